Context: an optimization exercise on an open-source flow, tuned for small area and a short achievable clock period. The choices shown serve that exercise and are no tape-out recipe.
At most, simulation tests tie the RTL to the original design; equivalence was not proved.
Runs are listed by start time; runs that overlapped did not see each other's results, and the first one shown may already differ from the original design.
Some runs may be left out. An edit can pass the tests and still lose a function that they never use.
For runs 3 to 9, 19, 20 and 25, only the layout was checked, not whether the RTL still works.

$ cat design/flow/design.v
`timescale 1ns / 1ps
module IDP_encoder_42(   
    input wire[29 - 1 : 0] datain,     
    input wire clock,
    output reg[41:0] codeout     
    );
    reg [3:0] code_reg;
    wire [41 - 4 : 0] code_wire;     
    reg [27 - 1 : 0] r_msb;    
    always @(datain) begin       
        if(datain < 102334155) begin   
            code_reg[3:0] = 4'b0000;
            r_msb = datain; 
        end
        else if( (datain >= 102334155) && (datain < 165580141) ) begin
            code_reg[3:0] = 4'b0001;
            r_msb = datain - 63245986; 
        end
        else if( (datain >= 165580141) && (datain < 267914296) ) begin
            code_reg[3:0] = 4'b1000;
            r_msb = datain - 165580141; 
        end
        else if( (datain >= 267914296) && (datain < (165580141 * 2)) ) begin
            code_reg[3:0] = 4'b1001;
            r_msb = datain - 63245986 - 165580141; 
        end
        else if( (datain >= (165580141 * 2)) && (datain < 433494437) ) begin
            code_reg[3:0] = 4'b0011;
            r_msb = datain - 63245986 - 267914296; 
        end
        else if( (datain >= 433494437) && (datain < (267914296 * 2)) ) begin
            code_reg[3:0] = 4'b1100;
            r_msb = datain - 267914296 - 165580141; 
        end
        else if( (datain >= (267914296 * 2)) && (datain < (267914296 * 2 + 63245986)) ) begin
            code_reg[3:0] = 4'b0110;
            r_msb = datain - (267914296 * 2); 
        end
        else if( (datain >= (267914296 * 2 + 63245986)) && (datain < 701408733) ) begin
            code_reg[3:0] = 4'b0111;
            r_msb = datain - (267914296 * 2) - 63245986; 
        end
        else if( (datain >= 701408733) && (datain < (701408733 + 63245986)) ) begin
            code_reg[3:0] = 4'b1110;
            r_msb = datain - (267914296 * 2) - 165580141; 
        end
        else begin
            code_reg[3:0] = 4'b1111;
            r_msb = datain - (267914296 * 2) - 165580141 - 63245986; 
        end
    end
    wire [26 - 1 : 0] r37;
    wire [26 - 1 : 0] r36;
    wire [25 - 1 : 0] r35;
    wire [24 - 1 : 0] r34;
    wire [24 - 1 : 0] r33;
    wire [23 - 1 : 0] r32;
    wire [22 - 1 : 0] r31;
    wire [22 - 1 : 0] r30;
    wire [21 - 1 : 0] r29;
    wire [20 - 1 : 0] r28;
    wire [19 - 1 : 0] r27;
    wire [19 - 1 : 0] r26;
    wire [18 - 1 : 0] r25;
    wire [17 - 1 : 0] r24;
    wire [17 - 1 : 0] r23;
    wire [16 - 1 : 0] r22;
    wire [15 - 1 : 0] r21;
    wire [15 - 1 : 0] r20;
    wire [14 - 1 : 0] r19;
    wire [13 - 1 : 0] r18;
    wire [13 - 1 : 0] r17;
    wire [12 - 1 : 0] r16;
    wire [11 - 1 : 0] r15;
    wire [10 - 1 : 0] r14;
    wire [10 - 1 : 0] r13;
    wire [9 - 1 : 0] r12;
    wire [8 - 1 : 0] r11;
    wire [8 - 1 : 0] r10;
    wire [7 - 1 : 0] r09;
    wire [6 - 1 : 0] r08;
    wire [6 - 1 : 0] r07;
    wire [5 - 1 : 0] r06;
    wire [4 - 1 : 0] r05;
    wire [3 - 1 : 0] r04;
    wire [3 - 1 : 0] r03;
    wire [2 - 1 : 0] r02;
    wire [1 - 1 : 0] r01;
    assign r37 = (code_wire[37] == 0) ? (r_msb) : (r_msb - 39088169);
    assign r36 = (code_wire[36] == 0) ? (r37) : (r37 - 24157817);
    assign r35 = (code_wire[35] == 0) ? (r36) : (r36 - 14930352);
    assign r34 = (code_wire[34] == 0) ? (r35) : (r35 - 9227465);
    assign r33 = (code_wire[33] == 0) ? (r34) : (r34 - 5702887);
    assign r32 = (code_wire[32] == 0) ? (r33) : (r33 - 3524578);
    assign r31 = (code_wire[31] == 0) ? (r32) : (r32 - 2178309);
    assign r30 = (code_wire[30] == 0) ? (r31) : (r31 - 1346269);
    assign r29 = (code_wire[29] == 0) ? (r30) : (r30 - 832040);
    assign r28 = (code_wire[28] == 0) ? (r29) : (r29 - 514229);
    assign r27 = (code_wire[27] == 0) ? (r28) : (r28 - 317811);
    assign r26 = (code_wire[26] == 0) ? (r27) : (r27 - 196418);
    assign r25 = (code_wire[25] == 0) ? (r26) : (r26 - 121393);
    assign r24 = (code_wire[24] == 0) ? (r25) : (r25 - 75025);
    assign r23 = (code_wire[23] == 0) ? (r24) : (r24 - 46368);
    assign r22 = (code_wire[22] == 0) ? (r23) : (r23 - 28657);
    assign r21 = (code_wire[21] == 0) ? (r22) : (r22 - 17711);
    assign r20 = (code_wire[20] == 0) ? (r21) : (r21 - 10946);
    assign r19 = (code_wire[19] == 0) ? (r20) : (r20 - 6765);
    assign r18 = (code_wire[18] == 0) ? (r19) : (r19 - 4181);
    assign r17 = (code_wire[17] == 0) ? (r18) : (r18 - 2584);
    assign r16 = (code_wire[16] == 0) ? (r17) : (r17 - 1597);
    assign r15 = (code_wire[15] == 0) ? (r16) : (r16 - 987);
    assign r14 = (code_wire[14] == 0) ? (r15) : (r15 - 610);
    assign r13 = (code_wire[13] == 0) ? (r14) : (r14 - 377);
    assign r12 = (code_wire[12] == 0) ? (r13) : (r13 - 233);
    assign r11 = (code_wire[11] == 0) ? (r12) : (r12 - 144);
    assign r10 = (code_wire[10] == 0) ? (r11) : (r11 - 89);
    assign r09 = (code_wire[09] == 0) ? (r10) : (r10 - 55);
    assign r08 = (code_wire[08] == 0) ? (r09) : (r09 - 34);
    assign r07 = (code_wire[07] == 0) ? (r08) : (r08 - 21);
    assign r06 = (code_wire[06] == 0) ? (r07) : (r07 - 13);
    assign r05 = (code_wire[05] == 0) ? (r06) : (r06 - 8);
    assign r04 = (code_wire[04] == 0) ? (r05) : (r05 - 5);
    assign r03 = (code_wire[03] == 0) ? (r04) : (r04 - 3);
    assign r02 = (code_wire[02] == 0) ? (r03) : (r03 - 2);
    assign r01 = (code_wire[01] == 0) ? (r02) : (r02 - 1);
    assign code_wire[37] = (r_msb < 39088169) ? (0) : ( (r_msb >= 63245986) ? (1) : (code_reg[0]) );
    assign code_wire[36] = (r37 < 24157817) ? (0) : ( (r37 >= 39088169) ? (1) : (code_wire[37]) );
    assign code_wire[35] = (r36 < 14930352) ? (0) : ( (r36 >= 24157817) ? (1) : (code_wire[36]) );
    assign code_wire[34] = (r35 < 9227465) ? (0) : ( (r35 >= 14930352) ? (1) : (code_wire[35]) );
    assign code_wire[33] = (r34 < 5702887) ? (0) : ( (r34 >= 9227465) ? (1) : (code_wire[34]) );
    assign code_wire[32] = (r33 < 3524578) ? (0) : ( (r33 >= 5702887) ? (1) : (code_wire[33]) );
    assign code_wire[31] = (r32 < 2178309) ? (0) : ( (r32 >= 3524578) ? (1) : (code_wire[32]) );
    assign code_wire[30] = (r31 < 1346269) ? (0) : ( (r31 >= 2178309) ? (1) : (code_wire[31]) );
    assign code_wire[29] = (r30 < 832040) ? (0) : ( (r30 >= 1346269) ? (1) : (code_wire[30]) );
    assign code_wire[28] = (r29 < 514229) ? (0) : ( (r29 >= 832040) ? (1) : (code_wire[29]) );
    assign code_wire[27] = (r28 < 317811) ? (0) : ( (r28 >= 514229) ? (1) : (code_wire[28]) );
    assign code_wire[26] = (r27 < 196418) ? (0) : ( (r27 >= 317811) ? (1) : (code_wire[27]) );
    assign code_wire[25] = (r26 < 121393) ? (0) : ( (r26 >= 196418) ? (1) : (code_wire[26]) );
    assign code_wire[24] = (r25 < 75025) ? (0) : ( (r25 >= 121393) ? (1) : (code_wire[25]) );
    assign code_wire[23] = (r24 < 46368) ? (0) : ( (r24 >= 75025) ? (1) : (code_wire[24]) );
    assign code_wire[22] = (r23 < 28657) ? (0) : ( (r23 >= 46368) ? (1) : (code_wire[23]) );
    assign code_wire[21] = (r22 < 17711) ? (0) : ( (r22 >= 28657) ? (1) : (code_wire[22]) );
    assign code_wire[20] = (r21 < 10946) ? (0) : ( (r21 >= 17711) ? (1) : (code_wire[21]) );
    assign code_wire[19] = (r20 < 6765) ? (0) : ( (r20 >= 10946) ? (1) : (code_wire[20]) );
    assign code_wire[18] = (r19 < 4181) ? (0) : ( (r19 >= 6765) ? (1) : (code_wire[19]) );
    assign code_wire[17] = (r18 < 2584) ? (0) : ( (r18 >= 4181) ? (1) : (code_wire[18]) );
    assign code_wire[16] = (r17 < 1597) ? (0) : ( (r17 >= 2584) ? (1) : (code_wire[17]) );
    assign code_wire[15] = (r16 < 987) ? (0) : ( (r16 >= 1597) ? (1) : (code_wire[16]) );
    assign code_wire[14] = (r15 < 610) ? (0) : ( (r15 >= 987) ? (1) : (code_wire[15]) );
    assign code_wire[13] = (r14 < 377) ? (0) : ( (r14 >= 610) ? (1) : (code_wire[14]) );
    assign code_wire[12] = (r13 < 233) ? (0) : ( (r13 >= 377) ? (1) : (code_wire[13]) );
    assign code_wire[11] = (r12 < 144) ? (0) : ( (r12 >= 233) ? (1) : (code_wire[12]) );
    assign code_wire[10] = (r11 < 89) ? (0) : ( (r11 >= 144) ? (1) : (code_wire[11]) );
    assign code_wire[9] = (r10 < 55) ? (0) : ( (r10 >= 89) ? (1) : (code_wire[10]) );
    assign code_wire[8] = (r09 < 34) ? (0) : ( (r09 >= 55) ? (1) : (code_wire[9]) );
    assign code_wire[7] = (r08 < 21) ? (0) : ( (r08 >= 34) ? (1) : (code_wire[8]) );
    assign code_wire[6] = (r07 < 13) ? (0) : ( (r07 >= 21) ? (1) : (code_wire[7]) );
    assign code_wire[5] = (r06 < 8) ? (0) : ( (r06 >= 13) ? (1) : (code_wire[6]) );
    assign code_wire[4] = (r05 < 5) ? (0) : ( (r05 >= 8) ? (1) : (code_wire[5]) );
    assign code_wire[3] = (r04 < 3) ? (0) : ( (r04 >= 5) ? (1) : (code_wire[4]) );
    assign code_wire[2] = (r03 < 2) ? (0) : ( (r03 >= 3) ? (1) : (code_wire[3]) );
    assign code_wire[1] = (r02 < 1) ? (0) : ( (r02 >= 2) ? (1) : (code_wire[2]) );
    assign code_wire[0] = r01;
    always @(posedge clock) begin
        codeout[41 - 4 : 0] <= code_wire;
        codeout[41 : 41 - 3] <= code_reg;
    end
endmodule
$ cat design/flow/run.sh
#!/bin/bash
# synth_recipe.tcl (not shown) runs the flow's synth.tcl, then flattens the netlist and writes it again
# the make line also repeats each setting of config.mk as NAME=value (left out here)
make -C /OpenROAD-flow-scripts/flow DESIGN_CONFIG=/design/flow/config.mk WORK_HOME=/design/flow/orfs CLKGATE_MAP_FILE= SYNTH_SCRIPT=/design/flow/synth_recipe.tcl finish
$ cat design/flow/config.mk
export PLATFORM = sky130hd
export DESIGN_NAME = IDP_encoder_42
export DESIGN_NICKNAME = IDP_encoder_42
export VERILOG_FILES = /design/flow/design.v
export SDC_FILE = /design/flow/constraint.sdc
export NUM_CORES = 4
export LEC_CHECK = 0
export CAP_MARGIN = 20
export CORE_MARGIN = 2
export CORE_UTILIZATION = 40
export CTS_CLUSTER_DIAMETER = 60
export CTS_CLUSTER_SIZE = 10
export SLEW_MARGIN = 20
$ cat design/flow/constraint.sdc
create_clock -name core_clock -period 70.0 [get_ports {clock}]
set_input_delay 14.0000 -clock core_clock [delete_from_list [all_inputs] [get_ports {clock}]]
set_output_delay 14.0000 -clock core_clock [all_outputs]
set_load 0.01 [all_outputs]
==> notes.md, run 1 <==
The most numerous cell type found on the critical path is sky130_fd_sc_hd__ha_1. The count of antenna-violating nets left after detailed routing came out at 0. The tools report the total DRC errors in the routed layout as 0. The setup path with the least slack is of type input pin to flip-flop. Counting I/O delays and the setup requirement, the final critical path takes 67.50 ns. The deepest level of the CTS H-tree is 2. Routability-driven placement finished with a final weighted congestion of 1.06. The share of the synthesized area in the top cell type works out to 0.0921. The commonest cells after synthesis are sky130_fd_sc_hd__nor2_1, sky130_fd_sc_hd__nand2_1, sky130_fd_sc_hd__xnor2_1.

The area added between synthesis and finish came out at 18.2%. The die covers 0.111 sq mm. The nature of the critical path endpoint is a flip-flop. For the number of detailed-route iterations in the first pass, the log shows 9. Once layout is done, the placed cells without fillers occupy 0.0514 sq mm.

During placement, the flow inserted port buffers numbering 71. The detailed router placed 52,700 vias in this run. Prior to clock tree synthesis, the placed netlist has a worst setup slack of -1.34 ns.

The register with the most flip-flops in the layout has 42 of them. The floorplan step set the die height to 334 um. The data required time at the worst endpoint came out at 70.29 ns. The library cell with the largest summed area after synthesis was sky130_fd_sc_hd__xnor2_1.

For the final-report hold violation count, the log shows 0. The tool flagged a number of max-cap violations equal to 0. The primary flip-flop cell chosen by synthesis mapping was sky130_fd_sc_hd__dfxtp_1. Number of max-slew violations in the final report: 0. The highest-delay cell along the critical path is sky130_fd_sc_hd__or4b_2.

The tools report the total track usage as 0.304. The logs give 0.0193 for the post-synthesis sequential area ratio and 183,000 um for the final wirelength. The tools report the largest net degree at the start of global routing as 38. The synthesized netlist occupies a cell area of 0.0435 sq mm. The first-pass GRT wire length is 278,000 um, and the floorplan die width is 334 um. Register with the highest flop count: codeout. In this run the standard cell core region covers 0.107 sq mm. The synthesized area divided by synthesized cell count is 7.17 sq um.

Count of cell types in the netlist: 213. 72 I/O pins were placed. The placed wire-length estimate was 145,000 um; the worst setup margin was 2.50 ns. The largest registers in the layout are codeout (42). The clock drives 42 sinks. After detailed placement, the total cell area comes to 0.0485 sq mm. The starting density of the core was 0.405; the final worst hold slack was 14.77 ns. No sink is reached through more buffers than the 2 on the longest clock path. Setup violations remaining at the end of the flow were counted as 0. STA classifies the critical path startpoint as an input pin.

Layout cell share with drive strength beyond 1: 0.251. Of all nets on the critical path, the largest fanout is 15. For this run, the top clock speed supported by timing is 0.0148 GHz. The count of routing violations after the opening detailed-route iteration is 6,258, and the net count of the mapped netlist is 6,184. Ranked by total cell area, the synthesized netlist is headed by sky130_fd_sc_hd__xnor2_1, sky130_fd_sc_hd__nor2_1, sky130_fd_sc_hd__nand2_1. For the worst max-slew margin expressed relative to the limit, the log shows 0.245. The gate count after technology mapping is 6,063. The share of synthesized registers carrying an async set or reset was 0.

Data on the critical path arrives at its endpoint at 67.79 ns. In the post-synthesis netlist, the cell with the most instances is sky130_fd_sc_hd__nor2_1. For this run, the slowest stage of the critical path takes 0.70 ns. The via count of the first global-routing pass is 47,800. The detail-routed net length per standard cell came out at 23.0 um. Class of the tightest hold or removal check: input pin to flip-flop. Final net count: 6,669. The flow ran to the end and the layout has no timing, DRC or antenna violations.

Summed over all layers, the global routing overflow is 0. TritonCTS built the clock tree. Total CTS buffers: 5.

The family of cells with the greatest summed delay on the critical path was compound AO/OA/AOI/OAI gates. The initial antenna violation count was 4. The slew at the pin with the worst max-slew slack was 1.12 ns; the number of cell rows was 120.

Counting flops with a built-in enable in the synthesized netlist gives 0. The ratio of final minimum period to clock period came out at 0.964. The tools report the cell at the root of the clock tree as sky130_fd_sc_hd__clkbuf_16. The filler cells instantiated in the layout total 10,900. The run gives 1 as the warning count from the yosys run.

The via density per instance came out at 6.62. The flop and latch count out of synthesis is 42, and the buffering stage count on the worst path with inverters included is 35. Clock-pin transition on the worst setup and hold timing paths: 0.12 ns.
-- cells by family after synthesis --
| kind of cell | Yosys count | share of synthesized area |
|---|---|---|
| mux | 160 | 0.0407 |
| xor+xnor | 638 | 0.138 |
| buf+inv | 528 | 0.0743 |
| compound gates | 2188 | 0.401 |
| flops | 42 | 0.0193 |
| simple gates | 2416 | 0.301 |
| fa+ha+maj | 91 | 0.0262 |
-- routing by layer --
layer  part of all wire  GRT usage  vias to the layer above
met2               0.44      0.482                     2578
met4              0.027     0.0792                        0
li1                   -          -                    24400
met5                  0          0                        -
met1               0.44      0.426                    25300
met3              0.087     0.0468                      375
-- timing repair --
item	4_1_cts	5_1_grt
cloned	0	1
buffers inserted	1	108
endpoints found under the hold margin	0	0
resized for setup	17	323
setup endpoints to repair	4	8
hold buffers	0	0
pin swaps	0	74
-- stage by stage --
step,instances,utilization,setup TNS [ns]
after floorplan,6063,-,0
after global placement,7833,0.452,-0.935
after detailed placement,7833,0.452,-4.67
after CTS,7842,0.454,0
after global routing,7952,0.479,-0.953
final,7956,0.479,0
-- cell type report --
type | instances | area [sq um] | area share
clock inverters | 3 | 26.3 | 0.000511
flip-flops and latches | 42 | 841 | 0.0164
repair buffers | 788 | 6360 | 0.124
diodes | 4 | 10.0 | 0.000195
inverters | 217 | 877 | 0.0171
well taps | 1403 | 1760 | 0.0342
multi-input cells | 5494 | 41400 | 0.806
clock buffers | 5 | 125 | 0.00243
-- worst paths after layout --
kind	end	from	cells after the start	slack, ns
setup / recovery	codeout[0]	datain[6]	249	2.50
hold / removal	codeout[40]	datain[27]	5	14.77
-- placed cells by master, fill, tap and decap left out, drive strengths merged, types with 42 or more instances in the layout --
cell type and n:
buf 716, nor2 578, nand2 492, xnor2 476, a21oi 361, o21ai 359, nor3 241, nand3 218
inv 213, xor2 157, a211oi 132, a31oi 129, o211ai 118, and2 113, mux2i 109, a21o 99
nor4 96, nand4 94, or2 93, and3 91, ha 91, o31ai 84, or3 77, o21a 70
nand2b 56, mux2 51, o22ai 50, a2111oi 50, clkdlybuf4s50 48, or4 46, a221oi 44, dfxtp 42
o2111ai 42
-- worst min-delay path: cells and delay by family --
family	cells	cell delay [ns]
and+or+nand+nor	3	0.72
buffers and inverters	2	0.38
Power of run 1 is not shown: default switching activity piles up to over one toggle a cycle in this logic, so the estimate is an artifact.
==> run 2: too many edits to list; what changed since run 1 <==
design/flow/design.v: 168 -> 1666 lines; modules unchanged: 0
  IDP_encoder_42: edited, 167 -> 1666 lines, shown in part
  code outside the modules changed too, not shown
==> module IDP_encoder_42 as of run 2, first 35 of 1666 lines <==
module IDP_encoder_42(
  input wire [28:0] datain,
  input wire clock,
  output reg [41:0] codeout
);
  wire t_a63245986_b1 = ~datain[1];
  wire t_a63245986_b2 = (~datain[2] & t_a63245986_b1);
  wire t_a63245986_b3 = (~datain[3] & t_a63245986_b2);
  wire t_a63245986_b4 = (~datain[4] & t_a63245986_b3);
  wire t_a63245986_b5 = (~datain[5] | t_a63245986_b4);
  wire t_a63245986_b6 = (~datain[6] & t_a63245986_b5);
  wire t_a63245986_b7 = (~datain[7] | t_a63245986_b6);
  wire t_a63245986_b8 = (~datain[8] & t_a63245986_b7);
  wire t_a63245986_b9 = (~datain[9] | t_a63245986_b8);
  wire t_a63245986_b10 = (~datain[10] | t_a63245986_b9);
  wire t_a63245986_b11 = (~datain[11] | t_a63245986_b10);
  wire t_a63245986_b12 = (~datain[12] & t_a63245986_b11);
  wire t_a63245986_b13 = (~datain[13] & t_a63245986_b12);
  wire t_a63245986_b14 = (~datain[14] & t_a63245986_b13);
  wire t_a63245986_b15 = (~datain[15] & t_a63245986_b14);
  wire t_a63245986_b16 = (~datain[16] | t_a63245986_b15);
  wire t_a63245986_b17 = (~datain[17] & t_a63245986_b16);
  wire t_a63245986_b18 = (~datain[18] | t_a63245986_b17);
  wire t_a63245986_b19 = (~datain[19] & t_a63245986_b18);
  wire t_a63245986_b20 = (~datain[20] & t_a63245986_b19);
  wire t_a63245986_b21 = (~datain[21] & t_a63245986_b20);
  wire t_a63245986_b22 = (~datain[22] | t_a63245986_b21);
  wire t_a63245986_b23 = (~datain[23] | t_a63245986_b22);
  wire t_a63245986_b24 = (~datain[24] | t_a63245986_b23);
  wire t_a63245986_b25 = (~datain[25] | t_a63245986_b24);
  wire t_a63245986_b26 = (~datain[26] & t_a63245986_b25);
  wire t_a63245986_b27 = (~datain[27] & t_a63245986_b26);
  wire t_a63245986_b28 = (~datain[28] & t_a63245986_b27);
  wire t_a165580141_b29 = ~datain[0];
  wire t_a165580141_b30 = (~datain[1] & t_a165580141_b29);
--- a/design/flow/config.mk
+++ b/design/flow/config.mk
@@ -7,2 +7,3 @@
 export LEC_CHECK = 0
+export ABC_AREA = 1
 export CAP_MARGIN = 20
==> run 2 against run 1 <==
  * Area after synthesis fell by 64%
  * Die area is 64% lower
  * Wire length is 69% lower
  * Final area down 67%
  * Non-clock buffer count decreased by 716
  * Final cell count decreased by 56%
  * Worst hold slack got worse by 0.054 ns
  * Global-route usage shrank 3.3 points
  * Via count shrank 63%
  * Core utilization fell by 4.1 points
  * Sequential share of layout area is 3.3 points higher
  * Synthesized cell count down 52%
==> notes.md, run 2 <==
The flow ran to the end and the layout has no timing, DRC or antenna violations. The floorplan die width works out to 201 um (-40%). The worst slack at placement came out at 33.05 ns (+34.38 ns). In this design, the critical path's most frequently occurring cell is sky130_fd_sc_hd__nand2_1. The met1 layer wirelength in the final routing was 24,900 um (-69%); the count of cell types in the netlist was 72 (-66%).

The area of the core is 0.0386 sq mm (-64%), and the slew at the pin with the worst max-slew slack is 0.791 ns (-0.331 ns). The tools report the number of detailed-route iterations in the first pass as 6 (-3). The largest registers in the layout are codeout (42). The total DRC errors in the routed layout was 0 (unchanged).

The library cells used most frequently in the layout, excluding fill and tap cells, are sky130_fd_sc_hd__nand2_1, sky130_fd_sc_hd__nand3_1, sky130_fd_sc_hd__inv_1. The tools report the largest net degree at the start of global routing as 16 (-58%). The number of max-slew violations in the final report is 0 (unchanged), and the starting density of the core is 0.403 (-0.00156). The via density per instance is 5.56 (-16%), and the ratio of final minimum period to clock period is 0.529 (-0.436). The number of antenna diodes was 0 (-4); the final worst hold slack was 14.71 ns (-0.0540 ns). Source of the critical timing path: datain[3].

The library cell with the largest summed area after synthesis is sky130_fd_sc_hd__nand2_1. Relative to the synthesized area, the layout overhead comes to 8.55%. For the via count of the first global-routing pass, the log shows 17,800 (-63%). The family of cells with the greatest summed delay on the critical path was simple AND/OR/NAND/NOR gates. In this run the top signal layer used is met4. The initial antenna violation count was 0 (-4). The worst setup path is of the input pin to flip-flop kind. The total track usage was 0.271 (-0.0330). The class of the tightest hold or removal check is input pin to flip-flop. For the last weighted congestion value of the routability-driven placer, the log shows 1.00 (-5.9%).

Minimum period implied by the final worst setup slack: 37.00 ns (-30.50 ns). The most repeated cell in the gate-level netlist after synthesis was sky130_fd_sc_hd__nand2_1. The run gives 47,200 um (-67%) as the placed wire-length estimate. The most used flip-flop cell after synthesis is sky130_fd_sc_hd__dfxtp_1. The logs give 91,200 um (-67%) for the first-pass GRT wire length and 0.0405 sq mm (-64%) for the area enclosed by the die boundary. The run gives 42 (unchanged) as the clock sink total. The area of the mapped netlist came out at 0.0156 sq mm (-64%).

Following the worst setup path forward leads to its endpoint at codeout[1]. For the net count of the mapped netlist, the log shows 2,953 (-52%). The run gives 5 (unchanged) as the total CTS buffers. The logs give 3,012 (-55%) for the final net count and 33.00 ns (+30.50 ns) for the worst setup margin. The synthesized area divided by synthesized cell count is 5.34 sq um (-25%), and the gate count after technology mapping is 2,911 (-52%).

The number of synthesized flops with an enable pin was 0 (unchanged); the detail-routed net length per standard cell was 16.2 um (-29%). The tools report the sum of negative setup slack as 0 ns (unchanged). The share of synthesized registers carrying an async set or reset came out at 0 (unchanged). The warning count from the yosys run is 1 (unchanged). Flip-flop count of the largest register after layout: 42 (unchanged). The post-route core utilization came out at 0.438 (-0.0408). The tools report the nature of the critical path endpoint as a flip-flop. The count of routing violations after the opening detailed-route iteration is 1,905 (-70%). The maximum net fanout on the critical path works out to 15 (unchanged). The number of buffers inserted by hold repair at cts was 0 (unchanged).

The number of max-cap violations is 0 (unchanged), and the layout cell share with drive strength beyond 1 is 0.157 (-0.0946). The logs give 19,400 (-63%) for the routed via count and 2 (unchanged) for the number of buffers on the longest clock path. Worst max-slew margin expressed relative to the limit: 0.471 (+0.226). The buffering stage count on the worst path with inverters included was 23 (-34%); the deepest level of the CTS H-tree was 2 (unchanged).

The cell sitting at the root of the clock tree is a sky130_fd_sc_hd__clkbuf_16. The share of the synthesized area in the top cell type was 0.243 (+0.151); the number of cell rows was 72 (-40%). By count the netlist is led by sky130_fd_sc_hd__nand2_1, sky130_fd_sc_hd__nand3_1, sky130_fd_sc_hd__inv_1. The post-synthesis sequential area ratio is 0.0541 (+0.0347). The most frequent standard cell in the layout excluding fill and tap cells was sky130_fd_sc_hd__nand2_1. The startpoint identified for the worst hold timing path is datain[28]. The maximum frequency from static timing analysis was 0.0270 GHz (+82%); the final-report hold violation count was 0 (unchanged). The final setup violation count came out at 0 (unchanged). The count of buffers from port buffering is 71 (unchanged), and the number of buffers inserted by post-CTS setup repair is 0 (-1).

The met3 layer wire length in the routed design was 3370 um (-79%); the flop and latch count out of synthesis was 42 (unchanged). The final wirelength is 56,600 um (-69%). Setup repair after global routing left no endpoint under its margin. The clock-pin transition on the worst setup and hold timing paths works out to 0.08 ns (-0.04 ns). The count of instances resized after the clock tree is built is 0 (-17). The number of primary I/O pins is 72 (unchanged). The tools report the data arrival time at the worst-slack endpoint as 37.22 ns (-30.57 ns). The slowest stage of the critical path belongs to the cell sky130_fd_sc_hd__clkdlybuf4s50_1. The routed wire length on met2 was 26,700 um (-67%).

The type of origin of the critical path is an input pin. The remaining global-route overflow was 0 (unchanged). Register with the highest flop count: codeout. The longest individual stage delay on the worst path works out to 0.72 ns (+0.02 ns).

The y dimension of the die came out at 201 um (-40%). The count of antenna-violating nets left after detailed routing came out at 0 (unchanged). TritonCTS built the clock tree.

Ranked by total cell area, the synthesized netlist is headed by sky130_fd_sc_hd__nand2_1, sky130_fd_sc_hd__nand3_1, sky130_fd_sc_hd__nand4_1. The tools report the data required time at the worst endpoint as 70.22 ns (-0.07 ns). The number of stages on the worst setup path is 193 (-22%).
==> run 2: cell types whose count changed after synthesis, sizes merged, moves of 108 or more <==
cell	change
a31oi	-125
mux2i	-108
nand2	+700
xnor2	-474
o211ai	-110
inv	+149
nand3	+219
o21ai	-279
buf	-197
a21oi	-289
a211oi	-130
and2	-110
nor3	-203
nor2	-284
==> run 2: worst min path at each step <==
stage                  endpoint  depth (start not counted)
finish              codeout[39]                          5
floorplan            codeout[0]                          0
detailed placement  codeout[11]                          1
global route        codeout[39]                          5
CTS                 codeout[39]                          5
global placement    codeout[20]                          1
==> run 2: worst min-delay path: cells and delay by family <==
family | cells | cell delay, ns
buf+inv | 2 | 0.68
compound gates | 1 | 0.09
simple gates | 2 | 0.20
==> run 2: stage by stage <==
stage | std cells | cell area (sq um)
3_5_place_dp | 3481 | 16700
2_1_floorplan | 2911 | 15600
5_1_grt | 3489 | 16900
6_report | 3489 | 16900
3_3_place_gp | 3481 | 16700
4_1_cts | 3489 | 16900
==> run 2: logic make-up (layout without fill, tap and decap cells) <==
logic type | count (synthesis) | count (layout) | synth area share
AO/OA/AOI/OAI | 203 | 203 | 0.0844
XOR/XNOR | 68 | 68 | 0.0617
adder cells (fa/ha/maj) | 12 | 12 | 0.00965
buffers and inverters | 399 | 459 | 0.105
flip-flops | 42 | 42 | 0.0541
multiplexers | 1 | 1 | 0.000644
AND/OR/NAND/NOR | 2186 | 2186 | 0.684
==> run 2: layout make-up <==
| type | count | area (sq um) |
|---|---|---|
| Fill cell | 4365 | 21700 |
| Multi-Input combinational cell | 2470 | 13100 |
| Inverter | 379 | 1450 |
| Sequential cell | 42 | 841 |
| Timing Repair Buffer | 72 | 718 |
| Tap cell | 518 | 648 |
| Clock buffer | 5 | 125 |
| Clock inverter | 3 | 23.8 |
==> run 2: metal layers <==
| metal | global-route usage | vias to the layer above |
|---|---|---|
| li1 | - | 9696 |
| met1 | 0.353 | 8852 |
| met2 | 0.466 | 753 |
| met3 | 0.0311 | 98 |
| met4 | 0.0861 | 0 |
| met5 | 0 | - |
Power of run 2 is left out for the same reason.
--- run 3: outline of the changes from run 2 ---
design/flow/design.v: 1666 -> 1819 lines; modules unchanged: 0
  IDP_encoder_42: edited, 1666 -> 1819 lines, shown in part
==> module IDP_encoder_42 as of run 3, first 35 of 1819 lines <==
module IDP_encoder_42(
  input wire [28:0] datain,
  input wire clock,
  output reg [41:0] codeout
);
  wire t_a63245986_b1 = ~datain[1];
  wire t_a63245986_b2 = (~datain[2] & t_a63245986_b1);
  wire t_a63245986_b3 = (~datain[3] & t_a63245986_b2);
  wire t_a63245986_b4 = (~datain[4] & t_a63245986_b3);
  wire t_a63245986_b5 = (~datain[5] | t_a63245986_b4);
  wire t_a63245986_b6 = (~datain[6] & t_a63245986_b5);
  wire t_a63245986_b7 = (~datain[7] | t_a63245986_b6);
  wire t_a63245986_b8 = (~datain[8] & t_a63245986_b7);
  wire t_a63245986_b9 = (~datain[9] | t_a63245986_b8);
  wire t_a63245986_b10 = (~datain[10] | t_a63245986_b9);
  wire t_a63245986_b11 = (~datain[11] | t_a63245986_b10);
  wire t_a63245986_b12 = (~datain[12] & t_a63245986_b11);
  wire t_a63245986_b13 = (~datain[13] & t_a63245986_b12);
  wire t_a63245986_b14 = (~datain[14] & t_a63245986_b13);
  wire t_a63245986_b15 = (~datain[15] & t_a63245986_b14);
  wire t_a63245986_b16 = (~datain[16] | t_a63245986_b15);
  wire t_a63245986_b17 = (~datain[17] & t_a63245986_b16);
  wire t_a63245986_b18 = (~datain[18] | t_a63245986_b17);
  wire t_a63245986_b19 = (~datain[19] & t_a63245986_b18);
  wire t_a63245986_b20 = (~datain[20] & t_a63245986_b19);
  wire t_a63245986_b21 = (~datain[21] & t_a63245986_b20);
  wire t_a63245986_b22 = (~datain[22] | t_a63245986_b21);
  wire t_a63245986_b23 = (~datain[23] | t_a63245986_b22);
  wire t_a63245986_b24 = (~datain[24] | t_a63245986_b23);
  wire t_a63245986_b25 = (~datain[25] | t_a63245986_b24);
  wire t_a63245986_b26 = (~datain[26] & t_a63245986_b25);
  wire t_a63245986_b27 = (~datain[27] & t_a63245986_b26);
  wire t_a63245986_b28 = (~datain[28] & t_a63245986_b27);
  wire t_a165580141_b29 = ~datain[0];
  wire t_a165580141_b30 = (~datain[1] & t_a165580141_b29);
removed: design/flow/run.sh
==> design/flow/flow/run.sh (new file) <==
#!/bin/bash
# Own flow: the standard ORFS flow, with ORFS's area ABC script replaced by flow/abc_area.script.
set -euo pipefail
W=$(pwd)
rm -rf "$W/scripts_mod"
cp -r "$FLOW_HOME/scripts" "$W/scripts_mod"
cp "$W/flow/abc_area.script" "$W/scripts_mod/abc_area.script"
bash "$W/standard.sh" SCRIPTS_DIR="$W/scripts_mod" finish > "$W/orfs_make.log" 2>&1 || { tail -50 "$W/orfs_make.log"; exit 1; }
tail -5 "$W/orfs_make.log"
==> design/flow/flow/abc_area.script (new file) <==
strash
dc2
dch -f
amap -m
topo
stime -c
==> design/flow/standard.sh (new file) <==
#!/bin/bash
# synth_recipe.tcl (not shown) runs the flow's synth.tcl, then flattens the netlist and writes it again
# the make line also repeats each setting of config.mk as NAME=value (left out here)
make -C /OpenROAD-flow-scripts/flow DESIGN_CONFIG=/design/flow/config.mk WORK_HOME=/design/flow/orfs CLKGATE_MAP_FILE= SYNTH_SCRIPT=/design/flow/synth_recipe.tcl "${@:-finish}"
==> run 3 against run 2 <==
  * Critical path depth fell by 32
  * Core utilization grew 2.6 points
  * Non-clock buffer count up 21
  * Final area is 28% lower
  * First-iteration DRC count grew 2.0%
  * Wire length fell by 24%
  * Setup slack worse by 14 ns
==> notes.md, run 3 <==
The run finished with no timing, DRC or antenna violations. The count of buffers from port buffering works out to 71 (unchanged). The met1 demand-to-capacity share in global routing was 0.379 (+0.0256); the y dimension of the die was 167 um (-17%). Setup repair after global routing left no endpoint under its margin.

The via density per instance is 6.24 (+12%). The run gives 42,900 um (-24%) as the final wirelength. For the number of cell rows, the log shows 59 (-18%). The largest family of logic cells by synthesized area was simple AND/OR/NAND/NOR gates.

The minimum period implied by the final worst setup slack is 50.51 ns (+13.51 ns). The final setup violation count was 0 (unchanged); the detail-routed net length per standard cell was 17.0 um (+4.7%). The tools report the cell at the root of the clock tree as sky130_fd_sc_hd__clkbuf_16.

The class of the tightest hold or removal check was input pin to flip-flop. For the count of routing violations after the opening detailed-route iteration, the log shows 1,944 (+2.0%). Leaving out fill and tap cells, the most frequent cell in the layout is sky130_fd_sc_hd__nor2_1. The area of the mapped netlist came out at 0.0106 sq mm (-32%).

The layout cell share with drive strength beyond 1 is 0.0137 (-0.143), and the number of buffers inserted by post-CTS setup repair is 0 (unchanged). The logs give 70.23 ns (about the same) for the data required time at the worst endpoint and 72 (unchanged) for the number of primary I/O pins. Type of origin of the critical path: an input pin. The area of the core is 0.0261 sq mm (-32%). TritonCTS built the clock tree.

The logs give 0.0279 sq mm (-31%) for the area enclosed by the die boundary and 15,800 (-19%) for the routed via count. The final-report hold violation count came out at 0 (unchanged). For this run, the leading register cell type out of synthesis is sky130_fd_sc_hd__dfxtp_1. The final worst hold slack is 14.48 ns (-0.227 ns), and the number of synthesized flops with an enable pin is 0 (unchanged). The run gives 0 ns (unchanged) as the sum of negative setup slack. The number of max-cap violations is 0 (unchanged), and the xor and xnor area share after synthesis is 0.000823 (-0.0609). The share of the synthesized area in the top cell type came out at 0.244 (+0.00121). The total track usage was 0.291 (+0.0199). Counting instances in the post-synthesis netlist gives the leading cell types as sky130_fd_sc_hd__nor2_1, sky130_fd_sc_hd__clkinv_1, sky130_fd_sc_hd__nand2_1. The global routing's busiest layer is met2. The synthesized area divided by synthesized cell count works out to 5.10 sq um (-4.6%). In the post-synthesis netlist, the cell with the most instances is sky130_fd_sc_hd__nor2_1.

Share of synthesized registers carrying an async set or reset: 0 (unchanged). Compared with the post-synthesis result, the final layout area differs by 13.5%. The logs give 0 (unchanged) for the initial antenna violation count and 2 (unchanged) for the number of buffers on the longest clock path. The run gives 0.487 (+0.0214) as the met2 demand-to-capacity share in global routing. The met3 track utilization from global routing was 0.0291 (-0.00203). The mux cell area share after synthesis works out to 0 (-0.000644).

The run gives 2 (unchanged) as the deepest level of the CTS H-tree. The highest-delay cell along the critical path is sky130_fd_sc_hd__o21ai_0. The placed wire-length estimate was 34,600 um (-27%); the longest individual stage delay on the worst path was 0.78 ns (+0.06 ns). For the count of instances resized after the clock tree is built, the log shows 0 (unchanged). The via count of the first global-routing pass came out at 14,300 (-19%).

The share of synthesized cell area in full adder, half adder and majority cells works out to 0 (-0.00965). The largest registers in the layout are codeout (42). The clock-pin transition on the worst setup and hold timing paths works out to 0.07 ns (about the same). The floorplan die width is 167 um (-17%). By instance count, the cell type seen most on the critical path is sky130_fd_sc_hd__nor2_1. The tools report the last weighted congestion value of the routability-driven placer as 1.04 (+4.0%). Sorting the synthesized cells by area gives the leading types as sky130_fd_sc_hd__nor2_1, sky130_fd_sc_hd__clkinv_1, sky130_fd_sc_hd__o21ai_0. The run gives 47 (-35%) as the count of cell types in the netlist.

The clock sink total is 42 (unchanged), and the count of antenna-violating nets left after detailed routing is 0 (unchanged). The largest net degree at the start of global routing was 19 (+3); the net count of the mapped netlist was 2,119 (-28%). The category of the critical setup timing path is input pin to flip-flop. The slew at the pin with the worst max-slew slack was 1.12 ns (+0.324 ns); the post-synthesis sequential area ratio was 0.0790 (+0.0249). The gate count after technology mapping is 2,089 (-28%), and the flip-flop count of the largest register after layout is 42 (unchanged). The depth of the worst hold-timing path is 3 (-2), and the number of detailed-route iterations in the first pass is 7 (+1).

The flop and latch count out of synthesis was 42 (unchanged). The final net count was 2,219 (-26%); the first-pass GRT wire length was 69,200 um (-24%). The ratio of final minimum period to clock period is 0.722 (+0.193).

The starting density of the core is 0.409 (+0.00515), and the total DRC errors in the routed layout is 0 (unchanged). Counting flops per register, the top entry is codeout. The tools report the remaining global-route overflow as 0 (unchanged).

Total CTS buffers: 5 (unchanged). Leaving out fill and tap cells, the most frequent cells in the layout are sky130_fd_sc_hd__nor2_1, sky130_fd_sc_hd__clkinv_1, sky130_fd_sc_hd__nand2_1. Of all cell types, the one taking the most synthesized area is sky130_fd_sc_hd__nor2_1.

The data arrival time at the worst-slack endpoint came out at 50.74 ns (+13.52 ns). The simple-gate share of the synthesized area is 0.468 (-0.216), and the maximum frequency from static timing analysis is 0.0198 GHz (-27%). Maximum net fanout on the critical path: 18 (+3). The run gives 0 (unchanged) as the number of buffers inserted by hold repair at cts. The warning count from the yosys run was 1 (unchanged). The complex-gate fraction of the synthesized area is 0.361 (+0.277), and the number of max-slew violations in the final report is 0 (unchanged). The number of antenna diodes was 0 (unchanged).

The worst setup path is captured at a flip-flop. For the worst max-slew margin expressed relative to the limit, the log shows 0.249 (-0.222).
## run 3: critical path, delay by kind of cell
kind	cells	cell delay [ns]
simple gates	101	18.88
compound gates	39	11.16
buf+inv	21	6.65
## run 3: final timing paths
kind,slack [ns],to,from
hold / removal,14.48,codeout[40],datain[28]
setup / recovery,19.49,codeout[0],datain[3]
## run 3: metrics by stage
step                      instances  utilization  worst slack [ns]  instance area [sq um]
after global placement         2517        0.458             19.52                  11900
after detailed placement       2517        0.458             20.59                  11900
after global routing           2525        0.464             15.94                  12100
final                          2525        0.464             19.49                  12100
after CTS                      2525        0.464             20.76                  12100
after floorplan                2089            -             29.08                  10600
## run 3: logic make-up after synthesis
logic type	Yosys count
DFF	42
buffers and inverters	257
AOI/OAI and AO/OA	610
xor gates and xnor gates	1
and+or+nand+nor	1179
## run 3: layout make-up
| class | instances | area [sq um] |
|---|---|---|
| fillers | 2834 | 14000 |
| multi-input cells | 1790 | 8840 |
| inverters | 257 | 965 |
| repair buffers | 93 | 876 |
| flip-flops and latches | 42 | 841 |
| well taps | 335 | 419 |
| clock buffers | 5 | 125 |
| clock inverters | 3 | 21.3 |
## run 3: routing by layer
| metal | up-vias | part of all wire |
|---|---|---|
| met1 | 6876 | 0.42 |
| met5 | - | 0 |
| met4 | 0 | 0.043 |
| li1 | 7696 | - |
| met2 | 1014 | 0.44 |
| met3 | 181 | 0.088 |
Power of run 3 is left out for the same reason.
==> run 4, diff against run 3 <==
==> design/flow/run.sh (new file) <==
#!/bin/bash
# synth_recipe.tcl (not shown) runs the flow's synth.tcl, then flattens the netlist and writes it again
# the make line also repeats each setting of config.mk as NAME=value (left out here)
make -C /OpenROAD-flow-scripts/flow DESIGN_CONFIG=/design/flow/config.mk WORK_HOME=/design/flow/orfs CLKGATE_MAP_FILE= SYNTH_SCRIPT=/design/flow/synth_recipe.tcl finish
removed: design/flow/flow/run.sh
removed: design/flow/flow/abc_area.script
removed: design/flow/standard.sh
==> run 4 against run 3 <==
  * Still clean on timing, DRC and antenna
  * Sequential share of layout area is 2.8 points lower
  * Maximum frequency is 55% higher
  * Via count is 29% higher
  * Final area is 66% higher
  * Final cell count is 51% higher
  * Critical path type unchanged
==> notes.md, run 4 <==
The run gives 0.0294 (+0.000345) as the met3 track utilization from global routing. The via density per instance is 5.33 (-15%). The ratio of final minimum period to clock period was 0.465 (-0.256).

The floorplan die width works out to 221 um (+32%). Post-synthesis sequential area ratio: 0.0448 (-0.0342). The sum of negative setup slack is 0 ns (unchanged).

For the data arrival time at the worst-slack endpoint, the log shows 32.79 ns (-17.95 ns). The number of max-slew violations in the final report was 0 (unchanged); the slew at the pin with the worst max-slew slack was 0.879 ns (-0.236 ns). The tools report the area of the core as 0.0465 sq mm (+78%). TritonCTS built the clock tree. The initial antenna violation count was 0 (unchanged); the synthesized area divided by synthesized cell count was 5.93 sq um (+16%). The number of fill cells in the layout came out at 5,068 (+79%). Sorting the synthesized cells by area gives the leading types as sky130_fd_sc_hd__nand2_1, sky130_fd_sc_hd__nand2_2, sky130_fd_sc_hd__nand2_4.

The post-route cell area is 0.0200 sq mm (+66%). The tools report the number of primary I/O pins as 72 (unchanged). The root buffer cell chosen for the clock tree is sky130_fd_sc_hd__clkbuf_16. The logs give 0 (unchanged) for the final setup violation count and 0.324 (-0.0547) for the met1 demand-to-capacity share in global routing.

The worst max-slew margin expressed relative to the limit came out at 0.408 (+0.160). The via count of the first global-routing pass is 19,300 (+35%), and the largest net degree at the start of global routing is 18 (-1). The flow ran to the end and the layout has no timing, DRC or antenna violations.

The count of buffers from port buffering is 71 (unchanged). Class of the tightest hold or removal check: input pin to flip-flop. The worst setup path is of the input pin to flip-flop kind.

The number of buffers inserted by post-CTS setup repair came out at 0 (unchanged). The number of detailed-route iterations in the first pass is 8 (+1). The number of buffers inserted by hold repair at cts was 0 (unchanged). The longest individual stage delay on the worst path came out at 0.84 ns (+0.06 ns). For the maximum frequency from static timing analysis, the log shows 0.0307 GHz (+55%).

The library cells used most frequently in the layout, excluding fill and tap cells, are sky130_fd_sc_hd__nand2_1, sky130_fd_sc_hd__nand2_2, sky130_fd_sc_hd__nand3_1. The detail-routed net length per standard cell was 15.9 um (-6.5%); the minimum period implied by the final worst setup slack was 32.56 ns (-17.94 ns). Y dimension of the die: 221 um (+32%). The largest individual stage delay along the critical path comes from the cell sky130_fd_sc_hd__clkdlybuf4s50_1. The layout cell share with drive strength beyond 1 was 0.296 (+0.282). met2 is the most crowded layer.

Ranked by flip-flop count, first place goes to codeout. The number of antenna diodes came out at 0 (unchanged). sky130_fd_sc_hd__nand2_1 takes more of the synthesized area than any other cell. The placed wire-length estimate is 50,000 um (+44%), and the last weighted congestion value of the routability-driven placer is 0.994 (-4.5%). The area after detailed placement is 0.0199 sq mm (+66%), and the met2 demand-to-capacity share in global routing is 0.417 (-0.0701). The number of synthesized flops with an enable pin came out at 0 (unchanged). The largest registers in the layout are codeout (42). The flop and latch count out of synthesis was 42 (unchanged); the net count of the mapped netlist was 3,196 (+51%).

The run gives 60,800 um (+42%) as the final wirelength. Setup repair after global routing left no endpoint under its margin. The tools report the count of instances resized after the clock tree is built as 0 (unchanged). After synthesis, the most frequently instantiated cells are sky130_fd_sc_hd__nand2_1, sky130_fd_sc_hd__nand2_2, sky130_fd_sc_hd__nand3_1.

The run gives 0.0188 sq mm (+76%) as the area of the mapped netlist. The gate count after technology mapping is 3,166 (+52%). The count of routing violations after the opening detailed-route iteration is 1,607 (-17%). The area enclosed by the die boundary came out at 0.0487 sq mm (+74%). Count of cell types in the netlist: 75 (+60%).

The routed via count is 20,400 (+29%). The clock sink total came out at 42 (unchanged). Among all flip-flop cells after synthesis, the most frequent one is sky130_fd_sc_hd__dfxtp_1. The tools report the remaining global-route overflow as 0 (unchanged). The run gives 14.69 ns (+0.207 ns) as the final worst hold slack.

The run gives 0.249 (-0.0419) as the total track usage. The number of cell rows is 79 (+34%), and the share of synthesized registers carrying an async set or reset is 0 (unchanged). Flip-flop count of the largest register after layout: 42 (unchanged). Among the stages of the critical path, the cell type that occurs most often is sky130_fd_sc_hd__nand2_1. Leaving out fill and tap cells, the most frequent cell in the layout is sky130_fd_sc_hd__nand2_1. The count of antenna-violating nets left after detailed routing is 0 (unchanged). The nature of the critical path endpoint was a flip-flop. Among all cell types in the netlist, the one instantiated most often is sky130_fd_sc_hd__nand2_1. The maximum net fanout on the critical path was 15 (-3). The number of buffers on the longest clock path is 2 (unchanged).

The clock-pin transition on the worst setup and hold timing paths is 0.09 ns (+0.02 ns). The deepest level of the CTS H-tree came out at 2 (unchanged). STA classifies the critical path startpoint as an input pin.

The starting density of the core is 0.404 (-0.00452), and the final net count is 3,245 (+46%). Final-report hold violation count: 0 (unchanged). The share of the synthesized area in the top cell type was 0.186 (-0.0582); the first-pass GRT wire length was 98,600 um (+42%). Data required time at the worst endpoint: 70.22 ns (about the same). Total CTS buffers: 5 (unchanged). The area added between synthesis and finish came out at 6.69%.

The logs give 0 (unchanged) for the total DRC errors in the routed layout and 0 (unchanged) for the number of max-cap violations. The warning count from the yosys run is 1 (unchanged).
-- run 4: path summary, 6_finish.rpt --
path	from	endpoint	slack, ns	cells past startpoint
min	datain[28]	codeout[39]	14.69	5
max	datain[27]	codeout[0]	37.44	128
-- run 4: logic make-up (layout without fill, tap and decap cells) --
| kind of cell | count (synthesis) | after routing | synth area share |
|---|---|---|---|
| AND/OR/NAND/NOR | 2410 | 2410 | 0.709 |
| flip-flops | 42 | 42 | 0.0448 |
| XOR/XNOR | 44 | 44 | 0.0387 |
| buffers and inverters | 421 | 471 | 0.115 |
| AO/OA/AOI/OAI | 249 | 249 | 0.0924 |
-- run 4: stage by stage --
step	cells	setup slack [ns]	util
after floorplan	3166	42.47	-
after global placement	3815	37.17	0.427
after detailed placement	3815	37.48	0.427
after CTS	3823	37.80	0.431
after global routing	3823	35.50	0.431
final	3823	37.44	0.431
-- run 4: worst max-delay path: cells and delay by family --
| kind | cells | cell delay, ns |
|---|---|---|
| and+or+nand+nor | 102 | 11.91 |
| xor gates and xnor gates | 4 | 1.66 |
| AOI/OAI and AO/OA | 9 | 1.63 |
| buffers and inverters | 13 | 3.49 |
-- run 4: area by class of cell --
| cell class | count | area, sq um | share of cell area |
|---|---|---|---|
| multi-input cells | 2703 | 15800 | 0.788 |
| inverters | 391 | 1770 | 0.0882 |
| flip-flops and latches | 42 | 841 | 0.0420 |
| well taps | 607 | 759 | 0.0379 |
| repair buffers | 72 | 718 | 0.0359 |
| clock buffers | 6 | 129 | 0.00644 |
| clock inverters | 2 | 37.5 | 0.00187 |
-- run 4: routing by layer --
layer	routed length [um]	vias to the layer above
met3	3370	125
met1	27200	9118
met2	28000	720
met4	2200	0
li1	-	10400
met5	0	-
Power of run 4 is left out for the same reason.
==> run 5, diff against run 4 <==
==> design/flow/flow/run.sh (new file) <==
#!/bin/bash
# Own flow: the standard ORFS flow, with ORFS's area ABC script replaced by flow/abc_area.script.
set -euo pipefail
W=$(pwd)
rm -rf "$W/scripts_mod"
cp -r "$FLOW_HOME/scripts" "$W/scripts_mod"
cp "$W/flow/abc_area.script" "$W/scripts_mod/abc_area.script"
bash "$W/standard.sh" SCRIPTS_DIR="$W/scripts_mod" finish > "$W/orfs_make.log" 2>&1 || { tail -50 "$W/orfs_make.log"; exit 1; }
tail -5 "$W/orfs_make.log"
==> design/flow/flow/abc_area.script (new file) <==
strash
dc2
dch -f
map -D 16000
topo
buffer -c
upsize -c -D 16000
dnsize -c -D 16000
==> design/flow/standard.sh (new file) <==
#!/bin/bash
# synth_recipe.tcl (not shown) runs the flow's synth.tcl, then flattens the netlist and writes it again
# the make line also repeats each setting of config.mk as NAME=value (left out here)
make -C /OpenROAD-flow-scripts/flow DESIGN_CONFIG=/design/flow/config.mk WORK_HOME=/design/flow/orfs CLKGATE_MAP_FILE= SYNTH_SCRIPT=/design/flow/synth_recipe.tcl "${@:-finish}"
--- a/design/flow/config.mk
+++ b/design/flow/config.mk
@@ -10,3 +10,3 @@
 export CORE_MARGIN = 2
-export CORE_UTILIZATION = 40
+export CORE_UTILIZATION = 55
 export CTS_CLUSTER_DIAMETER = 60
removed: design/flow/run.sh
==> run 5 against run 4 <==
  * Still clean
  * Wire length decreased by 26%
  * Via count fell by 19%
  * Sequential share of layout area up 1.7 points
  * Clock-buffer cell count shrank 1
  * Final cell count down 31%
  * Area after synthesis decreased by 30%
  * Final area shrank 29%
  * Sequential cell count did not move
  * Maximum frequency decreased by 15%
  * First-iteration DRC count increased by 39%
  * Worst hold slack worse by 0.19 ns
  * Setup slack got worse by 5.7 ns
  * Critical endpoint unchanged
==> notes.md, run 5 <==
The layout cell share with drive strength beyond 1 works out to 0.167 (-0.128). The count of buffers from port buffering works out to 71 (unchanged). The worst slack at placement came out at 32.11 ns (-5.37 ns).

The synthesized area divided by synthesized cell count works out to 5.77 sq um (-2.6%). For the number of max-slew violations in the final report, the log shows 0 (unchanged). More flip-flops sit in one register than any other, and that register is codeout. In the final layout, the registers with the most flip-flops are codeout (42). The logs give 20 (+2) for the largest net degree at the start of global routing and 841 sq um (unchanged) for the footprint of the flip-flops and latches.

The via density per instance was 6.23 (+17%); the data required time at the worst endpoint was 70.20 ns (-0.02 ns). The via count of the first global-routing pass was 15,300 (-21%). The maximum frequency from static timing analysis came out at 0.0261 GHz (-15%). The kind of cell with the highest combined delay along the critical path is simple AND/OR/NAND/NOR gates. The tools report the number of buffers inserted by post-CTS setup repair as 0 (unchanged). sky130_fd_sc_hd__nand2_1 is the most common cell in the netlist.

The count of antenna-violating nets left after detailed routing was 0 (unchanged); the deepest level of the CTS H-tree was 2 (unchanged). Remaining global-route overflow: 0 (unchanged). In the layout the commonest cells are sky130_fd_sc_hd__nand2_1, sky130_fd_sc_hd__nor2_1, sky130_fd_sc_hd__inv_1. For the number of buffers inserted by hold repair at cts, the log shows 0 (unchanged). The most numerous cell type found on the critical path is sky130_fd_sc_hd__nand2_1. The buffering stage count on the worst path with inverters included was 8 (-5); the first-pass GRT wire length was 72,900 um (-26%). Warning count from the yosys run: 1 (unchanged). The logs give 0 (unchanged) for the final setup violation count and 0.0643 (+0.0195) for the post-synthesis sequential area ratio. Longest individual stage delay on the worst path: 0.66 ns (-0.18 ns). The count of instances resized after the clock tree is built came out at 0 (unchanged). By area the synthesized netlist is led by sky130_fd_sc_hd__nand2_1, sky130_fd_sc_hd__nor2_1, sky130_fd_sc_hd__dfxtp_1. The logs give 0.0109 sq mm (-31%) for the area used by multi-input combinational logic and 0 (unchanged) for the total DRC errors in the routed layout. The logs give 0 ns (unchanged) for the sum of negative setup slack and 31.69 ns (-5.75 ns) for the worst setup margin.

The minimum period implied by the final worst setup slack is 38.31 ns (+5.75 ns), and the worst max-slew margin expressed relative to the limit is 0.269 (-0.140). The number of detailed-route iterations in the first pass is 6 (-2), and the y dimension of the die is 158 um (-28%). The flop and latch count out of synthesis was 42 (unchanged). The last weighted congestion value of the routability-driven placer was 1.11 (+11%); the ratio of final minimum period to clock period was 0.547 (+0.0821).

For this design, the slowest cell found on the critical path is sky130_fd_sc_hd__nor2_2. The type of origin of the critical path is an input pin. Clock tree synthesis selected as its root buffer the cell sky130_fd_sc_hd__clkbuf_16. The biggest area contributor in the post-synthesis netlist is sky130_fd_sc_hd__nand2_1. The share of synthesized registers carrying an async set or reset is 0 (unchanged). The most frequent standard cell in the layout excluding fill and tap cells is sky130_fd_sc_hd__nand2_1. The data arrival time at the worst-slack endpoint is 38.51 ns (+5.72 ns). The run gives 0.0234 sq mm (-50%) as the area of the core. Floorplan die width: 158 um (-28%).

Launch point of the worst hold path: datain[28]. The slew at the pin with the worst max-slew slack came out at 1.09 ns (+0.208 ns). For the count of routing violations after the opening detailed-route iteration, the log shows 2,234 (+39%).

The number of max-cap violations came out at 0 (unchanged). The placed wire-length estimate was 36,400 um (-27%). Source of the critical timing path: datain[2]. Setup repair after global routing left no endpoint under its margin. The total CTS buffers was 5 (unchanged); the count of cell types in the netlist was 91 (+21%). The number of primary I/O pins came out at 72 (unchanged). Number of buffers on the longest clock path: 2 (unchanged). TritonCTS built the clock tree. Net count of the mapped netlist: 2,295 (-28%). The number of cell rows came out at 56 (-29%). By startpoint and endpoint, the worst setup path is classified as input pin to flip-flop.

The most used flip-flop cell after synthesis is sky130_fd_sc_hd__dfxtp_1. The routed via count was 16,500 (-19%). The class of the tightest hold or removal check was input pin to flip-flop. Clock-pin transition on the worst setup and hold timing paths: 0.08 ns (about the same).

The number of antenna diodes is 0 (unchanged), and the starting density of the core is 0.559 (+0.155). The flip-flop count of the largest register after layout was 42 (unchanged); the area added between synthesis and finish was 8.80%. The area of the mapped netlist is 0.0131 sq mm (-30%). The total track usage was 0.355 (+0.106).

The run finished with no timing, DRC or antenna violations. Number of fill cells in the layout: 2,345 (-54%). The clock sink total was 42 (unchanged); the gate count after technology mapping was 2,265 (-28%). The final net count is 2,354 (-27%), and the number of synthesized flops with an enable pin is 0 (unchanged). The initial antenna violation count was 0 (unchanged).

The tools report the final-report hold violation count as 0 (unchanged). The commonest cells after synthesis are sky130_fd_sc_hd__nand2_1, sky130_fd_sc_hd__nor2_1, sky130_fd_sc_hd__inv_1. For the area enclosed by the die boundary, the log shows 0.0250 sq mm (-49%). The worst setup path is captured at a flip-flop. The share of the synthesized area in the top cell type came out at 0.164 (-0.0216). The detail-routed net length per standard cell is 17.1 um (+7.2%), and the final wirelength is 45,100 um (-26%). The maximum net fanout on the critical path works out to 19 (+4).
[run 5: cell types whose count changed in the layout (fill, tap and decap cells not counted), sizes merged, moves of 46 or more]
cell	before	now
nand2	1406	611
nand3	425	138
nand4	150	37
xor2	43	113
inv	350	302
a22oi	1	47
[run 5: routing by layer]
metal  track usage  share of wire
met4         0.172          0.045
met3        0.0323          0.080
met1         0.441           0.40
met5             0              0
met2         0.616           0.47
[run 5: stage by stage]
step / std cells / instance area (sq um) / hold slack (ns) / util
finish: 2644 / 14200 / 14.50 / 0.608
global route: 2644 / 14200 / 14.53 / 0.608
CTS: 2644 / 14200 / 14.49 / 0.608
detailed placement: 2636 / 14100 / 14.73 / 0.601
global placement: 2636 / 14100 / 14.73 / 0.601
floorplan: 2265 / 13100 / 14.19 / -
[run 5: worst paths after layout]
check	slack, ns	to	cells after the start
max	31.69	codeout[0]	150
min	14.50	codeout[40]	5
[run 5: final cells by class]
| cell class | instances | area share |
|---|---|---|
| Clock buffer | 5 | 0.00879 |
| Tap cell | 319 | 0.0281 |
| Multi-Input combinational cell | 1893 | 0.768 |
| Sequential cell | 42 | 0.0591 |
| Timing Repair Buffer | 72 | 0.0505 |
| Inverter | 310 | 0.0823 |
| Clock inverter | 3 | 0.00281 |
[run 5: kinds of logic after synthesis]
family | count (synthesis) | synth area share
and+or+nand+nor | 1268 | 0.438
AOI/OAI and AO/OA | 510 | 0.293
xor gates and xnor gates | 115 | 0.105
buffers and inverters | 330 | 0.0996
DFF | 42 | 0.0643
Power of run 5 is left out for the same reason.
==> run 6, diff against run 5 <==
==> design/flow/flow/abc_area.script (replaced) <==
strash
dc2
dch -f
map -D 24000
topo
buffer -c
upsize -c -D 24000
dnsize -c -D 24000
==> run 6 against run 5 <==
  * Wire length decreased by 7.4%
  * Final cell count shrank 1.7%
  * Still clean on timing, DRC and antenna
  * Sequential cell count stayed put
  * Final area fell by 12%
  * Non-clock buffer count grew 2
  * Critical endpoint unchanged
  * Critical path depth increased by 22
  * Area after synthesis is 13% lower
  * First-iteration DRC count rose by 0.85%
==> notes.md, run 6 <==
The worst setup margin came out at 25.98 ns (-5.71 ns). The detail-routed net length per standard cell was 16.1 um (-5.8%). The data arrival time at the worst-slack endpoint was 44.24 ns (+5.73 ns); the count of cell types in the netlist was 45 (-51%).

The logs give 5 (unchanged) for the total CTS buffers and 0 (unchanged) for the number of max-slew violations in the final report. The slew at the pin with the worst max-slew slack is 1.05 ns (-0.0414 ns), and the share of the synthesized area in the top cell type is 0.168 (+0.00419). The footprint of the flip-flops and latches is 841 sq um (unchanged), and the floorplan die width is 148 um (-6.4%). The tools report the area of the mapped netlist as 0.0114 sq mm (-13%). Relative to the synthesized area, the layout overhead comes to 10.2%. The flip-flop count of the largest register after layout is 42 (unchanged), and the last weighted congestion value of the routability-driven placer is 1.12 (+1.6%). For the placed wire-length estimate, the log shows 33,300 um (-8.4%). The cell at the root of the clock tree was sky130_fd_sc_hd__clkbuf_16.

The routed via count is 16,100 (-2.5%), and the ratio of final minimum period to clock period is 0.629 (+0.0816). The post-route core utilization was 0.620 (+0.0116). Longest individual stage delay on the worst path: 0.80 ns (+0.14 ns).

The post-synthesis sequential area ratio came out at 0.0737 (+0.00937). The layout cell share with drive strength beyond 1 is 0.0116 (-0.156), and the maximum frequency from static timing analysis is 0.0227 GHz (-13%). Clock-pin transition on the worst setup and hold timing paths: 0.07 ns (about the same).

For this design, the slowest cell found on the critical path is sky130_fd_sc_hd__nor3_1. After synthesis, the most frequently instantiated cells are sky130_fd_sc_hd__nand2_1, sky130_fd_sc_hd__nor2_1, sky130_fd_sc_hd__inv_1. The most common cell in the synthesized netlist is sky130_fd_sc_hd__nand2_1.

Setup repair after global routing left no endpoint under its margin. Share of synthesized registers carrying an async set or reset: 0 (unchanged). The tools report the count of antenna-violating nets left after detailed routing as 0 (unchanged). Post-route cell area: 0.0126 sq mm (-12%).

The run finished with no timing, DRC or antenna violations. The number of buffers inserted by hold repair at cts was 0 (unchanged); the via count of the first global-routing pass was 14,500 (-5.3%). Count of instances resized after the clock tree is built: 0 (unchanged). The largest registers in the layout are codeout (42). The most frequent standard cell in the layout excluding fill and tap cells is sky130_fd_sc_hd__nand2_1.

The tools report the final setup violation count as 0 (unchanged). The run gives 2 (unchanged) as the deepest level of the CTS H-tree. The warning count from the yosys run is 1 (unchanged). In the layout the commonest cells are sky130_fd_sc_hd__nand2_1, sky130_fd_sc_hd__nor2_1, sky130_fd_sc_hd__inv_1. Area of the core: 0.0203 sq mm (-13%). The most frequent cell on the critical path is sky130_fd_sc_hd__nand2_1. The minimum period implied by the final worst setup slack is 44.02 ns (+5.71 ns). The data required time at the worst endpoint was 70.22 ns (+0.02 ns). For the initial antenna violation count, the log shows 0 (unchanged). The via density per instance is 6.18 (-0.80%), and the number of synthesized flops with an enable pin is 0 (unchanged). Gate count after technology mapping: 2,264 (-0.044%). By startpoint and endpoint, the worst setup path is classified as input pin to flip-flop. The tools report the total DRC errors in the routed layout as 0 (unchanged). STA classifies the critical path endpoint as a flip-flop. The run gives 0.0219 sq mm (-12%) as the area enclosed by the die boundary. The starting density of the core is 0.562 (+0.00350). The first-pass GRT wire length is 67,300 um (-7.6%). The count of routing violations after the opening detailed-route iteration came out at 2,253 (+0.85%).

The number of primary I/O pins came out at 72 (unchanged). The number of max-cap violations is 0 (unchanged), and the y dimension of the die is 148 um (-6.4%). The tools report the area used by multi-input combinational logic as 0.00907 sq mm (-17%). Yosys attributes the largest share of cell area to sky130_fd_sc_hd__nand2_1, sky130_fd_sc_hd__nor2_1, sky130_fd_sc_hd__inv_1. The logs give 52 (-7.1%) for the number of cell rows and 0 (unchanged) for the number of buffers inserted by post-CTS setup repair. The count of buffers from port buffering is 71 (unchanged), and the number of detailed-route iterations in the first pass is 7 (+1).

Remaining global-route overflow: 0 (unchanged). TritonCTS built the clock tree. The final-report hold violation count is 0 (unchanged), and the clock sink total is 42 (unchanged). The number of fill cells in the layout is 2,062 (-12%), and the total track usage is 0.362 (+0.00693). Library cell with the largest summed area after synthesis: sky130_fd_sc_hd__nand2_1. For the sum of negative setup slack, the log shows 0 ns (unchanged). Largest net degree at the start of global routing: 18 (-10%).

For the final wirelength, the log shows 41,800 um (-7.4%). The tools report the type of origin of the critical path as an input pin. The run gives 2,359 (+0.21%) as the final net count.

Class of the tightest hold or removal check: input pin to flip-flop. The worst slack at placement is 27.12 ns (-4.99 ns). The primary flip-flop cell chosen by synthesis mapping is sky130_fd_sc_hd__dfxtp_1.

The depth of the worst hold-timing path came out at 5 (unchanged). The tools report the net count of the mapped netlist as 2,294 (-0.044%). The worst max-slew margin expressed relative to the limit came out at 0.297 (+0.0289). The synthesized area divided by synthesized cell count was 5.04 sq um (-13%); the number of antenna diodes was 0 (unchanged). The register with the highest flop count is codeout.

The area after detailed placement is 0.0124 sq mm (-12%). The number of buffers on the longest clock path is 2 (unchanged), and the maximum net fanout on the critical path is 17 (-2). The flop and latch count out of synthesis was 42 (unchanged).
==> run 6: cell types whose count changed after synthesis, moves of 20 or more <==
cell,change
sky130_fd_sc_hd__inv_1,+188
sky130_fd_sc_hd__nor2_1,+139
sky130_fd_sc_hd__inv_2,-116
sky130_fd_sc_hd__o21ai_0,+77
sky130_fd_sc_hd__nand2_1,-60
sky130_fd_sc_hd__o21ai_1,-48
sky130_fd_sc_hd__xor2_1,+44
sky130_fd_sc_hd__xor2_2,-42
sky130_fd_sc_hd__nor2_2,-41
sky130_fd_sc_hd__nand2_2,-37
sky130_fd_sc_hd__nor3_1,+31
sky130_fd_sc_hd__a21oi_2,-20
==> run 6: metrics by stage <==
stage               instances  hold slack, ns
global placement         2592           14.74
finish                   2600           14.47
global route             2600           14.51
floorplan                2264           14.20
CTS                      2600           14.46
detailed placement       2592           14.73
==> run 6: kinds of logic after synthesis <==
| logic type | share of synthesized area |
|---|---|
| AO/OA/AOI/OAI | 0.268 |
| AND/OR/NAND/NOR | 0.437 |
| buffers and inverters | 0.131 |
| flip-flops | 0.0737 |
| XOR/XNOR | 0.0898 |
| multiplexers | 0.000877 |
==> run 6: path summary, 6_finish.rpt <==
kind	startpoint	endpoint
worst max-delay path	datain[2]	codeout[0]
worst min-delay path	datain[28]	codeout[40]
==> run 6: per-layer routing <==
layer,track usage,routed length [um],vias to the layer above
met5,0,0,-
met4,0.165,1870,0
met3,0.0457,4340,184
met2,0.617,19100,1137
met1,0.456,16400,7069
li1,-,-,7677
==> run 6: area by class of cell <==
type,count,share of cell area
Clock buffer,6,0.0110
Sequential cell,42,0.0669
Inverter,383,0.114
Multi-Input combinational cell,1823,0.722
Tap cell,270,0.0269
Timing Repair Buffer,74,0.0583
Clock inverter,2,0.000995
==> run 6: critical path, delay by kind of cell <==
kind / cells / cell delay [ns]
xor+xnor: 10 / 3.54
compound gates: 36 / 6.54
mux: 1 / 0.14
buf+inv: 33 / 5.23
simple gates: 92 / 14.72
Power of run 6 is left out for the same reason.
## Run 7: large edit since run 6, in outline
design/flow/design.v: 1819 -> 1476 lines; modules unchanged: 0
  IDP_encoder_42: edited, 1819 -> 1476 lines, shown in part
==> module IDP_encoder_42 as of run 7, first 35 of 1476 lines <==
module IDP_encoder_42(
  input wire [28:0] datain,
  input wire clock,
  output reg [41:0] codeout
);
  wire t_a63245986_b1 = ~datain[1];
  wire t_a63245986_b2 = (~datain[2] & t_a63245986_b1);
  wire t_a63245986_b3 = (~datain[3] & t_a63245986_b2);
  wire t_a63245986_b4 = (~datain[4] & t_a63245986_b3);
  wire t_a63245986_b5 = (~datain[5] | t_a63245986_b4);
  wire t_a63245986_b6 = (~datain[6] & t_a63245986_b5);
  wire t_a63245986_b7 = (~datain[7] | t_a63245986_b6);
  wire t_a63245986_b8 = (~datain[8] & t_a63245986_b7);
  wire t_a63245986_b9 = (~datain[9] | t_a63245986_b8);
  wire t_a63245986_b10 = (~datain[10] | t_a63245986_b9);
  wire t_a63245986_b11 = (~datain[11] | t_a63245986_b10);
  wire t_a63245986_b12 = (~datain[12] & t_a63245986_b11);
  wire t_a63245986_b13 = (~datain[13] & t_a63245986_b12);
  wire t_a63245986_b14 = (~datain[14] & t_a63245986_b13);
  wire t_a63245986_b15 = (~datain[15] & t_a63245986_b14);
  wire t_a63245986_b16 = (~datain[16] | t_a63245986_b15);
  wire t_a63245986_b17 = (~datain[17] & t_a63245986_b16);
  wire t_a63245986_b18 = (~datain[18] | t_a63245986_b17);
  wire t_a63245986_b19 = (~datain[19] & t_a63245986_b18);
  wire t_a63245986_b20 = (~datain[20] & t_a63245986_b19);
  wire t_a63245986_b21 = (~datain[21] & t_a63245986_b20);
  wire t_a63245986_b22 = (~datain[22] | t_a63245986_b21);
  wire t_a63245986_b23 = (~datain[23] | t_a63245986_b22);
  wire t_a63245986_b24 = (~datain[24] | t_a63245986_b23);
  wire t_a63245986_b25 = (~datain[25] | t_a63245986_b24);
  wire t_a63245986_b26 = (~datain[26] & t_a63245986_b25);
  wire t_a63245986_b27 = (~datain[27] & t_a63245986_b26);
  wire t_a63245986_b28 = (~datain[28] & t_a63245986_b27);
  wire t_a165580141_b29 = ~datain[0];
  wire t_a165580141_b30 = (~datain[1] & t_a165580141_b29);
==> design/flow/flow/run.sh (replaced) <==
#!/bin/bash
set -euo pipefail
W=$(pwd)
rm -rf "$W/scripts_mod"
cp -r "$FLOW_HOME/scripts" "$W/scripts_mod"
cp "$W/flow/abc_area.script" "$W/scripts_mod/abc_area.script"
EXTRA=()
if [[ -f "$W/flow/make_args" ]]; then read -r -a EXTRA < "$W/flow/make_args"; fi
bash "$W/standard.sh" SCRIPTS_DIR="$W/scripts_mod" "${EXTRA[@]}" finish > "$W/orfs_make.log" 2>&1 || { tail -50 "$W/orfs_make.log"; exit 1; }
tail -5 "$W/orfs_make.log"
==> design/flow/flow/abc_area.script (replaced) <==
strash
dc2
dch -f
amap -m
topo
stime -c
==> design/flow/flow/make_args (new file) <==
SETUP_SLACK_MARGIN=32
--- a/design/flow/config.mk
+++ b/design/flow/config.mk
@@ -10,3 +10,3 @@
 export CORE_MARGIN = 2
-export CORE_UTILIZATION = 55
+export CORE_UTILIZATION = 50
 export CTS_CLUSTER_DIAMETER = 60
==> run 7 against run 6 <==
  * The flow now stops in global routing (5_1_grt)
  * Area after synthesis is 19% lower
  * Synthesized cell count down 21%
==> notes.md, run 7 <==
The run stopped with a tool error. Terminating stage of the flow: global routing (5_1_grt). The tool reported: "[ERROR GRT-0116] Global routing finished with congestion. Check the congestion regions in the DRC Viewer". In the post-synthesis netlist, the cell with the most instances is sky130_fd_sc_hd__nor2_1. The tools report the net count of the mapped netlist as 1,832 (-20%). The number of cell rows is 49 (-5.8%).

The tools report the warning count from the yosys run as 1 (unchanged). The tools report the total CTS buffers as 5 (unchanged). The via count of the first global-routing pass was 21,800; the total track usage was 0.797. For the remaining global-route overflow, the log shows 79. Entering global routing, the biggest net connects 16 pins.

Ranked by instance count, the synthesized netlist is headed by sky130_fd_sc_hd__nor2_1, sky130_fd_sc_hd__clkinv_1, sky130_fd_sc_hd__o21ai_0. Flop and latch count out of synthesis: 42 (unchanged). The share of the synthesized area in the top cell type works out to 0.230 (+0.0614). After synthesis, the cell types taking the most area are sky130_fd_sc_hd__nor2_1, sky130_fd_sc_hd__clkinv_1, sky130_fd_sc_hd__o21ai_0.

The gate count after technology mapping is 1,790 (-21%), and the number of buffers inserted by hold repair at cts is 0 (unchanged). The number of buffers on the longest clock path is 2 (unchanged). The deepest level of the CTS H-tree came out at 2 (unchanged).

The tools report the cell at the root of the clock tree as sky130_fd_sc_hd__clkbuf_16. The floorplan die width was 140 um (-5.3%); the number of synthesized flops with an enable pin was 0 (unchanged). The y dimension of the die is 140 um (-5.3%). The library cell with the largest summed area after synthesis is sky130_fd_sc_hd__nor2_1. The post-synthesis sequential area ratio was 0.0906 (+0.0169); the placed wire-length estimate was 26,200 um (-22%). The starting density of the core was 0.513 (-0.0491); the last weighted congestion value of the routability-driven placer was 0.981 (-13%).

The first global-routing pass estimated 125,000 um of wire. For the number of primary I/O pins, the log shows 72 (unchanged). The count of cell types in the netlist is 47 (+4.4%). The worst slack at placement was 24.11 ns (-3.01 ns); the synthesized area divided by synthesized cell count was 5.18 sq um (+2.8%). The tools report the area of the mapped netlist as 0.00928 sq mm (-19%). The share of synthesized registers carrying an async set or reset is 0 (unchanged).

The primary flip-flop cell chosen by synthesis mapping is sky130_fd_sc_hd__dfxtp_1. The count of buffers from port buffering was 71 (unchanged). For the clock sink total, the log shows 42 (unchanged).
==> run 7: what timing repair did <==
| action | CTS |
|---|---|
| gates resized for setup | 525 |
| hold endpoints to repair | 0 |
| setup endpoints to repair | 18 |
| cloned | 0 |
| pin swaps | 246 |
| buffers inserted | 475 |
==> run 7: cell families after synthesis <==
group	share of synthesized area
DFF	0.0906
buffers and inverters	0.0938
xor gates and xnor gates	0.000944
AOI/OAI and AO/OA	0.372
adders and majority gates	0.0162
and+or+nand+nor	0.427
==> run 7: through the flow <==
stage / cells / hold slack (ns) / utilization / cell area (sq um)
CTS: 2575 / 14.64 / 0.934 / 16900
floorplan: 1790 / 14.23 / - / 10300
global placement: 2092 / 14.73 / 0.624 / 11300
detailed placement: 2092 / 14.73 / 0.624 / 11300
==> run 7: worst max path at each step <==
stage | from | to | slack [ns] | cells past startpoint
after floorplan | datain[1] | codeout[0] | 30.71 | 197
after global placement | datain[3] | codeout[0] | 23.91 | 177
after detailed placement | datain[3] | codeout[0] | 24.11 | 170
after CTS | datain[3] | codeout[0] | 30.12 | 196
==> run 7: metal layers <==
layer	overflow	GRT usage
met5	0	0.293
met3	4	0.628
met2	43	0.973
met1	0	0.786
met4	32	0.829
==> run 8, diff against run 7 <==
--- a/design/flow/flow/run.sh
+++ b/design/flow/flow/run.sh
@@ -7,3 +7,3 @@
 EXTRA=()
-if [[ -f "$W/flow/make_args" ]]; then read -r -a EXTRA < "$W/flow/make_args"; fi
+if [[ -f "$W/flow/make_args" ]]; then mapfile -t EXTRA < "$W/flow/make_args"; fi
 bash "$W/standard.sh" SCRIPTS_DIR="$W/scripts_mod" "${EXTRA[@]}" finish > "$W/orfs_make.log" 2>&1 || { tail -50 "$W/orfs_make.log"; exit 1; }
==> design/flow/flow/abc_area.script (replaced) <==
strash
dc2
dch -f
map -D 20000
topo
buffer -c
upsize -c -D 20000
dnsize -c -D 20000
==> design/flow/flow/make_args (replaced) <==
BUFFER_PORTS_ARGS=-buffer_cell sky130_fd_sc_hd__buf_2
--- a/design/flow/config.mk
+++ b/design/flow/config.mk
@@ -10,3 +10,3 @@
 export CORE_MARGIN = 2
-export CORE_UTILIZATION = 50
+export CORE_UTILIZATION = 45
 export CTS_CLUSTER_DIAMETER = 60
==> run 8 against run 7 <==
  * The run now finishes clean
  * Synthesized cell count up 1.2%
  * Area after synthesis up 22%
==> notes.md, run 8 <==
Total track usage: 0.245. The clock-pin transition on the worst setup and hold timing paths is 0.07 ns. The final wirelength is 32,500 um, and the synthesized area divided by synthesized cell count is 6.26 sq um (+21%). Entering global routing, the biggest net connects 16 pins. Setup violations remaining at the end of the flow were counted as 0. TritonCTS built the clock tree. The tools report the data arrival time at the worst-slack endpoint as 41.31 ns. Longest individual stage delay on the worst path: 0.50 ns. Max-cap violations in this run came to 0. The number of synthesized flops with an enable pin is 0 (unchanged). Flop and latch count out of synthesis: 42 (unchanged). The area added between synthesis and finish is 6.86%.

Register with the highest flop count: codeout. The area of the mapped netlist was 0.0114 sq mm (+22%); the number of max-slew violations in the final report was 0. The starting density of the core is 0.455 (-0.0584), and the initial antenna violation count is 0. Among all stages on the critical path, the largest delay is contributed by sky130_fd_sc_hd__xor2_1. The run finished with no timing, DRC or antenna violations.

After detailed routing, the number of vias per cell comes to 5.48. Gate count after technology mapping: 1,812 (+1.2%). By area the synthesized netlist is led by sky130_fd_sc_hd__nand2_1, sky130_fd_sc_hd__xor2_1, sky130_fd_sc_hd__nor2_1. For the number of buffers inserted by post-CTS setup repair, the log shows 0 (-100%). In the synthesized netlist the dominant register cell turns out to be sky130_fd_sc_hd__dfxtp_1.

The met2 demand-to-capacity share in global routing is 0.444. The share of the synthesized area in the top cell type is 0.113 (-0.116), and the number of cell rows is 58 (+18%). The post-synthesis sequential area ratio was 0.0741 (-0.0165). The biggest area contributor in the post-synthesis netlist is sky130_fd_sc_hd__nand2_1.

Net count of the mapped netlist: 1,854 (+1.2%). The area enclosed by the die boundary is 0.0265 sq mm. The layout cell share with drive strength beyond 1 was 0.217; the data required time at the worst endpoint was 70.25 ns. Total CTS buffers: 5 (unchanged). The run gives 72 (unchanged) as the number of primary I/O pins.

The class of the tightest hold or removal check was input pin to flip-flop. The worst setup path is of the input pin to flip-flop kind. The last weighted congestion value of the routability-driven placer came out at 0.941 (-4.1%). The number of antenna diodes in the final layout is 0. Along the worst path, the maximum fanout reaches 12. The worst path in the final design needs a cycle of 41.06 ns, including I/O delays and setup.

STA classifies the critical path endpoint as a flip-flop. The detailed router placed 12,100 vias in this run. The register with the most flip-flops in the layout has 42 of them. For the clock sink total, the log shows 42 (unchanged). The warning count from the yosys run came out at 1 (unchanged). The top cell types in the final layout, fill and taps aside, are sky130_fd_sc_hd__nand2_1, sky130_fd_sc_hd__nor2_1, sky130_fd_sc_hd__inv_1.

The run gives 0.00908 sq mm as the area used by multi-input combinational logic. The global routing's busiest layer is met2. STA classifies the critical path startpoint as an input pin. The pre-antenna-repair detailed-routing pass consisted of 5 iterations. The count of nets left with antenna violations once routing finished came out at 0. Once layout is complete, the cells apart from fillers number 2,207. After detailed routing, the average wire length per cell comes to 14.7 um. Once routing completed, OpenROAD measured the worst setup slack at 28.94 ns. The post-placement cell count is 2,199 (+5.1%), and the ratio of final minimum period to clock period is 0.587. The share of synthesized registers carrying an async set or reset works out to 0 (unchanged). Met3 track utilization from global routing: 0.0201. In the final timing run, aggregate negative setup slack is 0 ns. The run gives 2 (unchanged) as the deepest level of the CTS H-tree. Endpoint of the worst setup timing path: codeout[0]. Number of buffers on the longest clock path: 2 (unchanged).

The tools report the count of cell types in the netlist as 92 (+96%). Most repeated cell in the gate-level netlist after synthesis: sky130_fd_sc_hd__nand2_1. The run gives 0.304 as the met1 demand-to-capacity share in global routing.

The most critical setup path has its startpoint at datain[1]. In the final layout, the registers with the most flip-flops are codeout (42). The logs give 841 sq um for the footprint of the flip-flops and latches and 0 (unchanged) for the number of buffers inserted by hold repair at cts. The tree is rooted in a sky130_fd_sc_hd__clkbuf_16. The floorplan die width works out to 163 um (+16%). The count of buffers from port buffering is 71 (unchanged). Static timing analysis puts the maximum clock frequency at 0.0244 GHz. For the final-report hold violation count, the log shows 0. Number of fill cells in the layout: 2,621.

Leaving out fill and tap cells, the most frequent cell in the layout is sky130_fd_sc_hd__nand2_1. The run gives 27,200 um (+4.1%) as the placed wire-length estimate. Setup repair after global routing left no endpoint under its margin.

Worst max-slew margin expressed relative to the limit: 0.520. For the count of instances resized after the clock tree is built, the log shows 0 (-100%). The tools report the worst slack at placement as 28.99 ns (+4.88 ns). The count of routing violations after the opening detailed-route iteration is 812, and the via count of the first global-routing pass is 11,300. After the last flow step, the layout net total stands at 1,918. The area of the core was 0.0250 sq mm. The remaining global-route overflow was 0; the slew at the pin with the worst max-slew slack was 0.718 ns. The first-pass GRT wire length was 54,000 um. For this run, design rule violations remaining after detail routing come to 0. Sorting the synthesized cells by how often they occur yields sky130_fd_sc_hd__nand2_1, sky130_fd_sc_hd__nor2_1, sky130_fd_sc_hd__inv_1.

The most frequent cell on the critical path was sky130_fd_sc_hd__nand2_1. The y dimension of the die is 163 um (+16%).
-- run 8: final cells by class --
cell class,instances,share of cell area
inverter,293,0.107
timing repair buffer,71,0.0293
sequential,42,0.0693
clock buffer,5,0.0103
tap,330,0.0340
multi-input combinational,1463,0.749
clock inverter,3,0.00196
-- run 8: cell families after synthesis --
| group | count (synthesis) | share of synthesized area |
|---|---|---|
| AO/OA/AOI/OAI | 417 | 0.264 |
| adder cells (fa/ha/maj) | 12 | 0.0132 |
| AND/OR/NAND/NOR | 868 | 0.371 |
| XOR/XNOR | 165 | 0.151 |
| buffers and inverters | 307 | 0.126 |
| multiplexers | 1 | 0.000992 |
| flip-flops | 42 | 0.0741 |
-- run 8: stage by stage --
stage          hold slack (ns)  utilization  instance area (sq um)
2_1_floorplan            14.30            -                  11400
3_3_place_gp             14.39        0.480                  12000
3_5_place_dp             14.39        0.480                  12000
4_1_cts                  14.24        0.486                  12100
5_1_grt                  14.28        0.486                  12100
6_report                 14.24        0.486                  12100
-- run 8: worst min path at each step --
stage                     cells past startpoint           to        start
after floorplan                               0   codeout[0]   codeout[0]
after global placement                        1  codeout[36]  codeout[36]
after detailed placement                      1  codeout[15]  codeout[15]
after CTS                                     5  codeout[39]   datain[28]
after global routing                          5  codeout[39]   datain[28]
final                                         5  codeout[39]   datain[28]
-- run 8: worst max-delay path, delay by kind of cell --
family / cells / cell delay, ns
xor+xnor: 13 / 3.79
simple gates: 133 / 16.09
compound gates: 21 / 3.32
fa+ha+maj: 8 / 1.57
buf+inv: 22 / 2.09
mux: 1 / 0.29
-- run 8: metal layers --
| metal | share of wire | wire length, um | up-vias |
|---|---|---|---|
| met2 | 0.49 | 15900 | 351 |
| met1 | 0.44 | 14300 | 5491 |
| met4 | 0.029 | 949 | 0 |
| met3 | 0.039 | 1260 | 60 |
| met5 | 0 | 0 | - |
| li1 | - | - | 6182 |
Power of run 8 is left out for the same reason.
==> run 9, diff against run 8 <==
==> design/flow/flow/abc_area.script (replaced) <==
strash
dc2
dch -f
map -D 24000
topo
buffer -c
upsize -c -D 24000
dnsize -c -D 24000
==> run 9 against run 8 <==
  * Still clean on timing, DRC and antenna
  * Final cell count shrank 1.3%
  * Sequential cell count unchanged
  * Core utilization rose by 0.84 points
  * Via count up 0.87%
  * Worst hold slack lost 0.051 ns
  * Setup slack lost 4.4 ns
  * Sequential share of layout area rose by 0.89 points
  * Global-route usage grew 1.8 points
  * Synthesized cell count grew 1.2%
  * Critical path type unchanged
  * Highest routed layer unchanged
==> notes.md, run 9 <==
The nature of the critical path endpoint is a flip-flop. The share of the synthesized area in the top cell type works out to 0.141 (+0.0273). Post-route core utilization: 0.494 (+0.00844).

For the number of max-slew violations in the final report, the log shows 0 (unchanged). TritonCTS built the clock tree. The library cell used most frequently in the layout, excluding fill and tap cells, is sky130_fd_sc_hd__nand2_1. The synthesized area divided by synthesized cell count was 5.43 sq um (-13%); the gate count after technology mapping was 1,833 (+1.2%).

In the layout the commonest cells are sky130_fd_sc_hd__nand2_1, sky130_fd_sc_hd__nor2_1, sky130_fd_sc_hd__inv_1. The warning count from the yosys run is 1 (unchanged), and the maximum net fanout on the critical path is 12 (unchanged). The number of detailed-route iterations in the first pass came out at 6 (+1). The type of origin of the critical path is an input pin. Via count of the first global-routing pass: 11,400 (+0.25%). The number of buffers on the longest clock path was 2 (unchanged); the number of primary I/O pins was 72 (unchanged).

In the synthesized netlist the dominant register cell turns out to be sky130_fd_sc_hd__dfxtp_1. The logs give 0 (unchanged) for the number of buffers inserted by post-CTS setup repair and 0 (unchanged) for the final-report hold violation count. The run gives 0.0220 GHz (-9.7%) as the maximum frequency from static timing analysis.

For the largest net degree at the start of global routing, the log shows 16 (unchanged). The data required time at the worst endpoint was 70.19 ns (-0.06 ns). The flow ran to the end and the layout has no timing, DRC or antenna violations. The total track usage was 0.263 (+0.0178); the number of max-cap violations was 0 (unchanged). The library cell with the largest summed area after synthesis is sky130_fd_sc_hd__xor2_1.

The count of antenna-violating nets left after detailed routing was 0 (unchanged). Longest individual stage delay on the worst path: 0.76 ns (+0.26 ns). The critical path in this run is classified as input pin to flip-flop. The flop and latch count out of synthesis was 42 (unchanged); the starting density of the core was 0.458 (+0.00310).

Worst max-slew margin expressed relative to the limit: 0.393 (-0.127). The layout cell share with drive strength beyond 1 was 0.0664 (-0.151); the footprint of the flip-flops and latches was 841 sq um (unchanged). The last weighted congestion value of the routability-driven placer was 0.978 (+4.0%); the first-pass GRT wire length was 52,500 um (-2.8%).

The worst setup margin was 24.54 ns (-4.40 ns). The clock-pin transition on the worst setup and hold timing paths works out to 0.07 ns (about the same). Count of buffers from port buffering: 71 (unchanged). The number of buffers inserted by hold repair at cts came out at 0 (unchanged). The tools report the area of the mapped netlist as 0.00996 sq mm (-12%).

The final wirelength was 31,800 um (-2.1%); the slew at the pin with the worst max-slew slack was 0.907 ns (+0.190 ns). The final setup violation count is 0 (unchanged). The total CTS buffers is 5 (unchanged), and the count of routing violations after the opening detailed-route iteration is 993 (+22%). Floorplan die width: 153 um (-6.2%). For the total DRC errors in the routed layout, the log shows 0 (unchanged). The number of cell rows is 54 (-6.9%), and the clock sink total is 42 (unchanged). For the remaining global-route overflow, the log shows 0 (unchanged). The largest individual stage delay along the critical path comes from the cell sky130_fd_sc_hd__nor2_1.

Relative to the synthesized area, the layout overhead comes to 7.98%. For the deepest level of the CTS H-tree, the log shows 2 (unchanged). The cell that appears most often on the critical path is sky130_fd_sc_hd__nor2_1. The minimum period implied by the final worst setup slack was 45.46 ns (+4.40 ns); the post-synthesis sequential area ratio was 0.0844 (+0.0103).

The share of synthesized registers carrying an async set or reset was 0 (unchanged). In the final layout, the registers with the most flip-flops are codeout (42). The flip-flop count of the largest register after layout is 42 (unchanged).

In the synthesized netlist, the cells that appear most often are sky130_fd_sc_hd__nand2_1, sky130_fd_sc_hd__nor2_1, sky130_fd_sc_hd__inv_1. The placed wire-length estimate is 26,200 um (-3.8%). The detail-routed net length per standard cell was 14.6 um (-0.83%); the count of cell types in the netlist was 61 (-34%). The area enclosed by the die boundary is 0.0233 sq mm (-12%). In the post-synthesis netlist, the cell with the most instances is sky130_fd_sc_hd__nand2_1. Setup repair after global routing left no endpoint under its margin.

For the number of fill cells in the layout, the log shows 2,391 (-8.8%). The depth of the worst hold-timing path was 5 (unchanged). The run gives 1,939 (+1.1%) as the final net count. The run gives 1,875 (+1.1%) as the net count of the mapped netlist. The tightest min-delay check is of the input pin to flip-flop type. The register with the highest flop count was codeout.

The routed via count is 12,200 (+0.87%), and the via density per instance is 5.60 (+2.2%). The y dimension of the die is 153 um (-6.2%), and the ratio of final minimum period to clock period is 0.649 (+0.0628). By area the synthesized netlist is led by sky130_fd_sc_hd__xor2_1, sky130_fd_sc_hd__nand2_1, sky130_fd_sc_hd__nor2_1. The startpoint identified for the worst hold timing path is datain[20]. For the count of instances resized after the clock tree is built, the log shows 0 (unchanged). The number of antenna diodes came out at 0 (unchanged).

The data arrival time at the worst-slack endpoint came out at 45.66 ns (+4.35 ns). The number of synthesized flops with an enable pin is 0 (unchanged). The sum of negative setup slack is 0 ns (unchanged). The cell at the root of the clock tree is sky130_fd_sc_hd__clkbuf_16. Tracing the worst setup path back leads to its startpoint at datain[1]. The initial antenna violation count came out at 0 (unchanged). The area of the core is 0.0218 sq mm (-13%). The worst slack at placement came out at 24.99 ns (-4.00 ns).

The area used by multi-input combinational logic came out at 0.00778 sq mm (-14%).
[run 9: cell count changes in the layout (fill, tap and decap cells not counted), moves of 16 or more]
cell	previous run	this run
sky130_fd_sc_hd__xor2_2	20	0
sky130_fd_sc_hd__o21ai_1	51	7
sky130_fd_sc_hd__a21oi_1	96	112
sky130_fd_sc_hd__nor2_2	38	10
sky130_fd_sc_hd__nor2_1	230	322
sky130_fd_sc_hd__o21ai_0	46	91
sky130_fd_sc_hd__inv_1	192	320
sky130_fd_sc_hd__inv_2	57	7
sky130_fd_sc_hd__xor2_1	130	160
sky130_fd_sc_hd__nand2_2	53	4
[run 9: cells by family after synthesis]
family                   count (synthesis)  share of synthesized area
adder cells (fa/ha/maj)                 12                     0.0151
flip-flops                              42                     0.0844
AND/OR/NAND/NOR                        851                      0.352
AO/OA/AOI/OAI                          417                      0.269
buffers and inverters                  346                      0.134
XOR/XNOR                               165                      0.145
[run 9: final timing paths]
kind | to | slack [ns]
worst max-delay path | codeout[0] | 24.54
worst min-delay path | codeout[39] | 14.19
[run 9: final cells by class]
class                           instances  share of cell area
Sequential cell                        42              0.0782
Inverter                              332               0.116
Tap cell                              280              0.0326
Timing Repair Buffer                   71              0.0330
Clock buffer                            5              0.0116
Clock inverter                          3             0.00454
Multi-Input combinational cell       1445               0.724
[run 9: per-layer routing]
layer / share of wire / routed length [um] / track usage / vias to the layer above
li1: - / - / - / 6212
met1: 0.42 / 13500 / 0.313 / 5486
met2: 0.49 / 15600 / 0.485 / 404
met3: 0.049 / 1560 / 0.0199 / 87
met4: 0.038 / 1200 / 0.107 / 0
met5: 0 / 0 / 0 / -
[run 9: worst max-delay path: cells and delay by family]
kind                     cells  cell delay [ns]
AND/OR/NAND/NOR            117            17.47
AO/OA/AOI/OAI               28             5.20
buffers and inverters       32             4.17
XOR/XNOR                    12             3.44
adder cells (fa/ha/maj)      6             1.30
[run 9: metrics by stage]
stage / cells / hold slack (ns) / area, sq um
CTS: 2178 / 14.19 / 10800
global route: 2178 / 14.24 / 10800
floorplan: 1833 / 14.29 / 9960
detailed placement: 2170 / 14.39 / 10600
global placement: 2170 / 14.39 / 10600
finish: 2178 / 14.19 / 10800
Power of run 9 is left out for the same reason.
==> run 10, diff against run 9 <==
--- a/design/flow/design.v
+++ b/design/flow/design.v
@@ -3,3 +3,3 @@
   input wire clock,
-  output reg [41:0] codeout
+  output wire [41:0] codeout
 );
@@ -870,96 +870,102 @@
   wire w28__c865 = w28__r837 | w28__r838 | w28__r839;
-  wire w25__a46368_b866 = ~w28__v849;
-  wire w25__a46368_b867 = (~w28__v850 & w25__a46368_b866);
-  wire w25__a46368_b868 = (~w28__v851 & w25__a46368_b867);
-  wire w25__a46368_b869 = (~w28__v852 | w25__a46368_b868);
-  wire w25__a46368_b870 = (~w28__v853 & w25__a46368_b869);
-  wire w25__a46368_b871 = (~w28__v854 | w25__a46368_b870);
-  wire w25__a46368_b872 = (~w28__v855 & w25__a46368_b871);
-  wire w25__a46368_b873 = (~w28__v856 | w25__a46368_b872);
-  wire w25__a46368_b874 = (~w28__v857 | w25__a46368_b873);
-  wire w25__a46368_b875 = (~w28__v858 & w25__a46368_b874);
-  wire w25__a46368_b876 = (~w28__v859 | w25__a46368_b875);
-  wire w25__a46368_b877 = (~w28__v860 & w25__a46368_b876);
-  wire w25__a46368_b878 = (~w28__v861 & w25__a46368_b877);
-  wire w25__a46368_b879 = (~w28__v862 & w25__a46368_b878);
-  wire w25__a121393_b880 = ~w28__v844;
-  wire w25__a121393_b881 = (~w28__v845 & w25__a121393_b880);
-  wire w25__a121393_b882 = (~w28__v846 & w25__a121393_b881);
-  wire w25__a121393_b883 = (~w28__v847 & w25__a121393_b882);
-  wire w25__a121393_b884 = (~w28__v848 | w25__a121393_b883);
-  wire w25__a121393_b885 = (~w28__v849 | w25__a121393_b884);
-  wire w25__a121393_b886 = (~w28__v850 & w25__a121393_b885);
-  wire w25__a121393_b887 = (~w28__v851 & w25__a121393_b886);
-  wire w25__a121393_b888 = (~w28__v852 & w25__a121393_b887);
-  wire w25__a121393_b889 = (~w28__v853 | w25__a121393_b888);
-  wire w25__a121393_b890 = (~w28__v854 & w25__a121393_b889);
-  wire w25__a121393_b891 = (~w28__v855 | w25__a121393_b890);
-  wire w25__a121393_b892 = (~w28__v856 | w25__a121393_b891);
-  wire w25__a121393_b893 = (~w28__v857 & w25__a121393_b892);
-  wire w25__a121393_b894 = (~w28__v858 | w25__a121393_b893);
-  wire w25__a121393_b895 = (~w28__v859 | w25__a121393_b894);
-  wire w25__a121393_b896 = (~w28__v860 | w25__a121393_b895);
-  wire w25__a121393_b897 = (~w28__v861 & w25__a121393_b896);
-  wire w25__a121393_b898 = (~w28__v862 & w25__a121393_b897);
-  wire w25__a196418_b899 = ~w28__v845;
-  wire w25__a196418_b900 = (~w28__v846 & w25__a196418_b899);
-  wire w25__a196418_b901 = (~w28__v847 & w25__a196418_b900);
-  wire w25__a196418_b902 = (~w28__v848 & w25__a196418_b901);
-  wire w25__a196418_b903 = (~w28__v849 & w25__a196418_b902);
-  wire w25__a196418_b904 = (~w28__v850 | w25__a196418_b903);
-  wire w25__a196418_b905 = (~w28__v851 & w25__a196418_b904);
-  wire w25__a196418_b906 = (~w28__v852 | w25__a196418_b905);
-  wire w25__a196418_b907 = (~w28__v853 | w25__a196418_b906);
-  wire w25__a196418_b908 = (~w28__v854 | w25__a196418_b907);
-  wire w25__a196418_b909 = (~w28__v855 | w25__a196418_b908);
-  wire w25__a196418_b910 = (~w28__v856 | w25__a196418_b909);
-  wire w25__a196418_b911 = (~w28__v857 | w25__a196418_b910);
-  wire w25__a196418_b912 = (~w28__v858 | w25__a196418_b911);
-  wire w25__a196418_b913 = (~w28__v859 | w25__a196418_b912);
-  wire w25__a196418_b914 = (~w28__v860 & w25__a196418_b913);
-  wire w25__a196418_b915 = (~w28__v861 | w25__a196418_b914);
-  wire w25__a196418_b916 = (~w28__v862 & w25__a196418_b915);
-  wire w25__a242786_b917 = ~w28__v845;
-  wire w25__a242786_b918 = (~w28__v846 & w25__a242786_b917);
-  wire w25__a242786_b919 = (~w28__v847 & w25__a242786_b918);
-  wire w25__a242786_b920 = (~w28__v848 & w25__a242786_b919);
-  wire w25__a242786_b921 = (~w28__v849 | w25__a242786_b920);
-  wire w25__a242786_b922 = (~w28__v850 | w25__a242786_b921);
-  wire w25__a242786_b923 = (~w28__v851 & w25__a242786_b922);
-  wire w25__a242786_b924 = (~w28__v852 & w25__a242786_b923);
-  wire w25__a242786_b925 = (~w28__v853 & w25__a242786_b924);
-  wire w25__a242786_b926 = (~w28__v854 | w25__a242786_b925);
-  wire w25__a242786_b927 = (~w28__v855 & w25__a242786_b926);
-  wire w25__a242786_b928 = (~w28__v856 | w25__a242786_b927);
-  wire w25__a242786_b929 = (~w28__v857 | w25__a242786_b928);
-  wire w25__a242786_b930 = (~w28__v858 & w25__a242786_b929);
-  wire w25__a242786_b931 = (~w28__v859 | w25__a242786_b930);
-  wire w25__a242786_b932 = (~w28__v860 | w25__a242786_b931);
-  wire w25__a242786_b933 = (~w28__v861 | w25__a242786_b932);
-  wire w25__a242786_b934 = (~w28__v862 & w25__a242786_b933);
-  wire w25__t75025_b935 = ~w28__v844;
-  wire w25__t75025_b936 = (~w28__v845 & w25__t75025_b935);
-  wire w25__t75025_b937 = (~w28__v846 & w25__t75025_b936);
-  wire w25__t75025_b938 = (~w28__v847 & w25__t75025_b937);
-  wire w25__t75025_b939 = (~w28__v848 | w25__t75025_b938);
-  wire w25__t75025_b940 = (~w28__v849 & w25__t75025_b939);
-  wire w25__t75025_b941 = (~w28__v850 & w25__t75025_b940);
-  wire w25__t75025_b942 = (~w28__v851 & w25__t75025_b941);
-  wire w25__t75025_b943 = (~w28__v852 | w25__t75025_b942);
-  wire w25__t75025_b944 = (~w28__v853 & w25__t75025_b943);
-  wire w25__t75025_b945 = (~w28__v854 | w25__t75025_b944);
-  wire w25__t75025_b946 = (~w28__v855 & w25__t75025_b945);
-  wire w25__t75025_b947 = (~w28__v856 & w25__t75025_b946);
-  wire w25__t75025_b948 = (~w28__v857 | w25__t75025_b947);
-  wire w25__t75025_b949 = (~w28__v858 & w25__t75025_b948);
-  wire w25__t75025_b950 = (~w28__v859 & w25__t75025_b949);
-  wire w25__t75025_b951 = (~w28__v860 | w25__t75025_b950);
-  wire w25__t75025_b952 = (~w28__v861 & w25__t75025_b951);
-  wire w25__t75025_b953 = (~w28__v862 & w25__t75025_b952);
+  reg [18:0] cut_v;
+  reg [15:0] cut_c;
+  always @(posedge clock) begin
+    cut_v <= {w28__v862, w28__v861, w28__v860, w28__v859, w28__v858, w28__v857, w28__v856, w28__v855, w28__v854, w28__v853, w28__v852, w28__v851, w28__v850, w28__v849, w28__v848, w28__v847, w28__v846, w28__v845, w28__v844};
+    cut_c <= {t_c267, t_c266, t_c265, t_c264, w37__c434, w37__c433, w37__c432, w34__c589, w34__c588, w34__c587, w31__c733, w31__c732, w31__c731, w28__c865, w28__c864, w28__c863};
+  end
+  wire w25__a46368_b866 = ~cut_v[5];
+  wire w25__a46368_b867 = (~cut_v[6] & w25__a46368_b866);
+  wire w25__a46368_b868 = (~cut_v[7] & w25__a46368_b867);
+  wire w25__a46368_b869 = (~cut_v[8] | w25__a46368_b868);
+  wire w25__a46368_b870 = (~cut_v[9] & w25__a46368_b869);
+  wire w25__a46368_b871 = (~cut_v[10] | w25__a46368_b870);
+  wire w25__a46368_b872 = (~cut_v[11] & w25__a46368_b871);
+  wire w25__a46368_b873 = (~cut_v[12] | w25__a46368_b872);
+  wire w25__a46368_b874 = (~cut_v[13] | w25__a46368_b873);
+  wire w25__a46368_b875 = (~cut_v[14] & w25__a46368_b874);
+  wire w25__a46368_b876 = (~cut_v[15] | w25__a46368_b875);
+  wire w25__a46368_b877 = (~cut_v[16] & w25__a46368_b876);
+  wire w25__a46368_b878 = (~cut_v[17] & w25__a46368_b877);
+  wire w25__a46368_b879 = (~cut_v[18] & w25__a46368_b878);
+  wire w25__a121393_b880 = ~cut_v[0];
+  wire w25__a121393_b881 = (~cut_v[1] & w25__a121393_b880);
+  wire w25__a121393_b882 = (~cut_v[2] & w25__a121393_b881);
+  wire w25__a121393_b883 = (~cut_v[3] & w25__a121393_b882);
+  wire w25__a121393_b884 = (~cut_v[4] | w25__a121393_b883);
+  wire w25__a121393_b885 = (~cut_v[5] | w25__a121393_b884);
+  wire w25__a121393_b886 = (~cut_v[6] & w25__a121393_b885);
+  wire w25__a121393_b887 = (~cut_v[7] & w25__a121393_b886);
+  wire w25__a121393_b888 = (~cut_v[8] & w25__a121393_b887);
+  wire w25__a121393_b889 = (~cut_v[9] | w25__a121393_b888);
+  wire w25__a121393_b890 = (~cut_v[10] & w25__a121393_b889);
+  wire w25__a121393_b891 = (~cut_v[11] | w25__a121393_b890);
+  wire w25__a121393_b892 = (~cut_v[12] | w25__a121393_b891);
+  wire w25__a121393_b893 = (~cut_v[13] & w25__a121393_b892);
+  wire w25__a121393_b894 = (~cut_v[14] | w25__a121393_b893);
+  wire w25__a121393_b895 = (~cut_v[15] | w25__a121393_b894);
+  wire w25__a121393_b896 = (~cut_v[16] | w25__a121393_b895);
+  wire w25__a121393_b897 = (~cut_v[17] & w25__a121393_b896);
+  wire w25__a121393_b898 = (~cut_v[18] & w25__a121393_b897);
+  wire w25__a196418_b899 = ~cut_v[1];
+  wire w25__a196418_b900 = (~cut_v[2] & w25__a196418_b899);
+  wire w25__a196418_b901 = (~cut_v[3] & w25__a196418_b900);
+  wire w25__a196418_b902 = (~cut_v[4] & w25__a196418_b901);
+  wire w25__a196418_b903 = (~cut_v[5] & w25__a196418_b902);
+  wire w25__a196418_b904 = (~cut_v[6] | w25__a196418_b903);
+  wire w25__a196418_b905 = (~cut_v[7] & w25__a196418_b904);
+  wire w25__a196418_b906 = (~cut_v[8] | w25__a196418_b905);
+  wire w25__a196418_b907 = (~cut_v[9] | w25__a196418_b906);
+  wire w25__a196418_b908 = (~cut_v[10] | w25__a196418_b907);
+  wire w25__a196418_b909 = (~cut_v[11] | w25__a196418_b908);
+  wire w25__a196418_b910 = (~cut_v[12] | w25__a196418_b909);
+  wire w25__a196418_b911 = (~cut_v[13] | w25__a196418_b910);
+  wire w25__a196418_b912 = (~cut_v[14] | w25__a196418_b911);
+  wire w25__a196418_b913 = (~cut_v[15] | w25__a196418_b912);
+  wire w25__a196418_b914 = (~cut_v[16] & w25__a196418_b913);
+  wire w25__a196418_b915 = (~cut_v[17] | w25__a196418_b914);
+  wire w25__a196418_b916 = (~cut_v[18] & w25__a196418_b915);
+  wire w25__a242786_b917 = ~cut_v[1];
+  wire w25__a242786_b918 = (~cut_v[2] & w25__a242786_b917);
+  wire w25__a242786_b919 = (~cut_v[3] & w25__a242786_b918);
+  wire w25__a242786_b920 = (~cut_v[4] & w25__a242786_b919);
+  wire w25__a242786_b921 = (~cut_v[5] | w25__a242786_b920);
+  wire w25__a242786_b922 = (~cut_v[6] | w25__a242786_b921);
+  wire w25__a242786_b923 = (~cut_v[7] & w25__a242786_b922);
+  wire w25__a242786_b924 = (~cut_v[8] & w25__a242786_b923);
+  wire w25__a242786_b925 = (~cut_v[9] & w25__a242786_b924);
+  wire w25__a242786_b926 = (~cut_v[10] | w25__a242786_b925);
+  wire w25__a242786_b927 = (~cut_v[11] & w25__a242786_b926);
+  wire w25__a242786_b928 = (~cut_v[12] | w25__a242786_b927);
+  wire w25__a242786_b929 = (~cut_v[13] | w25__a242786_b928);
+  wire w25__a242786_b930 = (~cut_v[14] & w25__a242786_b929);
+  wire w25__a242786_b931 = (~cut_v[15] | w25__a242786_b930);
+  wire w25__a242786_b932 = (~cut_v[16] | w25__a242786_b931);
+  wire w25__a242786_b933 = (~cut_v[17] | w25__a242786_b932);
+  wire w25__a242786_b934 = (~cut_v[18] & w25__a242786_b933);
+  wire w25__t75025_b935 = ~cut_v[0];
+  wire w25__t75025_b936 = (~cut_v[1] & w25__t75025_b935);
+  wire w25__t75025_b937 = (~cut_v[2] & w25__t75025_b936);
+  wire w25__t75025_b938 = (~cut_v[3] & w25__t75025_b937);
+  wire w25__t75025_b939 = (~cut_v[4] | w25__t75025_b938);
+  wire w25__t75025_b940 = (~cut_v[5] & w25__t75025_b939);
+  wire w25__t75025_b941 = (~cut_v[6] & w25__t75025_b940);
+  wire w25__t75025_b942 = (~cut_v[7] & w25__t75025_b941);
+  wire w25__t75025_b943 = (~cut_v[8] | w25__t75025_b942);
+  wire w25__t75025_b944 = (~cut_v[9] & w25__t75025_b943);
+  wire w25__t75025_b945 = (~cut_v[10] | w25__t75025_b944);
+  wire w25__t75025_b946 = (~cut_v[11] & w25__t75025_b945);
+  wire w25__t75025_b947 = (~cut_v[12] & w25__t75025_b946);
+  wire w25__t75025_b948 = (~cut_v[13] | w25__t75025_b947);
+  wire w25__t75025_b949 = (~cut_v[14] & w25__t75025_b948);
+  wire w25__t75025_b950 = (~cut_v[15] & w25__t75025_b949);
+  wire w25__t75025_b951 = (~cut_v[16] | w25__t75025_b950);
+  wire w25__t75025_b952 = (~cut_v[17] & w25__t75025_b951);
+  wire w25__t75025_b953 = (~cut_v[18] & w25__t75025_b952);
   wire w25__r954 = w25__t75025_b953;
   wire w25__r955 = ~w25__t75025_b953 & w25__a121393_b898;
-  wire w25__r956 = ~w28__c863 & ~w25__a121393_b898 & w25__a196418_b916;
+  wire w25__r956 = ~cut_c[0] & ~w25__a121393_b898 & w25__a196418_b916;
   wire w25__r957 = ~w25__a196418_b916 & w25__a242786_b934;
   wire w25__r958 = ~w25__a242786_b934;
-  wire w25__r959 = w28__c863 & ~w25__a121393_b898 & w25__a196418_b916;
+  wire w25__r959 = cut_c[0] & ~w25__a121393_b898 & w25__a196418_b916;
   wire w25__s960 = w25__r955;
@@ -968,19 +974,19 @@
   wire w25__s963 = w25__r958;
-  wire w25__v964 = w28__v844 ^ (w25__s961);
-  wire w25__v965 = w28__v845 ^ ((w25__s961 & w25__a121393_b880) | w25__s962 | w25__s963);
-  wire w25__v966 = w28__v846 ^ ((w25__s961 & w25__a121393_b881) | (w25__s962 & w25__a196418_b899) | (w25__s963 & w25__a242786_b917));
-  wire w25__v967 = w28__v847 ^ ((w25__s961 & w25__a121393_b882) | (w25__s962 & w25__a196418_b900) | (w25__s963 & w25__a242786_b918));
-  wire w25__v968 = w28__v848 ^ ((w25__s961 & ~w25__a121393_b883) | (w25__s962 & w25__a196418_b901) | (w25__s963 & w25__a242786_b919));
-  wire w25__v969 = w28__v849 ^ (w25__s960 | (w25__s961 & ~w25__a121393_b884) | (w25__s962 & w25__a196418_b902) | (w25__s963 & ~w25__a242786_b920));
-  wire w25__v970 = w28__v850 ^ ((w25__s960 & w25__a46368_b866) | (w25__s961 & w25__a121393_b885) | (w25__s962 & ~w25__a196418_b903) | (w25__s963 & ~w25__a242786_b921));
-  wire w25__v971 = w28__v851 ^ ((w25__s960 & w25__a46368_b867) | (w25__s961 & w25__a121393_b886) | (w25__s962 & w25__a196418_b904) | (w25__s963 & w25__a242786_b922));
-  wire w25__v972 = w28__v852 ^ ((w25__s960 & ~w25__a46368_b868) | (w25__s961 & w25__a121393_b887) | (w25__s962 & ~w25__a196418_b905) | (w25__s963 & w25__a242786_b923));
-  wire w25__v973 = w28__v853 ^ ((w25__s960 & w25__a46368_b869) | (w25__s961 & ~w25__a121393_b888) | (w25__s962 & ~w25__a196418_b906) | (w25__s963 & w25__a242786_b924));
-  wire w25__v974 = w28__v854 ^ ((w25__s960 & ~w25__a46368_b870) | (w25__s961 & w25__a121393_b889) | (w25__s962 & ~w25__a196418_b907) | (w25__s963 & ~w25__a242786_b925));
-  wire w25__v975 = w28__v855 ^ ((w25__s960 & w25__a46368_b871) | (w25__s961 & ~w25__a121393_b890) | (w25__s962 & ~w25__a196418_b908) | (w25__s963 & w25__a242786_b926));
-  wire w25__v976 = w28__v856 ^ ((w25__s960 & ~w25__a46368_b872) | (w25__s961 & ~w25__a121393_b891) | (w25__s962 & ~w25__a196418_b909) | (w25__s963 & ~w25__a242786_b927));
-  wire w25__v977 = w28__v857 ^ ((w25__s960 & ~w25__a46368_b873) | (w25__s961 & w25__a121393_b892) | (w25__s962 & ~w25__a196418_b910) | (w25__s963 & ~w25__a242786_b928));
-  wire w25__v978 = w28__v858 ^ ((w25__s960 & w25__a46368_b874) | (w25__s961 & ~w25__a121393_b893) | (w25__s962 & ~w25__a196418_b911) | (w25__s963 & w25__a242786_b929));
-  wire w25__v979 = w28__v859 ^ ((w25__s960 & ~w25__a46368_b875) | (w25__s961 & ~w25__a121393_b894) | (w25__s962 & ~w25__a196418_b912) | (w25__s963 & ~w25__a242786_b930));
-  wire w25__v980 = w28__v860 ^ ((w25__s960 & w25__a46368_b876) | (w25__s961 & ~w25__a121393_b895) | (w25__s962 & w25__a196418_b913) | (w25__s963 & ~w25__a242786_b931));
+  wire w25__v964 = cut_v[0] ^ (w25__s961);
+  wire w25__v965 = cut_v[1] ^ ((w25__s961 & w25__a121393_b880) | w25__s962 | w25__s963);
+  wire w25__v966 = cut_v[2] ^ ((w25__s961 & w25__a121393_b881) | (w25__s962 & w25__a196418_b899) | (w25__s963 & w25__a242786_b917));
+  wire w25__v967 = cut_v[3] ^ ((w25__s961 & w25__a121393_b882) | (w25__s962 & w25__a196418_b900) | (w25__s963 & w25__a242786_b918));
+  wire w25__v968 = cut_v[4] ^ ((w25__s961 & ~w25__a121393_b883) | (w25__s962 & w25__a196418_b901) | (w25__s963 & w25__a242786_b919));
+  wire w25__v969 = cut_v[5] ^ (w25__s960 | (w25__s961 & ~w25__a121393_b884) | (w25__s962 & w25__a196418_b902) | (w25__s963 & ~w25__a242786_b920));
+  wire w25__v970 = cut_v[6] ^ ((w25__s960 & w25__a46368_b866) | (w25__s961 & w25__a121393_b885) | (w25__s962 & ~w25__a196418_b903) | (w25__s963 & ~w25__a242786_b921));
+  wire w25__v971 = cut_v[7] ^ ((w25__s960 & w25__a46368_b867) | (w25__s961 & w25__a121393_b886) | (w25__s962 & w25__a196418_b904) | (w25__s963 & w25__a242786_b922));
+  wire w25__v972 = cut_v[8] ^ ((w25__s960 & ~w25__a46368_b868) | (w25__s961 & w25__a121393_b887) | (w25__s962 & ~w25__a196418_b905) | (w25__s963 & w25__a242786_b923));
+  wire w25__v973 = cut_v[9] ^ ((w25__s960 & w25__a46368_b869) | (w25__s961 & ~w25__a121393_b888) | (w25__s962 & ~w25__a196418_b906) | (w25__s963 & w25__a242786_b924));
+  wire w25__v974 = cut_v[10] ^ ((w25__s960 & ~w25__a46368_b870) | (w25__s961 & w25__a121393_b889) | (w25__s962 & ~w25__a196418_b907) | (w25__s963 & ~w25__a242786_b925));
+  wire w25__v975 = cut_v[11] ^ ((w25__s960 & w25__a46368_b871) | (w25__s961 & ~w25__a121393_b890) | (w25__s962 & ~w25__a196418_b908) | (w25__s963 & w25__a242786_b926));
+  wire w25__v976 = cut_v[12] ^ ((w25__s960 & ~w25__a46368_b872) | (w25__s961 & ~w25__a121393_b891) | (w25__s962 & ~w25__a196418_b909) | (w25__s963 & ~w25__a242786_b927));
+  wire w25__v977 = cut_v[13] ^ ((w25__s960 & ~w25__a46368_b873) | (w25__s961 & w25__a121393_b892) | (w25__s962 & ~w25__a196418_b910) | (w25__s963 & ~w25__a242786_b928));
+  wire w25__v978 = cut_v[14] ^ ((w25__s960 & w25__a46368_b874) | (w25__s961 & ~w25__a121393_b893) | (w25__s962 & ~w25__a196418_b911) | (w25__s963 & w25__a242786_b929));
+  wire w25__v979 = cut_v[15] ^ ((w25__s960 & ~w25__a46368_b875) | (w25__s961 & ~w25__a121393_b894) | (w25__s962 & ~w25__a196418_b912) | (w25__s963 & ~w25__a242786_b930));
+  wire w25__v980 = cut_v[16] ^ ((w25__s960 & w25__a46368_b876) | (w25__s961 & ~w25__a121393_b895) | (w25__s962 & w25__a196418_b913) | (w25__s963 & ~w25__a242786_b931));
   wire w25__c981 = w25__r955 | w25__r956 | w25__r958;
@@ -1473,4 +1479,3 @@
   wire w1__c1468 = w1__r1463 | w1__r1465;
-  wire [41:0] code_w = {t_c267, t_c266, t_c265, t_c264, w37__c434, w37__c433, w37__c432, w34__c589, w34__c588, w34__c587, w31__c733, w31__c732, w31__c731, w28__c865, w28__c864, w28__c863, w25__c983, w25__c982, w25__c981, w22__c1089, w22__c1088, w22__c1087, w19__c1185, w19__c1184, w19__c1183, w16__c1268, w16__c1267, w16__c1266, w13__c1333, w13__c1332, w13__c1331, w10__c1386, w10__c1385, w10__c1384, w7__c1428, w7__c1427, w7__c1426, w4__c1458, w4__c1457, w4__c1456, w1__c1468, w1__v1467};
-  always @(posedge clock) codeout <= code_w;
+  assign codeout = {cut_c[15], cut_c[14], cut_c[13], cut_c[12], cut_c[11], cut_c[10], cut_c[9], cut_c[8], cut_c[7], cut_c[6], cut_c[5], cut_c[4], cut_c[3], cut_c[2], cut_c[1], cut_c[0], w25__c983, w25__c982, w25__c981, w22__c1089, w22__c1088, w22__c1087, w19__c1185, w19__c1184, w19__c1183, w16__c1268, w16__c1267, w16__c1266, w13__c1333, w13__c1332, w13__c1331, w10__c1386, w10__c1385, w10__c1384, w7__c1428, w7__c1427, w7__c1426, w4__c1458, w4__c1457, w4__c1456, w1__c1468, w1__v1467};
 endmodule
==> design/flow/run.sh (new file) <==
#!/bin/bash
# synth_recipe.tcl (not shown) runs the flow's synth.tcl, then flattens the netlist and writes it again
# the make line also repeats each setting of config.mk as NAME=value (left out here)
make -C /OpenROAD-flow-scripts/flow DESIGN_CONFIG=/design/flow/config.mk WORK_HOME=/design/flow/orfs CLKGATE_MAP_FILE= SYNTH_SCRIPT=/design/flow/synth_recipe.tcl finish
removed: design/flow/flow/run.sh
removed: design/flow/flow/abc_area.script
removed: design/flow/flow/make_args
removed: design/flow/standard.sh
==> run 10 against run 9 <==
  * Via count up 43%
  * Critical path type is now flip-flop to output port
  * Core utilization down 0.92 points
  * Maximum frequency up 69%
  * Area after synthesis up 45%
  * Highest routed layer unchanged
==> notes.md, run 10 <==
Most frequent standard cell in the layout excluding fill and tap cells: sky130_fd_sc_hd__nand2_1. By instance count, the leading cell after synthesis is sky130_fd_sc_hd__nand2_1. The highest-delay cell along the critical path was sky130_fd_sc_hd__clkdlybuf4s50_1.

By area the synthesized netlist is led by sky130_fd_sc_hd__nand2_1, sky130_fd_sc_hd__nand3_1, sky130_fd_sc_hd__inv_1. Area of the core: 0.0316 sq mm (+45%). Setup repair after global routing left no endpoint under its margin. TritonCTS built the clock tree. For the area of the mapped netlist, the log shows 0.0145 sq mm (+45%). Counting flops per register, the top entry is cut_v.

The data arrival time at the worst-slack endpoint came out at 12.83 ns (-32.83 ns). The tightest min-delay check is of the input pin to flip-flop type. The first-pass GRT wire length was 77,000 um (+47%).

Type of origin of the critical path: a flip-flop. The worst setup path is captured at an output port. The post-placement cell count was 3,122 (+44%); the number of antenna diodes was 0 (unchanged). The share of synthesized registers carrying an async set or reset works out to 0 (unchanged). The tools report the number of buffers inserted by post-CTS setup repair as 0 (unchanged). The number of buffers on the longest clock path came out at 2 (unchanged). The share of the synthesized area in the top cell type is 0.235 (+0.0942), and the detail-routed net length per standard cell is 14.8 um (+1.4%).

Total CTS buffers: 5 (unchanged). The depth of the worst hold-timing path was 5 (unchanged); the placed wire-length estimate was 38,500 um (+47%). The number of detailed-route iterations in the first pass is 6 (unchanged), and the minimum period implied by the final worst setup slack is 26.83 ns (-18.64 ns). By startpoint and endpoint, the worst setup path is classified as flip-flop to output port.

The flop and latch count out of synthesis works out to 35 (-17%). The final net count is 2,769 (+43%), and the final setup violation count is 0 (unchanged). For the count of cell types in the netlist, the log shows 69 (+13%).

In the layout the commonest cells are sky130_fd_sc_hd__nand2_1, sky130_fd_sc_hd__nand3_1, sky130_fd_sc_hd__inv_1. For the worst max-slew margin expressed relative to the limit, the log shows 0.413 (+0.0196). The tools report the count of routing violations after the opening detailed-route iteration as 1,202 (+21%).

The worst setup margin was 43.17 ns (+18.64 ns); the last weighted congestion value of the routability-driven placer was 0.956 (-2.2%). The run gives 1 (unchanged) as the warning count from the yosys run. The run gives 0 (unchanged) as the remaining global-route overflow.

For the deepest level of the CTS H-tree, the log shows 2 (unchanged). The logs give 35 (-17%) for the clock sink total and 0 (unchanged) for the count of antenna-violating nets left after detailed routing. The maximum frequency from static timing analysis is 0.0373 GHz (+69%), and the total DRC errors in the routed layout is 0 (unchanged). The tools report the final wirelength as 46,300 um (+46%). The starting density of the core came out at 0.457 (-0.000718).

The post-route cell area was 0.0153 sq mm (+43%); the post-synthesis sequential area ratio was 0.0485 (-0.0360). The run gives 0 (unchanged) as the number of buffers inserted by hold repair at cts. The tools report the capture endpoint of the worst hold path as cut_c[13]. The longest individual stage delay on the worst path came out at 0.53 ns (-0.23 ns). The largest net degree at the start of global routing is 18 (+2). The worst slack at placement is 43.61 ns (+18.62 ns), and the sum of negative setup slack is 0 ns (unchanged). Ranked by instance count, the synthesized netlist is headed by sky130_fd_sc_hd__nand2_1, sky130_fd_sc_hd__nand3_1, sky130_fd_sc_hd__inv_1. The run gives 65 (+20%) as the number of cell rows.

The number of primary I/O pins was 72 (unchanged). The count of non-filler cells in the finished layout is 3,130 (+44%), and the y dimension of the die is 183 um (+20%). The largest registers in the layout are cut_v (19), cut_c (16). The maximum net fanout on the critical path is 13 (+1).

The clock-pin transition on the worst setup and hold timing paths works out to 0.06 ns (about the same). The primary flip-flop cell chosen by synthesis mapping was sky130_fd_sc_hd__dfxtp_1. The cell at the root of the clock tree is sky130_fd_sc_hd__clkbuf_16. The flow ran to the end and the layout has no timing, DRC or antenna violations. The area enclosed by the die boundary was 0.0336 sq mm (+44%).

The layout cell share with drive strength beyond 1 was 0.157 (+0.0901); the flip-flop count of the largest register after layout was 19 (-55%). The worst hold path begins at datain[28]. Summed over all instances, the cell type with the most area after synthesis is sky130_fd_sc_hd__nand2_1.

For the count of instances resized after the clock tree is built, the log shows 0 (unchanged). The floorplan die width was 183 um (+20%); the number of synthesized flops with an enable pin was 0 (unchanged). The cell that appears most often on the critical path is sky130_fd_sc_hd__nand2_1. The slew at the pin with the worst max-slew slack works out to 0.859 ns (-0.0483 ns).

The final-report hold violation count is 0 (unchanged). The total track usage is 0.274 (+0.0111), and the area added between synthesis and finish is 6.13%. The synthesized area divided by synthesized cell count was 5.34 sq um (-1.7%); the via density per instance was 5.55 (-0.75%). The tools report the area after detailed placement as 0.0152 sq mm (+43%). The run gives 56.00 ns (-14.19 ns) as the data required time at the worst endpoint. The logs give 2,749 (+47%) for the net count of the mapped netlist and 17,400 (+43%) for the routed via count. The initial antenna violation count was 1 (+1); the number of max-cap violations was 0 (unchanged). The gate count after technology mapping is 2,707 (+48%).

The count of buffers from port buffering was 71 (unchanged); the ratio of final minimum period to clock period was 0.383 (-0.266). The via count of the first global-routing pass came out at 16,200 (+42%). For the number of fill cells in the layout, the log shows 3,430 (+43%). The number of max-slew violations in the final report is 0 (unchanged).
run 10: layout make-up:
class                           count  area, sq um  area share
Inverter                          365         1390      0.0903
Timing Repair Buffer               71          711      0.0463
Clock buffer                        5          125     0.00815
Clock inverter                      3         43.8     0.00285
Multi-Input combinational cell   2249        11900       0.774
Tap cell                          402          503      0.0328
Sequential cell                    35          701      0.0457
run 10: critical path: cells and delay by family (launching register included):
kind | cells | cell delay [ns]
buf+inv | 14 | 1.59
fa+ha+maj | 7 | 1.28
flops | 1 | 0.32
compound gates | 4 | 0.93
xor+xnor | 1 | 0.39
simple gates | 75 | 7.99
run 10: cell families (layout without fill, tap and decap cells):
logic type | after synthesis | in the layout | share of synthesized area
buf+inv | 423 | 444 | 0.130
simple gates | 1973 | 1973 | 0.668
compound gates | 196 | 196 | 0.0864
flops | 35 | 35 | 0.0485
fa+ha+maj | 12 | 12 | 0.0104
xor+xnor | 68 | 68 | 0.0570
run 10: worst max-delay path by stage:
stage	start	end	slack [ns]	depth (start not counted)
floorplan	cut_v[2]	codeout[0]	45.70	109
global placement	cut_v[2]	codeout[0]	43.98	103
detailed placement	cut_v[2]	codeout[0]	43.61	101
CTS	cut_v[2]	codeout[0]	43.23	103
global route	cut_v[2]	codeout[0]	41.65	101
finish	cut_v[2]	codeout[0]	43.17	101
run 10: layer usage:
layer	track usage	vias to the layer above	routed length, um
met1	0.336	7892	20000
met4	0.100	0	1590
li1	-	8821	-
met5	0	-	0
met2	0.501	576	22400
met3	0.0167	96	2260
run 10: per-stage QoR:
| step | hold slack (ns) | util |
|---|---|---|
| after floorplan | 14.22 | - |
| after global placement | 14.74 | 0.480 |
| after detailed placement | 14.74 | 0.480 |
| after CTS | 14.66 | 0.485 |
| after global routing | 14.72 | 0.485 |
| final | 14.67 | 0.485 |
Power of run 10 is left out for the same reason.
==> run 11, diff against run 10 <==
==> design/flow/flow/run.sh (new file) <==
#!/bin/bash
set -euo pipefail
W=$(pwd)
rm -rf "$W/scripts_mod"
cp -r "$FLOW_HOME/scripts" "$W/scripts_mod"
cp "$W/flow/abc_area.script" "$W/scripts_mod/abc_area.script"
EXTRA=()
if [[ -f "$W/flow/make_args" ]]; then mapfile -t EXTRA < "$W/flow/make_args"; fi
bash "$W/standard.sh" SCRIPTS_DIR="$W/scripts_mod" "${EXTRA[@]}" finish > "$W/orfs_make.log" 2>&1 || { tail -50 "$W/orfs_make.log"; exit 1; }
tail -5 "$W/orfs_make.log"
==> design/flow/flow/abc_area.script (new file) <==
strash
dc2
dch -f
map -D 12000
topo
buffer -c
upsize -c -D 12000
dnsize -c -D 12000
==> design/flow/flow/make_args (new file) <==
BUFFER_PORTS_ARGS=-buffer_cell sky130_fd_sc_hd__buf_2
==> design/flow/standard.sh (new file) <==
#!/bin/bash
# synth_recipe.tcl (not shown) runs the flow's synth.tcl, then flattens the netlist and writes it again
# the make line also repeats each setting of config.mk as NAME=value (left out here)
make -C /OpenROAD-flow-scripts/flow DESIGN_CONFIG=/design/flow/config.mk WORK_HOME=/design/flow/orfs CLKGATE_MAP_FILE= SYNTH_SCRIPT=/design/flow/synth_recipe.tcl "${@:-finish}"
removed: design/flow/run.sh
==> run 11 against run 10 <==
  * Die area is 30% lower
  * Wire length is 32% lower
  * Core utilization hardly changed
  * Critical endpoint is now cut_v[13]
==> notes.md, run 11 <==
The total CTS buffers was 5 (unchanged). The tools report the area enclosed by the die boundary as 0.0236 sq mm (-30%). The logs give 0.00778 sq mm (-35%) for the area used by multi-input combinational logic and 701 sq um (unchanged) for the footprint of the flip-flops and latches. The simple-gate share of the synthesized area was 0.356 (-0.311). Area of the mapped netlist: 0.0101 sq mm (-30%). The library cells used most frequently in the layout, excluding fill and tap cells, are sky130_fd_sc_hd__nand2_1, sky130_fd_sc_hd__inv_1, sky130_fd_sc_hd__nor2_1. The family of cells with the greatest summed delay on the critical path was simple AND/OR/NAND/NOR gates. The last weighted congestion value of the routability-driven placer was 1.00 (+4.7%); the number of buffers inserted by hold repair at cts was 0 (unchanged).

The final-report hold violation count was 0 (unchanged); the floorplan die width was 154 um (-16%). Minimum period implied by the final worst setup slack: 30.45 ns (+3.63 ns). The initial antenna violation count is 0 (-1). The data arrival time at the worst-slack endpoint was 30.62 ns (+17.79 ns).

The highest-delay cell along the critical path is sky130_fd_sc_hd__nor2_1. The run gives 5 (-1) as the number of detailed-route iterations in the first pass. The placed wire-length estimate came out at 26,600 um (-31%). The number of max-slew violations in the final report is 0 (unchanged). The count of instances resized after the clock tree is built is 0 (unchanged). The number of max-cap violations is 0 (unchanged), and the starting density of the core is 0.461 (+0.00355).

The remaining global-route overflow is 0 (unchanged), and the post-placement cell count is 2,178 (-30%). Among all cell types in the netlist, the one instantiated most often is sky130_fd_sc_hd__nand2_1. The clock-pin transition on the worst setup and hold timing paths came out at 0.06 ns (about the same).

By count the netlist is led by sky130_fd_sc_hd__nand2_1, sky130_fd_sc_hd__inv_1, sky130_fd_sc_hd__nor2_1. The most critical setup path has its endpoint at cut_v[13]. The run gives 0.0105 sq mm (-31%) as the area after detailed placement.

The maximum net fanout on the critical path works out to 13 (unchanged). The worst setup path is captured at a flip-flop. The flow ran to the end and the layout has no timing, DRC or antenna violations. The count of buffers from port buffering came out at 71 (unchanged). The synthesized area divided by synthesized cell count is 5.40 sq um (+1.2%).

Summed over all instances, the cell type with the most area after synthesis is sky130_fd_sc_hd__xor2_1. The logs give 70.16 ns (+14.16 ns) for the data required time at the worst endpoint and 18 (unchanged) for the largest net degree at the start of global routing. The logs give 0 (unchanged) for the final setup violation count and 0 (unchanged) for the total DRC errors in the routed layout. The via density per instance is 5.56 (about the same), and the ratio of final minimum period to clock period is 0.435 (+0.0518). The path class of the tightest hold or removal check is input pin to flip-flop. The run gives 72 (unchanged) as the number of primary I/O pins. The library cell used most frequently in the layout, excluding fill and tap cells, is sky130_fd_sc_hd__nand2_1. The via count of the first global-routing pass was 11,000 (-32%); the number of synthesized flops with an enable pin was 0 (unchanged).

In the final layout, the registers with the most flip-flops are cut_v (19), cut_c (16). The final wirelength was 31,600 um (-32%); the area added between synthesis and finish was 5.37%. The number of buffers on the longest clock path was 2 (unchanged); the count of non-filler cells in the finished layout was 2,186 (-30%). The total track usage came out at 0.258 (-0.0159).

The logs give 60 (-13%) for the count of cell types in the netlist and 12,100 (-30%) for the routed via count. The warning count from the yosys run was 1 (unchanged); the share of synthesized registers carrying an async set or reset was 0 (unchanged). TritonCTS built the clock tree. The flip-flop count of the largest register after layout was 19 (unchanged). The share of the synthesized area in the top cell type is 0.134 (-0.101). Counting flops per register, the top entry is cut_v. The deepest level of the CTS H-tree was 2 (unchanged). The post-route cell area came out at 0.0106 sq mm (-31%). Clock sink total: 35 (unchanged). Setup repair after global routing left no endpoint under its margin. The number of stages on the worst setup path works out to 86 (-15%).

The tools report the count of antenna-violating nets left after detailed routing as 0 (unchanged). STA classifies the critical path startpoint as an input pin. The critical path is of the input pin to flip-flop type.

Among all flip-flop cells after synthesis, the most frequent one is sky130_fd_sc_hd__dfxtp_1. The sum of negative setup slack is 0 ns (unchanged), and the share of synthesized cell area in full adder, half adder and majority cells is 0.0149 (+0.00451). The y dimension of the die was 154 um (-16%); the xor and xnor area share after synthesis was 0.144 (+0.0869). The tree is rooted in a sky130_fd_sc_hd__clkbuf_16. Tracing the worst setup path back leads to its startpoint at datain[4]. Detail-routed net length per standard cell: 14.5 um (-2.3%). Largest family of logic cells by synthesized area: simple AND/OR/NAND/NOR gates.

The number of fill cells in the layout was 2,397 (-30%). The number of antenna diodes is 0 (unchanged), and the number of buffers inserted by post-CTS setup repair is 0 (unchanged). The buffering stage count on the worst path with inverters included works out to 12 (-2). The longest individual stage delay on the worst path is 0.88 ns (+0.35 ns). The net count of the mapped netlist was 1,908 (-31%); the final net count was 1,947 (-30%).

The gate count after technology mapping was 1,866 (-31%). The layout cell share with drive strength beyond 1 was 0.0682 (-0.0883). The maximum frequency from static timing analysis is 0.0328 GHz (-12%). The first-pass GRT wire length is 52,000 um (-32%).

The mux cell area share after synthesis works out to 0 (unchanged). The flop and latch count out of synthesis is 35 (unchanged). The tools report the number of cell rows as 54 (-17%). In this design, the critical path's most frequently occurring cell is sky130_fd_sc_hd__nand2_1. The worst max-slew margin expressed relative to the limit was 0.356 (-0.0566).

The area of the core is 0.0219 sq mm (-31%), and the count of routing violations after the opening detailed-route iteration is 1,023 (-15%). The final worst hold slack is 14.22 ns (-0.450 ns), and the post-synthesis sequential area ratio is 0.0695 (+0.0210). The slew at the pin with the worst max-slew slack came out at 0.962 ns (+0.103 ns). Yosys attributes the largest share of cell area to sky130_fd_sc_hd__xor2_1, sky130_fd_sc_hd__nand2_1, sky130_fd_sc_hd__inv_1.

The complex-gate fraction of the synthesized area was 0.256 (+0.170).
[run 11: worst min-delay path, cell delays in order]
cell and delay [ns]:
sky130_fd_sc_hd__buf_2 0.11, sky130_fd_sc_hd__inv_1 0.08, sky130_fd_sc_hd__a31oi_2 0.06, sky130_fd_sc_hd__nand2_1 0.10, sky130_fd_sc_hd__nand2_1 0.08
[run 11: metal layers]
metal / track usage / routed length, um / vias up
met2: 0.468 / 15300 / 399
met5: 0 / 0 / -
li1: - / - / 6210
met1: 0.325 / 13900 / 5482
met4: 0.0839 / 933 / 0
met3: 0.0147 / 1510 / 55
[run 11: worst min path at each step]
stage               cells past startpoint     endpoint  startpoint  slack, ns
floorplan                               4    cut_c[13]  datain[28]      14.29
global placement                        1  codeout[29]    cut_c[3]      14.39
detailed placement                      1  codeout[31]    cut_c[5]      14.39
CTS                                     5    cut_c[13]  datain[28]      14.20
global route                            5    cut_c[13]  datain[28]      14.24
finish                                  5    cut_c[13]  datain[28]      14.22
[run 11: cell families after synthesis]
group	after synthesis
buf+inv	380
fa+ha+maj	12
compound gates	417
xor+xnor	164
flops	35
simple gates	858
[run 11: area by class of cell]
cell class,count,area share
repair buffers,71,0.0334
flip-flops and latches,35,0.0659
multi-input cells,1451,0.732
inverters,341,0.120
well taps,280,0.0330
clock buffers,7,0.0144
clock inverters,1,0.000707
[run 11: through the flow]
step / worst slack [ns] / util
after floorplan: 44.05 / -
after global placement: 39.17 / 0.478
after detailed placement: 39.61 / 0.478
after CTS: 39.85 / 0.485
after global routing: 37.70 / 0.485
final: 39.55 / 0.485
Power of run 11 is left out for the same reason.
==> run 12, diff against run 11 <==
--- a/design/flow/config.mk
+++ b/design/flow/config.mk
@@ -13,2 +13,3 @@
 export CTS_CLUSTER_SIZE = 10
+export PLACE_DENSITY = 0.75
 export SLEW_MARGIN = 20
==> run 12 against run 11 <==
  * Final area down 0.15%
  * Sequential cell count is the same
  * Final cell count barely moved
  * Core utilization shrank 0.074 points
  * Worst hold slack gained 0.015 ns
  * Synthesized cell count unchanged
  * Sequential share of layout area about the same
  * First-iteration DRC count grew 36%
  * Critical path depth rose by 10
  * Setup slack better by 0.31 ns
==> notes.md, run 12 <==
The tree is rooted in a sky130_fd_sc_hd__clkbuf_16. The logs give 0 (unchanged) for the final-report hold violation count and 30,200 um (-4.4%) for the final wirelength. For the maximum frequency from static timing analysis, the log shows 0.0332 GHz (+1.0%). The type of origin of the critical path is an input pin.

The count of antenna-violating nets left after detailed routing is 0 (unchanged), and the post-synthesis sequential area ratio is 0.0695 (unchanged). The largest registers in the layout are cut_v (19), cut_c (16). The clock sink total is 35 (unchanged), and the number of buffers inserted by hold repair at cts is 0 (unchanged). The number of detailed-route iterations in the first pass is 6 (+1).

Sorting the synthesized cells by area gives the leading types as sky130_fd_sc_hd__xor2_1, sky130_fd_sc_hd__nand2_1, sky130_fd_sc_hd__inv_1. Placed wire-length estimate: 25,100 um (-5.6%). STA classifies the critical path endpoint as a flip-flop. Initial antenna violation count: 0 (unchanged). The startpoint identified for the worst hold timing path is datain[28].

The flip-flop count of the largest register after layout was 19 (unchanged); the share of synthesized registers carrying an async set or reset was 0 (unchanged). For the count of routing violations after the opening detailed-route iteration, the log shows 1,387 (+36%). The minimum period implied by the final worst setup slack works out to 30.14 ns (-0.311 ns).

The number of buffers on the longest clock path was 2 (unchanged); the xor and xnor area share after synthesis was 0.144 (unchanged). In this run the worst setup path begins at datain[1]. The run gives 1,908 (unchanged) as the net count of the mapped netlist. The last weighted congestion value of the routability-driven placer is 1.02 (+1.6%), and the complex-gate fraction of the synthesized area is 0.256 (unchanged). The mux cell area share after synthesis came out at 0 (unchanged). The area of the core was 0.0219 sq mm (unchanged); the area added between synthesis and finish was 5.21%. The flop and latch count out of synthesis was 35 (unchanged); the via density per instance was 5.71 (+2.8%). The layout cell share with drive strength beyond 1 came out at 0.0677 (-0.000489). The most frequent cell on the critical path was sky130_fd_sc_hd__nand2_1. The number of synthesized flops with an enable pin was 0 (unchanged). Y dimension of the die: 154 um (unchanged).

Sum of negative setup slack: 0 ns (unchanged). For the number of buffers inserted by post-CTS setup repair, the log shows 0 (unchanged). Ranked by flip-flop count, first place goes to cut_v. The buffering stage count on the worst path with inverters included works out to 11 (-1). The number of max-cap violations is 0 (unchanged). The worst setup path is of the input pin to flip-flop kind. The synthesized area divided by synthesized cell count is 5.40 sq um (unchanged).

Ranked by instance count, the synthesized netlist is headed by sky130_fd_sc_hd__nand2_1, sky130_fd_sc_hd__inv_1, sky130_fd_sc_hd__nor2_1. The total track usage was 0.248 (-0.00986). The tools report the data arrival time at the worst-slack endpoint as 30.30 ns (-0.32 ns).

The tools report the routed via count as 12,500 (+2.8%). Share of synthesized cell area in full adder, half adder and majority cells: 0.0149 (unchanged). Yosys instantiated no cell more often than sky130_fd_sc_hd__nand2_1. The primary flip-flop cell chosen by synthesis mapping was sky130_fd_sc_hd__dfxtp_1. The slew at the pin with the worst max-slew slack works out to 0.954 ns (-0.00830 ns). The clock-pin transition on the worst setup and hold timing paths works out to 0.05 ns (about the same). The flow ran to the end and the layout has no timing, DRC or antenna violations. Gate count after technology mapping: 1,866 (unchanged).

The run gives 0 (unchanged) as the total DRC errors in the routed layout. Number of antenna diodes: 0 (unchanged). The logs give 60 (unchanged) for the count of cell types in the netlist and 18 (unchanged) for the largest net degree at the start of global routing. The most frequent standard cell in the layout excluding fill and tap cells was sky130_fd_sc_hd__nand2_1. TritonCTS built the clock tree. The worst max-slew margin expressed relative to the limit came out at 0.362 (+0.00555). After synthesis, the largest family of logic cells by area is simple AND/OR/NAND/NOR gates. The total CTS buffers is 5 (unchanged), and the final setup violation count is 0 (unchanged). For the starting density of the core, the log shows 0.461 (unchanged). Count of buffers from port buffering: 71 (unchanged). The run gives 0.0236 sq mm (unchanged) as the area enclosed by the die boundary. The number of max-slew violations in the final report was 0 (unchanged); the count of instances resized after the clock tree is built was 0 (unchanged). The area of the mapped netlist is 0.0101 sq mm (unchanged). The run gives 72 (unchanged) as the number of primary I/O pins. The share of the synthesized area in the top cell type works out to 0.134 (unchanged).

The number of cell rows was 54 (unchanged); the maximum net fanout on the critical path was 14 (+1). Highest-delay cell along the critical path: sky130_fd_sc_hd__nor2_1. In the layout the commonest cells are sky130_fd_sc_hd__nand2_1, sky130_fd_sc_hd__inv_1, sky130_fd_sc_hd__nor2_1. The simple-gate share of the synthesized area was 0.356 (unchanged); the detail-routed net length per standard cell was 13.8 um (-4.3%).

The warning count from the yosys run was 1 (unchanged); the final net count was 1,947 (unchanged). The number of fill cells in the layout is 2,318 (-3.3%). The library cell with the largest summed area after synthesis was sky130_fd_sc_hd__xor2_1. For the remaining global-route overflow, the log shows 0 (unchanged). Ratio of final minimum period to clock period: 0.431 (-0.00444). The first-pass GRT wire length was 51,100 um (-1.7%).

The via count of the first global-routing pass is 11,400 (+3.3%). Setup repair after global routing left no endpoint under its margin. The floorplan die width works out to 154 um (unchanged). The class of the tightest hold or removal check was input pin to flip-flop. On the critical path the largest part of the delay comes from simple AND/OR/NAND/NOR gates. The data required time at the worst endpoint was 70.15 ns (about the same).

The tools report the deepest level of the CTS H-tree as 2 (unchanged). The longest individual stage delay on the worst path was 0.76 ns (-0.12 ns); the final worst hold slack was 14.23 ns (+0.0146 ns).
## run 12: cell types whose count changed in the layout (fill, tap and decap cells not counted)
cell and delta:
sky130_fd_sc_hd__clkbuf_8 -1, sky130_fd_sc_hd__clkinvlp_4 -1, sky130_fd_sc_hd__clkinv_2 +1
## run 12: cell type report
class	count	area, sq um	area share
clock inverters	1	5.00	0.000472
multi-input cells	1451	7780	0.733
repair buffers	71	355	0.0335
flip-flops and latches	35	701	0.0660
clock buffers	6	139	0.0131
inverters	341	1280	0.121
well taps	280	350	0.0330
## run 12: metrics by stage
| step | std cells | instance area (sq um) | setup slack, ns | util |
|---|---|---|---|---|
| 2_1_floorplan | 1866 | 10100 | 44.05 | - |
| 3_3_place_gp | 2178 | 10500 | 40.21 | 0.478 |
| 3_5_place_dp | 2178 | 10500 | 40.32 | 0.478 |
| 4_1_cts | 2185 | 10600 | 40.55 | 0.485 |
| 5_1_grt | 2185 | 10600 | 38.20 | 0.485 |
| 6_report | 2185 | 10600 | 39.86 | 0.485 |
## run 12: logic make-up after synthesis
group / Yosys count
flops: 35
buf+inv: 380
simple gates: 858
xor+xnor: 164
fa+ha+maj: 12
compound gates: 417
## run 12: path summary, 6_finish.rpt
kind | endpoint | slack [ns] | depth (start not counted)
max | cut_v[13] | 39.86 | 96
min | cut_c[13] | 14.23 | 5
## run 12: metal layers
layer / GRT usage / share of wire / up-vias / wire length, um
li1: - / - / 6185 / -
met1: 0.308 / 0.42 / 5601 / 12600
met2: 0.440 / 0.47 / 606 / 14300
met3: 0.0206 / 0.074 / 89 / 2250
met4: 0.104 / 0.036 / 0 / 1080
met5: 0 / 0 / - / 0
Power of run 12 is left out for the same reason.
==> run 13, diff against run 12 <==
==> design/flow/flow/abc_area.script (replaced) <==
strash
dc2
dch -f
map -D 14000
strash
dch -f
map -D 14000
topo
buffer -c
upsize -c -D 14000
dnsize -c -D 14000
==> design/flow/flow/make_args (replaced) <==
BUFFER_PORTS_ARGS=-buffer_cell sky130_fd_sc_hd__buf_1
--- a/design/flow/config.mk
+++ b/design/flow/config.mk
@@ -11,4 +11,5 @@
 export CORE_UTILIZATION = 45
-export CTS_CLUSTER_DIAMETER = 60
-export CTS_CLUSTER_SIZE = 10
+export CTS_BUF_LIST = sky130_fd_sc_hd__clkbuf_8
+export CTS_CLUSTER_DIAMETER = 150
+export CTS_CLUSTER_SIZE = 40
 export PLACE_DENSITY = 0.75
==> run 13 against run 12 <==
  * Still clean on timing, DRC and antenna
  * Global-route usage is 0.86 points higher
  * Final area fell by 3.2%
  * Core utilization up 0.097 points
  * Sequential share of layout area increased by 0.22 points
  * Final cell count shrank 1.5%
  * Synthesized cell count decreased by 1.8%
  * Setup slack got worse by 0.93 ns
  * Largest cell class unchanged
  * Highest routed layer unchanged
==> notes.md, run 13 <==
The synthesized area divided by synthesized cell count was 5.33 sq um (-1.3%). The ratio of final minimum period to clock period was 0.444 (+0.0133); the number of cell rows was 53 (-1.9%). The final setup violation count is 0 (unchanged), and the area enclosed by the die boundary is 0.0229 sq mm (-3.1%). The floorplan die width came out at 151 um (-1.5%). The xor and xnor area share after synthesis came out at 0.149 (+0.00492).

For the number of buffers on the longest clock path, the log shows 2 (unchanged). The count of antenna-violating nets left after detailed routing was 0 (unchanged). The run gives 0 (unchanged) as the remaining global-route overflow. The worst setup path is launched from an input pin. By count the netlist is led by sky130_fd_sc_hd__nor2_1, sky130_fd_sc_hd__nand2_1, sky130_fd_sc_hd__inv_1. The last weighted congestion value of the routability-driven placer is 0.987 (-3.0%). The layout cell share with drive strength beyond 1 was 0.0139 (-0.0539). TritonCTS built the clock tree. Setup repair after global routing left no endpoint under its margin.

The gate count after technology mapping was 1,832 (-1.8%). Number of max-cap violations: 0 (unchanged). Starting density of the core: 0.462 (+0.00108). The flip-flop count of the largest register after layout was 19 (unchanged); the count of buffers from port buffering was 71 (unchanged). For the total CTS buffers, the log shows 5 (unchanged). The clock-pin transition on the worst setup and hold timing paths is 0.08 ns (+0.03 ns), and the share of the synthesized area in the top cell type is 0.140 (+0.00613). The number of buffers inserted by post-CTS setup repair is 0 (unchanged).

The min-delay analysis places its worst path in the category input pin to flip-flop. The via density per instance was 5.68 (-0.58%); the share of synthesized registers carrying an async set or reset was 0 (unchanged). Most repeated cell in the gate-level netlist after synthesis: sky130_fd_sc_hd__nor2_1. The slew at the pin with the worst max-slew slack was 0.836 ns (-0.118 ns); the area of the core was 0.0212 sq mm (-3.4%). The run gives 0 ns (unchanged) as the sum of negative setup slack. The largest family of logic cells by synthesized area was simple AND/OR/NAND/NOR gates. Worst max-slew margin expressed relative to the limit: 0.440 (+0.0787).

Count of non-filler cells in the finished layout: 2,152 (-1.5%). The logs give 0 (unchanged) for the final-report hold violation count and 38.92 ns (-0.934 ns) for the worst setup margin. The placed wire-length estimate was 24,600 um (-1.9%); the maximum net fanout on the critical path was 13 (-1). The setup path with the least slack is of type input pin to flip-flop. The met1 demand-to-capacity share in global routing is 0.324 (+0.0163). The maximum frequency from static timing analysis came out at 0.0322 GHz (-3.0%). The primary flip-flop cell chosen by synthesis mapping was sky130_fd_sc_hd__dfxtp_1. The final worst hold slack was 14.28 ns (+0.0486 ns). The cell at the root of the clock tree is sky130_fd_sc_hd__clkbuf_8. The met2 demand-to-capacity share in global routing is 0.451 (+0.0107). The number of primary I/O pins was 72 (unchanged). For the final net count, the log shows 1,918 (-1.5%). Of all cell types, the one taking the most synthesized area is sky130_fd_sc_hd__xor2_1. The deepest level of the CTS H-tree came out at 2 (unchanged). The count of routing violations after the opening detailed-route iteration came out at 1,090 (-21%). The number of max-slew violations in the final report was 0 (unchanged). The post-placement cell count was 2,144 (-1.6%); the routed via count was 12,200 (-2.1%).

The tools report the count of instances resized after the clock tree is built as 0 (unchanged). Highest-delay cell along the critical path: sky130_fd_sc_hd__a2111oi_0. The longest individual stage delay on the worst path works out to 0.67 ns (-0.09 ns). The logs give 1,874 (-1.8%) for the net count of the mapped netlist and 49,200 um (-3.7%) for the first-pass GRT wire length. Number of detailed-route iterations in the first pass: 8 (+2). Largest net degree at the start of global routing: 17 (-1). The initial antenna violation count was 0 (unchanged). The count of cell types in the netlist is 45 (-25%).

For the number of antenna diodes, the log shows 0 (unchanged). The data arrival time at the worst-slack endpoint is 31.26 ns (+0.96 ns). The nature of the critical path endpoint was a flip-flop. The flow ran to the end and the layout has no timing, DRC or antenna violations. Worst slack at placement: 39.45 ns (-0.869 ns).

The tools report the final wirelength as 30,000 um (-0.72%). met2 is the most crowded layer. The run gives 70.19 ns (+0.04 ns) as the data required time at the worst endpoint.

Leaving out fill and tap cells, the most frequent cell in the layout is sky130_fd_sc_hd__nor2_1. The complex-gate fraction of the synthesized area was 0.260 (+0.00383); the flop and latch count out of synthesis was 35 (unchanged). In the layout the commonest cells are sky130_fd_sc_hd__nor2_1, sky130_fd_sc_hd__nand2_1, sky130_fd_sc_hd__inv_1.

Number of buffers inserted by hold repair at cts: 0 (unchanged). The total track usage was 0.256 (+0.00858). Mux cell area share after synthesis: 0 (unchanged). The via count of the first global-routing pass is 10,900 (-4.5%), and the total DRC errors in the routed layout is 0 (unchanged). Ranked by total cell area, the synthesized netlist is headed by sky130_fd_sc_hd__xor2_1, sky130_fd_sc_hd__nor2_1, sky130_fd_sc_hd__nand2_1. The post-synthesis sequential area ratio was 0.0717 (+0.00225); the area of the mapped netlist was 0.00977 sq mm (-3.1%). The detail-routed net length per standard cell was 13.9 um (+0.80%).

The y dimension of the die was 151 um (-1.5%). The number of synthesized flops with an enable pin is 0 (unchanged), and the simple-gate share of the synthesized area is 0.352 (-0.00421). Counting flops per register, the top entry is cut_v. In the final layout, the registers with the most flip-flops are cut_v (19), cut_c (16). The area added between synthesis and finish works out to 5.18% (about the same). For the warning count from the yosys run, the log shows 1 (unchanged). The met3 track utilization from global routing is 0.0199 (-0.000695), and the clock sink total is 35 (unchanged).

The share of synthesized cell area in full adder, half adder and majority cells was 0.0154 (+0.000483); the minimum period implied by the final worst setup slack was 31.08 ns (+0.934 ns).
run 13: stage by stage:
step,utilization,cell area (sq um)
CTS,0.486,10300
floorplan,-,9770
global route,0.486,10300
global placement,0.480,10200
detailed placement,0.480,10200
finish,0.486,10300
run 13: worst max-delay path: cells and delay by family:
family	cells	cell delay (ns)
buffers and inverters	18	2.66
xor gates and xnor gates	5	1.20
AOI/OAI and AO/OA	16	3.00
and+or+nand+nor	65	10.36
run 13: final timing paths:
kind,start,slack [ns],depth (start not counted),end
worst min-delay path,datain[28],14.28,5,cut_c[13]
worst max-delay path,datain[2],38.92,104,cut_v[17]
run 13: routing by layer:
metal  up-vias  routed length (um)
met5         -                   0
met4         0                 987
met3        77                1780
met2       511               14000
met1      5505               13200
li1       6128                   -
run 13: area by class of cell:
| class | instances | area [sq um] |
|---|---|---|
| clock buffer | 5 | 68.8 |
| timing repair buffer | 73 | 282 |
| multi-input combinational | 1428 | 7580 |
| sequential | 35 | 701 |
| clock inverter | 3 | 43.8 |
| fill | 2266 | 10900 |
| tap | 275 | 344 |
| inverter | 333 | 1250 |
run 13: cells by family (layout without fill, tap and decap cells):
| kind of cell | Yosys count | in the layout |
|---|---|---|
| AOI/OAI and AO/OA | 400 | 400 |
| buffers and inverters | 369 | 414 |
| xor gates and xnor gates | 166 | 166 |
| and+or+nand+nor | 850 | 850 |
| DFF | 35 | 35 |
| adders and majority gates | 12 | 12 |
Power of run 13 is left out for the same reason.
==> run 14, diff against run 13 <==
==> design/flow/flow/abc_area.script (replaced) <==
strash
dc2
dch -f
map -D 12000
strash
dch -f
map -D 12000
topo
buffer -c
upsize -c -D 12000
dnsize -c -D 12000
--- a/design/flow/config.mk
+++ b/design/flow/config.mk
@@ -14,3 +14,3 @@
 export CTS_CLUSTER_SIZE = 40
-export PLACE_DENSITY = 0.75
+export PLACE_DENSITY = 0.85
 export SLEW_MARGIN = 20
==> run 14 against run 13 <==
  * Still clean
  * Clock-buffer cell count increased by 1
  * Wire length increased by 0.71%
  * First-iteration DRC count increased by 46%
  * Global-route usage decreased by 0.64 points
  * Final cell count increased by 0.14%
  * Setup slack improved by 1.4 ns
  * Sequential share of layout area about the same
  * Highest routed layer unchanged
==> notes.md, run 14 <==
The flow ran to the end and the layout has no timing, DRC or antenna violations. The synthesized area divided by synthesized cell count was 5.38 sq um (+0.83%). The library cell used most frequently in the layout, excluding fill and tap cells, is sky130_fd_sc_hd__nand2_1.

The slew at the pin with the worst max-slew slack came out at 0.941 ns (+0.105 ns). The tools report the data required time at the worst endpoint as 56.00 ns (-14.19 ns). The type of origin of the critical path was a flip-flop.

Warning count from the yosys run: 1 (unchanged). The largest registers in the layout are cut_v (19), cut_c (16). The via density per instance is 5.70 (+0.29%). For the number of max-cap violations, the log shows 0 (unchanged).

The run gives 24,800 um (+0.58%) as the placed wire-length estimate. The worst slack at placement is 40.94 ns (+1.49 ns), and the deepest level of the CTS H-tree is 2 (unchanged). Setup repair after global routing left no endpoint under its margin. The longest individual stage delay on the worst path was 0.44 ns (-0.23 ns); the count of routing violations after the opening detailed-route iteration was 1,590 (+46%). The run gives 6 (-2) as the number of detailed-route iterations in the first pass. For the sum of negative setup slack, the log shows 0 ns (unchanged). The ratio of final minimum period to clock period is 0.425 (-0.0194), and the post-route core utilization is 0.477 (-0.00811). The mux cell area share after synthesis was 0 (unchanged).

The share of the synthesized area in the top cell type was 0.138 (-0.00204). The complex-gate fraction of the synthesized area is 0.259 (-0.00164), and the final net count is 1,917 (-0.052%). The path class of the tightest hold or removal check is input pin to flip-flop. The last weighted congestion value of the routability-driven placer was 1.03 (+3.9%); the y dimension of the die was 152 um (+0.40%). Number of buffers inserted by hold repair at cts: 0 (unchanged).

The net count of the mapped netlist is 1,874 (unchanged). CTS placed an instance of sky130_fd_sc_hd__clkbuf_8 at the clock tree root. The tools report the number of cell rows as 54 (+1.9%). The tools report the remaining global-route overflow as 0 (unchanged). The routed via count came out at 12,300 (+0.43%).

STA classifies the critical path endpoint as an output port. Among all flip-flop cells after synthesis, the most frequent one is sky130_fd_sc_hd__dfxtp_1. cut_v holds more flip-flops than any other register.

The post-route cell area was 0.0103 sq mm (+0.50%); the number of antenna diodes was 0 (unchanged). The area of the core was 0.0216 sq mm (+2.2%); the minimum period implied by the final worst setup slack was 29.72 ns (-1.36 ns). By area, the combinational part of the netlist is dominated by simple AND/OR/NAND/NOR gates. The maximum frequency from static timing analysis was 0.0336 GHz (+4.6%); the total CTS buffers was 5 (unchanged). The run gives 50,600 um (+2.9%) as the first-pass GRT wire length. By area the synthesized netlist is led by sky130_fd_sc_hd__xor2_1, sky130_fd_sc_hd__nand2_1, sky130_fd_sc_hd__nor2_1. The count of antenna-violating nets left after detailed routing is 0 (unchanged). The largest net degree at the start of global routing is 17 (unchanged), and the detail-routed net length per standard cell is 14.0 um (+0.57%). The final setup violation count was 0 (unchanged); the final-report hold violation count was 0 (unchanged). The data arrival time at the worst-slack endpoint is 15.72 ns (-15.54 ns).

The library cells used most frequently in the layout, excluding fill and tap cells, are sky130_fd_sc_hd__nand2_1, sky130_fd_sc_hd__nor2_1, sky130_fd_sc_hd__inv_1. The flop and latch count out of synthesis was 35 (unchanged); the simple-gate share of the synthesized area was 0.356 (+0.00370). The clock-pin transition on the worst setup and hold timing paths works out to 0.08 ns (about the same). The number of synthesized flops with an enable pin works out to 0 (unchanged).

Final wirelength: 30,200 um (+0.71%). The most common cell in the synthesized netlist is sky130_fd_sc_hd__nand2_1. The clock sink total is 35 (unchanged), and the area of the mapped netlist is 0.00985 sq mm (+0.83%). The logs give 0 (unchanged) for the number of buffers inserted by post-CTS setup repair and 0 (unchanged) for the initial antenna violation count.

The count of buffers from port buffering is 71 (unchanged). The count of instances resized after the clock tree is built came out at 0 (unchanged). Maximum net fanout on the critical path: 8 (-5).

TritonCTS built the clock tree. Count of cell types in the netlist: 54 (+20%). Ranked by instance count, the synthesized netlist is headed by sky130_fd_sc_hd__nand2_1, sky130_fd_sc_hd__nor2_1, sky130_fd_sc_hd__inv_1. The area enclosed by the die boundary was 0.0231 sq mm (+0.81%); the total track usage was 0.250 (-0.00639). The number of max-slew violations in the final report was 0 (unchanged); the worst max-slew margin expressed relative to the limit was 0.370 (-0.0700). Floorplan die width: 152 um (+0.40%). The flip-flop count of the largest register after layout was 19 (unchanged).

The depth of the worst hold-timing path is 5 (unchanged), and the worst setup margin is 40.28 ns (+1.36 ns). The synthesized design spends more area on one cell type than any other, namely sky130_fd_sc_hd__xor2_1. Number of primary I/O pins: 72 (unchanged). The highest-delay cell along the critical path is sky130_fd_sc_hd__o21ai_0. Total DRC errors in the routed layout: 0 (unchanged). The logs give 11,200 (+3.0%) for the via count of the first global-routing pass and 0.0102 sq mm (+0.75%) for the area after detailed placement.

The number of buffers on the longest clock path was 2 (unchanged). The gate count after technology mapping was 1,832 (unchanged). Post-synthesis sequential area ratio: 0.0711 (-0.000592). The layout cell share with drive strength beyond 1 was 0.0315 (+0.0176); the area added between synthesis and finish was 4.83%.

The share of synthesized registers carrying an async set or reset is 0 (unchanged). The xor and xnor area share after synthesis came out at 0.148 (-0.000467). For the starting density of the core, the log shows 0.455 (-0.00620).

Category of the critical setup timing path: flip-flop to output port. Most frequent cell on the critical path: sky130_fd_sc_hd__nand2_1. The share of synthesized cell area in full adder, half adder and majority cells is 0.0152 (-0.000127).
==> run 14: cell count changes after synthesis, sizes merged <==
cell,previous run,this run
inv,328,333
clkbuf,9,6
clkinv,5,0
buf,27,30
==> run 14: cell families after synthesis <==
| logic type | after synthesis |
|---|---|
| fa+ha+maj | 12 |
| simple gates | 850 |
| flops | 35 |
| xor+xnor | 166 |
| compound gates | 400 |
| buf+inv | 369 |
==> run 14: through the flow <==
step	hold slack, ns	cells
3_3_place_gp	14.39	2148
6_report	14.20	2155
5_1_grt	14.25	2155
2_1_floorplan	14.30	1832
3_5_place_dp	14.39	2148
4_1_cts	14.18	2155
==> run 14: cell type report <==
cell class,instances,area [sq um]
Tap cell,280,350
Inverter,333,1250
Clock buffer,6,82.6
Multi-Input combinational cell,1428,7660
Timing Repair Buffer,72,274
Clock inverter,1,5.00
Sequential cell,35,701
Fill cell,2319,11300
==> run 14: critical path, delay by kind of cell, from the launching register on <==
kind / cells / cell delay, ns
AND/OR/NAND/NOR: 52 / 6.96
AO/OA/AOI/OAI: 14 / 2.88
XOR/XNOR: 8 / 2.30
buffers and inverters: 17 / 2.09
adder cells (fa/ha/maj): 4 / 0.75
flip-flops: 1 / 0.40
==> run 14: worst paths after layout <==
kind	from	endpoint	slack [ns]
worst max-delay path	cut_v[3]	codeout[0]	40.28
worst min-delay path	datain[28]	cut_c[13]	14.20
==> run 14: per-layer routing <==
metal,up-vias,part of all wire,global-route usage
li1,6115,-,-
met1,5475,0.43,0.321
met2,589,0.46,0.427
met3,95,0.070,0.0225
met4,0,0.040,0.108
met5,-,0,0
Power of run 14 is left out for the same reason.
==> run 15, diff against run 14 <==
==> design/flow/flow/abc_area.script (replaced) <==
strash
dc2
dch -f
map -D 10000
strash
dch -f
map -D 10000
topo
buffer -c
upsize -c -D 10000
dnsize -c -D 10000
--- a/design/flow/config.mk
+++ b/design/flow/config.mk
@@ -14,3 +14,3 @@
 export CTS_CLUSTER_SIZE = 40
-export PLACE_DENSITY = 0.85
+export PLACE_DENSITY = 0.75
 export SLEW_MARGIN = 20
==> run 15 against run 14 <==
  * Still clean
  * Sequential share of layout area is 0.44 points lower
  * Area after synthesis increased by 7.7%
  * Maximum frequency grew 4.9%
  * First-iteration DRC count decreased by 19%
  * Worst hold slack improved by 0.087 ns
  * Global-route usage fell by 0.99 points
  * Die area is 7.5% higher
  * Synthesized cell count is 0.98% higher
  * Final cell count is 2.3% higher
  * Critical path type unchanged
==> notes.md, run 15 <==
The logs give 2 (unchanged) for the number of buffers on the longest clock path and 0 (unchanged) for the number of buffers inserted by hold repair at cts. The via count of the first global-routing pass is 10,900 (-2.5%). Leaving out fill and tap cells, the most frequent cell in the layout is sky130_fd_sc_hd__nand2_1.

Initial antenna violation count: 0 (unchanged). Cell at the root of the clock tree: sky130_fd_sc_hd__clkbuf_8. The logs give 14 (-3) for the largest net degree at the start of global routing and 0.240 (-0.00993) for the total track usage. The number of buffers inserted by post-CTS setup repair was 0 (unchanged); the placed wire-length estimate was 25,200 um (+1.7%).

In the final layout, the registers with the most flip-flops are cut_v (19), cut_c (16). The area growth from synthesis to layout is 4.01%. The area of the core was 0.0233 sq mm (+7.9%); the total CTS buffers was 5 (unchanged).

The layout cell share with drive strength beyond 1 is 0.126 (+0.0948). Summed over all instances, the cell type with the most area after synthesis is sky130_fd_sc_hd__nand2_1. The deepest level of the CTS H-tree is 2 (unchanged), and the area enclosed by the die boundary is 0.0248 sq mm (+7.5%).

The highest-delay cell along the critical path is sky130_fd_sc_hd__xor2_1. The worst hold path terminates at cut_c[14]. Leaving out fill and tap cells, the most frequent cells in the layout are sky130_fd_sc_hd__nand2_1, sky130_fd_sc_hd__nor2_1, sky130_fd_sc_hd__inv_1. Setup repair after global routing left no endpoint under its margin. The via density per instance is 5.56 (-2.4%).

The most common cell in the synthesized netlist is sky130_fd_sc_hd__nand2_1. The logs give 12,300 (-0.15%) for the routed via count and 1 (unchanged) for the warning count from the yosys run. The number of primary I/O pins was 72 (unchanged); the post-route cell area was 0.0110 sq mm (+6.9%). The count of routing violations after the opening detailed-route iteration was 1,285 (-19%); the longest individual stage delay on the worst path was 0.57 ns (+0.13 ns). Total DRC errors in the routed layout: 0 (unchanged).

The worst setup path is launched from a flip-flop. The ratio of final minimum period to clock period is 0.405 (-0.0197). The last weighted congestion value of the routability-driven placer was 1.01 (-1.6%).

The flow ran to the end and the layout has no timing, DRC or antenna violations. The final net count is 1,926 (+0.47%), and the clock sink total is 35 (unchanged). The logs give 0 (unchanged) for the number of antenna diodes and 0 (unchanged) for the final-report hold violation count.

Count of buffers from port buffering: 71 (unchanged). The starting density of the core is 0.455 (-0.000757), and the flip-flop count of the largest register after layout is 19 (unchanged). The worst setup path is captured at an output port. The tightest min-delay check is of the input pin to flip-flop type. The primary flip-flop cell chosen by synthesis mapping is sky130_fd_sc_hd__dfxtp_1.

The final setup violation count was 0 (unchanged). The run gives 0 (unchanged) as the count of antenna-violating nets left after detailed routing. The maximum frequency from static timing analysis was 0.0353 GHz (+4.9%); the net count of the mapped netlist was 1,892 (+0.96%). The share of the synthesized area in the top cell type was 0.130 (-0.00766); the area after detailed placement was 0.0110 sq mm (+7.0%). The category of the critical setup timing path was flip-flop to output port. TritonCTS built the clock tree. The tools report the number of max-cap violations as 0 (unchanged).

The y dimension of the die was 158 um (+3.7%). The data arrival time at the worst-slack endpoint was 14.34 ns (-1.38 ns); the slew at the pin with the worst max-slew slack was 0.841 ns (-0.0996 ns). For the number of detailed-route iterations in the first pass, the log shows 7 (+1). The area of the mapped netlist came out at 0.0106 sq mm (+7.7%). Ranked by flip-flop count, first place goes to cut_v. Data required time at the worst endpoint: 56.00 ns (about the same). The count of instances resized after the clock tree is built is 0 (unchanged).

The count of cell types in the netlist came out at 78 (+44%). The final worst hold slack was 14.29 ns (+0.0873 ns); the maximum net fanout on the critical path was 8 (unchanged). The launch point of the worst hold path is datain[28].

The logs give 0.437 (+0.0666) for the worst max-slew margin expressed relative to the limit and 0 ns (unchanged) for the sum of negative setup slack. The first-pass GRT wire length is 50,500 um (-0.31%). The logs give 0 (unchanged) for the remaining global-route overflow and 1,850 (+0.98%) for the gate count after technology mapping.

For the count of non-filler cells in the finished layout, the log shows 2,204 (+2.3%). The floorplan die width is 158 um (+3.7%). The logs give 0 (unchanged) for the number of max-slew violations in the final report and 2,196 (+2.2%) for the post-placement cell count. The post-synthesis sequential area ratio was 0.0660 (-0.00511); the minimum period implied by the final worst setup slack was 28.34 ns (-1.38 ns). The synthesized area divided by synthesized cell count came out at 5.74 sq um (+6.7%). Number of synthesized flops with an enable pin: 0 (unchanged).

By count the netlist is led by sky130_fd_sc_hd__nand2_1, sky130_fd_sc_hd__nor2_1, sky130_fd_sc_hd__inv_1. The number of cell rows was 56 (+3.7%). The clock-pin transition on the worst setup and hold timing paths came out at 0.07 ns (about the same).

The detail-routed net length per standard cell is 13.8 um (-1.8%), and the final wirelength is 30,300 um (+0.42%). The share of synthesized registers carrying an async set or reset is 0 (unchanged). Ranked by total cell area, the synthesized netlist is headed by sky130_fd_sc_hd__nand2_1, sky130_fd_sc_hd__xor2_1, sky130_fd_sc_hd__nor2_1. The flop and latch count out of synthesis is 35 (unchanged).

Depth of the worst hold-timing path: 5 (unchanged).
-- run 15: layout make-up --
type	count	area, sq um
Fill cell	2439	12300
Inverter	307	1190
Sequential cell	35	701
Clock inverter	3	16.3
Tap cell	319	399
Multi-Input combinational cell	1464	8390
Timing Repair Buffer	71	267
Clock buffer	5	68.8
-- run 15: how the worst max path moves through the flow --
| stage | startpoint | endpoint | slack (ns) | cells past startpoint |
|---|---|---|---|---|
| after global routing | cut_v[3] | codeout[0] | 40.11 | 95 |
| final | cut_v[3] | codeout[0] | 41.66 | 90 |
| after global placement | cut_v[3] | codeout[0] | 42.40 | 90 |
| after CTS | cut_v[3] | codeout[0] | 41.82 | 91 |
| after floorplan | cut_v[3] | codeout[0] | 44.31 | 91 |
| after detailed placement | cut_v[3] | codeout[0] | 42.21 | 90 |
-- run 15: critical path, delay by kind of cell, from the launching register on --
kind / cells / cell delay, ns
DFF: 1 / 0.42
and+or+nand+nor: 48 / 6.09
adders and majority gates: 6 / 1.08
AOI/OAI and AO/OA: 14 / 2.36
buffers and inverters: 14 / 1.45
xor gates and xnor gates: 8 / 2.64
-- run 15: cell families (layout without fill, tap and decap cells) --
logic type,count (synthesis),count (layout),synth area share
flops,35,35,0.0660
mux,1,1,0.000943
compound gates,399,399,0.255
buf+inv,351,386,0.143
simple gates,893,893,0.379
fa+ha+maj,12,12,0.0142
xor+xnor,159,159,0.142
-- run 15: metrics by stage --
| stage | utilization | worst slack, ns |
|---|---|---|
| final | 0.473 | 41.66 |
| after global routing | 0.473 | 40.11 |
| after CTS | 0.473 | 41.82 |
| after detailed placement | 0.469 | 42.21 |
| after global placement | 0.469 | 42.40 |
| after floorplan | - | 44.31 |
-- run 15: layer usage --
metal / up-vias / GRT usage / wire [um] / share of wire
li1: 6145 / - / - / -
met1: 5496 / 0.313 / 13300 / 0.44
met2: 546 / 0.413 / 14100 / 0.46
met3: 69 / 0.0245 / 2160 / 0.071
met4: 0 / 0.0792 / 833 / 0.027
met5: - / 0 / 0 / 0
Power of run 15 is left out for the same reason.
==> run 16, diff against run 15 <==
==> design/flow/flow/abc_area.script (replaced) <==
strash
dc2
dch -f
map -D 11000
strash
dch -f
map -D 11000
topo
buffer -c
upsize -c -D 11000
dnsize -c -D 11000
==> run 16 against run 15 <==
  * Global-route usage rose by 0.61 points
  * Final area rose by 0.14%
  * Clock-buffer cell count did not move
  * Still clean on timing, DRC and antenna
  * Highest routed layer unchanged
  * Sequential share of layout area barely moved
  * Core utilization rose by 1.1 points
==> notes.md, run 16 <==
The share of synthesized registers carrying an async set or reset was 0 (unchanged). Ratio of final minimum period to clock period: 0.410 (+0.00469). The floorplan die width came out at 157 um (-0.33%). The final wirelength came out at 30,600 um (+0.86%).

Most frequent cell on the critical path: sky130_fd_sc_hd__nand2_1. The tools report the remaining global-route overflow as 0 (unchanged). The logs give 17 (+3) for the largest net degree at the start of global routing and 0.0247 sq mm (-0.65%) for the area enclosed by the die boundary.

Type of origin of the critical path: a flip-flop. The run finished with no timing, DRC or antenna violations. The tools report the final net count as 1,910 (-0.83%). In the post-synthesis netlist, the biggest area contributors are sky130_fd_sc_hd__xor2_1, sky130_fd_sc_hd__nand2_1, sky130_fd_sc_hd__nor2_1. The logs give 0.0665 (+0.000447) for the post-synthesis sequential area ratio and 0 (unchanged) for the total DRC errors in the routed layout.

The number of cell rows was 55 (-1.8%); the minimum period implied by the final worst setup slack was 28.67 ns (+0.328 ns). Warning count from the yosys run: 1 (unchanged). The first-pass GRT wire length was 51,600 um (+2.2%); the data required time at the worst endpoint was 56.00 ns (about the same). The area of the mapped netlist was 0.0105 sq mm (-0.67%); the flip-flop count of the largest register after layout was 19 (unchanged).

The count of routing violations after the opening detailed-route iteration was 1,181 (-8.1%). Most frequent standard cell in the layout excluding fill and tap cells: sky130_fd_sc_hd__nand2_1. The data arrival time at the worst-slack endpoint is 14.67 ns (+0.33 ns).

In the layout the commonest cells are sky130_fd_sc_hd__nand2_1, sky130_fd_sc_hd__nor2_1, sky130_fd_sc_hd__inv_1. The layout cell share with drive strength beyond 1 is 0.135 (+0.00911). For the placed wire-length estimate, the log shows 25,600 um (+1.7%).

Library cell with the largest summed area after synthesis: sky130_fd_sc_hd__xor2_1. The number of buffers inserted by post-CTS setup repair is 0 (unchanged). Count of buffers from port buffering: 71 (unchanged). The clock-pin transition on the worst setup and hold timing paths is 0.07 ns (about the same). The total track usage came out at 0.246 (+0.00608).

Relative to the synthesized area, the layout overhead comes to 4.86%. Highest-delay cell along the critical path: sky130_fd_sc_hd__xor2_1. The logs give 2 (unchanged) for the deepest level of the CTS H-tree and 0 (unchanged) for the count of antenna-violating nets left after detailed routing. Routed via count: 12,200 (-0.25%). The tools report the total CTS buffers as 5 (unchanged).

For the net count of the mapped netlist, the log shows 1,864 (-1.5%). For the number of primary I/O pins, the log shows 72 (unchanged). The starting density of the core was 0.461 (+0.00654). The longest individual stage delay on the worst path was 0.49 ns (-0.08 ns); the number of antenna diodes was 0 (unchanged). For the last weighted congestion value of the routability-driven placer, the log shows 1.02 (+1.1%).

Category of the critical setup timing path: flip-flop to output port. The share of the synthesized area in the top cell type was 0.121 (-0.00969). Number of buffers on the longest clock path: 2 (unchanged).

Ranked by instance count, the synthesized netlist is headed by sky130_fd_sc_hd__nand2_1, sky130_fd_sc_hd__nor2_1, sky130_fd_sc_hd__inv_1. The tools report the cell at the root of the clock tree as sky130_fd_sc_hd__clkbuf_8. The sum of negative setup slack was 0 ns (unchanged); the gate count after technology mapping was 1,822 (-1.5%). The via density per instance was 5.60 (+0.75%); the via count of the first global-routing pass was 11,300 (+3.7%). Setup repair after global routing left no endpoint under its margin.

TritonCTS built the clock tree. The run gives 0 (unchanged) as the final-report hold violation count. The slew at the pin with the worst max-slew slack came out at 0.747 ns (-0.0945 ns). The flop and latch count out of synthesis was 35 (unchanged).

The final setup violation count came out at 0 (unchanged). The worst max-slew margin expressed relative to the limit is 0.499 (+0.0617), and the clock sink total is 35 (unchanged). The maximum frequency from static timing analysis came out at 0.0349 GHz (-1.1%). Number of max-slew violations in the final report: 0 (unchanged). The synthesized area divided by synthesized cell count was 5.78 sq um (+0.85%). The nature of the critical path endpoint was an output port.

The largest registers in the layout are cut_v (19), cut_c (16). The detail-routed net length per standard cell is 14.0 um (+1.9%), and the number of max-cap violations is 0 (unchanged). The worst hold path belongs to the class input pin to flip-flop. sky130_fd_sc_hd__nand2_1 is the most common cell in the netlist. For the count of cell types in the netlist, the log shows 82 (+5.1%).

The number of detailed-route iterations in the first pass was 5 (-2). The y dimension of the die was 157 um (-0.33%); the maximum net fanout on the critical path was 8 (unchanged). The number of synthesized flops with an enable pin was 0 (unchanged); the number of buffers inserted by hold repair at cts was 0 (unchanged).

The run gives 0 (unchanged) as the count of instances resized after the clock tree is built. Among all flip-flop cells after synthesis, the most frequent one is sky130_fd_sc_hd__dfxtp_1. The run gives 0 (unchanged) as the initial antenna violation count. Counting flops per register, the top entry is cut_v. The area of the core was 0.0228 sq mm (-2.1%).
run 16: cell types whose count changed after synthesis, sizes merged, moves of 10 or more:
cell	before	now
nand2	401	318
inv	297	333
nor2	315	341
nand3	87	64
a21oi	108	121
buf	43	32
nor3	43	53
xor2	148	158
run 16: final timing paths:
check                   from          to  slack, ns  depth (start not counted)
setup / recovery    cut_v[3]  codeout[0]      41.33                         96
hold / removal    datain[28]   cut_c[13]      14.21                          5
run 16: area by class of cell:
cell class | count | area [sq um]
Timing Repair Buffer | 71 | 267
Tap cell | 313 | 392
Multi-Input combinational cell | 1418 | 8340
Sequential cell | 35 | 701
Fill cell | 2446 | 11800
Clock inverter | 3 | 12.5
Inverter | 337 | 1270
Clock buffer | 5 | 68.8
run 16: metrics by stage:
step | area, sq um | std cells | hold slack, ns | setup WS [ns] | utilization
global route | 11100 | 2182 | 14.23 | 39.52 | 0.484
finish | 11100 | 2182 | 14.21 | 41.33 | 0.484
floorplan | 10500 | 1822 | 14.29 | 44.04 | -
global placement | 11000 | 2174 | 14.39 | 41.88 | 0.480
CTS | 11100 | 2182 | 14.18 | 41.51 | 0.484
detailed placement | 11000 | 2174 | 14.39 | 41.89 | 0.480
run 16: kinds of logic after synthesis:
logic type / after synthesis / synth area share
buf+inv: 369 / 0.142
simple gates: 820 / 0.358
xor+xnor: 167 / 0.149
mux: 1 / 0.000950
fa+ha+maj: 12 / 0.0142
flops: 35 / 0.0665
compound gates: 418 / 0.269
run 16: critical path: cells and delay by family, from the launching register on:
family	cells	cell delay, ns
AOI/OAI and AO/OA	16	2.81
DFF	1	0.41
buffers and inverters	18	1.53
and+or+nand+nor	50	6.22
xor gates and xnor gates	8	2.68
adders and majority gates	4	0.74
run 16: metal layers:
metal / up-vias / track usage / wire [um]
li1: 6122 / - / -
met1: 5498 / 0.313 / 13100
met2: 525 / 0.435 / 14600
met3: 80 / 0.00991 / 1740
met4: 0 / 0.104 / 1120
met5: - / 0 / 0
Power of run 16 is left out for the same reason.
==> run 17, diff against run 16 <==
==> design/flow/flow/abc_area.script (replaced) <==
strash
dc2
dch -f
map -D 12000
strash
dch -f
map -D 12000
topo
buffer -c
upsize -c -D 12000
dnsize -c -D 12000
==> run 17 against run 16 <==
  * Still clean
  * Final cell count shrank 1.1%
  * Critical path depth grew 3
  * Core utilization shrank 0.53 points
  * Sequential cell count is the same
  * Area after synthesis shrank 6.6%
==> notes.md, run 17 <==
For the total track usage, the log shows 0.245 (-0.000757). The count of buffers from port buffering was 71 (unchanged); the routed wire length on met2 was 13,800 um (-5.4%). The ratio of final minimum period to clock period came out at 0.424 (+0.0143). The total CTS buffers came out at 5 (unchanged). The via count of the first global-routing pass is 11,000 (-3.0%). The longest individual stage delay on the worst path is 0.49 ns (about the same).

By instance count, the leading cell after synthesis is sky130_fd_sc_hd__nand2_1. The placed wire-length estimate was 24,600 um (-3.8%). Gate count after technology mapping: 1,832 (+0.55%). The net count of the mapped netlist was 1,874 (+0.54%).

In the post-synthesis netlist, the biggest area contributors are sky130_fd_sc_hd__xor2_1, sky130_fd_sc_hd__nand2_1, sky130_fd_sc_hd__nor2_1. The number of primary I/O pins is 72 (unchanged). The layout cell share with drive strength beyond 1 works out to 0.0320 (-0.103). The number of cell rows was 54 (-1.8%). STA classifies the critical path startpoint as a flip-flop. The tools report the count of antenna-violating nets left after detailed routing as 0 (unchanged). The worst hold path belongs to the class input pin to flip-flop.

The final-report hold violation count came out at 0 (unchanged). The run gives 2 (unchanged) as the deepest level of the CTS H-tree. The logs give 0 ns (unchanged) for the sum of negative setup slack and 1.03 (+1.2%) for the last weighted congestion value of the routability-driven placer.

The number of max-slew violations in the final report was 0 (unchanged). The clock-pin transition on the worst setup and hold timing paths was 0.07 ns (about the same). The category of the critical setup timing path was flip-flop to output port.

The tools report the met3 layer wire length in the routed design as 2060 um (+19%). The tools report the post-route cell area as 0.0103 sq mm (-6.4%). The run gives 1,222 (+3.5%) as the count of routing violations after the opening detailed-route iteration. The logs give 0.00985 sq mm (-6.6%) for the area of the mapped netlist and 1 (unchanged) for the warning count from the yosys run. The run gives 0 (unchanged) as the final setup violation count.

The area of the core was 0.0216 sq mm (-5.4%). Setup repair after global routing left no endpoint under its margin. The maximum net fanout on the critical path is 9 (+1). The run gives 30,000 um (-2.0%) as the final wirelength.

The logs give 17 (unchanged) for the largest net degree at the start of global routing and 0 (unchanged) for the number of antenna diodes. The number of buffers on the longest clock path came out at 2 (unchanged). The tools report the data arrival time at the worst-slack endpoint as 15.67 ns (+1.00 ns). The remaining global-route overflow is 0 (unchanged). The tools report the worst max-slew margin expressed relative to the limit as 0.511 (+0.0125). For the clock sink total, the log shows 35 (unchanged). The library cell used most frequently in the layout, excluding fill and tap cells, is sky130_fd_sc_hd__nand2_1. Synthesized area divided by synthesized cell count: 5.38 sq um (-7.1%). For this design, the slowest cell found on the critical path is sky130_fd_sc_hd__xor2_1.

In the final layout, the registers with the most flip-flops are cut_v (19), cut_c (16). The commonest cells after synthesis are sky130_fd_sc_hd__nand2_1, sky130_fd_sc_hd__nor2_1, sky130_fd_sc_hd__inv_1. For the maximum frequency from static timing analysis, the log shows 0.0337 GHz (-3.4%). The run gives 1,918 (+0.42%) as the final net count.

TritonCTS built the clock tree. Flop and latch count out of synthesis: 35 (unchanged). The flow ran to the end and the layout has no timing, DRC or antenna violations.

The minimum period implied by the final worst setup slack works out to 29.67 ns (+1.00 ns). The total DRC errors in the routed layout is 0 (unchanged), and the slew at the pin with the worst max-slew slack is 0.728 ns (-0.0193 ns). Among the stages of the critical path, the cell type that occurs most often is sky130_fd_sc_hd__nor2_1. Y dimension of the die: 152 um (-3.2%).

The met1 layer wirelength in the final routing was 13,300 um (+1.2%). The data required time at the worst endpoint was 56.00 ns (about the same); the detail-routed net length per standard cell was 13.9 um (-0.83%). The area added between synthesis and finish was 5.03%; the floorplan die width was 152 um (-3.2%). The share of synthesized registers carrying an async set or reset is 0 (unchanged). In the layout the commonest cells are sky130_fd_sc_hd__nand2_1, sky130_fd_sc_hd__nor2_1, sky130_fd_sc_hd__inv_1. The flip-flop count of the largest register after layout works out to 19 (unchanged). The number of buffers inserted by post-CTS setup repair was 0 (unchanged). The post-route core utilization is 0.478 (-0.00527), and the number of detailed-route iterations in the first pass is 9 (+4).

The root buffer cell chosen for the clock tree is sky130_fd_sc_hd__clkbuf_8. The number of synthesized flops with an enable pin came out at 0 (unchanged). The tools report the routed via count as 12,200 (+0.18%).

Count of instances resized after the clock tree is built: 0 (unchanged). The number of max-cap violations was 0 (unchanged). The via density per instance was 5.68 (+1.3%).

STA classifies the critical path endpoint as an output port. Share of the synthesized area in the top cell type: 0.138 (+0.0173). The initial antenna violation count was 0 (unchanged). The primary flip-flop cell chosen by synthesis mapping was sky130_fd_sc_hd__dfxtp_1. The run gives 0.455 (-0.00578) as the starting density of the core. The tools report the first-pass GRT wire length as 49,600 um (-3.8%). The synthesized design spends more area on one cell type than any other, namely sky130_fd_sc_hd__xor2_1. The logs give 0.0231 sq mm (-6.4%) for the area enclosed by the die boundary and 2,157 (-1.1%) for the count of non-filler cells in the finished layout.

The post-placement cell count was 2,149 (-1.1%). Ranked by flip-flop count, first place goes to cut_v. Area after detailed placement: 0.0102 sq mm (-6.6%). Post-synthesis sequential area ratio: 0.0711 (+0.00466). The number of buffers inserted by hold repair at cts came out at 0 (unchanged).

Routed signal wires occupy layers up through met4. The count of cell types in the netlist was 54 (-34%).
run 17: layout make-up:
type,instances,area (sq um)
flip-flops and latches,35,701
fillers,2322,11300
repair buffers,73,282
well taps,280,350
inverters,333,1250
multi-input cells,1428,7660
clock buffers,7,96.3
clock inverters,1,3.75
run 17: kinds of logic (layout without fill, tap and decap cells):
logic type               Yosys count  after routing  synth area share
flip-flops                        35             35            0.0711
adder cells (fa/ha/maj)           12             12            0.0152
XOR/XNOR                         166            166             0.148
buffers and inverters            369            414             0.151
AO/OA/AOI/OAI                    400            400             0.259
AND/OR/NAND/NOR                  850            850             0.356
run 17: critical path: cells and delay by family, from the launching register on:
kind	cells	cell delay [ns]
AOI/OAI and AO/OA	12	2.26
and+or+nand+nor	57	8.01
adders and majority gates	5	0.97
xor gates and xnor gates	7	1.81
buffers and inverters	18	1.89
DFF	1	0.41
run 17: layer usage:
layer / vias to the layer above / track usage
li1: 6111 / -
met1: 5509 / 0.321
met2: 550 / 0.424
met3: 77 / 0.0260
met4: 0 / 0.0765
met5: - / 0
run 17: final timing paths:
check        from         end  cells past startpoint
max      cut_v[3]  codeout[0]                     99
min    datain[28]   cut_c[13]                      5
run 17: per-stage QoR:
step                setup WS [ns]  hold WS, ns
floorplan                   43.58        14.30
global placement            41.17        14.39
detailed placement          41.01        14.38
CTS                         40.59        14.23
global route                38.46        14.30
finish                      40.33        14.24
Power of run 17 is left out for the same reason.
==> run 18, diff against run 17 <==
--- a/design/flow/design.v
+++ b/design/flow/design.v
@@ -3,3 +3,3 @@
   input wire clock,
-  output wire [41:0] codeout
+  output reg [41:0] codeout
 );
@@ -870,102 +870,96 @@
   wire w28__c865 = w28__r837 | w28__r838 | w28__r839;
-  reg [18:0] cut_v;
-  reg [15:0] cut_c;
-  always @(posedge clock) begin
-    cut_v <= {w28__v862, w28__v861, w28__v860, w28__v859, w28__v858, w28__v857, w28__v856, w28__v855, w28__v854, w28__v853, w28__v852, w28__v851, w28__v850, w28__v849, w28__v848, w28__v847, w28__v846, w28__v845, w28__v844};
-    cut_c <= {t_c267, t_c266, t_c265, t_c264, w37__c434, w37__c433, w37__c432, w34__c589, w34__c588, w34__c587, w31__c733, w31__c732, w31__c731, w28__c865, w28__c864, w28__c863};
-  end
-  wire w25__a46368_b866 = ~cut_v[5];
-  wire w25__a46368_b867 = (~cut_v[6] & w25__a46368_b866);
-  wire w25__a46368_b868 = (~cut_v[7] & w25__a46368_b867);
-  wire w25__a46368_b869 = (~cut_v[8] | w25__a46368_b868);
-  wire w25__a46368_b870 = (~cut_v[9] & w25__a46368_b869);
-  wire w25__a46368_b871 = (~cut_v[10] | w25__a46368_b870);
-  wire w25__a46368_b872 = (~cut_v[11] & w25__a46368_b871);
-  wire w25__a46368_b873 = (~cut_v[12] | w25__a46368_b872);
-  wire w25__a46368_b874 = (~cut_v[13] | w25__a46368_b873);
-  wire w25__a46368_b875 = (~cut_v[14] & w25__a46368_b874);
-  wire w25__a46368_b876 = (~cut_v[15] | w25__a46368_b875);
-  wire w25__a46368_b877 = (~cut_v[16] & w25__a46368_b876);
-  wire w25__a46368_b878 = (~cut_v[17] & w25__a46368_b877);
-  wire w25__a46368_b879 = (~cut_v[18] & w25__a46368_b878);
-  wire w25__a121393_b880 = ~cut_v[0];
-  wire w25__a121393_b881 = (~cut_v[1] & w25__a121393_b880);
-  wire w25__a121393_b882 = (~cut_v[2] & w25__a121393_b881);
-  wire w25__a121393_b883 = (~cut_v[3] & w25__a121393_b882);
-  wire w25__a121393_b884 = (~cut_v[4] | w25__a121393_b883);
-  wire w25__a121393_b885 = (~cut_v[5] | w25__a121393_b884);
-  wire w25__a121393_b886 = (~cut_v[6] & w25__a121393_b885);
-  wire w25__a121393_b887 = (~cut_v[7] & w25__a121393_b886);
-  wire w25__a121393_b888 = (~cut_v[8] & w25__a121393_b887);
-  wire w25__a121393_b889 = (~cut_v[9] | w25__a121393_b888);
-  wire w25__a121393_b890 = (~cut_v[10] & w25__a121393_b889);
-  wire w25__a121393_b891 = (~cut_v[11] | w25__a121393_b890);
-  wire w25__a121393_b892 = (~cut_v[12] | w25__a121393_b891);
-  wire w25__a121393_b893 = (~cut_v[13] & w25__a121393_b892);
-  wire w25__a121393_b894 = (~cut_v[14] | w25__a121393_b893);
-  wire w25__a121393_b895 = (~cut_v[15] | w25__a121393_b894);
-  wire w25__a121393_b896 = (~cut_v[16] | w25__a121393_b895);
-  wire w25__a121393_b897 = (~cut_v[17] & w25__a121393_b896);
-  wire w25__a121393_b898 = (~cut_v[18] & w25__a121393_b897);
-  wire w25__a196418_b899 = ~cut_v[1];
-  wire w25__a196418_b900 = (~cut_v[2] & w25__a196418_b899);
-  wire w25__a196418_b901 = (~cut_v[3] & w25__a196418_b900);
-  wire w25__a196418_b902 = (~cut_v[4] & w25__a196418_b901);
-  wire w25__a196418_b903 = (~cut_v[5] & w25__a196418_b902);
-  wire w25__a196418_b904 = (~cut_v[6] | w25__a196418_b903);
-  wire w25__a196418_b905 = (~cut_v[7] & w25__a196418_b904);
-  wire w25__a196418_b906 = (~cut_v[8] | w25__a196418_b905);
-  wire w25__a196418_b907 = (~cut_v[9] | w25__a196418_b906);
-  wire w25__a196418_b908 = (~cut_v[10] | w25__a196418_b907);
-  wire w25__a196418_b909 = (~cut_v[11] | w25__a196418_b908);
-  wire w25__a196418_b910 = (~cut_v[12] | w25__a196418_b909);
-  wire w25__a196418_b911 = (~cut_v[13] | w25__a196418_b910);
-  wire w25__a196418_b912 = (~cut_v[14] | w25__a196418_b911);
-  wire w25__a196418_b913 = (~cut_v[15] | w25__a196418_b912);
-  wire w25__a196418_b914 = (~cut_v[16] & w25__a196418_b913);
-  wire w25__a196418_b915 = (~cut_v[17] | w25__a196418_b914);
-  wire w25__a196418_b916 = (~cut_v[18] & w25__a196418_b915);
-  wire w25__a242786_b917 = ~cut_v[1];
-  wire w25__a242786_b918 = (~cut_v[2] & w25__a242786_b917);
-  wire w25__a242786_b919 = (~cut_v[3] & w25__a242786_b918);
-  wire w25__a242786_b920 = (~cut_v[4] & w25__a242786_b919);
-  wire w25__a242786_b921 = (~cut_v[5] | w25__a242786_b920);
-  wire w25__a242786_b922 = (~cut_v[6] | w25__a242786_b921);
-  wire w25__a242786_b923 = (~cut_v[7] & w25__a242786_b922);
-  wire w25__a242786_b924 = (~cut_v[8] & w25__a242786_b923);
-  wire w25__a242786_b925 = (~cut_v[9] & w25__a242786_b924);
-  wire w25__a242786_b926 = (~cut_v[10] | w25__a242786_b925);
-  wire w25__a242786_b927 = (~cut_v[11] & w25__a242786_b926);
-  wire w25__a242786_b928 = (~cut_v[12] | w25__a242786_b927);
-  wire w25__a242786_b929 = (~cut_v[13] | w25__a242786_b928);
-  wire w25__a242786_b930 = (~cut_v[14] & w25__a242786_b929);
-  wire w25__a242786_b931 = (~cut_v[15] | w25__a242786_b930);
-  wire w25__a242786_b932 = (~cut_v[16] | w25__a242786_b931);
-  wire w25__a242786_b933 = (~cut_v[17] | w25__a242786_b932);
-  wire w25__a242786_b934 = (~cut_v[18] & w25__a242786_b933);
-  wire w25__t75025_b935 = ~cut_v[0];
-  wire w25__t75025_b936 = (~cut_v[1] & w25__t75025_b935);
-  wire w25__t75025_b937 = (~cut_v[2] & w25__t75025_b936);
-  wire w25__t75025_b938 = (~cut_v[3] & w25__t75025_b937);
-  wire w25__t75025_b939 = (~cut_v[4] | w25__t75025_b938);
-  wire w25__t75025_b940 = (~cut_v[5] & w25__t75025_b939);
-  wire w25__t75025_b941 = (~cut_v[6] & w25__t75025_b940);
-  wire w25__t75025_b942 = (~cut_v[7] & w25__t75025_b941);
-  wire w25__t75025_b943 = (~cut_v[8] | w25__t75025_b942);
-  wire w25__t75025_b944 = (~cut_v[9] & w25__t75025_b943);
-  wire w25__t75025_b945 = (~cut_v[10] | w25__t75025_b944);
-  wire w25__t75025_b946 = (~cut_v[11] & w25__t75025_b945);
-  wire w25__t75025_b947 = (~cut_v[12] & w25__t75025_b946);
-  wire w25__t75025_b948 = (~cut_v[13] | w25__t75025_b947);
-  wire w25__t75025_b949 = (~cut_v[14] & w25__t75025_b948);
-  wire w25__t75025_b950 = (~cut_v[15] & w25__t75025_b949);
-  wire w25__t75025_b951 = (~cut_v[16] | w25__t75025_b950);
-  wire w25__t75025_b952 = (~cut_v[17] & w25__t75025_b951);
-  wire w25__t75025_b953 = (~cut_v[18] & w25__t75025_b952);
+  wire w25__a46368_b866 = ~w28__v849;
+  wire w25__a46368_b867 = (~w28__v850 & w25__a46368_b866);
+  wire w25__a46368_b868 = (~w28__v851 & w25__a46368_b867);
+  wire w25__a46368_b869 = (~w28__v852 | w25__a46368_b868);
+  wire w25__a46368_b870 = (~w28__v853 & w25__a46368_b869);
+  wire w25__a46368_b871 = (~w28__v854 | w25__a46368_b870);
+  wire w25__a46368_b872 = (~w28__v855 & w25__a46368_b871);
+  wire w25__a46368_b873 = (~w28__v856 | w25__a46368_b872);
+  wire w25__a46368_b874 = (~w28__v857 | w25__a46368_b873);
+  wire w25__a46368_b875 = (~w28__v858 & w25__a46368_b874);
+  wire w25__a46368_b876 = (~w28__v859 | w25__a46368_b875);
+  wire w25__a46368_b877 = (~w28__v860 & w25__a46368_b876);
+  wire w25__a46368_b878 = (~w28__v861 & w25__a46368_b877);
+  wire w25__a46368_b879 = (~w28__v862 & w25__a46368_b878);
+  wire w25__a121393_b880 = ~w28__v844;
+  wire w25__a121393_b881 = (~w28__v845 & w25__a121393_b880);
+  wire w25__a121393_b882 = (~w28__v846 & w25__a121393_b881);
+  wire w25__a121393_b883 = (~w28__v847 & w25__a121393_b882);
+  wire w25__a121393_b884 = (~w28__v848 | w25__a121393_b883);
+  wire w25__a121393_b885 = (~w28__v849 | w25__a121393_b884);
+  wire w25__a121393_b886 = (~w28__v850 & w25__a121393_b885);
+  wire w25__a121393_b887 = (~w28__v851 & w25__a121393_b886);
+  wire w25__a121393_b888 = (~w28__v852 & w25__a121393_b887);
+  wire w25__a121393_b889 = (~w28__v853 | w25__a121393_b888);
+  wire w25__a121393_b890 = (~w28__v854 & w25__a121393_b889);
+  wire w25__a121393_b891 = (~w28__v855 | w25__a121393_b890);
+  wire w25__a121393_b892 = (~w28__v856 | w25__a121393_b891);
+  wire w25__a121393_b893 = (~w28__v857 & w25__a121393_b892);
+  wire w25__a121393_b894 = (~w28__v858 | w25__a121393_b893);
+  wire w25__a121393_b895 = (~w28__v859 | w25__a121393_b894);
+  wire w25__a121393_b896 = (~w28__v860 | w25__a121393_b895);
+  wire w25__a121393_b897 = (~w28__v861 & w25__a121393_b896);
+  wire w25__a121393_b898 = (~w28__v862 & w25__a121393_b897);
+  wire w25__a196418_b899 = ~w28__v845;
+  wire w25__a196418_b900 = (~w28__v846 & w25__a196418_b899);
+  wire w25__a196418_b901 = (~w28__v847 & w25__a196418_b900);
+  wire w25__a196418_b902 = (~w28__v848 & w25__a196418_b901);
+  wire w25__a196418_b903 = (~w28__v849 & w25__a196418_b902);
+  wire w25__a196418_b904 = (~w28__v850 | w25__a196418_b903);
+  wire w25__a196418_b905 = (~w28__v851 & w25__a196418_b904);
+  wire w25__a196418_b906 = (~w28__v852 | w25__a196418_b905);
+  wire w25__a196418_b907 = (~w28__v853 | w25__a196418_b906);
+  wire w25__a196418_b908 = (~w28__v854 | w25__a196418_b907);
+  wire w25__a196418_b909 = (~w28__v855 | w25__a196418_b908);
+  wire w25__a196418_b910 = (~w28__v856 | w25__a196418_b909);
+  wire w25__a196418_b911 = (~w28__v857 | w25__a196418_b910);
+  wire w25__a196418_b912 = (~w28__v858 | w25__a196418_b911);
+  wire w25__a196418_b913 = (~w28__v859 | w25__a196418_b912);
+  wire w25__a196418_b914 = (~w28__v860 & w25__a196418_b913);
+  wire w25__a196418_b915 = (~w28__v861 | w25__a196418_b914);
+  wire w25__a196418_b916 = (~w28__v862 & w25__a196418_b915);
+  wire w25__a242786_b917 = ~w28__v845;
+  wire w25__a242786_b918 = (~w28__v846 & w25__a242786_b917);
+  wire w25__a242786_b919 = (~w28__v847 & w25__a242786_b918);
+  wire w25__a242786_b920 = (~w28__v848 & w25__a242786_b919);
+  wire w25__a242786_b921 = (~w28__v849 | w25__a242786_b920);
+  wire w25__a242786_b922 = (~w28__v850 | w25__a242786_b921);
+  wire w25__a242786_b923 = (~w28__v851 & w25__a242786_b922);
+  wire w25__a242786_b924 = (~w28__v852 & w25__a242786_b923);
+  wire w25__a242786_b925 = (~w28__v853 & w25__a242786_b924);
+  wire w25__a242786_b926 = (~w28__v854 | w25__a242786_b925);
+  wire w25__a242786_b927 = (~w28__v855 & w25__a242786_b926);
+  wire w25__a242786_b928 = (~w28__v856 | w25__a242786_b927);
+  wire w25__a242786_b929 = (~w28__v857 | w25__a242786_b928);
+  wire w25__a242786_b930 = (~w28__v858 & w25__a242786_b929);
+  wire w25__a242786_b931 = (~w28__v859 | w25__a242786_b930);
+  wire w25__a242786_b932 = (~w28__v860 | w25__a242786_b931);
+  wire w25__a242786_b933 = (~w28__v861 | w25__a242786_b932);
+  wire w25__a242786_b934 = (~w28__v862 & w25__a242786_b933);
+  wire w25__t75025_b935 = ~w28__v844;
+  wire w25__t75025_b936 = (~w28__v845 & w25__t75025_b935);
+  wire w25__t75025_b937 = (~w28__v846 & w25__t75025_b936);
+  wire w25__t75025_b938 = (~w28__v847 & w25__t75025_b937);
+  wire w25__t75025_b939 = (~w28__v848 | w25__t75025_b938);
+  wire w25__t75025_b940 = (~w28__v849 & w25__t75025_b939);
+  wire w25__t75025_b941 = (~w28__v850 & w25__t75025_b940);
+  wire w25__t75025_b942 = (~w28__v851 & w25__t75025_b941);
+  wire w25__t75025_b943 = (~w28__v852 | w25__t75025_b942);
+  wire w25__t75025_b944 = (~w28__v853 & w25__t75025_b943);
+  wire w25__t75025_b945 = (~w28__v854 | w25__t75025_b944);
+  wire w25__t75025_b946 = (~w28__v855 & w25__t75025_b945);
+  wire w25__t75025_b947 = (~w28__v856 & w25__t75025_b946);
+  wire w25__t75025_b948 = (~w28__v857 | w25__t75025_b947);
+  wire w25__t75025_b949 = (~w28__v858 & w25__t75025_b948);
+  wire w25__t75025_b950 = (~w28__v859 & w25__t75025_b949);
+  wire w25__t75025_b951 = (~w28__v860 | w25__t75025_b950);
+  wire w25__t75025_b952 = (~w28__v861 & w25__t75025_b951);
+  wire w25__t75025_b953 = (~w28__v862 & w25__t75025_b952);
   wire w25__r954 = w25__t75025_b953;
   wire w25__r955 = ~w25__t75025_b953 & w25__a121393_b898;
-  wire w25__r956 = ~cut_c[0] & ~w25__a121393_b898 & w25__a196418_b916;
+  wire w25__r956 = ~w28__c863 & ~w25__a121393_b898 & w25__a196418_b916;
   wire w25__r957 = ~w25__a196418_b916 & w25__a242786_b934;
   wire w25__r958 = ~w25__a242786_b934;
-  wire w25__r959 = cut_c[0] & ~w25__a121393_b898 & w25__a196418_b916;
+  wire w25__r959 = w28__c863 & ~w25__a121393_b898 & w25__a196418_b916;
   wire w25__s960 = w25__r955;
@@ -974,19 +968,19 @@
   wire w25__s963 = w25__r958;
-  wire w25__v964 = cut_v[0] ^ (w25__s961);
-  wire w25__v965 = cut_v[1] ^ ((w25__s961 & w25__a121393_b880) | w25__s962 | w25__s963);
-  wire w25__v966 = cut_v[2] ^ ((w25__s961 & w25__a121393_b881) | (w25__s962 & w25__a196418_b899) | (w25__s963 & w25__a242786_b917));
-  wire w25__v967 = cut_v[3] ^ ((w25__s961 & w25__a121393_b882) | (w25__s962 & w25__a196418_b900) | (w25__s963 & w25__a242786_b918));
-  wire w25__v968 = cut_v[4] ^ ((w25__s961 & ~w25__a121393_b883) | (w25__s962 & w25__a196418_b901) | (w25__s963 & w25__a242786_b919));
-  wire w25__v969 = cut_v[5] ^ (w25__s960 | (w25__s961 & ~w25__a121393_b884) | (w25__s962 & w25__a196418_b902) | (w25__s963 & ~w25__a242786_b920));
-  wire w25__v970 = cut_v[6] ^ ((w25__s960 & w25__a46368_b866) | (w25__s961 & w25__a121393_b885) | (w25__s962 & ~w25__a196418_b903) | (w25__s963 & ~w25__a242786_b921));
-  wire w25__v971 = cut_v[7] ^ ((w25__s960 & w25__a46368_b867) | (w25__s961 & w25__a121393_b886) | (w25__s962 & w25__a196418_b904) | (w25__s963 & w25__a242786_b922));
-  wire w25__v972 = cut_v[8] ^ ((w25__s960 & ~w25__a46368_b868) | (w25__s961 & w25__a121393_b887) | (w25__s962 & ~w25__a196418_b905) | (w25__s963 & w25__a242786_b923));
-  wire w25__v973 = cut_v[9] ^ ((w25__s960 & w25__a46368_b869) | (w25__s961 & ~w25__a121393_b888) | (w25__s962 & ~w25__a196418_b906) | (w25__s963 & w25__a242786_b924));
-  wire w25__v974 = cut_v[10] ^ ((w25__s960 & ~w25__a46368_b870) | (w25__s961 & w25__a121393_b889) | (w25__s962 & ~w25__a196418_b907) | (w25__s963 & ~w25__a242786_b925));
-  wire w25__v975 = cut_v[11] ^ ((w25__s960 & w25__a46368_b871) | (w25__s961 & ~w25__a121393_b890) | (w25__s962 & ~w25__a196418_b908) | (w25__s963 & w25__a242786_b926));
-  wire w25__v976 = cut_v[12] ^ ((w25__s960 & ~w25__a46368_b872) | (w25__s961 & ~w25__a121393_b891) | (w25__s962 & ~w25__a196418_b909) | (w25__s963 & ~w25__a242786_b927));
-  wire w25__v977 = cut_v[13] ^ ((w25__s960 & ~w25__a46368_b873) | (w25__s961 & w25__a121393_b892) | (w25__s962 & ~w25__a196418_b910) | (w25__s963 & ~w25__a242786_b928));
-  wire w25__v978 = cut_v[14] ^ ((w25__s960 & w25__a46368_b874) | (w25__s961 & ~w25__a121393_b893) | (w25__s962 & ~w25__a196418_b911) | (w25__s963 & w25__a242786_b929));
-  wire w25__v979 = cut_v[15] ^ ((w25__s960 & ~w25__a46368_b875) | (w25__s961 & ~w25__a121393_b894) | (w25__s962 & ~w25__a196418_b912) | (w25__s963 & ~w25__a242786_b930));
-  wire w25__v980 = cut_v[16] ^ ((w25__s960 & w25__a46368_b876) | (w25__s961 & ~w25__a121393_b895) | (w25__s962 & w25__a196418_b913) | (w25__s963 & ~w25__a242786_b931));
+  wire w25__v964 = w28__v844 ^ (w25__s961);
+  wire w25__v965 = w28__v845 ^ ((w25__s961 & w25__a121393_b880) | w25__s962 | w25__s963);
+  wire w25__v966 = w28__v846 ^ ((w25__s961 & w25__a121393_b881) | (w25__s962 & w25__a196418_b899) | (w25__s963 & w25__a242786_b917));
+  wire w25__v967 = w28__v847 ^ ((w25__s961 & w25__a121393_b882) | (w25__s962 & w25__a196418_b900) | (w25__s963 & w25__a242786_b918));
+  wire w25__v968 = w28__v848 ^ ((w25__s961 & ~w25__a121393_b883) | (w25__s962 & w25__a196418_b901) | (w25__s963 & w25__a242786_b919));
+  wire w25__v969 = w28__v849 ^ (w25__s960 | (w25__s961 & ~w25__a121393_b884) | (w25__s962 & w25__a196418_b902) | (w25__s963 & ~w25__a242786_b920));
+  wire w25__v970 = w28__v850 ^ ((w25__s960 & w25__a46368_b866) | (w25__s961 & w25__a121393_b885) | (w25__s962 & ~w25__a196418_b903) | (w25__s963 & ~w25__a242786_b921));
+  wire w25__v971 = w28__v851 ^ ((w25__s960 & w25__a46368_b867) | (w25__s961 & w25__a121393_b886) | (w25__s962 & w25__a196418_b904) | (w25__s963 & w25__a242786_b922));
+  wire w25__v972 = w28__v852 ^ ((w25__s960 & ~w25__a46368_b868) | (w25__s961 & w25__a121393_b887) | (w25__s962 & ~w25__a196418_b905) | (w25__s963 & w25__a242786_b923));
+  wire w25__v973 = w28__v853 ^ ((w25__s960 & w25__a46368_b869) | (w25__s961 & ~w25__a121393_b888) | (w25__s962 & ~w25__a196418_b906) | (w25__s963 & w25__a242786_b924));
+  wire w25__v974 = w28__v854 ^ ((w25__s960 & ~w25__a46368_b870) | (w25__s961 & w25__a121393_b889) | (w25__s962 & ~w25__a196418_b907) | (w25__s963 & ~w25__a242786_b925));
+  wire w25__v975 = w28__v855 ^ ((w25__s960 & w25__a46368_b871) | (w25__s961 & ~w25__a121393_b890) | (w25__s962 & ~w25__a196418_b908) | (w25__s963 & w25__a242786_b926));
+  wire w25__v976 = w28__v856 ^ ((w25__s960 & ~w25__a46368_b872) | (w25__s961 & ~w25__a121393_b891) | (w25__s962 & ~w25__a196418_b909) | (w25__s963 & ~w25__a242786_b927));
+  wire w25__v977 = w28__v857 ^ ((w25__s960 & ~w25__a46368_b873) | (w25__s961 & w25__a121393_b892) | (w25__s962 & ~w25__a196418_b910) | (w25__s963 & ~w25__a242786_b928));
+  wire w25__v978 = w28__v858 ^ ((w25__s960 & w25__a46368_b874) | (w25__s961 & ~w25__a121393_b893) | (w25__s962 & ~w25__a196418_b911) | (w25__s963 & w25__a242786_b929));
+  wire w25__v979 = w28__v859 ^ ((w25__s960 & ~w25__a46368_b875) | (w25__s961 & ~w25__a121393_b894) | (w25__s962 & ~w25__a196418_b912) | (w25__s963 & ~w25__a242786_b930));
+  wire w25__v980 = w28__v860 ^ ((w25__s960 & w25__a46368_b876) | (w25__s961 & ~w25__a121393_b895) | (w25__s962 & w25__a196418_b913) | (w25__s963 & ~w25__a242786_b931));
   wire w25__c981 = w25__r955 | w25__r956 | w25__r958;
@@ -1479,3 +1473,3 @@
   wire w1__c1468 = w1__r1463 | w1__r1465;
-  assign codeout = {cut_c[15], cut_c[14], cut_c[13], cut_c[12], cut_c[11], cut_c[10], cut_c[9], cut_c[8], cut_c[7], cut_c[6], cut_c[5], cut_c[4], cut_c[3], cut_c[2], cut_c[1], cut_c[0], w25__c983, w25__c982, w25__c981, w22__c1089, w22__c1088, w22__c1087, w19__c1185, w19__c1184, w19__c1183, w16__c1268, w16__c1267, w16__c1266, w13__c1333, w13__c1332, w13__c1331, w10__c1386, w10__c1385, w10__c1384, w7__c1428, w7__c1427, w7__c1426, w4__c1458, w4__c1457, w4__c1456, w1__c1468, w1__v1467};
+  always @(posedge clock) codeout <= {t_c267, t_c266, t_c265, t_c264, w37__c434, w37__c433, w37__c432, w34__c589, w34__c588, w34__c587, w31__c733, w31__c732, w31__c731, w28__c865, w28__c864, w28__c863, w25__c983, w25__c982, w25__c981, w22__c1089, w22__c1088, w22__c1087, w19__c1185, w19__c1184, w19__c1183, w16__c1268, w16__c1267, w16__c1266, w13__c1333, w13__c1332, w13__c1331, w10__c1386, w10__c1385, w10__c1384, w7__c1428, w7__c1427, w7__c1426, w4__c1458, w4__c1457, w4__c1456, w1__c1468, w1__v1467};
 endmodule
==> design/flow/flow/abc_area.script (replaced) <==
strash
dc2
dch -f
map -D 24000
strash
dch -f
map -D 24000
topo
buffer -c
upsize -c -D 24000
dnsize -c -D 24000
==> run 18 against run 17 <==
  * Still clean on timing, DRC and antenna
  * Non-clock buffer count up 1
  * Sequential share of layout area up 1.2 points
  * Synthesized cell count about the same
  * Core utilization up 1.0 points
  * Sequential cell count up 7
  * Setup slack worse by 15 ns
  * Global-route usage up 0.67 points
==> notes.md, run 18 <==
The met3 layer wire length in the routed design came out at 2060 um (-0.15%). The minimum period implied by the final worst setup slack is 44.46 ns (+14.79 ns), and the final wirelength is 30,400 um (+1.4%). The sum of negative setup slack came out at 0 ns (unchanged). Post-synthesis sequential area ratio: 0.0854 (+0.0143). The logs give 12,400 (+1.0%) for the routed via count and 1 (unchanged) for the warning count from the yosys run. The maximum frequency from static timing analysis was 0.0225 GHz (-33%); the number of antenna diodes was 0 (unchanged). The number of buffers inserted by post-CTS setup repair was 0 (unchanged); the net count of the mapped netlist was 1,875 (+0.053%). Area enclosed by the die boundary: 0.0231 sq mm (about the same). The count of antenna-violating nets left after detailed routing is 0 (unchanged).

The layout cell share with drive strength beyond 1 was 0.0246 (-0.00732). The number of synthesized flops with an enable pin is 0 (unchanged). Flip-flop count of the largest register after layout: 42 (+23).

The worst setup path is launched from an input pin. The register with the highest flop count is codeout. The area growth from synthesis to layout is 7.26%. The logs give 14,200 um (+2.3%) for the routed wire length on met2 and 2 (unchanged) for the deepest level of the CTS H-tree. The number of max-cap violations was 0 (unchanged). For the number of primary I/O pins, the log shows 72 (unchanged).

The via density per instance was 5.66 (-0.37%); the maximum net fanout on the critical path was 12 (+3). The most frequent standard cell in the layout excluding fill and tap cells is sky130_fd_sc_hd__nand2_1. The most frequent cell on the critical path is sky130_fd_sc_hd__nand2_1. The flop and latch count out of synthesis was 42 (+20%).

Total track usage: 0.252 (+0.00665). The tools report the total DRC errors in the routed layout as 0 (unchanged). Via count of the first global-routing pass: 11,300 (+3.0%). The share of the synthesized area in the top cell type was 0.142 (+0.00450); the remaining global-route overflow was 0 (unchanged). Clock tree synthesis selected as its root buffer the cell sky130_fd_sc_hd__clkbuf_8. The worst max-slew margin expressed relative to the limit was 0.425 (-0.0858). The number of buffers inserted by hold repair at cts was 0 (unchanged). The final worst hold slack was 14.32 ns (+0.0820 ns); the data arrival time at the worst-slack endpoint was 44.72 ns (+29.05 ns). For the number of detailed-route iterations in the first pass, the log shows 5 (-4).

The number of cell rows was 54 (unchanged). The detail-routed net length per standard cell was 13.9 um (about the same); the count of routing violations after the opening detailed-route iteration was 1,005 (-18%). The ratio of final minimum period to clock period is 0.635 (+0.211). Ranked by total cell area, the synthesized netlist is headed by sky130_fd_sc_hd__xor2_1, sky130_fd_sc_hd__nand2_1, sky130_fd_sc_hd__inv_1. Sorting the synthesized cells by how often they occur yields sky130_fd_sc_hd__nand2_1, sky130_fd_sc_hd__inv_1, sky130_fd_sc_hd__nor2_1. The library cell with the largest summed area after synthesis was sky130_fd_sc_hd__xor2_1. The slowest stage of the critical path belongs to the cell sky130_fd_sc_hd__nor2_1. The placed wire-length estimate was 24,600 um (-0.16%); the number of buffers on the longest clock path was 2 (unchanged). Met1 layer wirelength in the final routing: 13,400 um (+1.0%). The largest registers in the layout are codeout (42). Largest net degree at the start of global routing: 18 (+1). The critical path in this run is classified as input pin to flip-flop. The slew at the pin with the worst max-slew slack was 0.859 ns (+0.131 ns); the count of buffers from port buffering was 71 (unchanged). In the layout the commonest cells are sky130_fd_sc_hd__nand2_1, sky130_fd_sc_hd__inv_1, sky130_fd_sc_hd__nor2_1. Total CTS buffers: 5 (unchanged). The area of the mapped netlist is 0.00984 sq mm (about the same). Class of the tightest hold or removal check: input pin to flip-flop. The last weighted congestion value of the routability-driven placer is 0.973 (-5.7%), and the y dimension of the die is 152 um (about the same).

The highest layer touched by signal routing is met4. First-pass GRT wire length: 50,700 um (+2.1%). By instance count, the leading cell after synthesis is sky130_fd_sc_hd__nand2_1. TritonCTS built the clock tree.

The logs give 2,341 (+0.82%) for the number of fill cells in the layout and 1,948 (+1.6%) for the final net count. The floorplan die width works out to 152 um (about the same). The tools report the number of max-slew violations in the final report as 0 (unchanged). The clock-pin transition on the worst setup and hold timing paths was 0.09 ns (+0.02 ns); the final-report hold violation count was 0 (unchanged). For the data required time at the worst endpoint, the log shows 70.26 ns (+14.26 ns). The longest individual stage delay on the worst path was 0.65 ns (+0.16 ns). The initial antenna violation count was 0 (unchanged).

Setup repair after global routing left no endpoint under its margin. The final setup violation count came out at 0 (unchanged). The flow ran to the end and the layout has no timing, DRC or antenna violations. Primary flip-flop cell chosen by synthesis mapping: sky130_fd_sc_hd__dfxtp_1. The run gives 1,833 (+0.055%) as the gate count after technology mapping. The worst setup path is captured at a flip-flop.

The run gives 42 (+20%) as the clock sink total. The share of synthesized registers carrying an async set or reset came out at 0 (unchanged). The count of instances resized after the clock tree is built came out at 0 (unchanged). The area of the core is 0.0216 sq mm (unchanged), and the count of cell types in the netlist is 56 (+3.7%). Post-route core utilization: 0.488 (+0.00995). The synthesized area divided by synthesized cell count was 5.37 sq um (about the same). The starting density of the core came out at 0.455 (about the same).
[run 18: layout make-up]
class	instances	area, sq um	share of cell area
clock buffers	5	68.8	0.00652
clock inverters	3	40.0	0.00379
inverters	348	1310	0.124
multi-input cells	1435	7660	0.726
flip-flops and latches	42	841	0.0796
well taps	280	350	0.0332
repair buffers	74	289	0.0274
[run 18: kinds of logic (layout without fill, tap and decap cells)]
logic type	after synthesis	count (layout)	synth area share
and+or+nand+nor	858	858	0.358
AOI/OAI and AO/OA	398	398	0.257
buffers and inverters	356	430	0.136
xor gates and xnor gates	167	167	0.149
DFF	42	42	0.0854
adders and majority gates	12	12	0.0153
[run 18: metrics by stage]
step	instance area (sq um)	setup WS (ns)	std cells
finish	10600	25.54	2187
global placement	10500	26.57	2179
floorplan	9840	32.38	1833
CTS	10600	26.52	2187
global route	10600	22.04	2187
detailed placement	10500	26.38	2179
[run 18: final timing paths]
| kind | from | end | slack (ns) | cells after the start |
|---|---|---|---|---|
| hold / removal | datain[26] | codeout[40] | 14.32 | 5 |
| setup / recovery | datain[3] | codeout[0] | 25.54 | 202 |
[run 18: critical path, delay by kind of cell]
kind | cells | cell delay, ns
buf+inv | 33 | 3.83
xor+xnor | 13 | 4.12
compound gates | 29 | 5.39
fa+ha+maj | 5 | 0.92
simple gates | 122 | 16.41
[run 18: metal layers]
metal  vias up  global-route usage
met3        78              0.0311
met4         0              0.0828
met5         -                   0
li1       6180                   -
met1      5572               0.324
met2       542               0.438
Power of run 18 is left out for the same reason.
==> run 19, diff against run 18 <==
--- a/design/flow/design.v
+++ b/design/flow/design.v
@@ -3,3 +3,3 @@
   input wire clock,
-  output reg [41:0] codeout
+  output wire [41:0] codeout
 );
@@ -870,96 +870,102 @@
   wire w28__c865 = w28__r837 | w28__r838 | w28__r839;
-  wire w25__a46368_b866 = ~w28__v849;
-  wire w25__a46368_b867 = (~w28__v850 & w25__a46368_b866);
-  wire w25__a46368_b868 = (~w28__v851 & w25__a46368_b867);
-  wire w25__a46368_b869 = (~w28__v852 | w25__a46368_b868);
-  wire w25__a46368_b870 = (~w28__v853 & w25__a46368_b869);
-  wire w25__a46368_b871 = (~w28__v854 | w25__a46368_b870);
-  wire w25__a46368_b872 = (~w28__v855 & w25__a46368_b871);
-  wire w25__a46368_b873 = (~w28__v856 | w25__a46368_b872);
-  wire w25__a46368_b874 = (~w28__v857 | w25__a46368_b873);
-  wire w25__a46368_b875 = (~w28__v858 & w25__a46368_b874);
-  wire w25__a46368_b876 = (~w28__v859 | w25__a46368_b875);
-  wire w25__a46368_b877 = (~w28__v860 & w25__a46368_b876);
-  wire w25__a46368_b878 = (~w28__v861 & w25__a46368_b877);
-  wire w25__a46368_b879 = (~w28__v862 & w25__a46368_b878);
-  wire w25__a121393_b880 = ~w28__v844;
-  wire w25__a121393_b881 = (~w28__v845 & w25__a121393_b880);
-  wire w25__a121393_b882 = (~w28__v846 & w25__a121393_b881);
-  wire w25__a121393_b883 = (~w28__v847 & w25__a121393_b882);
-  wire w25__a121393_b884 = (~w28__v848 | w25__a121393_b883);
-  wire w25__a121393_b885 = (~w28__v849 | w25__a121393_b884);
-  wire w25__a121393_b886 = (~w28__v850 & w25__a121393_b885);
-  wire w25__a121393_b887 = (~w28__v851 & w25__a121393_b886);
-  wire w25__a121393_b888 = (~w28__v852 & w25__a121393_b887);
-  wire w25__a121393_b889 = (~w28__v853 | w25__a121393_b888);
-  wire w25__a121393_b890 = (~w28__v854 & w25__a121393_b889);
-  wire w25__a121393_b891 = (~w28__v855 | w25__a121393_b890);
-  wire w25__a121393_b892 = (~w28__v856 | w25__a121393_b891);
-  wire w25__a121393_b893 = (~w28__v857 & w25__a121393_b892);
-  wire w25__a121393_b894 = (~w28__v858 | w25__a121393_b893);
-  wire w25__a121393_b895 = (~w28__v859 | w25__a121393_b894);
-  wire w25__a121393_b896 = (~w28__v860 | w25__a121393_b895);
-  wire w25__a121393_b897 = (~w28__v861 & w25__a121393_b896);
-  wire w25__a121393_b898 = (~w28__v862 & w25__a121393_b897);
-  wire w25__a196418_b899 = ~w28__v845;
-  wire w25__a196418_b900 = (~w28__v846 & w25__a196418_b899);
-  wire w25__a196418_b901 = (~w28__v847 & w25__a196418_b900);
-  wire w25__a196418_b902 = (~w28__v848 & w25__a196418_b901);
-  wire w25__a196418_b903 = (~w28__v849 & w25__a196418_b902);
-  wire w25__a196418_b904 = (~w28__v850 | w25__a196418_b903);
-  wire w25__a196418_b905 = (~w28__v851 & w25__a196418_b904);
-  wire w25__a196418_b906 = (~w28__v852 | w25__a196418_b905);
-  wire w25__a196418_b907 = (~w28__v853 | w25__a196418_b906);
-  wire w25__a196418_b908 = (~w28__v854 | w25__a196418_b907);
-  wire w25__a196418_b909 = (~w28__v855 | w25__a196418_b908);
-  wire w25__a196418_b910 = (~w28__v856 | w25__a196418_b909);
-  wire w25__a196418_b911 = (~w28__v857 | w25__a196418_b910);
-  wire w25__a196418_b912 = (~w28__v858 | w25__a196418_b911);
-  wire w25__a196418_b913 = (~w28__v859 | w25__a196418_b912);
-  wire w25__a196418_b914 = (~w28__v860 & w25__a196418_b913);
-  wire w25__a196418_b915 = (~w28__v861 | w25__a196418_b914);
-  wire w25__a196418_b916 = (~w28__v862 & w25__a196418_b915);
-  wire w25__a242786_b917 = ~w28__v845;
-  wire w25__a242786_b918 = (~w28__v846 & w25__a242786_b917);
-  wire w25__a242786_b919 = (~w28__v847 & w25__a242786_b918);
-  wire w25__a242786_b920 = (~w28__v848 & w25__a242786_b919);
-  wire w25__a242786_b921 = (~w28__v849 | w25__a242786_b920);
-  wire w25__a242786_b922 = (~w28__v850 | w25__a242786_b921);
-  wire w25__a242786_b923 = (~w28__v851 & w25__a242786_b922);
-  wire w25__a242786_b924 = (~w28__v852 & w25__a242786_b923);
-  wire w25__a242786_b925 = (~w28__v853 & w25__a242786_b924);
-  wire w25__a242786_b926 = (~w28__v854 | w25__a242786_b925);
-  wire w25__a242786_b927 = (~w28__v855 & w25__a242786_b926);
-  wire w25__a242786_b928 = (~w28__v856 | w25__a242786_b927);
-  wire w25__a242786_b929 = (~w28__v857 | w25__a242786_b928);
-  wire w25__a242786_b930 = (~w28__v858 & w25__a242786_b929);
-  wire w25__a242786_b931 = (~w28__v859 | w25__a242786_b930);
-  wire w25__a242786_b932 = (~w28__v860 | w25__a242786_b931);
-  wire w25__a242786_b933 = (~w28__v861 | w25__a242786_b932);
-  wire w25__a242786_b934 = (~w28__v862 & w25__a242786_b933);
-  wire w25__t75025_b935 = ~w28__v844;
-  wire w25__t75025_b936 = (~w28__v845 & w25__t75025_b935);
-  wire w25__t75025_b937 = (~w28__v846 & w25__t75025_b936);
-  wire w25__t75025_b938 = (~w28__v847 & w25__t75025_b937);
-  wire w25__t75025_b939 = (~w28__v848 | w25__t75025_b938);
-  wire w25__t75025_b940 = (~w28__v849 & w25__t75025_b939);
-  wire w25__t75025_b941 = (~w28__v850 & w25__t75025_b940);
-  wire w25__t75025_b942 = (~w28__v851 & w25__t75025_b941);
-  wire w25__t75025_b943 = (~w28__v852 | w25__t75025_b942);
-  wire w25__t75025_b944 = (~w28__v853 & w25__t75025_b943);
-  wire w25__t75025_b945 = (~w28__v854 | w25__t75025_b944);
-  wire w25__t75025_b946 = (~w28__v855 & w25__t75025_b945);
-  wire w25__t75025_b947 = (~w28__v856 & w25__t75025_b946);
-  wire w25__t75025_b948 = (~w28__v857 | w25__t75025_b947);
-  wire w25__t75025_b949 = (~w28__v858 & w25__t75025_b948);
-  wire w25__t75025_b950 = (~w28__v859 & w25__t75025_b949);
-  wire w25__t75025_b951 = (~w28__v860 | w25__t75025_b950);
-  wire w25__t75025_b952 = (~w28__v861 & w25__t75025_b951);
-  wire w25__t75025_b953 = (~w28__v862 & w25__t75025_b952);
+  reg [18:0] cut_v;
+  reg [15:0] cut_c;
+  always @(posedge clock) begin
+    cut_v <= {w28__v862, w28__v861, w28__v860, w28__v859, w28__v858, w28__v857, w28__v856, w28__v855, w28__v854, w28__v853, w28__v852, w28__v851, w28__v850, w28__v849, w28__v848, w28__v847, w28__v846, w28__v845, w28__v844};
+    cut_c <= {t_c267, t_c266, t_c265, t_c264, w37__c434, w37__c433, w37__c432, w34__c589, w34__c588, w34__c587, w31__c733, w31__c732, w31__c731, w28__c865, w28__c864, w28__c863};
+  end
+  wire w25__a46368_b866 = ~cut_v[5];
+  wire w25__a46368_b867 = (~cut_v[6] & w25__a46368_b866);
+  wire w25__a46368_b868 = (~cut_v[7] & w25__a46368_b867);
+  wire w25__a46368_b869 = (~cut_v[8] | w25__a46368_b868);
+  wire w25__a46368_b870 = (~cut_v[9] & w25__a46368_b869);
+  wire w25__a46368_b871 = (~cut_v[10] | w25__a46368_b870);
+  wire w25__a46368_b872 = (~cut_v[11] & w25__a46368_b871);
+  wire w25__a46368_b873 = (~cut_v[12] | w25__a46368_b872);
+  wire w25__a46368_b874 = (~cut_v[13] | w25__a46368_b873);
+  wire w25__a46368_b875 = (~cut_v[14] & w25__a46368_b874);
+  wire w25__a46368_b876 = (~cut_v[15] | w25__a46368_b875);
+  wire w25__a46368_b877 = (~cut_v[16] & w25__a46368_b876);
+  wire w25__a46368_b878 = (~cut_v[17] & w25__a46368_b877);
+  wire w25__a46368_b879 = (~cut_v[18] & w25__a46368_b878);
+  wire w25__a121393_b880 = ~cut_v[0];
+  wire w25__a121393_b881 = (~cut_v[1] & w25__a121393_b880);
+  wire w25__a121393_b882 = (~cut_v[2] & w25__a121393_b881);
+  wire w25__a121393_b883 = (~cut_v[3] & w25__a121393_b882);
+  wire w25__a121393_b884 = (~cut_v[4] | w25__a121393_b883);
+  wire w25__a121393_b885 = (~cut_v[5] | w25__a121393_b884);
+  wire w25__a121393_b886 = (~cut_v[6] & w25__a121393_b885);
+  wire w25__a121393_b887 = (~cut_v[7] & w25__a121393_b886);
+  wire w25__a121393_b888 = (~cut_v[8] & w25__a121393_b887);
+  wire w25__a121393_b889 = (~cut_v[9] | w25__a121393_b888);
+  wire w25__a121393_b890 = (~cut_v[10] & w25__a121393_b889);
+  wire w25__a121393_b891 = (~cut_v[11] | w25__a121393_b890);
+  wire w25__a121393_b892 = (~cut_v[12] | w25__a121393_b891);
+  wire w25__a121393_b893 = (~cut_v[13] & w25__a121393_b892);
+  wire w25__a121393_b894 = (~cut_v[14] | w25__a121393_b893);
+  wire w25__a121393_b895 = (~cut_v[15] | w25__a121393_b894);
+  wire w25__a121393_b896 = (~cut_v[16] | w25__a121393_b895);
+  wire w25__a121393_b897 = (~cut_v[17] & w25__a121393_b896);
+  wire w25__a121393_b898 = (~cut_v[18] & w25__a121393_b897);
+  wire w25__a196418_b899 = ~cut_v[1];
+  wire w25__a196418_b900 = (~cut_v[2] & w25__a196418_b899);
+  wire w25__a196418_b901 = (~cut_v[3] & w25__a196418_b900);
+  wire w25__a196418_b902 = (~cut_v[4] & w25__a196418_b901);
+  wire w25__a196418_b903 = (~cut_v[5] & w25__a196418_b902);
+  wire w25__a196418_b904 = (~cut_v[6] | w25__a196418_b903);
+  wire w25__a196418_b905 = (~cut_v[7] & w25__a196418_b904);
+  wire w25__a196418_b906 = (~cut_v[8] | w25__a196418_b905);
+  wire w25__a196418_b907 = (~cut_v[9] | w25__a196418_b906);
+  wire w25__a196418_b908 = (~cut_v[10] | w25__a196418_b907);
+  wire w25__a196418_b909 = (~cut_v[11] | w25__a196418_b908);
+  wire w25__a196418_b910 = (~cut_v[12] | w25__a196418_b909);
+  wire w25__a196418_b911 = (~cut_v[13] | w25__a196418_b910);
+  wire w25__a196418_b912 = (~cut_v[14] | w25__a196418_b911);
+  wire w25__a196418_b913 = (~cut_v[15] | w25__a196418_b912);
+  wire w25__a196418_b914 = (~cut_v[16] & w25__a196418_b913);
+  wire w25__a196418_b915 = (~cut_v[17] | w25__a196418_b914);
+  wire w25__a196418_b916 = (~cut_v[18] & w25__a196418_b915);
+  wire w25__a242786_b917 = ~cut_v[1];
+  wire w25__a242786_b918 = (~cut_v[2] & w25__a242786_b917);
+  wire w25__a242786_b919 = (~cut_v[3] & w25__a242786_b918);
+  wire w25__a242786_b920 = (~cut_v[4] & w25__a242786_b919);
+  wire w25__a242786_b921 = (~cut_v[5] | w25__a242786_b920);
+  wire w25__a242786_b922 = (~cut_v[6] | w25__a242786_b921);
+  wire w25__a242786_b923 = (~cut_v[7] & w25__a242786_b922);
+  wire w25__a242786_b924 = (~cut_v[8] & w25__a242786_b923);
+  wire w25__a242786_b925 = (~cut_v[9] & w25__a242786_b924);
+  wire w25__a242786_b926 = (~cut_v[10] | w25__a242786_b925);
+  wire w25__a242786_b927 = (~cut_v[11] & w25__a242786_b926);
+  wire w25__a242786_b928 = (~cut_v[12] | w25__a242786_b927);
+  wire w25__a242786_b929 = (~cut_v[13] | w25__a242786_b928);
+  wire w25__a242786_b930 = (~cut_v[14] & w25__a242786_b929);
+  wire w25__a242786_b931 = (~cut_v[15] | w25__a242786_b930);
+  wire w25__a242786_b932 = (~cut_v[16] | w25__a242786_b931);
+  wire w25__a242786_b933 = (~cut_v[17] | w25__a242786_b932);
+  wire w25__a242786_b934 = (~cut_v[18] & w25__a242786_b933);
+  wire w25__t75025_b935 = ~cut_v[0];
+  wire w25__t75025_b936 = (~cut_v[1] & w25__t75025_b935);
+  wire w25__t75025_b937 = (~cut_v[2] & w25__t75025_b936);
+  wire w25__t75025_b938 = (~cut_v[3] & w25__t75025_b937);
+  wire w25__t75025_b939 = (~cut_v[4] | w25__t75025_b938);
+  wire w25__t75025_b940 = (~cut_v[5] & w25__t75025_b939);
+  wire w25__t75025_b941 = (~cut_v[6] & w25__t75025_b940);
+  wire w25__t75025_b942 = (~cut_v[7] & w25__t75025_b941);
+  wire w25__t75025_b943 = (~cut_v[8] | w25__t75025_b942);
+  wire w25__t75025_b944 = (~cut_v[9] & w25__t75025_b943);
+  wire w25__t75025_b945 = (~cut_v[10] | w25__t75025_b944);
+  wire w25__t75025_b946 = (~cut_v[11] & w25__t75025_b945);
+  wire w25__t75025_b947 = (~cut_v[12] & w25__t75025_b946);
+  wire w25__t75025_b948 = (~cut_v[13] | w25__t75025_b947);
+  wire w25__t75025_b949 = (~cut_v[14] & w25__t75025_b948);
+  wire w25__t75025_b950 = (~cut_v[15] & w25__t75025_b949);
+  wire w25__t75025_b951 = (~cut_v[16] | w25__t75025_b950);
+  wire w25__t75025_b952 = (~cut_v[17] & w25__t75025_b951);
+  wire w25__t75025_b953 = (~cut_v[18] & w25__t75025_b952);
   wire w25__r954 = w25__t75025_b953;
   wire w25__r955 = ~w25__t75025_b953 & w25__a121393_b898;
-  wire w25__r956 = ~w28__c863 & ~w25__a121393_b898 & w25__a196418_b916;
+  wire w25__r956 = ~cut_c[0] & ~w25__a121393_b898 & w25__a196418_b916;
   wire w25__r957 = ~w25__a196418_b916 & w25__a242786_b934;
   wire w25__r958 = ~w25__a242786_b934;
-  wire w25__r959 = w28__c863 & ~w25__a121393_b898 & w25__a196418_b916;
+  wire w25__r959 = cut_c[0] & ~w25__a121393_b898 & w25__a196418_b916;
   wire w25__s960 = w25__r955;
@@ -968,19 +974,19 @@
   wire w25__s963 = w25__r958;
-  wire w25__v964 = w28__v844 ^ (w25__s961);
-  wire w25__v965 = w28__v845 ^ ((w25__s961 & w25__a121393_b880) | w25__s962 | w25__s963);
-  wire w25__v966 = w28__v846 ^ ((w25__s961 & w25__a121393_b881) | (w25__s962 & w25__a196418_b899) | (w25__s963 & w25__a242786_b917));
-  wire w25__v967 = w28__v847 ^ ((w25__s961 & w25__a121393_b882) | (w25__s962 & w25__a196418_b900) | (w25__s963 & w25__a242786_b918));
-  wire w25__v968 = w28__v848 ^ ((w25__s961 & ~w25__a121393_b883) | (w25__s962 & w25__a196418_b901) | (w25__s963 & w25__a242786_b919));
-  wire w25__v969 = w28__v849 ^ (w25__s960 | (w25__s961 & ~w25__a121393_b884) | (w25__s962 & w25__a196418_b902) | (w25__s963 & ~w25__a242786_b920));
-  wire w25__v970 = w28__v850 ^ ((w25__s960 & w25__a46368_b866) | (w25__s961 & w25__a121393_b885) | (w25__s962 & ~w25__a196418_b903) | (w25__s963 & ~w25__a242786_b921));
-  wire w25__v971 = w28__v851 ^ ((w25__s960 & w25__a46368_b867) | (w25__s961 & w25__a121393_b886) | (w25__s962 & w25__a196418_b904) | (w25__s963 & w25__a242786_b922));
-  wire w25__v972 = w28__v852 ^ ((w25__s960 & ~w25__a46368_b868) | (w25__s961 & w25__a121393_b887) | (w25__s962 & ~w25__a196418_b905) | (w25__s963 & w25__a242786_b923));
-  wire w25__v973 = w28__v853 ^ ((w25__s960 & w25__a46368_b869) | (w25__s961 & ~w25__a121393_b888) | (w25__s962 & ~w25__a196418_b906) | (w25__s963 & w25__a242786_b924));
-  wire w25__v974 = w28__v854 ^ ((w25__s960 & ~w25__a46368_b870) | (w25__s961 & w25__a121393_b889) | (w25__s962 & ~w25__a196418_b907) | (w25__s963 & ~w25__a242786_b925));
-  wire w25__v975 = w28__v855 ^ ((w25__s960 & w25__a46368_b871) | (w25__s961 & ~w25__a121393_b890) | (w25__s962 & ~w25__a196418_b908) | (w25__s963 & w25__a242786_b926));
-  wire w25__v976 = w28__v856 ^ ((w25__s960 & ~w25__a46368_b872) | (w25__s961 & ~w25__a121393_b891) | (w25__s962 & ~w25__a196418_b909) | (w25__s963 & ~w25__a242786_b927));
-  wire w25__v977 = w28__v857 ^ ((w25__s960 & ~w25__a46368_b873) | (w25__s961 & w25__a121393_b892) | (w25__s962 & ~w25__a196418_b910) | (w25__s963 & ~w25__a242786_b928));
-  wire w25__v978 = w28__v858 ^ ((w25__s960 & w25__a46368_b874) | (w25__s961 & ~w25__a121393_b893) | (w25__s962 & ~w25__a196418_b911) | (w25__s963 & w25__a242786_b929));
-  wire w25__v979 = w28__v859 ^ ((w25__s960 & ~w25__a46368_b875) | (w25__s961 & ~w25__a121393_b894) | (w25__s962 & ~w25__a196418_b912) | (w25__s963 & ~w25__a242786_b930));
-  wire w25__v980 = w28__v860 ^ ((w25__s960 & w25__a46368_b876) | (w25__s961 & ~w25__a121393_b895) | (w25__s962 & w25__a196418_b913) | (w25__s963 & ~w25__a242786_b931));
+  wire w25__v964 = cut_v[0] ^ (w25__s961);
+  wire w25__v965 = cut_v[1] ^ ((w25__s961 & w25__a121393_b880) | w25__s962 | w25__s963);
+  wire w25__v966 = cut_v[2] ^ ((w25__s961 & w25__a121393_b881) | (w25__s962 & w25__a196418_b899) | (w25__s963 & w25__a242786_b917));
+  wire w25__v967 = cut_v[3] ^ ((w25__s961 & w25__a121393_b882) | (w25__s962 & w25__a196418_b900) | (w25__s963 & w25__a242786_b918));
+  wire w25__v968 = cut_v[4] ^ ((w25__s961 & ~w25__a121393_b883) | (w25__s962 & w25__a196418_b901) | (w25__s963 & w25__a242786_b919));
+  wire w25__v969 = cut_v[5] ^ (w25__s960 | (w25__s961 & ~w25__a121393_b884) | (w25__s962 & w25__a196418_b902) | (w25__s963 & ~w25__a242786_b920));
+  wire w25__v970 = cut_v[6] ^ ((w25__s960 & w25__a46368_b866) | (w25__s961 & w25__a121393_b885) | (w25__s962 & ~w25__a196418_b903) | (w25__s963 & ~w25__a242786_b921));
+  wire w25__v971 = cut_v[7] ^ ((w25__s960 & w25__a46368_b867) | (w25__s961 & w25__a121393_b886) | (w25__s962 & w25__a196418_b904) | (w25__s963 & w25__a242786_b922));
+  wire w25__v972 = cut_v[8] ^ ((w25__s960 & ~w25__a46368_b868) | (w25__s961 & w25__a121393_b887) | (w25__s962 & ~w25__a196418_b905) | (w25__s963 & w25__a242786_b923));
+  wire w25__v973 = cut_v[9] ^ ((w25__s960 & w25__a46368_b869) | (w25__s961 & ~w25__a121393_b888) | (w25__s962 & ~w25__a196418_b906) | (w25__s963 & w25__a242786_b924));
+  wire w25__v974 = cut_v[10] ^ ((w25__s960 & ~w25__a46368_b870) | (w25__s961 & w25__a121393_b889) | (w25__s962 & ~w25__a196418_b907) | (w25__s963 & ~w25__a242786_b925));
+  wire w25__v975 = cut_v[11] ^ ((w25__s960 & w25__a46368_b871) | (w25__s961 & ~w25__a121393_b890) | (w25__s962 & ~w25__a196418_b908) | (w25__s963 & w25__a242786_b926));
+  wire w25__v976 = cut_v[12] ^ ((w25__s960 & ~w25__a46368_b872) | (w25__s961 & ~w25__a121393_b891) | (w25__s962 & ~w25__a196418_b909) | (w25__s963 & ~w25__a242786_b927));
+  wire w25__v977 = cut_v[13] ^ ((w25__s960 & ~w25__a46368_b873) | (w25__s961 & w25__a121393_b892) | (w25__s962 & ~w25__a196418_b910) | (w25__s963 & ~w25__a242786_b928));
+  wire w25__v978 = cut_v[14] ^ ((w25__s960 & w25__a46368_b874) | (w25__s961 & ~w25__a121393_b893) | (w25__s962 & ~w25__a196418_b911) | (w25__s963 & w25__a242786_b929));
+  wire w25__v979 = cut_v[15] ^ ((w25__s960 & ~w25__a46368_b875) | (w25__s961 & ~w25__a121393_b894) | (w25__s962 & ~w25__a196418_b912) | (w25__s963 & ~w25__a242786_b930));
+  wire w25__v980 = cut_v[16] ^ ((w25__s960 & w25__a46368_b876) | (w25__s961 & ~w25__a121393_b895) | (w25__s962 & w25__a196418_b913) | (w25__s963 & ~w25__a242786_b931));
   wire w25__c981 = w25__r955 | w25__r956 | w25__r958;
@@ -1433,43 +1439,42 @@
   wire w7__c1428 = w7__r1415 | w7__r1416 | w7__r1417;
-  wire w4__a2_b1429 = ~w7__v1423;
-  wire w4__a2_b1430 = (~w7__v1424 & w4__a2_b1429);
-  wire w4__a2_b1431 = (~w7__v1425 & w4__a2_b1430);
-  wire w4__a5_b1432 = ~w7__v1422;
-  wire w4__a5_b1433 = (~w7__v1423 & w4__a5_b1432);
-  wire w4__a5_b1434 = (~w7__v1424 | w4__a5_b1433);
-  wire w4__a5_b1435 = (~w7__v1425 & w4__a5_b1434);
-  wire w4__a8_b1436 = ~w7__v1425;
-  wire w4__a10_b1437 = ~w7__v1423;
-  wire w4__a10_b1438 = (~w7__v1424 & w4__a10_b1437);
-  wire w4__a10_b1439 = (~w7__v1425 | w4__a10_b1438);
-  wire w4__t3_b1440 = ~w7__v1422;
-  wire w4__t3_b1441 = (~w7__v1423 | w4__t3_b1440);
-  wire w4__t3_b1442 = (~w7__v1424 & w4__t3_b1441);
-  wire w4__t3_b1443 = (~w7__v1425 & w4__t3_b1442);
-  wire w4__r1444 = w4__t3_b1443;
-  wire w4__r1445 = ~w4__t3_b1443 & w4__a5_b1435;
-  wire w4__r1446 = ~w7__c1426 & ~w4__a5_b1435 & w4__a8_b1436;
-  wire w4__r1447 = ~w4__a8_b1436 & w4__a10_b1439;
-  wire w4__r1448 = ~w4__a10_b1439;
-  wire w4__r1449 = w7__c1426 & ~w4__a5_b1435 & w4__a8_b1436;
-  wire w4__s1450 = w4__r1445;
-  wire w4__s1451 = w4__r1446 | w4__r1449;
-  wire w4__s1452 = w4__r1447;
-  wire w4__s1453 = w4__r1448;
-  wire w4__v1454 = w7__v1422 ^ (w4__s1451);
-  wire w4__v1455 = w7__v1423 ^ (w4__s1450 | (w4__s1451 & w4__a5_b1432) | w4__s1453);
-  wire w4__c1456 = w4__r1445 | w4__r1446 | w4__r1448;
-  wire w4__c1457 = w4__r1446 | w4__r1447 | w4__r1448;
-  wire w4__c1458 = w4__r1447 | w4__r1448 | w4__r1449;
-  wire w1__a1_b1459 = ~w4__v1454;
-  wire w1__a1_b1460 = (~w4__v1455 & w1__a1_b1459);
-  wire w1__t2_b1461 = ~w4__v1455;
-  wire w1__r1462 = ~w4__c1456 & w1__t2_b1461;
-  wire w1__r1463 = ~w4__c1456 & ~w1__t2_b1461;
-  wire w1__r1464 = w4__c1456 & w1__a1_b1460;
-  wire w1__r1465 = w4__c1456 & ~w1__a1_b1460;
-  wire w1__s1466 = w1__r1463 | w1__r1465;
-  wire w1__v1467 = w4__v1454 ^ (w1__s1466);
-  wire w1__c1468 = w1__r1463 | w1__r1465;
-  always @(posedge clock) codeout <= {t_c267, t_c266, t_c265, t_c264, w37__c434, w37__c433, w37__c432, w34__c589, w34__c588, w34__c587, w31__c733, w31__c732, w31__c731, w28__c865, w28__c864, w28__c863, w25__c983, w25__c982, w25__c981, w22__c1089, w22__c1088, w22__c1087, w19__c1185, w19__c1184, w19__c1183, w16__c1268, w16__c1267, w16__c1266, w13__c1333, w13__c1332, w13__c1331, w10__c1386, w10__c1385, w10__c1384, w7__c1428, w7__c1427, w7__c1426, w4__c1458, w4__c1457, w4__c1456, w1__c1468, w1__v1467};
+  wire w4__a3_b1429 = ~w7__v1422;
+  wire w4__a3_b1430 = (~w7__v1423 | w4__a3_b1429);
+  wire w4__a3_b1431 = (~w7__v1424 & w4__a3_b1430);
+  wire w4__a3_b1432 = (~w7__v1425 & w4__a3_b1431);
+  wire w4__a5_b1433 = ~w7__v1422;
+  wire w4__a5_b1434 = (~w7__v1423 & w4__a5_b1433);
+  wire w4__a5_b1435 = (~w7__v1424 | w4__a5_b1434);
+  wire w4__a5_b1436 = (~w7__v1425 & w4__a5_b1435);
+  wire w4__a8_b1437 = ~w7__v1425;
+  wire w4__r1438 = w4__a5_b1436;
+  wire w4__r1439 = ~w7__c1426 & ~w4__a5_b1436 & w4__a8_b1437;
+  wire w4__r1440 = ~w4__a8_b1437;
+  wire w4__r1441 = w7__c1426 & ~w4__a5_b1436 & w4__a8_b1437;
+  wire w4__s1442 = w4__r1439;
+  wire w4__s1443 = w4__r1441;
+  wire w4__s1444 = w4__r1440;
+  wire w4__v1445 = w7__v1422 ^ (w4__s1442 | w4__s1443);
+  wire w4__v1446 = w7__v1423 ^ ((w4__s1442 & ~w4__a3_b1429) | (w4__s1443 & w4__a5_b1433));
+  wire w4__v1447 = w7__v1424 ^ ((w4__s1442 & w4__a3_b1430) | (w4__s1443 & ~w4__a5_b1434));
+  wire w4__c1448 = w4__r1439 | w4__r1440;
+  wire w4__c1449 = w4__r1440 | w4__r1441;
+  wire w2__a1_b1450 = ~w4__v1445;
+  wire w2__a1_b1451 = (~w4__v1446 & w2__a1_b1450);
+  wire w2__a1_b1452 = (~w4__v1447 & w2__a1_b1451);
+  wire w2__a2_b1453 = ~w4__v1446;
+  wire w2__a2_b1454 = (~w4__v1447 & w2__a2_b1453);
+  wire w2__a3_b1455 = ~w4__v1445;
+  wire w2__a3_b1456 = (~w4__v1446 | w2__a3_b1455);
+  wire w2__a3_b1457 = (~w4__v1447 & w2__a3_b1456);
+  wire w2__r1458 = w2__a2_b1454;
+  wire w2__r1459 = ~w4__c1448 & ~w2__a2_b1454 & w2__a3_b1457;
+  wire w2__r1460 = ~w2__a3_b1457;
+  wire w2__r1461 = w4__c1448 & ~w2__a2_b1454 & w2__a3_b1457;
+  wire w2__s1462 = w2__r1459;
+  wire w2__s1463 = w2__r1461;
+  wire w2__s1464 = w2__r1460;
+  wire w2__v1465 = w4__v1445 ^ (w2__s1462 | w2__s1464);
+  wire w2__c1466 = w2__r1459 | w2__r1460;
+  wire w2__c1467 = w2__r1460 | w2__r1461;
+  assign codeout = {cut_c[15], cut_c[14], cut_c[13], cut_c[12], cut_c[11], cut_c[10], cut_c[9], cut_c[8], cut_c[7], cut_c[6], cut_c[5], cut_c[4], cut_c[3], cut_c[2], cut_c[1], cut_c[0], w25__c983, w25__c982, w25__c981, w22__c1089, w22__c1088, w22__c1087, w19__c1185, w19__c1184, w19__c1183, w16__c1268, w16__c1267, w16__c1266, w13__c1333, w13__c1332, w13__c1331, w10__c1386, w10__c1385, w10__c1384, w7__c1428, w7__c1427, w7__c1426, w4__c1449, w4__c1448, w2__c1467, w2__c1466, w2__v1465};
 endmodule
==> design/flow/flow/abc_area.script (replaced) <==
strash
dc2
dch -f
map -D 12000
strash
dch -f
map -D 12000
topo
buffer -c
upsize -c -D 12000
dnsize -c -D 12000
==> run 19 against run 18 <==
  * Still clean on timing, DRC and antenna
  * First-iteration DRC count up 39%
  * Synthesized cell count up 1.1%
  * Via count up 0.27%
  * Final area down 0.96%
  * Critical endpoint is now cut_v[10]
  * Largest cell class unchanged
==> notes.md, run 19 <==
The logs give 1,934 (-0.72%) for the final net count and 0.248 (-0.00447) for the total track usage. The logs give 24,900 um (+1.3%) for the placed wire-length estimate and 0.0337 GHz (+50%) for the maximum frequency from static timing analysis. Tracing the worst setup path back leads to its startpoint at datain[2]. For the final setup violation count, the log shows 0 (unchanged). The largest individual stage delay along the critical path comes from the cell sky130_fd_sc_hd__nor2_1. The tools report the area of the mapped netlist as 0.00998 sq mm (+1.4%). The starting density of the core came out at 0.457 (+0.00191). The run gives 35 (-17%) as the clock sink total. The count of routing violations after the opening detailed-route iteration came out at 1,400 (+39%). The post-route cell area was 0.0105 sq mm (-0.96%). TritonCTS built the clock tree.

The logs give 0 (unchanged) for the number of buffers inserted by post-CTS setup repair and 58 (+3.6%) for the count of cell types in the netlist. The ratio of final minimum period to clock period is 0.424 (-0.211). The number of antenna diodes is 0 (unchanged), and the sum of negative setup slack is 0 ns (unchanged).

The area of the core is 0.0218 sq mm (+0.94%). The largest registers in the layout are cut_v (19), cut_c (16). The number of synthesized flops with an enable pin is 0 (unchanged), and the first-pass GRT wire length is 50,600 um (about the same).

Number of max-slew violations in the final report: 0 (unchanged). The worst max-slew margin expressed relative to the limit is 0.430 (+0.00481). For the final wirelength, the log shows 30,300 um (-0.19%). The depth of the worst hold-timing path was 5 (unchanged). Yosys instantiated no cell more often than sky130_fd_sc_hd__nand2_1. The flow ran to the end and the layout has no timing, DRC or antenna violations. Deepest level of the CTS H-tree: 2 (unchanged). The most critical setup path has its endpoint at cut_v[10]. The area enclosed by the die boundary is 0.0234 sq mm (+1.3%). The nature of the critical path endpoint was a flip-flop.

The detail-routed net length per standard cell works out to 14.0 um (+0.40%). The tools report the count of instances resized after the clock tree is built as 0 (unchanged). The via density per instance works out to 5.71 (+0.87%). The tools report the post-synthesis sequential area ratio as 0.0702 (-0.0152). The logs give 29.93 ns (-14.79 ns) for the data arrival time at the worst-slack endpoint and 0 (unchanged) for the initial antenna violation count. The synthesized area divided by synthesized cell count is 5.38 sq um (+0.21%). The count of antenna-violating nets left after detailed routing is 0 (unchanged). The tools report the number of max-cap violations as 0 (unchanged). Category of the critical setup timing path: input pin to flip-flop. The number of primary I/O pins is 72 (unchanged). The run gives 5 (unchanged) as the total CTS buffers.

The number of cell rows was 54 (unchanged). Class of the tightest hold or removal check: input pin to flip-flop. For the total DRC errors in the routed layout, the log shows 0 (unchanged). The logs give 14.23 ns (-0.0980 ns) for the final worst hold slack and 11,100 (-1.7%) for the via count of the first global-routing pass. Cell at the root of the clock tree: sky130_fd_sc_hd__clkbuf_8.

The tools report the routed via count as 12,400 (+0.27%). For the area after detailed placement, the log shows 0.0103 sq mm (-1.1%). The count of buffers from port buffering is 71 (unchanged). The register with the highest flop count was cut_v. The net count of the mapped netlist came out at 1,895 (+1.1%). The final-report hold violation count is 0 (unchanged). Type of origin of the critical path: an input pin. In the post-synthesis netlist, the biggest area contributors are sky130_fd_sc_hd__xor2_1, sky130_fd_sc_hd__nand2_1, sky130_fd_sc_hd__inv_1.

The primary flip-flop cell chosen by synthesis mapping was sky130_fd_sc_hd__dfxtp_1. Setup repair after global routing left no endpoint under its margin. The worst slack at placement was 40.63 ns (+14.25 ns); the minimum period implied by the final worst setup slack was 29.70 ns (-14.76 ns).

The flop and latch count out of synthesis was 35 (-17%); the number of buffers inserted by hold repair at cts was 0 (unchanged). The y dimension of the die was 153 um (+0.66%); the number of detailed-route iterations in the first pass was 6 (+1). The most frequent cell on the critical path is sky130_fd_sc_hd__nand2_1.

The slew at the pin with the worst max-slew slack is 0.851 ns (-0.00718 ns), and the data required time at the worst endpoint is 70.23 ns (-0.03 ns). The tools report the gate count after technology mapping as 1,854 (+1.1%). The share of the synthesized area in the top cell type was 0.137 (-0.00542); the floorplan die width was 153 um (+0.66%). The last weighted congestion value of the routability-driven placer is 1.05 (+8.2%).

The longest individual stage delay on the worst path is 0.70 ns (+0.05 ns), and the warning count from the yosys run is 1 (unchanged). The maximum net fanout on the critical path was 12 (unchanged). The library cell with the largest summed area after synthesis was sky130_fd_sc_hd__xor2_1. The flip-flop count of the largest register after layout is 19 (-55%). The tools report the worst setup margin as 40.30 ns (+14.76 ns). Sorting the synthesized cells by how often they occur yields sky130_fd_sc_hd__nand2_1, sky130_fd_sc_hd__inv_1, sky130_fd_sc_hd__nor2_1. The largest net degree at the start of global routing is 14 (-4), and the remaining global-route overflow is 0 (unchanged). From synthesis to final layout, the design area changed by 4.80%.

The library cell used most frequently in the layout, excluding fill and tap cells, is sky130_fd_sc_hd__nand2_1. The number of buffers on the longest clock path was 2 (unchanged); the share of synthesized registers carrying an async set or reset was 0 (unchanged). Leaving out fill and tap cells, the most frequent cells in the layout are sky130_fd_sc_hd__nand2_1, sky130_fd_sc_hd__inv_1, sky130_fd_sc_hd__nor2_1. The layout cell share with drive strength beyond 1 is 0.0359 (+0.0113), and the clock-pin transition on the worst setup and hold timing paths is 0.09 ns (about the same).
==> run 19: changes by cell type after synthesis, sizes merged, moves of 9 or more <==
cell	delta
a21oi	-23
nand2	-21
o211ai	-9
nor3	+11
o21ai	+10
nor2	+13
a22oi	+9
buf	+27
==> run 19: how the worst min path moves through the flow <==
stage / start / to / slack (ns)
after floorplan: cut_c[1] / codeout[27] / 14.30
after global placement: cut_c[13] / codeout[39] / 14.39
after detailed placement: cut_c[9] / codeout[35] / 14.39
after CTS: datain[28] / cut_c[13] / 14.20
after global routing: datain[28] / cut_c[13] / 14.27
final: datain[28] / cut_c[13] / 14.23
==> run 19: area by class of cell <==
class,count,area [sq um]
inverter,349,1310
fill,2337,11400
multi-input combinational,1431,7710
timing repair buffer,71,267
sequential,35,701
tap,280,350
clock buffer,6,82.6
clock inverter,2,35.0
==> run 19: kinds of logic (layout without fill, tap and decap cells) <==
logic type | after synthesis | after routing | share of synthesized area
and+or+nand+nor | 863 | 863 | 0.360
AOI/OAI and AO/OA | 391 | 391 | 0.252
buffers and inverters | 388 | 428 | 0.157
xor gates and xnor gates | 166 | 166 | 0.147
DFF | 35 | 35 | 0.0702
adders and majority gates | 11 | 11 | 0.0138
==> run 19: per-stage QoR <==
step                 util  std cells
floorplan               -       1854
global placement    0.474       2166
detailed placement  0.474       2166
CTS                 0.479       2174
global route        0.479       2174
finish              0.479       2174
==> run 19: critical path: cells and delay by family <==
family | cells | cell delay [ns]
compound gates | 13 | 1.98
xor+xnor | 5 | 1.22
fa+ha+maj | 1 | 0.26
buf+inv | 17 | 1.83
simple gates | 73 | 10.63
==> run 19: layer usage <==
layer	share of wire	GRT usage	wire, um
met1	0.44	0.323	13200
met2	0.46	0.428	14000
met3	0.082	0.0363	2470
met4	0.020	0.0626	616
met5	0	0	0
Power of run 19 is left out for the same reason.
==> run 20, diff against run 19 <==
--- a/design/flow/design.v
+++ b/design/flow/design.v
@@ -870,102 +870,96 @@
   wire w28__c865 = w28__r837 | w28__r838 | w28__r839;
-  reg [18:0] cut_v;
-  reg [15:0] cut_c;
-  always @(posedge clock) begin
-    cut_v <= {w28__v862, w28__v861, w28__v860, w28__v859, w28__v858, w28__v857, w28__v856, w28__v855, w28__v854, w28__v853, w28__v852, w28__v851, w28__v850, w28__v849, w28__v848, w28__v847, w28__v846, w28__v845, w28__v844};
-    cut_c <= {t_c267, t_c266, t_c265, t_c264, w37__c434, w37__c433, w37__c432, w34__c589, w34__c588, w34__c587, w31__c733, w31__c732, w31__c731, w28__c865, w28__c864, w28__c863};
-  end
-  wire w25__a46368_b866 = ~cut_v[5];
-  wire w25__a46368_b867 = (~cut_v[6] & w25__a46368_b866);
-  wire w25__a46368_b868 = (~cut_v[7] & w25__a46368_b867);
-  wire w25__a46368_b869 = (~cut_v[8] | w25__a46368_b868);
-  wire w25__a46368_b870 = (~cut_v[9] & w25__a46368_b869);
-  wire w25__a46368_b871 = (~cut_v[10] | w25__a46368_b870);
-  wire w25__a46368_b872 = (~cut_v[11] & w25__a46368_b871);
-  wire w25__a46368_b873 = (~cut_v[12] | w25__a46368_b872);
-  wire w25__a46368_b874 = (~cut_v[13] | w25__a46368_b873);
-  wire w25__a46368_b875 = (~cut_v[14] & w25__a46368_b874);
-  wire w25__a46368_b876 = (~cut_v[15] | w25__a46368_b875);
-  wire w25__a46368_b877 = (~cut_v[16] & w25__a46368_b876);
-  wire w25__a46368_b878 = (~cut_v[17] & w25__a46368_b877);
-  wire w25__a46368_b879 = (~cut_v[18] & w25__a46368_b878);
-  wire w25__a121393_b880 = ~cut_v[0];
-  wire w25__a121393_b881 = (~cut_v[1] & w25__a121393_b880);
-  wire w25__a121393_b882 = (~cut_v[2] & w25__a121393_b881);
-  wire w25__a121393_b883 = (~cut_v[3] & w25__a121393_b882);
-  wire w25__a121393_b884 = (~cut_v[4] | w25__a121393_b883);
-  wire w25__a121393_b885 = (~cut_v[5] | w25__a121393_b884);
-  wire w25__a121393_b886 = (~cut_v[6] & w25__a121393_b885);
-  wire w25__a121393_b887 = (~cut_v[7] & w25__a121393_b886);
-  wire w25__a121393_b888 = (~cut_v[8] & w25__a121393_b887);
-  wire w25__a121393_b889 = (~cut_v[9] | w25__a121393_b888);
-  wire w25__a121393_b890 = (~cut_v[10] & w25__a121393_b889);
-  wire w25__a121393_b891 = (~cut_v[11] | w25__a121393_b890);
-  wire w25__a121393_b892 = (~cut_v[12] | w25__a121393_b891);
-  wire w25__a121393_b893 = (~cut_v[13] & w25__a121393_b892);
-  wire w25__a121393_b894 = (~cut_v[14] | w25__a121393_b893);
-  wire w25__a121393_b895 = (~cut_v[15] | w25__a121393_b894);
-  wire w25__a121393_b896 = (~cut_v[16] | w25__a121393_b895);
-  wire w25__a121393_b897 = (~cut_v[17] & w25__a121393_b896);
-  wire w25__a121393_b898 = (~cut_v[18] & w25__a121393_b897);
-  wire w25__a196418_b899 = ~cut_v[1];
-  wire w25__a196418_b900 = (~cut_v[2] & w25__a196418_b899);
-  wire w25__a196418_b901 = (~cut_v[3] & w25__a196418_b900);
-  wire w25__a196418_b902 = (~cut_v[4] & w25__a196418_b901);
-  wire w25__a196418_b903 = (~cut_v[5] & w25__a196418_b902);
-  wire w25__a196418_b904 = (~cut_v[6] | w25__a196418_b903);
-  wire w25__a196418_b905 = (~cut_v[7] & w25__a196418_b904);
-  wire w25__a196418_b906 = (~cut_v[8] | w25__a196418_b905);
-  wire w25__a196418_b907 = (~cut_v[9] | w25__a196418_b906);
-  wire w25__a196418_b908 = (~cut_v[10] | w25__a196418_b907);
-  wire w25__a196418_b909 = (~cut_v[11] | w25__a196418_b908);
-  wire w25__a196418_b910 = (~cut_v[12] | w25__a196418_b909);
-  wire w25__a196418_b911 = (~cut_v[13] | w25__a196418_b910);
-  wire w25__a196418_b912 = (~cut_v[14] | w25__a196418_b911);
-  wire w25__a196418_b913 = (~cut_v[15] | w25__a196418_b912);
-  wire w25__a196418_b914 = (~cut_v[16] & w25__a196418_b913);
-  wire w25__a196418_b915 = (~cut_v[17] | w25__a196418_b914);
-  wire w25__a196418_b916 = (~cut_v[18] & w25__a196418_b915);
-  wire w25__a242786_b917 = ~cut_v[1];
-  wire w25__a242786_b918 = (~cut_v[2] & w25__a242786_b917);
-  wire w25__a242786_b919 = (~cut_v[3] & w25__a242786_b918);
-  wire w25__a242786_b920 = (~cut_v[4] & w25__a242786_b919);
-  wire w25__a242786_b921 = (~cut_v[5] | w25__a242786_b920);
-  wire w25__a242786_b922 = (~cut_v[6] | w25__a242786_b921);
-  wire w25__a242786_b923 = (~cut_v[7] & w25__a242786_b922);
-  wire w25__a242786_b924 = (~cut_v[8] & w25__a242786_b923);
-  wire w25__a242786_b925 = (~cut_v[9] & w25__a242786_b924);
-  wire w25__a242786_b926 = (~cut_v[10] | w25__a242786_b925);
-  wire w25__a242786_b927 = (~cut_v[11] & w25__a242786_b926);
-  wire w25__a242786_b928 = (~cut_v[12] | w25__a242786_b927);
-  wire w25__a242786_b929 = (~cut_v[13] | w25__a242786_b928);
-  wire w25__a242786_b930 = (~cut_v[14] & w25__a242786_b929);
-  wire w25__a242786_b931 = (~cut_v[15] | w25__a242786_b930);
-  wire w25__a242786_b932 = (~cut_v[16] | w25__a242786_b931);
-  wire w25__a242786_b933 = (~cut_v[17] | w25__a242786_b932);
-  wire w25__a242786_b934 = (~cut_v[18] & w25__a242786_b933);
-  wire w25__t75025_b935 = ~cut_v[0];
-  wire w25__t75025_b936 = (~cut_v[1] & w25__t75025_b935);
-  wire w25__t75025_b937 = (~cut_v[2] & w25__t75025_b936);
-  wire w25__t75025_b938 = (~cut_v[3] & w25__t75025_b937);
-  wire w25__t75025_b939 = (~cut_v[4] | w25__t75025_b938);
-  wire w25__t75025_b940 = (~cut_v[5] & w25__t75025_b939);
-  wire w25__t75025_b941 = (~cut_v[6] & w25__t75025_b940);
-  wire w25__t75025_b942 = (~cut_v[7] & w25__t75025_b941);
-  wire w25__t75025_b943 = (~cut_v[8] | w25__t75025_b942);
-  wire w25__t75025_b944 = (~cut_v[9] & w25__t75025_b943);
-  wire w25__t75025_b945 = (~cut_v[10] | w25__t75025_b944);
-  wire w25__t75025_b946 = (~cut_v[11] & w25__t75025_b945);
-  wire w25__t75025_b947 = (~cut_v[12] & w25__t75025_b946);
-  wire w25__t75025_b948 = (~cut_v[13] | w25__t75025_b947);
-  wire w25__t75025_b949 = (~cut_v[14] & w25__t75025_b948);
-  wire w25__t75025_b950 = (~cut_v[15] & w25__t75025_b949);
-  wire w25__t75025_b951 = (~cut_v[16] | w25__t75025_b950);
-  wire w25__t75025_b952 = (~cut_v[17] & w25__t75025_b951);
-  wire w25__t75025_b953 = (~cut_v[18] & w25__t75025_b952);
+  wire w25__a46368_b866 = ~w28__v849;
+  wire w25__a46368_b867 = (~w28__v850 & w25__a46368_b866);
+  wire w25__a46368_b868 = (~w28__v851 & w25__a46368_b867);
+  wire w25__a46368_b869 = (~w28__v852 | w25__a46368_b868);
+  wire w25__a46368_b870 = (~w28__v853 & w25__a46368_b869);
+  wire w25__a46368_b871 = (~w28__v854 | w25__a46368_b870);
+  wire w25__a46368_b872 = (~w28__v855 & w25__a46368_b871);
+  wire w25__a46368_b873 = (~w28__v856 | w25__a46368_b872);
+  wire w25__a46368_b874 = (~w28__v857 | w25__a46368_b873);
+  wire w25__a46368_b875 = (~w28__v858 & w25__a46368_b874);
+  wire w25__a46368_b876 = (~w28__v859 | w25__a46368_b875);
+  wire w25__a46368_b877 = (~w28__v860 & w25__a46368_b876);
+  wire w25__a46368_b878 = (~w28__v861 & w25__a46368_b877);
+  wire w25__a46368_b879 = (~w28__v862 & w25__a46368_b878);
+  wire w25__a121393_b880 = ~w28__v844;
+  wire w25__a121393_b881 = (~w28__v845 & w25__a121393_b880);
+  wire w25__a121393_b882 = (~w28__v846 & w25__a121393_b881);
+  wire w25__a121393_b883 = (~w28__v847 & w25__a121393_b882);
+  wire w25__a121393_b884 = (~w28__v848 | w25__a121393_b883);
+  wire w25__a121393_b885 = (~w28__v849 | w25__a121393_b884);
+  wire w25__a121393_b886 = (~w28__v850 & w25__a121393_b885);
+  wire w25__a121393_b887 = (~w28__v851 & w25__a121393_b886);
+  wire w25__a121393_b888 = (~w28__v852 & w25__a121393_b887);
+  wire w25__a121393_b889 = (~w28__v853 | w25__a121393_b888);
+  wire w25__a121393_b890 = (~w28__v854 & w25__a121393_b889);
+  wire w25__a121393_b891 = (~w28__v855 | w25__a121393_b890);
+  wire w25__a121393_b892 = (~w28__v856 | w25__a121393_b891);
+  wire w25__a121393_b893 = (~w28__v857 & w25__a121393_b892);
+  wire w25__a121393_b894 = (~w28__v858 | w25__a121393_b893);
+  wire w25__a121393_b895 = (~w28__v859 | w25__a121393_b894);
+  wire w25__a121393_b896 = (~w28__v860 | w25__a121393_b895);
+  wire w25__a121393_b897 = (~w28__v861 & w25__a121393_b896);
+  wire w25__a121393_b898 = (~w28__v862 & w25__a121393_b897);
+  wire w25__a196418_b899 = ~w28__v845;
+  wire w25__a196418_b900 = (~w28__v846 & w25__a196418_b899);
+  wire w25__a196418_b901 = (~w28__v847 & w25__a196418_b900);
+  wire w25__a196418_b902 = (~w28__v848 & w25__a196418_b901);
+  wire w25__a196418_b903 = (~w28__v849 & w25__a196418_b902);
+  wire w25__a196418_b904 = (~w28__v850 | w25__a196418_b903);
+  wire w25__a196418_b905 = (~w28__v851 & w25__a196418_b904);
+  wire w25__a196418_b906 = (~w28__v852 | w25__a196418_b905);
+  wire w25__a196418_b907 = (~w28__v853 | w25__a196418_b906);
+  wire w25__a196418_b908 = (~w28__v854 | w25__a196418_b907);
+  wire w25__a196418_b909 = (~w28__v855 | w25__a196418_b908);
+  wire w25__a196418_b910 = (~w28__v856 | w25__a196418_b909);
+  wire w25__a196418_b911 = (~w28__v857 | w25__a196418_b910);
+  wire w25__a196418_b912 = (~w28__v858 | w25__a196418_b911);
+  wire w25__a196418_b913 = (~w28__v859 | w25__a196418_b912);
+  wire w25__a196418_b914 = (~w28__v860 & w25__a196418_b913);
+  wire w25__a196418_b915 = (~w28__v861 | w25__a196418_b914);
+  wire w25__a196418_b916 = (~w28__v862 & w25__a196418_b915);
+  wire w25__a242786_b917 = ~w28__v845;
+  wire w25__a242786_b918 = (~w28__v846 & w25__a242786_b917);
+  wire w25__a242786_b919 = (~w28__v847 & w25__a242786_b918);
+  wire w25__a242786_b920 = (~w28__v848 & w25__a242786_b919);
+  wire w25__a242786_b921 = (~w28__v849 | w25__a242786_b920);
+  wire w25__a242786_b922 = (~w28__v850 | w25__a242786_b921);
+  wire w25__a242786_b923 = (~w28__v851 & w25__a242786_b922);
+  wire w25__a242786_b924 = (~w28__v852 & w25__a242786_b923);
+  wire w25__a242786_b925 = (~w28__v853 & w25__a242786_b924);
+  wire w25__a242786_b926 = (~w28__v854 | w25__a242786_b925);
+  wire w25__a242786_b927 = (~w28__v855 & w25__a242786_b926);
+  wire w25__a242786_b928 = (~w28__v856 | w25__a242786_b927);
+  wire w25__a242786_b929 = (~w28__v857 | w25__a242786_b928);
+  wire w25__a242786_b930 = (~w28__v858 & w25__a242786_b929);
+  wire w25__a242786_b931 = (~w28__v859 | w25__a242786_b930);
+  wire w25__a242786_b932 = (~w28__v860 | w25__a242786_b931);
+  wire w25__a242786_b933 = (~w28__v861 | w25__a242786_b932);
+  wire w25__a242786_b934 = (~w28__v862 & w25__a242786_b933);
+  wire w25__t75025_b935 = ~w28__v844;
+  wire w25__t75025_b936 = (~w28__v845 & w25__t75025_b935);
+  wire w25__t75025_b937 = (~w28__v846 & w25__t75025_b936);
+  wire w25__t75025_b938 = (~w28__v847 & w25__t75025_b937);
+  wire w25__t75025_b939 = (~w28__v848 | w25__t75025_b938);
+  wire w25__t75025_b940 = (~w28__v849 & w25__t75025_b939);
+  wire w25__t75025_b941 = (~w28__v850 & w25__t75025_b940);
+  wire w25__t75025_b942 = (~w28__v851 & w25__t75025_b941);
+  wire w25__t75025_b943 = (~w28__v852 | w25__t75025_b942);
+  wire w25__t75025_b944 = (~w28__v853 & w25__t75025_b943);
+  wire w25__t75025_b945 = (~w28__v854 | w25__t75025_b944);
+  wire w25__t75025_b946 = (~w28__v855 & w25__t75025_b945);
+  wire w25__t75025_b947 = (~w28__v856 & w25__t75025_b946);
+  wire w25__t75025_b948 = (~w28__v857 | w25__t75025_b947);
+  wire w25__t75025_b949 = (~w28__v858 & w25__t75025_b948);
+  wire w25__t75025_b950 = (~w28__v859 & w25__t75025_b949);
+  wire w25__t75025_b951 = (~w28__v860 | w25__t75025_b950);
+  wire w25__t75025_b952 = (~w28__v861 & w25__t75025_b951);
+  wire w25__t75025_b953 = (~w28__v862 & w25__t75025_b952);
   wire w25__r954 = w25__t75025_b953;
   wire w25__r955 = ~w25__t75025_b953 & w25__a121393_b898;
-  wire w25__r956 = ~cut_c[0] & ~w25__a121393_b898 & w25__a196418_b916;
+  wire w25__r956 = ~w28__c863 & ~w25__a121393_b898 & w25__a196418_b916;
   wire w25__r957 = ~w25__a196418_b916 & w25__a242786_b934;
   wire w25__r958 = ~w25__a242786_b934;
-  wire w25__r959 = cut_c[0] & ~w25__a121393_b898 & w25__a196418_b916;
+  wire w25__r959 = w28__c863 & ~w25__a121393_b898 & w25__a196418_b916;
   wire w25__s960 = w25__r955;
@@ -974,19 +968,19 @@
   wire w25__s963 = w25__r958;
-  wire w25__v964 = cut_v[0] ^ (w25__s961);
-  wire w25__v965 = cut_v[1] ^ ((w25__s961 & w25__a121393_b880) | w25__s962 | w25__s963);
-  wire w25__v966 = cut_v[2] ^ ((w25__s961 & w25__a121393_b881) | (w25__s962 & w25__a196418_b899) | (w25__s963 & w25__a242786_b917));
-  wire w25__v967 = cut_v[3] ^ ((w25__s961 & w25__a121393_b882) | (w25__s962 & w25__a196418_b900) | (w25__s963 & w25__a242786_b918));
-  wire w25__v968 = cut_v[4] ^ ((w25__s961 & ~w25__a121393_b883) | (w25__s962 & w25__a196418_b901) | (w25__s963 & w25__a242786_b919));
-  wire w25__v969 = cut_v[5] ^ (w25__s960 | (w25__s961 & ~w25__a121393_b884) | (w25__s962 & w25__a196418_b902) | (w25__s963 & ~w25__a242786_b920));
-  wire w25__v970 = cut_v[6] ^ ((w25__s960 & w25__a46368_b866) | (w25__s961 & w25__a121393_b885) | (w25__s962 & ~w25__a196418_b903) | (w25__s963 & ~w25__a242786_b921));
-  wire w25__v971 = cut_v[7] ^ ((w25__s960 & w25__a46368_b867) | (w25__s961 & w25__a121393_b886) | (w25__s962 & w25__a196418_b904) | (w25__s963 & w25__a242786_b922));
-  wire w25__v972 = cut_v[8] ^ ((w25__s960 & ~w25__a46368_b868) | (w25__s961 & w25__a121393_b887) | (w25__s962 & ~w25__a196418_b905) | (w25__s963 & w25__a242786_b923));
-  wire w25__v973 = cut_v[9] ^ ((w25__s960 & w25__a46368_b869) | (w25__s961 & ~w25__a121393_b888) | (w25__s962 & ~w25__a196418_b906) | (w25__s963 & w25__a242786_b924));
-  wire w25__v974 = cut_v[10] ^ ((w25__s960 & ~w25__a46368_b870) | (w25__s961 & w25__a121393_b889) | (w25__s962 & ~w25__a196418_b907) | (w25__s963 & ~w25__a242786_b925));
-  wire w25__v975 = cut_v[11] ^ ((w25__s960 & w25__a46368_b871) | (w25__s961 & ~w25__a121393_b890) | (w25__s962 & ~w25__a196418_b908) | (w25__s963 & w25__a242786_b926));
-  wire w25__v976 = cut_v[12] ^ ((w25__s960 & ~w25__a46368_b872) | (w25__s961 & ~w25__a121393_b891) | (w25__s962 & ~w25__a196418_b909) | (w25__s963 & ~w25__a242786_b927));
-  wire w25__v977 = cut_v[13] ^ ((w25__s960 & ~w25__a46368_b873) | (w25__s961 & w25__a121393_b892) | (w25__s962 & ~w25__a196418_b910) | (w25__s963 & ~w25__a242786_b928));
-  wire w25__v978 = cut_v[14] ^ ((w25__s960 & w25__a46368_b874) | (w25__s961 & ~w25__a121393_b893) | (w25__s962 & ~w25__a196418_b911) | (w25__s963 & w25__a242786_b929));
-  wire w25__v979 = cut_v[15] ^ ((w25__s960 & ~w25__a46368_b875) | (w25__s961 & ~w25__a121393_b894) | (w25__s962 & ~w25__a196418_b912) | (w25__s963 & ~w25__a242786_b930));
-  wire w25__v980 = cut_v[16] ^ ((w25__s960 & w25__a46368_b876) | (w25__s961 & ~w25__a121393_b895) | (w25__s962 & w25__a196418_b913) | (w25__s963 & ~w25__a242786_b931));
+  wire w25__v964 = w28__v844 ^ (w25__s961);
+  wire w25__v965 = w28__v845 ^ ((w25__s961 & w25__a121393_b880) | w25__s962 | w25__s963);
+  wire w25__v966 = w28__v846 ^ ((w25__s961 & w25__a121393_b881) | (w25__s962 & w25__a196418_b899) | (w25__s963 & w25__a242786_b917));
+  wire w25__v967 = w28__v847 ^ ((w25__s961 & w25__a121393_b882) | (w25__s962 & w25__a196418_b900) | (w25__s963 & w25__a242786_b918));
+  wire w25__v968 = w28__v848 ^ ((w25__s961 & ~w25__a121393_b883) | (w25__s962 & w25__a196418_b901) | (w25__s963 & w25__a242786_b919));
+  wire w25__v969 = w28__v849 ^ (w25__s960 | (w25__s961 & ~w25__a121393_b884) | (w25__s962 & w25__a196418_b902) | (w25__s963 & ~w25__a242786_b920));
+  wire w25__v970 = w28__v850 ^ ((w25__s960 & w25__a46368_b866) | (w25__s961 & w25__a121393_b885) | (w25__s962 & ~w25__a196418_b903) | (w25__s963 & ~w25__a242786_b921));
+  wire w25__v971 = w28__v851 ^ ((w25__s960 & w25__a46368_b867) | (w25__s961 & w25__a121393_b886) | (w25__s962 & w25__a196418_b904) | (w25__s963 & w25__a242786_b922));
+  wire w25__v972 = w28__v852 ^ ((w25__s960 & ~w25__a46368_b868) | (w25__s961 & w25__a121393_b887) | (w25__s962 & ~w25__a196418_b905) | (w25__s963 & w25__a242786_b923));
+  wire w25__v973 = w28__v853 ^ ((w25__s960 & w25__a46368_b869) | (w25__s961 & ~w25__a121393_b888) | (w25__s962 & ~w25__a196418_b906) | (w25__s963 & w25__a242786_b924));
+  wire w25__v974 = w28__v854 ^ ((w25__s960 & ~w25__a46368_b870) | (w25__s961 & w25__a121393_b889) | (w25__s962 & ~w25__a196418_b907) | (w25__s963 & ~w25__a242786_b925));
+  wire w25__v975 = w28__v855 ^ ((w25__s960 & w25__a46368_b871) | (w25__s961 & ~w25__a121393_b890) | (w25__s962 & ~w25__a196418_b908) | (w25__s963 & w25__a242786_b926));
+  wire w25__v976 = w28__v856 ^ ((w25__s960 & ~w25__a46368_b872) | (w25__s961 & ~w25__a121393_b891) | (w25__s962 & ~w25__a196418_b909) | (w25__s963 & ~w25__a242786_b927));
+  wire w25__v977 = w28__v857 ^ ((w25__s960 & ~w25__a46368_b873) | (w25__s961 & w25__a121393_b892) | (w25__s962 & ~w25__a196418_b910) | (w25__s963 & ~w25__a242786_b928));
+  wire w25__v978 = w28__v858 ^ ((w25__s960 & w25__a46368_b874) | (w25__s961 & ~w25__a121393_b893) | (w25__s962 & ~w25__a196418_b911) | (w25__s963 & w25__a242786_b929));
+  wire w25__v979 = w28__v859 ^ ((w25__s960 & ~w25__a46368_b875) | (w25__s961 & ~w25__a121393_b894) | (w25__s962 & ~w25__a196418_b912) | (w25__s963 & ~w25__a242786_b930));
+  wire w25__v980 = w28__v860 ^ ((w25__s960 & w25__a46368_b876) | (w25__s961 & ~w25__a121393_b895) | (w25__s962 & w25__a196418_b913) | (w25__s963 & ~w25__a242786_b931));
   wire w25__c981 = w25__r955 | w25__r956 | w25__r958;
@@ -994,86 +988,92 @@
   wire w25__c983 = w25__r957 | w25__r958 | w25__r959;
-  wire w22__a10946_b984 = ~w25__v965;
-  wire w22__a10946_b985 = (~w25__v966 & w22__a10946_b984);
-  wire w22__a10946_b986 = (~w25__v967 & w22__a10946_b985);
-  wire w22__a10946_b987 = (~w25__v968 & w22__a10946_b986);
-  wire w22__a10946_b988 = (~w25__v969 & w22__a10946_b987);
-  wire w22__a10946_b989 = (~w25__v970 | w22__a10946_b988);
-  wire w22__a10946_b990 = (~w25__v971 | w22__a10946_b989);
-  wire w22__a10946_b991 = (~w25__v972 & w22__a10946_b990);
-  wire w22__a10946_b992 = (~w25__v973 | w22__a10946_b991);
-  wire w22__a10946_b993 = (~w25__v974 & w22__a10946_b992);
-  wire w22__a10946_b994 = (~w25__v975 | w22__a10946_b993);
-  wire w22__a10946_b995 = (~w25__v976 & w22__a10946_b994);
-  wire w22__a10946_b996 = (~w25__v977 | w22__a10946_b995);
-  wire w22__a10946_b997 = (~w25__v978 & w22__a10946_b996);
-  wire w22__a10946_b998 = (~w25__v979 & w22__a10946_b997);
-  wire w22__a10946_b999 = (~w25__v980 & w22__a10946_b998);
-  wire w22__a28657_b1000 = ~w25__v964;
-  wire w22__a28657_b1001 = (~w25__v965 & w22__a28657_b1000);
-  wire w22__a28657_b1002 = (~w25__v966 & w22__a28657_b1001);
-  wire w22__a28657_b1003 = (~w25__v967 & w22__a28657_b1002);
-  wire w22__a28657_b1004 = (~w25__v968 | w22__a28657_b1003);
-  wire w22__a28657_b1005 = (~w25__v969 | w22__a28657_b1004);
-  wire w22__a28657_b1006 = (~w25__v970 | w22__a28657_b1005);
-  wire w22__a28657_b1007 = (~w25__v971 | w22__a28657_b1006);
-  wire w22__a28657_b1008 = (~w25__v972 | w22__a28657_b1007);
-  wire w22__a28657_b1009 = (~w25__v973 | w22__a28657_b1008);
-  wire w22__a28657_b1010 = (~w25__v974 | w22__a28657_b1009);
-  wire w22__a28657_b1011 = (~w25__v975 | w22__a28657_b1010);
-  wire w22__a28657_b1012 = (~w25__v976 & w22__a28657_b1011);
-  wire w22__a28657_b1013 = (~w25__v977 | w22__a28657_b1012);
-  wire w22__a28657_b1014 = (~w25__v978 | w22__a28657_b1013);
-  wire w22__a28657_b1015 = (~w25__v979 & w22__a28657_b1014);
-  wire w22__a28657_b1016 = (~w25__v980 & w22__a28657_b1015);
-  wire w22__a46368_b1017 = ~w25__v969;
-  wire w22__a46368_b1018 = (~w25__v970 & w22__a46368_b1017);
-  wire w22__a46368_b1019 = (~w25__v971 & w22__a46368_b1018);
-  wire w22__a46368_b1020 = (~w25__v972 | w22__a46368_b1019);
-  wire w22__a46368_b1021 = (~w25__v973 & w22__a46368_b1020);
-  wire w22__a46368_b1022 = (~w25__v974 | w22__a46368_b1021);
-  wire w22__a46368_b1023 = (~w25__v975 & w22__a46368_b1022);
-  wire w22__a46368_b1024 = (~w25__v976 | w22__a46368_b1023);
-  wire w22__a46368_b1025 = (~w25__v977 | w22__a46368_b1024);
-  wire w22__a46368_b1026 = (~w25__v978 & w22__a46368_b1025);
-  wire w22__a46368_b1027 = (~w25__v979 | w22__a46368_b1026);
-  wire w22__a46368_b1028 = (~w25__v980 & w22__a46368_b1027);
-  wire w22__a57314_b1029 = ~w25__v965;
-  wire w22__a57314_b1030 = (~w25__v966 & w22__a57314_b1029);
-  wire w22__a57314_b1031 = (~w25__v967 & w22__a57314_b1030);
-  wire w22__a57314_b1032 = (~w25__v968 & w22__a57314_b1031);
-  wire w22__a57314_b1033 = (~w25__v969 | w22__a57314_b1032);
-  wire w22__a57314_b1034 = (~w25__v970 | w22__a57314_b1033);
-  wire w22__a57314_b1035 = (~w25__v971 | w22__a57314_b1034);
-  wire w22__a57314_b1036 = (~w25__v972 | w22__a57314_b1035);
-  wire w22__a57314_b1037 = (~w25__v973 | w22__a57314_b1036);
-  wire w22__a57314_b1038 = (~w25__v974 | w22__a57314_b1037);
-  wire w22__a57314_b1039 = (~w25__v975 | w22__a57314_b1038);
-  wire w22__a57314_b1040 = (~w25__v976 | w22__a57314_b1039);
-  wire w22__a57314_b1041 = (~w25__v977 & w22__a57314_b1040);
-  wire w22__a57314_b1042 = (~w25__v978 | w22__a57314_b1041);
-  wire w22__a57314_b1043 = (~w25__v979 | w22__a57314_b1042);
-  wire w22__a57314_b1044 = (~w25__v980 & w22__a57314_b1043);
-  wire w22__t17711_b1045 = ~w25__v964;
-  wire w22__t17711_b1046 = (~w25__v965 | w22__t17711_b1045);
-  wire w22__t17711_b1047 = (~w25__v966 | w22__t17711_b1046);
-  wire w22__t17711_b1048 = (~w25__v967 | w22__t17711_b1047);
-  wire w22__t17711_b1049 = (~w25__v968 & w22__t17711_b1048);
-  wire w22__t17711_b1050 = (~w25__v969 | w22__t17711_b1049);
-  wire w22__t17711_b1051 = (~w25__v970 & w22__t17711_b1050);
-  wire w22__t17711_b1052 = (~w25__v971 & w22__t17711_b1051);
-  wire w22__t17711_b1053 = (~w25__v972 | w22__t17711_b1052);
-  wire w22__t17711_b1054 = (~w25__v973 & w22__t17711_b1053);
-  wire w22__t17711_b1055 = (~w25__v974 | w22__t17711_b1054);
-  wire w22__t17711_b1056 = (~w25__v975 & w22__t17711_b1055);
-  wire w22__t17711_b1057 = (~w25__v976 & w22__t17711_b1056);
-  wire w22__t17711_b1058 = (~w25__v977 & w22__t17711_b1057);
-  wire w22__t17711_b1059 = (~w25__v978 | w22__t17711_b1058);
-  wire w22__t17711_b1060 = (~w25__v979 & w22__t17711_b1059);
-  wire w22__t17711_b1061 = (~w25__v980 & w22__t17711_b1060);
+  reg [16:0] cut_v;
+  reg [18:0] cut_c;
+  always @(posedge clock) begin
+    cut_v <= {w25__v980, w25__v979, w25__v978, w25__v977, w25__v976, w25__v975, w25__v974, w25__v973, w25__v972, w25__v971, w25__v970, w25__v969, w25__v968, w25__v967, w25__v966, w25__v965, w25__v964};
+    cut_c <= {t_c267, t_c266, t_c265, t_c264, w37__c434, w37__c433, w37__c432, w34__c589, w34__c588, w34__c587, w31__c733, w31__c732, w31__c731, w28__c865, w28__c864, w28__c863, w25__c983, w25__c982, w25__c981};
+  end
+  wire w22__a10946_b984 = ~cut_v[1];
+  wire w22__a10946_b985 = (~cut_v[2] & w22__a10946_b984);
+  wire w22__a10946_b986 = (~cut_v[3] & w22__a10946_b985);
+  wire w22__a10946_b987 = (~cut_v[4] & w22__a10946_b986);
+  wire w22__a10946_b988 = (~cut_v[5] & w22__a10946_b987);
+  wire w22__a10946_b989 = (~cut_v[6] | w22__a10946_b988);
+  wire w22__a10946_b990 = (~cut_v[7] | w22__a10946_b989);
+  wire w22__a10946_b991 = (~cut_v[8] & w22__a10946_b990);
+  wire w22__a10946_b992 = (~cut_v[9] | w22__a10946_b991);
+  wire w22__a10946_b993 = (~cut_v[10] & w22__a10946_b992);
+  wire w22__a10946_b994 = (~cut_v[11] | w22__a10946_b993);
+  wire w22__a10946_b995 = (~cut_v[12] & w22__a10946_b994);
+  wire w22__a10946_b996 = (~cut_v[13] | w22__a10946_b995);
+  wire w22__a10946_b997 = (~cut_v[14] & w22__a10946_b996);
+  wire w22__a10946_b998 = (~cut_v[15] & w22__a10946_b997);
+  wire w22__a10946_b999 = (~cut_v[16] & w22__a10946_b998);
+  wire w22__a28657_b1000 = ~cut_v[0];
+  wire w22__a28657_b1001 = (~cut_v[1] & w22__a28657_b1000);
+  wire w22__a28657_b1002 = (~cut_v[2] & w22__a28657_b1001);
+  wire w22__a28657_b1003 = (~cut_v[3] & w22__a28657_b1002);
+  wire w22__a28657_b1004 = (~cut_v[4] | w22__a28657_b1003);
+  wire w22__a28657_b1005 = (~cut_v[5] | w22__a28657_b1004);
+  wire w22__a28657_b1006 = (~cut_v[6] | w22__a28657_b1005);
+  wire w22__a28657_b1007 = (~cut_v[7] | w22__a28657_b1006);
+  wire w22__a28657_b1008 = (~cut_v[8] | w22__a28657_b1007);
+  wire w22__a28657_b1009 = (~cut_v[9] | w22__a28657_b1008);
+  wire w22__a28657_b1010 = (~cut_v[10] | w22__a28657_b1009);
+  wire w22__a28657_b1011 = (~cut_v[11] | w22__a28657_b1010);
+  wire w22__a28657_b1012 = (~cut_v[12] & w22__a28657_b1011);
+  wire w22__a28657_b1013 = (~cut_v[13] | w22__a28657_b1012);
+  wire w22__a28657_b1014 = (~cut_v[14] | w22__a28657_b1013);
+  wire w22__a28657_b1015 = (~cut_v[15] & w22__a28657_b1014);
+  wire w22__a28657_b1016 = (~cut_v[16] & w22__a28657_b1015);
+  wire w22__a46368_b1017 = ~cut_v[5];
+  wire w22__a46368_b1018 = (~cut_v[6] & w22__a46368_b1017);
+  wire w22__a46368_b1019 = (~cut_v[7] & w22__a46368_b1018);
+  wire w22__a46368_b1020 = (~cut_v[8] | w22__a46368_b1019);
+  wire w22__a46368_b1021 = (~cut_v[9] & w22__a46368_b1020);
+  wire w22__a46368_b1022 = (~cut_v[10] | w22__a46368_b1021);
+  wire w22__a46368_b1023 = (~cut_v[11] & w22__a46368_b1022);
+  wire w22__a46368_b1024 = (~cut_v[12] | w22__a46368_b1023);
+  wire w22__a46368_b1025 = (~cut_v[13] | w22__a46368_b1024);
+  wire w22__a46368_b1026 = (~cut_v[14] & w22__a46368_b1025);
+  wire w22__a46368_b1027 = (~cut_v[15] | w22__a46368_b1026);
+  wire w22__a46368_b1028 = (~cut_v[16] & w22__a46368_b1027);
+  wire w22__a57314_b1029 = ~cut_v[1];
+  wire w22__a57314_b1030 = (~cut_v[2] & w22__a57314_b1029);
+  wire w22__a57314_b1031 = (~cut_v[3] & w22__a57314_b1030);
+  wire w22__a57314_b1032 = (~cut_v[4] & w22__a57314_b1031);
+  wire w22__a57314_b1033 = (~cut_v[5] | w22__a57314_b1032);
+  wire w22__a57314_b1034 = (~cut_v[6] | w22__a57314_b1033);
+  wire w22__a57314_b1035 = (~cut_v[7] | w22__a57314_b1034);
+  wire w22__a57314_b1036 = (~cut_v[8] | w22__a57314_b1035);
+  wire w22__a57314_b1037 = (~cut_v[9] | w22__a57314_b1036);
+  wire w22__a57314_b1038 = (~cut_v[10] | w22__a57314_b1037);
+  wire w22__a57314_b1039 = (~cut_v[11] | w22__a57314_b1038);
+  wire w22__a57314_b1040 = (~cut_v[12] | w22__a57314_b1039);
+  wire w22__a57314_b1041 = (~cut_v[13] & w22__a57314_b1040);
+  wire w22__a57314_b1042 = (~cut_v[14] | w22__a57314_b1041);
+  wire w22__a57314_b1043 = (~cut_v[15] | w22__a57314_b1042);
+  wire w22__a57314_b1044 = (~cut_v[16] & w22__a57314_b1043);
+  wire w22__t17711_b1045 = ~cut_v[0];
+  wire w22__t17711_b1046 = (~cut_v[1] | w22__t17711_b1045);
+  wire w22__t17711_b1047 = (~cut_v[2] | w22__t17711_b1046);
+  wire w22__t17711_b1048 = (~cut_v[3] | w22__t17711_b1047);
+  wire w22__t17711_b1049 = (~cut_v[4] & w22__t17711_b1048);
+  wire w22__t17711_b1050 = (~cut_v[5] | w22__t17711_b1049);
+  wire w22__t17711_b1051 = (~cut_v[6] & w22__t17711_b1050);
+  wire w22__t17711_b1052 = (~cut_v[7] & w22__t17711_b1051);
+  wire w22__t17711_b1053 = (~cut_v[8] | w22__t17711_b1052);
+  wire w22__t17711_b1054 = (~cut_v[9] & w22__t17711_b1053);
+  wire w22__t17711_b1055 = (~cut_v[10] | w22__t17711_b1054);
+  wire w22__t17711_b1056 = (~cut_v[11] & w22__t17711_b1055);
+  wire w22__t17711_b1057 = (~cut_v[12] & w22__t17711_b1056);
+  wire w22__t17711_b1058 = (~cut_v[13] & w22__t17711_b1057);
+  wire w22__t17711_b1059 = (~cut_v[14] | w22__t17711_b1058);
+  wire w22__t17711_b1060 = (~cut_v[15] & w22__t17711_b1059);
+  wire w22__t17711_b1061 = (~cut_v[16] & w22__t17711_b1060);
   wire w22__r1062 = w22__t17711_b1061;
   wire w22__r1063 = ~w22__t17711_b1061 & w22__a28657_b1016;
-  wire w22__r1064 = ~w25__c981 & ~w22__a28657_b1016 & w22__a46368_b1028;
+  wire w22__r1064 = ~cut_c[0] & ~w22__a28657_b1016 & w22__a46368_b1028;
   wire w22__r1065 = ~w22__a46368_b1028 & w22__a57314_b1044;
   wire w22__r1066 = ~w22__a57314_b1044;
-  wire w22__r1067 = w25__c981 & ~w22__a28657_b1016 & w22__a46368_b1028;
+  wire w22__r1067 = cut_c[0] & ~w22__a28657_b1016 & w22__a46368_b1028;
   wire w22__s1068 = w22__r1063;
@@ -1082,17 +1082,17 @@
   wire w22__s1071 = w22__r1066;
-  wire w22__v1072 = w25__v964 ^ (w22__s1069);
-  wire w22__v1073 = w25__v965 ^ (w22__s1068 | (w22__s1069 & w22__a28657_b1000) | w22__s1071);
-  wire w22__v1074 = w25__v966 ^ ((w22__s1068 & w22__a10946_b984) | (w22__s1069 & w22__a28657_b1001) | (w22__s1071 & w22__a57314_b1029));
-  wire w22__v1075 = w25__v967 ^ ((w22__s1068 & w22__a10946_b985) | (w22__s1069 & w22__a28657_b1002) | (w22__s1071 & w22__a57314_b1030));
-  wire w22__v1076 = w25__v968 ^ ((w22__s1068 & w22__a10946_b986) | (w22__s1069 & ~w22__a28657_b1003) | (w22__s1071 & w22__a57314_b1031));
-  wire w22__v1077 = w25__v969 ^ ((w22__s1068 & w22__a10946_b987) | (w22__s1069 & ~w22__a28657_b1004) | w22__s1070 | (w22__s1071 & ~w22__a57314_b1032));
-  wire w22__v1078 = w25__v970 ^ ((w22__s1068 & ~w22__a10946_b988) | (w22__s1069 & ~w22__a28657_b1005) | (w22__s1070 & w22__a46368_b1017) | (w22__s1071 & ~w22__a57314_b1033));
-  wire w22__v1079 = w25__v971 ^ ((w22__s1068 & ~w22__a10946_b989) | (w22__s1069 & ~w22__a28657_b1006) | (w22__s1070 & w22__a46368_b1018) | (w22__s1071 & ~w22__a57314_b1034));
-  wire w22__v1080 = w25__v972 ^ ((w22__s1068 & w22__a10946_b990) | (w22__s1069 & ~w22__a28657_b1007) | (w22__s1070 & ~w22__a46368_b1019) | (w22__s1071 & ~w22__a57314_b1035));
-  wire w22__v1081 = w25__v973 ^ ((w22__s1068 & ~w22__a10946_b991) | (w22__s1069 & ~w22__a28657_b1008) | (w22__s1070 & w22__a46368_b1020) | (w22__s1071 & ~w22__a57314_b1036));
-  wire w22__v1082 = w25__v974 ^ ((w22__s1068 & w22__a10946_b992) | (w22__s1069 & ~w22__a28657_b1009) | (w22__s1070 & ~w22__a46368_b1021) | (w22__s1071 & ~w22__a57314_b1037));
-  wire w22__v1083 = w25__v975 ^ ((w22__s1068 & ~w22__a10946_b993) | (w22__s1069 & ~w22__a28657_b1010) | (w22__s1070 & w22__a46368_b1022) | (w22__s1071 & ~w22__a57314_b1038));
-  wire w22__v1084 = w25__v976 ^ ((w22__s1068 & w22__a10946_b994) | (w22__s1069 & w22__a28657_b1011) | (w22__s1070 & ~w22__a46368_b1023) | (w22__s1071 & ~w22__a57314_b1039));
-  wire w22__v1085 = w25__v977 ^ ((w22__s1068 & ~w22__a10946_b995) | (w22__s1069 & ~w22__a28657_b1012) | (w22__s1070 & ~w22__a46368_b1024) | (w22__s1071 & w22__a57314_b1040));
-  wire w22__v1086 = w25__v978 ^ ((w22__s1068 & w22__a10946_b996) | (w22__s1069 & ~w22__a28657_b1013) | (w22__s1070 & w22__a46368_b1025) | (w22__s1071 & ~w22__a57314_b1041));
+  wire w22__v1072 = cut_v[0] ^ (w22__s1069);
+  wire w22__v1073 = cut_v[1] ^ (w22__s1068 | (w22__s1069 & w22__a28657_b1000) | w22__s1071);
+  wire w22__v1074 = cut_v[2] ^ ((w22__s1068 & w22__a10946_b984) | (w22__s1069 & w22__a28657_b1001) | (w22__s1071 & w22__a57314_b1029));
+  wire w22__v1075 = cut_v[3] ^ ((w22__s1068 & w22__a10946_b985) | (w22__s1069 & w22__a28657_b1002) | (w22__s1071 & w22__a57314_b1030));
+  wire w22__v1076 = cut_v[4] ^ ((w22__s1068 & w22__a10946_b986) | (w22__s1069 & ~w22__a28657_b1003) | (w22__s1071 & w22__a57314_b1031));
+  wire w22__v1077 = cut_v[5] ^ ((w22__s1068 & w22__a10946_b987) | (w22__s1069 & ~w22__a28657_b1004) | w22__s1070 | (w22__s1071 & ~w22__a57314_b1032));
+  wire w22__v1078 = cut_v[6] ^ ((w22__s1068 & ~w22__a10946_b988) | (w22__s1069 & ~w22__a28657_b1005) | (w22__s1070 & w22__a46368_b1017) | (w22__s1071 & ~w22__a57314_b1033));
+  wire w22__v1079 = cut_v[7] ^ ((w22__s1068 & ~w22__a10946_b989) | (w22__s1069 & ~w22__a28657_b1006) | (w22__s1070 & w22__a46368_b1018) | (w22__s1071 & ~w22__a57314_b1034));
+  wire w22__v1080 = cut_v[8] ^ ((w22__s1068 & w22__a10946_b990) | (w22__s1069 & ~w22__a28657_b1007) | (w22__s1070 & ~w22__a46368_b1019) | (w22__s1071 & ~w22__a57314_b1035));
+  wire w22__v1081 = cut_v[9] ^ ((w22__s1068 & ~w22__a10946_b991) | (w22__s1069 & ~w22__a28657_b1008) | (w22__s1070 & w22__a46368_b1020) | (w22__s1071 & ~w22__a57314_b1036));
+  wire w22__v1082 = cut_v[10] ^ ((w22__s1068 & w22__a10946_b992) | (w22__s1069 & ~w22__a28657_b1009) | (w22__s1070 & ~w22__a46368_b1021) | (w22__s1071 & ~w22__a57314_b1037));
+  wire w22__v1083 = cut_v[11] ^ ((w22__s1068 & ~w22__a10946_b993) | (w22__s1069 & ~w22__a28657_b1010) | (w22__s1070 & w22__a46368_b1022) | (w22__s1071 & ~w22__a57314_b1038));
+  wire w22__v1084 = cut_v[12] ^ ((w22__s1068 & w22__a10946_b994) | (w22__s1069 & w22__a28657_b1011) | (w22__s1070 & ~w22__a46368_b1023) | (w22__s1071 & ~w22__a57314_b1039));
+  wire w22__v1085 = cut_v[13] ^ ((w22__s1068 & ~w22__a10946_b995) | (w22__s1069 & ~w22__a28657_b1012) | (w22__s1070 & ~w22__a46368_b1024) | (w22__s1071 & w22__a57314_b1040));
+  wire w22__v1086 = cut_v[14] ^ ((w22__s1068 & w22__a10946_b996) | (w22__s1069 & ~w22__a28657_b1013) | (w22__s1070 & w22__a46368_b1025) | (w22__s1071 & ~w22__a57314_b1041));
   wire w22__c1087 = w22__r1063 | w22__r1064 | w22__r1066;
@@ -1439,42 +1439,43 @@
   wire w7__c1428 = w7__r1415 | w7__r1416 | w7__r1417;
-  wire w4__a3_b1429 = ~w7__v1422;
-  wire w4__a3_b1430 = (~w7__v1423 | w4__a3_b1429);
-  wire w4__a3_b1431 = (~w7__v1424 & w4__a3_b1430);
-  wire w4__a3_b1432 = (~w7__v1425 & w4__a3_b1431);
-  wire w4__a5_b1433 = ~w7__v1422;
-  wire w4__a5_b1434 = (~w7__v1423 & w4__a5_b1433);
-  wire w4__a5_b1435 = (~w7__v1424 | w4__a5_b1434);
-  wire w4__a5_b1436 = (~w7__v1425 & w4__a5_b1435);
-  wire w4__a8_b1437 = ~w7__v1425;
-  wire w4__r1438 = w4__a5_b1436;
-  wire w4__r1439 = ~w7__c1426 & ~w4__a5_b1436 & w4__a8_b1437;
-  wire w4__r1440 = ~w4__a8_b1437;
-  wire w4__r1441 = w7__c1426 & ~w4__a5_b1436 & w4__a8_b1437;
-  wire w4__s1442 = w4__r1439;
-  wire w4__s1443 = w4__r1441;
-  wire w4__s1444 = w4__r1440;
-  wire w4__v1445 = w7__v1422 ^ (w4__s1442 | w4__s1443);
-  wire w4__v1446 = w7__v1423 ^ ((w4__s1442 & ~w4__a3_b1429) | (w4__s1443 & w4__a5_b1433));
-  wire w4__v1447 = w7__v1424 ^ ((w4__s1442 & w4__a3_b1430) | (w4__s1443 & ~w4__a5_b1434));
-  wire w4__c1448 = w4__r1439 | w4__r1440;
-  wire w4__c1449 = w4__r1440 | w4__r1441;
-  wire w2__a1_b1450 = ~w4__v1445;
-  wire w2__a1_b1451 = (~w4__v1446 & w2__a1_b1450);
-  wire w2__a1_b1452 = (~w4__v1447 & w2__a1_b1451);
-  wire w2__a2_b1453 = ~w4__v1446;
-  wire w2__a2_b1454 = (~w4__v1447 & w2__a2_b1453);
-  wire w2__a3_b1455 = ~w4__v1445;
-  wire w2__a3_b1456 = (~w4__v1446 | w2__a3_b1455);
-  wire w2__a3_b1457 = (~w4__v1447 & w2__a3_b1456);
-  wire w2__r1458 = w2__a2_b1454;
-  wire w2__r1459 = ~w4__c1448 & ~w2__a2_b1454 & w2__a3_b1457;
-  wire w2__r1460 = ~w2__a3_b1457;
-  wire w2__r1461 = w4__c1448 & ~w2__a2_b1454 & w2__a3_b1457;
-  wire w2__s1462 = w2__r1459;
-  wire w2__s1463 = w2__r1461;
-  wire w2__s1464 = w2__r1460;
-  wire w2__v1465 = w4__v1445 ^ (w2__s1462 | w2__s1464);
-  wire w2__c1466 = w2__r1459 | w2__r1460;
-  wire w2__c1467 = w2__r1460 | w2__r1461;
-  assign codeout = {cut_c[15], cut_c[14], cut_c[13], cut_c[12], cut_c[11], cut_c[10], cut_c[9], cut_c[8], cut_c[7], cut_c[6], cut_c[5], cut_c[4], cut_c[3], cut_c[2], cut_c[1], cut_c[0], w25__c983, w25__c982, w25__c981, w22__c1089, w22__c1088, w22__c1087, w19__c1185, w19__c1184, w19__c1183, w16__c1268, w16__c1267, w16__c1266, w13__c1333, w13__c1332, w13__c1331, w10__c1386, w10__c1385, w10__c1384, w7__c1428, w7__c1427, w7__c1426, w4__c1449, w4__c1448, w2__c1467, w2__c1466, w2__v1465};
+  wire w4__a2_b1429 = ~w7__v1423;
+  wire w4__a2_b1430 = (~w7__v1424 & w4__a2_b1429);
+  wire w4__a2_b1431 = (~w7__v1425 & w4__a2_b1430);
+  wire w4__a5_b1432 = ~w7__v1422;
+  wire w4__a5_b1433 = (~w7__v1423 & w4__a5_b1432);
+  wire w4__a5_b1434 = (~w7__v1424 | w4__a5_b1433);
+  wire w4__a5_b1435 = (~w7__v1425 & w4__a5_b1434);
+  wire w4__a8_b1436 = ~w7__v1425;
+  wire w4__a10_b1437 = ~w7__v1423;
+  wire w4__a10_b1438 = (~w7__v1424 & w4__a10_b1437);
+  wire w4__a10_b1439 = (~w7__v1425 | w4__a10_b1438);
+  wire w4__t3_b1440 = ~w7__v1422;
+  wire w4__t3_b1441 = (~w7__v1423 | w4__t3_b1440);
+  wire w4__t3_b1442 = (~w7__v1424 & w4__t3_b1441);
+  wire w4__t3_b1443 = (~w7__v1425 & w4__t3_b1442);
+  wire w4__r1444 = w4__t3_b1443;
+  wire w4__r1445 = ~w4__t3_b1443 & w4__a5_b1435;
+  wire w4__r1446 = ~w7__c1426 & ~w4__a5_b1435 & w4__a8_b1436;
+  wire w4__r1447 = ~w4__a8_b1436 & w4__a10_b1439;
+  wire w4__r1448 = ~w4__a10_b1439;
+  wire w4__r1449 = w7__c1426 & ~w4__a5_b1435 & w4__a8_b1436;
+  wire w4__s1450 = w4__r1445;
+  wire w4__s1451 = w4__r1446 | w4__r1449;
+  wire w4__s1452 = w4__r1447;
+  wire w4__s1453 = w4__r1448;
+  wire w4__v1454 = w7__v1422 ^ (w4__s1451);
+  wire w4__v1455 = w7__v1423 ^ (w4__s1450 | (w4__s1451 & w4__a5_b1432) | w4__s1453);
+  wire w4__c1456 = w4__r1445 | w4__r1446 | w4__r1448;
+  wire w4__c1457 = w4__r1446 | w4__r1447 | w4__r1448;
+  wire w4__c1458 = w4__r1447 | w4__r1448 | w4__r1449;
+  wire w1__a1_b1459 = ~w4__v1454;
+  wire w1__a1_b1460 = (~w4__v1455 & w1__a1_b1459);
+  wire w1__t2_b1461 = ~w4__v1455;
+  wire w1__r1462 = ~w4__c1456 & w1__t2_b1461;
+  wire w1__r1463 = ~w4__c1456 & ~w1__t2_b1461;
+  wire w1__r1464 = w4__c1456 & w1__a1_b1460;
+  wire w1__r1465 = w4__c1456 & ~w1__a1_b1460;
+  wire w1__s1466 = w1__r1463 | w1__r1465;
+  wire w1__v1467 = w4__v1454 ^ (w1__s1466);
+  wire w1__c1468 = w1__r1463 | w1__r1465;
+  assign codeout = {cut_c[18], cut_c[17], cut_c[16], cut_c[15], cut_c[14], cut_c[13], cut_c[12], cut_c[11], cut_c[10], cut_c[9], cut_c[8], cut_c[7], cut_c[6], cut_c[5], cut_c[4], cut_c[3], cut_c[2], cut_c[1], cut_c[0], w22__c1089, w22__c1088, w22__c1087, w19__c1185, w19__c1184, w19__c1183, w16__c1268, w16__c1267, w16__c1266, w13__c1333, w13__c1332, w13__c1331, w10__c1386, w10__c1385, w10__c1384, w7__c1428, w7__c1427, w7__c1426, w4__c1458, w4__c1457, w4__c1456, w1__c1468, w1__v1467};
 endmodule
==> run 20 against run 19 <==
  * Highest routed layer unchanged
  * Wire length up 4.1%
  * Synthesized cell count down 2.0%
  * Sequential share of layout area down 0.069 points
  * Die area up 4.0%
  * Core utilization up 0.083 points
  * Non-clock buffer count unchanged
  * Largest cell class unchanged
  * First-iteration DRC count down 9.0%
  * Sequential cell count up 1
  * Critical path depth up 6
  * Setup slack worse by 0.17 ns
==> notes.md, run 20 <==
The last weighted congestion value of the routability-driven placer is 1.00 (-4.7%). The run finished with no timing, DRC or antenna violations. The first-pass GRT wire length was 51,100 um (+1.0%); the area enclosed by the die boundary was 0.0243 sq mm (+4.0%). In this run the top signal layer used is met4. The routed wire length on met2 came out at 14,700 um (+4.5%).

Summed over all instances, the cell type with the most area after synthesis is sky130_fd_sc_hd__nand2_1. The cell at the root of the clock tree was sky130_fd_sc_hd__clkbuf_8. On the critical path the largest part of the delay comes from simple AND/OR/NAND/NOR gates.

On the critical path, the stage with the largest delay is an instance of sky130_fd_sc_hd__nor2_2. The share of synthesized registers carrying an async set or reset was 0 (unchanged); the largest net degree at the start of global routing was 15 (+1). The data arrival time at the worst-slack endpoint came out at 30.07 ns (+0.14 ns). The count of cell types in the netlist was 79 (+36%). The mux cell area share after synthesis came out at 0 (unchanged). The clock sink total was 36 (+2.9%).

In this run the worst setup path terminates at cut_v[15]. The complex-gate fraction of the synthesized area was 0.260 (+0.00804). Total DRC errors in the routed layout: 0 (unchanged).

The logs give 0 (unchanged) for the count of instances resized after the clock tree is built and 2 (unchanged) for the deepest level of the CTS H-tree. Via count of the first global-routing pass: 10,900 (-1.9%). Relative to the synthesized area, the layout overhead comes to 4.63%. The post-route core utilization is 0.480 (+0.000834), and the floorplan die width is 156 um (+2.0%).

The number of buffers inserted by post-CTS setup repair was 0 (unchanged). The area after detailed placement was 0.0108 sq mm (+4.2%). The final setup violation count is 0 (unchanged), and the met1 layer wirelength in the final routing is 13,600 um (+2.6%). The flop and latch count out of synthesis works out to 36 (+2.9%). The type of origin of the critical path is an input pin. The remaining global-route overflow was 0 (unchanged); the xor and xnor area share after synthesis was 0.150 (+0.00287).

The critical path is of the input pin to flip-flop type. The number of stages on the worst setup path is 115 (+5.5%), and the final net count is 1,905 (-1.5%). Primary flip-flop cell chosen by synthesis mapping: sky130_fd_sc_hd__dfxtp_1. The minimum period implied by the final worst setup slack was 29.87 ns (+0.169 ns); the sum of negative setup slack was 0 ns (unchanged). The tools report the number of detailed-route iterations in the first pass as 6 (unchanged). The logs give 0.502 (+0.0721) for the worst max-slew margin expressed relative to the limit and 14.29 ns (+0.0685 ns) for the final worst hold slack. For the total track usage, the log shows 0.250 (+0.00209). The run gives 26,100 um (+4.8%) as the placed wire-length estimate. The logs give 31,600 um (+4.1%) for the final wirelength and 1,817 (-2.0%) for the gate count after technology mapping. The most repeated cell in the gate-level netlist after synthesis was sky130_fd_sc_hd__nand2_1.

The starting density of the core is 0.459 (+0.00157). The most numerous cell type found on the critical path is sky130_fd_sc_hd__nand2_1. The number of primary I/O pins came out at 72 (unchanged). Class of the tightest hold or removal check: input pin to flip-flop.

In the synthesized netlist, the cells that appear most often are sky130_fd_sc_hd__nand2_1, sky130_fd_sc_hd__nor2_1, sky130_fd_sc_hd__inv_1. Clock-pin transition on the worst setup and hold timing paths: 0.07 ns (-0.02 ns). The tools report the routed via count as 12,300 (-0.97%). The flip-flop count of the largest register after layout came out at 19 (unchanged). The count of routing violations after the opening detailed-route iteration is 1,274 (-9.0%).

The tools report the number of max-cap violations as 0 (unchanged). The y dimension of the die was 156 um (+2.0%). The longest individual stage delay on the worst path is 0.53 ns (-0.17 ns). The tools report the nature of the critical path endpoint as a flip-flop. The post-route cell area is 0.0109 sq mm (+3.9%).

TritonCTS built the clock tree. The final-report hold violation count was 0 (unchanged); the synthesized area divided by synthesized cell count was 5.72 sq um (+6.2%). The register with the highest flop count was cut_c. The ratio of final minimum period to clock period is 0.427 (+0.00241), and the number of max-slew violations in the final report is 0 (unchanged). The net count of the mapped netlist was 1,859 (-1.9%); the met3 layer wire length in the routed design was 2460 um (-0.49%). The logs give 0 (unchanged) for the number of buffers inserted by hold repair at cts and 2 (unchanged) for the number of buffers on the longest clock path. The buffering stage count on the worst path with inverters included was 16 (-1).

For the area of the mapped netlist, the log shows 0.0104 sq mm (+4.1%). The slew at the pin with the worst max-slew slack came out at 0.728 ns (-0.124 ns). After synthesis, the largest family of logic cells by area is simple AND/OR/NAND/NOR gates. The area of the core is 0.0226 sq mm (+3.7%). The tools report the total CTS buffers as 5 (unchanged). The count of buffers from port buffering is 71 (unchanged). The number of synthesized flops with an enable pin was 0 (unchanged); the initial antenna violation count was 1 (+1). The warning count from the yosys run is 1 (unchanged). Setup repair after global routing left no endpoint under its margin.

The simple-gate share of the synthesized area came out at 0.365 (+0.00521). The tools report the maximum frequency from static timing analysis as 0.0335 GHz (-0.56%). The source of the critical timing path is datain[3]. The run gives 55 (+1.9%) as the number of cell rows.

The maximum net fanout on the critical path came out at 14 (+2). The library cell used most frequently in the layout, excluding fill and tap cells, is sky130_fd_sc_hd__nand2_1. In the layout the commonest cells are sky130_fd_sc_hd__nand2_1, sky130_fd_sc_hd__nor2_1, sky130_fd_sc_hd__inv_1.

The share of the synthesized area in the top cell type is 0.130 (-0.00720). The count of antenna-violating nets left after detailed routing was 0 (unchanged). The share of synthesized cell area in full adder, half adder and majority cells came out at 0.0145 (+0.000661). The largest registers in the layout are cut_c (19), cut_v (17). The post-synthesis sequential area ratio is 0.0694 (-0.000839). The layout cell share with drive strength beyond 1 was 0.0998 (+0.0639); the data required time at the worst endpoint was 70.20 ns (-0.03 ns). The via density per instance was 5.71 (+0.14%); the detail-routed net length per standard cell was 14.7 um (+5.3%). Yosys attributes the largest share of cell area to sky130_fd_sc_hd__nand2_1, sky130_fd_sc_hd__xor2_1, sky130_fd_sc_hd__nor2_1.
## run 20: stage by stage
| step | setup slack, ns | std cells |
|---|---|---|
| 6_report | 40.13 | 2150 |
| 5_1_grt | 38.32 | 2150 |
| 4_1_cts | 40.43 | 2149 |
| 3_5_place_dp | 40.17 | 2141 |
| 3_3_place_gp | 40.26 | 2141 |
| 2_1_floorplan | 43.41 | 1817 |
## run 20: per-layer routing
metal  track usage  vias up
li1              -     6112
met3        0.0325       62
met4        0.0917        0
met2         0.429      551
met1         0.319     5560
met5             0        -
## run 20: area by class of cell
type | count | area (sq um)
Antenna cell | 1 | 2.50
Clock buffer | 6 | 82.6
Clock inverter | 2 | 10.0
Fill cell | 2370 | 11800
Inverter | 322 | 1230
Multi-Input combinational cell | 1427 | 8200
Sequential cell | 36 | 721
Tap cell | 285 | 357
Timing Repair Buffer | 71 | 267
## run 20: worst min-delay path by stage
stage	from	endpoint	slack (ns)	cells after the start
floorplan	cut_c[1]	codeout[24]	14.30	0
global placement	cut_c[17]	codeout[40]	14.39	1
finish	datain[28]	cut_c[16]	14.29	5
CTS	datain[27]	cut_c[18]	14.28	5
detailed placement	cut_c[17]	codeout[40]	14.39	1
global route	datain[28]	cut_c[16]	14.32	5
## run 20: logic make-up (layout without fill, tap and decap cells)
group	Yosys count	in the layout
AND/OR/NAND/NOR	852	852
flip-flops	36	36
buffers and inverters	354	401
XOR/XNOR	163	163
adder cells (fa/ha/maj)	12	12
other	0	1
AO/OA/AOI/OAI	400	400
Power of run 20 is left out for the same reason.
==> run 21, diff against run 20 <==
==> design/flow/design.v: back to that of run 10 <==
--- a/design/flow/config.mk
+++ b/design/flow/config.mk
@@ -10,3 +10,3 @@
 export CORE_MARGIN = 2
-export CORE_UTILIZATION = 45
+export CORE_UTILIZATION = 65
 export CTS_BUF_LIST = sky130_fd_sc_hd__clkbuf_8
@@ -14,3 +14,3 @@
 export CTS_CLUSTER_SIZE = 40
-export PLACE_DENSITY = 0.75
+export PLACE_DENSITY = 0.8
 export SLEW_MARGIN = 20
==> run 21 against run 20 <==
  * Sequential share of layout area rose by 0.22 points
  * Critical path depth fell by 21
  * Global-route usage rose by 10 points
  * Final cell count fell by 4.2%
  * Wire length fell by 5.3%
  * Die area fell by 34%
  * Non-clock buffer count did not move
  * Sequential cell count fell by 1
  * Clock-buffer cell count fell by 1
  * Core utilization rose by 22 points
  * Final area fell by 6.0%
  * Largest cell class unchanged
==> notes.md, run 21 <==
The footprint of the flip-flops and latches is 701 sq um (-2.8%). The worst setup path is captured at an output port. The placed wire-length estimate was 24,400 um (-6.4%); the longest individual stage delay on the worst path was 0.48 ns (-0.05 ns). For the number of cell rows, the log shows 44 (-20%).

The library cell used most frequently in the layout, excluding fill and tap cells, is sky130_fd_sc_hd__nand2_1. The number of primary I/O pins was 72 (unchanged). The primary flip-flop cell chosen by synthesis mapping is sky130_fd_sc_hd__dfxtp_1. Layout cell share with drive strength beyond 1: 0.0315 (-0.0683). The tools report the final net count as 1,916 (+0.58%).

Setup repair after global routing left no endpoint under its margin. For the number of antenna diodes, the log shows 0 (-1). The run gives 1,420 (-40%) as the number of fill cells in the layout. The critical path is of the flip-flop to output port type. The count of cell types in the netlist was 54 (-32%). The y dimension of the die was 127 um (-18%); the data required time at the worst endpoint was 56.00 ns (-14.20 ns). The count of buffers from port buffering is 71 (unchanged). The library cell with the largest summed area after synthesis is sky130_fd_sc_hd__xor2_1. For the area enclosed by the die boundary, the log shows 0.0162 sq mm (-34%). In the layout the commonest cells are sky130_fd_sc_hd__nand2_1, sky130_fd_sc_hd__nor2_1, sky130_fd_sc_hd__inv_1. Ratio of final minimum period to clock period: 0.423 (-0.00408). Via density per instance: 6.02 (+5.4%).

The run gives 11,000 (+0.93%) as the via count of the first global-routing pass. STA classifies the critical path startpoint as a flip-flop. The largest net degree at the start of global routing is 17 (+2), and the deepest level of the CTS H-tree is 2 (unchanged). The run gives 49,100 um (-4.0%) as the first-pass GRT wire length.

The maximum net fanout on the critical path was 9 (-5); the floorplan die width was 127 um (-18%). The tools report the routed via count as 12,400 (+0.93%). Relative to the synthesized area, the layout overhead comes to 3.79%. Minimum period implied by the final worst setup slack: 29.59 ns (-0.286 ns). Counting flops per register, the top entry is cut_v. The number of buffers on the longest clock path is 2 (unchanged), and the count of antenna-violating nets left after detailed routing is 0 (unchanged). In the final layout, the registers with the most flip-flops are cut_v (19), cut_c (16). The run gives 6 (unchanged) as the number of detailed-route iterations in the first pass.

The total DRC errors in the routed layout was 0 (unchanged); the detail-routed net length per standard cell was 14.5 um (-1.1%). The starting density of the core was 0.673 (+0.214); the total CTS buffers was 5 (unchanged). The gate count after technology mapping is 1,832 (+0.83%), and the initial antenna violation count is 0 (-1). For the number of max-cap violations, the log shows 0 (unchanged). The slew at the pin with the worst max-slew slack was 0.957 ns (+0.230 ns); the post-placement cell count was 2,051 (-4.2%). Highest-delay cell along the critical path: sky130_fd_sc_hd__xor2_1.

TritonCTS built the clock tree. The remaining global-route overflow came out at 0 (unchanged). Capture endpoint of the worst hold path: cut_c[13]. The run gives 35 (-2.8%) as the clock sink total. The cell at the root of the clock tree is sky130_fd_sc_hd__clkbuf_8. The run gives 0.00985 sq mm (-5.2%) as the area of the mapped netlist.

The last weighted congestion value of the routability-driven placer is 1.06 (+5.4%), and the share of synthesized registers carrying an async set or reset is 0 (unchanged). Counting instances in the post-synthesis netlist gives the leading cell types as sky130_fd_sc_hd__nand2_1, sky130_fd_sc_hd__nor2_1, sky130_fd_sc_hd__inv_1. The flow ran to the end and the layout has no timing, DRC or antenna violations. The final setup violation count is 0 (unchanged). Synthesized area divided by synthesized cell count: 5.38 sq um (-6.0%). The startpoint identified for the worst hold timing path is datain[28]. The number of buffers inserted by hold repair at cts came out at 0 (unchanged). The number of buffers inserted by post-CTS setup repair is 0 (unchanged), and the clock-pin transition on the worst setup and hold timing paths is 0.08 ns (about the same).

The tools report the net count of the mapped netlist as 1,874 (+0.81%). The min-delay analysis places its worst path in the category input pin to flip-flop. After synthesis, the cell types taking the most area are sky130_fd_sc_hd__xor2_1, sky130_fd_sc_hd__nand2_1, sky130_fd_sc_hd__nor2_1.

The depth of the worst hold-timing path is 5 (unchanged), and the final-report hold violation count is 0 (unchanged). The number of max-slew violations in the final report was 0 (unchanged); the count of routing violations after the opening detailed-route iteration was 1,315 (+3.2%). The flip-flop count of the largest register after layout is 19 (unchanged). The flop and latch count out of synthesis was 35 (-2.8%); the sum of negative setup slack was 0 ns (unchanged).

The logs give 29,900 um (-5.3%) for the final wirelength and 0.698 (+0.218) for the post-route core utilization. The most repeated cell in the gate-level netlist after synthesis is sky130_fd_sc_hd__nand2_1. The number of synthesized flops with an enable pin came out at 0 (unchanged).

For the area used by multi-input combinational logic, the log shows 0.00766 sq mm (-6.6%). For the count of instances resized after the clock tree is built, the log shows 0 (unchanged). Count of non-filler cells in the finished layout: 2,059 (-4.2%).

The share of the synthesized area in the top cell type was 0.138 (+0.00812). For the post-synthesis sequential area ratio, the log shows 0.0711 (+0.00177). The warning count from the yosys run is 1 (unchanged), and the data arrival time at the worst-slack endpoint is 15.59 ns (-14.48 ns). The most frequent cell on the critical path is sky130_fd_sc_hd__nor2_1. The worst max-slew margin expressed relative to the limit was 0.359 (-0.143); the area of the core was 0.0146 sq mm (-35%). The tools report the total track usage as 0.355 (+0.105). For the maximum frequency from static timing analysis, the log shows 0.0338 GHz (+0.97%).
## run 21: per-stage QoR
step | hold WS [ns] | area [sq um] | setup WS, ns
floorplan | 14.30 | 9850 | 43.58
global placement | 14.39 | 10100 | 41.19
detailed placement | 14.39 | 10100 | 41.07
CTS | 14.20 | 10200 | 40.71
global route | 14.24 | 10200 | 38.61
finish | 14.21 | 10200 | 40.41
## run 21: kinds of logic after synthesis
family	after synthesis	share of synthesized area
flops	35	0.0711
buf+inv	369	0.151
fa+ha+maj	12	0.0152
compound gates	400	0.259
xor+xnor	166	0.148
simple gates	850	0.356
## run 21: routing by layer
| metal | vias up | part of all wire | global-route usage |
|---|---|---|---|
| li1 | 6112 | - | - |
| met3 | 99 | 0.085 | 0.0251 |
| met1 | 5490 | 0.41 | 0.452 |
| met5 | - | 0 | 0 |
| met4 | 0 | 0.033 | 0.125 |
| met2 | 698 | 0.47 | 0.632 |
## run 21: worst max-delay path, delay by kind of cell, from the launching register on
| kind | cells | cell delay, ns |
|---|---|---|
| AND/OR/NAND/NOR | 52 | 7.37 |
| adder cells (fa/ha/maj) | 4 | 0.74 |
| XOR/XNOR | 8 | 2.59 |
| buffers and inverters | 16 | 1.77 |
| AO/OA/AOI/OAI | 14 | 2.33 |
| flip-flops | 1 | 0.43 |
## run 21: worst max path at each step
stage / from / endpoint / slack [ns] / cells after the start
after floorplan: cut_v[1] / codeout[0] / 43.58 / 104
after global placement: cut_v[3] / codeout[0] / 41.19 / 98
after detailed placement: datain[2] / cut_v[13] / 41.07 / 105
after CTS: cut_v[3] / codeout[0] / 40.71 / 99
after global routing: cut_v[1] / codeout[0] / 38.61 / 101
final: cut_v[3] / codeout[0] / 40.41 / 94
## run 21: cell type report
type                       instances  share of cell area
inverter                         333               0.122
clock buffer                       5             0.00673
clock inverter                     3             0.00428
timing repair buffer              71              0.0261
sequential                        35              0.0686
tap                              184              0.0225
multi-input combinational       1428               0.750
Power of run 21 is left out for the same reason.
==> run 22, diff against run 21 <==
==> design/flow/flow/abc_area.script (replaced) <==
strash
dc2
&get -n
&dch -f
&nf -D 12000 -R 1000
&put
topo
buffer -c
upsize -c -D 12000
dnsize -c -D 12000
--- a/design/flow/config.mk
+++ b/design/flow/config.mk
@@ -10,3 +10,3 @@
 export CORE_MARGIN = 2
-export CORE_UTILIZATION = 65
+export CORE_UTILIZATION = 45
 export CTS_BUF_LIST = sky130_fd_sc_hd__clkbuf_8
@@ -14,3 +14,3 @@
 export CTS_CLUSTER_SIZE = 40
-export PLACE_DENSITY = 0.8
+export PLACE_DENSITY = 0.75
 export SLEW_MARGIN = 20
==> run 22 against run 21 <==
  * Still clean on timing, DRC and antenna
  * Die area increased by 45%
  * Clock-buffer cell count stayed put
  * Maximum frequency shrank 6.5%
  * Via count shrank 5.8%
  * Synthesized cell count down 11%
  * Critical path type is now input pin to flip-flop
  * Largest cell class unchanged
==> notes.md, run 22 <==
The final net count was 1,671 (-13%). The largest registers in the layout are cut_v (19), cut_c (16). The deepest level of the CTS H-tree came out at 2 (unchanged). The worst setup path is of the input pin to flip-flop kind. The complex-gate fraction of the synthesized area is 0.285 (+0.0261), and the count of buffers from port buffering is 71 (unchanged).

For the gate count after technology mapping, the log shows 1,626 (-11%). Setup repair after global routing left no endpoint under its margin. The synthesized area divided by synthesized cell count is 6.13 sq um (+14%), and the maximum frequency from static timing analysis is 0.0316 GHz (-6.5%).

Sorting the synthesized cells by area gives the leading types as sky130_fd_sc_hd__xnor2_1, sky130_fd_sc_hd__nand2_1, sky130_fd_sc_hd__nor2_1. The final setup violation count came out at 0 (unchanged). For the area of the mapped netlist, the log shows 0.00996 sq mm (+1.2%).

Sum of negative setup slack: 0 ns (unchanged). For the starting density of the core, the log shows 0.458 (-0.215). For the final-report hold violation count, the log shows 0 (unchanged).

The register with the most flip-flops in the final layout is cut_v. The area after detailed placement is 0.0102 sq mm (+0.55%), and the floorplan die width is 153 um (+20%). The run gives 0 (unchanged) as the remaining global-route overflow. TritonCTS built the clock tree. The worst max-slew margin expressed relative to the limit is 0.412 (+0.0526). The library cells used most frequently in the layout, excluding fill and tap cells, are sky130_fd_sc_hd__nand2_1, sky130_fd_sc_hd__nor2_1, sky130_fd_sc_hd__xnor2_1. The capture endpoint of the worst hold path was cut_c[14]. Count of cell types in the netlist: 96 (+78%). The clock-pin transition on the worst setup and hold timing paths is 0.10 ns (+0.02 ns).

The number of detailed-route iterations in the first pass came out at 6 (unchanged). The tools report the total track usage as 0.236 (-0.118). For the number of primary I/O pins, the log shows 72 (unchanged). Share of synthesized registers carrying an async set or reset: 0 (unchanged). Share of synthesized cell area in full adder, half adder and majority cells: 0.0151 (-0.000176). The flip-flop count of the largest register after layout was 19 (unchanged). The run gives 38.35 ns (-2.07 ns) as the worst setup margin. The tools report the area of the core as 0.0218 sq mm (+49%).

The flop and latch count out of synthesis was 35 (unchanged). The tools report the nature of the critical path endpoint as a flip-flop. Count of antenna-violating nets left after detailed routing: 0 (unchanged).

In this design, the critical path's most frequently occurring cell is sky130_fd_sc_hd__nor2_1. The depth of the worst hold-timing path came out at 3 (-2). The logs give 23,100 um (-5.3%) for the placed wire-length estimate and 0.0233 sq mm (+45%) for the area enclosed by the die boundary. The type of origin of the critical path is an input pin. The library cell used most frequently in the layout, excluding fill and tap cells, is sky130_fd_sc_hd__nand2_1. The buffering stage count on the worst path with inverters included works out to 5 (-11). The tools report the final worst hold slack as 14.09 ns (-0.114 ns). The mux cell area share after synthesis was 0.00615 (+0.00615); the count of routing violations after the opening detailed-route iteration was 1,040 (-21%).

For the number of buffers inserted by hold repair at cts, the log shows 0 (unchanged). The class of the tightest hold or removal check is input pin to flip-flop. The clock sink total was 35 (unchanged); the slew at the pin with the worst max-slew slack was 0.870 ns (-0.0868 ns). The number of max-slew violations in the final report was 0 (unchanged). The final wirelength was 28,900 um (-3.4%). The tools report the first-pass GRT wire length as 48,400 um (-1.5%).

The worst slack at placement is 38.60 ns (-2.47 ns). The last weighted congestion value of the routability-driven placer is 0.961 (-9.2%), and the number of synthesized flops with an enable pin is 0 (unchanged). The post-synthesis sequential area ratio came out at 0.0703 (-0.000822). The tools report the data required time at the worst endpoint as 70.24 ns (+14.24 ns). The layout cell share with drive strength beyond 1 was 0.0534 (+0.0219). The commonest cells after synthesis are sky130_fd_sc_hd__nand2_1, sky130_fd_sc_hd__nor2_1, sky130_fd_sc_hd__xnor2_1. The net count of the mapped netlist came out at 1,668 (-11%). The maximum net fanout on the critical path was 16 (+7). Library cell with the largest summed area after synthesis: sky130_fd_sc_hd__xnor2_1. The number of cell rows was 54 (+23%). The y dimension of the die works out to 153 um (+20%). The largest family of logic cells by synthesized area was simple AND/OR/NAND/NOR gates. The run gives 2 (unchanged) as the number of buffers on the longest clock path. For this design, the slowest cell found on the critical path is sky130_fd_sc_hd__or2_1. The warning count from the yosys run is 1 (unchanged), and the number of fill cells in the layout is 2,280 (+61%). The longest individual stage delay on the worst path came out at 0.56 ns (+0.08 ns).

The tools report the total CTS buffers as 5 (unchanged). The via count of the first global-routing pass was 10,600 (-4.2%). The tools report the number of buffers inserted by post-CTS setup repair as 0 (unchanged). The worst hold path begins at datain[28]. The number of antenna diodes is 0 (unchanged), and the initial antenna violation count is 0 (unchanged). The run finished with no timing, DRC or antenna violations. The number of max-cap violations is 0 (unchanged). Via density per instance: 6.12 (+1.6%).

On the critical path the largest part of the delay comes from simple AND/OR/NAND/NOR gates. Detail-routed net length per standard cell: 15.1 um (+4.1%). The routed via count was 11,700 (-5.8%); the minimum period implied by the final worst setup slack was 31.65 ns (+2.07 ns).

The data arrival time at the worst-slack endpoint is 31.90 ns (+16.31 ns), and the xor and xnor area share after synthesis is 0.161 (+0.0126). For this run, the leading register cell type out of synthesis is sky130_fd_sc_hd__dfxtp_1. The tools report the cell at the root of the clock tree as sky130_fd_sc_hd__clkbuf_8.

The most repeated cell in the gate-level netlist after synthesis is sky130_fd_sc_hd__nand2_1. The post-route cell area is 0.0103 sq mm (+0.54%), and the ratio of final minimum period to clock period is 0.452 (+0.0296). The simple-gate share of the synthesized area is 0.389 (+0.0334).

The total DRC errors in the routed layout came out at 0 (unchanged). The tools report the count of instances resized after the clock tree is built as 0 (unchanged). The share of the synthesized area in the top cell type is 0.102 (-0.0359), and the area added between synthesis and finish is 3.14%. The largest net degree at the start of global routing was 17 (unchanged).
==> run 22: how the worst max path moves through the flow <==
stage / start / end / slack, ns / cells past startpoint
after floorplan: datain[1] / cut_v[7] / 41.83 / 95
after global placement: datain[0] / cut_v[7] / 38.79 / 89
after detailed placement: datain[0] / cut_v[13] / 38.60 / 91
after CTS: datain[0] / cut_v[13] / 38.82 / 91
after global routing: datain[0] / cut_v[13] / 36.81 / 91
final: datain[0] / cut_v[13] / 38.35 / 91
==> run 22: through the flow <==
stage | util | std cells
after CTS | 0.472 | 1910
final | 0.472 | 1910
after global routing | 0.472 | 1910
after floorplan | - | 1626
after detailed placement | 0.467 | 1902
after global placement | 0.467 | 1902
==> run 22: cell families (layout without fill, tap and decap cells) <==
kind of cell	Yosys count	after routing
flops	35	35
xor+xnor	181	181
compound gates	428	428
buf+inv	156	160
mux	6	6
fa+ha+maj	12	12
simple gates	808	808
==> run 22: final cells by class <==
type                            count  area, sq um  area share
Tap cell                          280          350      0.0341
Multi-Input combinational cell   1435         8530       0.830
Clock inverter                      3         43.8     0.00426
Timing Repair Buffer               74          289      0.0281
Sequential cell                    35          701      0.0682
Inverter                           78          294      0.0286
Clock buffer                        5         68.8     0.00670
==> run 22: tightest hold or removal path: cells and delay by family <==
kind / cells / cell delay (ns)
buffers and inverters: 1 / 0.14
AO/OA/AOI/OAI: 1 / 0.10
AND/OR/NAND/NOR: 1 / 0.12
==> run 22: per-layer routing <==
layer,vias up,share of wire,track usage,wire length [um]
met5,-,0,0,0
met4,0,0.023,0.0807,664
met3,64,0.074,0.0247,2150
met2,548,0.47,0.407,13600
met1,5340,0.43,0.307,12500
li1,5731,-,-,-
Power of run 22 is left out for the same reason.
==> run 23, diff against run 22 <==
==> design/flow/flow/abc_area.script (replaced) <==
strash
dc2
dch -f
map -D 12000
strash
dch -f
map -D 12000
topo
buffer -c
upsize -c -D 12000
dnsize -c -D 12000
--- a/design/flow/config.mk
+++ b/design/flow/config.mk
@@ -14,2 +14,4 @@
 export CTS_CLUSTER_SIZE = 40
+export GPL_ROUTABILITY_DRIVEN = 0
+export GPL_TIMING_DRIVEN = 0
 export PLACE_DENSITY = 0.75
==> run 23 against run 22 <==
  * Still clean
  * Synthesized cell count is 13% higher
  * Clock-buffer cell count did not move
  * First-iteration DRC count rose by 19%
  * Non-clock buffer count rose by 30
  * Final area rose by 2.6%
  * Area after synthesis shrank 1.2%
  * Maximum frequency rose by 6.0%
  * Core utilization rose by 1.5 points
  * Die area down 1.1%
==> notes.md, run 23 <==
The flow ran to the end and the layout has no timing, DRC or antenna violations. The post-synthesis sequential area ratio came out at 0.0711 (+0.000822). The layout cell share with drive strength beyond 1 was 0.0456 (-0.00778).

By startpoint and endpoint, the worst setup path is classified as flip-flop to output port. The share of synthesized cell area in full adder, half adder and majority cells was 0.0152 (+0.000176); the worst max-slew margin expressed relative to the limit was 0.465 (+0.0531). The logs give 12 (-5) for the largest net degree at the start of global routing and 28,400 um (-1.7%) for the final wirelength. Worst slack at placement: 40.86 ns (+2.26 ns).

The gate count after technology mapping is 1,832 (+13%). The worst hold path belongs to the class input pin to flip-flop. The number of antenna diodes was 0 (unchanged). The final setup violation count was 0 (unchanged); the count of instances resized after the clock tree is built was 0 (unchanged). The minimum period implied by the final worst setup slack works out to 29.87 ns (-1.78 ns). The root buffer cell chosen for the clock tree is sky130_fd_sc_hd__clkbuf_8. The sum of negative setup slack is 0 ns (unchanged).

The warning count from the yosys run came out at 1 (unchanged). Count of routing violations after the opening detailed-route iteration: 1,238 (+19%). The complex-gate fraction of the synthesized area was 0.259 (-0.0261). For the placed wire-length estimate, the log shows 23,300 um (+0.72%).

The xor and xnor area share after synthesis came out at 0.148 (-0.0126). The clock-pin transition on the worst setup and hold timing paths came out at 0.08 ns (-0.02 ns). The share of the synthesized area in the top cell type was 0.138 (+0.0359); the number of synthesized flops with an enable pin was 0 (unchanged). The count of buffers from port buffering was 68 (-4.2%); the total DRC errors in the routed layout was 0 (unchanged). The run gives 0 (unchanged) as the number of max-cap violations. The most repeated cell in the gate-level netlist after synthesis was sky130_fd_sc_hd__nand2_1. Simple-gate share of the synthesized area: 0.356 (-0.0334).

The library cell used most frequently in the layout, excluding fill and tap cells, is sky130_fd_sc_hd__nand2_1. The area added between synthesis and finish came out at 7.01%. For the final net count, the log shows 1,949 (+17%). For the initial antenna violation count, the log shows 0 (unchanged).

The run gives 12,200 (+4.0%) as the routed via count. Counting flops per register, the top entry is cut_v. The detail-routed net length per standard cell was 13.0 um (-14%). The number of max-slew violations in the final report is 0 (unchanged). The slew at the pin with the worst max-slew slack is 0.797 ns (-0.0736 ns). The mux cell area share after synthesis was 0 (-0.00615). The ratio of final minimum period to clock period works out to 0.427 (-0.0254).

The run gives 0.0231 sq mm (-1.1%) as the area enclosed by the die boundary. Via density per instance: 5.56 (-9.2%). The run gives 0 (unchanged) as the final-report hold violation count.

On the critical path, the stage with the largest delay is an instance of sky130_fd_sc_hd__nor4_1. The total track usage is 0.232 (-0.00409), and the longest individual stage delay on the worst path is 0.44 ns (-0.12 ns). Number of buffers inserted by post-CTS setup repair: 0 (unchanged). Share of synthesized registers carrying an async set or reset: 0 (unchanged). The total CTS buffers came out at 5 (unchanged).

The most frequent cell on the critical path is sky130_fd_sc_hd__nand2_1. The worst setup path is launched from a flip-flop. Sorting the synthesized cells by area gives the leading types as sky130_fd_sc_hd__xor2_1, sky130_fd_sc_hd__nand2_1, sky130_fd_sc_hd__nor2_1. Starting density of the core: 0.455 (-0.00246). The run gives 0.00985 sq mm (-1.2%) as the area of the mapped netlist. The run gives 0.0335 GHz (+6.0%) as the maximum frequency from static timing analysis.

The maximum net fanout on the critical path came out at 9 (-7). The synthesized area divided by synthesized cell count is 5.38 sq um (-12%). The largest total area in the synthesized netlist belongs to sky130_fd_sc_hd__xor2_1. The area of the core is 0.0216 sq mm (-0.62%), and the deepest level of the CTS H-tree is 2 (unchanged). The run gives 54 (-44%) as the count of cell types in the netlist. In the synthesized netlist, the cells that appear most often are sky130_fd_sc_hd__nand2_1, sky130_fd_sc_hd__nor2_1, sky130_fd_sc_hd__inv_1.

The data required time at the worst endpoint is 56.00 ns (-14.24 ns), and the number of primary I/O pins is 72 (unchanged). For the number of detailed-route iterations in the first pass, the log shows 5 (-1). The number of cell rows was 54 (unchanged).

The net count of the mapped netlist was 1,874 (+12%). The flop and latch count out of synthesis is 35 (unchanged). The floorplan die width is 152 um (-0.56%). Flip-flop count of the largest register after layout: 19 (unchanged). Setup repair after global routing left no endpoint under its margin. The primary flip-flop cell chosen by synthesis mapping was sky130_fd_sc_hd__dfxtp_1.

The number of buffers inserted by hold repair at cts is 0 (unchanged). Leaving out fill and tap cells, the most frequent cells in the layout are sky130_fd_sc_hd__nand2_1, sky130_fd_sc_hd__nor2_1, sky130_fd_sc_hd__inv_1. The remaining global-route overflow was 0 (unchanged). In the final layout, the registers with the most flip-flops are cut_v (19), cut_c (16). For the via count of the first global-routing pass, the log shows 10,900 (+3.0%).

Y dimension of the die: 152 um (-0.56%). TritonCTS built the clock tree. After synthesis, the largest family of logic cells by area is simple AND/OR/NAND/NOR gates. Worst setup margin: 40.13 ns (+1.78 ns).

The count of antenna-violating nets left after detailed routing is 0 (unchanged), and the clock sink total is 35 (unchanged). The logs give 15.87 ns (-16.03 ns) for the data arrival time at the worst-slack endpoint and 47,200 um (-2.4%) for the first-pass GRT wire length. The worst setup path is captured at an output port.

The number of buffers on the longest clock path came out at 2 (unchanged).
[run 23: changes by cell type after synthesis, moves of 20 or more]
cell                       change
sky130_fd_sc_hd__nand2_1      +99
sky130_fd_sc_hd__a22oi_1      +31
sky130_fd_sc_hd__clkbuf_1     -20
sky130_fd_sc_hd__xnor2_1     -106
sky130_fd_sc_hd__nor2_1      +112
sky130_fd_sc_hd__or3_1        -22
sky130_fd_sc_hd__nand2b_1     -40
sky130_fd_sc_hd__xor2_1       +91
sky130_fd_sc_hd__inv_1       +253
sky130_fd_sc_hd__and2_1       -31
[run 23: layout make-up]
type                       instances  area (sq um)
sequential                        35           701
fill                            2269         11100
buffer                            36           236
inverter                         333          1250
clock inverter                     3          16.3
timing repair buffer              68           255
tap                              280           350
multi-input combinational       1428          7660
clock buffer                       5          68.8
[run 23: cells by family (layout without fill, tap and decap cells)]
group / Yosys count / after routing
compound gates: 400 / 400
xor+xnor: 166 / 166
fa+ha+maj: 12 / 12
buf+inv: 369 / 445
flops: 35 / 35
simple gates: 850 / 850
[run 23: routing by layer]
layer	GRT usage	routed length [um]
met3	0.0228	2000
met5	0	0
met4	0.0770	747
met2	0.409	13200
met1	0.297	12500
[run 23: worst paths after layout]
check,start,to,slack [ns],cells past startpoint
max,cut_v[1],codeout[0],40.13,101
min,datain[28],cut_c[13],14.28,5
[run 23: stage by stage]
stage          cells  cell area, sq um  hold slack, ns  utilization
2_1_floorplan   1832              9850           14.30            -
3_3_place_gp    2180             10500           14.39        0.484
3_5_place_dp    2180             10500           14.39        0.484
4_1_cts         2188             10500           14.24        0.487
5_1_grt         2188             10500           14.28        0.487
6_report        2188             10500           14.28        0.487
[run 23: critical path: cells and delay by family, from the launching register on]
family                     cells  cell delay (ns)
and+or+nand+nor               59             8.25
AOI/OAI and AO/OA             13             2.14
xor gates and xnor gates       8             2.12
buffers and inverters         17             1.93
adders and majority gates      4             0.76
DFF                            1             0.33
Power of run 23 is left out for the same reason.
==> run 24, diff against run 23 <==
==> design/flow/flow/abc_area.script (replaced) <==
strash
dc2
dch -f
map -D 12500
strash
dch -f
map -D 12500
topo
buffer -c
upsize -c -D 12500
dnsize -c -D 12500
--- a/design/flow/config.mk
+++ b/design/flow/config.mk
@@ -14,4 +14,2 @@
 export CTS_CLUSTER_SIZE = 40
-export GPL_ROUTABILITY_DRIVEN = 0
-export GPL_TIMING_DRIVEN = 0
 export PLACE_DENSITY = 0.75
==> run 24 against run 23 <==
  * Area after synthesis fell by 0.58%
  * Critical path depth shrank 3
  * Synthesized cell count did not move
  * Via count rose by 1.7%
  * Non-clock buffer count down 31
  * First-iteration DRC count decreased by 4.1%
  * Worst hold slack improved by 0.057 ns
  * Global-route usage is 2.7 points higher
  * Setup slack lost 0.70 ns
  * Critical path type unchanged
  * Critical endpoint unchanged
==> notes.md, run 24 <==
The deepest level of the CTS H-tree was 2 (unchanged). The number of primary I/O pins was 72 (unchanged); the maximum net fanout on the critical path was 9 (unchanged). After synthesis, the most frequently instantiated cells are sky130_fd_sc_hd__nor2_1, sky130_fd_sc_hd__nand2_1, sky130_fd_sc_hd__inv_1. The data arrival time at the worst-slack endpoint was 16.57 ns (+0.70 ns).

Total track usage: 0.259 (+0.0273). In the layout the commonest cells are sky130_fd_sc_hd__nor2_1, sky130_fd_sc_hd__nand2_1, sky130_fd_sc_hd__inv_1. STA classifies the critical path startpoint as a flip-flop.

The cell that appears most often on the critical path is sky130_fd_sc_hd__nor2_1. More flip-flops sit in one register than any other, and that register is cut_v. The number of buffers inserted by hold repair at cts is 0 (unchanged). The cell sitting at the root of the clock tree is a sky130_fd_sc_hd__clkbuf_8. The clock-pin transition on the worst setup and hold timing paths came out at 0.08 ns (about the same). Floorplan die width: 152 um (-0.29%).

Final-report hold violation count: 0 (unchanged). The launch point of the worst hold path is datain[28]. The tools report the first-pass GRT wire length as 50,300 um (+6.5%). The y dimension of the die came out at 152 um (-0.29%). The largest net degree at the start of global routing was 17 (+5); the via count of the first global-routing pass was 11,300 (+3.7%). Ratio of final minimum period to clock period: 0.437 (+0.00999).

The warning count from the yosys run is 1 (unchanged). The largest registers in the layout are cut_v (19), cut_c (16). Maximum frequency from static timing analysis: 0.0327 GHz (-2.3%).

The run gives 0 (unchanged) as the number of antenna diodes. The run gives 0 (unchanged) as the number of max-cap violations. The worst hold path terminates at cut_c[13].

The final net count is 1,918 (-1.6%), and the gate count after technology mapping is 1,832 (unchanged). Routed via count: 12,400 (+1.7%). The share of the synthesized area in the top cell type works out to 0.140 (+0.00170).

The remaining global-route overflow is 0 (unchanged). STA classifies the critical path endpoint as an output port. The area of the mapped netlist was 0.00979 sq mm (-0.58%).

The flop and latch count out of synthesis came out at 35 (unchanged). The flip-flop count of the largest register after layout is 19 (unchanged), and the post-synthesis sequential area ratio is 0.0716 (+0.000418). The tools report the number of buffers inserted by post-CTS setup repair as 0 (unchanged). The logs give 5 (unchanged) for the total CTS buffers and 2,334 (+2.9%) for the number of fill cells in the layout. Global routing's busiest layer: met2. The count of antenna-violating nets left after detailed routing came out at 0 (unchanged).

The longest individual stage delay on the worst path was 0.47 ns (+0.03 ns). The buffering stage count on the worst path with inverters included was 16 (-1). The tools report the met3 track utilization from global routing as 0.0216 (-0.00126). The cell family contributing the most delay on the critical path is simple AND/OR/NAND/NOR gates. The area of the core is 0.0212 sq mm (-1.9%), and the detail-routed net length per standard cell is 14.3 um (+10%). The number of max-slew violations in the final report was 0 (unchanged). The logs give 35 (unchanged) for the clock sink total and 30,700 um (+8.3%) for the final wirelength. The class of the tightest hold or removal check is input pin to flip-flop. The net count of the mapped netlist was 1,874 (unchanged). The layout cell share with drive strength beyond 1 is 0.0213 (-0.0243), and the via density per instance is 5.74 (+3.4%). The area enclosed by the die boundary was 0.0230 sq mm (-0.57%); the number of detailed-route iterations in the first pass was 8 (+3). Among all flip-flop cells after synthesis, the most frequent one is sky130_fd_sc_hd__dfxtp_1. TritonCTS built the clock tree. The slew at the pin with the worst max-slew slack is 0.731 ns (-0.0660 ns), and the count of buffers from port buffering is 71 (+4.4%). The starting density of the core is 0.461 (+0.00588), and the count of cell types in the netlist is 49 (-9.3%).

Setup repair after global routing left no endpoint under its margin. For the initial antenna violation count, the log shows 0 (unchanged). The data required time at the worst endpoint was 56.00 ns (about the same); the met2 demand-to-capacity share in global routing was 0.456 (+0.0475). The run gives 0 (unchanged) as the final setup violation count. For the number of cell rows, the log shows 53 (-1.9%). The area added between synthesis and finish was 5.15%; the met1 demand-to-capacity share in global routing was 0.324 (+0.0272). Ranked by total cell area, the synthesized netlist is headed by sky130_fd_sc_hd__xor2_1, sky130_fd_sc_hd__nor2_1, sky130_fd_sc_hd__nand2_1. The number of synthesized flops with an enable pin came out at 0 (unchanged). The sum of negative setup slack is 0 ns (unchanged), and the minimum period implied by the final worst setup slack is 30.57 ns (+0.700 ns). The largest total area in the synthesized netlist belongs to sky130_fd_sc_hd__xor2_1.

Leaving out fill and tap cells, the most frequent cell in the layout is sky130_fd_sc_hd__nor2_1. The share of synthesized registers carrying an async set or reset is 0 (unchanged). For the last weighted congestion value of the routability-driven placer, the log shows 1.08. The critical path is of the flip-flop to output port type. The logs give 39.43 ns (-0.700 ns) for the worst setup margin and 0 (unchanged) for the count of instances resized after the clock tree is built. The logs give 2 (unchanged) for the number of buffers on the longest clock path and 1,187 (-4.1%) for the count of routing violations after the opening detailed-route iteration. The run finished with no timing, DRC or antenna violations.

The worst max-slew margin expressed relative to the limit is 0.511 (+0.0457), and the placed wire-length estimate is 25,300 um (+8.6%). The slowest stage of the critical path is the sky130_fd_sc_hd__xor2_1 cell. The synthesized area divided by synthesized cell count came out at 5.34 sq um (-0.58%). sky130_fd_sc_hd__nor2_1 is the most common cell in the netlist.

The depth of the worst hold-timing path is 5 (unchanged), and the worst slack at placement is 40.21 ns (-0.648 ns). The total DRC errors in the routed layout was 0 (unchanged).
## run 24: cell types whose count changed in the layout (fill, tap and decap cells not counted), sizes merged
cell	change
buf	-25
bufinv	+1
clkbuf	-6
clkinv	+3
clkinvlp	-1
inv	-3
## run 24: kinds of logic after synthesis
logic type	synth area share
XOR/XNOR	0.148
AND/OR/NAND/NOR	0.353
buffers and inverters	0.152
AO/OA/AOI/OAI	0.260
flip-flops	0.0716
adder cells (fa/ha/maj)	0.0153
## run 24: area by class of cell
cell class / instances / area [sq um] / area share
clock buffers: 5 / 68.8 / 0.00668
multi-input cells: 1428 / 7610 / 0.739
inverters: 333 / 1250 / 0.121
flip-flops and latches: 35 / 701 / 0.0681
well taps: 275 / 344 / 0.0334
clock inverters: 3 / 43.8 / 0.00425
repair buffers: 73 / 282 / 0.0273
## run 24: worst min-delay path: stages
cell and delay [ns]:
sky130_fd_sc_hd__buf_1 0.11, sky130_fd_sc_hd__inv_1 0.08, sky130_fd_sc_hd__a31oi_1 0.06, sky130_fd_sc_hd__nand2_1 0.18
sky130_fd_sc_hd__nand2_1 0.14
## run 24: worst max-delay path by stage
stage	startpoint	to	slack, ns	cells after the start
finish	cut_v[1]	codeout[0]	39.43	98
detailed placement	cut_v[1]	codeout[0]	40.21	98
CTS	cut_v[1]	codeout[0]	39.80	98
global placement	cut_v[1]	codeout[0]	40.12	100
floorplan	cut_v[1]	codeout[0]	43.18	97
global route	cut_v[1]	codeout[0]	37.40	98
## run 24: routing by layer
metal	wire length (um)	part of all wire	up-vias
met2	14300	0.47	600
met1	12900	0.42	5525
met3	2300	0.075	134
li1	-	-	6098
met5	0	0	-
met4	1230	0.040	0
## run 24: stage by stage
stage	hold WS, ns	area [sq um]	std cells	util
after floorplan	14.30	9790	1832	-
after global placement	14.39	10200	2144	0.480
after detailed placement	14.39	10200	2144	0.480
after CTS	14.28	10300	2152	0.485
after global routing	14.33	10300	2152	0.485
final	14.34	10300	2152	0.485
Power of run 24 is left out for the same reason.
--- run 25: outline of the changes from run 24 ---
design/flow/design.v: 1481 -> 1447 lines; modules unchanged: 0
  IDP_encoder_42: edited, 1481 -> 1447 lines, shown in part
==> module IDP_encoder_42 as of run 25, first 34 of 1447 lines <==
module IDP_encoder_42(
  input wire [28:0] datain,
  input wire clock,
  output wire [41:0] codeout
);
  wire t_a165580141_b1 = ~datain[0];
  wire t_a165580141_b2 = (~datain[1] & t_a165580141_b1);
  wire t_a165580141_b3 = (~datain[2] | t_a165580141_b2);
  wire t_a165580141_b4 = (~datain[3] | t_a165580141_b3);
  wire t_a165580141_b5 = (~datain[4] & t_a165580141_b4);
  wire t_a165580141_b6 = (~datain[5] | t_a165580141_b5);
  wire t_a165580141_b7 = (~datain[6] | t_a165580141_b6);
  wire t_a165580141_b8 = (~datain[7] & t_a165580141_b7);
  wire t_a165580141_b9 = (~datain[8] | t_a165580141_b8);
  wire t_a165580141_b10 = (~datain[9] & t_a165580141_b9);
  wire t_a165580141_b11 = (~datain[10] | t_a165580141_b10);
  wire t_a165580141_b12 = (~datain[11] | t_a165580141_b11);
  wire t_a165580141_b13 = (~datain[12] & t_a165580141_b12);
  wire t_a165580141_b14 = (~datain[13] & t_a165580141_b13);
  wire t_a165580141_b15 = (~datain[14] & t_a165580141_b14);
  wire t_a165580141_b16 = (~datain[15] | t_a165580141_b15);
  wire t_a165580141_b17 = (~datain[16] & t_a165580141_b16);
  wire t_a165580141_b18 = (~datain[17] | t_a165580141_b17);
  wire t_a165580141_b19 = (~datain[18] | t_a165580141_b18);
  wire t_a165580141_b20 = (~datain[19] | t_a165580141_b19);
  wire t_a165580141_b21 = (~datain[20] | t_a165580141_b20);
  wire t_a165580141_b22 = (~datain[21] & t_a165580141_b21);
  wire t_a165580141_b23 = (~datain[22] | t_a165580141_b22);
  wire t_a165580141_b24 = (~datain[23] | t_a165580141_b23);
  wire t_a165580141_b25 = (~datain[24] | t_a165580141_b24);
  wire t_a165580141_b26 = (~datain[25] & t_a165580141_b25);
  wire t_a165580141_b27 = (~datain[26] & t_a165580141_b26);
  wire t_a165580141_b28 = (~datain[27] | t_a165580141_b27);
  wire t_a165580141_b29 = (~datain[28] & t_a165580141_b28);
==> design/flow/flow/abc_area.script (replaced) <==
strash
dc2
dch -f
map -D 12000
strash
dch -f
map -D 12000
topo
buffer -c
upsize -c -D 12000
dnsize -c -D 12000
==> run 25 against run 24 <==
  * Sequential cell count is 1 lower
  * Via count is 0.92% lower
  * Synthesized cell count up 1.9%
  * Critical path depth rose by 9
  * Setup slack improved by 0.76 ns
  * Sequential share of layout area fell by 0.29 points
  * Worst hold slack got worse by 0.063 ns
  * Clock-buffer cell count unchanged
  * Largest cell class unchanged
  * Highest routed layer unchanged
==> notes.md, run 25 <==
The flow ran to the end and the layout has no timing, DRC or antenna violations. Complex-gate fraction of the synthesized area: 0.255 (-0.00439). The run gives 0.0335 GHz (+2.6%) as the maximum frequency from static timing analysis.

TritonCTS built the clock tree. Longest individual stage delay on the worst path: 0.66 ns (+0.19 ns). Counting stages on the worst path, the most repeated cell is sky130_fd_sc_hd__nor2_1.

The routed via count was 12,200 (-0.92%); the sum of negative setup slack was 0 ns (unchanged). The mux cell area share after synthesis works out to 0 (unchanged). For the deepest level of the CTS H-tree, the log shows 2 (unchanged). The number of synthesized flops with an enable pin was 0 (unchanged). The flop and latch count out of synthesis came out at 34 (-2.9%). The number of fill cells in the layout came out at 2,345 (+0.47%).

The tools report the number of primary I/O pins as 72 (unchanged). The largest individual stage delay along the critical path comes from the cell sky130_fd_sc_hd__nor2_1. The share of the synthesized area in the top cell type came out at 0.145 (+0.00577). The largest registers in the layout are cut_v (19), cut_c (15). The final-report hold violation count is 0 (unchanged). Setup repair after global routing left no endpoint under its margin.

The flip-flop count of the largest register after layout was 19 (unchanged); the clock sink total was 34 (-2.9%). The slew at the pin with the worst max-slew slack is 0.844 ns (+0.114 ns), and the worst max-slew margin expressed relative to the limit is 0.435 (-0.0761). The area of the mapped netlist is 0.00994 sq mm (+1.6%). The final worst hold slack is 14.28 ns (-0.0625 ns), and the final setup violation count is 0 (unchanged). The run gives 1.02 (-5.2%) as the last weighted congestion value of the routability-driven placer.

The class of the tightest hold or removal check was input pin to flip-flop. The depth of the worst hold-timing path came out at 5 (unchanged). The detail-routed net length per standard cell was 13.4 um (-6.0%).

The run gives 49,500 um (-1.5%) as the first-pass GRT wire length. CTS placed an instance of sky130_fd_sc_hd__clkbuf_8 at the clock tree root. The total track usage was 0.242 (-0.0176). The floorplan die width is 153 um (+0.76%), and the layout cell share with drive strength beyond 1 is 0.0382 (+0.0169).

The run gives 29,400 um (-4.4%) as the final wirelength. The share of synthesized registers carrying an async set or reset came out at 0 (unchanged). The critical path in this run is classified as input pin to flip-flop. The most frequent standard cell in the layout excluding fill and tap cells is sky130_fd_sc_hd__nand2_1. For the data required time at the worst endpoint, the log shows 70.23 ns (+14.23 ns). The nature of the critical path endpoint is a flip-flop.

Among all flip-flop cells after synthesis, the most frequent one is sky130_fd_sc_hd__dfxtp_1. The starting density of the core came out at 0.457 (-0.00428). The tools report the area of the core as 0.0218 sq mm (+2.5%). The net count of the mapped netlist came out at 1,897 (+1.2%). The area added between synthesis and finish is 5.10% (about the same), and the xor and xnor area share after synthesis is 0.156 (+0.00739). Gate count after technology mapping: 1,867 (+1.9%). The library cell with the largest summed area after synthesis was sky130_fd_sc_hd__xor2_1. The maximum net fanout on the critical path came out at 13 (+4). The logs give 1,180 (-0.59%) for the count of routing violations after the opening detailed-route iteration and 15 (-2) for the largest net degree at the start of global routing. The y dimension of the die works out to 153 um (+0.76%).

In the post-synthesis netlist, the biggest area contributors are sky130_fd_sc_hd__xor2_1, sky130_fd_sc_hd__nand2_1, sky130_fd_sc_hd__inv_1. The share of synthesized cell area in full adder, half adder and majority cells is 0 (-0.0153). The placed wire-length estimate came out at 24,100 um (-4.6%).

For the number of detailed-route iterations in the first pass, the log shows 7 (-1). The count of buffers from port buffering was 71 (unchanged). The register with the highest flop count is cut_v. The remaining global-route overflow is 0 (unchanged), and the number of buffers inserted by hold repair at cts is 0 (unchanged). The number of buffers inserted by post-CTS setup repair was 0 (unchanged); the clock-pin transition on the worst setup and hold timing paths was 0.08 ns (about the same). The initial antenna violation count was 0 (unchanged). The count of cell types in the netlist was 62 (+27%). The detailed router used layers up to and including met4.

The post-synthesis sequential area ratio was 0.0684 (-0.00312). The count of antenna-violating nets left after detailed routing is 0 (unchanged), and the simple-gate share of the synthesized area is 0.362 (+0.00837). The minimum period implied by the final worst setup slack was 29.81 ns (-0.764 ns). The total CTS buffers came out at 5 (unchanged). The data arrival time at the worst-slack endpoint came out at 30.04 ns (+13.47 ns). Among all cell types in the netlist, the one instantiated most often is sky130_fd_sc_hd__nand2_1.

After synthesis, the most frequently instantiated cells are sky130_fd_sc_hd__nand2_1, sky130_fd_sc_hd__inv_1, sky130_fd_sc_hd__nor2_1. The ratio of final minimum period to clock period came out at 0.426 (-0.0109). The logs give 14,200 um (-0.71%) for the routed wire length on met2 and 1,938 (+1.0%) for the final net count. The number of cell rows is 54 (+1.9%), and the area enclosed by the die boundary is 0.0233 sq mm (+1.5%).

Synthesized area divided by synthesized cell count: 5.33 sq um (-0.33%). For the met3 layer wire length in the routed design, the log shows 1710 um (-26%). The via density per instance was 5.59 (-2.6%).

Total DRC errors in the routed layout: 0 (unchanged). The number of max-cap violations is 0 (unchanged). Count of instances resized after the clock tree is built: 0 (unchanged). The top cell types in the final layout, fill and taps aside, are sky130_fd_sc_hd__nand2_1, sky130_fd_sc_hd__inv_1, sky130_fd_sc_hd__nor2_1.

The number of buffers on the longest clock path is 2 (unchanged). The run gives 0 (unchanged) as the number of antenna diodes. The tools report the met1 layer wirelength in the final routing as 12,500 um (-3.2%). The warning count from the yosys run is 1 (unchanged).

The number of max-slew violations in the final report is 0 (unchanged), and the via count of the first global-routing pass is 11,000 (-2.4%). The worst setup path is launched from an input pin. The largest family of logic cells by synthesized area is simple AND/OR/NAND/NOR gates.
[run 25: routing by layer]
metal | GRT usage | vias up
li1 | - | 6168
met1 | 0.303 | 5457
met2 | 0.432 | 548
met3 | 0.0117 | 70
met4 | 0.0996 | 0
met5 | 0 | -
[run 25: worst max-delay path, delay by kind of cell]
kind | cells | cell delay, ns
compound gates | 14 | 1.56
buf+inv | 19 | 2.39
simple gates | 69 | 10.59
xor+xnor | 5 | 1.47
[run 25: metrics by stage]
step / util / setup WS, ns / std cells / instance area (sq um)
after floorplan: - / 44.31 / 1867 / 9940
after global placement: 0.474 / 40.43 / 2181 / 10300
after detailed placement: 0.474 / 40.52 / 2181 / 10300
after CTS: 0.480 / 40.75 / 2189 / 10500
after global routing: 0.480 / 38.15 / 2189 / 10500
final: 0.480 / 40.19 / 2189 / 10500
[run 25: path summary, 6_finish.rpt]
path | start | endpoint | slack (ns)
setup / recovery | datain[4] | cut_v[14] | 40.19
hold / removal | datain[23] | cut_c[10] | 14.28
[run 25: layout make-up]
type | instances | area (sq um) | area share
clock buffers | 5 | 68.8 | 0.00658
clock inverters | 3 | 68.8 | 0.00658
inverters | 354 | 1330 | 0.127
multi-input cells | 1442 | 7690 | 0.735
flip-flops and latches | 34 | 681 | 0.0651
well taps | 280 | 350 | 0.0335
repair buffers | 71 | 267 | 0.0255
[run 25: kinds of logic (layout without fill, tap and decap cells)]
family	after synthesis	in the layout
and+or+nand+nor	865	865
AOI/OAI and AO/OA	400	400
buffers and inverters	391	433
xor gates and xnor gates	177	177
DFF	34	34
Power of run 25 is left out for the same reason.
==> run 26, diff against run 25 <==
==> design/flow/design.v: back to that of run 10 <==
--- a/design/flow/flow/abc_area.script
+++ b/design/flow/flow/abc_area.script
@@ -1 +1,5 @@
+strash
+dc2
+dch -f
+map -D 12000
 strash
==> run 26 against run 25 <==
  * Setup slack improved by 0.29 ns
  * Maximum frequency increased by 1.0%
  * Still clean
  * Highest routed layer unchanged
  * Sequential cell count increased by 1
==> notes.md, run 26 <==
The run finished with no timing, DRC or antenna violations. The logs give 6 (-1) for the number of detailed-route iterations in the first pass and 0 (unchanged) for the final-report hold violation count. Maximum net fanout on the critical path: 16 (+3). The data arrival time at the worst-slack endpoint is 29.75 ns (-0.29 ns).

By count the netlist is led by sky130_fd_sc_hd__nand2_1, sky130_fd_sc_hd__nor2_1, sky130_fd_sc_hd__inv_1. Setup repair after global routing left no endpoint under its margin. The routed via count is 12,300 (+0.39%). The tools report the type of origin of the critical path as an input pin. The total track usage came out at 0.266 (+0.0243).

The flop and latch count out of synthesis works out to 35 (+2.9%). The sum of negative setup slack was 0 ns (unchanged); the area after detailed placement was 0.0102 sq mm (-1.5%). The via density per instance is 5.71 (+2.0%). For the number of max-cap violations, the log shows 0 (unchanged).

The run gives 2 (unchanged) as the number of buffers on the longest clock path. The count of antenna-violating nets left after detailed routing came out at 0 (unchanged). cut_v holds more flip-flops than any other register. TritonCTS built the clock tree.

After synthesis, the cell types taking the most area are sky130_fd_sc_hd__nand2_1, sky130_fd_sc_hd__xor2_1, sky130_fd_sc_hd__nor2_1. The final net count is 1,920 (-0.93%), and the count of routing violations after the opening detailed-route iteration is 1,220 (+3.4%). The largest registers in the layout are cut_v (19), cut_c (16).

The layout cell share with drive strength beyond 1 was 0.0298 (-0.00844). The worst setup margin is 40.48 ns (+0.295 ns), and the longest individual stage delay on the worst path is 0.75 ns (+0.09 ns). The worst setup path is captured at a flip-flop. The first-pass GRT wire length is 50,800 um (+2.6%), and the area enclosed by the die boundary is 0.0229 sq mm (-1.5%).

The share of the synthesized area in the top cell type was 0.134 (-0.0111); the worst slack at placement was 40.83 ns (+0.306 ns). The placed wire-length estimate was 25,500 um (+5.6%); the warning count from the yosys run was 1 (unchanged). The total CTS buffers is 5 (unchanged), and the via count of the first global-routing pass is 11,200 (+1.9%). The highest-delay cell along the critical path is sky130_fd_sc_hd__nor2_1. The run gives 0 (unchanged) as the count of instances resized after the clock tree is built. The slew at the pin with the worst max-slew slack came out at 0.922 ns (+0.0778 ns). The last weighted congestion value of the routability-driven placer is 1.03 (+0.48%), and the detail-routed net length per standard cell is 14.3 um (+6.7%).

The net count of the mapped netlist was 1,879 (-0.95%). CTS placed an instance of sky130_fd_sc_hd__clkbuf_8 at the clock tree root. The count of buffers from port buffering works out to 71 (unchanged).

The library cells used most frequently in the layout, excluding fill and tap cells, are sky130_fd_sc_hd__nand2_1, sky130_fd_sc_hd__nor2_1, sky130_fd_sc_hd__inv_1. The post-route cell area was 0.0103 sq mm (-1.7%); the ratio of final minimum period to clock period was 0.422 (-0.00421). Starting density of the core: 0.463 (+0.00555). The class of the tightest hold or removal check was input pin to flip-flop. The category of the critical setup timing path was input pin to flip-flop. The synthesized area divided by synthesized cell count is 5.33 sq um (about the same). For the deepest level of the CTS H-tree, the log shows 2 (unchanged). The share of synthesized registers carrying an async set or reset is 0 (unchanged). The tools report the initial antenna violation count as 0 (unchanged). The y dimension of the die was 151 um (-0.77%); the largest net degree at the start of global routing was 17 (+2).

The run gives 53 (-1.9%) as the number of cell rows. The final wirelength is 30,800 um (+5.0%). For the area of the mapped netlist, the log shows 0.00979 sq mm (-1.6%). The floorplan die width came out at 151 um (-0.77%).

The library cell used most frequently in the layout, excluding fill and tap cells, is sky130_fd_sc_hd__nand2_1. The worst max-slew margin expressed relative to the limit was 0.385 (-0.0498). The primary flip-flop cell chosen by synthesis mapping is sky130_fd_sc_hd__dfxtp_1.

The logs give 0.0339 GHz (+1.0%) for the maximum frequency from static timing analysis and 0.0716 (+0.00315) for the post-synthesis sequential area ratio. The clock sink total was 35 (+2.9%). The count of cell types in the netlist came out at 55 (-11%). The library cell with the largest summed area after synthesis was sky130_fd_sc_hd__nand2_1. The clock-pin transition on the worst setup and hold timing paths was 0.08 ns (about the same); the number of synthesized flops with an enable pin was 0 (unchanged). The logs give 0 (unchanged) for the final setup violation count and 0.0212 sq mm (-2.8%) for the area of the core.

By instance count, the leading cell after synthesis is sky130_fd_sc_hd__nand2_1. The minimum period implied by the final worst setup slack came out at 29.52 ns (-0.295 ns). Gate count after technology mapping: 1,837 (-1.6%). Number of primary I/O pins: 72 (unchanged). The tools report the number of max-slew violations in the final report as 0 (unchanged). The area added between synthesis and finish is 4.96%.

The total DRC errors in the routed layout is 0 (unchanged), and the number of buffers inserted by post-CTS setup repair is 0 (unchanged). Number of antenna diodes: 0 (unchanged). The tools report the number of buffers inserted by hold repair at cts as 0 (unchanged). For the post-route core utilization, the log shows 0.486 (+0.00521). The data required time at the worst endpoint was 70.23 ns (about the same). The flip-flop count of the largest register after layout was 19 (unchanged); the remaining global-route overflow was 0 (unchanged).
[run 26: cell types whose count changed after synthesis, sizes merged, moves of 13 or more]
cell / before / now
inv: 351 / 318
a22oi: 33 / 19
o21ai: 113 / 92
nor2: 336 / 353
xor2: 165 / 149
a21oi: 107 / 130
o22ai: 8 / 21
[run 26: per-layer routing]
metal / wire length, um / track usage
met5: 0 / 0
met4: 1010 / 0.107
met3: 1770 / 0.0156
met2: 15100 / 0.485
met1: 13000 / 0.325
[run 26: cell families (layout without fill, tap and decap cells)]
group           count (synthesis)  in the layout  synth area share
buf+inv                       358            400             0.148
simple gates                  879            879             0.371
xor+xnor                      160            160             0.143
compound gates                393            393             0.251
fa+ha+maj                      12             12            0.0153
flops                          35             35            0.0716
[run 26: worst paths after layout]
check / from / end / slack, ns / depth (start not counted)
min: datain[28] / cut_c[13] / 14.10 / 5
max: datain[2] / cut_v[15] / 40.48 / 109
[run 26: critical path: cells and delay by family]
family                   cells  cell delay, ns
XOR/XNOR                     4            1.13
buffers and inverters       19            1.91
AND/OR/NAND/NOR             74           10.28
adder cells (fa/ha/maj)      1            0.18
AO/OA/AOI/OAI               11            2.22
[run 26: final cells by class]
type | count | area [sq um]
tap | 275 | 344
timing repair buffer | 72 | 274
inverter | 320 | 1200
clock inverter | 3 | 43.8
sequential | 35 | 701
clock buffer | 5 | 68.8
multi-input combinational | 1444 | 7640
fill | 2254 | 10900
[run 26: stage by stage]
step,hold slack (ns),instances
final,14.10,2154
after global routing,14.18,2154
after CTS,14.09,2154
after detailed placement,14.39,2146
after global placement,14.39,2146
after floorplan,14.27,1837
Power of run 26 is left out for the same reason.

[afterwards: timing with drivers on the ports]
No port has a modelled driver above. Below, the same layouts with a new extraction and two added sets of constraints.
Step 1: set_driving_cell puts a clkbuf_16 on clock and a buf_2 on each other input, an assumption about the parent block.
Step 2 times the ports against the registers' clock, not the clock port: input delays grow and output delays shrink by t, the midpoint of the rising clock arrivals with the driver on.
Slacks: no drivers / after step 1 / after step 2; pairs: no drivers / after step 1.
run	t, ns	setup WS [ns]	worst data-port slew with drivers (ns)
run 1	0.460	2.499 / 2.538 / 2.079	0.12
run 2	0.361	33.001 / 33.020 / 32.659	0.06
run 3	0.340	19.494 / 19.511 / 19.171	0.03
run 4	0.387	37.437 / 37.462 / 37.075	0.03
run 5	0.350	31.692 / 31.713 / 31.363	0.04
run 6	0.335	25.983 / 25.984 / 25.650	0.04
run 8	0.348	28.936 / 28.959 / 28.610	0.03
run 9	0.344	24.538 / 24.564 / 24.220	0.03
run 10	0.349	43.175 / 43.132 / 43.481	0.03
run 11	0.314	39.546 / 39.565 / 39.252	0.03
run 12	0.314	39.856 / 39.874 / 39.560	0.03
run 13	0.336	38.923 / 38.935 / 38.599	0.03
run 14	0.344	40.280 / 40.244 / 40.335	0.04
run 15	0.325	41.662 / 41.626 / 41.951	0.03
run 16	0.322	41.334 / 41.300 / 41.622	0.04
run 17	0.347	40.333 / 40.299 / 40.484	0.03
run 18	0.374	25.538 / 25.563 / 25.188	0.03
run 19	0.346	40.298 / 40.310 / 39.965	0.04
run 20	0.337	40.129 / 40.151 / 39.814	0.03
run 21	0.330	40.415 / 40.380 / 40.137	0.04
run 22	0.355	38.345 / 38.365 / 38.010	0.03
run 23	0.346	40.125 / 40.089 / 40.434	0.03
run 24	0.326	39.426 / 39.394 / 39.719	0.03
run 25	0.322	40.190 / 40.197 / 39.875	0.03
run 26	0.333	40.484 / 40.456 / 40.162	0.03
After both steps every run listed still meets setup and hold. For run 1, which loses most, drivers alone change the setup slack by +0.039 ns; drivers and shift together by -0.420 ns.
